This design comes from an exercise in tuning for small area, a short achievable clock period and few clock cycles per item on the open sky130 flow, not from production work.
RTL that was checked went through simulation tests only; none was proved equivalent to the original.
The runs stand in the order in which they began. Some may have run side by side, so a run need not build on the results above it, and the first need not be the original design.
Not every run is shown, and edits may drop behaviour that the tests do not exercise.
The RTL of runs 5, 6, 8, 10, 12 to 19, 23 to 32, 36, 37, 40 and 42 to 47 was laid out without a check of its function.
Power figures rest on the tool's default switching activity, not on a simulated workload.

[run.sh]
#!/bin/bash
# synth_recipe.tcl (not shown) runs the flow's synth.tcl, then flattens the netlist and writes it again
# the make line also repeats each setting of config.mk as NAME=value (left out here)
make -C /OpenROAD-flow-scripts/flow DESIGN_CONFIG=/design/flow/config.mk WORK_HOME=/design/flow/orfs CLKGATE_MAP_FILE= SYNTH_SCRIPT=/design/flow/synth_recipe.tcl finish
[config.mk]
export PLATFORM = sky130hd
export DESIGN_NAME = simple_ALU
export DESIGN_NICKNAME = simple_ALU
export VERILOG_FILES = /design/flow/design.v
export SDC_FILE = /design/flow/constraint.sdc
export NUM_CORES = 4
export LEC_CHECK = 0
export CAP_MARGIN = 20
export CORE_MARGIN = 2
export CORE_UTILIZATION = 40
export SLEW_MARGIN = 20
[constraint.sdc]
create_clock -name core_clock -period 9.0 [get_ports {i_clk}]
set_input_delay 1.8000 -clock core_clock [delete_from_list [all_inputs] [get_ports {i_clk}]]
set_output_delay 1.8000 -clock core_clock [all_outputs]
set_load 0.01 [all_outputs]
[design.v]
`timescale 1ns / 1ns
module simple_ALU(input i_clk,
				  input i_rst,
				  input logic  [15:0] i_memData,
				  output logic  [15:0]  o_memData,
				  output logic [15:0] o_memAddr,
				  output logic o_memWrEnable);
  typedef enum bit [1:0] {FETCH, DECODE, EXECUTE, PCCOUNTER} state_t;
  state_t state, state_next;
  typedef enum bit [3:0] {ADD, ADDi, SUB, SUBi, SRA, SRAi, SRL, SRLi, SLL, SLLi, AND, ANDi, OR, ORi, XOR, XORi} state_opcode;
  state_opcode state_op, state_op_next;
  logic [5:0] r_programCounter, r_programCounter_next;
  logic [15:0] r_instruction, r_instruction_next;
  logic  [15:0] r_operand1, r_operand1_next;
  always@(posedge i_clk) begin
	r_programCounter	<=  r_programCounter_next;
	r_instruction 		<=  r_instruction_next;
	r_operand1 			<=  r_operand1_next;
    state 				<=  state_next;
    state_op 			<=  state_op_next;
  end
  always@(*) begin
    if(i_rst) begin
    	state_next 				= FETCH;
		state_op_next 			= ADD;
    	r_programCounter_next	= 0;
      	o_memAddr 				= 0;
  		r_instruction_next 		= 0;
		o_memData 				= 0;
		o_memWrEnable 			= 0;
		r_operand1_next 		= 0;
    end
  	else begin
		r_programCounter_next	= r_programCounter;
      	r_instruction_next 		= r_instruction;
		o_memWrEnable 			= 0;
		o_memData 				= 0;
		o_memAddr 				= 0;
		r_operand1_next 		= r_operand1;
      	state_next 				= state;
		state_op_next 			= state_op;
      case(state)
      	FETCH: begin
          r_instruction_next	= i_memData;
          o_memAddr 			= i_memData[11:6];
		  state_next 			= DECODE;
        end
        DECODE: begin
          case(r_instruction[15:12])
          	4'b0000: state_op_next = ADD	;
          	4'b1000: state_op_next = ADDi;
            4'b0001: state_op_next = SUB	;
            4'b1001: state_op_next = SUBi;
            4'b0010: state_op_next = SRA	;
            4'b1010: state_op_next = SRAi;
            4'b0011: state_op_next = SRL	;
            4'b1011: state_op_next = SRLi;
            4'b0100: state_op_next = SLL	;
            4'b1100: state_op_next = SLLi;
            4'b0101: state_op_next = AND	;
            4'b1101: state_op_next = ANDi;
            4'b0110: state_op_next = OR	;
            4'b1110: state_op_next = ORi	;
            4'b0111: state_op_next = XOR	;
            4'b1111: state_op_next = XORi;
            default: state_op_next = ADD;
          endcase
			r_operand1_next = i_memData;
			o_memAddr = r_instruction[5:0];
			state_next = EXECUTE;
        end
        EXECUTE: begin
			o_memAddr = r_instruction[11:6];
			o_memWrEnable = 1;
			case(state_op)
				ADD	: 	o_memData = r_operand1 + i_memData;
				ADDi:	o_memData = r_operand1 + r_instruction[5:0];
				SUB	:	o_memData = r_operand1 - i_memData;
				SUBi:	o_memData = r_operand1 - r_instruction[5:0];
				SRA	:	o_memData = $signed(r_operand1) >>> i_memData;
				SRAi:	o_memData = $signed(r_operand1) >>> r_instruction[5:0];
				SRL	:	o_memData = r_operand1 >> i_memData;
				SRLi:	o_memData = r_operand1 >> r_instruction[5:0];
				SLL	:	o_memData = r_operand1 << i_memData;
				SLLi:	o_memData = r_operand1 << r_instruction[5:0];
				AND	:	o_memData = r_operand1 & i_memData;
				ANDi:	o_memData = r_operand1 & r_instruction[5:0];
				OR	:	o_memData = r_operand1 | i_memData;
				ORi	:	o_memData = r_operand1 | r_instruction[5:0];
				XOR	:	o_memData = r_operand1 ^ i_memData;
				XORi:	o_memData = r_operand1 ^ r_instruction[5:0];
			endcase
			state_next = PCCOUNTER;
        end
        PCCOUNTER: begin
			r_programCounter_next	= r_programCounter + 1;
			o_memAddr 				= r_programCounter + 1;
			state_next 				= FETCH;
        end
		default : state_next = FETCH;
   	   endcase
    end
  end
endmodule
==> summary.md, run 1 <==
| Metric | Value |
|---|---|
| Crit path DAT | 6.16 ns |
| CP startpoint kind | primary input |
| Top layer used by detailed routing | met4 |
| Die height | 142 um |
| Layout Cells excl Fill | 1,233 |
| Status | finished clean |
| Bufs on Longest Clock Path | 2 |
| Area share of the largest cell type after synthesis | 0.152 |
| Remaining Overflow, GRT | 0 |
| Layout cells sized above 1 | 0.0741 |
| Register bit total from synthesis | 44 |
| Switching share of power | 0.481 |
| Met2 Wirelength | 13,500 um |
| Routed Antenna Nets | 0 |
| Tcrit/Tclk final | 0.885 |
| TritonRoute pass-1 iters | 5 |
| CP Capture Type | output port |
| Slowest stage delay, CP | 0.73 ns |
| Post-CTS Hold Fix Bufs | 0 |
| Width of the die | 142 um |
| Number of I/O pins | 51 |
| FF/Latch Area | 882 sq um |
| DR WL/cell | 25.2 um |
| Largest net degree at the start of global routing | 53 |
| ANT cells | 0 |
| Pwr dens | 155 nW/um^2 |
| Reg clk slew, reported paths | 0.07 ns |
| IO buf count | 41 |
| Sequential area share after synthesis | 0.116 |
| Flop pwr share | 0.244 |
| Initial antenna violation count | 0 |
| Clock network power share | 0.173 |
| Yosys cell types | 77 |
| Leakage power | 3.22 nW |
| DRC violations left | 0 |
| Async set-or-reset flop fraction in the synthesized netlist | 0 |
| Synth top area cells | mux2i_1 (15%), dfxtp_1 (12%), ha_1 (11%) |
| Fmax | 0.126 GHz |
| Clock latency on the worst-skew pair | 0.30 ns |
| Clk sinks | 44 |
| All-layer global routing usage | 0.307 |
| Final hold violations | 0 |
| Post_cts resized | 0 |
| Global-route wire length before repair | 47,200 um |
| Area grow syn2layout | 8.42% |
| Area leader, netlist | mux2i_1 |
| Final RePlAce weighted congestion | 1.02 |
| Die Area | 20,200 sq um |
| Psw | 0.616 mW |
| RSZ-0062 raised after global routing | false |
| Max-cap violations | 0 |
| TritonCTS Buffers | 5 |
| Vias | 8,213 |
| Rel. slew slack | 0.296 |
| DR iter-0 viols | 971 |
| Via density | 6.66 |
| Hold crit path type | register to register |
| # setup viols final | 0 |
| Core area | 18,700 sq um |
| Min Tclk post-route | 7.96 ns |
| Most used DFF post-synth | dfxtp_1 |
| CP max-delay cell | clkdlybuf4s50_1 |
| Yosys Warn Count | 1 |
| Setup Buffers After CTS | 0 |
| Mapped cell area | 7620 sq um |
| Setup TNS | 0 ns |
| Worst Path Required | 7.20 ns |
| Post-Place Cells | 1,224 |
| FP Rows | 50 |
| Combinational share of power | 0.584 |
| DP Wirelength | 23,300 um |
| Filler cell count | 1,962 |
| P_int | 0.665 mW |
| Setup Skew | 0.00698 ns |
| Area of the multi-input gates | 6160 sq um |
| Worst path bufs/invs | 4 |
| Avg Cell Area, Syn | 7.52 sq um |
| WS Path Type | primary input to output port |
| CP Max Fanout | 9 |
| Slew @ Worst Pin | 1.03 ns |
| H-Tree Depth | 2 |
| Syn Inst Count | 1,014 |
| Top Family by Delay on Critical Path | compound AO/OA/AOI/OAI gates |
| Met3 Routed Length | 2600 um |
| TritonCTS clock tree | built |
| Final Net Count | 1,086 |
| Clock root cell | clkbuf_16 |
| Worst path cell trace | clkdlybuf4s50_1 > inv_1 > ha_1 > nor2_1 > a21oi_1 > o221a_2 > inv_1 > ha_1 > nand2b_1 > a21oi_1 > o21ai_0 > o311ai_0 > nand2_1 > xor2_1 > a221oi_1 > clkdlybuf4s50_1 |
| M1 WL | 13,100 um |
| Post-synth EDFFs | 0 |
| Final WL | 31,100 um |
| Peak supply drop | 0.000136 V |
| Vias in the first global route | 7,746 |
| Initial Utilization | 0.407 |
| Fin. max-slew vios | 0 |
worst paths after layout:
path	slack [ns]	start	cells past startpoint	end
setup / recovery	1.04	i_memData[0]	16	o_memData[13]
hold / removal	0.49	r_instruction[14]	2	state_op[3]
setup reg to reg	7.21	state[0]	4	r_instruction[4]
hold reg to reg	0.49	r_instruction[14]	2	state_op[3]
sequential cells by signal (all words and copies together), names as in the netlist:
name / flops
r_instruction: 16
r_operand1: 16
r_programCounter: 6
state_op: 4
state: 2
cell usage after synthesis (7+ instances only):
cell type / instances
a211oi_1: 12
a21oi_1: 50
a221oi_1: 20
a22oi_1: 8
a31oi_1: 17
and2_1: 8
and3_1: 8
buf_4: 17
clkbuf_1: 65
dfxtp_1: 44
ha_1: 69
inv_1: 46
mux2_2: 12
mux2i_1: 116
mux4_2: 13
nand2_1: 76
nand3_1: 31
nand4_1: 10
nor2_1: 120
nor2b_1: 7
nor3_1: 28
o2111ai_1: 7
o211ai_1: 7
o21ai_0: 55
o22ai_1: 13
o31ai_1: 7
xnor2_1: 19
xor2_1: 9
power by group through the flow:
stage               Clock, mW  Combinational, mW  Sequential [mW]
floorplan                   0              0.549            0.251
global placement            0              0.726            0.311
detailed placement          0              0.728            0.310
CTS                     0.228              0.734            0.306
global route            0.234              0.812            0.314
finish                  0.221              0.748            0.312
layout by cell type (no fill, tap or decap), types with 17 or more instances in the layout:
master and n:
dfxtp_1 43, a21oi_1 50, o21ai_0 55, a31oi_1 17, mux2i_1 114, ha_1 69, nor3_1 28, clkdlybuf4s50_1 40
nor2_1 119, buf_4 21, a221oi_1 20, nand2_1 76, nand3_1 31, inv_1 46, xnor2_1 19
cell type report:
class	count	area share
multi-input cells	836	0.746
flip-flops and latches	44	0.107
inverters	48	0.0218
clock inverters	2	0.00469
clock buffers	6	0.0168
repair buffers	63	0.0687
well taps	234	0.0354
through the flow:
step / hold WS, ns / util / worst slack, ns / instance area (sq um) / power [mW]
after floorplan: 0.460 / - / 2.53 / 7650 / 0.800
after global placement: 0.474 / 0.432 / 1.12 / 8070 / 1.04
after detailed placement: 0.487 / 0.432 / 1.10 / 8080 / 1.04
after CTS: 0.496 / 0.442 / 1.07 / 8260 / 1.27
after global routing: 0.529 / 0.442 / 0.555 / 8260 / 1.36
final: 0.493 / 0.442 / 1.04 / 8260 / 1.28
metal layers:
metal / track usage / vias up
met5: 0 / -
met4: 0.157 / 0
met3: 0.0404 / 108
met2: 0.480 / 449
met1: 0.414 / 3943
li1: - / 3713
cells by family (layout without fill, tap and decap cells):
group,after synthesis,in the layout,synth area share
adders and majority gates,70,70,0.116
muxes,146,146,0.221
DFF,44,44,0.116
AOI/OAI and AO/OA,262,262,0.236
and+or+nand+nor,321,321,0.196
other,1,9,0.000492
buffers and inverters,142,119,0.0822
xor gates and xnor gates,28,28,0.0322
tightest hold or removal path: cells and delay by family, from the launching register on:
family	cells	cell delay, ns
DFF	1	0.33
muxes	1	0.07
and+or+nand+nor	1	0.07
Testbench counts, summed over its fixed seeds: cycles 639,992, instrs 160,000.
==> inputs of run 2 (changes only) <==
==> design.v (replaced) <==
`timescale 1ns / 1ns
module simple_ALU(input i_clk,
                  input i_rst,
                  input logic  [15:0] i_memData,
                  output logic [15:0] o_memData,
                  output logic [15:0] o_memAddr,
                  output logic o_memWrEnable);
  localparam logic [1:0] S_FETCH = 2'd0,   
                         S_WRITE = 2'd1,   
                         S_RD1   = 2'd2,   
                         S_RD2   = 2'd3;   
  logic [1:0]  state;
  logic [5:0]  addr;       
  logic [15:0] wdata;      
  logic        we;         
  logic        first;      
  logic [5:0]  pc;         
  logic        fwdI;       
  logic [15:0] ins;        
  logic [15:0] breg;       
  logic        aMem;       
  logic        bMem;       
  logic        twoRd;      
  assign o_memAddr     = {10'd0, addr};
  assign o_memData     = wdata;
  assign o_memWrEnable = we;
  wire [15:0] opA = aMem ? i_memData : wdata;
  wire [15:0] opB = bMem ? i_memData : breg;
  wire [2:0]  fn  = ins[14:12];
  wire        sub   = (fn == 3'd1);
  wire [15:0] sum   = opA + (opB ^ {16{sub}}) + {15'd0, sub};
  wire        big   = |opB[15:4];
  wire        left  = (fn == 3'd4);
  wire        fill  = (fn == 3'd2) & opA[15];
  wire [15:0] shin;
  wire [15:0] shout;
  wire [15:0] shres;
  genvar gi;
  generate
    for (gi = 0; gi < 16; gi++) begin : g_rev
      assign shin[gi]  = left ? opA[15-gi] : opA[gi];
      assign shres[gi] = left ? shout[15-gi] : shout[gi];
    end
  endgenerate
  wire [31:0] shx = {{16{fill}}, shin} >> opB[3:0];
  assign shout = shx[15:0];
  logic [15:0] alu;
  always_comb begin
    case (fn)
      3'd0, 3'd1: alu = sum;
      3'd2, 3'd3, 3'd4: alu = big ? {16{fill}} : shres;
      3'd5: alu = opA & opB;
      3'd6: alu = opA | opB;
      default: alu = opA ^ opB;
    endcase
  end
  wire [15:0] insIn = fwdI ? wdata : i_memData;
  wire [5:0]  dRd   = insIn[11:6];
  wire [5:0]  dRs   = insIn[5:0];
  wire        dImm  = insIn[15];
  wire        aKnown = we & (dRd == addr);
  wire        bKnown = dImm | (we & (dRs == addr));
  wire        needA  = ~aKnown;
  wire        needB  = ~bKnown;
  wire        same   = needA & needB & (dRd == dRs);
  wire        dTwo   = needA & needB & ~same;
  wire [5:0]  pcNext = pc + 6'd1;
  always_ff @(posedge i_clk) begin
    if (i_rst) begin
      state <= S_FETCH;
      addr  <= 6'd0;
      we    <= 1'b0;
      first <= 1'b1;
      pc    <= 6'd0;
      fwdI  <= 1'b0;
    end else begin
      case (state)
        S_FETCH: begin
          wdata <= alu;
          we    <= ~first;
          first <= 1'b0;
          addr  <= ins[11:6];
          pc    <= addr;
          fwdI  <= ~first & (ins[11:6] == addr);
          state <= S_WRITE;
        end
        S_WRITE: begin
          we    <= 1'b0;
          ins   <= insIn;
          breg  <= dImm ? {10'd0, dRs} : wdata;
          twoRd <= dTwo;
          aMem  <= needA;
          bMem  <= needB & ~dTwo;
          if (dTwo) begin
            addr  <= dRs;
            state <= S_RD1;
          end else if (needA) begin
            addr  <= dRd;
            state <= S_RD2;
          end else if (needB) begin
            addr  <= dRs;
            state <= S_RD2;
          end else begin
            addr  <= pcNext;
            state <= S_FETCH;
          end
        end
        S_RD1: begin
          addr  <= ins[11:6];
          state <= S_RD2;
        end
        default: begin   
          if (twoRd) breg <= i_memData;
          addr  <= pcNext;
          state <= S_FETCH;
        end
      endcase
    end
  end
endmodule
==> run 2 against run 1 <==
Against the previous run:
- via count fell by 32%
- fmax up 44%
- synthesized cell count is 31% lower
- cell count shrank 24%
- critical endpoint is now wdata[14]
- largest power group is now the clock network
- highest routed layer unchanged
==> summary.md, run 2 <==
| Metric | Value |
|---|---|
| Status | finished clean |
| Sequential area share after synthesis | 0.262 (+0.147) |
| Worst path bufs/invs | 2 (-2) |
| ANT cells | 0 (unchanged) |
| Design Power | 1.05 mW (-18%) |
| Routed Antenna Nets | 0 (unchanged) |
| Setup Skew | 0.00887 ns (+0.00189 ns) |
| Cell count along the critical path | 13 (-3) |
| CP startpoint kind | primary input |
| Worst path cell trace | clkdlybuf4s50_1 > mux2i_4 > inv_2 > mux2i_1 > fa_1 > a211oi_1 > o21ai_0 > a41o_1 > a21oi_1 > o21ai_0 > a31oi_1 > xnor2_1 > a22o_1 |
| Pwr dens | 147 nW/um^2 (-5.0%) |
| Post-CTS Hold Fix Bufs | 0 (unchanged) |
| Min Tclk post-route | 5.51 ns (-2.45 ns) |
| Dpl cell area | 6840 sq um (-15%) |
| FP Rows | 45 (-10%) |
| Layout cells sized above 1 | 0.0964 (+0.0223) |
| TritonCTS clock tree | built |
| Clock latency on the worst-skew pair | 0.33 ns (+0.03 ns) |
| Bufs on Longest Clock Path | 2 (unchanged) |
| Syn Inst Count | 701 (-31%) |
| Async set-or-reset flop fraction in the synthesized netlist | 0 (unchanged) |
| Fmax | 0.181 GHz (+44%) |
| Rel. slew slack | 0.269 (-0.0268) |
| DP Wirelength | 15,100 um (-36%) |
| Fin. max-slew vios | 0 (unchanged) |
| Yosys Warn Count | 1 (unchanged) |
| Via density | 5.95 (-11%) |
| Reg2Reg Setup Slack | 4.68 ns (-2.53 ns) |
| RSZ-0062 raised after global routing | false |
| Max-cap violations | 0 (unchanged) |
| Mapped cell area | 6330 sq um (-17%) |
| Area grow syn2layout | 13.0% |
| CP Capture Type | register |
| Post-synth EDFFs | 44 (+44) |
| DRC violations left | 0 (unchanged) |
| Area leader, netlist | edfxtp_1 |
| Top Family by Delay on Critical Path | compound AO/OA/AOI/OAI gates |
| CP Launch Point | i_memData[0] |
| FF-to-FF path depth | 13 (+9) |
| Reg2reg start | bMem |
| Remaining Overflow, GRT | 0 (unchanged) |
| Vias | 5,573 (-32%) |
| Die height | 130 um (-8.6%) |
| CP max-delay cell | fa_1 |
| Filler cell count | 1,487 (-24%) |
| Final WL | 20,200 um (-35%) |
| # setup viols final | 0 (unchanged) |
| Slowest stage delay, CP | 0.52 ns (-0.21 ns) |
| TritonRoute pass-1 iters | 5 (unchanged) |
| Crit path DAT | 5.60 ns (-0.56 ns) |
| Leakage power | 2.88 nW (-11%) |
| WS Path Type | primary input to register |
| Reg clk slew, reported paths | 0.06 ns (about the same) |
| Worst Path Required | 9.09 ns (+1.89 ns) |
| CP Max Fanout | 13 (+4) |
| Vias in the first global route | 5,320 (-31%) |
| Setup Buffers After CTS | 0 (unchanged) |
| Register bit total from synthesis | 61 (+39%) |
| Yosys cell types | 70 (-9.1%) |
| Hold crit path type | register to register |
| Worst slack at placement | 3.17 ns (+2.07 ns) |
| Synth top cells by count | mux2i_1 (68), nor2_1 (52), ha_1 (49) |
| Peak supply drop | 0.000132 V (-3.0%) |
| Width of the die | 130 um (-8.6%) |
| TritonCTS Buffers | 9 (+4) |
| Hold Path Stages | 1 (-1) |
| Tcrit/Tclk final | 0.613 (-0.272) |
| DR iter-0 viols | 459 (-53%) |
| Hold_sp | first |
| All-layer global routing usage | 0.239 (-0.0680) |
| Worst setup slack after layout | 3.49 ns (+2.45 ns) |
| Initial Utilization | 0.413 (+0.00599) |
| Endpoint of the worst hold-timing path | first |
| DR WL/cell | 21.5 um (-15%) |
| Number of I/O pins | 51 (unchanged) |
| IO buf count | 40 (-2.4%) |
| Critical path's most frequent cell | o21ai_0 |
| Final hold violations | 0 (unchanged) |
| Leading cell type in the layout, fill and taps excluded | mux2i_1 |
| H-Tree Depth | 3 (+1) |
| Most used DFF post-synth | edfxtp_1 |
| Final RePlAce weighted congestion | 1.00 (-1.2%) |
| Commonest non-fill, non-tap cells in the layout | mux2i_1 (68), nor2_1 (52), ha_1 (49) |
| Clk sinks | 61 (+39%) |
| Clock root cell | clkbuf_16 |
| Die Area | 16,900 sq um (-16%) |
| Leading cell type by number of instances after synthesis | mux2i_1 |
| Core area | 15,300 sq um (-18%) |
| Final Net Count | 789 (-27%) |
| Area share of the largest cell type after synthesis | 0.209 (+0.0563) |
| Reg-to-reg endpoint | wdata[14] |
| Setup TNS | 0 ns (unchanged) |
| Biggest regs | breg x16, wdata x16, ins x9 |
| Non-Filler Cell Area, Final | 7160 sq um (-13%) |
| Largest net degree at the start of global routing | 29 (-45%) |
| Synth top area cells | edfxtp_1 (21%), mux2i_1 (11%), ha_1 (9.7%) |
| Slew @ Worst Pin | 1.09 ns (+0.0680 ns) |
| Avg Cell Area, Syn | 9.03 sq um (+20%) |
| Global-route wire length before repair | 30,900 um (-35%) |
| Initial antenna violation count | 0 (unchanged) |
| Post_cts resized | 0 (unchanged) |
-- run 2: cells by family after synthesis --
logic type      after synthesis  share of synthesized area
mux                         107                      0.188
buf+inv                      89                     0.0658
fa+ha+maj                    50                      0.100
compound gates              185                      0.194
simple gates                148                      0.106
other cells                   1                   0.000592
flops                        61                      0.262
xor+xnor                     60                     0.0830
-- run 2: worst reg2reg max path: stages (launching register included) --
cell,delay [ns]
edfxtp_1,0.32
buf_4,0.33
mux2i_4,0.63
inv_2,0.28
mux2i_1,0.25
fa_1,0.52
a211oi_1,0.31
o21ai_0,0.20
a41o_1,0.28
a21oi_1,0.27
o21ai_0,0.20
a31oi_1,0.23
xnor2_1,0.08
a22o_1,0.18
-- run 2: area by class of cell --
type                       count  area (sq um)  area share
timing repair buffer          48           460      0.0643
multi-input combinational    560          4300       0.601
clock buffer                  13           272      0.0379
tap                          211           264      0.0369
inverter                      41           154      0.0215
clock inverter                 3          42.5     0.00594
sequential                    61          1660       0.232
-- run 2: per-stage QoR --
step           utilization  hold WS, ns  cells
3_5_place_dp         0.447        0.449    921
2_1_floorplan            -        0.427    710
5_1_grt              0.467        0.478    937
6_report             0.467        0.459    937
4_1_cts              0.467        0.463    937
3_3_place_gp         0.447        0.439    921
-- run 2: worst max path at each step --
stage / to / slack (ns)
global route: wdata[14] / 3.23
CTS: wdata[14] / 3.51
global placement: wdata[14] / 3.24
finish: wdata[14] / 3.49
detailed placement: wdata[14] / 3.17
floorplan: wdata[14] / 4.30
-- run 2: power by group --
group	internal, mW	switching (mW)
clock	0.239	0.133
combinational	0.142	0.191
sequential	0.327	0.0236
-- run 2: routing by layer --
metal | up-vias | global-route usage | share of wire
li1 | 2584 | - | -
met1 | 2756 | 0.329 | 0.45
met2 | 212 | 0.401 | 0.48
met3 | 21 | 0.0316 | 0.058
met4 | 0 | 0.0538 | 0.017
met5 | - | 0 | 0
Testbench counts for the RTL of run 2, summed over its fixed seeds: cycles 484,378, instrs 160,000.
==> inputs of run 3 (changes only) <==
==> design.v (replaced) <==
`timescale 1ns / 1ns
module simple_ALU(input i_clk,
                  input i_rst,
                  input logic  [15:0] i_memData,
                  output logic [15:0] o_memData,
                  output logic [15:0] o_memAddr,
                  output logic o_memWrEnable);
  localparam logic [1:0] S_FETCH = 2'd0,
                         S_DEC   = 2'd1,
                         S_RD1   = 2'd2,
                         S_RD2   = 2'd3;
  logic [1:0]  state;
  logic [5:0]  addr;       
  logic [15:0] wdata;      
  logic        we;         
  logic        kv;         
  logic        first;      
  logic [5:0]  pc;         
  logic        stale;      
  logic [5:0]  rd;         
  logic [5:0]  rs;         
  logic        twoRd;      
  logic        cmpB;       
  logic [15:0] breg;       
  logic        opAdd, opSh, opAnd, opOr, opXor;
  logic        sub, left, arith;
  assign o_memAddr     = {10'd0, addr};
  assign o_memData     = wdata;
  assign o_memWrEnable = we;
  wire [15:0] x = i_memData;
  wire [15:0] y = breg;
  wire [16:0] sum   = {x, 1'b1} + {y ^ {16{sub}}, sub};
  wire        big   = |y[15:4];
  wire        fill  = arith & x[15];
  wire [15:0] shin, shres;
  genvar gi;
  generate
    for (gi = 0; gi < 16; gi++) begin : g_rev
      assign shin[gi]  = left ? x[15-gi] : x[gi];
      assign shres[gi] = left ? shx[15-gi] : shx[gi];
    end
  endgenerate
  wire [31:0] shw = {{16{fill}}, shin} >> y[3:0];
  wire [15:0] shx = big ? {16{fill}} : shw[15:0];
  wire [15:0] alu = ({16{opAdd}} & sum[16:1])
                  | ({16{opSh}}  & shres)
                  | ({16{opAnd}} & (x & y))
                  | ({16{opOr}}  & (x | y))
                  | ({16{opXor}} & (x ^ y));
  wire [15:0] ins   = i_memData;
  wire [2:0]  dFn   = ins[14:12];
  wire [5:0]  dRd   = ins[11:6];
  wire [5:0]  dRs   = ins[5:0];
  wire        dImm  = ins[15];
  wire        aK    = kv & (dRd == addr);
  wire        bF    = ~dImm & kv & (dRs == addr);
  wire        bK    = dImm | bF;
  wire        comm  = (dFn == 3'd0) | (dFn[2] & (dFn[1:0] != 2'd0));
  wire        shift = (dFn == 3'd2) | (dFn == 3'd3) | (dFn == 3'd4);
  wire        eqRR  = (dRd == dRs);
  wire        same  = ~aK & ~bK & eqRR & ~shift;
  wire        bOnly = aK & ~bK & comm;
  wire        two   = ~bK & ~same & ~bOnly;      
  wire        none  = aK & bK;
  wire [5:0]  pcNext = pc + 6'd1;
  always_ff @(posedge i_clk) begin
    if (i_rst) begin
      state <= S_FETCH;
      addr  <= 6'd0;
      we    <= 1'b0;
      kv    <= 1'b0;
      first <= 1'b1;
      pc    <= 6'd0;
      stale <= 1'b0;
    end else begin
      case (state)
        S_FETCH: begin
          wdata <= alu;
          we    <= ~first;
          kv    <= ~first;
          first <= 1'b0;
          addr  <= rd;
          pc    <= addr;
          stale <= ~first & (rd == addr);
          state <= S_DEC;
        end
        S_DEC: begin
          we    <= 1'b0;
          if (stale) begin
            stale <= 1'b0;
          end else begin
            rd    <= dRd;
            rs    <= dRs;
            twoRd <= two;
            cmpB  <= two;
            sub   <= (dFn == 3'd1) & ~same;
            left  <= (dFn == 3'd4);
            arith <= (dFn == 3'd2);
            opAdd <= (dFn[2:1] == 2'd0) & ~same;
            opSh  <= shift | (same & (dFn == 3'd0));
            opAnd <= (dFn == 3'd5) | (same & (dFn == 3'd1 | dFn == 3'd7));
            opOr  <= (dFn == 3'd6);
            opXor <= (dFn == 3'd7) & ~same;
            if (same)
              breg <= (dFn == 3'd0) ? 16'd1 : (dFn == 3'd5) ? 16'hFFFF : 16'd0;
            else if (dImm)
              breg <= {10'd0, dRs};
            else
              breg <= wdata;
            if (same) begin
              left <= 1'b1;
              arith <= 1'b0;
            end
            if (two) begin
              addr  <= dRs;
              state <= S_RD1;
            end else if (none) begin
              addr  <= pcNext;
              state <= S_FETCH;
            end else begin
              addr  <= bOnly ? dRs : dRd;
              state <= S_RD2;
            end
          end
        end
        S_RD1: begin
          addr  <= rd;
          state <= S_RD2;
        end
        default: begin   
          if (cmpB) breg <= i_memData;
          addr  <= pcNext;
          state <= S_FETCH;
        end
      endcase
    end
  end
endmodule
==> run 3 against run 2 <==
Against the previous run:
- synthesized cell count rose by 2.3%
- cell area is 2.3% lower
- wire length up 0.36%
- core utilization is 0.90 points lower
- combinational power decreased by 13%
- setup slack improved by 0.53 ns
- total power down 1.8%
- area after synthesis shrank 1.0%
- first-iteration DRC count is 17% higher
- sequential power increased by 8.6%
- critical path type unchanged
==> summary.md, run 3 <==
| Metric | Value |
|---|---|
| Yosys cell types | 68 (-2.9%) |
| Adder-Cell Fraction of Synth Area | 0.104 (+0.00385) |
| Via density | 6.00 (+0.92%) |
| Largest net degree at the start of global routing | 23 (-21%) |
| DR WL/cell | 21.6 um (+0.14%) |
| RSZ-0062 raised after global routing | false |
| Initial antenna violation count | 0 (unchanged) |
| IO buf count | 40 (unchanged) |
| Tcrit/Tclk final | 0.554 (-0.0587) |
| Status | finished clean |
| Final hold violations | 0 (unchanged) |
| Compound-cell area share of the yosys netlist | 0.200 (+0.00565) |
| CP Launch Point | i_memData[9] |
| Mapped cell area | 6270 sq um (-1.0%) |
| Reg2Reg Setup Slack | 5.38 ns (+0.70 ns) |
| Dpl cell area | 6680 sq um (-2.4%) |
| Sequential area share after synthesis | 0.283 (+0.0203) |
| Reg-to-reg endpoint | wdata[12] |
| Post-Synth XOR/XNOR Area | 0.0825 (-0.000520) |
| TritonRoute pass-1 iters | 5 (unchanged) |
| Crit path DAT | 5.01 ns (-0.59 ns) |
| Slew @ Worst Pin | 1.07 ns (-0.0244 ns) |
| Die Area | 16,700 sq um (-1.0%) |
| DR iter-0 viols | 538 (+17%) |
| Final RePlAce weighted congestion | 0.918 (-8.6%) |
| Area of the multi-input gates | 4020 sq um (-6.7%) |
| Area leader, netlist | edfxtp_1 |
| Vias in the first global route | 5,254 (-1.2%) |
| Routed Antenna Nets | 0 (unchanged) |
| TritonCTS clock tree | built |
| FP Rows | 45 (unchanged) |
| Avg Cell Area, Syn | 8.74 sq um (-3.3%) |
| Hold slack | 0.455 ns (-0.00412 ns) |
| Bufs on Longest Clock Path | 2 (unchanged) |
| Async set-or-reset flop fraction in the synthesized netlist | 0 (unchanged) |
| Clock root cell | clkbuf_16 |
| All-layer global routing usage | 0.246 (+0.00731) |
| Worst Path Required | 9.02 ns (-0.07 ns) |
| Clk sinks | 65 (+6.6%) |
| Pwr dens | 148 nW/um^2 (+0.52%) |
| Vias | 5,636 (+1.1%) |
| Final Net Count | 793 (+0.51%) |
| Endpoint of the worst hold-timing path | first |
| Leakage power | 2.80 nW (-2.7%) |
| Syn Inst Count | 717 (+2.3%) |
| Setup Skew | 0.00946 ns (+0.000585 ns) |
| Non-Filler Cell Area, Final | 6990 sq um (-2.3%) |
| FF/Latch Area | 1770 sq um (+6.6%) |
| Met1 Track Usage GR | 0.358 (+0.0283) |
| Post-synthesis mux area share | 0.0911 (-0.0974) |
| Reg clk slew, reported paths | 0.06 ns (about the same) |
| Met3 Use GR | 0.0355 (+0.00394) |
| Post_cts resized | 0 (unchanged) |
| Min Tclk post-route | 4.99 ns (-0.529 ns) |
| Grt peak-use layer | met2 |
| Register bit total from synthesis | 65 (+6.6%) |
| Worst path cell trace | clkdlybuf4s50_1 > xnor2_1 > nand4_1 > or4_1 > nand3_1 > nor3_1 > nor2_1 > a22oi_1 |
| CP max-delay cell | nor2_1 |
| Simple-gate share of the synthesized area | 0.156 (+0.0504) |
| Hold Path Stages | 1 (unchanged) |
| Initial Utilization | 0.411 (-0.00282) |
| Number of I/O pins | 51 (unchanged) |
| Remaining Overflow, GRT | 0 (unchanged) |
| Leading cell type by number of instances after synthesis | nand2_1 |
| Setup TNS | 0 ns (unchanged) |
| Biggest regs | breg x16, wdata x16 |
| Core area | 15,300 sq um (-0.37%) |
| Global-route wire length before repair | 31,000 um (+0.31%) |
| Worst path bufs/invs | 1 (-1) |
| Area grow syn2layout | 11.6% |
| Clock latency on the worst-skew pair | 0.34 ns (about the same) |
| Top Family by Delay on Critical Path | simple AND/OR/NAND/NOR gates |
| DP Wirelength | 15,100 um (+0.57%) |
| # setup viols final | 0 (unchanged) |
| Hold crit path type | register to register |
| Leading cell type in the layout, fill and taps excluded | nand2_1 |
| Area share of the largest cell type after synthesis | 0.225 (+0.0166) |
| Fmax | 0.201 GHz (+11%) |
| Filler cell count | 1,441 (-3.1%) |
| Layout cells sized above 1 | 0.0701 (-0.0264) |
| Setup Buffers After CTS | 0 (unchanged) |
| ANT cells | 0 (unchanged) |
| Synth top cells by count | nand2_1 (79), ha_1 (52), a21oi_1 (49), nor2_1 (49), edfxtp_1 (47) |
| Final WL | 20,200 um (+0.36%) |
| Die height | 129 um (-0.51%) |
| CP Max Fanout | 15 (+2) |
| Commonest non-fill, non-tap cells in the layout | nand2_1 (79), ha_1 (52), nor2_1 (49), a21oi_1 (49), edfxtp_1 (47) |
| Max-cap violations | 0 (unchanged) |
| CP startpoint kind | primary input |
| Synth top area cells | edfxtp_1 (23%), ha_1 (10%), dfxtp_1 (5.8%) |
| FF-to-FF path depth | 7 (-6) |
| Slowest stage delay, CP | 0.82 ns (+0.30 ns) |
| Rel. slew slack | 0.284 (+0.0146) |
| Hold_sp | first |
| Post-synth EDFFs | 47 (+6.8%) |
| Met2 GRT Util | 0.383 (-0.0186) |
| Fin. max-slew vios | 0 (unchanged) |
| Most used DFF post-synth | edfxtp_1 |
| TritonCTS Buffers | 9 (unchanged) |
| Width of the die | 129 um (-0.51%) |
| WS Path Type | primary input to register |
| Post-CTS Hold Fix Bufs | 0 (unchanged) |
| Reg2reg start | breg[14] |
| H-Tree Depth | 3 (unchanged) |
| DRC violations left | 0 (unchanged) |
| Yosys Warn Count | 1 (unchanged) |
| CP Capture Type | register |
| Peak supply drop | 0.0000916 V (-31%) |
| Main combinational cell family by area after synthesis | compound AO/OA/AOI/OAI gates |
## run 3: layout make-up
| class | instances | area share |
|---|---|---|
| Timing Repair Buffer | 48 | 0.0658 |
| Clock inverter | 3 | 0.00250 |
| Inverter | 46 | 0.0247 |
| Sequential cell | 65 | 0.253 |
| Tap cell | 211 | 0.0377 |
| Multi-Input combinational cell | 553 | 0.574 |
| Clock buffer | 13 | 0.0419 |
## run 3: cell families (layout without fill, tap and decap cells)
group                    Yosys count  in the layout
XOR/XNOR                          59             59
buffers and inverters            108            110
other                              1             10
flip-flops                        65             65
multiplexers                      37             37
AO/OA/AOI/OAI                    185            185
AND/OR/NAND/NOR                  210            210
adder cells (fa/ha/maj)           52             52
## run 3: how the worst max path moves through the flow
stage,to,slack [ns],cells after the start
after floorplan,wdata[12],5.13,6
after global placement,breg[15],3.84,7
after detailed placement,breg[12],3.72,8
after CTS,breg[12],4.06,7
after global routing,breg[12],3.75,8
final,breg[12],4.01,8
## run 3: stage by stage
stage               total power, mW  setup WS, ns   util  std cells
floorplan                     0.577          5.13      -        726
global placement              0.662          3.84  0.438        922
detailed placement            0.668          3.72  0.438        922
CTS                            1.03          4.06  0.458        938
global route                   1.08          3.75  0.458        939
finish                         1.04          4.01  0.458        939
## run 3: power by group
part	internal [mW]	switching [mW]	leakage (nW)
registers	0.347	0.0325	0.579
logic	0.119	0.169	2.06
clock network	0.228	0.139	0.157
## run 3: layer usage
layer,part of all wire,wire (um)
met5,0,0
met4,0.019,390
met3,0.085,1710
met2,0.45,9150
met1,0.44,9000
## run 3: worst register-to-register path: cells and delay by family, from the launching register on
kind	cells	cell delay, ns
compound gates	1	0.15
mux	1	0.27
flops	1	0.47
simple gates	5	2.47
Testbench counts for the RTL of run 3, summed over its fixed seeds: cycles 486,726, instrs 160,000.
==> inputs of run 4 (changes only) <==
--- a/config.mk
+++ b/config.mk
@@ -9,3 +9,4 @@
 export CORE_MARGIN = 2
 export CORE_UTILIZATION = 40
+export SETUP_SLACK_MARGIN = 5
 export SLEW_MARGIN = 20
==> run 4 against run 3 <==
Against the previous run:
- wire length grew 0.27%
- sequential power barely moved
- first-iteration DRC count is 5.2% higher
- clock power about the same
- setup slack better by 0.99 ns
- still clean
- non-clock buffer count stayed put
- highest routed layer unchanged
- area after synthesis did not move
- fmax grew 25%
- critical endpoint is now wdata[14]
- largest cell class unchanged
- critical path type unchanged
- combinational power grew 2%
- cell area increased by 1.2%
- largest power group unchanged
==> summary.md, run 4 <==
| Metric | Value |
|---|---|
| Synth top cells by count | nand2_1 (79), ha_1 (52), a21oi_1 (49), nor2_1 (49), edfxtp_1 (47) |
| Clock network power share | 0.351 (-0.003) |
| Hold crit path type | register to register |
| Initial Utilization | 0.411 (unchanged) |
| Biggest regs | breg x16, wdata x16 |
| # setup viols final | 0 (unchanged) |
| Initial antenna violation count | 0 (unchanged) |
| Post-CTS Hold Fix Bufs | 0 (unchanged) |
| Combinational share of power | 0.284 (+0.005) |
| H-Tree Depth | 3 (unchanged) |
| Largest net degree at the start of global routing | 23 (unchanged) |
| Non-Filler Cell Area, Final | 7080 sq um (+1.2%) |
| Vias in the first global route | 5,322 (+1.3%) |
| Mapped cell area | 6270 sq um (unchanged) |
| Area grow syn2layout | 13.0% |
| Avg Cell Area, Syn | 8.74 sq um (unchanged) |
| TritonRoute pass-1 iters | 5 (unchanged) |
| DR iter-0 viols | 566 (+5.2%) |
| Final WL | 20,300 um (+0.27%) |
| Remaining Overflow, GRT | 0 (unchanged) |
| Leading cell type in the layout, fill and taps excluded | nand2_1 |
| Area share of the largest cell type after synthesis | 0.225 (unchanged) |
| Slew @ Worst Pin | 1.05 ns (-0.0216 ns) |
| Commonest non-fill, non-tap cells in the layout | nand2_1 (79), ha_1 (50), nor2_1 (48) |
| Status | finished clean |
| Switching share of power | 0.331 (+0.00137) |
| Pwr dens | 147 nW/um^2 (-0.65%) |
| Final RePlAce weighted congestion | 0.918 (unchanged) |
| CP Capture Type | register |
| Max-cap violations | 0 (unchanged) |
| Worst Path Required | 9.19 ns (+0.17 ns) |
| Width of the die | 129 um (unchanged) |
| DRC violations left | 0 (unchanged) |
| Reg clk slew, reported paths | 0.06 ns (about the same) |
| Die Area | 16,700 sq um (unchanged) |
| Most used DFF post-synth | edfxtp_1 |
| CP startpoint kind | primary input |
| Global-route wire length before repair | 31,200 um (+0.71%) |
| Leakage power | 2.82 nW (+0.90%) |
| RSZ-0062 raised after global routing | true |
| Setup Skew | 0.00755 ns (-0.00191 ns) |
| Routed Antenna Nets | 0 (unchanged) |
| TritonCTS clock tree | built |
| Rel. slew slack | 0.294 (+0.0106) |
| WS Path Type | primary input to register |
| Core area | 15,300 sq um (unchanged) |
| ANT cells | 0 (unchanged) |
| Fin. max-slew vios | 0 (unchanged) |
| Clock root cell | clkbuf_16 |
| Post-synth EDFFs | 47 (unchanged) |
| Area leader, netlist | edfxtp_1 |
| Die height | 129 um (unchanged) |
| Clock latency on the worst-skew pair | 0.34 ns (about the same) |
| Setup TNS | 0 ns (unchanged) |
| Sequential area share after synthesis | 0.283 (unchanged) |
| Via density | 6.07 (+1.2%) |
| Vias | 5,704 (+1.2%) |
| Fmax | 0.251 GHz (+25%) |
| Syn Inst Count | 717 (unchanged) |
| Peak supply drop | 0.0000923 V (+0.68%) |
| Layout cells sized above 1 | 0.114 (+0.0440) |
| Synth top area cells | edfxtp_1 (23%), ha_1 (10%), dfxtp_1 (5.8%) |
| Tcrit/Tclk final | 0.443 (-0.111) |
| CP Max Fanout | 15 (unchanged) |
| Crit path DAT | 4.18 ns (-0.83 ns) |
| IO buf count | 40 (unchanged) |
| DP Wirelength | 15,100 um (unchanged) |
| Clk sinks | 65 (unchanged) |
| Flop pwr share | 0.365 (-0.002) |
| Psw | 0.344 mW (+0.98%) |
| Bufs on Longest Clock Path | 2 (unchanged) |
| Number of I/O pins | 51 (unchanged) |
| Yosys Warn Count | 1 (unchanged) |
| Yosys cell types | 68 (unchanged) |
| Hold slack | 0.453 ns (-0.00189 ns) |
| FP Rows | 45 (unchanged) |
| Final Net Count | 793 (unchanged) |
| Async set-or-reset flop fraction in the synthesized netlist | 0 (unchanged) |
| DR WL/cell | 21.6 um (+0.27%) |
| Min Tclk post-route | 3.99 ns (-0.995 ns) |
| Final hold violations | 0 (unchanged) |
| Dpl cell area | 6680 sq um (unchanged) |
| TritonCTS Buffers | 9 (unchanged) |
| Leading cell type by number of instances after synthesis | nand2_1 |
| All-layer global routing usage | 0.248 (+0.00158) |
| Register bit total from synthesis | 65 (unchanged) |
| P_int | 0.697 mW (+0.36%) |
## run 4: metal layers
metal  routed length, um  global-route usage
met5                   0                   0
met4                 376              0.0723
met3                1890              0.0400
met2                9270               0.386
met1                8770               0.357
## run 4: critical path, stage by stage
cell and delay, ns:
clkdlybuf4s18_2 0.43, inv_1 0.25, o31ai_4 0.37, mux2i_1 0.23, a211o_1 0.33, a21oi_1 0.22, o221ai_1 0.31, nand4_1 0.22
## run 4: what timing repair did
action                                  in CTS  in global routing
gates resized for setup                     74                 14
pin swaps                                    1                  1
endpoints found under the setup margin      44                 24
buffers inserted                             1                  0
## run 4: area by class of cell
type	instances	area [sq um]
fill	1437	8180
sequential	65	1770
tap	211	264
timing repair buffer	48	417
multi-input combinational	553	4140
inverter	46	173
clock inverter	3	17.5
clock buffer	13	293
## run 4: cells by family (layout without fill, tap and decap cells)
group / count (synthesis) / after routing / synth area share
buf+inv: 108 / 110 / 0.0835
compound gates: 185 / 185 / 0.200
fa+ha+maj: 52 / 52 / 0.104
simple gates: 210 / 210 / 0.156
xor+xnor: 59 / 59 / 0.0825
flops: 65 / 65 / 0.283
other cells: 1 / 10 / 0.000598
mux: 37 / 37 / 0.0911
## run 4: worst paths after layout
| path | slack [ns] | cells after the start | end | startpoint |
|---|---|---|---|---|
| max reg2reg | 5.34 | 7 | wdata[12] | breg[14] |
| max | 5.01 | 8 | wdata[14] | i_memData[15] |
| min reg2reg | 0.45 | 1 | first | first |
| min | 0.45 | 1 | first | first |
## run 4: power groups by stage
stage / logic, mW / registers, mW / clock network [mW]
floorplan: 0.210 / 0.367 / 0
finish: 0.296 / 0.380 / 0.366
CTS: 0.292 / 0.379 / 0.368
global placement: 0.277 / 0.385 / 0
global route: 0.323 / 0.382 / 0.382
detailed placement: 0.283 / 0.385 / 0
## run 4: through the flow
step	util	cells	worst slack [ns]	power (mW)
final	0.464	939	5.01	1.04
after global routing	0.464	939	4.98	1.09
after CTS	0.464	939	5.00	1.04
after detailed placement	0.438	922	3.72	0.668
after global placement	0.438	922	3.84	0.662
after floorplan	-	726	5.13	0.577
==> inputs of run 5 (changes only) <==
--- a/design.v
+++ b/design.v
@@ -31,5 +31,4 @@
   wire [15:0] y = breg;
   wire [16:0] sum   = {x, 1'b1} + {y ^ {16{sub}}, sub};
-  wire        big   = |y[15:4];
   wire        fill  = arith & x[15];
   wire [15:0] shin, shres;
@@ -42,5 +41,5 @@
   endgenerate
   wire [31:0] shw = {{16{fill}}, shin} >> y[3:0];
-  wire [15:0] shx = big ? {16{fill}} : shw[15:0];
+  wire [15:0] shx = shw[15:0];
   wire [15:0] alu = ({16{opAdd}} & sum[16:1])
                   | ({16{opSh}}  & shres)
@@ -64,4 +63,6 @@
   wire        none  = aK & bK;
   wire [5:0]  pcNext = pc + 6'd1;
+  wire [15:0] bVal  = dImm ? {10'd0, dRs} : wdata;
+  wire        bBig  = dImm ? (dRs[5:4] != 2'd0) : (|wdata[15:4]);
   always_ff @(posedge i_clk) begin
     if (i_rst) begin
@@ -98,5 +99,6 @@
             arith <= (dFn == 3'd2);
             opAdd <= (dFn[2:1] == 2'd0) & ~same;
-            opSh  <= shift | (same & (dFn == 3'd0));
+            opSh  <= (shift & ~(bK & bBig & (dFn != 3'd2)))
+                   | (same & (dFn == 3'd0));
             opAnd <= (dFn == 3'd5) | (same & (dFn == 3'd1 | dFn == 3'd7));
             opOr  <= (dFn == 3'd6);
@@ -104,8 +106,6 @@
             if (same)
               breg <= (dFn == 3'd0) ? 16'd1 : (dFn == 3'd5) ? 16'hFFFF : 16'd0;
-            else if (dImm)
-              breg <= {10'd0, dRs};
             else
-              breg <= wdata;
+              breg <= (shift & bBig) ? 16'd15 : bVal;
             if (same) begin
               left <= 1'b1;
@@ -129,5 +129,8 @@
         end
         default: begin   
-          if (cmpB) breg <= i_memData;
+          if (cmpB) begin
+            breg <= (opSh & |i_memData[15:4]) ? 16'd15 : i_memData;
+            if (|i_memData[15:4] & ~arith) opSh <= 1'b0;
+          end
           addr  <= pcNext;
           state <= S_FETCH;
==> flow/run.sh (new file) <==
#!/bin/bash
set -euo pipefail
bash standard.sh SETUP_SLACK_MARGIN=6.5 finish > standard.log 2>&1
==> standard.sh (new file) <==
#!/bin/bash
# synth_recipe.tcl (not shown) runs the flow's synth.tcl, then flattens the netlist and writes it again
# the make line also repeats each setting of config.mk as NAME=value (left out here)
make -C /OpenROAD-flow-scripts/flow DESIGN_CONFIG=/design/flow/config.mk WORK_HOME=/design/flow/orfs CLKGATE_MAP_FILE= SYNTH_SCRIPT=/design/flow/synth_recipe.tcl "${@:-finish}"
--- a/config.mk
+++ b/config.mk
@@ -9,4 +9,3 @@
 export CORE_MARGIN = 2
 export CORE_UTILIZATION = 40
-export SETUP_SLACK_MARGIN = 5
 export SLEW_MARGIN = 20
removed: run.sh
==> run 5 against run 4 <==
Against the previous run:
- total power rose by 19%
- highest routed layer unchanged
- setup slack improved by 0.41 ns
- cell area rose by 30%
- first-iteration DRC count rose by 29%
- critical endpoint is now wdata[15]
==> summary.md, run 5 <==
| Metric | Value |
|---|---|
| Status | finished clean |
| Post-synth EDFFs | 47 (unchanged) |
| Initial antenna violation count | 0 (unchanged) |
| Routed Antenna Nets | 0 (unchanged) |
| Rel. slew slack | 0.339 (+0.0450) |
| Clock latency on the worst-skew pair | 0.34 ns (about the same) |
| CP Capture Type | register |
| Hold_sp | first |
| Peak supply drop | 0.0000798 V (-13%) |
| Slew @ Worst Pin | 0.991 ns (-0.0578 ns) |
| All-layer global routing usage | 0.285 (+0.0372) |
| Post-Place Cells | 977 (+6.0%) |
| Area grow syn2layout | 38.9% |
| Filler cell count | 1,441 (+0.28%) |
| Number of I/O pins | 51 (unchanged) |
| Worst path cell trace | buf_8 > buf_12 > mux2_4 > mux4_2 > nand2_2 > and3_4 > a21oi_4 > or4_1 |
| Leakage power | 3.60 nW (+27%) |
| Vias | 6,745 (+18%) |
| Setup Skew | 0.00749 ns (-0.0000523 ns) |
| Synth top cells by count | nand2_1 (88), o21ai_0 (57), a21oi_1 (54) |
| Core area | 16,300 sq um (+7.1%) |
| Yosys cell types | 72 (+5.9%) |
| Tcrit/Tclk final | 0.398 (-0.0458) |
| Bufs on Longest Clock Path | 2 (unchanged) |
| CP Launch Point | i_memData[15] |
| Min Tclk post-route | 3.58 ns (-0.413 ns) |
| Worst path bufs/invs | 2 (unchanged) |
| Leading cell type by number of instances after synthesis | nand2_1 |
| Die height | 133 um (+2.7%) |
| Avg Cell Area, Syn | 8.52 sq um (-2.6%) |
| ANT cells | 0 (unchanged) |
| Mapped cell area | 6620 sq um (+5.6%) |
| Die Area | 17,600 sq um (+5.4%) |
| Width of the die | 133 um (+2.7%) |
| CP Max Fanout | 6 (-9) |
| Global-route wire length before repair | 38,700 um (+24%) |
| Post-CTS Hold Fix Bufs | 0 (unchanged) |
| Setup TNS | 0 ns (unchanged) |
| Final Net Count | 934 (+18%) |
| Reg2reg start | breg[1] |
| Yosys Warn Count | 1 (unchanged) |
| Leading cell type in the layout, fill and taps excluded | nand2_1 |
| Worst Path Required | 9.08 ns (-0.11 ns) |
| Fin. max-slew vios | 0 (unchanged) |
| IO buf count | 40 (unchanged) |
| Clk sinks | 65 (unchanged) |
| TritonCTS Buffers | 9 (unchanged) |
| Area leader, netlist | edfxtp_1 |
| Final WL | 25,400 um (+25%) |
| Most used DFF post-synth | edfxtp_1 |
| Biggest regs | breg x16, wdata x16 |
| # setup viols final | 0 (unchanged) |
| Top Family by Delay on Critical Path | simple AND/OR/NAND/NOR gates |
| WS Path Type | primary input to register |
| Util after Layout | 0.562 (+0.0980) |
| TritonRoute pass-1 iters | 5 (unchanged) |
| Commonest non-fill, non-tap cells in the layout | nand2_1 (74), buf_4 (67), edfxtp_1 (47) |
| Remaining Overflow, GRT | 0 (unchanged) |
| CP max-delay cell | or4_1 |
| Layout cells sized above 1 | 0.368 (+0.254) |
| Sequential area share after synthesis | 0.268 (-0.0150) |
| Final RePlAce weighted congestion | 0.940 (+2.4%) |
| Design Power | 1.23 mW (+19%) |
| Crit path DAT | 3.65 ns (-0.53 ns) |
| DR WL/cell | 23.3 um (+7.8%) |
| Area share of the largest cell type after synthesis | 0.213 (-0.0119) |
| Largest net degree at the start of global routing | 33 (+43%) |
| Via density | 6.19 (+2.0%) |
| H-Tree Depth | 3 (unchanged) |
| Async set-or-reset flop fraction in the synthesized netlist | 0 (unchanged) |
| Reg clk slew, reported paths | 0.06 ns (about the same) |
| Non-Filler Cell Area, Final | 9190 sq um (+30%) |
| Pwr dens | 134 nW/um^2 (-8.7%) |
| Max-cap violations | 0 (unchanged) |
| DR iter-0 viols | 730 (+29%) |
| Hold crit path type | register to register |
| Layout Cells excl Fill | 1,089 (+16%) |
| Synth top area cells | edfxtp_1 (21%), ha_1 (9.8%), dfxtp_1 (5.4%) |
| TritonCTS clock tree | built |
| DRC violations left | 0 (unchanged) |
| Clock root cell | clkbuf_16 |
| Initial Utilization | 0.405 (-0.00595) |
| RSZ-0062 raised after global routing | true |
| Dpl cell area | 7200 sq um (+7.9%) |
| Syn Inst Count | 777 (+8.4%) |
| Register bit total from synthesis | 65 (unchanged) |
| Vias in the first global route | 6,580 (+24%) |
| Slowest stage delay, CP | 0.51 ns (+0.08 ns) |
| DP Wirelength | 16,400 um (+8.3%) |
| CP startpoint kind | primary input |
| FP Rows | 47 (+4.4%) |
| Final hold violations | 0 (unchanged) |
| Fmax | 0.279 GHz (+12%) |
[run 5: changes by cell type in the layout (fill, tap and decap cells not counted), moves of 10 or more]
cell	delta
buf_4	+60
clkdlybuf4s50_1	-24
buf_6	+32
nand2_2	+10
a21boi_2	+10
buf_12	+14
[run 5: cell type report]
| cell class | instances | area (sq um) | area share |
|---|---|---|---|
| tap | 220 | 275 | 0.0300 |
| clock inverter | 7 | 76.3 | 0.00831 |
| multi-input combinational | 605 | 5220 | 0.568 |
| inverter | 43 | 163 | 0.0177 |
| timing repair buffer | 140 | 1430 | 0.156 |
| clock buffer | 9 | 225 | 0.0245 |
| sequential | 65 | 1800 | 0.195 |
[run 5: path summary, 6_finish.rpt]
check	end	slack [ns]	depth (start not counted)
worst max-delay path	wdata[15]	5.42	8
worst min-delay path	first	0.45	2
worst max register to register	wdata[15]	5.74	8
worst min register to register	first	0.45	2
[run 5: kinds of logic after synthesis]
| group | after synthesis | share of synthesized area |
|---|---|---|
| flops | 65 | 0.268 |
| other cells | 1 | 0.000567 |
| mux | 37 | 0.0912 |
| buf+inv | 117 | 0.0785 |
| fa+ha+maj | 52 | 0.0983 |
| compound gates | 229 | 0.232 |
| simple gates | 217 | 0.154 |
| xor+xnor | 59 | 0.0781 |
[run 5: repair_timing]
item,CTS,global route
cloned,3,0
pin swaps,46,42
buffers inserted,77,16
setup endpoints to repair,135,87
resized for setup,352,55
[run 5: layer usage]
metal | share of wire | track usage | up-vias | wire (um)
li1 | - | - | 3007 | -
met3 | 0.099 | 0.0559 | 77 | 2510
met4 | 0.037 | 0.103 | 0 | 937
met2 | 0.46 | 0.455 | 407 | 11700
met1 | 0.40 | 0.385 | 3254 | 10300
met5 | 0 | 0 | - | 0
[run 5: power breakdown]
part | switching, mW | internal, mW
logic | 0.265 | 0.218
clock network | 0.156 | 0.217
registers | 0.0287 | 0.349
[run 5: tightest hold or removal path: stages (launching register included)]
cell and delay [ns]:
dfxtp_1 0.31, nand2_1 0.05, nand2_1 0.05
[run 5: through the flow]
stage | worst slack [ns] | hold WS (ns)
finish | 5.42 | 0.454
global route | 5.39 | 0.494
detailed placement | 4.01 | 0.438
global placement | 4.09 | 0.432
floorplan | 5.31 | 0.423
CTS | 5.46 | 0.447
==> inputs of run 6 (changes only) <==
==> run.sh (new file) <==
#!/bin/bash
# synth_recipe.tcl (not shown) runs the flow's synth.tcl, then flattens the netlist and writes it again
# the make line also repeats each setting of config.mk as NAME=value (left out here)
make -C /OpenROAD-flow-scripts/flow DESIGN_CONFIG=/design/flow/config.mk WORK_HOME=/design/flow/orfs CLKGATE_MAP_FILE= SYNTH_SCRIPT=/design/flow/synth_recipe.tcl finish
--- a/config.mk
+++ b/config.mk
@@ -9,3 +9,4 @@
 export CORE_MARGIN = 2
 export CORE_UTILIZATION = 40
+export SETUP_SLACK_MARGIN = 5
 export SLEW_MARGIN = 20
removed: flow/run.sh
removed: standard.sh
==> run 6 against run 5 <==
Against the previous run:
- register-to-register slack got worse by 0.42 ns
- highest routed layer unchanged
- total power fell by 11%
- cell area fell by 19%
- flip-flop and latch count did not move
- still clean
- sequential share of layout area rose by 4.2 points
- clock power fell by 5%
- first-iteration DRC count rose by 1.4%
- sequential power rose by 2%
- clock skew rose by 0.0023 ns
- via count fell by 5.9%
==> summary.md, run 6 <==
| Metric | Value |
|---|---|
| Reg2reg start | sub |
| DRC violations left | 0 (unchanged) |
| Sequential area share after synthesis | 0.268 (unchanged) |
| Clock latency on the worst-skew pair | 0.35 ns (about the same) |
| Leakage power | 2.90 nW (-20%) |
| Vias in the first global route | 6,021 (-8.5%) |
| Max-cap violations | 0 (unchanged) |
| Fmax | 0.251 GHz (-10%) |
| Reg-to-reg endpoint | wdata[15] |
| Combinational share of power | 0.324 (-0.067) |
| Leading cell type by number of instances after synthesis | nand2_1 |
| TritonCTS clock tree | built |
| Biggest regs | breg x16, wdata x16 |
| Vias | 6,346 (-5.9%) |
| DR iter-0 viols | 740 (+1.4%) |
| Tcrit/Tclk final | 0.443 (+0.0454) |
| Die Area | 17,600 sq um (unchanged) |
| Peak supply drop | 0.0000717 V (-10%) |
| Top Family by Delay on Critical Path | compound AO/OA/AOI/OAI gates |
| CP Max Fanout | 13 (+7) |
| Reg clk slew, reported paths | 0.06 ns (about the same) |
| Worst path cell trace | clkdlybuf4s15_2 > mux4_1 > mux2_2 > a22o_1 > a31oi_1 > o221ai_1 > a211o_1 |
| Status | finished clean |
| Clock root cell | clkbuf_16 |
| Final WL | 22,800 um (-10%) |
| Async set-or-reset flop fraction in the synthesized netlist | 0 (unchanged) |
| Rel. slew slack | 0.252 (-0.0870) |
| Avg Cell Area, Syn | 8.52 sq um (unchanged) |
| Slowest stage delay, CP | 0.62 ns (+0.11 ns) |
| Synth top area cells | edfxtp_1 (21%), ha_1 (9.8%), dfxtp_1 (5.4%) |
| IO buf count | 40 (unchanged) |
| Global-route wire length before repair | 35,000 um (-9.5%) |
| Initial antenna violation count | 0 (unchanged) |
| ANT cells | 0 (unchanged) |
| TritonCTS Buffers | 9 (unchanged) |
| Area share of the largest cell type after synthesis | 0.213 (unchanged) |
| Worst path bufs/invs | 1 (-1) |
| Area leader, netlist | edfxtp_1 |
| Met2 Wirelength | 10,500 um (-9.7%) |
| Hold crit path type | register to register |
| DP Wirelength | 16,000 um (-2.5%) |
| Clock network power share | 0.325 (+0.022) |
| Final hold violations | 0 (unchanged) |
| Clk sinks | 65 (unchanged) |
| Post-CTS Hold Fix Bufs | 0 (unchanged) |
| FF-to-FF path depth | 8 (unchanged) |
| Met3 Routed Length | 2500 um (-0.56%) |
| Mapped cell area | 6620 sq um (unchanged) |
| M1 WL | 9340 um (-9.1%) |
| Number of I/O pins | 51 (unchanged) |
| Initial Utilization | 0.405 (unchanged) |
| Final RePlAce weighted congestion | 0.968 (+3.0%) |
| Dpl cell area | 7030 sq um (-2.4%) |
| Routed Antenna Nets | 0 (unchanged) |
| Bufs on Longest Clock Path | 2 (unchanged) |
| Syn Inst Count | 777 (unchanged) |
| P_int | 0.706 mW (-9.9%) |
| Commonest non-fill, non-tap cells in the layout | nand2_1 (88), o21ai_0 (56), a21oi_1 (53) |
| H-Tree Depth | 3 (unchanged) |
| CP max-delay cell | mux4_1 |
| Fin. max-slew vios | 0 (unchanged) |
| FP Rows | 47 (unchanged) |
| All-layer global routing usage | 0.254 (-0.0309) |
| Reg2Reg Setup Slack | 5.32 ns (-0.42 ns) |
| DR WL/cell | 22.9 um (-1.8%) |
| Pwr dens | 147 nW/um^2 (+9.8%) |
| WS Path Type | primary input to register |
| # setup viols final | 0 (unchanged) |
| Min Tclk post-route | 3.99 ns (+0.409 ns) |
| Top layer used by detailed routing | met4 |
| Largest net degree at the start of global routing | 33 (unchanged) |
| Psw | 0.392 mW (-13%) |
| Via density | 6.36 (+2.7%) |
| RSZ-0062 raised after global routing | false |
| Yosys Warn Count | 1 (unchanged) |
| Remaining Overflow, GRT | 0 (unchanged) |
| CP Capture Type | register |
| Synth top cells by count | nand2_1 (88), o21ai_0 (57), a21oi_1 (54) |
| Die height | 133 um (unchanged) |
| Yosys cell types | 72 (unchanged) |
| Setup Skew | 0.00975 ns (+0.00225 ns) |
| Crit path DAT | 4.08 ns (+0.43 ns) |
| Layout cells sized above 1 | 0.114 (-0.254) |
| CP Launch Point | i_memData[13] |
| Register bit total from synthesis | 65 (unchanged) |
| Slew @ Worst Pin | 1.12 ns (+0.131 ns) |
| Non-Filler Cell Area, Final | 7450 sq um (-19%) |
| Width of the die | 133 um (unchanged) |
| Post-synth EDFFs | 47 (unchanged) |
| Area grow syn2layout | 12.6% |
| Critical path capture point | wdata[13] |
| Setup TNS | 0 ns (unchanged) |
| Worst Path Required | 9.09 ns (about the same) |
| Hold_sp | first |
| Cell count along the critical path | 7 (-1) |
| Core area | 16,300 sq um (unchanged) |
| Leading cell type in the layout, fill and taps excluded | nand2_1 |
| Switching share of power | 0.357 (-0.00779) |
| Most used DFF post-synth | edfxtp_1 |
| CP startpoint kind | primary input |
| Final Net Count | 843 (-9.7%) |
| Flop pwr share | 0.351 (+0.045) |
| TritonRoute pass-1 iters | 6 (+1) |
-- run 6: cell counts after synthesis --
No cell type changed its count.
-- run 6: area by class of cell --
class,count,area (sq um)
clock buffers,9,225
clock inverters,7,61.3
fillers,1607,8900
inverters,43,161
multi-input cells,604,4470
flip-flops and latches,65,1770
well taps,220,275
repair buffers,50,478
-- run 6: timing repair --
item	4_1_cts	5_1_grt
hold endpoints to repair	0	0
setup buffers	1	1
endpoints found under the setup margin	43	26
resized for setup	53	33
pin swaps	2	2
cloned	0	1
-- run 6: worst min-delay path by stage --
stage / to / slack [ns] / depth (start not counted)
2_1_floorplan: first / 0.42 / 2
3_3_place_gp: first / 0.43 / 2
3_5_place_dp: first / 0.45 / 2
4_1_cts: first / 0.46 / 2
5_1_grt: first / 0.48 / 2
6_report: first / 0.45 / 2
-- run 6: kinds of logic after synthesis --
group	after synthesis	share of synthesized area
multiplexers	37	0.0912
XOR/XNOR	59	0.0781
adder cells (fa/ha/maj)	52	0.0983
buffers and inverters	117	0.0785
AND/OR/NAND/NOR	217	0.154
other	1	0.000567
flip-flops	65	0.268
AO/OA/AOI/OAI	229	0.232
-- run 6: worst min-delay path, delay by kind of cell, from the launching register on --
| family | cells | cell delay (ns) |
|---|---|---|
| flops | 1 | 0.31 |
| simple gates | 2 | 0.10 |
-- run 6: metal layers --
layer,vias to the layer above,GRT usage
li1,2810,-
met4,0,0.0860
met1,3077,0.360
met3,50,0.0291
met2,409,0.404
met5,-,0
-- run 6: power groups by stage --
stage / sequential [mW] / clock [mW] / combinational [mW]
6_report: 0.385 / 0.356 / 0.356
5_1_grt: 0.387 / 0.362 / 0.385
4_1_cts: 0.384 / 0.355 / 0.339
3_5_place_dp: 0.390 / 0 / 0.334
3_3_place_gp: 0.390 / 0 / 0.329
2_1_floorplan: 0.372 / 0 / 0.244
-- run 6: through the flow --
stage / instances / setup slack [ns] / total power [mW] / utilization / hold WS [ns]
after floorplan: 786 / 5.08 / 0.617 / - / 0.423
after global routing: 998 / 5.00 / 1.13 / 0.456 / 0.480
after CTS: 996 / 4.90 / 1.08 / 0.450 / 0.459
after global placement: 979 / 3.94 / 0.719 / 0.430 / 0.431
after detailed placement: 979 / 3.94 / 0.724 / 0.430 / 0.451
final: 998 / 5.01 / 1.10 / 0.456 / 0.454
==> inputs of run 7 (changes only) <==
==> design.v (replaced) <==
`timescale 1ns / 1ns
module simple_ALU(input i_clk,
                  input i_rst,
                  input logic  [15:0] i_memData,
                  output logic [15:0] o_memData,
                  output logic [15:0] o_memAddr,
                  output logic o_memWrEnable);
  localparam logic [1:0] S_FETCH = 2'd0,
                         S_DEC   = 2'd1,
                         S_RD1   = 2'd2,
                         S_RD2   = 2'd3;
  logic [1:0]  state;
  logic [5:0]  addr;       
  logic [15:0] wdata;      
  logic        we;         
  logic        kv;         
  logic        first;      
  logic [5:0]  pc;         
  logic        stale;      
  logic [5:0]  rd;         
  logic        twoRd;      
  logic        sameRd;     
  logic [2:0]  fn;         
  logic [15:0] breg;       
  logic        zsh;        
  logic        opAdd, opSh, opAnd, opOr, opXor;
  logic        sub, left, arith;
  assign o_memAddr     = {10'd0, addr};
  assign o_memData     = wdata;
  assign o_memWrEnable = we;
  wire [15:0] x = i_memData;
  wire [15:0] y = breg;
  wire [16:0] sum   = {x, 1'b1} + {y ^ {16{sub}}, sub};
  wire        fill  = arith & x[15];
  wire [15:0] shin, shres;
  genvar gi;
  generate
    for (gi = 0; gi < 16; gi++) begin : g_rev
      assign shin[gi]  = left ? x[15-gi] : x[gi];
      assign shres[gi] = left ? shx[15-gi] : shx[gi];
    end
  endgenerate
  wire [31:0] shw = {{16{fill}}, shin} >> y[3:0];
  wire [15:0] shx = shw[15:0];
  wire [15:0] alu = ({16{opAdd}} & sum[16:1])
                  | ({16{opSh & ~zsh}} & shres)
                  | ({16{opAnd}} & (x & y))
                  | ({16{opOr}}  & (x | y))
                  | ({16{opXor}} & (x ^ y));
  wire [15:0] ins   = i_memData;
  wire [2:0]  dFn   = ins[14:12];
  wire [5:0]  dRd   = ins[11:6];
  wire [5:0]  dRs   = ins[5:0];
  wire        dImm  = ins[15];
  wire        aK    = kv & (dRd == addr);
  wire        bF    = ~dImm & kv & (dRs == addr);
  wire        bK    = dImm | bF;
  wire        dShift = (dFn == 3'd2) | (dFn == 3'd3) | (dFn == 3'd4);
  wire        dComm  = (dFn == 3'd0) | (dFn[2] & (dFn[1:0] != 2'd0));
  wire        same  = ~aK & ~bK & (dRd == dRs) & ~dShift;
  wire        bOnly = aK & ~bK & dComm;
  wire        two   = ~bK & ~same & ~bOnly;      
  wire        none  = aK & bK;
  wire [5:0]  pcNext = pc + 6'd1;
  wire [15:0] bVal  = dImm ? {10'd0, dRs} : wdata;
  wire        bBig  = dImm ? (dRs[5:4] != 2'd0) : (|wdata[15:4]);
  wire        mBig  = |i_memData[15:4];
  always_ff @(posedge i_clk) begin
    if (i_rst) begin
      state <= S_FETCH;
      addr  <= 6'd0;
      we    <= 1'b0;
      kv    <= 1'b0;
      first <= 1'b1;
      pc    <= 6'd0;
      stale <= 1'b0;
    end else begin
      case (state)
        S_FETCH: begin
          we    <= ~first;
          kv    <= ~first;
          first <= 1'b0;
          addr  <= rd;
          pc    <= addr;
          stale <= ~first & (rd == addr);
          state <= S_DEC;
        end
        S_DEC: begin
          we    <= 1'b0;
          if (stale) begin
            stale <= 1'b0;
          end else if (two) begin
            addr  <= dRs;
            state <= S_RD1;
          end else if (none) begin
            addr  <= pcNext;
            state <= S_FETCH;
          end else begin
            addr  <= bOnly ? dRs : dRd;
            state <= S_RD2;
          end
        end
        S_RD1: begin
          addr  <= rd;
          state <= S_RD2;
        end
        default: begin   
          addr  <= pcNext;
          state <= S_FETCH;
        end
      endcase
    end
  end
  always_ff @(posedge i_clk) begin
    case (state)
      S_FETCH: wdata <= alu;
      S_DEC: begin
        if (!stale) begin
          rd     <= dRd;
          fn     <= dFn;
          twoRd  <= two;
          sameRd <= same;
          sub    <= (dFn == 3'd1);
          left   <= (dFn == 3'd4);
          arith  <= (dFn == 3'd2);
          opAdd  <= (dFn[2:1] == 2'd0);
          opSh   <= dShift;
          opAnd  <= (dFn == 3'd5);
          opOr   <= (dFn == 3'd6);
          opXor  <= (dFn == 3'd7);
          breg   <= (dShift & bBig) ? 16'd15 : bVal;
          zsh    <= bBig & (dFn != 3'd2);
        end
      end
      S_RD2: begin
        if (twoRd) begin
          breg <= (opSh & mBig) ? 16'd15 : i_memData;
          zsh  <= mBig & ~arith;
        end
        if (sameRd) begin
          breg  <= (fn == 3'd0) ? 16'd1 : (fn == 3'd5) ? 16'hFFFF : 16'd0;
          zsh   <= 1'b0;
          sub   <= 1'b0;
          left  <= 1'b1;
          opAdd <= 1'b0;
          opSh  <= (fn == 3'd0);
          opAnd <= (fn == 3'd1) | (fn == 3'd5) | (fn == 3'd7);
          opXor <= 1'b0;
        end
      end
      default: ;
    endcase
  end
endmodule
==> run 7 against run 6 <==
Against the previous run:
- via count is 4.9% lower
- still clean on timing, DRC and antenna
- area after synthesis is 1.0% lower
- sequential power grew 31%
- non-clock buffer count rose by 2
- highest routed layer unchanged
- critical path depth rose by 2
- worst hold slack improved by 0.0038 ns
- wire length is 5.5% lower
- synthesized cell count up 0.51%
- total power rose by 35%
==> summary.md, run 7 <==
| Metric | Value |
|---|---|
| Status | finished clean |
| Tcrit/Tclk final | 0.445 (+0.00162) |
| Setup Skew | 0.00738 ns (-0.00237 ns) |
| Final WL | 21,600 um (-5.5%) |
| Worst Path Required | 9.10 ns (about the same) |
| IO buf count | 40 (unchanged) |
| CP Max Fanout | 13 (unchanged) |
| Final RePlAce weighted congestion | 0.964 (-0.46%) |
| Met2 Wirelength | 9620 um (-8.7%) |
| H-Tree Depth | 3 (unchanged) |
| Bufs on Longest Clock Path | 2 (unchanged) |
| DR WL/cell | 21.5 um (-5.9%) |
| Leading cell type by number of instances after synthesis | nand2_1 |
| Leakage power | 2.98 nW (+2.9%) |
| Number of I/O pins | 51 (unchanged) |
| Max-cap violations | 0 (unchanged) |
| FP Rows | 46 (-2.1%) |
| Die Area | 17,400 sq um (-1.0%) |
| Fin. max-slew vios | 0 (unchanged) |
| Die height | 132 um (-0.51%) |
| Layout cells sized above 1 | 0.0980 (-0.0164) |
| Setup TNS | 0 ns (unchanged) |
| Sequential area share after synthesis | 0.294 (+0.0257) |
| Top layer used by detailed routing | met4 |
| Core area | 15,900 sq um (-2.5%) |
| Fmax | 0.250 GHz (-0.36%) |
| Leading cell type in the layout, fill and taps excluded | nand2_1 |
| Area leader, netlist | edfxtp_1 |
| Post-CTS Hold Fix Bufs | 0 (unchanged) |
| Design Power | 1.49 mW (+35%) |
| Mapped cell area | 6550 sq um (-1.0%) |
| Routed Antenna Nets | 0 (unchanged) |
| Area grow syn2layout | 12.3% |
| Filler cell count | 1,566 (-2.6%) |
| Peak supply drop | 0.000109 V (+53%) |
| Yosys Warn Count | 1 (unchanged) |
| Initial Utilization | 0.411 (+0.00597) |
| Remaining Overflow, GRT | 0 (unchanged) |
| P_int | 0.889 mW (+26%) |
| TritonCTS clock tree | built |
| Psw | 0.597 mW (+52%) |
| Combinational share of power | 0.415 (+0.091) |
| Vias in the first global route | 5,554 (-7.8%) |
| DRC violations left | 0 (unchanged) |
| Min Tclk post-route | 4.00 ns (+0.0146 ns) |
| Clock network power share | 0.246 (-0.079) |
| Initial antenna violation count | 1 (+1) |
| WS Path Type | primary input to register |
| Clock latency on the worst-skew pair | 0.35 ns (about the same) |
| Syn Inst Count | 781 (+0.51%) |
| Width of the die | 132 um (-0.51%) |
| Commonest non-fill, non-tap cells in the layout | nand2_1 (91), nor2_1 (75), a21oi_1 (74) |
| Crit path DAT | 4.10 ns (+0.02 ns) |
| Post-synth EDFFs | 52 (+11%) |
| Avg Cell Area, Syn | 8.38 sq um (-1.5%) |
| Synth top area cells | edfxtp_1 (24%), ha_1 (9.7%), a21oi_1 (5.8%) |
| # setup viols final | 0 (unchanged) |
| Clk sinks | 70 (+7.7%) |
| All-layer global routing usage | 0.246 (-0.00879) |
| DR iter-0 viols | 853 (+15%) |
| Pwr dens | 202 nW/um^2 (+37%) |
| Area share of the largest cell type after synthesis | 0.238 (+0.0252) |
| Reg clk slew, reported paths | 0.06 ns (about the same) |
| Switching share of power | 0.402 (+0.0448) |
| Synth top cells by count | nand2_1 (92), nor2_1 (77), a21oi_1 (76) |
| Flop pwr share | 0.339 (-0.012) |
| Final Net Count | 850 (+0.83%) |
| DP Wirelength | 15,400 um (-3.9%) |
| Met3 Routed Length | 1960 um (-22%) |
| Global-route wire length before repair | 33,000 um (-5.7%) |
| CP startpoint kind | primary input |
| Hold crit path type | register to register |
| Clock root cell | clkbuf_16 |
| Via density | 6.02 (-5.3%) |
| Rel. slew slack | 0.273 (+0.0210) |
| TritonRoute pass-1 iters | 6 (unchanged) |
| Slew @ Worst Pin | 1.09 ns (-0.0315 ns) |
| Biggest regs | breg x16, wdata x16 |
| CP Capture Type | register |
| TritonCTS Buffers | 9 (unchanged) |
| Register bit total from synthesis | 70 (+7.7%) |
| Final hold violations | 0 (unchanged) |
| Largest net degree at the start of global routing | 25 (-24%) |
| Vias | 6,037 (-4.9%) |
| M1 WL | 9540 um (+2.2%) |
| RSZ-0062 raised after global routing | true |
| Most used DFF post-synth | edfxtp_1 |
| Yosys cell types | 62 (-14%) |
| Async set-or-reset flop fraction in the synthesized netlist | 0 (unchanged) |
==> run 7: cell types whose count changed in the layout (fill, tap and decap cells not counted), sizes merged, moves of 6 or more <==
cell,previous run,this run
a21o,4,10
nor2,43,77
a21boi,13,1
a21oi,54,76
a22oi,5,11
o21ai,57,47
==> run 7: cell type report <==
class	count	area (sq um)	share of cell area
antenna	1	2.50	0.000340
inverter	40	150	0.0204
sequential	70	1920	0.261
multi-input combinational	608	4220	0.574
clock buffer	11	264	0.0359
timing repair buffer	52	484	0.0658
clock inverter	5	37.5	0.00510
tap	216	270	0.0367
==> run 7: final timing paths <==
path | startpoint | end | slack (ns) | depth (start not counted)
hold reg to reg | first | first | 0.46 | 1
hold / removal | first | first | 0.46 | 1
setup reg to reg | left | wdata[14] | 5.79 | 4
setup / recovery | i_memData[11] | wdata[14] | 5.00 | 9
==> run 7: cells by family (layout without fill, tap and decap cells) <==
logic type | Yosys count | in the layout | synth area share
buffers and inverters | 112 | 108 | 0.0757
DFF | 70 | 70 | 0.294
other | 1 | 11 | 0.000573
and+or+nand+nor | 239 | 239 | 0.161
xor gates and xnor gates | 58 | 58 | 0.0776
AOI/OAI and AO/OA | 214 | 214 | 0.206
adders and majority gates | 51 | 51 | 0.0975
muxes | 36 | 36 | 0.0883
==> run 7: per-stage QoR <==
step,setup slack (ns),std cells,utilization,cell area [sq um],hold slack (ns)
after floorplan,5.24,790,-,6580,0.427
after global placement,4.03,979,0.436,6950,0.436
after detailed placement,4.00,979,0.436,6950,0.444
after CTS,4.98,996,0.457,7280,0.459
after global routing,4.89,1003,0.461,7350,0.492
final,5.00,1003,0.461,7350,0.458
==> run 7: power groups by stage <==
stage,logic [mW],clock network (mW),registers [mW]
final,0.617,0.365,0.504
after floorplan,0.441,0,0.461
after global placement,0.576,0,0.510
after global routing,0.673,0.385,0.512
after CTS,0.593,0.371,0.506
after detailed placement,0.584,0,0.512
==> run 7: layer usage <==
metal	vias to the layer above	global-route usage
li1	2791	-
met1	2882	0.349
met2	322	0.374
met3	42	0.0504
met4	0	0.0791
met5	-	0
==> run 7: timing repair <==
item / 4_1_cts / 5_1_grt
resized for setup: 36 / 28
cloned: 0 / 0
setup endpoints to repair: 37 / 21
setup buffers: 1 / 5
pin swaps: 1 / 5
==> run 7: worst max-delay path, stage by stage <==
cell	delay [ns]
clkdlybuf4s15_2	0.40
ha_1	0.49
a21o_1	0.21
a21o_1	0.16
a21oi_1	0.24
o21ai_0	0.13
a31oi_1	0.22
xnor2_1	0.09
a221o_1	0.34
Testbench counts for the RTL of run 7, summed over its fixed seeds: cycles 486,726, instrs 160,000.
==> inputs of run 8 (changes only) <==
==> design.v (replaced) <==
`timescale 1ns / 1ns
module simple_ALU(input i_clk,
                  input i_rst,
                  input logic  [15:0] i_memData,
                  output logic [15:0] o_memData,
                  output logic [15:0] o_memAddr,
                  output logic o_memWrEnable);
  localparam logic [2:0] S_FETCH = 3'd0,
                         S_DEC   = 3'd1,
                         S_RD1   = 3'd2,
                         S_RD2   = 3'd3,
                         S_SHX   = 3'd4;
  logic [2:0]  state;
  logic [5:0]  addr;       
  logic [15:0] wdata;      
  logic        we;         
  logic        kv;         
  logic        first;      
  logic [5:0]  pc;         
  logic        stale;      
  logic [5:0]  rd;         
  logic        twoRd;      
  logic        sameRd;     
  logic [15:0] breg;       
  logic        opAdd, opDbl, opAnd, opOr, opXor, opSh;
  logic        cin;        
  logic        left;       
  logic        arith;      
  logic        isAnd;      
  assign o_memAddr     = {10'd0, addr};
  assign o_memData     = wdata;
  assign o_memWrEnable = we;
  wire [15:0] x = i_memData;
  wire [15:0] y = breg;
  wire [16:0] sum = {x, 1'b1} + {y, cin};
  wire [15:0] xin;
  wire [15:0] u;
  genvar gi;
  generate
    for (gi = 0; gi < 16; gi++) begin : g_rev
      assign xin[gi] = left ? x[15-gi] : x[gi];
      assign u[gi]   = left ? s2[15-gi] : s2[gi];
    end
  endgenerate
  wire        fill1 = arith & x[15];
  wire [18:0] s1w   = {{3{fill1}}, xin} >> y[1:0];
  wire [15:0] s1    = s1w[15:0];
  wire        fill2 = arith & wdata[15];
  wire [27:0] s2w   = {{12{fill2}}, wdata} >> {y[3:2], 2'b00};
  wire [15:0] s2    = s2w[15:0];
  wire        big   = |y[15:4];
  wire [15:0] shr   = big ? {16{fill2}} : u;
  wire        inShx = (state == S_SHX);
  wire [15:0] alu = ({16{opAdd}} & sum[16:1])
                  | ({16{opDbl}} & {x[14:0], 1'b0})
                  | ({16{opAnd}} & (x & y))
                  | ({16{opOr}}  & (x | y))
                  | ({16{opXor}} & (x ^ y))
                  | ({16{opSh & inShx}} & s1)
                  | ({16{opSh & ~inShx}} & shr);
  wire [15:0] ins   = i_memData;
  wire [2:0]  dFn   = ins[14:12];
  wire [5:0]  dRd   = ins[11:6];
  wire [5:0]  dRs   = ins[5:0];
  wire        dImm  = ins[15];
  wire        aK    = kv & (dRd == addr);
  wire        bK    = dImm | (kv & (dRs == addr));
  wire        dShift = (dFn == 3'd2) | (dFn == 3'd3) | (dFn == 3'd4);
  wire        dComm  = (dFn == 3'd0) | (dFn[2] & (dFn[1:0] != 2'd0));
  wire        dSub   = (dFn == 3'd1);
  wire        same  = ~aK & ~bK & (dRd == dRs) & ~dShift;
  wire        bOnly = aK & ~bK & dComm;
  wire        two   = ~bK & ~same & ~bOnly;      
  wire        none  = aK & bK;
  wire [5:0]  pcNext = pc + 6'd1;
  wire [15:0] bDec  = dImm ? {10'd0, dRs} : wdata;
  always_ff @(posedge i_clk) begin
    if (i_rst) begin
      state <= S_FETCH;
      addr  <= 6'd0;
      we    <= 1'b0;
      kv    <= 1'b0;
      first <= 1'b1;
      pc    <= 6'd0;
      stale <= 1'b0;
    end else begin
      case (state)
        S_FETCH: begin
          we    <= ~first;
          kv    <= ~first;
          first <= 1'b0;
          addr  <= rd;
          pc    <= addr;
          stale <= ~first & (rd == addr);
          state <= S_DEC;
        end
        S_DEC: begin
          we    <= 1'b0;
          if (stale) begin
            stale <= 1'b0;
          end else if (two) begin
            addr  <= dRs;
            state <= S_RD1;
          end else if (none) begin
            addr  <= pcNext;
            state <= dShift ? S_SHX : S_FETCH;
          end else begin
            addr  <= bOnly ? dRs : dRd;
            state <= S_RD2;
          end
        end
        S_RD1: begin
          addr  <= rd;
          state <= S_RD2;
        end
        S_RD2: begin
          addr  <= pcNext;
          state <= opSh ? S_SHX : S_FETCH;
        end
        default: begin   
          state <= S_FETCH;
        end
      endcase
    end
  end
  always_ff @(posedge i_clk) begin
    case (state)
      S_FETCH, S_SHX: wdata <= alu;
      S_DEC: begin
        if (!stale) begin
          rd     <= dRd;
          twoRd  <= two;
          sameRd <= same;
          breg   <= bDec ^ {16{dSub}};
          cin    <= dSub;
          opAdd  <= (dFn[2:1] == 2'd0);
          opDbl  <= 1'b0;
          opAnd  <= (dFn == 3'd5);
          opOr   <= (dFn == 3'd6);
          opXor  <= (dFn == 3'd7);
          opSh   <= dShift;
          left   <= (dFn == 3'd4);
          arith  <= (dFn == 3'd2);
          isAnd  <= (dFn == 3'd5);
        end
      end
      S_RD2: begin
        if (twoRd) breg <= i_memData ^ {16{cin}};
        if (sameRd) begin
          opAdd <= 1'b0;
          opDbl <= opAdd & ~cin;
          opAnd <= cin | opAnd | opXor;
          opXor <= 1'b0;
          cin   <= 1'b0;
          breg  <= isAnd ? 16'hFFFF : 16'd0;
        end
      end
      default: ;
    endcase
  end
endmodule
==> flow/run.sh (new file) <==
#!/bin/bash
# Standard layout, with plain buffers (not delay cells) on the ports.
# Full make output goes to standard.log here; ORFS keeps each step's log
# under orfs/logs/.
set -euo pipefail
bash standard.sh "BUFFER_PORTS_ARGS=-buffer_cell sky130_fd_sc_hd__buf_2" finish > standard.log 2>&1
==> standard.sh (new file) <==
#!/bin/bash
# synth_recipe.tcl (not shown) runs the flow's synth.tcl, then flattens the netlist and writes it again
# the make line also repeats each setting of config.mk as NAME=value (left out here)
make -C /OpenROAD-flow-scripts/flow DESIGN_CONFIG=/design/flow/config.mk WORK_HOME=/design/flow/orfs CLKGATE_MAP_FILE= SYNTH_SCRIPT=/design/flow/synth_recipe.tcl "${@:-finish}"
--- a/config.mk
+++ b/config.mk
@@ -9,4 +9,5 @@
 export CORE_MARGIN = 2
 export CORE_UTILIZATION = 40
+export CTS_BUF_LIST = sky130_fd_sc_hd__clkbuf_8
 export SETUP_SLACK_MARGIN = 5
 export SLEW_MARGIN = 20
removed: run.sh
==> run 8 against run 7 <==
Against the previous run:
- still clean
- wire length is 0.21% lower
- combinational power shrank 5.0%
- cell count shrank 3.8%
- clock skew rose by 0.0061 ns
- sequential share of layout area rose by 0.82 points
- cell area fell by 5.1%
- first-iteration DRC count down 13%
- non-clock buffer count is 6 lower
- critical path type unchanged
- critical endpoint unchanged
- largest cell class unchanged
- highest routed layer unchanged
==> summary.md, run 8 <==
| Metric | Value |
|---|---|
| Min Tclk post-route | 3.81 ns (-0.190 ns) |
| Dpl cell area | 6790 sq um (-2.3%) |
| Max-cap violations | 0 (unchanged) |
| P_int | 0.770 mW (-13%) |
| Post-CTS Hold Fix Bufs | 0 (unchanged) |
| Yosys Warn Count | 1 (unchanged) |
| Vias | 5,989 (-0.80%) |
| Flop pwr share | 0.387 (+0.048) |
| Post_cts resized | 0 (-100%) |
| CP Launch Point | i_memData[0] |
| Switching share of power | 0.435 (+0.0333) |
| TritonCTS Buffers | 9 (unchanged) |
| Layout Cells excl Fill | 965 (-3.8%) |
| Hold_sp | pc[5] |
| Biggest regs | breg x16, wdata x16 |
| Post-synth EDFFs | 50 (-3.8%) |
| Fmax | 0.262 GHz (+5.0%) |
| Commonest non-fill, non-tap cells in the layout | nand2_1 (57), o21ai_0 (50), edfxtp_1 (50) |
| Rel. slew slack | 0.339 (+0.0657) |
| FF-to-FF path depth | 8 (+4) |
| Peak supply drop | 0.0000772 V (-29%) |
| Synth top cells by count | nand2_1 (57), edfxtp_1 (50), o21ai_0 (50) |
| Remaining Overflow, GRT | 0 (unchanged) |
| Final RePlAce weighted congestion | 0.961 (-0.33%) |
| IO buf count | 40 (unchanged) |
| Area grow syn2layout | 5.10% |
| Initial Utilization | 0.405 (-0.00575) |
| DP Wirelength | 15,600 um (+1.5%) |
| Yosys cell types | 70 (+13%) |
| Most used DFF post-synth | edfxtp_1 |
| Vias in the first global route | 5,739 (+3.3%) |
| Reg2reg start | breg[1] |
| Pwr dens | 195 nW/um^2 (-3.5%) |
| DRC violations left | 0 (unchanged) |
| CP Capture Type | register |
| FP Rows | 47 (+2.2%) |
| Global-route wire length before repair | 33,800 um (+2.4%) |
| RSZ-0062 raised after global routing | false |
| WS Path Type | primary input to register |
| Leakage power | 2.71 nW (-9.2%) |
| Layout cells sized above 1 | 0.133 (+0.0351) |
| Fin. max-slew vios | 0 (unchanged) |
| Die Area | 17,700 sq um (+1.4%) |
| Leading cell type in the layout, fill and taps excluded | nand2_1 |
| Mapped cell area | 6640 sq um (+1.5%) |
| Worst Path Required | 9.13 ns (+0.03 ns) |
| Post-Place Cells | 947 (-3.3%) |
| Clk sinks | 69 (-1.4%) |
| Register bit total from synthesis | 69 (-1.4%) |
| Reg2Reg Setup Slack | 5.58 ns (-0.21 ns) |
| Setup Buffers After CTS | 0 (-1) |
| Final WL | 21,600 um (-0.21%) |
| Clock network power share | 0.183 (-0.063) |
| Status | finished clean |
| Async set-or-reset flop fraction in the synthesized netlist | 0 (unchanged) |
| Die height | 133 um (+0.71%) |
| Endpoint of the worst hold-timing path | pc[5] |
| H-Tree Depth | 3 (unchanged) |
| Psw | 0.592 mW (-0.74%) |
| Width of the die | 133 um (+0.71%) |
| Reg-to-reg endpoint | wdata[14] |
| Setup TNS | 0 ns (unchanged) |
| Tcrit/Tclk final | 0.424 (-0.0211) |
| TritonCTS clock tree | built |
| Largest net degree at the start of global routing | 45 (+80%) |
| CP Max Fanout | 12 (-1) |
| Slew @ Worst Pin | 0.991 ns (-0.0986 ns) |
| Setup Skew | 0.0134 ns (+0.00606 ns) |
| Area share of the largest cell type after synthesis | 0.226 (-0.0125) |
| Non-Filler Cell Area, Final | 6980 sq um (-5.1%) |
| Hold crit path type | register to register |
| Sequential area share after synthesis | 0.283 (-0.0103) |
| Avg Cell Area, Syn | 8.87 sq um (+5.8%) |
| Leading cell type by number of instances after synthesis | nand2_1 |
| Clock root cell | clkbuf_8 |
| Combinational share of power | 0.430 (+0.015) |
| Reg clk slew, reported paths | 0.08 ns (+0.02 ns) |
| CP startpoint kind | primary input |
| # setup viols final | 0 (unchanged) |
| Bufs on Longest Clock Path | 2 (unchanged) |
| Core area | 16,400 sq um (+2.9%) |
| Syn Inst Count | 749 (-4.1%) |
| Design Power | 1.36 mW (-8.3%) |
| Via density | 6.21 (+3.1%) |
| Crit path DAT | 3.94 ns (-0.16 ns) |
| Hold Path Stages | 2 (+1) |
| DR WL/cell | 22.3 um (+3.7%) |
| All-layer global routing usage | 0.249 (+0.00320) |
| Routed Antenna Nets | 0 (unchanged) |
| DR iter-0 viols | 745 (-13%) |
| Final Net Count | 792 (-6.8%) |
| Area leader, netlist | edfxtp_1 |
| Synth top area cells | edfxtp_1 (23%), ha_1 (6.4%), mux4_2 (6.1%) |
| TritonRoute pass-1 iters | 9 (+3) |
| Number of I/O pins | 51 (unchanged) |
| Final hold violations | 0 (unchanged) |
| Clock latency on the worst-skew pair | 0.39 ns (+0.04 ns) |
| Initial antenna violation count | 1 (unchanged) |
==> run 8: power by group through the flow <==
stage / sequential, mW / combinational, mW / clock, mW
after floorplan: 0.465 / 0.475 / 0
after global placement: 0.530 / 0.567 / 0
after detailed placement: 0.530 / 0.576 / 0
after CTS: 0.524 / 0.579 / 0.252
after global routing: 0.537 / 0.640 / 0.266
final: 0.527 / 0.586 / 0.250
==> run 8: worst max path at each step <==
stage	to	slack, ns	depth (start not counted)
floorplan	wdata[9]	5.26	9
global placement	wdata[15]	4.95	6
detailed placement	wdata[14]	4.93	9
CTS	wdata[14]	5.33	9
global route	wdata[14]	5.07	9
finish	wdata[14]	5.19	9
==> run 8: final cells by class <==
cell class              instances  area (sq um)
repair buffers                 46           253
inverters                      44           165
flip-flops and latches         69          1880
clock inverters                 6          37.5
clock buffers                  10           138
diodes                          1          2.50
well taps                     220           275
fillers                      1625          9420
multi-input cells             569          4230
==> run 8: kinds of logic after synthesis <==
group | Yosys count | share of synthesized area
compound gates | 226 | 0.232
simple gates | 182 | 0.133
buf+inv | 120 | 0.0863
xor+xnor | 72 | 0.0960
flops | 69 | 0.283
mux | 44 | 0.102
fa+ha+maj | 35 | 0.0670
other cells | 1 | 0.000564
==> run 8: layer usage <==
layer | global-route usage | share of wire | vias to the layer above
li1 | - | - | 2703
met1 | 0.352 | 0.44 | 2957
met2 | 0.370 | 0.44 | 281
met3 | 0.0444 | 0.082 | 48
met4 | 0.114 | 0.036 | 0
met5 | 0 | 0 | -
==> run 8: critical path: stages <==
cell and delay [ns]:
buf_2 0.23, inv_1 0.13, ha_1 0.35, a211oi_1 0.43, o211ai_1 0.26, a31oi_1 0.35
o41ai_2 0.11, xnor2_1 0.19, o21ai_1 0.08
==> run 8: through the flow <==
step | hold slack, ns | worst slack, ns | utilization
detailed placement | 0.472 | 4.93 | 0.414
global route | 0.514 | 5.07 | 0.425
floorplan | 0.448 | 5.26 | -
global placement | 0.457 | 4.95 | 0.414
finish | 0.483 | 5.19 | 0.426
CTS | 0.484 | 5.33 | 0.425
==> inputs of run 9 (changes only) <==
==> design.v: back to that of run 3 <==
==> run 9 against run 8 <==
Against the previous run:
- synthesized cell count down 4.3%
- still clean
- die area is 5.5% lower
- sequential power fell by 28%
- clock power about the same
==> summary.md, run 9 <==
| Metric | Value |
|---|---|
| All-layer global routing usage | 0.245 (-0.00423) |
| Vias in the first global route | 5,286 (-7.9%) |
| Number of I/O pins | 51 (unchanged) |
| Peak supply drop | 0.0000842 V (+9.0%) |
| Avg Cell Area, Syn | 8.74 sq um (-1.5%) |
| Commonest non-fill, non-tap cells in the layout | nand2_1 (79), ha_1 (52), nor2_1 (48) |
| Yosys Warn Count | 1 (unchanged) |
| DR iter-0 viols | 604 (-19%) |
| WS Path Type | primary input to register |
| TritonCTS clock tree | built |
| Leading cell type by number of instances after synthesis | nand2_1 |
| CP Max Fanout | 12 (unchanged) |
| Reg-to-reg endpoint | wdata[12] |
| Layout Cells excl Fill | 937 (-2.9%) |
| IO buf count | 40 (unchanged) |
| # setup viols final | 0 (unchanged) |
| Vias | 5,716 (-4.6%) |
| Tcrit/Tclk final | 0.442 (+0.0188) |
| ANT cells | 0 (-1) |
| TritonCTS Buffers | 9 (unchanged) |
| Endpoint of the worst hold-timing path | pc[5] |
| Setup Skew | 0.0108 ns (-0.00267 ns) |
| Layout cells sized above 1 | 0.127 (-0.00634) |
| CP Launch Point | i_memData[1] |
| RSZ-0062 raised after global routing | false |
| Reg2Reg Setup Slack | 5.31 ns (-0.27 ns) |
| Max-cap violations | 0 (unchanged) |
| Hold_sp | pc[5] |
| Min Tclk post-route | 3.98 ns (+0.169 ns) |
| Remaining Overflow, GRT | 0 (unchanged) |
| CP max-delay cell | mux4_2 |
| Area share of the largest cell type after synthesis | 0.225 (-0.000749) |
| Worst Path Required | 9.11 ns (-0.02 ns) |
| Post-Place Cells | 921 (-2.7%) |
| Die height | 129 um (-2.8%) |
| Biggest regs | breg x16, wdata x16 |
| Fmax | 0.251 GHz (-4.3%) |
| Final Net Count | 791 (-0.13%) |
| Setup TNS | 0 ns (unchanged) |
| Hold crit path type | register to register |
| CP startpoint kind | primary input |
| Die Area | 16,700 sq um (-5.5%) |
| Synth top cells by count | nand2_1 (79), ha_1 (52), a21oi_1 (49), nor2_1 (49), edfxtp_1 (47) |
| Clock latency on the worst-skew pair | 0.38 ns (about the same) |
| Sequential area share after synthesis | 0.283 (-0.000492) |
| Worst path cell trace | buf_2 > mux4_2 > mux4_2 > a221oi_2 > o31ai_1 > or3_1 |
| Clock root cell | clkbuf_8 |
| H-Tree Depth | 3 (unchanged) |
| Async set-or-reset flop fraction in the synthesized netlist | 0 (unchanged) |
| Final RePlAce weighted congestion | 0.951 (-1.1%) |
| Rel. slew slack | 0.374 (+0.0344) |
| CP Capture Type | register |
| Syn Inst Count | 717 (-4.3%) |
| Core area | 15,300 sq um (-7.0%) |
| Reg clk slew, reported paths | 0.07 ns (about the same) |
| Largest net degree at the start of global routing | 26 (-42%) |
| Area grow syn2layout | 6.73% |
| DR WL/cell | 21.4 um (-4.0%) |
| Yosys cell types | 68 (-2.9%) |
| FF-to-FF path depth | 7 (-1) |
| Slew @ Worst Pin | 0.931 ns (-0.0602 ns) |
| Pwr dens | 136 nW/um^2 (-31%) |
| Width of the die | 129 um (-2.8%) |
| Fin. max-slew vios | 0 (unchanged) |
| Hold Path Stages | 2 (unchanged) |
| Filler cell count | 1,448 (-11%) |
| Slowest stage delay, CP | 0.56 ns (+0.13 ns) |
| Critical path's most frequent cell | mux4_2 |
| Global-route wire length before repair | 30,800 um (-9.0%) |
| Status | finished clean |
| Synth top area cells | edfxtp_1 (23%), ha_1 (10%), dfxtp_1 (5.8%) |
| Most used DFF post-synth | edfxtp_1 |
| Crit path DAT | 4.09 ns (+0.15 ns) |
| Bufs on Longest Clock Path | 2 (unchanged) |
| Setup Buffers After CTS | 0 (unchanged) |
| Clk sinks | 65 (-5.8%) |
| Leading cell type in the layout, fill and taps excluded | nand2_1 |
| Via density | 6.10 (-1.7%) |
| Initial Utilization | 0.411 (+0.00572) |
| Register bit total from synthesis | 65 (-5.8%) |
| Mapped cell area | 6270 sq um (-5.7%) |
| DP Wirelength | 15,000 um (-3.8%) |
| Post-synth EDFFs | 47 (-6.0%) |
| Routed Antenna Nets | 0 (unchanged) |
| Final hold violations | 0 (unchanged) |
| Final WL | 20,100 um (-6.8%) |
| Area leader, netlist | edfxtp_1 |
| TritonRoute pass-1 iters | 5 (-4) |
| DRC violations left | 0 (unchanged) |
| Initial antenna violation count | 0 (-1) |
| FP Rows | 45 (-4.3%) |
| Reg2reg start | breg[13] |
| Leakage power | 2.74 nW (+1.3%) |
-- run 9: power by group --
group          switching [mW]  internal, mW  leakage, nW
registers              0.0313         0.346        0.579
clock network           0.125         0.123        0.102
logic                   0.172         0.109         2.06
total                   0.328         0.578         2.74
-- run 9: worst max-delay path, delay by kind of cell --
family / cells / cell delay (ns)
multiplexers: 2 / 1.11
AO/OA/AOI/OAI: 2 / 0.52
AND/OR/NAND/NOR: 1 / 0.45
buffers and inverters: 1 / 0.21
-- run 9: per-stage QoR --
step                 util  power (mW)  area (sq um)  worst slack [ns]  hold WS (ns)
CTS                 0.437       0.900          6670              5.04         0.479
floorplan               -       0.577          6300              5.13         0.427
finish              0.438       0.906          6690              5.02         0.478
global route        0.438       0.950          6690              5.01         0.496
detailed placement  0.424       0.655          6470              4.20         0.457
global placement    0.424       0.650          6470              4.37         0.436
-- run 9: area by class of cell --
class	count	area, sq um	area share
well taps	211	264	0.0395
flip-flops and latches	65	1770	0.265
clock inverters	7	56.3	0.00842
clock buffers	9	124	0.0185
multi-input cells	553	4050	0.606
inverters	46	173	0.0258
repair buffers	46	245	0.0367
-- run 9: routing by layer --
layer,track usage,share of wire,vias up
met3,0.0582,0.095,36
met4,0.0844,0.024,0
met1,0.338,0.43,2776
met5,0,0,-
li1,-,-,2604
met2,0.376,0.45,300
-- run 9: repair_timing --
item,CTS,global route
setup endpoints to repair,17,18
resized for setup,4,4
endpoints found under the hold margin,0,0
hold buffers,0,0
-- run 9: how the worst max path moves through the flow --
stage / end / slack (ns) / depth (start not counted)
6_report: wdata[12] / 5.02 / 6
5_1_grt: breg[14] / 5.01 / 8
4_1_cts: wdata[12] / 5.04 / 9
3_5_place_dp: breg[10] / 4.20 / 8
3_3_place_gp: breg[12] / 4.37 / 7
2_1_floorplan: wdata[12] / 5.13 / 6
-- run 9: cells by family (layout without fill, tap and decap cells) --
group / after synthesis / count (layout) / share of synthesized area
buf+inv: 108 / 108 / 0.0835
fa+ha+maj: 52 / 52 / 0.104
xor+xnor: 59 / 59 / 0.0825
compound gates: 185 / 185 / 0.200
mux: 37 / 37 / 0.0911
simple gates: 210 / 210 / 0.156
other cells: 1 / 10 / 0.000598
flops: 65 / 65 / 0.283
Testbench counts for the RTL of run 9, summed over its fixed seeds: cycles 486,726, instrs 160,000.
==> inputs of run 10 (changes only) <==
==> design.v: back to that of run 8 <==
==> flow/run.sh (replaced) <==
#!/bin/bash
# Standard layout, with plain buffers (not delay cells) on the ports and the
# timing repair aiming at 5.5 ns of setup slack.
# Full make output goes to standard.log here; ORFS keeps each step's log
# under orfs/logs/.
set -euo pipefail
bash standard.sh "BUFFER_PORTS_ARGS=-buffer_cell sky130_fd_sc_hd__buf_2" SETUP_SLACK_MARGIN=5.5 finish > standard.log 2>&1
--- a/config.mk
+++ b/config.mk
@@ -10,4 +10,3 @@
 export CORE_UTILIZATION = 40
 export CTS_BUF_LIST = sky130_fd_sc_hd__clkbuf_8
-export SETUP_SLACK_MARGIN = 5
 export SLEW_MARGIN = 20
==> run 10 against run 9 <==
Against the previous run:
- still clean
- sequential share of layout area is 0.29 points lower
- setup slack better by 0.54 ns
- fmax increased by 16%
- clock-buffer cell count stayed put
- clock power barely moved
- cell area is 7.4% higher
- global-route usage grew 0.84 points
- critical path type unchanged
- critical endpoint is now wdata[14]
==> summary.md, run 10 <==
| Metric | Value |
|---|---|
| Reg clk slew, reported paths | 0.08 ns (about the same) |
| Leading cell type in the layout, fill and taps excluded | nand2_1 |
| FF-to-FF path depth | 9 (+2) |
| Final Net Count | 793 (+0.25%) |
| Initial antenna violation count | 0 (unchanged) |
| TritonRoute pass-1 iters | 5 (unchanged) |
| Layout Cells excl Fill | 965 (+3.0%) |
| TritonCTS Buffers | 9 (unchanged) |
| Clk sinks | 69 (+6.2%) |
| Util after Layout | 0.438 (-0.000560) |
| Die height | 133 um (+2.9%) |
| Status | finished clean |
| Synth top cells by count | nand2_1 (57), edfxtp_1 (50), o21ai_0 (50) |
| Die Area | 17,700 sq um (+5.8%) |
| Layout cells sized above 1 | 0.172 (+0.0451) |
| DRC violations left | 0 (unchanged) |
| Flop pwr share | 0.376 (-0.041) |
| Syn Inst Count | 749 (+4.5%) |
| Peak supply drop | 0.0000775 V (-7.9%) |
| Routed Antenna Nets | 0 (unchanged) |
| Worst path bufs/invs | 3 (+2) |
| Worst Path Required | 9.12 ns (about the same) |
| Via density | 6.18 (+1.2%) |
| CP startpoint kind | primary input |
| Combinational share of power | 0.445 (+0.135) |
| Sequential area share after synthesis | 0.283 (+0.000492) |
| Hold_sp | pc[5] |
| Slew @ Worst Pin | 0.997 ns (+0.0661 ns) |
| Bufs on Longest Clock Path | 2 (unchanged) |
| CP Max Fanout | 12 (unchanged) |
| Clock network power share | 0.180 (-0.094) |
| Area share of the largest cell type after synthesis | 0.226 (+0.000749) |
| Rel. slew slack | 0.335 (-0.0384) |
| Tcrit/Tclk final | 0.382 (-0.0603) |
| Worst slack at placement | 5.01 ns (+0.807 ns) |
| Top Family by Delay on Critical Path | compound AO/OA/AOI/OAI gates |
| Commonest non-fill, non-tap cells in the layout | nand2_1 (57), edfxtp_1 (50), o21ai_0 (47) |
| Core area | 16,400 sq um (+7.5%) |
| Async set-or-reset flop fraction in the synthesized netlist | 0 (unchanged) |
| Setup Skew | 0.00943 ns (-0.00134 ns) |
| Fmax | 0.291 GHz (+16%) |
| Mapped cell area | 6640 sq um (+6.0%) |
| Reg2reg start | breg[1] |
| Fin. max-slew vios | 0 (unchanged) |
| Reg2Reg Setup Slack | 5.77 ns (+0.46 ns) |
| RSZ-0062 raised after global routing | true |
| Width of the die | 133 um (+2.9%) |
| Vias | 5,960 (+4.3%) |
| ANT cells | 0 (unchanged) |
| Yosys cell types | 70 (+2.9%) |
| Avg Cell Area, Syn | 8.87 sq um (+1.5%) |
| Synth top area cells | edfxtp_1 (23%), ha_1 (6.4%), mux4_2 (6.1%) |
| Final hold violations | 0 (unchanged) |
| Dpl cell area | 6940 sq um (+7.3%) |
| # setup viols final | 0 (unchanged) |
| TritonCTS clock tree | built |
| Max-cap violations | 0 (unchanged) |
| Global-route wire length before repair | 33,900 um (+9.9%) |
| Leakage power | 2.72 nW (-0.91%) |
| Clock root cell | clkbuf_8 |
| Leading cell type by number of instances after synthesis | nand2_1 |
| CP max-delay cell | buf_2 |
| Post-Place Cells | 947 (+2.8%) |
| Final RePlAce weighted congestion | 0.981 (+3.2%) |
| Post-CTS Hold Fix Bufs | 0 (unchanged) |
| Design Power | 1.39 mW (+54%) |
| Biggest regs | breg x16, wdata x16 |
| CP Capture Type | register |
| Yosys Warn Count | 1 (unchanged) |
| Psw | 0.609 mW (+86%) |
| All-layer global routing usage | 0.253 (+0.00841) |
==> run 10: cell count changes after synthesis, moves of 8 or more <==
cell / delta
nand2_1: -22
o211ai_1: +19
ha_1: -18
o21ai_1: +18
buf_2: +15
a21oi_1: -14
xnor2_1: +13
o21ai_0: +12
nor2b_1: +9
o221ai_1: -9
a22o_1: +8
o31ai_1: -8
==> run 10: layout make-up <==
cell class | count | area (sq um)
Clock inverter | 7 | 51.3
Tap cell | 220 | 275
Timing Repair Buffer | 47 | 285
Inverter | 44 | 168
Clock buffer | 9 | 124
Multi-Input combinational cell | 569 | 4400
Fill cell | 1614 | 9230
Sequential cell | 69 | 1880
==> run 10: worst max path at each step <==
stage | from | cells past startpoint | slack (ns) | endpoint
floorplan | i_memData[0] | 9 | 5.49 | wdata[9]
global placement | i_memData[0] | 9 | 5.02 | wdata[14]
detailed placement | i_memData[0] | 9 | 5.01 | wdata[14]
CTS | i_memData[3] | 9 | 5.51 | wdata[14]
global route | i_memData[9] | 9 | 5.49 | wdata[14]
finish | i_memData[5] | 10 | 5.56 | wdata[14]
==> run 10: cell families after synthesis <==
group / after synthesis / share of synthesized area
AO/OA/AOI/OAI: 226 / 0.232
AND/OR/NAND/NOR: 182 / 0.133
buffers and inverters: 120 / 0.0863
XOR/XNOR: 72 / 0.0960
flip-flops: 69 / 0.283
multiplexers: 44 / 0.102
adder cells (fa/ha/maj): 35 / 0.0670
other: 1 / 0.000564
==> run 10: repair_timing <==
item / CTS / global route
setup buffers: 1 / 0
pin swaps: 1 / 2
endpoints found under the hold margin: 0 / 0
resized for setup: 2 / 15
setup endpoints to repair: 4 / 8
==> run 10: tightest hold or removal path, cell delays in order (launching register included) <==
cell and delay (ns):
dfxtp_1 0.32, nand2_1 0.06, a21oi_1 0.05
==> run 10: routing by layer <==
| metal | part of all wire | vias up | wire length (um) | track usage |
|---|---|---|---|---|
| met2 | 0.45 | 291 | 9830 | 0.381 |
| li1 | - | 2711 | - | - |
| met3 | 0.085 | 42 | 1870 | 0.0659 |
| met4 | 0.035 | 2 | 766 | 0.115 |
| met5 | 0.0024 | - | 52 | 0.0222 |
| met1 | 0.43 | 2914 | 9530 | 0.339 |
==> run 10: power by group through the flow <==
stage / Clock (mW) / Sequential (mW) / Combinational [mW]
4_1_cts: 0.255 / 0.522 / 0.609
6_report: 0.250 / 0.524 / 0.620
3_3_place_gp: 0 / 0.527 / 0.597
2_1_floorplan: 0 / 0.465 / 0.503
5_1_grt: 0.267 / 0.534 / 0.677
3_5_place_dp: 0 / 0.529 / 0.603
==> inputs of run 11 (changes only) <==
==> design.v: back to that of run 3 <==
==> run 11 against run 10 <==
Against the previous run:
- synthesized cell count decreased by 4.3%
- sequential share of layout area decreased by 2.9 points
- critical path type unchanged
- sequential power decreased by 27%
- area after synthesis decreased by 5.7%
- core utilization increased by 6.0 points
- combinational power decreased by 45%
- clock power increased by 14%
- non-clock buffer count increased by 37
- setup slack got worse by 0.25 ns
- largest power group is now sequential cells
- critical path depth decreased by 4
- die area decreased by 5.5%
==> summary.md, run 11 <==
| Metric | Value |
|---|---|
| Status | finished clean |
| Register bit total from synthesis | 65 |
| Vias in the first global route | 5,613 |
| Clock latency on the worst-skew pair | 0.36 ns |
| Synth top area cells | edfxtp_1 (23%), ha_1 (10%), dfxtp_1 (5.8%) |
| RSZ-0062 raised after global routing | true |
| Area grow syn2layout | 21.1% |
| Worst slack at placement | 4.44 ns (-0.566 ns) |
| Biggest regs | breg x16, wdata x16 |
| Hold slack | 0.459 ns |
| Worst setup slack after layout | 5.31 ns |
| WS Path Type | primary input to register |
| CP Capture Type | register |
| Setup TNS | 0 ns |
| Global-route wire length before repair | 32,500 um (-4.1%) |
| Switching share of power | 0.349 |
| CP startpoint kind | primary input |
| Setup Skew | 0.00767 ns (-0.00175 ns) |
| Layout cells sized above 1 | 0.250 (+0.0782) |
| TritonCTS clock tree | built |
| FF-to-FF path depth | 9 (unchanged) |
| Post-CTS Hold Fix Bufs | 0 (unchanged) |
| Crit path DAT | 3.80 ns |
| Avg Cell Area, Syn | 8.74 sq um (-1.5%) |
| Pwr dens | 132 nW/um^2 |
| ANT cells | 0 (unchanged) |
| Util after Layout | 0.497 (+0.0598) |
| Hold Path Stages | 1 |
| DP Wirelength | 15,200 um |
| DR WL/cell | 22.0 um |
| Width of the die | 129 um (-2.8%) |
| Slew @ Worst Pin | 0.864 ns (-0.133 ns) |
| FP Rows | 45 |
| Worst Path Required | 9.10 ns (-0.02 ns) |
| Non-Filler Cell Area, Final | 7590 sq um |
| Mapped cell area | 6270 sq um (-5.7%) |
| Reg clk slew, reported paths | 0.07 ns (about the same) |
| Leading cell type in the layout, fill and taps excluded | nand2_1 |
| DRC violations left | 0 (unchanged) |
| Via density | 6.03 (-2.4%) |
| Synth top cells by count | nand2_1 (79), ha_1 (52), a21oi_1 (49), nor2_1 (49), edfxtp_1 (47) |
| Psw | 0.350 mW (-43%) |
| Dpl cell area | 6570 sq um (-5.4%) |
| Filler cell count | 1,416 (-12%) |
| Rel. slew slack | 0.419 (+0.0834) |
| Clk sinks | 65 (-5.8%) |
| CP Max Fanout | 11 (-1) |
| Core area | 15,300 sq um (-7.0%) |
| Yosys Warn Count | 1 (unchanged) |
| TritonCTS Buffers | 9 (unchanged) |
| Commonest non-fill, non-tap cells in the layout | nand2_1 (78), nor2_1 (47), edfxtp_1 (47) |
| Bufs on Longest Clock Path | 2 (unchanged) |
| P_int | 0.653 mW |
| Final Net Count | 829 (+4.5%) |
| Leakage power | 3.06 nW (+13%) |
| TritonRoute pass-1 iters | 7 (+2) |
| Clock root cell | clkbuf_8 |
| Fmax | 0.271 GHz (-6.9%) |
| Vias | 5,878 (-1.4%) |
| Final hold violations | 0 (unchanged) |
| Remaining Overflow, GRT | 0 |
| Sequential area share after synthesis | 0.283 (-0.000492) |
| Yosys cell types | 68 (-2.9%) |
| # setup viols final | 0 (unchanged) |
| Clock network power share | 0.284 (+0.104) |
| Min Tclk post-route | 3.69 ns |
| Die height | 129 um (-2.8%) |
| Most used DFF post-synth | edfxtp_1 |
| Number of I/O pins | 51 |
| Async set-or-reset flop fraction in the synthesized netlist | 0 (unchanged) |
| IO buf count | 40 |
| Final WL | 21,400 um |
| Area leader, netlist | edfxtp_1 |
| Fin. max-slew vios | 0 (unchanged) |
| Combinational share of power | 0.337 (-0.108) |
| Leading cell type by number of instances after synthesis | nand2_1 |
| Area share of the largest cell type after synthesis | 0.225 (-0.000749) |
| Initial Utilization | 0.411 |
| Peak supply drop | 0.0000797 V (+2.9%) |
| Die Area | 16,700 sq um (-5.5%) |
| DR iter-0 viols | 539 |
| H-Tree Depth | 3 |
| Routed Antenna Nets | 0 (unchanged) |
| Final RePlAce weighted congestion | 0.936 (-4.6%) |
| Syn Inst Count | 717 (-4.3%) |
| Largest net degree at the start of global routing | 32 |
| Tcrit/Tclk final | 0.410 (+0.0282) |
| Post-synth EDFFs | 47 |
| Hold crit path type | register to register |
| Initial antenna violation count | 0 (unchanged) |
| All-layer global routing usage | 0.258 (+0.00473) |
| Max-cap violations | 0 (unchanged) |
| Flop pwr share | 0.379 (+0.003) |
==> run 11: cell types whose count changed in the layout (fill, tap and decap cells not counted), sizes merged, moves of 8 or more <==
cell	previous run	this run
o21ai	68	38
nor2b	11	2
o31ai	0	8
nand2	57	79
xnor2	32	19
o221ai	1	10
buf	40	84
a21oi	35	50
ha	34	52
a22o	8	0
o211ai	28	9
==> run 11: worst paths after layout <==
kind | start | endpoint | slack, ns
worst min register to register | first | first | 0.46
worst max-delay path | i_memData[13] | wdata[12] | 5.31
worst min-delay path | first | first | 0.46
worst max register to register | breg[2] | wdata[15] | 5.84
==> run 11: repair_timing <==
item	in CTS	in global routing
gates resized for setup	79	40
endpoints found under the setup margin	36	38
setup buffers	23	15
pin swaps	20	25
==> run 11: layout make-up <==
cell class	count	area (sq um)	area share
Clock inverter	6	82.6	0.0109
Inverter	46	176	0.0232
Sequential cell	65	1770	0.233
Clock buffer	10	138	0.0181
Multi-Input combinational cell	553	4460	0.587
Timing Repair Buffer	84	702	0.0925
Tap cell	211	264	0.0348
==> run 11: cells by family (layout without fill, tap and decap cells) <==
kind of cell             Yosys count  after routing  synth area share
flip-flops                        65             65             0.283
adder cells (fa/ha/maj)           52             52             0.104
other                              1             10          0.000598
buffers and inverters            108            146            0.0835
AO/OA/AOI/OAI                    185            185             0.200
multiplexers                      37             37            0.0911
XOR/XNOR                          59             59            0.0825
AND/OR/NAND/NOR                  210            210             0.156
==> run 11: worst max-delay path: stages <==
cell      delay, ns
buf_6          0.13
mux4_2         0.48
mux4_2         0.55
a221oi_4       0.34
o31ai_4        0.14
or3_1          0.35
==> run 11: per-stage QoR <==
stage                     std cells  total power [mW]
after detailed placement        920             0.662
after global routing            975              1.05
after floorplan                 726             0.586
after global placement          920             0.656
final                           975              1.00
after CTS                       959             0.980
==> run 11: power groups by stage <==
stage / logic (mW) / clock network, mW / registers, mW
floorplan: 0.218 / 0 / 0.367
global placement: 0.271 / 0 / 0.386
detailed placement: 0.276 / 0 / 0.386
CTS: 0.313 / 0.287 / 0.380
global route: 0.367 / 0.301 / 0.382
finish: 0.338 / 0.285 / 0.380
==> run 11: routing by layer <==
metal	vias up	wire [um]	GRT usage
li1	2682	-	-
met1	2848	9060	0.355
met2	301	9470	0.384
met3	47	2160	0.0665
met4	0	720	0.109
met5	-	0	0
Testbench counts for the RTL of run 11, summed over its fixed seeds: cycles 486,726, instrs 160,000.
==> inputs of run 12 (changes only) <==
==> design.v: back to that of run 8 <==
==> flow/run.sh (replaced) <==
#!/bin/bash
# Standard layout, with plain buffers (not delay cells) on the ports and the
# timing repair aiming at 6.0 ns of setup slack.
# Full make output goes to standard.log here; ORFS keeps each step's log
# under orfs/logs/.
set -euo pipefail
bash standard.sh "BUFFER_PORTS_ARGS=-buffer_cell sky130_fd_sc_hd__buf_2" SETUP_SLACK_MARGIN=6.0 finish > standard.log 2>&1
==> run 12 against run 11 <==
Against the previous run:
- still clean
- critical endpoint unchanged
- clock skew rose by 0.0075 ns
- synthesized cell count rose by 4.5%
- fmax rose by 14%
- combinational power rose by 120%
- flip-flop and latch count rose by 4
- cell count rose by 4.3%
- sequential power rose by 39%
- first-iteration DRC count rose by 15%
- wire length rose by 10%
==> summary.md, run 12 <==
| Metric | Value |
|---|---|
| Routed Antenna Nets | 0 (unchanged) |
| H-Tree Depth | 3 (unchanged) |
| Area share of the largest cell type after synthesis | 0.226 (+0.000749) |
| Clock network power share | 0.171 (-0.113) |
| Vias in the first global route | 5,902 (+5.1%) |
| Initial antenna violation count | 1 (+1) |
| # setup viols final | 0 (unchanged) |
| Yosys Warn Count | 1 (unchanged) |
| TritonCTS Buffers | 9 (unchanged) |
| Most used DFF post-synth | edfxtp_1 |
| Crit path DAT | 3.36 ns (-0.44 ns) |
| Final Net Count | 845 (+1.9%) |
| Via density | 6.19 (+2.7%) |
| Remaining Overflow, GRT | 0 (unchanged) |
| Commonest non-fill, non-tap cells in the layout | nand2_1 (55), buf_4 (51), edfxtp_1 (50) |
| Max-cap violations | 0 (unchanged) |
| Setup TNS | 0 ns (unchanged) |
| Psw | 0.650 mW (+86%) |
| Biggest regs | breg x16, wdata x16 |
| Combinational share of power | 0.485 (+0.148) |
| Bufs on Longest Clock Path | 2 (unchanged) |
| Initial Utilization | 0.405 (-0.00572) |
| TritonRoute pass-1 iters | 5 (-2) |
| TritonCTS clock tree | built |
| Width of the die | 133 um (+2.9%) |
| Min Tclk post-route | 3.24 ns (-0.448 ns) |
| Mapped cell area | 6640 sq um (+6.0%) |
| Post-CTS Hold Fix Bufs | 0 (unchanged) |
| P_int | 0.889 mW (+36%) |
| Pwr dens | 189 nW/um^2 (+43%) |
| Rel. slew slack | 0.290 (-0.129) |
| Leading cell type in the layout, fill and taps excluded | nand2_1 |
| Design Power | 1.54 mW (+53%) |
| Largest net degree at the start of global routing | 45 (+41%) |
| Flop pwr share | 0.344 (-0.035) |
| Clock root cell | clkbuf_8 |
| Dpl cell area | 7010 sq um (+6.8%) |
| CP Max Fanout | 5 (-6) |
| DP Wirelength | 16,100 um (+5.9%) |
| Core area | 16,400 sq um (+7.5%) |
| Non-Filler Cell Area, Final | 8160 sq um (+7.5%) |
| Worst Path Required | 9.11 ns (about the same) |
| Status | finished clean |
| Synth top area cells | edfxtp_1 (23%), ha_1 (6.4%), mux4_2 (6.1%) |
| Peak supply drop | 0.0000681 V (-15%) |
| Clock latency on the worst-skew pair | 0.38 ns (+0.02 ns) |
| Final RePlAce weighted congestion | 0.922 (-1.5%) |
| DR WL/cell | 23.2 um (+5.7%) |
| Final hold violations | 0 (unchanged) |
| Reg clk slew, reported paths | 0.08 ns (about the same) |
| Synth top cells by count | nand2_1 (57), edfxtp_1 (50), o21ai_0 (50) |
| Setup Skew | 0.0152 ns (+0.00751 ns) |
| Hold_sp | pc[1] |
| Layout cells sized above 1 | 0.281 (+0.0311) |
| Leakage power | 3.12 nW (+2.1%) |
| Tcrit/Tclk final | 0.360 (-0.0498) |
| Area grow syn2layout | 22.8% |
| Yosys cell types | 70 (+2.9%) |
| DRC violations left | 0 (unchanged) |
| Avg Cell Area, Syn | 8.87 sq um (+1.5%) |
| Die height | 133 um (+2.9%) |
| FP Rows | 47 (+4.4%) |
| Final WL | 23,600 um (+10%) |
| Global-route wire length before repair | 36,400 um (+12%) |
| Area leader, netlist | edfxtp_1 |
| Async set-or-reset flop fraction in the synthesized netlist | 0 (unchanged) |
| Register bit total from synthesis | 69 (+6.2%) |
| Vias | 6,298 (+7.1%) |
| All-layer global routing usage | 0.270 (+0.0119) |
| Clk sinks | 69 (+6.2%) |
| Reg2Reg Setup Slack | 5.89 ns (+0.05 ns) |
| Fmax | 0.308 GHz (+14%) |
| ANT cells | 0 (unchanged) |
| Slew @ Worst Pin | 1.07 ns (+0.202 ns) |
| RSZ-0062 raised after global routing | true |
| Syn Inst Count | 749 (+4.5%) |
| Post-synth EDFFs | 50 (+6.4%) |
| CP Capture Type | register |
| Hold crit path type | register to register |
| CP startpoint kind | primary input |
| Fin. max-slew vios | 0 (unchanged) |
| Number of I/O pins | 51 (unchanged) |
| IO buf count | 40 (unchanged) |
| WS Path Type | primary input to register |
| CP Launch Point | i_memData[1] |
| Leading cell type by number of instances after synthesis | nand2_1 |
| Switching share of power | 0.422 (+0.0733) |
| Sequential area share after synthesis | 0.283 (+0.000492) |
| Reg2reg start | breg[1] |
| DR iter-0 viols | 619 (+15%) |
| Die Area | 17,700 sq um (+5.8%) |
## run 12: changes by cell type after synthesis, moves of 9 or more
cell      change
xnor2_1      +13
nand2_1      -22
a21oi_1      -14
ha_1         -18
o211ai_1     +19
nor2b_1       +9
o221ai_1      -9
o21ai_1      +18
o21ai_0      +12
buf_2        +15
## run 12: cells by family after synthesis
group / count (synthesis) / synth area share
other: 1 / 0.000564
multiplexers: 44 / 0.102
buffers and inverters: 120 / 0.0863
XOR/XNOR: 72 / 0.0960
AO/OA/AOI/OAI: 226 / 0.232
AND/OR/NAND/NOR: 182 / 0.133
flip-flops: 69 / 0.283
adder cells (fa/ha/maj): 35 / 0.0670
## run 12: worst max-delay path, cell delays in order
cell	delay (ns)
buf_12	0.09
inv_2	0.04
ha_4	0.27
o21ai_2	0.08
o211ai_1	0.19
buf_4	0.19
nand3_2	0.07
a211o_1	0.32
xor2_1	0.23
o21ai_1	0.09
## run 12: layer usage
| layer | share of wire | vias up | global-route usage |
|---|---|---|---|
| met5 | 0 | - | 0 |
| met4 | 0.037 | 0 | 0.107 |
| met3 | 0.079 | 65 | 0.0345 |
| met2 | 0.46 | 330 | 0.420 |
| met1 | 0.42 | 3091 | 0.381 |
| li1 | - | 2812 | - |
## run 12: through the flow
| stage | utilization | worst slack, ns | hold slack, ns | std cells |
|---|---|---|---|---|
| after floorplan | - | 5.52 | 0.448 | 758 |
| after global placement | 0.428 | 5.00 | 0.457 | 947 |
| after detailed placement | 0.428 | 4.98 | 0.484 | 947 |
| after CTS | 0.482 | 5.81 | 0.496 | 999 |
| after global routing | 0.497 | 5.73 | 0.546 | 1017 |
| final | 0.497 | 5.76 | 0.495 | 1017 |
## run 12: area by class of cell
type	count	area, sq um
Sequential cell	69	1880
Clock buffer	9	124
Multi-Input combinational cell	569	4710
Tap cell	220	275
Clock inverter	7	66.3
Fill cell	1554	8250
Inverter	44	184
Timing Repair Buffer	99	917
## run 12: timing repair
item,CTS,global route
pin swaps,45,27
gates cloned,1,1
gates resized for setup,95,27
setup endpoints to repair,40,27
setup buffers,35,17
## run 12: final timing paths
kind / end / depth (start not counted)
max reg2reg: wdata[12] / 9
min reg2reg: pc[1] / 2
max: wdata[12] / 10
min: pc[1] / 2
## run 12: power groups by stage
stage / Sequential [mW] / Combinational, mW / Clock [mW]
final: 0.529 / 0.747 / 0.263
after global placement: 0.529 / 0.609 / 0
after CTS: 0.523 / 0.705 / 0.268
after detailed placement: 0.531 / 0.615 / 0
after floorplan: 0.465 / 0.516 / 0
after global routing: 0.536 / 0.805 / 0.279
==> inputs of run 13 (changes only) <==
==> flow/run.sh (replaced) <==
#!/bin/bash
# Standard layout, with plain buffers (not delay cells) on the ports and the
# timing repair aiming at 5.5 ns of setup slack.
# Full make output goes to standard.log here; ORFS keeps each step's log
# under orfs/logs/.
set -euo pipefail
bash standard.sh "BUFFER_PORTS_ARGS=-buffer_cell sky130_fd_sc_hd__buf_2" SETUP_SLACK_MARGIN=5.5 finish > standard.log 2>&1
--- a/config.mk
+++ b/config.mk
@@ -6,4 +6,5 @@
 export NUM_CORES = 4
 export LEC_CHECK = 0
+export ABC_AREA = 1
 export CAP_MARGIN = 20
 export CORE_MARGIN = 2
==> run 13 against run 12 <==
Against the previous run:
- still clean on timing, DRC and antenna
- register-to-register slack is essentially flat
- first-iteration DRC count grew 32%
- worst hold slack lost 0.037 ns
- area after synthesis grew 0.85%
- non-clock buffer count shrank 54
- fmax shrank 4.1%
- cell count grew 22%
- critical path depth grew 1
- largest cell class unchanged
==> summary.md, run 13 <==
| Metric | Value |
|---|---|
| Hold_sp | first |
| Pwr dens | 161 nW/um^2 (-14%) |
| Hold Path Stages | 2 (unchanged) |
| CP Max Fanout | 9 (+4) |
| Non-Filler Cell Area, Final | 7210 sq um (-12%) |
| Endpoint of the worst hold-timing path | first |
| H-Tree Depth | 3 (unchanged) |
| Slew @ Worst Pin | 1.11 ns (+0.0439 ns) |
| Most used DFF post-synth | edfxtp_1 |
| Psw | 0.495 mW (-24%) |
| All-layer global routing usage | 0.274 (+0.00441) |
| IO buf count | 40 (unchanged) |
| Area leader, netlist | edfxtp_1 |
| Via density | 5.65 (-8.7%) |
| Bufs on Longest Clock Path | 2 (unchanged) |
| Reg clk slew, reported paths | 0.09 ns (about the same) |
| Vias in the first global route | 6,343 (+7.5%) |
| Area of the multi-input gates | 4200 sq um (-11%) |
| WS Path Type | primary input to register |
| Leading cell type by number of instances after synthesis | nand2_1 |
| Remaining Overflow, GRT | 0 (unchanged) |
| Crit path DAT | 3.51 ns (+0.15 ns) |
| Initial antenna violation count | 0 (-1) |
| Dpl cell area | 6950 sq um (-0.91%) |
| TritonCTS clock tree | built |
| Register bit total from synthesis | 69 (unchanged) |
| DP Wirelength | 18,000 um (+12%) |
| Area share of the largest cell type after synthesis | 0.224 (-0.00190) |
| Fin. max-slew vios | 0 (unchanged) |
| Initial Utilization | 0.407 (+0.00197) |
| Leakage power | 3.23 nW (+3.5%) |
| DRC violations left | 0 (unchanged) |
| Area grow syn2layout | 7.64% |
| Commonest non-fill, non-tap cells in the layout | nand2_1 (288), o21ai_0 (110), inv_1 (77) |
| DR WL/cell | 19.5 um (-16%) |
| Synth top cells by count | nand2_1 (291), o21ai_0 (111), inv_1 (77) |
| Switching share of power | 0.425 (+0.00268) |
| Final WL | 24,200 um (+2.5%) |
| Max-cap violations | 0 (unchanged) |
| Setup Skew | 0.0198 ns (+0.00459 ns) |
| Clk sinks | 69 (unchanged) |
| Syn Inst Count | 1,010 (+35%) |
| Rel. slew slack | 0.258 (-0.0317) |
| Combinational share of power | 0.380 (-0.105) |
| Peak supply drop | 0.0000975 V (+43%) |
| Status | finished clean |
| TritonRoute pass-1 iters | 6 (+1) |
| Routed Antenna Nets | 0 (unchanged) |
| TritonCTS Buffers | 9 (unchanged) |
| Final Net Count | 1,067 (+26%) |
| Post-synth EDFFs | 50 (unchanged) |
| Design Power | 1.16 mW (-24%) |
| Global-route wire length before repair | 37,100 um (+1.8%) |
| Flop pwr share | 0.386 (+0.042) |
| Number of I/O pins | 51 (unchanged) |
| Mapped cell area | 6700 sq um (+0.85%) |
| Final RePlAce weighted congestion | 0.956 (+3.7%) |
| CP Capture Type | register |
| Reg2reg start | breg[1] |
| Leading cell type in the layout, fill and taps excluded | nand2_1 |
| Width of the die | 133 um (+0.41%) |
| Sequential area share after synthesis | 0.281 (-0.00238) |
| Die height | 133 um (+0.41%) |
| Yosys Warn Count | 1 (unchanged) |
| FF/Latch Area | 1880 sq um (about the same) |
| Clock network power share | 0.234 (+0.063) |
| Worst slack at placement | 5.11 ns (+0.134 ns) |
| Core area | 16,500 sq um (+0.36%) |
| Min Tclk post-route | 3.38 ns (+0.140 ns) |
| Final hold violations | 0 (unchanged) |
| Clock root cell | clkbuf_8 |
| Layout Cells excl Fill | 1,239 (+22%) |
| Yosys cell types | 50 (-29%) |
| Clock latency on the worst-skew pair | 0.38 ns (about the same) |
| Biggest regs | breg x16, wdata x16 |
| CP startpoint kind | primary input |
| Fmax | 0.296 GHz (-4.1%) |
| Setup TNS | 0 ns (unchanged) |
| Vias | 7,006 (+11%) |
| Filler cell count | 1,800 (+16%) |
| Reg2Reg Setup Slack | 5.90 ns (about the same) |
| Worst Path Required | 9.12 ns (about the same) |
| RSZ-0062 raised after global routing | true |
| FP Rows | 47 (unchanged) |
| FF-to-FF path depth | 15 (+6) |
| P_int | 0.669 mW (-25%) |
| Layout cells sized above 1 | 0.115 (-0.166) |
| Largest net degree at the start of global routing | 57 (+27%) |
| Hold crit path type | register to register |
| Die Area | 17,800 sq um (+0.82%) |
| Post-Place Cells | 1,222 (+29%) |
| ANT cells | 0 (unchanged) |
| Async set-or-reset flop fraction in the synthesized netlist | 0 (unchanged) |
| # setup viols final | 0 (unchanged) |
| Worst setup slack after layout | 5.62 ns (-0.140 ns) |
| Avg Cell Area, Syn | 6.63 sq um (-25%) |
| Tcrit/Tclk final | 0.376 (+0.0155) |
| Synth top area cells | edfxtp_1 (22%), nand2_1 (16%), o21ai_0 (8.3%) |
| Reg-to-reg endpoint | wdata[10] |
| DR iter-0 viols | 815 (+32%) |
## run 13: final cells by class
type | count | area share
flip-flops and latches | 69 | 0.261
clock inverters | 7 | 0.0104
well taps | 220 | 0.0382
clock buffers | 9 | 0.0172
repair buffers | 45 | 0.0361
inverters | 106 | 0.0555
multi-input cells | 783 | 0.582
## run 13: cell families (layout without fill, tap and decap cells)
group | after synthesis | count (layout) | share of synthesized area
adders and majority gates | 35 | 35 | 0.0665
AOI/OAI and AO/OA | 241 | 241 | 0.202
muxes | 6 | 6 | 0.00896
xor gates and xnor gates | 39 | 39 | 0.0510
and+or+nand+nor | 452 | 452 | 0.285
DFF | 69 | 69 | 0.281
buffers and inverters | 167 | 167 | 0.105
other | 1 | 10 | 0.000560
## run 13: power by group through the flow
stage               clock [mW]  sequential [mW]  combinational, mW
floorplan                    0            0.429              0.318
global placement             0            0.454              0.425
detailed placement           0            0.455              0.425
CTS                      0.274            0.448              0.427
global route             0.284            0.455              0.496
finish                   0.272            0.449              0.443
## run 13: worst max-delay path by stage
stage	startpoint	to	cells after the start
after floorplan	i_memData[0]	wdata[13]	17
after CTS	i_memData[2]	wdata[5]	12
after global placement	i_memData[1]	wdata[10]	16
final	i_memData[7]	wdata[14]	11
after global routing	i_memData[1]	wdata[10]	16
after detailed placement	i_memData[1]	wdata[10]	16
## run 13: what timing repair did
item,CTS,global route
resized for setup,1,21
endpoints found under the setup margin,1,10
hold buffers,0,0
setup buffers,0,1
hold endpoints to repair,0,0
## run 13: layer usage
layer  vias to the layer above  GRT usage  part of all wire
li1                       3363          -                 -
met1                      3281      0.393              0.45
met2                       329      0.424              0.44
met3                        33     0.0468             0.089
met4                         0     0.0804             0.021
met5                         -          0                 0
## run 13: metrics by stage
step,hold WS (ns),util
6_report,0.458,0.438
5_1_grt,0.490,0.438
4_1_cts,0.459,0.434
3_5_place_dp,0.439,0.422
3_3_place_gp,0.431,0.422
2_1_floorplan,0.420,-
## run 13: worst max-delay path, stage by stage
cell and delay [ns]:
clkbuf_4 0.22, inv_1 0.10, ha_1 0.41, a21oi_2 0.17, nor2_1 0.06, nor2_1 0.17, nor2_1 0.06, a211oi_1 0.25
nand3_1 0.12, nand3_1 0.09, nand2_1 0.06
==> inputs of run 14 (changes only) <==
--- a/design.v
+++ b/design.v
@@ -12,10 +12,11 @@
                          S_SHX   = 3'd4;
   logic [2:0]  state;
-  logic [5:0]  addr;       
+  logic [5:0]  rs;         
+  logic [5:0]  pcn;        
+  logic        selRd, selRs, selPc;   
   logic [15:0] wdata;      
   logic        we;         
   logic        kv;         
   logic        first;      
-  logic [5:0]  pc;         
   logic        stale;      
   logic [5:0]  rd;         
@@ -28,4 +29,5 @@
   logic        arith;      
   logic        isAnd;      
+  wire  [5:0]  addr = ({6{selRd}} & rd) | ({6{selRs}} & rs) | ({6{selPc}} & pcn);
   assign o_memAddr     = {10'd0, addr};
   assign o_memData     = wdata;
@@ -64,6 +66,6 @@
   wire [5:0]  dRs   = ins[5:0];
   wire        dImm  = ins[15];
-  wire        aK    = kv & (dRd == addr);
-  wire        bK    = dImm | (kv & (dRs == addr));
+  wire        aK    = kv & (dRd == rd);
+  wire        bK    = dImm | (kv & (dRs == rd));
   wire        dShift = (dFn == 3'd2) | (dFn == 3'd3) | (dFn == 3'd4);
   wire        dComm  = (dFn == 3'd0) | (dFn[2] & (dFn[1:0] != 2'd0));
@@ -73,14 +75,15 @@
   wire        two   = ~bK & ~same & ~bOnly;      
   wire        none  = aK & bK;
-  wire [5:0]  pcNext = pc + 6'd1;
   wire [15:0] bDec  = dImm ? {10'd0, dRs} : wdata;
   always_ff @(posedge i_clk) begin
     if (i_rst) begin
       state <= S_FETCH;
-      addr  <= 6'd0;
+      selRd <= 1'b0;
+      selRs <= 1'b0;
+      selPc <= 1'b1;
+      pcn   <= 6'd0;
       we    <= 1'b0;
       kv    <= 1'b0;
       first <= 1'b1;
-      pc    <= 6'd0;
       stale <= 1'b0;
     end else begin
@@ -90,7 +93,7 @@
           kv    <= ~first;
           first <= 1'b0;
-          addr  <= rd;
-          pc    <= addr;
-          stale <= ~first & (rd == addr);
+          {selRd, selRs, selPc} <= 3'b100;
+          pcn   <= pcn + 6'd1;
+          stale <= ~first & (rd == pcn);
           state <= S_DEC;
         end
@@ -99,21 +102,22 @@
           if (stale) begin
             stale <= 1'b0;
+            kv    <= 1'b0;
           end else if (two) begin
-            addr  <= dRs;
+            {selRd, selRs, selPc} <= 3'b010;
             state <= S_RD1;
           end else if (none) begin
-            addr  <= pcNext;
+            {selRd, selRs, selPc} <= 3'b001;
             state <= dShift ? S_SHX : S_FETCH;
           end else begin
-            addr  <= bOnly ? dRs : dRd;
+            {selRd, selRs, selPc} <= {~bOnly, bOnly, 1'b0};
             state <= S_RD2;
           end
         end
         S_RD1: begin
-          addr  <= rd;
+          {selRd, selRs, selPc} <= 3'b100;
           state <= S_RD2;
         end
         S_RD2: begin
-          addr  <= pcNext;
+          {selRd, selRs, selPc} <= 3'b001;
           state <= opSh ? S_SHX : S_FETCH;
         end
@@ -124,10 +128,11 @@
     end
   end
+  always_ff @(posedge i_clk) wdata <= alu;
   always_ff @(posedge i_clk) begin
     case (state)
-      S_FETCH, S_SHX: wdata <= alu;
       S_DEC: begin
         if (!stale) begin
           rd     <= dRd;
+          rs     <= dRs;
           twoRd  <= two;
           sameRd <= same;
--- a/config.mk
+++ b/config.mk
@@ -6,5 +6,4 @@
 export NUM_CORES = 4
 export LEC_CHECK = 0
-export ABC_AREA = 1
 export CAP_MARGIN = 20
 export CORE_MARGIN = 2
==> run 14 against run 13 <==
Against the previous run:
- first-iteration DRC count is 18% lower
- cell area shrank 4.2%
- setup slack lost 0.093 ns
- sequential power up 11%
- register-to-register slack got worse by 0.04 ns
- global-route usage shrank 3.3 points
- critical endpoint is now wdata[8]
==> summary.md, run 14 <==
| Metric | Value |
|---|---|
| Register bit total from synthesis | 72 (+4.3%) |
| Worst Path Required | 9.26 ns (+0.14 ns) |
| DR iter-0 viols | 666 (-18%) |
| Synth top cells by count | o21ai_0 (63), nand2_1 (51), nor2_1 (47) |
| Hold crit path type | register to register |
| All-layer global routing usage | 0.241 (-0.0329) |
| Async set-or-reset flop fraction in the synthesized netlist | 0 (unchanged) |
| Final hold violations | 0 (unchanged) |
| Bufs on Longest Clock Path | 2 (unchanged) |
| H-Tree Depth | 3 (unchanged) |
| CP max-delay cell | ha_1 |
| TritonRoute pass-1 iters | 6 (unchanged) |
| WS Path Type | primary input to register |
| Avg Cell Area, Syn | 8.94 sq um (+35%) |
| Vias | 5,765 (-18%) |
| Sequential area share after synthesis | 0.283 (+0.00167) |
| Area share of the largest cell type after synthesis | 0.184 (-0.0398) |
| Clock root cell | clkbuf_8 |
| FP Rows | 46 (-2.1%) |
| TritonCTS clock tree | built |
| Fin. max-slew vios | 0 (unchanged) |
| Commonest non-fill, non-tap cells in the layout | o21ai_0 (62), nand2_1 (51), nor2_1 (46), inv_1 (46) |
| Worst path cell trace | clkbuf_4 > inv_1 > ha_1 > a211oi_1 > o21a_2 > a21oi_1 > o21ai_0 > o32ai_1 > a221o_1 |
| Final WL | 20,700 um (-14%) |
| Hold Path Stages | 2 (unchanged) |
| CP startpoint kind | primary input |
| Fmax | 0.288 GHz (-2.7%) |
| IO buf count | 40 (unchanged) |
| DR WL/cell | 22.0 um (+13%) |
| Layout cells sized above 1 | 0.157 (+0.0422) |
| Initial antenna violation count | 0 (unchanged) |
| Die height | 132 um (-1.3%) |
| Post-CTS Hold Fix Bufs | 0 (unchanged) |
| Width of the die | 132 um (-1.3%) |
| # setup viols final | 0 (unchanged) |
| Layout Cells excl Fill | 942 (-24%) |
| Remaining Overflow, GRT | 0 (unchanged) |
| Slew @ Worst Pin | 1.05 ns (-0.0565 ns) |
| Most used DFF post-synth | edfxtp_1 |
| Area leader, netlist | edfxtp_1 |
| Number of I/O pins | 51 (unchanged) |
| Final RePlAce weighted congestion | 0.972 (+1.7%) |
| Yosys Warn Count | 1 (unchanged) |
| Rel. slew slack | 0.296 (+0.0378) |
| RSZ-0062 raised after global routing | true |
| Post-synth EDFFs | 40 (-20%) |
| Status | finished clean |
| Core area | 15,900 sq um (-3.5%) |
| Reg2reg start | state[0] |
| Clock latency on the worst-skew pair | 0.37 ns (about the same) |
| Global-route wire length before repair | 32,600 um (-12%) |
| TritonCTS Buffers | 9 (unchanged) |
| Reg clk slew, reported paths | 0.09 ns (about the same) |
| CP Capture Type | register |
| Routed Antenna Nets | 0 (unchanged) |
| Die Area | 17,300 sq um (-2.6%) |
| Top Family by Delay on Critical Path | compound AO/OA/AOI/OAI gates |
| Final Net Count | 774 (-27%) |
| Tcrit/Tclk final | 0.386 (+0.0103) |
| DRC violations left | 0 (unchanged) |
| Reg2Reg Setup Slack | 5.86 ns (-0.04 ns) |
| Syn Inst Count | 729 (-28%) |
| Pwr dens | 179 nW/um^2 (+11%) |
| Endpoint of the worst hold-timing path | we |
| Worst slack at placement | 5.11 ns (-0.00441 ns) |
| Synth top area cells | edfxtp_1 (18%), dfxtp_1 (9.8%), ha_1 (6.5%) |
| Post-Place Cells | 926 (-24%) |
| Biggest regs | breg x16, wdata x16 |
| Max-cap violations | 0 (unchanged) |
| Design Power | 1.24 mW (+6.3%) |
| Slowest stage delay, CP | 0.35 ns (-0.06 ns) |
| Setup Skew | 0.0101 ns (-0.00964 ns) |
| Yosys cell types | 75 (+50%) |
| FF-to-FF path depth | 5 (-10) |
| Hold_sp | we |
| Vias in the first global route | 5,476 (-14%) |
| Clk sinks | 72 (+4.3%) |
| Setup TNS | 0 ns (unchanged) |
| Peak supply drop | 0.0000725 V (-26%) |
| CP Max Fanout | 10 (+1) |
| Crit path DAT | 3.74 ns (+0.23 ns) |
| Area grow syn2layout | 6.03% |
| Leading cell type in the layout, fill and taps excluded | o21ai_0 |
| Initial Utilization | 0.410 (+0.00345) |
| Reg-to-reg endpoint | breg[6] |
| Largest net degree at the start of global routing | 36 (-37%) |
| Worst path bufs/invs | 2 (unchanged) |
| Worst setup slack after layout | 5.52 ns (-0.0931 ns) |
| Mapped cell area | 6520 sq um (-2.7%) |
| Via density | 6.12 (+8.2%) |
| Leakage power | 2.72 nW (-16%) |
| ANT cells | 0 (unchanged) |
| Min Tclk post-route | 3.48 ns (+0.0931 ns) |
| DP Wirelength | 15,300 um (-15%) |
| Leading cell type by number of instances after synthesis | o21ai_0 |
run 14: timing repair:
item,in CTS,in global routing
setup buffers,0,0
endpoints found under the setup margin,1,9
gates resized for setup,0,10
pin swaps,1,0
hold endpoints to repair,0,0
run 14: per-stage QoR:
| stage | utilization | hold slack, ns | area (sq um) |
|---|---|---|---|
| after floorplan | - | 0.445 | 6630 |
| after global placement | 0.423 | 0.445 | 6710 |
| after detailed placement | 0.423 | 0.460 | 6710 |
| after CTS | 0.433 | 0.471 | 6880 |
| after global routing | 0.435 | 0.486 | 6910 |
| final | 0.435 | 0.467 | 6910 |
run 14: worst max path at each step:
stage,cells past startpoint,end,start
floorplan,9,wdata[9],i_memData[5]
global placement,9,wdata[8],i_memData[0]
detailed placement,9,wdata[8],i_memData[0]
CTS,9,wdata[8],i_memData[0]
global route,9,wdata[8],i_memData[0]
finish,9,wdata[8],i_memData[0]
run 14: logic make-up after synthesis:
group | after synthesis | share of synthesized area
multiplexers | 42 | 0.0987
AND/OR/NAND/NOR | 168 | 0.130
XOR/XNOR | 70 | 0.0941
AO/OA/AOI/OAI | 223 | 0.238
other | 1 | 0.000575
flip-flops | 72 | 0.283
adder cells (fa/ha/maj) | 35 | 0.0683
buffers and inverters | 118 | 0.0875
run 14: routing by layer:
metal | vias up | GRT usage | share of wire
met5 | - | 0 | 0
met2 | 286 | 0.363 | 0.44
met1 | 2818 | 0.346 | 0.44
met4 | 0 | 0.0960 | 0.030
met3 | 37 | 0.0367 | 0.082
li1 | 2624 | - | -
run 14: worst reg2reg max path, cell delays in order (launching register included):
cell     delay (ns)
dfxtp_1        0.58
nand2_1        0.19
nor2_2         0.64
buf_4          0.37
a21o_1         0.31
a21o_1         0.67
run 14: power by group:
group | switching (mW) | total, mW | internal, mW
sequential | 0.0951 | 0.497 | 0.402
clock | 0.145 | 0.246 | 0.100
combinational | 0.285 | 0.495 | 0.210
run 14: cell type report:
type                            count  area, sq um
Fill cell                        1607         8970
Multi-Input combinational cell    548         4210
Sequential cell                    72         1840
Tap cell                          216          270
Timing Repair Buffer               44          240
Inverter                           46          175
Clock buffer                        9          124
Clock inverter                      7         47.5
==> inputs of run 15 (changes only) <==
--- a/config.mk
+++ b/config.mk
@@ -6,4 +6,5 @@
 export NUM_CORES = 4
 export LEC_CHECK = 0
+export ABC_AREA = 1
 export CAP_MARGIN = 20
 export CORE_MARGIN = 2
==> run 15 against run 14 <==
Against the previous run:
- still clean on timing, DRC and antenna
- fmax up 2.4%
- worst hold slack worse by 0.014 ns
- cell area down 0.58%
- critical endpoint is now wdata[9]
- largest cell class unchanged
==> summary.md, run 15 <==
| Metric | Value |
|---|---|
| TritonCTS clock tree | built |
| Final WL | 23,800 um (+15%) |
| Hold Path Stages | 2 (unchanged) |
| Vias in the first global route | 6,114 (+12%) |
| Peak supply drop | 0.0000854 V (+18%) |
| Bufs on Longest Clock Path | 2 (unchanged) |
| Die height | 131 um (-0.67%) |
| Synth top cells by count | nand2_1 (305), o21ai_0 (95), a21oi_1 (77) |
| Biggest regs | breg x16, wdata x16 |
| Setup Skew | 0.00703 ns (-0.00310 ns) |
| Fmax | 0.294 GHz (+2.4%) |
| Initial antenna violation count | 0 (unchanged) |
| Setup TNS | 0 ns (unchanged) |
| Hold slack | 0.453 ns (-0.0138 ns) |
| Reg2Reg Setup Slack | 5.75 ns (-0.11 ns) |
| Top layer used by detailed routing | met4 |
| IO buf count | 40 (unchanged) |
| TritonCTS Buffers | 9 (unchanged) |
| Final Net Count | 1,033 (+33%) |
| Initial Utilization | 0.408 (-0.00272) |
| Met3 Routed Length | 1870 um (+10%) |
| Remaining Overflow, GRT | 0 (unchanged) |
| Number of I/O pins | 51 (unchanged) |
| Fin. max-slew vios | 0 (unchanged) |
| Width of the die | 131 um (-0.67%) |
| Final hold violations | 0 (unchanged) |
| Async set-or-reset flop fraction in the synthesized netlist | 0 (unchanged) |
| TritonRoute pass-1 iters | 5 (-1) |
| Filler cell count | 1,723 (+7.2%) |
| Reg-to-reg endpoint | wdata[9] |
| CP startpoint kind | primary input |
| Mapped cell area | 6430 sq um (-1.4%) |
| DRC violations left | 0 (unchanged) |
| M1 WL | 10,900 um (+18%) |
| Vias | 6,748 (+17%) |
| Yosys Warn Count | 1 (unchanged) |
| Layout cells sized above 1 | 0.0904 (-0.0667) |
| Clock latency on the worst-skew pair | 0.38 ns (about the same) |
| Post-synth EDFFs | 40 (unchanged) |
| Sequential area share after synthesis | 0.286 (+0.00396) |
| CP Max Fanout | 9 (-1) |
| DR WL/cell | 19.8 um (-10%) |
| Area leader, netlist | edfxtp_1 |
| Hold_sp | first |
| Yosys cell types | 46 (-39%) |
| Reg2reg start | breg[1] |
| Global-route wire length before repair | 36,600 um (+12%) |
| Core area | 15,800 sq um (-0.72%) |
| H-Tree Depth | 3 (unchanged) |
| FF-to-FF path depth | 9 (+4) |
| Min Tclk post-route | 3.40 ns (-0.0805 ns) |
| Reg clk slew, reported paths | 0.09 ns (about the same) |
| Tcrit/Tclk final | 0.377 (-0.00895) |
| WS Path Type | primary input to register |
| Met2 Wirelength | 10,300 um (+12%) |
| Routed Antenna Nets | 0 (unchanged) |
| Max-cap violations | 0 (unchanged) |
| Final RePlAce weighted congestion | 0.954 (-1.9%) |
| DR iter-0 viols | 831 (+25%) |
| Leading cell type by number of instances after synthesis | nand2_1 |
| Hold crit path type | register to register |
| Leakage power | 3.11 nW (+14%) |
| # setup viols final | 0 (unchanged) |
| Largest net degree at the start of global routing | 47 (+31%) |
| Worst slack at placement | 5.23 ns (+0.128 ns) |
| All-layer global routing usage | 0.289 (+0.0475) |
| Syn Inst Count | 968 (+33%) |
| Rel. slew slack | 0.393 (+0.0978) |
| Slew @ Worst Pin | 0.900 ns (-0.153 ns) |
| Area grow syn2layout | 6.89% |
| Via density | 5.62 (-8.2%) |
| Area share of the largest cell type after synthesis | 0.187 (+0.00258) |
| Synth top area cells | edfxtp_1 (19%), nand2_1 (18%), dfxtp_1 (10%) |
| DP Wirelength | 17,600 um (+15%) |
| Setup Buffers After CTS | 0 (unchanged) |
| Crit path DAT | 3.68 ns (-0.06 ns) |
| Clk sinks | 72 (unchanged) |
| Pwr dens | 174 nW/um^2 (-3.0%) |
| FP Rows | 46 (unchanged) |
| Commonest non-fill, non-tap cells in the layout | nand2_1 (305), o21ai_0 (95), a21oi_1 (77) |
| RSZ-0062 raised after global routing | false |
| CP Capture Type | register |
| Die Area | 17,100 sq um (-1.3%) |
| Leading cell type in the layout, fill and taps excluded | nand2_1 |
| Post_cts resized | 0 (unchanged) |
| Most used DFF post-synth | edfxtp_1 |
| Register bit total from synthesis | 72 (unchanged) |
| ANT cells | 0 (unchanged) |
| CP Launch Point | i_memData[2] |
| Clock root cell | clkbuf_8 |
| Endpoint of the worst hold-timing path | first |
| Worst setup slack after layout | 5.60 ns (+0.0805 ns) |
| Avg Cell Area, Syn | 6.64 sq um (-26%) |
| Post-CTS Hold Fix Bufs | 0 (unchanged) |
| Status | finished clean |
| Worst Path Required | 9.28 ns (+0.02 ns) |
## run 15: changes by cell type after synthesis, sizes merged, moves of 13 or more
| cell | previous run | this run |
|---|---|---|
| nand3 | 7 | 58 |
| xnor2 | 30 | 17 |
| nand2 | 51 | 306 |
| xor2 | 40 | 10 |
| o211ai | 25 | 12 |
| o21ai | 76 | 103 |
| a21oi | 36 | 79 |
| inv | 46 | 92 |
| mux4 | 17 | 0 |
## run 15: worst max-delay path by stage
stage | endpoint | slack (ns) | depth (start not counted)
floorplan | wdata[9] | 5.66 | 10
global placement | wdata[9] | 5.23 | 9
detailed placement | wdata[9] | 5.23 | 9
CTS | wdata[9] | 5.63 | 9
global route | wdata[9] | 5.52 | 10
finish | wdata[9] | 5.60 | 10
## run 15: through the flow
step,std cells,instance area (sq um),power (mW),utilization
after global placement,1185,6660,0.897,0.422
after floorplan,977,6460,0.754,-
after detailed placement,1185,6660,0.897,0.422
after global routing,1201,6870,1.27,0.436
after CTS,1201,6870,1.19,0.436
final,1201,6870,1.19,0.436
## run 15: cell families after synthesis
family	count (synthesis)	share of synthesized area
AND/OR/NAND/NOR	446	0.285
AO/OA/AOI/OAI	227	0.200
buffers and inverters	148	0.103
flip-flops	72	0.286
adder cells (fa/ha/maj)	35	0.0693
XOR/XNOR	27	0.0368
multiplexers	12	0.0187
other	1	0.000583
## run 15: cell type report
type | count | area [sq um] | share of cell area
Timing Repair Buffer | 44 | 230 | 0.0335
Multi-Input combinational cell | 757 | 3960 | 0.576
Sequential cell | 72 | 1840 | 0.268
Clock buffer | 10 | 138 | 0.0200
Tap cell | 216 | 270 | 0.0393
Inverter | 96 | 360 | 0.0524
Clock inverter | 6 | 73.8 | 0.0107
## run 15: worst max-delay path, cell delays in order
cell	delay [ns]
buf_2	0.24
inv_2	0.10
ha_1	0.39
a21oi_1	0.16
nand2_1	0.13
a21oi_1	0.31
o21ai_0	0.15
or2_2	0.29
nand2_1	0.08
nand2_1	0.04
## run 15: power breakdown
part / switching, mW / leakage, nW / internal (mW)
sequential: 0.0656 / 0.648 / 0.395
combinational: 0.295 / 2.35 / 0.147
clock: 0.150 / 0.109 / 0.140
## run 15: routing by layer
layer  vias up  track usage
met5         -            0
met4         0        0.103
met3        46       0.0497
met2       327        0.430
met1      3133        0.420
li1       3242            -
==> inputs of run 16 (changes only) <==
--- a/design.v
+++ b/design.v
@@ -28,5 +28,4 @@
   logic        left;       
   logic        arith;      
-  logic        isAnd;      
   wire  [5:0]  addr = ({6{selRd}} & rd) | ({6{selRs}} & rs) | ({6{selPc}} & pcn);
   assign o_memAddr     = {10'd0, addr};
@@ -76,4 +75,7 @@
   wire        none  = aK & bK;
   wire [15:0] bDec  = dImm ? {10'd0, dRs} : wdata;
+  wire        bLoad = (state == S_DEC) ? ~stale : (state == S_RD2) & twoRd;
+  wire [15:0] bNew  = ((state == S_DEC) ? bDec : i_memData)
+                    ^ {16{(state == S_DEC) ? dSub : cin}};
   always_ff @(posedge i_clk) begin
     if (i_rst) begin
@@ -130,4 +132,5 @@
   always_ff @(posedge i_clk) wdata <= alu;
   always_ff @(posedge i_clk) begin
+    if (bLoad) breg <= bNew;
     case (state)
       S_DEC: begin
@@ -137,5 +140,4 @@
           twoRd  <= two;
           sameRd <= same;
-          breg   <= bDec ^ {16{dSub}};
           cin    <= dSub;
           opAdd  <= (dFn[2:1] == 2'd0);
@@ -147,9 +149,7 @@
           left   <= (dFn == 3'd4);
           arith  <= (dFn == 3'd2);
-          isAnd  <= (dFn == 3'd5);
         end
       end
       S_RD2: begin
-        if (twoRd) breg <= i_memData ^ {16{cin}};
         if (sameRd) begin
           opAdd <= 1'b0;
@@ -158,5 +158,5 @@
           opXor <= 1'b0;
           cin   <= 1'b0;
-          breg  <= isAnd ? 16'hFFFF : 16'd0;
+          breg  <= opAnd ? 16'hFFFF : 16'd0;
         end
       end
==> run 16 against run 15 <==
Against the previous run:
- die area down 2.9%
- cell count fell by 0.17%
- clock-buffer cell count shrank 1
- synthesized cell count is 2.4% higher
==> summary.md, run 16 <==
| Metric | Value |
|---|---|
| Max-cap violations | 0 (unchanged) |
| Routed Antenna Nets | 0 (unchanged) |
| Yosys Warn Count | 1 (unchanged) |
| Clock root cell | clkbuf_8 |
| Avg Cell Area, Syn | 6.30 sq um (-5.2%) |
| Leading cell type by number of instances after synthesis | nand2_1 |
| Dpl cell area | 6480 sq um (-2.7%) |
| Area grow syn2layout | 7.72% |
| WS Path Type | primary input to register |
| Vias | 6,893 (+2.1%) |
| Core area | 15,200 sq um (-3.6%) |
| DR WL/cell | 20.0 um (+1.1%) |
| Leading cell type in the layout, fill and taps excluded | nand2_1 |
| Slew @ Worst Pin | 0.997 ns (+0.0966 ns) |
| Number of I/O pins | 51 (unchanged) |
| Commonest non-fill, non-tap cells in the layout | nand2_1 (307), inv_1 (112), nand3_1 (86) |
| Syn Inst Count | 991 (+2.4%) |
| Final RePlAce weighted congestion | 0.998 (+4.6%) |
| Reg clk slew, reported paths | 0.09 ns (about the same) |
| Final Net Count | 1,059 (+2.5%) |
| Setup TNS | 0 ns (unchanged) |
| Setup Skew | 0.0153 ns (+0.00824 ns) |
| Clk sinks | 71 (-1.4%) |
| Crit path DAT | 3.59 ns (-0.09 ns) |
| DR iter-0 viols | 813 (-2.2%) |
| Util after Layout | 0.442 (+0.00632) |
| Die height | 129 um (-1.4%) |
| Die Area | 16,600 sq um (-2.9%) |
| Area leader, netlist | nand2_1 |
| CP Max Fanout | 8 (-1) |
| Fin. max-slew vios | 0 (unchanged) |
| DRC violations left | 0 (unchanged) |
| ANT cells | 0 (unchanged) |
| Fmax | 0.298 GHz (+1.3%) |
| Hold crit path type | register to register |
| CP Capture Type | register |
| Initial antenna violation count | 1 (+1) |
| DP Wirelength | 18,700 um (+5.8%) |
| Clock latency on the worst-skew pair | 0.38 ns (about the same) |
| # setup viols final | 0 (unchanged) |
| Worst Path Required | 9.24 ns (-0.04 ns) |
| Width of the die | 129 um (-1.4%) |
| Min Tclk post-route | 3.35 ns (-0.0434 ns) |
| Remaining Overflow, GRT | 0 (unchanged) |
| TritonCTS Buffers | 9 (unchanged) |
| Sequential area share after synthesis | 0.265 (-0.0218) |
| Vias in the first global route | 6,130 (+0.26%) |
| Non-Filler Cell Area, Final | 6720 sq um (-2.2%) |
| Design Power | 1.55 mW (+30%) |
| Async set-or-reset flop fraction in the synthesized netlist | 0 (unchanged) |
| Layout Cells excl Fill | 1,199 (-0.17%) |
| Setup Buffers After CTS | 0 (unchanged) |
| RSZ-0062 raised after global routing | false |
| Synth top cells by count | nand2_1 (307), inv_1 (112), nand3_1 (86) |
| All-layer global routing usage | 0.295 (+0.00632) |
| CP startpoint kind | primary input |
| Rel. slew slack | 0.328 (-0.0651) |
| TritonRoute pass-1 iters | 6 (+1) |
| Area share of the largest cell type after synthesis | 0.185 (-0.00213) |
| FP Rows | 45 (-2.2%) |
| Final hold violations | 0 (unchanged) |
| Status | finished clean |
| Worst slack at placement | 5.09 ns (-0.147 ns) |
| TritonCTS clock tree | built |
| Filler cell count | 1,682 (-2.4%) |
| Mapped cell area | 6240 sq um (-3.0%) |
| Peak supply drop | 0.000102 V (+19%) |
| Synth top area cells | nand2_1 (18%), dfxtp_1 (15%), edfxtp_1 (11%) |
| IO buf count | 40 (unchanged) |
| Yosys cell types | 47 (+2.2%) |
| Bufs on Longest Clock Path | 2 (unchanged) |
| Post-synth EDFFs | 23 (-43%) |
| Largest net degree at the start of global routing | 50 (+6.4%) |
| Tcrit/Tclk final | 0.373 (-0.00482) |
| Worst setup slack after layout | 5.65 ns (+0.0434 ns) |
| Initial Utilization | 0.410 (+0.00272) |
| Pwr dens | 230 nW/um^2 (+33%) |
| Leakage power | 3.24 nW (+4.2%) |
| Biggest regs | breg x16, wdata x16 |
| Post-Place Cells | 1,183 (-0.17%) |
| Most used DFF post-synth | dfxtp_1 |
| Layout cells sized above 1 | 0.0762 (-0.0142) |
| Global-route wire length before repair | 36,400 um (-0.43%) |
| Via density | 5.75 (+2.3%) |
| Register bit total from synthesis | 71 (-1.4%) |
| H-Tree Depth | 3 (unchanged) |
| Hold slack | 0.460 ns (+0.00735 ns) |
| Final WL | 24,000 um (+0.91%) |
==> run 16: changes by cell type after synthesis, moves of 11 or more <==
cell	previous run	this run
inv_2	16	5
nand3_1	57	86
edfxtp_1	40	23
dfxtp_1	32	48
xnor2_1	17	6
a21oi_1	77	66
inv_1	76	112
o21ai_0	95	71
==> run 16: repair_timing <==
action	4_1_cts	5_1_grt
hold buffers	0	0
endpoints found under the setup margin	1	2
gates resized for setup	1	2
gates cloned	0	0
==> run 16: metal layers <==
layer | track usage | vias up | share of wire
met4 | 0.114 | 0 | 0.032
met5 | 0 | - | 0
li1 | - | 3320 | -
met2 | 0.420 | 347 | 0.41
met1 | 0.420 | 3179 | 0.45
met3 | 0.0840 | 47 | 0.10
==> run 16: power breakdown <==
group	total (mW)	switching [mW]	internal, mW
combinational	0.748	0.503	0.246
sequential	0.500	0.103	0.397
clock	0.301	0.142	0.159
==> run 16: cell type report <==
type / instances / area, sq um / share of cell area
Inverter: 120 / 450 / 0.0670
Sequential cell: 71 / 1650 / 0.246
Tap cell: 188 / 235 / 0.0350
Clock buffer: 9 / 124 / 0.0184
Clock inverter: 7 / 100 / 0.0149
Multi-Input combinational cell: 762 / 3940 / 0.587
Timing Repair Buffer: 42 / 215 / 0.0320
==> run 16: worst paths after layout <==
path	start	endpoint	slack [ns]	cells after the start
worst min-delay path	first	first	0.46	2
worst min register to register	first	first	0.46	2
worst max-delay path	i_memData[7]	wdata[8]	5.65	10
worst max register to register	breg[1]	wdata[12]	5.95	11
==> run 16: critical path, cell delays in order <==
cell and delay (ns):
buf_2 0.25, inv_1 0.14, ha_1 0.44, nand2_1 0.14, nor2_1 0.21, nand3_1 0.13, nand3_1 0.10, nand2_1 0.05
nand3_1 0.19, nand4_1 0.15
==> run 16: kinds of logic (layout without fill, tap and decap cells) <==
kind of cell / Yosys count / in the layout / share of synthesized area
xor+xnor: 8 / 8 / 0.0112
compound gates: 210 / 210 / 0.196
buf+inv: 167 / 178 / 0.111
mux: 8 / 8 / 0.0128
fa+ha+maj: 35 / 35 / 0.0714
simple gates: 491 / 491 / 0.332
flops: 71 / 71 / 0.265
other cells: 1 / 10 / 0.000601
==> inputs of run 17 (changes only) <==
==> flow/run.sh (replaced) <==
#!/bin/bash
# Standard layout, with plain buffers (not delay cells) on the ports and the
# timing repair aiming at 5.75 ns of setup slack.
# Full make output goes to standard.log here; ORFS keeps each step's log
# under orfs/logs/.
set -euo pipefail
bash standard.sh "BUFFER_PORTS_ARGS=-buffer_cell sky130_fd_sc_hd__buf_2" SETUP_SLACK_MARGIN=5.75 finish > standard.log 2>&1
==> run 17 against run 16 <==
Against the previous run:
- still clean on timing, DRC and antenna
- global-route usage decreased by 0.31 points
- clock skew increased by 0.0023 ns
- cell area increased by 2.5%
- clock power about the same
- critical endpoint is now wdata[15]
- largest cell class unchanged
- highest routed layer unchanged
==> summary.md, run 17 <==
| Metric | Value |
|---|---|
| Crit path DAT | 3.48 ns (-0.11 ns) |
| Width of the die | 129 um (unchanged) |
| Area share of the largest cell type after synthesis | 0.185 (unchanged) |
| Compound-cell area share of the yosys netlist | 0.196 (unchanged) |
| Tcrit/Tclk final | 0.356 (-0.0168) |
| Synth top area cells | nand2_1 (18%), dfxtp_1 (15%), edfxtp_1 (11%) |
| Simple-gate share of the synthesized area | 0.332 (unchanged) |
| FP Rows | 45 (unchanged) |
| Remaining Overflow, GRT | 0 (unchanged) |
| Async set-or-reset flop fraction in the synthesized netlist | 0 (unchanged) |
| Max-cap violations | 0 (unchanged) |
| Clock root cell | clkbuf_8 |
| # setup viols final | 0 (unchanged) |
| Commonest non-fill, non-tap cells in the layout | nand2_1 (303), inv_1 (107), nand3_1 (86) |
| Leading cell type by number of instances after synthesis | nand2_1 |
| Adder-Cell Fraction of Synth Area | 0.0714 (unchanged) |
| Final Net Count | 1,062 (+0.28%) |
| Main combinational cell family by area after synthesis | simple AND/OR/NAND/NOR gates |
| Hold slack | 0.468 ns (+0.00731 ns) |
| Leakage power | 3.25 nW (+0.26%) |
| Vias in the first global route | 6,085 (-0.73%) |
| Global-route wire length before repair | 36,400 um (unchanged) |
| Clock latency on the worst-skew pair | 0.39 ns (about the same) |
| Reg clk slew, reported paths | 0.09 ns (about the same) |
| Layout cells sized above 1 | 0.103 (+0.0264) |
| Peak supply drop | 0.0000932 V (-8.6%) |
| Setup TNS | 0 ns (unchanged) |
| Worst Path Required | 9.28 ns (+0.04 ns) |
| Sequential area share after synthesis | 0.265 (unchanged) |
| Pwr dens | 229 nW/um^2 (-0.62%) |
| Final RePlAce weighted congestion | 1.05 (+5.6%) |
| WS Path Type | primary input to register |
| Hold crit path type | register to register |
| DR WL/cell | 20.0 um (-0.13%) |
| Number of I/O pins | 51 (unchanged) |
| DRC violations left | 0 (unchanged) |
| Area leader, netlist | nand2_1 |
| Min Tclk post-route | 3.20 ns (-0.152 ns) |
| Rel. slew slack | 0.401 (+0.0729) |
| RSZ-0062 raised after global routing | true |
| Bufs on Longest Clock Path | 2 (unchanged) |
| Biggest regs | breg x16, wdata x16 |
| Avg Cell Area, Syn | 6.30 sq um (unchanged) |
| Design Power | 1.58 mW (+1.9%) |
| Syn Inst Count | 991 (unchanged) |
| Area grow syn2layout | 10.4% |
| Post-synth EDFFs | 23 (unchanged) |
| IO buf count | 40 (unchanged) |
| Slew @ Worst Pin | 0.896 ns (-0.101 ns) |
| Register bit total from synthesis | 71 (unchanged) |
| Leading cell type in the layout, fill and taps excluded | nand2_1 |
| Status | finished clean |
| CP startpoint kind | primary input |
| Post-Synth XOR/XNOR Area | 0.0112 (unchanged) |
| Setup Skew | 0.0175 ns (+0.00226 ns) |
| DR iter-0 viols | 788 (-3.1%) |
| DP Wirelength | 18,300 um (-2.1%) |
| Fmax | 0.312 GHz (+4.7%) |
| Die height | 129 um (unchanged) |
| Yosys cell types | 47 (unchanged) |
| ANT cells | 0 (unchanged) |
| TritonRoute pass-1 iters | 5 (-1) |
| Synth top cells by count | nand2_1 (307), inv_1 (112), nand3_1 (86) |
| Die Area | 16,600 sq um (unchanged) |
| H-Tree Depth | 3 (unchanged) |
| Most used DFF post-synth | dfxtp_1 |
| Final WL | 24,000 um (+0.12%) |
| Initial Utilization | 0.410 (unchanged) |
| Yosys Warn Count | 1 (unchanged) |
| Vias | 6,890 (-0.044%) |
| Largest net degree at the start of global routing | 46 (-8.0%) |
| Core area | 15,200 sq um (unchanged) |
| TritonCTS Buffers | 9 (unchanged) |
| Post-CTS Hold Fix Bufs | 0 (unchanged) |
| Clk sinks | 71 (unchanged) |
| Fin. max-slew vios | 0 (unchanged) |
| All-layer global routing usage | 0.292 (-0.00308) |
| TritonCTS clock tree | built |
| Via density | 5.73 (-0.29%) |
| Routed Antenna Nets | 0 (unchanged) |
| Final hold violations | 0 (unchanged) |
| Mapped cell area | 6240 sq um (unchanged) |
| CP Capture Type | register |
| Initial antenna violation count | 0 (-1) |
| Filler cell count | 1,657 (-1.5%) |
| CP Max Fanout | 8 (unchanged) |
| Post-synthesis mux area share | 0.0128 (unchanged) |
==> run 17: changes by cell type in the layout (fill, tap and decap cells not counted), moves of 4 or more <==
cell	delta
ha_1	-11
buf_2	-7
clkbuf_4	+7
ha_4	+7
inv_1	-5
ha_2	+4
nand2_1	-4
nand2_2	+4
==> run 17: layer usage <==
| layer | global-route usage | vias to the layer above | routed length [um] |
|---|---|---|---|
| met5 | 0 | - | 0 |
| li1 | - | 3325 | - |
| met3 | 0.0723 | 50 | 2220 |
| met2 | 0.425 | 305 | 10300 |
| met1 | 0.419 | 3210 | 10800 |
| met4 | 0.102 | 0 | 763 |
==> run 17: final cells by class <==
cell class                 instances  area, sq um  share of cell area
tap                              188          235              0.0342
sequential                        71         1650               0.240
inverter                         120          459              0.0667
clock buffer                       9          124              0.0180
clock inverter                     7         93.8              0.0136
multi-input combinational        762         4070               0.591
timing repair buffer              45          255              0.0371
==> run 17: timing repair <==
item	CTS	global route
setup buffers	2	1
pin swaps	1	1
resized for setup	5	30
setup endpoints to repair	18	12
hold endpoints to repair	0	0
==> run 17: stage by stage <==
step	cells	setup WS, ns	area (sq um)	util
5_1_grt	1202	5.74	6890	0.453
2_1_floorplan	1000	5.76	6300	-
3_3_place_gp	1183	5.06	6500	0.428
4_1_cts	1201	5.78	6770	0.445
6_report	1202	5.80	6890	0.453
3_5_place_dp	1183	5.04	6500	0.428
==> run 17: report_power, final <==
group          internal, mW  switching [mW]
sequential            0.397           0.107
combinational         0.268           0.505
clock                 0.157           0.144
total                 0.822           0.756
==> run 17: path summary, 6_finish.rpt <==
kind / start / to / slack, ns / cells past startpoint
setup / recovery: i_memData[15] / wdata[15] / 5.80 / 9
setup reg to reg: breg[1] / wdata[10] / 6.05 / 10
hold / removal: first / first / 0.47 / 2
hold reg to reg: first / first / 0.47 / 2
==> run 17: worst max-delay path, cell delays in order <==
cell and delay (ns):
buf_2 0.27, inv_1 0.23, ha_1 0.35, inv_1 0.08, o22ai_1 0.07, a221oi_1 0.43
nand2_1 0.10, nor2_1 0.09, nand2_1 0.05
==> run 17: cell families after synthesis <==
group           count (synthesis)
compound gates                210
xor+xnor                        8
buf+inv                       167
fa+ha+maj                      35
simple gates                  491
other cells                     1
mux                             8
flops                          71
==> inputs of run 18 (changes only) <==
==> flow/run.sh (replaced) <==
#!/bin/bash
# Standard layout, with plain buffers (not delay cells) on the ports and the
# timing repair aiming at 6.0 ns of setup slack.
# Full make output goes to standard.log here; ORFS keeps each step's log
# under orfs/logs/.
set -euo pipefail
bash standard.sh "BUFFER_PORTS_ARGS=-buffer_cell sky130_fd_sc_hd__buf_2" SETUP_SLACK_MARGIN=6.0 finish > standard.log 2>&1
==> run 18 against run 17 <==
Against the previous run:
- still clean on timing, DRC and antenna
- sequential share of layout area fell by 1.1 points
- non-clock buffer count grew 7
- setup slack better by 0.12 ns
- largest power group unchanged
==> summary.md, run 18 <==
| Metric | Value |
|---|---|
| Status | finished clean |
| Leakage power | 3.31 nW (+2.0%) |
| Sequential area share after synthesis | 0.265 (unchanged) |
| Width of the die | 129 um (unchanged) |
| Util after Layout | 0.475 (+0.0215) |
| Via density | 5.73 (about the same) |
| Post-synth EDFFs | 23 (unchanged) |
| Met2 GRT Util | 0.428 (+0.00311) |
| RSZ-0062 raised after global routing | true |
| Area of the multi-input gates | 4270 sq um (+5.0%) |
| Setup TNS | 0 ns (unchanged) |
| Met3 Use GR | 0.0557 (-0.0166) |
| Clock root cell | clkbuf_8 |
| Area grow syn2layout | 15.6% |
| CP max-delay cell | ha_4 |
| CP Capture Type | register |
| FP Rows | 45 (unchanged) |
| Die Area | 16,600 sq um (unchanged) |
| Slowest stage delay, CP | 0.27 ns (-0.16 ns) |
| Final hold violations | 0 (unchanged) |
| Filler cell count | 1,577 (-4.8%) |
| DP Wirelength | 17,900 um (-1.8%) |
| Slew @ Worst Pin | 0.825 ns (-0.0708 ns) |
| Tcrit/Tclk final | 0.342 (-0.0136) |
| Largest net degree at the start of global routing | 50 (+8.7%) |
| Max-cap violations | 0 (unchanged) |
| CP Max Fanout | 8 (unchanged) |
| TritonCTS clock tree | built |
| Combinational share of power | 0.525 (+0.035) |
| Vias in the first global route | 6,088 (+0.049%) |
| Core area | 15,200 sq um (unchanged) |
| Global-route wire length before repair | 35,900 um (-1.4%) |
| Reg2Reg Setup Slack | 6.24 ns (+0.19 ns) |
| Dpl cell area | 6690 sq um (+2.9%) |
| Critical path's most frequent cell | nand2_1 |
| Min Tclk post-route | 3.08 ns (-0.123 ns) |
| Met1 Track Usage GR | 0.421 (+0.00254) |
| Synth top cells by count | nand2_1 (307), inv_1 (112), nand3_1 (86) |
| Biggest regs | breg x16, wdata x16 |
| TritonCTS Buffers | 9 (unchanged) |
| Avg Cell Area, Syn | 6.30 sq um (unchanged) |
| Layout cells sized above 1 | 0.153 (+0.0502) |
| Bufs on Longest Clock Path | 2 (unchanged) |
| Hold_sp | first |
| Hold Path Stages | 2 (unchanged) |
| Flop pwr share | 0.305 (-0.014) |
| Synth top area cells | nand2_1 (18%), dfxtp_1 (15%), edfxtp_1 (11%) |
| IO buf count | 40 (unchanged) |
| Grt peak-use layer | met2 |
| Final RePlAce weighted congestion | 1.00 (-5.0%) |
| Peak supply drop | 0.0000821 V (-12%) |
| Crit path DAT | 3.38 ns (-0.10 ns) |
| TritonRoute pass-1 iters | 5 (unchanged) |
| Initial antenna violation count | 0 (unchanged) |
| Clock latency on the worst-skew pair | 0.36 ns (-0.03 ns) |
| FF-to-FF path depth | 10 (unchanged) |
| Clock network power share | 0.169 (-0.022) |
| Area share of the largest cell type after synthesis | 0.185 (unchanged) |
| Fmax | 0.325 GHz (+4.0%) |
| Yosys Warn Count | 1 (unchanged) |
| Reg-to-reg endpoint | wdata[14] |
| Non-Filler Cell Area, Final | 7210 sq um (+4.7%) |
| P_int | 0.835 mW (+1.7%) |
| Final Net Count | 1,069 (+0.66%) |
| Yosys cell types | 47 (unchanged) |
| WS Path Type | primary input to register |
| Worst path cell trace | buf_4 > inv_2 > ha_4 > a21o_1 > a21o_1 > a21oi_1 > nand2_1 > nand2_1 > nand3_1 > nand2_1 |
| Initial Utilization | 0.410 (unchanged) |
| ANT cells | 0 (unchanged) |
| Setup Skew | 0.0224 ns (+0.00483 ns) |
| Psw | 0.779 mW (+3.0%) |
| Area leader, netlist | nand2_1 |
| Register bit total from synthesis | 71 (unchanged) |
| Reg2reg start | breg[1] |
| Die height | 129 um (unchanged) |
| Routed Antenna Nets | 0 (unchanged) |
| Vias | 6,932 (+0.61%) |
| Leading cell type in the layout, fill and taps excluded | nand2_1 |
| Clk sinks | 71 (unchanged) |
| Leading cell type by number of instances after synthesis | nand2_1 |
| Endpoint of the worst hold-timing path | first |
| Commonest non-fill, non-tap cells in the layout | nand2_1 (298), inv_1 (96), nand3_1 (79) |
| Remaining Overflow, GRT | 0 (unchanged) |
| Number of I/O pins | 51 (unchanged) |
| H-Tree Depth | 3 (unchanged) |
| Final WL | 23,800 um (-1.1%) |
| Rel. slew slack | 0.450 (+0.0486) |
| DR iter-0 viols | 844 (+7.1%) |
| # setup viols final | 0 (unchanged) |
| Pwr dens | 224 nW/um^2 (-2.3%) |
| Layout Cells excl Fill | 1,209 (+0.58%) |
| FF/Latch Area | 1650 sq um (+0.15%) |
| DRC violations left | 0 (unchanged) |
| Post-Place Cells | 1,184 (+0.085%) |
| CP startpoint kind | primary input |
| Syn Inst Count | 991 (unchanged) |
| Hold crit path type | register to register |
| Mapped cell area | 6240 sq um (unchanged) |
| Switching share of power | 0.482 (+0.00336) |
| DR WL/cell | 19.7 um (-1.7%) |
| Hold slack | 0.459 ns (-0.00815 ns) |
| Most used DFF post-synth | dfxtp_1 |
| Worst Path Required | 9.30 ns (+0.02 ns) |
| Reg clk slew, reported paths | 0.09 ns (about the same) |
| Fin. max-slew vios | 0 (unchanged) |
| All-layer global routing usage | 0.288 (-0.00354) |
| Async set-or-reset flop fraction in the synthesized netlist | 0 (unchanged) |
## run 18: cell counts after synthesis
Identical to the previous run, type by type.
## run 18: per-stage QoR
stage | power (mW) | worst slack, ns
floorplan | 1.04 | 5.95
CTS | 1.56 | 5.93
detailed placement | 1.27 | 5.22
global placement | 1.27 | 5.29
finish | 1.61 | 5.92
global route | 1.72 | 5.86
## run 18: worst max-delay path, delay by kind of cell
kind | cells | cell delay, ns
AO/OA/AOI/OAI | 3 | 0.57
adder cells (fa/ha/maj) | 1 | 0.27
buffers and inverters | 2 | 0.28
AND/OR/NAND/NOR | 4 | 0.45
## run 18: kinds of logic after synthesis
| group | Yosys count | synth area share |
|---|---|---|
| adders and majority gates | 35 | 0.0714 |
| and+or+nand+nor | 491 | 0.332 |
| other | 1 | 0.000601 |
| buffers and inverters | 167 | 0.111 |
| AOI/OAI and AO/OA | 210 | 0.196 |
| xor gates and xnor gates | 8 | 0.0112 |
| DFF | 71 | 0.265 |
| muxes | 8 | 0.0128 |
## run 18: worst max path at each step
stage | startpoint | end | depth (start not counted)
3_5_place_dp | i_memData[13] | breg[14] | 8
3_3_place_gp | i_memData[13] | breg[14] | 8
5_1_grt | i_memData[7] | wdata[14] | 10
2_1_floorplan | i_memData[0] | wdata[9] | 13
4_1_cts | i_memData[9] | wdata[14] | 10
6_report | i_memData[7] | wdata[14] | 10
## run 18: timing repair
action | 4_1_cts | 5_1_grt
pin swaps | 1 | 7
hold buffers | 0 | 0
resized for setup | 37 | 37
setup buffers | 5 | 4
setup endpoints to repair | 38 | 35
## run 18: area by class of cell
type                       count  share of cell area
inverter                     120              0.0666
multi-input combinational    762               0.592
timing repair buffer          52              0.0510
sequential                    71               0.229
tap                          188              0.0326
clock inverter                 6             0.00937
clock buffer                  10              0.0191
## run 18: per-layer routing
metal / up-vias / wire (um)
li1: 3352 / -
met5: - / 0
met3: 43 / 2470
met4: 0 / 682
met1: 3210 / 10500
met2: 327 / 10100
## run 18: power by group through the flow
stage | Sequential (mW) | Combinational, mW | Clock, mW
2_1_floorplan | 0.456 | 0.582 | 0
3_3_place_gp | 0.494 | 0.777 | 0
3_5_place_dp | 0.492 | 0.781 | 0
4_1_cts | 0.486 | 0.806 | 0.272
5_1_grt | 0.497 | 0.937 | 0.287
6_report | 0.492 | 0.848 | 0.274
==> inputs of run 19 (changes only) <==
--- a/design.v
+++ b/design.v
@@ -35,21 +35,18 @@
   wire [15:0] y = breg;
   wire [16:0] sum = {x, 1'b1} + {y, cin};
-  wire [15:0] xin;
+  wire [15:0] win;
   wire [15:0] u;
   genvar gi;
   generate
     for (gi = 0; gi < 16; gi++) begin : g_rev
-      assign xin[gi] = left ? x[15-gi] : x[gi];
-      assign u[gi]   = left ? s2[15-gi] : s2[gi];
+      assign win[gi] = left ? wdata[15-gi] : wdata[gi];
+      assign u[gi]   = left ? sw[15-gi] : sw[gi];
     end
   endgenerate
-  wire        fill1 = arith & x[15];
-  wire [18:0] s1w   = {{3{fill1}}, xin} >> y[1:0];
-  wire [15:0] s1    = s1w[15:0];
-  wire        fill2 = arith & wdata[15];
-  wire [27:0] s2w   = {{12{fill2}}, wdata} >> {y[3:2], 2'b00};
-  wire [15:0] s2    = s2w[15:0];
+  wire        fill  = arith & wdata[15];
+  wire [31:0] sww   = {{16{fill}}, win} >> y[3:0];
+  wire [15:0] sw    = sww[15:0];
   wire        big   = |y[15:4];
-  wire [15:0] shr   = big ? {16{fill2}} : u;
+  wire [15:0] shr   = big ? {16{fill}} : u;
   wire        inShx = (state == S_SHX);
   wire [15:0] alu = ({16{opAdd}} & sum[16:1])
@@ -58,5 +55,5 @@
                   | ({16{opOr}}  & (x | y))
                   | ({16{opXor}} & (x ^ y))
-                  | ({16{opSh & inShx}} & s1)
+                  | ({16{opSh & inShx}} & x)
                   | ({16{opSh & ~inShx}} & shr);
   wire [15:0] ins   = i_memData;
==> flow/run.sh (replaced) <==
#!/bin/bash
# Standard layout, with plain buffers (not delay cells) on the ports and the
# timing repair aiming at 5.75 ns of setup slack.
# Full make output goes to standard.log here; ORFS keeps each step's log
# under orfs/logs/.
set -euo pipefail
bash standard.sh "BUFFER_PORTS_ARGS=-buffer_cell sky130_fd_sc_hd__buf_2" SETUP_SLACK_MARGIN=5.75 finish > standard.log 2>&1
==> run 19 against run 18 <==
Against the previous run:
- core utilization down 1.9 points
- clock power up 24%
- area after synthesis down 0.26%
- flip-flop and latch count unchanged
- register-to-register slack worse by 0.25 ns
- critical endpoint is now wdata[12]
- first-iteration DRC count down 0.95%
- via count down 1.8%
==> summary.md, run 19 <==
| Metric | Value |
|---|---|
| Die Area | 16,600 sq um (-0.26%) |
| Routed Antenna Nets | 0 (unchanged) |
| Mapped cell area | 6220 sq um (-0.26%) |
| Syn Inst Count | 965 (-2.6%) |
| Initial Utilization | 0.409 (-0.00107) |
| TritonCTS Buffers | 9 (unchanged) |
| Avg Cell Area, Syn | 6.45 sq um (+2.4%) |
| Crit path DAT | 3.53 ns (+0.15 ns) |
| Fin. max-slew vios | 0 (unchanged) |
| Yosys cell types | 50 (+6.4%) |
| ANT cells | 0 (unchanged) |
| Vias in the first global route | 6,206 (+1.9%) |
| Dpl cell area | 6460 sq um (-3.5%) |
| Bufs on Longest Clock Path | 2 (unchanged) |
| Post-Place Cells | 1,157 (-2.3%) |
| Clk sinks | 71 (unchanged) |
| CP Max Fanout | 6 (-2) |
| Leakage power | 3.22 nW (-2.6%) |
| Final hold violations | 0 (unchanged) |
| Post-synth EDFFs | 23 (unchanged) |
| FP Rows | 45 (unchanged) |
| Async set-or-reset flop fraction in the synthesized netlist | 0 (unchanged) |
| DRC violations left | 0 (unchanged) |
| Final Net Count | 1,034 (-3.3%) |
| Global-route wire length before repair | 33,800 um (-5.9%) |
| TritonRoute pass-1 iters | 8 (+3) |
| DR WL/cell | 18.6 um (-5.3%) |
| # setup viols final | 0 (unchanged) |
| Core area | 15,200 sq um (unchanged) |
| Area grow syn2layout | 11.4% |
| Via density | 5.80 (+1.2%) |
| Synth top cells by count | nand2_1 (259), nand3_1 (194), inv_1 (97) |
| IO buf count | 40 (unchanged) |
| Filler cell count | 1,655 (+4.9%) |
| Reg clk slew, reported paths | 0.08 ns (about the same) |
| Worst slack at placement | 5.26 ns (+0.0407 ns) |
| Peak supply drop | 0.0000880 V (+7.2%) |
| Register bit total from synthesis | 71 (unchanged) |
| Vias | 6,810 (-1.8%) |
| Worst setup slack after layout | 5.80 ns (-0.120 ns) |
| Hold crit path type | register to register |
| Clock root cell | clkbuf_8 |
| RSZ-0062 raised after global routing | true |
| Die height | 129 um (-0.13%) |
| Leading cell type by number of instances after synthesis | nand2_1 |
| CP startpoint kind | primary input |
| Largest net degree at the start of global routing | 34 (-32%) |
| Fmax | 0.313 GHz (-3.8%) |
| Area of the multi-input gates | 4120 sq um (-3.5%) |
| Setup TNS | 0 ns (unchanged) |
| CP Capture Type | register |
| Area leader, netlist | nand2_1 |
| FF/Latch Area | 1650 sq um (-0.15%) |
| Commonest non-fill, non-tap cells in the layout | nand2_1 (252), nand3_1 (192), inv_1 (92) |
| Area share of the largest cell type after synthesis | 0.156 (-0.0285) |
| Max-cap violations | 0 (unchanged) |
| DP Wirelength | 16,300 um (-9.2%) |
| Setup Skew | 0.00961 ns (-0.0128 ns) |
| Min Tclk post-route | 3.20 ns (+0.120 ns) |
| Rel. slew slack | 0.293 (-0.157) |
| Sequential area share after synthesis | 0.265 (+0.000692) |
| Width of the die | 129 um (-0.13%) |
| Layout cells sized above 1 | 0.117 (-0.0362) |
| Initial antenna violation count | 0 (unchanged) |
| Status | finished clean |
| Most used DFF post-synth | dfxtp_1 |
| H-Tree Depth | 3 (unchanged) |
| Final WL | 21,900 um (-8.0%) |
| Synth top area cells | nand2_1 (16%), nand3_1 (16%), dfxtp_1 (15%) |
| Biggest regs | breg x16, wdata x16 |
| Tcrit/Tclk final | 0.355 (+0.0134) |
| Non-Filler Cell Area, Final | 6930 sq um (-3.9%) |
| TritonCTS clock tree | built |
| Number of I/O pins | 51 (unchanged) |
| Worst Path Required | 9.33 ns (+0.03 ns) |
| DR iter-0 viols | 836 (-0.95%) |
| Slew @ Worst Pin | 1.05 ns (+0.229 ns) |
| Final RePlAce weighted congestion | 0.971 (-3.0%) |
| Yosys Warn Count | 1 (unchanged) |
| Leading cell type in the layout, fill and taps excluded | nand2_1 |
| Clock latency on the worst-skew pair | 0.39 ns (+0.03 ns) |
| All-layer global routing usage | 0.265 (-0.0230) |
| Remaining Overflow, GRT | 0 (unchanged) |
| Layout Cells excl Fill | 1,174 (-2.9%) |
| WS Path Type | primary input to register |
| Pwr dens | 249 nW/um^2 (+11%) |
[run 19: worst paths after layout]
check	from	to	slack [ns]	cells past startpoint
worst max-delay path	i_memData[11]	wdata[12]	5.80	13
worst min-delay path	we	we	0.46	2
worst max register to register	breg[2]	wdata[12]	5.99	12
worst min register to register	we	we	0.46	2
[run 19: metal layers]
layer / global-route usage / part of all wire / routed length (um)
met5: 0 / 0 / 0
met4: 0.0908 / 0.028 / 605
met3: 0.0486 / 0.081 / 1760
met2: 0.404 / 0.44 / 9560
met1: 0.378 / 0.45 / 9950
[run 19: repair_timing]
item                                    4_1_cts  5_1_grt
hold endpoints to repair                      0        0
pin swaps                                     1        2
buffers inserted                              0        1
cloned                                        0        0
gates resized for setup                       5       42
hold buffers                                  0        0
endpoints found under the setup margin        7       13
[run 19: kinds of logic (layout without fill, tap and decap cells)]
family,Yosys count,in the layout,synth area share
fa+ha+maj,35,35,0.0716
xor+xnor,13,13,0.0183
other cells,1,10,0.000603
simple gates,523,523,0.371
buf+inv,155,167,0.108
flops,71,71,0.265
compound gates,167,167,0.166
[run 19: per-stage QoR]
stage | hold slack [ns] | power (mW) | utilization
after detailed placement | 0.451 | 1.32 | 0.425
after floorplan | 0.448 | 1.08 | -
after CTS | 0.463 | 1.66 | 0.443
final | 0.462 | 1.72 | 0.456
after global placement | 0.450 | 1.32 | 0.425
after global routing | 0.489 | 1.85 | 0.456
[run 19: final cells by class]
cell class | count | area share
sequential | 71 | 0.238
clock inverter | 5 | 0.0150
multi-input combinational | 748 | 0.595
timing repair buffer | 45 | 0.0370
inverter | 106 | 0.0590
clock buffer | 11 | 0.0218
tap | 188 | 0.0339
[run 19: critical path, cell delays in order]
cell	delay [ns]
buf_2	0.20
inv_1	0.19
ha_4	0.30
nand2_1	0.08
inv_1	0.06
a21oi_1	0.16
o21a_1	0.13
nand2_1	0.08
nand2_1	0.07
nand2_1	0.05
o21bai_1	0.25
inv_1	0.07
nand2_1	0.08
[run 19: where the power goes]
part           internal [mW]  switching, mW  leakage, nW
registers              0.397          0.124        0.620
logic                  0.315          0.548         2.47
clock network          0.199          0.141        0.130
==> inputs of run 20 (changes only) <==
--- a/design.v
+++ b/design.v
@@ -6,10 +6,10 @@
                   output logic [15:0] o_memAddr,
                   output logic o_memWrEnable);
-  localparam logic [2:0] S_FETCH = 3'd0,
-                         S_DEC   = 3'd1,
-                         S_RD1   = 3'd2,
-                         S_RD2   = 3'd3,
-                         S_SHX   = 3'd4;
-  logic [2:0]  state;
+  localparam logic [1:0] S_FETCH = 2'd0,
+                         S_DEC   = 2'd1,
+                         S_RD1   = 2'd2,
+                         S_RD2   = 2'd3;
+  logic [1:0]  state;
+  logic [5:0]  rd;         
   logic [5:0]  rs;         
   logic [5:0]  pcn;        
@@ -20,8 +20,8 @@
   logic        first;      
   logic        stale;      
-  logic [5:0]  rd;         
   logic        twoRd;      
   logic        sameRd;     
   logic [15:0] breg;       
+  logic        zsh;        
   logic        opAdd, opDbl, opAnd, opOr, opXor, opSh;
   logic        cin;        
@@ -35,19 +35,16 @@
   wire [15:0] y = breg;
   wire [16:0] sum = {x, 1'b1} + {y, cin};
-  wire [15:0] win;
+  wire [15:0] xin;
   wire [15:0] u;
   genvar gi;
   generate
     for (gi = 0; gi < 16; gi++) begin : g_rev
-      assign win[gi] = left ? wdata[15-gi] : wdata[gi];
+      assign xin[gi] = left ? x[15-gi] : x[gi];
       assign u[gi]   = left ? sw[15-gi] : sw[gi];
     end
   endgenerate
-  wire        fill  = arith & wdata[15];
-  wire [31:0] sww   = {{16{fill}}, win} >> y[3:0];
-  wire [15:0] sw    = sww[15:0];
-  wire        big   = |y[15:4];
-  wire [15:0] shr   = big ? {16{fill}} : u;
-  wire        inShx = (state == S_SHX);
+  wire        fill = arith & x[15];
+  wire [31:0] sww  = {{16{fill}}, xin} >> y[3:0];
+  wire [15:0] sw   = sww[15:0];
   wire [15:0] alu = ({16{opAdd}} & sum[16:1])
                   | ({16{opDbl}} & {x[14:0], 1'b0})
@@ -55,6 +52,5 @@
                   | ({16{opOr}}  & (x | y))
                   | ({16{opXor}} & (x ^ y))
-                  | ({16{opSh & inShx}} & x)
-                  | ({16{opSh & ~inShx}} & shr);
+                  | ({16{opSh & ~zsh}} & u);
   wire [15:0] ins   = i_memData;
   wire [2:0]  dFn   = ins[14:12];
@@ -71,8 +67,11 @@
   wire        two   = ~bK & ~same & ~bOnly;      
   wire        none  = aK & bK;
-  wire [15:0] bDec  = dImm ? {10'd0, dRs} : wdata;
-  wire        bLoad = (state == S_DEC) ? ~stale : (state == S_RD2) & twoRd;
-  wire [15:0] bNew  = ((state == S_DEC) ? bDec : i_memData)
-                    ^ {16{(state == S_DEC) ? dSub : cin}};
+  wire        inDec = (state == S_DEC);
+  wire        bLoad = inDec ? ~stale : (state == S_RD2) & twoRd;
+  wire [15:0] bSrc  = inDec ? (dImm ? {10'd0, dRs} : wdata) : i_memData;
+  wire        bSh   = inDec ? dShift : opSh;
+  wire        bSra  = inDec ? (dFn == 3'd2) : arith;
+  wire        bBig  = |bSrc[15:4];
+  wire [15:0] bNew  = (bSh & bBig) ? 16'd15 : bSrc ^ {16{inDec ? dSub : cin}};
   always_ff @(posedge i_clk) begin
     if (i_rst) begin
@@ -107,5 +106,5 @@
           end else if (none) begin
             {selRd, selRs, selPc} <= 3'b001;
-            state <= dShift ? S_SHX : S_FETCH;
+            state <= S_FETCH;
           end else begin
             {selRd, selRs, selPc} <= {~bOnly, bOnly, 1'b0};
@@ -117,9 +116,6 @@
           state <= S_RD2;
         end
-        S_RD2: begin
+        default: begin   
           {selRd, selRs, selPc} <= 3'b001;
-          state <= opSh ? S_SHX : S_FETCH;
-        end
-        default: begin   
           state <= S_FETCH;
         end
@@ -129,5 +125,8 @@
   always_ff @(posedge i_clk) wdata <= alu;
   always_ff @(posedge i_clk) begin
-    if (bLoad) breg <= bNew;
+    if (bLoad) begin
+      breg <= bNew;
+      zsh  <= bSh & bBig & ~bSra;
+    end
     case (state)
       S_DEC: begin
==> run 20 against run 19 <==
Against the previous run:
- critical path depth is 3 lower
- sequential power hardly changed
- total power is 0.46% lower
- sequential share of layout area is 1.1 points higher
- still clean
- via count is 3.2% lower
- first-iteration DRC count is 12% lower
- largest power group unchanged
- clock skew is 0.0095 ns higher
- setup slack worse by 0.014 ns
- synthesized cell count is 2.1% lower
==> summary.md, run 20 <==
| Metric | Value |
|---|---|
| Status | finished clean |
| CP startpoint kind | primary input |
| Width of the die | 128 um (-0.77%) |
| Vias | 6,590 (-3.2%) |
| Syn Inst Count | 945 (-2.1%) |
| DP Wirelength | 16,100 um (-1.0%) |
| Reg2reg start | breg[0] |
| Commonest non-fill, non-tap cells in the layout | nand2_1 (226), nand3_1 (196), inv_1 (97) |
| Die height | 128 um (-0.77%) |
| Layout cells sized above 1 | 0.0947 (-0.0219) |
| H-Tree Depth | 3 (unchanged) |
| Global-route wire length before repair | 34,100 um (+0.86%) |
| Post-Place Cells | 1,132 (-2.2%) |
| Hold crit path type | register to register |
| Leakage power | 3.09 nW (-4.2%) |
| Crit path DAT | 3.48 ns (-0.05 ns) |
| Clock root cell | clkbuf_8 |
| Biggest regs | breg x16, wdata x16 |
| DRC violations left | 0 (unchanged) |
| Hold slack | 0.465 ns (+0.00381 ns) |
| CP Capture Type | register |
| Min Tclk post-route | 3.21 ns (+0.0137 ns) |
| Worst setup slack after layout | 5.79 ns (-0.0137 ns) |
| Sequential area share after synthesis | 0.271 (+0.00592) |
| Rel. slew slack | 0.277 (-0.0159) |
| Reg-to-reg endpoint | wdata[9] |
| Mapped cell area | 6120 sq um (-1.6%) |
| Area share of the largest cell type after synthesis | 0.161 (+0.00477) |
| # setup viols final | 0 (unchanged) |
| Setup Skew | 0.0191 ns (+0.00949 ns) |
| Filler cell count | 1,636 (-1.1%) |
| Combinational share of power | 0.536 (+0.035) |
| Endpoint of the worst hold-timing path | we |
| Most used DFF post-synth | dfxtp_1 |
| Bufs on Longest Clock Path | 2 (unchanged) |
| CP Max Fanout | 8 (+2) |
| Core area | 15,100 sq um (-0.74%) |
| All-layer global routing usage | 0.274 (+0.00846) |
| Design Power | 1.72 mW (-0.46%) |
| Dpl cell area | 6340 sq um (-1.8%) |
| TritonCTS Buffers | 9 (unchanged) |
| Met3 Use GR | 0.0463 (-0.00232) |
| Number of I/O pins | 51 (unchanged) |
| Flop pwr share | 0.303 (about the same) |
| Avg Cell Area, Syn | 6.48 sq um (+0.49%) |
| Area leader, netlist | nand3_1 |
| DR WL/cell | 19.2 um (+2.9%) |
| Final RePlAce weighted congestion | 0.919 (-5.4%) |
| Vias in the first global route | 6,072 (-2.2%) |
| Non-Filler Cell Area, Final | 6660 sq um (-4.0%) |
| Clk sinks | 71 (unchanged) |
| Final hold violations | 0 (unchanged) |
| Die Area | 16,300 sq um (-1.5%) |
| Yosys cell types | 38 (-24%) |
| Max-cap violations | 0 (unchanged) |
| FF-to-FF path depth | 9 (-3) |
| Setup TNS | 0 ns (unchanged) |
| Async set-or-reset flop fraction in the synthesized netlist | 0 (unchanged) |
| Final WL | 22,000 um (+0.70%) |
| Switching share of power | 0.492 (+0.0210) |
| Met2 GRT Util | 0.425 (+0.0210) |
| FP Rows | 45 (unchanged) |
| Leading cell type in the layout, fill and taps excluded | nand2_1 |
| Psw | 0.845 mW (+4.0%) |
| Reg2Reg Setup Slack | 5.96 ns (-0.03 ns) |
| Routed Antenna Nets | 0 (unchanged) |
| FF/Latch Area | 1660 sq um (+0.61%) |
| Layout Cells excl Fill | 1,149 (-2.1%) |
| Reg clk slew, reported paths | 0.09 ns (about the same) |
| Clock network power share | 0.161 (-0.036) |
| Worst Path Required | 9.26 ns (-0.07 ns) |
| Leading cell type by number of instances after synthesis | nand2_1 |
| IO buf count | 40 (unchanged) |
| Initial Utilization | 0.406 (-0.00350) |
| Fmax | 0.311 GHz (-0.43%) |
| DR iter-0 viols | 735 (-12%) |
| Worst slack at placement | 5.26 ns (-0.00134 ns) |
| ANT cells | 0 (unchanged) |
| Post-synth EDFFs | 24 (+4.3%) |
| Fin. max-slew vios | 0 (unchanged) |
| Remaining Overflow, GRT | 0 (unchanged) |
| WS Path Type | primary input to register |
| Initial antenna violation count | 0 (unchanged) |
| Grt peak-use layer | met2 |
| Slew @ Worst Pin | 1.08 ns (+0.0270 ns) |
| Hold Path Stages | 2 (unchanged) |
| Util after Layout | 0.441 (-0.0148) |
| Area grow syn2layout | 8.68% |
| TritonCTS clock tree | built |
| Peak supply drop | 0.000112 V (+27%) |
| Yosys Warn Count | 1 (unchanged) |
| Hold_sp | we |
| Pwr dens | 258 nW/um^2 (+3.7%) |
| Tcrit/Tclk final | 0.357 (+0.00153) |
| Area of the multi-input gates | 3900 sq um (-5.3%) |
| Register bit total from synthesis | 71 (unchanged) |
| Via density | 5.74 (-1.1%) |
| TritonRoute pass-1 iters | 5 (-3) |
| P_int | 0.871 mW (-4.4%) |
| Synth top area cells | nand3_1 (16%), dfxtp_1 (15%), nand2_1 (14%) |
| Met1 Track Usage GR | 0.388 (+0.0103) |
| Synth top cells by count | nand2_1 (227), nand3_1 (197), inv_1 (99) |
| Final Net Count | 1,009 (-2.4%) |
| Largest net degree at the start of global routing | 34 (unchanged) |
| RSZ-0062 raised after global routing | true |
| Clock latency on the worst-skew pair | 0.38 ns (about the same) |
-- run 20: cell types whose count changed after synthesis, moves of 15 or more --
| cell | previous run | this run |
|---|---|---|
| a21o_1 | 15 | 0 |
| a21oi_1 | 32 | 53 |
| a31oi_1 | 17 | 1 |
| nand2_1 | 259 | 227 |
| nor2_1 | 37 | 53 |
-- run 20: how the worst max path moves through the flow --
stage,start,end,slack (ns),cells past startpoint
after floorplan,i_memData[3],wdata[8],5.77,11
after global placement,i_memData[15],breg[8],5.29,10
after detailed placement,i_memData[2],wdata[9],5.26,11
after CTS,i_memData[0],wdata[9],5.73,10
after global routing,i_memData[0],wdata[9],5.72,10
final,i_memData[0],wdata[9],5.79,10
-- run 20: what timing repair did --
action                                  4_1_cts  5_1_grt
gates resized for setup                       7       23
setup buffers                                 0        1
endpoints found under the setup margin       19       23
pin swaps                                     0        1
hold buffers                                  0        0
-- run 20: layout make-up --
type / count / share of cell area
tap: 188 / 0.0353
clock inverter: 7 / 0.0117
sequential: 71 / 0.250
inverter: 105 / 0.0609
clock buffer: 9 / 0.0186
multi-input combinational: 725 / 0.587
timing repair buffer: 44 / 0.0372
-- run 20: power groups by stage --
stage | Combinational [mW] | Sequential (mW) | Clock (mW)
final | 0.921 | 0.519 | 0.276
after global routing | 1.03 | 0.526 | 0.295
after CTS | 0.884 | 0.514 | 0.281
after floorplan | 0.672 | 0.471 | 0
after global placement | 0.868 | 0.522 | 0
after detailed placement | 0.870 | 0.520 | 0
-- run 20: logic make-up after synthesis --
family | synth area share
xor+xnor | 0.0400
flops | 0.271
buf+inv | 0.113
fa+ha+maj | 0.0727
other cells | 0.000612
simple gates | 0.372
compound gates | 0.131
-- run 20: worst max-delay path: stages --
cell and delay (ns):
buf_2 0.19, inv_2 0.11, fa_2 0.44, o21ai_4 0.20, nand2_1 0.07, nand2_1 0.12, a21oi_1 0.10, or2_2 0.28
nand3_1 0.07, nand3_1 0.08
-- run 20: routing by layer --
metal	wire length (um)	vias to the layer above
li1	-	3172
met1	9740	3075
met2	9900	309
met3	1830	34
met4	558	0
met5	0	-
Testbench counts for the RTL of run 20, summed over its fixed seeds: cycles 487,097, instrs 160,000.
==> inputs of run 21 (changes only) <==
==> flow/run.sh (replaced) <==
#!/bin/bash
# Standard layout, with plain buffers (not delay cells) on the ports and the
# timing repair aiming at 6.0 ns of setup slack.
# Full make output goes to standard.log here; ORFS keeps each step's log
# under orfs/logs/.
set -euo pipefail
bash standard.sh "BUFFER_PORTS_ARGS=-buffer_cell sky130_fd_sc_hd__buf_2" SETUP_SLACK_MARGIN=6.0 finish > standard.log 2>&1
==> run 21 against run 20 <==
Against the previous run:
- register-to-register slack improved by 0.19 ns
- via count increased by 2.1%
- clock skew decreased by 0.0074 ns
- clock-buffer cell count unchanged
- clock power decreased by 6%
- first-iteration DRC count decreased by 3.1%
- fmax increased by 8.4%
- non-clock buffer count increased by 14
- area after synthesis unchanged
- sequential share of layout area decreased by 1.5 points
- flip-flop and latch count unchanged
==> summary.md, run 21 <==
| Metric | Value |
|---|---|
| Status | finished clean |
| Area leader, netlist | nand3_1 |
| Width of the die | 128 um (unchanged) |
| Initial Utilization | 0.406 (unchanged) |
| Final RePlAce weighted congestion | 0.942 (+2.5%) |
| TritonCTS Buffers | 9 (unchanged) |
| Min Tclk post-route | 2.96 ns (-0.249 ns) |
| Clock latency on the worst-skew pair | 0.39 ns (about the same) |
| Pwr dens | 253 nW/um^2 (-1.8%) |
| Switching share of power | 0.496 (+0.00412) |
| Psw | 0.892 mW (+5.6%) |
| Vias in the first global route | 6,043 (-0.48%) |
| Die Area | 16,300 sq um (unchanged) |
| Layout Cells excl Fill | 1,165 (+1.4%) |
| Initial antenna violation count | 0 (unchanged) |
| Number of I/O pins | 51 (unchanged) |
| Core area | 15,100 sq um (unchanged) |
| Async set-or-reset flop fraction in the synthesized netlist | 0 (unchanged) |
| Slew @ Worst Pin | 1.02 ns (-0.0656 ns) |
| CP Max Fanout | 9 (+1) |
| Area grow syn2layout | 15.8% |
| CP startpoint kind | primary input |
| Syn Inst Count | 945 (unchanged) |
| Leading cell type by number of instances after synthesis | nand2_1 |
| Leakage power | 3.22 nW (+4.2%) |
| Biggest regs | breg x16, wdata x16 |
| WS Path Type | primary input to register |
| IO buf count | 40 (unchanged) |
| DP Wirelength | 16,000 um (-0.74%) |
| Clock root cell | clkbuf_8 |
| Synth top area cells | nand3_1 (16%), dfxtp_1 (15%), nand2_1 (14%) |
| Synth top cells by count | nand2_1 (227), nand3_1 (197), inv_1 (99) |
| CP Capture Type | register |
| Register bit total from synthesis | 71 (unchanged) |
| Commonest non-fill, non-tap cells in the layout | nand2_1 (221), nand3_1 (194), inv_1 (87) |
| FP Rows | 45 (unchanged) |
| Area of the multi-input gates | 4150 sq um (+6.3%) |
| Area share of the largest cell type after synthesis | 0.161 (unchanged) |
| Leading cell type in the layout, fill and taps excluded | nand2_1 |
| TritonCTS clock tree | built |
| Final Net Count | 1,025 (+1.6%) |
| Hold crit path type | register to register |
| DR iter-0 viols | 712 (-3.1%) |
| Global-route wire length before repair | 33,900 um (-0.67%) |
| Layout cells sized above 1 | 0.162 (+0.0670) |
| ANT cells | 0 (unchanged) |
| Peak supply drop | 0.000155 V (+39%) |
| Most used DFF post-synth | dfxtp_1 |
| All-layer global routing usage | 0.272 (-0.00139) |
| FF/Latch Area | 1670 sq um (+0.38%) |
| Rel. slew slack | 0.322 (+0.0447) |
| Post-synth EDFFs | 24 (unchanged) |
| Yosys cell types | 38 (unchanged) |
| H-Tree Depth | 3 (unchanged) |
| Setup TNS | 0 ns (unchanged) |
| Clk sinks | 71 (unchanged) |
| Sequential area share after synthesis | 0.271 (unchanged) |
| # setup viols final | 0 (unchanged) |
| RSZ-0062 raised after global routing | true |
| Mapped cell area | 6120 sq um (unchanged) |
| Filler cell count | 1,589 (-2.9%) |
| Die height | 128 um (unchanged) |
| Largest net degree at the start of global routing | 34 (unchanged) |
| Setup Skew | 0.0118 ns (-0.00736 ns) |
| TritonRoute pass-1 iters | 6 (+1) |
| Remaining Overflow, GRT | 0 (unchanged) |
| Bufs on Longest Clock Path | 2 (unchanged) |
| P_int | 0.905 mW (+3.9%) |
| Routed Antenna Nets | 0 (unchanged) |
| Clock network power share | 0.145 (-0.016) |
| Yosys Warn Count | 1 (unchanged) |
| Combinational share of power | 0.569 (+0.033) |
| Crit path DAT | 3.23 ns (-0.25 ns) |
| DR WL/cell | 19.2 um (+0.29%) |
| Worst Path Required | 9.27 ns (about the same) |
| Reg clk slew, reported paths | 0.10 ns (about the same) |
| Vias | 6,727 (+2.1%) |
| Fmax | 0.337 GHz (+8.4%) |
| Via density | 5.77 (+0.68%) |
| Max-cap violations | 0 (unchanged) |
| DRC violations left | 0 (unchanged) |
| Final WL | 22,400 um (+1.7%) |
| Final hold violations | 0 (unchanged) |
| Avg Cell Area, Syn | 6.48 sq um (unchanged) |
| Post-Place Cells | 1,132 (unchanged) |
| Tcrit/Tclk final | 0.329 (-0.0277) |
| Flop pwr share | 0.286 (-0.017) |
| Fin. max-slew vios | 0 (unchanged) |
run 21: cells by family after synthesis:
family	share of synthesized area
AO/OA/AOI/OAI	0.131
XOR/XNOR	0.0400
adder cells (fa/ha/maj)	0.0727
buffers and inverters	0.113
flip-flops	0.271
other	0.000612
AND/OR/NAND/NOR	0.372
run 21: layout make-up:
cell class,instances,share of cell area
timing repair buffer,58,0.0607
clock inverter,7,0.00829
clock buffer,9,0.0175
inverter,105,0.0605
sequential,71,0.235
tap,188,0.0332
multi-input combinational,727,0.585
run 21: stage by stage:
stage	instance area [sq um]	worst slack (ns)	total power [mW]	utilization	hold slack (ns)
CTS	6850	5.99	1.73	0.454	0.460
global placement	6560	5.35	1.45	0.435	0.442
floorplan	6440	5.96	1.20	-	0.451
detailed placement	6560	5.33	1.45	0.435	0.446
global route	7090	5.98	1.93	0.470	0.496
finish	7090	6.04	1.80	0.470	0.459
run 21: power groups by stage:
| stage | logic (mW) | registers (mW) | clock network, mW |
|---|---|---|---|
| finish | 1.02 | 0.514 | 0.260 |
| global route | 1.13 | 0.521 | 0.280 |
| CTS | 0.956 | 0.511 | 0.266 |
| detailed placement | 0.935 | 0.519 | 0 |
| global placement | 0.932 | 0.519 | 0 |
| floorplan | 0.728 | 0.471 | 0 |
run 21: final timing paths:
path / slack [ns] / depth (start not counted) / end / start
hold reg to reg: 0.46 / 2 / we / we
hold / removal: 0.46 / 2 / we / we
setup / recovery: 6.04 / 11 / wdata[8] / i_memData[3]
setup reg to reg: 6.15 / 10 / wdata[6] / left
run 21: what timing repair did:
action,4_1_cts,5_1_grt
endpoints found under the setup margin,29,36
pin swaps,0,6
cloned,0,2
resized for setup,17,50
setup buffers,5,9
hold buffers,0,0
run 21: per-layer routing:
layer / global-route usage / vias up / routed length, um
met3: 0.0484 / 75 / 1870
met1: 0.372 / 3103 / 9440
met5: 0 / - / 0
li1: - / 3215 / -
met2: 0.421 / 334 / 10100
met4: 0.123 / 0 / 988
run 21: critical path, stage by stage:
cell and delay, ns:
clkbuf_4 0.23, inv_4 0.06, ha_4 0.30, inv_2 0.04, o21ai_2 0.15, inv_1 0.09
nand2_2 0.09, a21oi_2 0.08, or2_4 0.25, nand3_2 0.05, nand3_1 0.08
==> inputs of run 22 (changes only) <==
==> flow/run.sh (replaced) <==
#!/bin/bash
# Standard layout, with plain buffers (not delay cells) on the ports and the
# timing repair aiming at 6.25 ns of setup slack.
# Full make output goes to standard.log here; ORFS keeps each step's log
# under orfs/logs/.
set -euo pipefail
bash standard.sh "BUFFER_PORTS_ARGS=-buffer_cell sky130_fd_sc_hd__buf_2" SETUP_SLACK_MARGIN=6.25 finish > standard.log 2>&1
==> run 22 against run 21 <==
Against the previous run:
- highest routed layer unchanged
- sequential share of layout area fell by 3.2 points
- setup slack improved by 0.072 ns
- largest cell class unchanged
- clock skew rose by 0.0076 ns
- still clean
- synthesized cell count did not move
- die area did not move
- core utilization rose by 8.2 points
- wire length rose by 8.3%
- worst hold slack got worse by 0.0027 ns
- clock-buffer cell count did not move
==> summary.md, run 22 <==
| Metric | Value |
|---|---|
| Peak supply drop | 0.000120 V (-23%) |
| Core area | 15,100 sq um (unchanged) |
| Critical path's most frequent cell | nand3_2 |
| RSZ-0062 raised after global routing | true |
| CP startpoint kind | primary input |
| CP max-delay cell | ha_4 |
| Layout Cells excl Fill | 1,203 (+3.3%) |
| Post-synth EDFFs | 24 (unchanged) |
| TritonCTS clock tree | built |
| Worst setup slack after layout | 6.11 ns (+0.0716 ns) |
| Vias | 7,075 (+5.2%) |
| Register bit total from synthesis | 71 (unchanged) |
| Layout cells sized above 1 | 0.324 (+0.162) |
| Fmax | 0.346 GHz (+2.5%) |
| Routed Antenna Nets | 0 (unchanged) |
| Worst slack at placement | 5.41 ns (+0.0814 ns) |
| Number of I/O pins | 51 (unchanged) |
| Post-Place Cells | 1,133 (+0.088%) |
| Tcrit/Tclk final | 0.321 (-0.00796) |
| Setup TNS | 0 ns (unchanged) |
| TritonRoute pass-1 iters | 6 (unchanged) |
| Design Power | 2.07 mW (+15%) |
| Clk sinks | 71 (unchanged) |
| Area grow syn2layout | 35.9% |
| DP Wirelength | 16,200 um (+1.1%) |
| Setup Skew | 0.0193 ns (+0.00757 ns) |
| Post-CTS Hold Fix Bufs | 0 (unchanged) |
| Clock root cell | clkbuf_8 |
| Global-route wire length before repair | 35,900 um (+6.0%) |
| Initial Utilization | 0.406 (unchanged) |
| WS Path Type | primary input to register |
| Synth top area cells | nand3_1 (16%), dfxtp_1 (15%), nand2_1 (14%) |
| Min Tclk post-route | 2.89 ns (-0.0716 ns) |
| Reg clk slew, reported paths | 0.09 ns (about the same) |
| ANT cells | 0 (unchanged) |
| Vias in the first global route | 6,345 (+5.0%) |
| Worst path cell trace | buf_12 > inv_4 > ha_4 > inv_1 > o21ai_2 > inv_2 > nand2_4 > a21oi_2 > or2_4 > nand3_2 > nand3_2 |
| Hold crit path type | register to register |
| Die height | 128 um (unchanged) |
| Dpl cell area | 6700 sq um (+2.1%) |
| Syn Inst Count | 945 (unchanged) |
| Clock latency on the worst-skew pair | 0.39 ns (about the same) |
| DR WL/cell | 20.2 um (+4.8%) |
| Synth top cells by count | nand2_1 (227), nand3_1 (197), inv_1 (99) |
| Commonest non-fill, non-tap cells in the layout | nand2_1 (187), nand3_1 (154), inv_1 (74) |
| H-Tree Depth | 3 (unchanged) |
| DRC violations left | 0 (unchanged) |
| Leading cell type in the layout, fill and taps excluded | nand2_1 |
| Filler cell count | 1,460 (-8.1%) |
| Final hold violations | 0 (unchanged) |
| Fin. max-slew vios | 0 (unchanged) |
| CP Max Fanout | 8 (-1) |
| FF/Latch Area | 1690 sq um (+1.4%) |
| Async set-or-reset flop fraction in the synthesized netlist | 0 (unchanged) |
| Non-Filler Cell Area, Final | 8320 sq um (+17%) |
| Die Area | 16,300 sq um (unchanged) |
| TritonCTS Buffers | 9 (unchanged) |
| Final Net Count | 1,063 (+3.7%) |
| Avg Cell Area, Syn | 6.48 sq um (unchanged) |
| Leakage power | 3.65 nW (+14%) |
| CP Capture Type | register |
| Max-cap violations | 0 (unchanged) |
| Most used DFF post-synth | dfxtp_1 |
| Area share of the largest cell type after synthesis | 0.161 (unchanged) |
| All-layer global routing usage | 0.288 (+0.0161) |
| Slew @ Worst Pin | 0.870 ns (-0.146 ns) |
| Yosys cell types | 38 (unchanged) |
| Via density | 5.88 (+1.9%) |
| Final WL | 24,300 um (+8.3%) |
| Biggest regs | breg x16, wdata x16 |
| Area leader, netlist | nand3_1 |
| Worst Path Required | 9.28 ns (about the same) |
| Mapped cell area | 6120 sq um (unchanged) |
| Initial antenna violation count | 0 (unchanged) |
| DR iter-0 viols | 679 (-4.6%) |
| Hold slack | 0.456 ns (-0.00269 ns) |
| Final RePlAce weighted congestion | 1.02 (+8.7%) |
| Bufs on Longest Clock Path | 2 (unchanged) |
| IO buf count | 40 (unchanged) |
| Yosys Warn Count | 1 (unchanged) |
| Rel. slew slack | 0.420 (+0.0981) |
| Status | finished clean |
| Remaining Overflow, GRT | 0 (unchanged) |
| FP Rows | 45 (unchanged) |
| Leading cell type by number of instances after synthesis | nand2_1 |
| Largest net degree at the start of global routing | 34 (unchanged) |
| Pwr dens | 248 nW/um^2 (-1.9%) |
| # setup viols final | 0 (unchanged) |
| Slowest stage delay, CP | 0.29 ns (about the same) |
| Sequential area share after synthesis | 0.271 (unchanged) |
| Width of the die | 128 um (unchanged) |
| Area of the multi-input gates | 4810 sq um (+16%) |
| Crit path DAT | 3.17 ns (-0.06 ns) |
| Util after Layout | 0.552 (+0.0815) |
run 22: cell types whose count changed in the layout (fill, tap and decap cells not counted), moves of 8 or more:
cell     delta
a21oi_1    -12
buf_12      +8
buf_4      +23
dfxtp_1    -12
dfxtp_2     +9
inv_1      -13
nand2_1    -34
nand2_2    +22
nand2_4     +9
nand3_1    -40
nand3_2    +36
nor2_1      -8
run 22: layout make-up:
cell class,instances,share of cell area
Inverter,105,0.0586
Clock inverter,7,0.00707
Timing Repair Buffer,95,0.109
Sequential cell,71,0.203
Timing Repair inverter,1,0.000601
Multi-Input combinational cell,727,0.578
Clock buffer,9,0.0149
Tap cell,188,0.0283
run 22: power by group:
group	leakage, nW	internal, mW	switching (mW)
registers	0.624	0.415	0.113
logic	2.93	0.507	0.773
clock network	0.0974	0.106	0.154
total	3.65	1.03	1.04
run 22: per-layer routing:
layer,up-vias,part of all wire,routed length [um],global-route usage
li1,3304,-,-,-
met1,3315,0.41,9950,0.385
met2,371,0.46,11300,0.463
met3,85,0.079,1920,0.0501
met4,0,0.046,1120,0.119
met5,-,0,0,0
run 22: critical path, delay by kind of cell:
family,cells,cell delay [ns]
AOI/OAI and AO/OA,2,0.31
adders and majority gates,1,0.29
buffers and inverters,4,0.31
and+or+nand+nor,4,0.45
run 22: worst paths after layout:
path | start | to | slack (ns) | cells after the start
max | i_memData[4] | wdata[9] | 6.11 | 11
min | we | we | 0.46 | 2
max reg2reg | breg[1] | wdata[9] | 6.19 | 10
min reg2reg | we | we | 0.46 | 2
run 22: cell families after synthesis:
logic type / count (synthesis) / share of synthesized area
and+or+nand+nor: 512 / 0.372
AOI/OAI and AO/OA: 140 / 0.131
DFF: 71 / 0.271
xor gates and xnor gates: 28 / 0.0400
buffers and inverters: 158 / 0.113
other: 1 / 0.000612
adders and majority gates: 35 / 0.0727
run 22: repair_timing:
action | 4_1_cts | 5_1_grt
setup endpoints to repair | 50 | 47
resized for setup | 114 | 152
pin swaps | 38 | 76
cloned | 2 | 2
setup buffers | 25 | 25
==> inputs of run 23 (changes only) <==
--- a/design.v
+++ b/design.v
@@ -23,5 +23,4 @@
   logic        sameRd;     
   logic [15:0] breg;       
-  logic        zsh;        
   logic        opAdd, opDbl, opAnd, opOr, opXor, opSh;
   logic        cin;        
@@ -47,4 +46,5 @@
   wire [31:0] sww  = {{16{fill}}, xin} >> y[3:0];
   wire [15:0] sw   = sww[15:0];
+  wire        big  = |y[15:4];
   wire [15:0] alu = ({16{opAdd}} & sum[16:1])
                   | ({16{opDbl}} & {x[14:0], 1'b0})
@@ -52,5 +52,6 @@
                   | ({16{opOr}}  & (x | y))
                   | ({16{opXor}} & (x ^ y))
-                  | ({16{opSh & ~zsh}} & u);
+                  | ({16{opSh & ~big}} & u)
+                  | ({16{arith & big}} & {16{x[15]}});
   wire [15:0] ins   = i_memData;
   wire [2:0]  dFn   = ins[14:12];
@@ -70,8 +71,5 @@
   wire        bLoad = inDec ? ~stale : (state == S_RD2) & twoRd;
   wire [15:0] bSrc  = inDec ? (dImm ? {10'd0, dRs} : wdata) : i_memData;
-  wire        bSh   = inDec ? dShift : opSh;
-  wire        bSra  = inDec ? (dFn == 3'd2) : arith;
-  wire        bBig  = |bSrc[15:4];
-  wire [15:0] bNew  = (bSh & bBig) ? 16'd15 : bSrc ^ {16{inDec ? dSub : cin}};
+  wire [15:0] bNew  = bSrc ^ {16{inDec ? dSub : cin}};
   always_ff @(posedge i_clk) begin
     if (i_rst) begin
@@ -125,8 +123,5 @@
   always_ff @(posedge i_clk) wdata <= alu;
   always_ff @(posedge i_clk) begin
-    if (bLoad) begin
-      breg <= bNew;
-      zsh  <= bSh & bBig & ~bSra;
-    end
+    if (bLoad) breg <= bNew;
     case (state)
       S_DEC: begin
==> flow/run.sh (replaced) <==
#!/bin/bash
# Standard layout, with plain buffers (not delay cells) on the ports and the
# timing repair aiming at 6.0 ns of setup slack.
# Full make output goes to standard.log here; ORFS keeps each step's log
# under orfs/logs/.
set -euo pipefail
bash standard.sh "BUFFER_PORTS_ARGS=-buffer_cell sky130_fd_sc_hd__buf_2" SETUP_SLACK_MARGIN=6.0 finish > standard.log 2>&1
==> run 23 against run 22 <==
Against the previous run:
- clock-buffer cell count increased by 1
- critical path depth unchanged
- flip-flop and latch count decreased by 1
- global-route usage decreased by 0.55 points
- still clean
- area after synthesis decreased by 3.0%
- total power decreased by 26%
- setup slack got worse by 0.090 ns
- critical endpoint is now wdata[14]
- highest routed layer unchanged
==> summary.md, run 23 <==
| Metric | Value |
|---|---|
| Status | finished clean |
| Crit path DAT | 3.23 ns (+0.06 ns) |
| Endpoint of the worst hold-timing path | we |
| Reg clk slew, reported paths | 0.08 ns (about the same) |
| Routed Antenna Nets | 0 (unchanged) |
| Clock latency on the worst-skew pair | 0.37 ns (-0.02 ns) |
| Hold_sp | we |
| Clock root cell | clkbuf_8 |
| DP Wirelength | 16,200 um (+0.35%) |
| All-layer global routing usage | 0.283 (-0.00549) |
| TritonRoute pass-1 iters | 5 (-1) |
| Compound-cell area share of the yosys netlist | 0.131 (about the same) |
| Core area | 14,500 sq um (-3.7%) |
| Post-Place Cells | 1,113 (-1.8%) |
| Yosys Warn Count | 1 (unchanged) |
| FF-to-FF path depth | 11 (+1) |
| Avg Cell Area, Syn | 6.39 sq um (-1.3%) |
| Peak supply drop | 0.0000764 V (-36%) |
| H-Tree Depth | 3 (unchanged) |
| TritonCTS clock tree | built |
| Die height | 126 um (-1.5%) |
| Simple-gate share of the synthesized area | 0.391 (+0.0186) |
| Post-synth EDFFs | 23 (-4.2%) |
| # setup viols final | 0 (unchanged) |
| Yosys cell types | 42 (+11%) |
| Initial Utilization | 0.409 (+0.00294) |
| CP Max Fanout | 8 (unchanged) |
| CP max-delay cell | or2_2 |
| Post-Synth XOR/XNOR Area | 0.0310 (-0.00909) |
| Layout Cells excl Fill | 1,150 (-4.4%) |
| Async set-or-reset flop fraction in the synthesized netlist | 0 (unchanged) |
| Synth top cells by count | nand2_1 (245), nand3_1 (194), inv_1 (73) |
| Pwr dens | 219 nW/um^2 (-12%) |
| IO buf count | 40 (unchanged) |
| Worst path cell trace | buf_4 > inv_2 > ha_4 > nand2_1 > or2_2 > nand3_4 > nand3_2 > nand2_1 > nand2_1 > nand3_1 > nand3_1 |
| Min Tclk post-route | 2.98 ns (+0.0895 ns) |
| Fin. max-slew vios | 0 (unchanged) |
| Main combinational cell family by area after synthesis | simple AND/OR/NAND/NOR gates |
| Clk sinks | 70 (-1.4%) |
| Fmax | 0.335 GHz (-3.0%) |
| Adder-Cell Fraction of Synth Area | 0.0750 (+0.00224) |
| DR iter-0 viols | 709 (+4.4%) |
| Sequential area share after synthesis | 0.275 (+0.00329) |
| Met1 Track Usage GR | 0.384 (-0.000916) |
| Area leader, netlist | nand3_1 |
| Reg2Reg Setup Slack | 6.20 ns (about the same) |
| Die Area | 15,800 sq um (-2.9%) |
| TritonCTS Buffers | 9 (unchanged) |
| Rel. slew slack | 0.295 (-0.125) |
| Vias in the first global route | 6,163 (-2.9%) |
| Filler cell count | 1,523 (+4.3%) |
| Mapped cell area | 5940 sq um (-3.0%) |
| Commonest non-fill, non-tap cells in the layout | nand2_1 (233), nand3_1 (187), nor2_1 (58) |
| Final hold violations | 0 (unchanged) |
| Vias | 6,667 (-5.8%) |
| Final RePlAce weighted congestion | 0.978 (-4.5%) |
| Initial antenna violation count | 1 (+1) |
| Bufs on Longest Clock Path | 2 (unchanged) |
| Critical path's most frequent cell | nand2_1 |
| Largest net degree at the start of global routing | 33 (-2.9%) |
| Leakage power | 3.05 nW (-16%) |
| Slew @ Worst Pin | 1.05 ns (+0.183 ns) |
| Top Family by Delay on Critical Path | simple AND/OR/NAND/NOR gates |
| Via density | 5.80 (-1.4%) |
| Leading cell type by number of instances after synthesis | nand2_1 |
| Register bit total from synthesis | 70 (-1.4%) |
| Max-cap violations | 0 (unchanged) |
| Post-synthesis mux area share | 0 (unchanged) |
| DR WL/cell | 19.5 um (-3.4%) |
| Setup Skew | 0.00916 ns (-0.0102 ns) |
| Met3 Use GR | 0.0565 (+0.00642) |
| Area grow syn2layout | 17.9% |
| Biggest regs | breg x16, wdata x16 |
| Most used DFF post-synth | dfxtp_1 |
| Remaining Overflow, GRT | 0 (unchanged) |
| Tcrit/Tclk final | 0.331 (+0.00995) |
| WS Path Type | primary input to register |
| Layout cells sized above 1 | 0.180 (-0.144) |
| RSZ-0062 raised after global routing | true |
| Width of the die | 126 um (-1.5%) |
| Reg-to-reg endpoint | wdata[12] |
| CP startpoint kind | primary input |
| Number of I/O pins | 51 (unchanged) |
| FP Rows | 44 (-2.2%) |
| Reg2reg start | breg[1] |
| Syn Inst Count | 929 (-1.7%) |
| Worst slack at placement | 5.36 ns (-0.0533 ns) |
| Slowest stage delay, CP | 0.33 ns (+0.04 ns) |
| Worst setup slack after layout | 6.02 ns (-0.0895 ns) |
| Setup TNS | 0 ns (unchanged) |
| Synth top area cells | nand3_1 (16%), dfxtp_1 (16%), nand2_1 (15%) |
| Met2 GRT Util | 0.448 (-0.0153) |
| CP Capture Type | register |
| Final WL | 22,400 um (-7.7%) |
| Leading cell type in the layout, fill and taps excluded | nand2_1 |
| Global-route wire length before repair | 35,000 um (-2.4%) |
| DRC violations left | 0 (unchanged) |
| Final Net Count | 1,013 (-4.7%) |
| Area share of the largest cell type after synthesis | 0.163 (+0.00242) |
| Worst Path Required | 9.25 ns (-0.03 ns) |
| Hold Path Stages | 2 (unchanged) |
| Grt peak-use layer | met2 |
run 23: timing repair:
action,4_1_cts,5_1_grt
endpoints found under the setup margin,27,31
pin swaps,1,10
hold buffers,0,0
gates resized for setup,26,66
cloned,0,0
buffers inserted,6,14
run 23: report_power, final:
group / leakage (nW) / switching, mW / internal (mW) / total, mW
sequential: 0.614 / 0.0978 / 0.385 / 0.482
clock: 0.107 / 0.138 / 0.137 / 0.275
combinational: 2.33 / 0.479 / 0.298 / 0.777
total: 3.05 / 0.714 / 0.820 / 1.53
run 23: logic make-up after synthesis:
family	Yosys count
fa+ha+maj	35
other cells	1
compound gates	135
buf+inv	135
simple gates	532
flops	70
xor+xnor	21
run 23: layout make-up:
| type | instances | area [sq um] | area share |
|---|---|---|---|
| Multi-Input combinational cell | 733 | 4140 | 0.591 |
| Sequential cell | 70 | 1640 | 0.234 |
| Timing Repair Buffer | 63 | 455 | 0.0650 |
| Inverter | 83 | 333 | 0.0475 |
| Tap cell | 184 | 230 | 0.0329 |
| Clock buffer | 10 | 138 | 0.0197 |
| Clock inverter | 6 | 67.6 | 0.00965 |
| Antenna cell | 1 | 2.50 | 0.000357 |
run 23: tightest hold or removal path: cells and delay by family, from the launching register on:
kind               cells  cell delay [ns]
AOI/OAI and AO/OA      1             0.05
DFF                    1             0.31
and+or+nand+nor        1             0.05
run 23: layer usage:
layer	wire [um]	part of all wire
met1	9720	0.43
met2	10200	0.46
met3	1780	0.079
met4	689	0.031
met5	0	0
run 23: how the worst max path moves through the flow:
| stage | from | cells after the start | slack (ns) | end |
|---|---|---|---|---|
| 3_3_place_gp | i_memData[15] | 8 | 5.33 | breg[5] |
| 2_1_floorplan | i_memData[2] | 12 | 5.91 | wdata[13] |
| 4_1_cts | i_memData[15] | 8 | 5.99 | breg[5] |
| 3_5_place_dp | i_memData[15] | 8 | 5.36 | breg[5] |
| 6_report | i_memData[4] | 11 | 6.02 | wdata[14] |
| 5_1_grt | i_memData[2] | 12 | 5.92 | wdata[12] |
run 23: metrics by stage:
step | util | cell area [sq um] | power (mW) | hold WS, ns
floorplan | - | 6190 | 0.983 | 0.420
global placement | 0.435 | 6320 | 1.18 | 0.432
detailed placement | 0.437 | 6350 | 1.18 | 0.443
CTS | 0.460 | 6690 | 1.47 | 0.462
global route | 0.482 | 7000 | 1.64 | 0.493
finish | 0.482 | 7000 | 1.53 | 0.457
==> inputs of run 24 (changes only) <==
==> flow/run.sh (replaced) <==
#!/bin/bash
# Standard layout, with plain buffers (not delay cells) on the ports and the
# timing repair aiming at 6.0 ns of setup slack, then power (area) recovery
# on the paths with slack.
# Full make output goes to standard.log here; ORFS keeps each step's log
# under orfs/logs/.
set -euo pipefail
bash standard.sh "BUFFER_PORTS_ARGS=-buffer_cell sky130_fd_sc_hd__buf_2" SETUP_SLACK_MARGIN=6.0 RECOVER_POWER=100 finish > standard.log 2>&1
==> run 24 against run 23 <==
Against the previous run:
- cell area decreased by 2.9%
- worst hold slack better by 0.0033 ns
- setup slack got worse by 0.68 ns
- largest cell class unchanged
- critical path depth is 1 lower
- critical endpoint is now wdata[13]
- total power down 1.6%
- via count down 0.43%
- first-iteration DRC count increased by 5.9%
- die area unchanged
- clock skew about the same
- highest routed layer unchanged
- flip-flop and latch count is the same
==> summary.md, run 24 <==
| Metric | Value |
|---|---|
| Hold slack | 0.461 ns (+0.00330 ns) |
| Core area | 14,500 sq um (unchanged) |
| Post-synth EDFFs | 23 (unchanged) |
| Via density | 5.77 (-0.43%) |
| DP Wirelength | 16,200 um (unchanged) |
| TritonCTS Buffers | 9 (unchanged) |
| Filler cell count | 1,569 (+3.0%) |
| Worst slack at placement | 5.36 ns (unchanged) |
| Syn Inst Count | 929 (unchanged) |
| Fmax | 0.273 GHz (-19%) |
| Die height | 126 um (unchanged) |
| Worst setup slack after layout | 5.34 ns (-0.683 ns) |
| Synth top area cells | nand3_1 (16%), dfxtp_1 (16%), nand2_1 (15%) |
| Avg Cell Area, Syn | 6.39 sq um (unchanged) |
| Leading cell type in the layout, fill and taps excluded | nand2_1 |
| Vias in the first global route | 6,163 (unchanged) |
| Routed Antenna Nets | 0 (unchanged) |
| Commonest non-fill, non-tap cells in the layout | nand2_1 (237), nand3_1 (189), nor2_1 (58) |
| Area leader, netlist | nand3_1 |
| Synth top cells by count | nand2_1 (245), nand3_1 (194), inv_1 (73) |
| Final Net Count | 1,013 (unchanged) |
| Sequential area share after synthesis | 0.275 (unchanged) |
| CP Capture Type | register |
| Area grow syn2layout | 14.5% |
| Async set-or-reset flop fraction in the synthesized netlist | 0 (unchanged) |
| Util after Layout | 0.468 (-0.0139) |
| FP Rows | 44 (unchanged) |
| Final hold violations | 0 (unchanged) |
| Most used DFF post-synth | dfxtp_1 |
| Setup TNS | 0 ns (unchanged) |
| Clock latency on the worst-skew pair | 0.37 ns (about the same) |
| WS Path Type | primary input to register |
| Non-Filler Cell Area, Final | 6800 sq um (-2.9%) |
| Clock root cell | clkbuf_8 |
| CP startpoint kind | primary input |
| DR iter-0 viols | 751 (+5.9%) |
| Yosys cell types | 42 (unchanged) |
| Leakage power | 2.92 nW (-4.5%) |
| DRC violations left | 0 (unchanged) |
| Area share of the largest cell type after synthesis | 0.163 (unchanged) |
| TritonRoute pass-1 iters | 5 (unchanged) |
| Final RePlAce weighted congestion | 0.978 (unchanged) |
| Initial antenna violation count | 1 (unchanged) |
| Peak supply drop | 0.0000749 V (-2.0%) |
| CP Max Fanout | 8 (unchanged) |
| TritonCTS clock tree | built |
| Biggest regs | breg x16, wdata x16 |
| Width of the die | 126 um (unchanged) |
| Register bit total from synthesis | 70 (unchanged) |
| Reg clk slew, reported paths | 0.08 ns (about the same) |
| Status | finished clean |
| Post-CTS Hold Fix Bufs | 0 (unchanged) |
| # setup viols final | 0 (unchanged) |
| H-Tree Depth | 3 (unchanged) |
| Clk sinks | 70 (unchanged) |
| Layout cells sized above 1 | 0.122 (-0.0580) |
| Min Tclk post-route | 3.66 ns (+0.683 ns) |
| Dpl cell area | 6350 sq um (unchanged) |
| IO buf count | 40 (unchanged) |
| Bufs on Longest Clock Path | 2 (unchanged) |
| Tcrit/Tclk final | 0.407 (+0.0759) |
| Final WL | 22,400 um (about the same) |
| Leading cell type by number of instances after synthesis | nand2_1 |
| Max-cap violations | 0 (unchanged) |
| Die Area | 15,800 sq um (unchanged) |
| Largest net degree at the start of global routing | 33 (unchanged) |
| DR WL/cell | 19.5 um (about the same) |
| Slew @ Worst Pin | 1.35 ns (+0.298 ns) |
| Crit path DAT | 3.93 ns (+0.70 ns) |
| RSZ-0062 raised after global routing | true |
| All-layer global routing usage | 0.283 (unchanged) |
| Hold crit path type | register to register |
| Setup Skew | 0.00871 ns (-0.000447 ns) |
| Global-route wire length before repair | 35,000 um (unchanged) |
| Mapped cell area | 5940 sq um (unchanged) |
| Yosys Warn Count | 1 (unchanged) |
| Initial Utilization | 0.409 (unchanged) |
| Fin. max-slew vios | 0 (unchanged) |
| Rel. slew slack | 0.0898 (-0.206) |
| Worst Path Required | 9.26 ns (about the same) |
| Pwr dens | 222 nW/um^2 (+1.3%) |
| Vias | 6,638 (-0.43%) |
| Number of I/O pins | 51 (unchanged) |
| Remaining Overflow, GRT | 0 (unchanged) |
run 24: cell counts after synthesis:
No cell type changed its count.
run 24: per-stage QoR:
| stage | total power, mW | std cells |
|---|---|---|
| after floorplan | 0.983 | 938 |
| after global placement | 1.18 | 1112 |
| after detailed placement | 1.18 | 1113 |
| after CTS | 1.47 | 1135 |
| after global routing | 1.62 | 1149 |
| final | 1.51 | 1150 |
run 24: final timing paths:
check	from	to	slack, ns	cells past startpoint
worst max-delay path	i_memData[8]	wdata[13]	5.34	10
worst min-delay path	we	we	0.46	2
worst max register to register	state[1]	breg[13]	5.98	8
worst min register to register	we	we	0.46	2
run 24: timing repair:
item,CTS,global route
endpoints found under the setup margin,27,31
pin swaps,1,10
endpoints found under the hold margin,0,0
setup buffers,6,14
resized for setup,26,66
run 24: worst max-delay path, stage by stage:
cell and delay, ns:
clkbuf_1 0.47, clkinvlp_2 0.36, ha_1 0.43, nand2_1 0.14, nor4_1 0.30, nand2_2 0.10, a21oi_2 0.13, nor2_1 0.04
nor2_1 0.09, nand2_1 0.05
run 24: metal layers:
metal	part of all wire	up-vias	GRT usage
met2	0.46	285	0.448
met3	0.077	45	0.0565
met4	0.029	0	0.105
met1	0.44	3130	0.384
li1	-	3178	-
met5	0	-	0
run 24: report_power, final:
part | internal [mW] | leakage [nW] | total [mW] | switching, mW
logic | 0.279 | 2.19 | 0.752 | 0.473
registers | 0.385 | 0.614 | 0.482 | 0.0976
clock network | 0.137 | 0.107 | 0.276 | 0.138
run 24: cells by family (layout without fill, tap and decap cells):
logic type                 Yosys count  count (layout)  synth area share
and+or+nand+nor                    532             532             0.391
DFF                                 70              70             0.275
other                                1              11          0.000631
buffers and inverters              135             162            0.0975
xor gates and xnor gates            21              21            0.0310
AOI/OAI and AO/OA                  135             135             0.131
adders and majority gates           35              35            0.0750
run 24: final cells by class:
type,instances,area [sq um],share of cell area
Sequential cell,70,1640,0.241
Inverter,83,328,0.0482
Timing Repair Buffer,63,347,0.0510
Multi-Input combinational cell,733,4050,0.595
Antenna cell,1,2.50,0.000368
Tap cell,184,230,0.0338
Clock buffer,10,138,0.0202
Clock inverter,6,67.6,0.00993
==> inputs of run 25 (changes only) <==
==> flow/run.sh (replaced) <==
#!/bin/bash
# Standard layout, with plain buffers (not delay cells) on the ports and the
# timing repair aiming at 6.0 ns of setup slack.
# Full make output goes to standard.log here; ORFS keeps each step's log
# under orfs/logs/.
set -euo pipefail
bash standard.sh "BUFFER_PORTS_ARGS=-buffer_cell sky130_fd_sc_hd__buf_2" SETUP_SLACK_MARGIN=6.0 finish > standard.log 2>&1
--- a/config.mk
+++ b/config.mk
@@ -9,5 +9,5 @@
 export CAP_MARGIN = 20
 export CORE_MARGIN = 2
-export CORE_UTILIZATION = 40
+export CORE_UTILIZATION = 60
 export CTS_BUF_LIST = sky130_fd_sc_hd__clkbuf_8
 export SLEW_MARGIN = 20
==> run 25 against run 24 <==
Against the previous run:
- via count up 7.0%
- still clean
- first-iteration DRC count up 39%
- clock-buffer cell count unchanged
- largest cell class unchanged
- critical path depth down 7
- total power up 4.1%
- critical path type is now register to output port
- flip-flop and latch count unchanged
- register-to-register slack better by 0.22 ns
- synthesized cell count unchanged
- global-route usage up 12 points
- fmax up 22%
- wire length up 0.27%
==> summary.md, run 25 <==
| Metric | Value |
|---|---|
| Status | finished clean |
| Rel. slew slack | 0.343 (+0.253) |
| Final RePlAce weighted congestion | 1.00 (+2.5%) |
| Global-route wire length before repair | 33,700 um (-3.8%) |
| Largest net degree at the start of global routing | 34 (+3.0%) |
| CP Capture Type | output port |
| Peak supply drop | 0.000110 V (+47%) |
| Mapped cell area | 5940 sq um (unchanged) |
| Vias in the first global route | 6,201 (+0.62%) |
| # setup viols final | 0 (unchanged) |
| Synth top cells by count | nand2_1 (245), nand3_1 (194), inv_1 (73) |
| Fmax | 0.333 GHz (+22%) |
| Initial Utilization | 0.613 (+0.205) |
| Pwr dens | 227 nW/um^2 (+2.2%) |
| Combinational share of power | 0.526 (+0.028) |
| P_int | 0.823 mW (+2.8%) |
| DR WL/cell | 20.5 um (+5.1%) |
| Non-Filler Cell Area, Final | 6920 sq um (+1.8%) |
| TritonCTS Buffers | 9 (unchanged) |
| Area share of the largest cell type after synthesis | 0.163 (unchanged) |
| Area leader, netlist | nand3_1 |
| Clock root cell | clkbuf_8 |
| Hold crit path type | register to register |
| Remaining Overflow, GRT | 0 (unchanged) |
| Min Tclk post-route | 3.00 ns (-0.664 ns) |
| Die Area | 10,700 sq um (-32%) |
| Final WL | 22,500 um (+0.27%) |
| Commonest non-fill, non-tap cells in the layout | nand2_1 (233), nand3_1 (186), nor2_1 (55) |
| DR iter-0 viols | 1,047 (+39%) |
| Routed Antenna Nets | 0 (unchanged) |
| RSZ-0062 raised after global routing | true |
| Crit path DAT | 1.20 ns (-2.73 ns) |
| TritonRoute pass-1 iters | 8 (+3) |
| Psw | 0.748 mW (+5.5%) |
| Width of the die | 104 um (-18%) |
| Leading cell type by number of instances after synthesis | nand2_1 |
| Switching share of power | 0.476 (+0.00641) |
| Setup TNS | 0 ns (unchanged) |
| Flop pwr share | 0.305 (-0.014) |
| Post-CTS Hold Fix Bufs | 0 (unchanged) |
| H-Tree Depth | 3 (unchanged) |
| Vias | 7,103 (+7.0%) |
| Initial antenna violation count | 0 (-1) |
| Bufs on Longest Clock Path | 2 (unchanged) |
| Async set-or-reset flop fraction in the synthesized netlist | 0 (unchanged) |
| FP Rows | 36 (-18%) |
| Leakage power | 3.05 nW (+4.5%) |
| Die height | 104 um (-18%) |
| All-layer global routing usage | 0.398 (+0.115) |
| Leading cell type in the layout, fill and taps excluded | nand2_1 |
| Tcrit/Tclk final | 0.333 (-0.0738) |
| DP Wirelength | 16,000 um (-1.6%) |
| IO buf count | 40 (unchanged) |
| CP startpoint kind | register |
| Reg2reg start | breg[3] |
| Slew @ Worst Pin | 0.982 ns (-0.369 ns) |
| WS Path Type | register to output port |
| DRC violations left | 0 (unchanged) |
| CP Launch Point | rd[4] |
| Post-synth EDFFs | 23 (unchanged) |
| Avg Cell Area, Syn | 6.39 sq um (unchanged) |
| Clock latency on the worst-skew pair | 0.36 ns (about the same) |
| Clock network power share | 0.169 (-0.014) |
| Yosys Warn Count | 1 (unchanged) |
| Layout cells sized above 1 | 0.182 (+0.0593) |
| CP Max Fanout | 2 (-6) |
| Reg clk slew, reported paths | 0.08 ns (about the same) |
| Hold slack | 0.459 ns (-0.00138 ns) |
| Biggest regs | breg x16, wdata x16 |
| Final hold violations | 0 (unchanged) |
| ANT cells | 0 (-1) |
| Final Net Count | 1,012 (-0.099%) |
| Fin. max-slew vios | 0 (unchanged) |
| Clk sinks | 70 (unchanged) |
| Yosys cell types | 42 (unchanged) |
| Most used DFF post-synth | dfxtp_1 |
| Via density | 6.47 (+12%) |
| Worst Path Required | 7.20 ns (-2.06 ns) |
| Synth top area cells | nand3_1 (16%), dfxtp_1 (16%), nand2_1 (15%) |
| Number of I/O pins | 51 (unchanged) |
| Setup Skew | 0.0112 ns (+0.00250 ns) |
| Core area | 9680 sq um (-33%) |
| Dpl cell area | 6260 sq um (-1.4%) |
| Max-cap violations | 0 (unchanged) |
| Hold_sp | we |
| Area grow syn2layout | 16.5% |
| Syn Inst Count | 929 (unchanged) |
| TritonCTS clock tree | built |
| Register bit total from synthesis | 70 (unchanged) |
| Sequential area share after synthesis | 0.275 (unchanged) |
[run 25: cell counts after synthesis]
Identical to the previous run, type by type.
[run 25: through the flow]
stage | setup slack, ns | power (mW) | instances | util
2_1_floorplan | 5.91 | 0.983 | 938 | -
3_3_place_gp | 5.29 | 1.17 | 1062 | 0.647
3_5_place_dp | 5.28 | 1.18 | 1062 | 0.647
4_1_cts | 5.98 | 1.47 | 1084 | 0.683
5_1_grt | 5.92 | 1.65 | 1097 | 0.715
6_report | 6.00 | 1.57 | 1097 | 0.715
[run 25: timing repair]
item                       4_1_cts  5_1_grt
gates cloned                     0        1
pin swaps                        4       22
setup buffers                    6       11
resized for setup               31       73
setup endpoints to repair       21       29
[run 25: per-layer routing]
| metal | track usage | up-vias | part of all wire |
|---|---|---|---|
| met1 | 0.551 | 3211 | 0.37 |
| met3 | 0.0831 | 111 | 0.14 |
| li1 | - | 3189 | - |
| met5 | 0 | - | 0 |
| met2 | 0.604 | 592 | 0.44 |
| met4 | 0.171 | 0 | 0.050 |
[run 25: path summary, 6_finish.rpt]
path	to	slack, ns	cells after the start
max	o_memAddr[4]	6.00	3
min	we	0.46	2
max reg2reg	wdata[15]	6.20	11
min reg2reg	we	0.46	2
[run 25: cell families after synthesis]
logic type | count (synthesis) | synth area share
other cells | 1 | 0.000631
simple gates | 532 | 0.391
compound gates | 135 | 0.131
flops | 70 | 0.275
buf+inv | 135 | 0.0975
fa+ha+maj | 35 | 0.0750
xor+xnor | 21 | 0.0310
[run 25: cell type report]
| type | instances | area [sq um] |
|---|---|---|
| sequential | 70 | 1640 |
| multi-input combinational | 733 | 4140 |
| tap | 133 | 166 |
| timing repair inverter | 1 | 7.51 |
| inverter | 83 | 330 |
| clock inverter | 6 | 61.3 |
| clock buffer | 10 | 138 |
| timing repair buffer | 61 | 442 |
| fill | 797 | 2760 |
[run 25: power groups by stage]
stage / registers [mW] / clock network (mW) / logic, mW
2_1_floorplan: 0.434 / 0 / 0.549
3_3_place_gp: 0.475 / 0 / 0.693
3_5_place_dp: 0.478 / 0 / 0.706
4_1_cts: 0.469 / 0.265 / 0.737
5_1_grt: 0.479 / 0.273 / 0.897
6_report: 0.479 / 0.266 / 0.826
[run 25: worst max-delay path, stage by stage, from the launching register on]
cell and delay (ns):
edfxtp_1 0.41, inv_2 0.06, o211ai_1 0.20, buf_2 0.17
==> inputs of run 26 (changes only) <==
--- a/config.mk
+++ b/config.mk
@@ -9,5 +9,6 @@
 export CAP_MARGIN = 20
 export CORE_MARGIN = 2
-export CORE_UTILIZATION = 60
+export CORE_UTILIZATION = 40
 export CTS_BUF_LIST = sky130_fd_sc_hd__clkbuf_8
 export SLEW_MARGIN = 20
+export TNS_END_PERCENT = 0
==> run 26 against run 25 <==
Against the previous run:
- first-iteration DRC count fell by 33%
- clock power up 3%
- total power fell by 4.7%
- sequential power is essentially flat
- critical endpoint is now o_memAddr[2]
- worst hold slack lost 0.0080 ns
- highest routed layer unchanged
- fmax is 1.2% lower
- critical path depth unchanged
- global-route usage shrank 13 points
- setup slack worse by 0.036 ns
==> summary.md, run 26 <==
| Metric | Value |
|---|---|
| Die Area | 15,800 sq um (+48%) |
| FF/Latch Area | 1630 sq um (-0.46%) |
| Status | finished clean |
| Rel. slew slack | 0.322 (-0.0213) |
| TritonRoute pass-1 iters | 5 (-3) |
| Leading cell type in the layout, fill and taps excluded | nand2_1 |
| Pwr dens | 221 nW/um^2 (-2.7%) |
| Remaining Overflow, GRT | 0 (unchanged) |
| Async set-or-reset flop fraction in the synthesized netlist | 0 (unchanged) |
| ANT cells | 0 (unchanged) |
| TritonCTS clock tree | built |
| Largest net degree at the start of global routing | 33 (-2.9%) |
| Worst path cell trace | inv_1 > o211ai_1 > buf_2 |
| DR iter-0 viols | 701 (-33%) |
| DRC violations left | 0 (unchanged) |
| Peak supply drop | 0.000123 V (+12%) |
| Leading cell type by number of instances after synthesis | nand2_1 |
| Post-CTS Hold Fix Bufs | 0 (unchanged) |
| Syn Inst Count | 929 (unchanged) |
| Fin. max-slew vios | 0 (unchanged) |
| CP Max Fanout | 4 (+2) |
| Slew @ Worst Pin | 1.01 ns (+0.0318 ns) |
| Final hold violations | 0 (unchanged) |
| H-Tree Depth | 3 (unchanged) |
| Tcrit/Tclk final | 0.337 (+0.00401) |
| Yosys cell types | 42 (unchanged) |
| Via density | 5.72 (-12%) |
| Worst Path Required | 7.20 ns (about the same) |
| Routed Antenna Nets | 0 (unchanged) |
| Bufs on Longest Clock Path | 2 (unchanged) |
| Min Tclk post-route | 3.04 ns (+0.0361 ns) |
| Most used DFF post-synth | dfxtp_1 |
| WS Path Type | register to output port |
| Area grow syn2layout | 14.1% |
| Layout cells sized above 1 | 0.139 (-0.0427) |
| Synth top area cells | nand3_1 (16%), dfxtp_1 (16%), nand2_1 (15%) |
| Final WL | 21,500 um (-4.4%) |
| Area of the multi-input gates | 4000 sq um (-3.3%) |
| Sequential area share after synthesis | 0.275 (unchanged) |
| Vias in the first global route | 5,858 (-5.5%) |
| CP startpoint kind | register |
| Number of I/O pins | 51 (unchanged) |
| TritonCTS Buffers | 9 (unchanged) |
| Register bit total from synthesis | 70 (unchanged) |
| CP Capture Type | output port |
| DP Wirelength | 15,800 um (-1.1%) |
| Yosys Warn Count | 1 (unchanged) |
| Global-route wire length before repair | 33,400 um (-0.92%) |
| Crit path DAT | 1.24 ns (+0.04 ns) |
| Initial Utilization | 0.409 (-0.205) |
| Commonest non-fill, non-tap cells in the layout | nand2_1 (240), nand3_1 (189), inv_1 (63) |
| Design Power | 1.50 mW (-4.7%) |
| Area leader, netlist | nand3_1 |
| Filler cell count | 1,530 (+92%) |
| Setup Skew | 0.0130 ns (+0.00174 ns) |
| FP Rows | 44 (+22%) |
| Vias | 6,533 (-8.0%) |
| Width of the die | 126 um (+22%) |
| Hold crit path type | register to register |
| Core area | 14,500 sq um (+50%) |
| DR WL/cell | 18.8 um (-8.1%) |
| RSZ-0062 raised after global routing | true |
| Biggest regs | breg x16, wdata x16 |
| Area share of the largest cell type after synthesis | 0.163 (unchanged) |
| Post-synth EDFFs | 23 (unchanged) |
| Clock root cell | clkbuf_8 |
| Clock latency on the worst-skew pair | 0.36 ns (about the same) |
| Final Net Count | 1,006 (-0.59%) |
| Avg Cell Area, Syn | 6.39 sq um (unchanged) |
| Slowest stage delay, CP | 0.47 ns (+0.06 ns) |
| Die height | 126 um (+22%) |
| Synth top cells by count | nand2_1 (245), nand3_1 (194), inv_1 (73) |
| Fmax | 0.329 GHz (-1.2%) |
| Max-cap violations | 0 (unchanged) |
| IO buf count | 40 (unchanged) |
| Clk sinks | 70 (unchanged) |
| Setup TNS | 0 ns (unchanged) |
| Final RePlAce weighted congestion | 0.960 (-4.2%) |
| All-layer global routing usage | 0.269 (-0.130) |
| Initial antenna violation count | 0 (unchanged) |
| Leakage power | 3.00 nW (-1.5%) |
| Mapped cell area | 5940 sq um (unchanged) |
| Reg clk slew, reported paths | 0.08 ns (about the same) |
| # setup viols final | 0 (unchanged) |
| CP max-delay cell | edfxtp_1 |
## run 26: layout make-up
type                    count  area share
repair buffers             56      0.0550
clock buffers              11      0.0223
multi-input cells         733       0.591
clock inverters             5     0.00868
inverters                  83      0.0486
well taps                 184      0.0340
flip-flops and latches     70       0.241
## run 26: path summary, 6_finish.rpt
kind | cells after the start | startpoint | end | slack (ns)
setup / recovery | 3 | rd[2] | o_memAddr[2] | 5.96
hold / removal | 2 | we | we | 0.45
setup reg to reg | 11 | breg[2] | wdata[13] | 6.19
hold reg to reg | 2 | we | we | 0.45
## run 26: stage by stage
stage	worst slack, ns	cell area (sq um)	instances	util	hold slack, ns
after floorplan	5.91	6110	938	-	0.420
after global placement	5.33	6250	1112	0.430	0.439
after detailed placement	5.29	6270	1113	0.431	0.447
after CTS	5.87	6550	1130	0.451	0.457
after global routing	5.87	6780	1142	0.466	0.473
final	5.96	6780	1142	0.466	0.451
## run 26: logic make-up after synthesis
group | share of synthesized area
AND/OR/NAND/NOR | 0.391
AO/OA/AOI/OAI | 0.131
buffers and inverters | 0.0975
flip-flops | 0.275
adder cells (fa/ha/maj) | 0.0750
XOR/XNOR | 0.0310
other | 0.000631
## run 26: layer usage
metal,GRT usage,share of wire
met3,0.0259,0.068
met5,0,0
met1,0.385,0.45
met4,0.112,0.035
met2,0.416,0.45
## run 26: power breakdown
group | switching, mW | total [mW] | internal (mW) | leakage (nW)
registers | 0.0942 | 0.478 | 0.384 | 0.612
clock network | 0.132 | 0.275 | 0.144 | 0.107
logic | 0.463 | 0.744 | 0.281 | 2.28
## run 26: worst max-delay path, delay by kind of cell (launching register included)
family | cells | cell delay (ns)
flops | 1 | 0.47
compound gates | 1 | 0.16
buf+inv | 2 | 0.25
## run 26: timing repair
item / CTS / global route
setup endpoints to repair: 30 / 35
gates resized for setup: 20 / 37
buffers inserted: 1 / 12
pin swaps: 0 / 6
==> inputs of run 27 (changes only) <==
--- a/design.v
+++ b/design.v
@@ -33,5 +33,5 @@
   wire [15:0] x = i_memData;
   wire [15:0] y = breg;
-  wire [16:0] sum = {x, 1'b1} + {y, cin};
+  wire [16:0] sum = {x, 1'b1} + {y ^ {16{cin}}, cin};
   wire [15:0] xin;
   wire [15:0] u;
@@ -70,6 +70,5 @@
   wire        inDec = (state == S_DEC);
   wire        bLoad = inDec ? ~stale : (state == S_RD2) & twoRd;
-  wire [15:0] bSrc  = inDec ? (dImm ? {10'd0, dRs} : wdata) : i_memData;
-  wire [15:0] bNew  = bSrc ^ {16{inDec ? dSub : cin}};
+  wire [15:0] bNew  = inDec ? (dImm ? {10'd0, dRs} : wdata) : i_memData;
   always_ff @(posedge i_clk) begin
     if (i_rst) begin
@@ -122,4 +121,5 @@
   end
   always_ff @(posedge i_clk) wdata <= alu;
+  always_ff @(posedge i_clk) rs <= dRs;
   always_ff @(posedge i_clk) begin
     if (bLoad) breg <= bNew;
@@ -128,5 +128,4 @@
         if (!stale) begin
           rd     <= dRd;
-          rs     <= dRs;
           twoRd  <= two;
           sameRd <= same;
==> run 27 against run 26 <==
Against the previous run:
- still clean on timing, DRC and antenna
- cell area up 3.3%
- non-clock buffer count fell by 6
- area after synthesis rose by 5.9%
- sequential share of layout area fell by 1.6 points
- register-to-register slack better by 0.25 ns
- clock skew down 0.0045 ns
- combinational power rose by 19%
- worst hold slack gained 0.016 ns
- critical path type is now primary input to register
- highest routed layer unchanged
==> summary.md, run 27 <==
| Metric | Value |
|---|---|
| Area grow syn2layout | 11.3% |
| Final RePlAce weighted congestion | 0.988 (+2.9%) |
| Setup Skew | 0.00841 ns (-0.00454 ns) |
| Yosys cell types | 48 (+14%) |
| Syn Inst Count | 952 (+2.5%) |
| Avg Cell Area, Syn | 6.61 sq um (+3.3%) |
| Worst Path Required | 9.28 ns (+2.08 ns) |
| Initial Utilization | 0.412 (+0.00355) |
| TritonCTS clock tree | built |
| Slowest stage delay, CP | 0.40 ns (-0.07 ns) |
| Async set-or-reset flop fraction in the synthesized netlist | 0 (unchanged) |
| Core area | 15,300 sq um (+5.0%) |
| TritonCTS Buffers | 9 (unchanged) |
| Number of I/O pins | 51 (unchanged) |
| Post-synth EDFFs | 17 (-26%) |
| Crit path DAT | 3.26 ns (+2.02 ns) |
| Via density | 5.65 (-1.3%) |
| CP max-delay cell | ha_2 |
| Largest net degree at the start of global routing | 34 (+3.0%) |
| DR iter-0 viols | 653 (-6.8%) |
| Rel. slew slack | 0.410 (+0.0884) |
| Status | finished clean |
| Synth top cells by count | nand2_1 (258), nand3_1 (179), inv_1 (64) |
| Fmax | 0.335 GHz (+1.8%) |
| Biggest regs | breg x16, wdata x16 |
| FP Rows | 45 (+2.3%) |
| # setup viols final | 0 (unchanged) |
| Min Tclk post-route | 2.98 ns (-0.0530 ns) |
| Reg clk slew, reported paths | 0.08 ns (about the same) |
| Hold slack | 0.467 ns (+0.0161 ns) |
| Initial antenna violation count | 0 (unchanged) |
| CP Max Fanout | 9 (+5) |
| CP startpoint kind | primary input |
| Vias in the first global route | 5,925 (+1.1%) |
| Clock latency on the worst-skew pair | 0.38 ns (+0.02 ns) |
| Reg2reg start | breg[1] |
| Fin. max-slew vios | 0 (unchanged) |
| Util after Layout | 0.459 (-0.00746) |
| Die height | 129 um (+2.8%) |
| Leading cell type in the layout, fill and taps excluded | nand2_1 |
| Leakage power | 3.16 nW (+5.3%) |
| Vias | 6,703 (+2.6%) |
| Width of the die | 129 um (+2.8%) |
| Layout cells sized above 1 | 0.128 (-0.0108) |
| H-Tree Depth | 3 (unchanged) |
| Final hold violations | 0 (unchanged) |
| Post-CTS Hold Fix Bufs | 0 (unchanged) |
| Hold crit path type | register to register |
| Setup TNS | 0 ns (unchanged) |
| Final Net Count | 1,041 (+3.5%) |
| Synth top area cells | dfxtp_1 (17%), nand2_1 (15%), nand3_1 (14%) |
| Slew @ Worst Pin | 0.885 ns (-0.129 ns) |
| All-layer global routing usage | 0.261 (-0.00751) |
| RSZ-0062 raised after global routing | true |
| Max-cap violations | 0 (unchanged) |
| DR WL/cell | 18.4 um (-2.4%) |
| Register bit total from synthesis | 70 (unchanged) |
| Hold_sp | we |
| Die Area | 16,700 sq um (+5.7%) |
| Area share of the largest cell type after synthesis | 0.169 (+0.00522) |
| Tcrit/Tclk final | 0.332 (-0.00588) |
| TritonRoute pass-1 iters | 9 (+4) |
| DP Wirelength | 15,700 um (-0.61%) |
| DRC violations left | 0 (unchanged) |
| Global-route wire length before repair | 33,100 um (-0.85%) |
| Bufs on Longest Clock Path | 2 (unchanged) |
| Area leader, netlist | dfxtp_1 |
| Final WL | 21,800 um (+1.5%) |
| Mapped cell area | 6290 sq um (+5.9%) |
| Remaining Overflow, GRT | 0 (unchanged) |
| Clock root cell | clkbuf_8 |
| Worst path cell trace | clkbuf_4 > ha_2 > nand2_1 > o21ai_0 > a21oi_1 > a21oi_1 > nor2_1 > nor2_1 > nand2_1 |
| Routed Antenna Nets | 0 (unchanged) |
| Most used DFF post-synth | dfxtp_1 |
| Leading cell type by number of instances after synthesis | nand2_1 |
| Peak supply drop | 0.000117 V (-4.9%) |
| WS Path Type | primary input to register |
| Commonest non-fill, non-tap cells in the layout | nand2_1 (258), nand3_1 (178), inv_1 (62) |
| Post-Place Cells | 1,164 (+4.6%) |
| CP Launch Point | i_memData[7] |
| Sequential area share after synthesis | 0.250 (-0.0248) |
| CP Capture Type | register |
| Pwr dens | 240 nW/um^2 (+8.6%) |
| Non-Filler Cell Area, Final | 7000 sq um (+3.3%) |
| Clk sinks | 70 (unchanged) |
| Dpl cell area | 6510 sq um (+3.9%) |
| IO buf count | 40 (unchanged) |
| Layout Cells excl Fill | 1,187 (+3.9%) |
| ANT cells | 0 (unchanged) |
| Yosys Warn Count | 1 (unchanged) |
-- run 27: critical path: cells and delay by family --
| family | cells | cell delay (ns) |
|---|---|---|
| compound gates | 3 | 0.55 |
| fa+ha+maj | 1 | 0.40 |
| simple gates | 4 | 0.33 |
| buf+inv | 1 | 0.18 |
-- run 27: logic make-up after synthesis --
family	Yosys count	share of synthesized area
AOI/OAI and AO/OA	131	0.128
xor gates and xnor gates	32	0.0446
adders and majority gates	52	0.103
buffers and inverters	132	0.0973
DFF	70	0.250
other	1	0.000596
and+or+nand+nor	534	0.376
-- run 27: layout make-up --
type	instances	area [sq um]
inverters	81	312
fillers	1620	8260
repair buffers	50	315
clock buffers	10	138
clock inverters	6	93.8
well taps	211	264
flip-flops and latches	70	1580
multi-input cells	759	4300
-- run 27: repair_timing --
item	in CTS	in global routing
endpoints found under the setup margin	10	23
gates resized for setup	4	48
pin swaps	0	1
buffers inserted	3	4
-- run 27: metrics by stage --
step | power [mW] | setup WS, ns
after CTS | 1.61 | 5.94
final | 1.68 | 6.02
after detailed placement | 1.31 | 5.51
after global placement | 1.31 | 5.48
after global routing | 1.81 | 5.96
after floorplan | 1.10 | 5.96
-- run 27: final timing paths --
path | slack, ns | to | cells past startpoint
max reg2reg | 6.44 | wdata[12] | 12
max | 6.02 | wdata[12] | 9
min | 0.47 | we | 2
min reg2reg | 0.47 | we | 2
-- run 27: per-layer routing --
layer / vias to the layer above / routed length, um / share of wire / global-route usage
met2: 304 / 9660 / 0.44 / 0.406
met5: - / 0 / 0 / 0
met1: 3103 / 9610 / 0.44 / 0.358
met3: 47 / 1790 / 0.082 / 0.0537
met4: 0 / 733 / 0.034 / 0.0980
li1: 3249 / - / - / -
-- run 27: power breakdown --
group	internal, mW	leakage, nW	switching, mW
logic	0.334	2.44	0.550
clock network	0.165	0.113	0.138
registers	0.388	0.607	0.106
total	0.887	3.16	0.793
==> inputs of run 28 (changes only) <==
--- a/design.v
+++ b/design.v
@@ -33,5 +33,5 @@
   wire [15:0] x = i_memData;
   wire [15:0] y = breg;
-  wire [16:0] sum = {x, 1'b1} + {y ^ {16{cin}}, cin};
+  wire [16:0] sum = {x, 1'b1} + {y, cin};
   wire [15:0] xin;
   wire [15:0] u;
@@ -70,5 +70,6 @@
   wire        inDec = (state == S_DEC);
   wire        bLoad = inDec ? ~stale : (state == S_RD2) & twoRd;
-  wire [15:0] bNew  = inDec ? (dImm ? {10'd0, dRs} : wdata) : i_memData;
+  wire [15:0] bSrc  = inDec ? (dImm ? {10'd0, dRs} : wdata) : i_memData;
+  wire [15:0] bNew  = bSrc ^ {16{inDec ? dSub : cin}};
   always_ff @(posedge i_clk) begin
     if (i_rst) begin
==> run 28 against run 27 <==
Against the previous run:
- wire length fell by 2.8%
- clock skew is 0.0017 ns higher
- cell area decreased by 5.2%
- critical path type unchanged
==> summary.md, run 28 <==
| Metric | Value |
|---|---|
| Area leader, netlist | dfxtp_1 |
| Slew @ Worst Pin | 1.02 ns (+0.131 ns) |
| Design Power | 1.48 mW (-12%) |
| Fmax | 0.327 GHz (-2.4%) |
| Post-Place Cells | 1,121 (-3.7%) |
| Tcrit/Tclk final | 0.340 (+0.00821) |
| Final WL | 21,200 um (-2.8%) |
| Routed Antenna Nets | 0 (unchanged) |
| Commonest non-fill, non-tap cells in the layout | nand2_1 (234), nand3_1 (193), nor2_1 (70) |
| DRC violations left | 0 (unchanged) |
| Final Net Count | 1,008 (-3.2%) |
| TritonCTS Buffers | 9 (unchanged) |
| WS Path Type | primary input to register |
| Met1 Track Usage GR | 0.385 (+0.0265) |
| Area of the multi-input gates | 3960 sq um (-8.0%) |
| Post-synth EDFFs | 17 (unchanged) |
| Hold Path Stages | 2 (unchanged) |
| Leading cell type in the layout, fill and taps excluded | nand2_1 |
| Non-Filler Cell Area, Final | 6630 sq um (-5.2%) |
| FF-to-FF path depth | 11 (-1) |
| Yosys Warn Count | 1 (unchanged) |
| DR iter-0 viols | 676 (+3.5%) |
| Die Area | 15,700 sq um (-6.3%) |
| Clock latency on the worst-skew pair | 0.38 ns (about the same) |
| # setup viols final | 0 (unchanged) |
| Remaining Overflow, GRT | 0 (unchanged) |
| Largest net degree at the start of global routing | 34 (unchanged) |
| Clock root cell | clkbuf_8 |
| Avg Cell Area, Syn | 6.27 sq um (-5.1%) |
| RSZ-0062 raised after global routing | true |
| Grt peak-use layer | met2 |
| Most used DFF post-synth | dfxtp_1 |
| Async set-or-reset flop fraction in the synthesized netlist | 0 (unchanged) |
| TritonCTS clock tree | built |
| TritonRoute pass-1 iters | 5 (-4) |
| Final hold violations | 0 (unchanged) |
| CP Max Fanout | 8 (-1) |
| Layout cells sized above 1 | 0.125 (-0.00307) |
| Filler cell count | 1,535 (-5.2%) |
| Number of I/O pins | 51 (unchanged) |
| Leakage power | 2.97 nW (-6.0%) |
| Mapped cell area | 5880 sq um (-6.5%) |
| Setup TNS | 0 ns (unchanged) |
| Max-cap violations | 0 (unchanged) |
| Register bit total from synthesis | 70 (unchanged) |
| Synth top area cells | dfxtp_1 (18%), nand3_1 (17%), nand2_1 (15%) |
| Util after Layout | 0.460 (+0.00113) |
| Min Tclk post-route | 3.06 ns (+0.0739 ns) |
| Met3 Use GR | 0.0561 (+0.00238) |
| CP startpoint kind | primary input |
| Status | finished clean |
| Crit path DAT | 3.33 ns (+0.07 ns) |
| Reg2Reg Setup Slack | 6.21 ns (-0.23 ns) |
| Width of the die | 125 um (-3.2%) |
| DP Wirelength | 15,700 um (-0.26%) |
| Setup Skew | 0.0101 ns (+0.00169 ns) |
| Pwr dens | 224 nW/um^2 (-6.8%) |
| Via density | 5.74 (+1.7%) |
| H-Tree Depth | 3 (unchanged) |
| Biggest regs | breg x16, wdata x16 |
| Dpl cell area | 6140 sq um (-5.6%) |
| DR WL/cell | 18.5 um (+0.82%) |
| Final RePlAce weighted congestion | 0.897 (-9.2%) |
| ANT cells | 0 (unchanged) |
| CP Capture Type | register |
| All-layer global routing usage | 0.272 (+0.0110) |
| Clk sinks | 70 (unchanged) |
| IO buf count | 40 (unchanged) |
| Synth top cells by count | nand2_1 (237), nand3_1 (196), inv_1 (75) |
| Leading cell type by number of instances after synthesis | nand2_1 |
| Initial antenna violation count | 0 (unchanged) |
| Rel. slew slack | 0.320 (-0.0901) |
| Syn Inst Count | 938 (-1.5%) |
| Fin. max-slew vios | 0 (unchanged) |
| Layout Cells excl Fill | 1,144 (-3.6%) |
| Peak supply drop | 0.0000909 V (-22%) |
| Yosys cell types | 38 (-21%) |
| Die height | 125 um (-3.2%) |
| FF/Latch Area | 1570 sq um (-0.16%) |
| Area share of the largest cell type after synthesis | 0.180 (+0.0118) |
| Initial Utilization | 0.408 (-0.00468) |
| Bufs on Longest Clock Path | 2 (unchanged) |
| FP Rows | 44 (-2.2%) |
| Global-route wire length before repair | 33,500 um (+1.3%) |
| Hold crit path type | register to register |
| Worst Path Required | 9.28 ns (about the same) |
| Reg clk slew, reported paths | 0.09 ns (about the same) |
| Vias in the first global route | 5,920 (-0.084%) |
| Area grow syn2layout | 12.8% |
| Sequential area share after synthesis | 0.267 (+0.0175) |
| Core area | 14,400 sq um (-5.5%) |
| Vias | 6,571 (-2.0%) |
| Post-CTS Hold Fix Bufs | 0 (unchanged) |
| Met2 GRT Util | 0.402 (-0.00340) |
[run 28: final timing paths]
kind / startpoint / endpoint
setup / recovery: i_memData[2] / wdata[13]
hold / removal: we / we
setup reg to reg: breg[2] / wdata[13]
hold reg to reg: we / we
[run 28: area by class of cell]
| type | instances | share of cell area |
|---|---|---|
| inverters | 84 | 0.0500 |
| multi-input cells | 739 | 0.597 |
| clock inverters | 7 | 0.0153 |
| flip-flops and latches | 70 | 0.237 |
| well taps | 184 | 0.0347 |
| repair buffers | 51 | 0.0475 |
| clock buffers | 9 | 0.0187 |
[run 28: per-stage QoR]
| stage | setup slack (ns) | hold WS [ns] |
|---|---|---|
| finish | 5.94 | 0.454 |
| global route | 5.88 | 0.521 |
| CTS | 5.96 | 0.457 |
| detailed placement | 5.29 | 0.444 |
| global placement | 5.28 | 0.443 |
| floorplan | 5.82 | 0.451 |
[run 28: worst max-delay path, stage by stage]
cell	delay [ns]
buf_4	0.17
inv_1	0.13
ha_4	0.33
a21oi_1	0.08
nand2_2	0.11
inv_2	0.05
o21ai_4	0.20
nand2_1	0.09
a21oi_1	0.17
nor2_1	0.05
nor2_1	0.09
nand2_1	0.06
[run 28: where the power goes]
group	internal, mW	switching (mW)
Sequential	0.378	0.0844
Clock	0.160	0.144
Combinational	0.262	0.456
[run 28: kinds of logic after synthesis]
group,after synthesis,share of synthesized area
simple gates,534,0.393
xor+xnor,15,0.0223
flops,70,0.267
fa+ha+maj,35,0.0758
buf+inv,138,0.101
compound gates,145,0.140
other cells,1,0.000638
[run 28: repair_timing]
| action | in CTS | in global routing |
|---|---|---|
| setup buffers | 7 | 0 |
| setup endpoints to repair | 22 | 29 |
| resized for setup | 35 | 19 |
| pin swaps | 1 | 0 |
[run 28: layer usage]
metal,up-vias,wire [um]
met5,-,0
met4,0,751
met3,56,1690
met2,304,9120
met1,3031,9600
li1,3180,-
==> inputs of run 29 (changes only) <==
==> flow/run.sh (replaced) <==
#!/bin/bash
# Standard layout, with plain buffers (not delay cells) on the ports, the
# timing repair aiming at 6.0 ns of setup slack, and clock tree synthesis
# without dummy loads.
# Full make output goes to standard.log here; ORFS keeps each step's log
# under orfs/logs/.
set -euo pipefail
bash standard.sh "BUFFER_PORTS_ARGS=-buffer_cell sky130_fd_sc_hd__buf_2" SETUP_SLACK_MARGIN=6.0 "CTS_ARGS=-sink_clustering_enable -repair_clock_nets -buf_list sky130_fd_sc_hd__clkbuf_8 -dont_use_dummy_load" finish > standard.log 2>&1
==> run 29 against run 28 <==
Against the previous run:
- still clean
- sequential power is essentially flat
- largest power group unchanged
- flip-flop and latch count is the same
- sequential share of layout area grew 0.35 points
- combinational power is essentially flat
- via count decreased by 0.81%
- cell area down 1.5%
- highest routed layer unchanged
==> summary.md, run 29 <==
| Metric | Value |
|---|---|
| Syn Inst Count | 938 (unchanged) |
| RSZ-0062 raised after global routing | true |
| Slowest stage delay, CP | 0.33 ns (about the same) |
| CP Launch Point | i_memData[0] |
| Reg clk slew, reported paths | 0.09 ns (about the same) |
| ANT cells | 0 (unchanged) |
| TritonCTS clock tree | built |
| FF/Latch Area | 1570 sq um (unchanged) |
| TritonRoute pass-1 iters | 5 (unchanged) |
| Status | finished clean |
| Worst Path Required | 9.26 ns (-0.02 ns) |
| Crit path DAT | 3.30 ns (-0.03 ns) |
| Number of I/O pins | 51 (unchanged) |
| Leading cell type in the layout, fill and taps excluded | nand2_1 |
| Rel. slew slack | 0.325 (+0.00533) |
| CP Capture Type | register |
| Bufs on Longest Clock Path | 2 (unchanged) |
| FF-to-FF path depth | 11 (unchanged) |
| Vias in the first global route | 5,885 (-0.59%) |
| Synth top area cells | dfxtp_1 (18%), nand3_1 (17%), nand2_1 (15%) |
| Peak supply drop | 0.0000910 V (+0.14%) |
| Post-CTS Hold Fix Bufs | 0 (unchanged) |
| Area leader, netlist | dfxtp_1 |
| Die Area | 15,700 sq um (unchanged) |
| Mapped cell area | 5880 sq um (unchanged) |
| Remaining Overflow, GRT | 0 (unchanged) |
| Post-Place Cells | 1,121 (unchanged) |
| Final WL | 21,200 um (+0.12%) |
| Setup Skew | 0.0238 ns (+0.0136 ns) |
| Biggest regs | breg x16, wdata x16 |
| Hold crit path type | register to register |
| Hold_sp | we |
| Clock root cell | clkbuf_8 |
| FP Rows | 44 (unchanged) |
| Leakage power | 2.92 nW (-1.8%) |
| CP max-delay cell | fa_2 |
| Width of the die | 125 um (unchanged) |
| Post-synth EDFFs | 17 (unchanged) |
| WS Path Type | primary input to register |
| Tcrit/Tclk final | 0.338 (-0.00141) |
| DRC violations left | 0 (unchanged) |
| Avg Cell Area, Syn | 6.27 sq um (unchanged) |
| Largest net degree at the start of global routing | 34 (unchanged) |
| Async set-or-reset flop fraction in the synthesized netlist | 0 (unchanged) |
| DR WL/cell | 18.6 um (+0.74%) |
| Fmax | 0.328 GHz (+0.42%) |
| Setup TNS | 0 ns (unchanged) |
| CP Max Fanout | 9 (+1) |
| Final RePlAce weighted congestion | 0.897 (unchanged) |
| Min Tclk post-route | 3.05 ns (-0.0127 ns) |
| Sequential area share after synthesis | 0.267 (unchanged) |
| IO buf count | 40 (unchanged) |
| Hold Path Stages | 2 (unchanged) |
| Non-Filler Cell Area, Final | 6540 sq um (-1.5%) |
| Yosys cell types | 38 (unchanged) |
| Area share of the largest cell type after synthesis | 0.180 (unchanged) |
| Area of the multi-input gates | 3960 sq um (about the same) |
| Layout cells sized above 1 | 0.122 (-0.00328) |
| H-Tree Depth | 3 (unchanged) |
| Dpl cell area | 6140 sq um (unchanged) |
| Initial antenna violation count | 0 (unchanged) |
| Reg2reg start | breg[2] |
| All-layer global routing usage | 0.271 (-0.000656) |
| DP Wirelength | 15,700 um (unchanged) |
| Register bit total from synthesis | 70 (unchanged) |
| Filler cell count | 1,546 (+0.72%) |
| Fin. max-slew vios | 0 (unchanged) |
| Leading cell type by number of instances after synthesis | nand2_1 |
| Core area | 14,400 sq um (unchanged) |
| Clock latency on the worst-skew pair | 0.38 ns (about the same) |
| Die height | 125 um (unchanged) |
| Max-cap violations | 0 (unchanged) |
| DR iter-0 viols | 679 (+0.44%) |
| # setup viols final | 0 (unchanged) |
| Synth top cells by count | nand2_1 (237), nand3_1 (196), inv_1 (75) |
| Layout Cells excl Fill | 1,137 (-0.61%) |
| Slew @ Worst Pin | 1.01 ns (-0.00797 ns) |
| Clk sinks | 70 (unchanged) |
| Global-route wire length before repair | 33,200 um (-0.82%) |
| Final hold violations | 0 (unchanged) |
| Worst path cell trace | buf_4 > inv_4 > fa_2 > inv_2 > nand3_2 > nand2_2 > inv_2 > o21ai_4 > nand2_1 > a21oi_1 > nor2_1 > nor2_1 > nand2_1 |
| Final Net Count | 1,008 (unchanged) |
| Via density | 5.73 (-0.20%) |
| Most used DFF post-synth | dfxtp_1 |
| Initial Utilization | 0.408 (unchanged) |
| Area grow syn2layout | 11.2% |
| Commonest non-fill, non-tap cells in the layout | nand2_1 (234), nand3_1 (193), nor2_1 (70) |
| CP startpoint kind | primary input |
| Pwr dens | 212 nW/um^2 (-5.2%) |
| Routed Antenna Nets | 0 (unchanged) |
| TritonCTS Buffers | 9 (unchanged) |
| Yosys Warn Count | 1 (unchanged) |
| Vias | 6,518 (-0.81%) |
[run 29: cell type report]
type / count / share of cell area
inverter: 84 / 0.0507
tap: 184 / 0.0352
sequential: 70 / 0.241
clock buffer: 9 / 0.0189
timing repair buffer: 51 / 0.0486
multi-input combinational: 739 / 0.606
[run 29: routing by layer]
| layer | vias up | track usage | share of wire |
|---|---|---|---|
| met1 | 2984 | 0.383 | 0.45 |
| met2 | 311 | 0.405 | 0.43 |
| met4 | 0 | 0.112 | 0.032 |
| met5 | - | 0 | 0 |
| met3 | 49 | 0.0535 | 0.084 |
| li1 | 3174 | - | - |
[run 29: logic make-up after synthesis]
kind of cell | synth area share
xor+xnor | 0.0223
other cells | 0.000638
compound gates | 0.140
fa+ha+maj | 0.0758
buf+inv | 0.101
simple gates | 0.393
flops | 0.267
[run 29: path summary, 6_finish.rpt]
check	slack, ns	endpoint
min	0.45	we
max reg2reg	6.23	wdata[13]
min reg2reg	0.45	we
max	5.95	wdata[13]
[run 29: worst max-delay path: cells and delay by family]
family | cells | cell delay, ns
AND/OR/NAND/NOR | 6 | 0.45
AO/OA/AOI/OAI | 2 | 0.36
buffers and inverters | 4 | 0.35
adder cells (fa/ha/maj) | 1 | 0.33
[run 29: through the flow]
step	worst slack, ns	hold WS (ns)	utilization	total power, mW
floorplan	5.82	0.451	-	0.937
global placement	5.28	0.443	0.426	1.12
detailed placement	5.29	0.444	0.426	1.12
CTS	5.97	0.457	0.449	1.36
global route	5.88	0.521	0.453	1.50
finish	5.95	0.455	0.453	1.39
[run 29: repair_timing]
action,4_1_cts,5_1_grt
resized for setup,41,16
endpoints found under the setup margin,22,27
pin swaps,1,1
setup buffers,7,0
[run 29: report_power, final]
part | switching (mW) | internal (mW) | leakage [nW]
clock | 0.117 | 0.0892 | 0.0647
combinational | 0.456 | 0.263 | 2.25
sequential | 0.0842 | 0.378 | 0.607
total | 0.657 | 0.730 | 2.92
==> inputs of run 30 (changes only) <==
==> flow/run.sh (replaced) <==
#!/bin/bash
# Standard layout, with plain buffers (not delay cells) on the ports and the
# timing repair aiming at 6.15 ns of setup slack.
# Full make output goes to standard.log here; ORFS keeps each step's log
# under orfs/logs/.
set -euo pipefail
bash standard.sh "BUFFER_PORTS_ARGS=-buffer_cell sky130_fd_sc_hd__buf_2" SETUP_SLACK_MARGIN=6.15 finish > standard.log 2>&1
==> run 30 against run 29 <==
Against the previous run:
- sequential share of layout area fell by 0.96 points
- wire length grew 0.79%
- setup slack improved by 0.065 ns
- still clean on timing, DRC and antenna
- flip-flop and latch count is the same
- critical path depth fell by 10
- die area did not move
- largest cell class unchanged
==> summary.md, run 30 <==
| Metric | Value |
|---|---|
| Area share of the largest cell type after synthesis | 0.180 (unchanged) |
| Core area | 14,400 sq um (unchanged) |
| Pwr dens | 223 nW/um^2 (+5.0%) |
| Setup Skew | 0.0147 ns (-0.00910 ns) |
| Yosys Warn Count | 1 (unchanged) |
| DR WL/cell | 18.6 um (-0.43%) |
| Max-cap violations | 0 (unchanged) |
| Min Tclk post-route | 2.98 ns (-0.0646 ns) |
| Register bit total from synthesis | 70 (unchanged) |
| M1 WL | 9710 um (+1.8%) |
| Number of I/O pins | 51 (unchanged) |
| RSZ-0062 raised after global routing | true |
| CP Capture Type | output port |
| Dpl cell area | 6140 sq um (unchanged) |
| Status | finished clean |
| Die height | 125 um (unchanged) |
| All-layer global routing usage | 0.273 (+0.00129) |
| Hold crit path type | register to register |
| Setup TNS | 0 ns (unchanged) |
| Synth top area cells | dfxtp_1 (18%), nand3_1 (17%), nand2_1 (15%) |
| Most used DFF post-synth | dfxtp_1 |
| Hold slack | 0.454 ns (-0.00116 ns) |
| Vias in the first global route | 5,910 (+0.42%) |
| Fin. max-slew vios | 0 (unchanged) |
| Peak supply drop | 0.0000921 V (+1.2%) |
| Post-Place Cells | 1,121 (unchanged) |
| Final RePlAce weighted congestion | 0.897 (unchanged) |
| Die Area | 15,700 sq um (unchanged) |
| Design Power | 1.52 mW (+9.9%) |
| CP Max Fanout | 2 (-7) |
| IO buf count | 40 (unchanged) |
| Final Net Count | 1,015 (+0.69%) |
| Leading cell type in the layout, fill and taps excluded | nand2_1 |
| Bufs on Longest Clock Path | 2 (unchanged) |
| Mapped cell area | 5880 sq um (unchanged) |
| Met3 Routed Length | 1680 um (-5.6%) |
| Layout Cells excl Fill | 1,151 (+1.2%) |
| Fmax | 0.336 GHz (+2.2%) |
| Clock latency on the worst-skew pair | 0.39 ns (about the same) |
| Biggest regs | breg x16, wdata x16 |
| Area grow syn2layout | 16.3% |
| Filler cell count | 1,509 (-2.4%) |
| Yosys cell types | 38 (unchanged) |
| Async set-or-reset flop fraction in the synthesized netlist | 0 (unchanged) |
| Syn Inst Count | 938 (unchanged) |
| H-Tree Depth | 3 (unchanged) |
| Met2 Wirelength | 9280 um (+0.91%) |
| Largest net degree at the start of global routing | 34 (unchanged) |
| Slew @ Worst Pin | 1.01 ns (+0.00341 ns) |
| # setup viols final | 0 (unchanged) |
| ANT cells | 0 (unchanged) |
| FF/Latch Area | 1580 sq um (+0.48%) |
| Initial antenna violation count | 0 (unchanged) |
| Reg clk slew, reported paths | 0.09 ns (about the same) |
| Initial Utilization | 0.408 (unchanged) |
| Avg Cell Area, Syn | 6.27 sq um (unchanged) |
| Leading cell type by number of instances after synthesis | nand2_1 |
| Sequential area share after synthesis | 0.267 (unchanged) |
| Worst slack at placement | 5.29 ns (unchanged) |
| Commonest non-fill, non-tap cells in the layout | nand2_1 (230), nand3_1 (191), nor2_1 (68) |
| Rel. slew slack | 0.323 (-0.00228) |
| Clock root cell | clkbuf_8 |
| TritonCTS Buffers | 9 (unchanged) |
| CP startpoint kind | register |
| DR iter-0 viols | 739 (+8.8%) |
| Routed Antenna Nets | 0 (unchanged) |
| Worst Path Required | 7.20 ns (-2.06 ns) |
| Global-route wire length before repair | 33,400 um (+0.50%) |
| Layout cells sized above 1 | 0.158 (+0.0365) |
| Worst setup slack after layout | 6.02 ns (+0.0646 ns) |
| Crit path DAT | 1.18 ns (-2.12 ns) |
| Util after Layout | 0.474 (+0.0210) |
| Area leader, netlist | dfxtp_1 |
| Via density | 5.68 (-0.85%) |
| Width of the die | 125 um (unchanged) |
| Leakage power | 3.03 nW (+3.6%) |
| Area of the multi-input gates | 4060 sq um (+2.6%) |
| Top layer used by detailed routing | met4 |
| Non-Filler Cell Area, Final | 6840 sq um (+4.6%) |
| Tcrit/Tclk final | 0.331 (-0.00718) |
| DRC violations left | 0 (unchanged) |
| Final WL | 21,400 um (+0.79%) |
| Vias | 6,542 (+0.37%) |
| TritonCTS clock tree | built |
| Remaining Overflow, GRT | 0 (unchanged) |
| FP Rows | 44 (unchanged) |
| DP Wirelength | 15,700 um (unchanged) |
| WS Path Type | register to output port |
| Final hold violations | 0 (unchanged) |
| Synth top cells by count | nand2_1 (237), nand3_1 (196), inv_1 (75) |
| TritonRoute pass-1 iters | 6 (+1) |
| Post-synth EDFFs | 17 (unchanged) |
| Clk sinks | 70 (unchanged) |
-- run 30: cell type report --
type | instances | area share
Sequential cell | 70 | 0.231
Clock buffer | 9 | 0.0181
Inverter | 84 | 0.0492
Timing Repair Buffer | 58 | 0.0593
Tap cell | 184 | 0.0337
Clock inverter | 7 | 0.0148
Multi-Input combinational cell | 739 | 0.594
-- run 30: path summary, 6_finish.rpt --
kind,startpoint,to,slack [ns],depth (start not counted)
worst max-delay path,rd[4],o_memAddr[4],6.02,3
worst min-delay path,we,we,0.45,2
worst max register to register,breg[2],wdata[13],6.28,11
worst min register to register,we,we,0.45,2
-- run 30: power by group --
group	switching [mW]	internal, mW	total [mW]
Sequential	0.0845	0.378	0.463
Clock	0.144	0.160	0.304
Combinational	0.471	0.286	0.757
Total	0.700	0.824	1.52
-- run 30: repair_timing --
item                                    in CTS  in global routing
hold buffers                                 0                  0
buffers inserted                             8                  6
endpoints found under the hold margin        0                  0
endpoints found under the setup margin      31                 39
pin swaps                                    1                 10
gates resized for setup                     42                 58
-- run 30: per-layer routing --
metal  vias to the layer above  track usage
met4                         0        0.114
met2                       285        0.405
met1                      3010        0.385
met5                         -            0
li1                       3198            -
met3                        49       0.0565
-- run 30: kinds of logic after synthesis --
kind of cell / Yosys count / share of synthesized area
simple gates: 534 / 0.393
compound gates: 145 / 0.140
flops: 70 / 0.267
fa+ha+maj: 35 / 0.0758
xor+xnor: 15 / 0.0223
other cells: 1 / 0.000638
buf+inv: 138 / 0.101
-- run 30: worst max-delay path, cell delays in order (launching register included) --
cell	delay, ns
edfxtp_1	0.39
inv_2	0.05
o211ai_1	0.19
buf_2	0.17
==> inputs of run 31 (changes only) <==
==> flow/run.sh (replaced) <==
#!/bin/bash
# Standard layout, with plain buffers (not delay cells) on the ports, the
# timing repair aiming at 6.15 ns of setup slack, and clock tree synthesis
# without dummy loads.
# Full make output goes to standard.log here; ORFS keeps each step's log
# under orfs/logs/.
set -euo pipefail
bash standard.sh "BUFFER_PORTS_ARGS=-buffer_cell sky130_fd_sc_hd__buf_2" SETUP_SLACK_MARGIN=6.15 "CTS_ARGS=-sink_clustering_enable -repair_clock_nets -buf_list sky130_fd_sc_hd__clkbuf_8 -dont_use_dummy_load" finish > standard.log 2>&1
==> run 31 against run 30 <==
Against the previous run:
- die area stayed put
- global-route usage down 0.13 points
- critical path depth stayed put
- area after synthesis unchanged
- clock power decreased by 32%
- total power decreased by 4.8%
- sequential share of layout area barely moved
- clock skew is 0.010 ns higher
- setup slack improved by 0.0041 ns
==> summary.md, run 31 <==
| Metric | Value |
|---|---|
| Status | finished clean |
| Hold_sp | we |
| Fin. max-slew vios | 0 (unchanged) |
| Switching share of power | 0.471 (+0.0120) |
| Clk sinks | 70 (unchanged) |
| WS Path Type | register to output port |
| All-layer global routing usage | 0.271 (-0.00129) |
| Worst Path Required | 7.20 ns (about the same) |
| Reg clk slew, reported paths | 0.09 ns (about the same) |
| # setup viols final | 0 (unchanged) |
| Clock network power share | 0.142 (-0.057) |
| Design Power | 1.45 mW (-4.8%) |
| P_int | 0.767 mW (-6.9%) |
| Remaining Overflow, GRT | 0 (unchanged) |
| Tcrit/Tclk final | 0.331 (-0.000452) |
| Commonest non-fill, non-tap cells in the layout | nand2_1 (229), nand3_1 (190), nor2_1 (67) |
| Die height | 125 um (unchanged) |
| Non-Filler Cell Area, Final | 6830 sq um (-0.20%) |
| Reg2reg start | breg[2] |
| Hold Path Stages | 2 (unchanged) |
| Area share of the largest cell type after synthesis | 0.180 (unchanged) |
| Final hold violations | 0 (unchanged) |
| Initial antenna violation count | 0 (unchanged) |
| CP Capture Type | output port |
| DR iter-0 viols | 703 (-4.9%) |
| TritonCTS Buffers | 9 (unchanged) |
| Post-CTS Hold Fix Bufs | 0 (unchanged) |
| Fmax | 0.336 GHz (+0.14%) |
| Most used DFF post-synth | dfxtp_1 |
| DR WL/cell | 18.8 um (+1.1%) |
| Synth top area cells | dfxtp_1 (18%), nand3_1 (17%), nand2_1 (15%) |
| Rel. slew slack | 0.296 (-0.0268) |
| H-Tree Depth | 3 (unchanged) |
| Final Net Count | 1,019 (+0.39%) |
| Width of the die | 125 um (unchanged) |
| Slew @ Worst Pin | 1.05 ns (+0.0400 ns) |
| Routed Antenna Nets | 0 (unchanged) |
| Biggest regs | breg x16, wdata x16 |
| Reg2Reg Setup Slack | 6.27 ns (about the same) |
| Max-cap violations | 0 (unchanged) |
| IO buf count | 40 (unchanged) |
| Via density | 5.74 (+1.0%) |
| Final WL | 21,500 um (+0.85%) |
| Reg-to-reg endpoint | wdata[13] |
| Avg Cell Area, Syn | 6.27 sq um (unchanged) |
| Clock root cell | clkbuf_8 |
| Async set-or-reset flop fraction in the synthesized netlist | 0 (unchanged) |
| Largest net degree at the start of global routing | 34 (unchanged) |
| Area leader, netlist | dfxtp_1 |
| Die Area | 15,700 sq um (unchanged) |
| ANT cells | 0 (unchanged) |
| Bufs on Longest Clock Path | 2 (unchanged) |
| Number of I/O pins | 51 (unchanged) |
| TritonCTS clock tree | built |
| DRC violations left | 0 (unchanged) |
| Critical path capture point | o_memAddr[4] |
| Layout Cells excl Fill | 1,148 (-0.26%) |
| Leakage power | 3.00 nW (-0.78%) |
| Psw | 0.684 mW (-2.3%) |
| Final RePlAce weighted congestion | 0.897 (unchanged) |
| Vias | 6,591 (+0.75%) |
| Setup Skew | 0.0246 ns (+0.00996 ns) |
| Vias in the first global route | 5,883 (-0.46%) |
| Core area | 14,400 sq um (unchanged) |
| Combinational share of power | 0.539 (+0.042) |
| Hold crit path type | register to register |
| Global-route wire length before repair | 33,200 um (-0.52%) |
| Pwr dens | 213 nW/um^2 (-4.6%) |
| Yosys Warn Count | 1 (unchanged) |
| Min Tclk post-route | 2.98 ns (-0.00407 ns) |
| Mapped cell area | 5880 sq um (unchanged) |
| CP Launch Point | selRd |
| FF-to-FF path depth | 11 (unchanged) |
| CP startpoint kind | register |
| Register bit total from synthesis | 70 (unchanged) |
| TritonRoute pass-1 iters | 6 (unchanged) |
| Layout cells sized above 1 | 0.164 (+0.00568) |
| Leading cell type by number of instances after synthesis | nand2_1 |
| Initial Utilization | 0.408 (unchanged) |
| DP Wirelength | 15,700 um (unchanged) |
| Synth top cells by count | nand2_1 (237), nand3_1 (196), inv_1 (75) |
| Dpl cell area | 6140 sq um (unchanged) |
| Yosys cell types | 38 (unchanged) |
| Post-synth EDFFs | 17 (unchanged) |
| Crit path DAT | 1.18 ns (about the same) |
| Sequential area share after synthesis | 0.267 (unchanged) |
| CP Max Fanout | 6 (+4) |
| Leading cell type in the layout, fill and taps excluded | nand2_1 |
| Syn Inst Count | 938 (unchanged) |
| Util after Layout | 0.473 (-0.000955) |
| Post-Place Cells | 1,121 (unchanged) |
| Area grow syn2layout | 16.1% |
| FP Rows | 44 (unchanged) |
| Flop pwr share | 0.319 (+0.015) |
| Setup TNS | 0 ns (unchanged) |
| Peak supply drop | 0.0000905 V (-1.7%) |
| RSZ-0062 raised after global routing | true |
| Clock latency on the worst-skew pair | 0.38 ns (about the same) |
==> run 31: cell counts after synthesis <==
Identical to the previous run, type by type.
==> run 31: worst max-delay path, cell delays in order, from the launching register on <==
cell and delay [ns]:
dfxtp_2 0.36, inv_4 0.05, o211ai_1 0.20, buf_2 0.17
==> run 31: through the flow <==
step	hold slack, ns	setup slack [ns]
after floorplan	0.451	5.82
after global placement	0.443	5.28
after detailed placement	0.444	5.29
after CTS	0.457	5.98
after global routing	0.521	5.98
final	0.454	6.02
==> run 31: cell type report <==
type | instances | area, sq um
Clock buffer | 9 | 124
Fill cell | 1513 | 7600
Inverter | 84 | 337
Multi-Input combinational cell | 739 | 4110
Sequential cell | 70 | 1580
Tap cell | 184 | 230
Timing Repair Buffer | 62 | 443
==> run 31: repair_timing <==
| action | CTS | global route |
|---|---|---|
| gates resized for setup | 43 | 70 |
| buffers inserted | 7 | 11 |
| setup endpoints to repair | 32 | 39 |
| pin swaps | 1 | 15 |
==> run 31: how the worst min path moves through the flow <==
stage | end | slack [ns]
finish | we | 0.45
global route | kv | 0.52
CTS | we | 0.46
detailed placement | we | 0.44
global placement | we | 0.44
floorplan | first | 0.45
==> run 31: cell families after synthesis <==
logic type | Yosys count | share of synthesized area
other | 1 | 0.000638
AOI/OAI and AO/OA | 145 | 0.140
adders and majority gates | 35 | 0.0758
buffers and inverters | 138 | 0.101
xor gates and xnor gates | 15 | 0.0223
DFF | 70 | 0.267
and+or+nand+nor | 534 | 0.393
==> run 31: power groups by stage <==
stage	Sequential [mW]	Combinational, mW	Clock [mW]
finish	0.463	0.781	0.206
detailed placement	0.465	0.655	0
global route	0.470	0.867	0.220
floorplan	0.428	0.509	0
global placement	0.469	0.652	0
CTS	0.457	0.694	0.208
==> run 31: layer usage <==
| metal | GRT usage | part of all wire | vias to the layer above |
|---|---|---|---|
| met4 | 0.112 | 0.036 | 0 |
| met3 | 0.0535 | 0.081 | 57 |
| li1 | - | - | 3194 |
| met5 | 0 | 0 | - |
| met2 | 0.405 | 0.43 | 306 |
| met1 | 0.383 | 0.45 | 3034 |
==> inputs of run 32 (changes only) <==
--- a/design.v
+++ b/design.v
@@ -17,5 +17,4 @@
   logic [15:0] wdata;      
   logic        we;         
-  logic        kv;         
   logic        first;      
   logic        stale;      
@@ -23,5 +22,5 @@
   logic        sameRd;     
   logic [15:0] breg;       
-  logic        opAdd, opDbl, opAnd, opOr, opXor, opSh;
+  logic        opAdd, opAnd, opOr, opXor, opSh;
   logic        cin;        
   logic        left;       
@@ -34,19 +33,17 @@
   wire [15:0] y = breg;
   wire [16:0] sum = {x, 1'b1} + {y, cin};
-  wire [15:0] xin;
-  wire [15:0] u;
-  genvar gi;
-  generate
-    for (gi = 0; gi < 16; gi++) begin : g_rev
-      assign xin[gi] = left ? x[15-gi] : x[gi];
-      assign u[gi]   = left ? sw[15-gi] : sw[gi];
-    end
-  endgenerate
+  wire [3:0]  rot  = left ? 4'd0 - y[3:0] : y[3:0];
+  wire [15:0] r0   = rot[0] ? {x[0], x[15:1]}     : x;
+  wire [15:0] r1   = rot[1] ? {r0[1:0], r0[15:2]} : r0;
+  wire [15:0] r2   = rot[2] ? {r1[3:0], r1[15:4]} : r1;
+  wire [15:0] r3   = rot[3] ? {r2[7:0], r2[15:8]} : r2;
   wire        fill = arith & x[15];
-  wire [31:0] sww  = {{16{fill}}, xin} >> y[3:0];
-  wire [15:0] sw   = sww[15:0];
+  logic [15:0] keep;
+  always_comb
+    for (int i = 0; i < 16; i++)
+      keep[i] = left ? (i >= y[3:0]) : (i + y[3:0] < 16);
+  wire [15:0] u    = (keep & r3) | (~keep & {16{fill}});
   wire        big  = |y[15:4];
   wire [15:0] alu = ({16{opAdd}} & sum[16:1])
-                  | ({16{opDbl}} & {x[14:0], 1'b0})
                   | ({16{opAnd}} & (x & y))
                   | ({16{opOr}}  & (x | y))
@@ -59,6 +56,6 @@
   wire [5:0]  dRs   = ins[5:0];
   wire        dImm  = ins[15];
-  wire        aK    = kv & (dRd == rd);
-  wire        bK    = dImm | (kv & (dRs == rd));
+  wire        aK    = we & (dRd == rd);
+  wire        bK    = dImm | (we & (dRs == rd));
   wire        dShift = (dFn == 3'd2) | (dFn == 3'd3) | (dFn == 3'd4);
   wire        dComm  = (dFn == 3'd0) | (dFn[2] & (dFn[1:0] != 2'd0));
@@ -80,5 +77,4 @@
       pcn   <= 6'd0;
       we    <= 1'b0;
-      kv    <= 1'b0;
       first <= 1'b1;
       stale <= 1'b0;
@@ -87,5 +83,4 @@
         S_FETCH: begin
           we    <= ~first;
-          kv    <= ~first;
           first <= 1'b0;
           {selRd, selRs, selPc} <= 3'b100;
@@ -98,5 +93,4 @@
           if (stale) begin
             stale <= 1'b0;
-            kv    <= 1'b0;
           end else if (two) begin
             {selRd, selRs, selPc} <= 3'b010;
@@ -133,5 +127,4 @@
           cin    <= dSub;
           opAdd  <= (dFn[2:1] == 2'd0);
-          opDbl  <= 1'b0;
           opAnd  <= (dFn == 3'd5);
           opOr   <= (dFn == 3'd6);
@@ -145,9 +138,10 @@
         if (sameRd) begin
           opAdd <= 1'b0;
-          opDbl <= opAdd & ~cin;
+          opSh  <= opAdd & ~cin;
+          left  <= opAdd & ~cin;
           opAnd <= cin | opAnd | opXor;
           opXor <= 1'b0;
           cin   <= 1'b0;
-          breg  <= opAnd ? 16'hFFFF : 16'd0;
+          breg  <= opAnd ? 16'hFFFF : {15'd0, opAdd & ~cin};
         end
       end
==> flow/run.sh (replaced) <==
#!/bin/bash
# Standard layout, with plain buffers (not delay cells) on the ports, the
# timing repair aiming at 6.0 ns of setup slack, and clock tree synthesis
# without dummy loads.
# Full make output goes to standard.log here; ORFS keeps each step's log
# under orfs/logs/.
set -euo pipefail
bash standard.sh "BUFFER_PORTS_ARGS=-buffer_cell sky130_fd_sc_hd__buf_2" SETUP_SLACK_MARGIN=6.0 "CTS_ARGS=-sink_clustering_enable -repair_clock_nets -buf_list sky130_fd_sc_hd__clkbuf_8 -dont_use_dummy_load" finish > standard.log 2>&1
==> run 32 against run 31 <==
Against the previous run:
- critical path depth rose by 10
- largest power group unchanged
- total power rose by 17%
- clock skew fell by 0.012 ns
- critical endpoint is now wdata[11]
- global-route usage barely moved
- cell count fell by 0.87%
- via count fell by 3.5%
- clock-buffer cell count did not move
- sequential power rose by 3%
- wire length rose by 0.98%
- still clean on timing, DRC and antenna
- register-to-register slack got worse by 0.08 ns
==> summary.md, run 32 <==
| Metric | Value |
|---|---|
| Status | finished clean |
| Leading cell type in the layout, fill and taps excluded | nand2_1 |
| Combinational share of power | 0.600 (+0.061) |
| Slowest stage delay, CP | 0.34 ns (-0.02 ns) |
| Biggest regs | breg x16, wdata x16 |
| Crit path DAT | 3.29 ns (+2.11 ns) |
| Routed Antenna Nets | 0 (unchanged) |
| Pwr dens | 246 nW/um^2 (+16%) |
| CP Capture Type | register |
| Initial Utilization | 0.409 (+0.00182) |
| Via density | 5.59 (-2.6%) |
| Rel. slew slack | 0.405 (+0.109) |
| Bufs on Longest Clock Path | 2 (unchanged) |
| Die height | 126 um (+0.59%) |
| TritonRoute pass-1 iters | 5 (-1) |
| Final hold violations | 0 (unchanged) |
| Max-cap violations | 0 (unchanged) |
| Slew @ Worst Pin | 0.893 ns (-0.159 ns) |
| Compound-cell area share of the yosys netlist | 0.184 (+0.0433) |
| DRC violations left | 0 (unchanged) |
| Final RePlAce weighted congestion | 0.966 (+7.7%) |
| Commonest non-fill, non-tap cells in the layout | nand2_1 (251), nand3_1 (80), nor2_1 (64) |
| Synth top cells by count | nand2_1 (267), nand3_1 (90), inv_1 (77) |
| Psw | 0.852 mW (+25%) |
| Synth top area cells | dfxtp_1 (17%), nand2_1 (17%), edfxtp_1 (8.1%) |
| Adder-Cell Fraction of Synth Area | 0.0833 (+0.00750) |
| Sequential area share after synthesis | 0.256 (-0.0116) |
| Area of the multi-input gates | 4260 sq um (+3.7%) |
| Clock network power share | 0.120 (-0.022) |
| Clock root cell | clkbuf_8 |
| Reg2reg start | breg[0] |
| Flop pwr share | 0.280 (-0.039) |
| Util after Layout | 0.475 (+0.00175) |
| Min Tclk post-route | 3.06 ns (+0.0789 ns) |
| Leading cell type by number of instances after synthesis | nand2_1 |
| Tcrit/Tclk final | 0.339 (+0.00877) |
| Post-synthesis mux area share | 0.00168 (+0.00168) |
| Number of I/O pins | 51 (unchanged) |
| Most used DFF post-synth | dfxtp_1 |
| DP Wirelength | 16,300 um (+3.9%) |
| WS Path Type | primary input to register |
| Yosys cell types | 50 (+32%) |
| # setup viols final | 0 (unchanged) |
| Worst path cell trace | buf_8 > clkinvlp_4 > ha_4 > buf_4 > nand3_2 > nand2_2 > nand3_2 > nand2_4 > nand2_2 > nand2_2 > a21oi_2 > o21ai_1 > nand4_1 |
| Post-synth EDFFs | 16 (-1) |
| Yosys Warn Count | 1 (unchanged) |
| Worst setup slack after layout | 5.94 ns (-0.0789 ns) |
| Vias in the first global route | 5,955 (+1.2%) |
| IO buf count | 40 (unchanged) |
| Clk sinks | 68 (-2.9%) |
| FP Rows | 44 (unchanged) |
| DR WL/cell | 19.1 um (+1.9%) |
| Width of the die | 126 um (+0.59%) |
| Area grow syn2layout | 16.0% (about the same) |
| Peak supply drop | 0.000149 V (+64%) |
| Register bit total from synthesis | 68 (-2.9%) |
| Critical path's most frequent cell | nand2_2 |
| CP Max Fanout | 7 (+1) |
| TritonCTS clock tree | built |
| ANT cells | 0 (unchanged) |
| Setup TNS | 0 ns (unchanged) |
| Vias | 6,362 (-3.5%) |
| Final WL | 21,800 um (+0.98%) |
| Avg Cell Area, Syn | 6.48 sq um (+3.4%) |
| Main combinational cell family by area after synthesis | simple AND/OR/NAND/NOR gates |
| Worst slack at placement | 5.35 ns (+0.0615 ns) |
| Clock latency on the worst-skew pair | 0.36 ns (-0.02 ns) |
| Layout cells sized above 1 | 0.192 (+0.0279) |
| Setup Skew | 0.0128 ns (-0.0118 ns) |
| Area share of the largest cell type after synthesis | 0.175 (-0.00553) |
| Simple-gate share of the synthesized area | 0.339 (-0.0535) |
| Leakage power | 3.07 nW (+2.2%) |
| Fin. max-slew vios | 0 (unchanged) |
| Largest net degree at the start of global routing | 36 (+5.9%) |
| Core area | 14,500 sq um (+0.76%) |
| Die Area | 15,900 sq um (+1.2%) |
| Mapped cell area | 5950 sq um (+1.2%) |
| Global-route wire length before repair | 33,500 um (+0.85%) |
| CP startpoint kind | primary input |
| Area leader, netlist | dfxtp_1 |
| Initial antenna violation count | 0 (unchanged) |
| Switching share of power | 0.502 (+0.0304) |
| Syn Inst Count | 918 (-2.1%) |
| P_int | 0.846 mW (+10%) |
| Post-Synth XOR/XNOR Area | 0.0311 (+0.00877) |
| Hold crit path type | register to register |
| Hold slack | 0.482 ns (+0.0282 ns) |
| Fmax | 0.327 GHz (-2.6%) |
| Worst Path Required | 9.23 ns (+2.03 ns) |
| Remaining Overflow, GRT | 0 (unchanged) |
| Async set-or-reset flop fraction in the synthesized netlist | 0 (unchanged) |
| H-Tree Depth | 3 (unchanged) |
| TritonCTS Buffers | 9 (unchanged) |
| Reg clk slew, reported paths | 0.07 ns (-0.02 ns) |
| RSZ-0062 raised after global routing | true |
| CP max-delay cell | ha_4 |
| DR iter-0 viols | 683 (-2.8%) |
| CP Launch Point | i_memData[1] |
| All-layer global routing usage | 0.272 (+0.000410) |
| Filler cell count | 1,551 (+2.5%) |
| Hold_sp | first |
| Design Power | 1.70 mW (+17%) |
| FF/Latch Area | 1520 sq um (-3.7%) |
| Final Net Count | 1,013 (-0.59%) |
run 32: cell count changes after synthesis, moves of 9 or more:
cell,change
a22oi_1,+9
buf_2,-11
clkbuf_1,-12
nand2_1,+30
nand3_1,-106
o21ai_0,+20
o21ai_1,-13
run 32: repair_timing:
item | 4_1_cts | 5_1_grt
resized for setup | 42 | 60
setup buffers | 9 | 9
endpoints found under the setup margin | 19 | 34
pin swaps | 3 | 20
gates cloned | 0 | 0
hold buffers | 0 | 0
run 32: logic make-up after synthesis:
family,after synthesis
AOI/OAI and AO/OA,184
xor gates and xnor gates,19
adders and majority gates,39
buffers and inverters,131
DFF,68
muxes,1
other,1
and+or+nand+nor,475
run 32: power groups by stage:
stage               sequential (mW)  clock (mW)  combinational (mW)
global placement              0.480           0               0.880
CTS                           0.473       0.205               0.920
floorplan                     0.443           0               0.686
detailed placement            0.479           0               0.872
finish                        0.476       0.203                1.02
global route                  0.482       0.215                1.13
run 32: final timing paths:
kind | to | slack (ns) | cells after the start
worst max register to register | wdata[3] | 6.19 | 11
worst min register to register | first | 0.48 | 2
worst max-delay path | wdata[11] | 5.94 | 13
worst min-delay path | first | 0.48 | 2
run 32: area by class of cell:
cell class,count,area share
Multi-Input combinational cell,728,0.617
Sequential cell,68,0.221
Timing Repair Buffer,61,0.0591
Inverter,88,0.0518
Tap cell,184,0.0333
Clock buffer,9,0.0179
run 32: per-stage QoR:
stage / std cells / cell area [sq um]
CTS: 1129 / 6600
floorplan: 927 / 6100
finish: 1138 / 6900
detailed placement: 1111 / 6270
global route: 1138 / 6900
global placement: 1111 / 6270
run 32: worst max-delay path, delay by kind of cell:
kind	cells	cell delay [ns]
AOI/OAI and AO/OA	2	0.17
adders and majority gates	1	0.34
buffers and inverters	3	0.37
and+or+nand+nor	7	0.60
run 32: per-layer routing:
metal | global-route usage | wire, um | vias to the layer above
met3 | 0.0535 | 1730 | 35
li1 | - | - | 3128
met5 | 0 | 0 | -
met4 | 0.0931 | 639 | 0
met1 | 0.368 | 9530 | 2929
met2 | 0.434 | 9850 | 270
==> inputs of run 33 (changes only) <==
--- a/design.v
+++ b/design.v
@@ -33,15 +33,16 @@
   wire [15:0] y = breg;
   wire [16:0] sum = {x, 1'b1} + {y, cin};
-  wire [3:0]  rot  = left ? 4'd0 - y[3:0] : y[3:0];
-  wire [15:0] r0   = rot[0] ? {x[0], x[15:1]}     : x;
-  wire [15:0] r1   = rot[1] ? {r0[1:0], r0[15:2]} : r0;
-  wire [15:0] r2   = rot[2] ? {r1[3:0], r1[15:4]} : r1;
-  wire [15:0] r3   = rot[3] ? {r2[7:0], r2[15:8]} : r2;
+  wire [15:0] xin;
+  wire [15:0] u;
+  genvar gi;
+  generate
+    for (gi = 0; gi < 16; gi++) begin : g_rev
+      assign xin[gi] = left ? x[15-gi] : x[gi];
+      assign u[gi]   = left ? sw[15-gi] : sw[gi];
+    end
+  endgenerate
   wire        fill = arith & x[15];
-  logic [15:0] keep;
-  always_comb
-    for (int i = 0; i < 16; i++)
-      keep[i] = left ? (i >= y[3:0]) : (i + y[3:0] < 16);
-  wire [15:0] u    = (keep & r3) | (~keep & {16{fill}});
+  wire [31:0] sww  = {{16{fill}}, xin} >> y[3:0];
+  wire [15:0] sw   = sww[15:0];
   wire        big  = |y[15:4];
   wire [15:0] alu = ({16{opAdd}} & sum[16:1])
==> flow/run.sh (replaced) <==
#!/bin/bash
# Standard layout, with plain buffers (not delay cells) on the ports, the
# timing repair aiming at 5.9 ns of setup slack, and clock tree synthesis
# without dummy loads.
# Full make output goes to standard.log here; ORFS keeps each step's log
# under orfs/logs/.
set -euo pipefail
bash standard.sh "BUFFER_PORTS_ARGS=-buffer_cell sky130_fd_sc_hd__buf_2" SETUP_SLACK_MARGIN=5.9 "CTS_ARGS=-sink_clustering_enable -repair_clock_nets -buf_list sky130_fd_sc_hd__clkbuf_8 -dont_use_dummy_load" finish > standard.log 2>&1
==> run 33 against run 32 <==
Against the previous run:
- first-iteration DRC count fell by 7.0%
- combinational power decreased by 9%
- clock skew up 0.0070 ns
- worst hold slack better by 0.029 ns
- largest power group unchanged
- non-clock buffer count decreased by 19
- clock-buffer cell count is the same
- highest routed layer unchanged
- register-to-register slack worse by 0.21 ns
- sequential power grew 5.9%
- flip-flop and latch count did not move
- synthesized cell count is 4.1% higher
- critical path type unchanged
- global-route usage is 1.2 points lower
- fmax decreased by 2.7%
==> summary.md, run 33 <==
| Metric | Value |
|---|---|
| Crit path DAT | 3.38 ns (+0.09 ns) |
| Die height | 126 um (-0.23%) |
| CP max-delay cell | or2_2 |
| Mapped cell area | 5920 sq um (-0.46%) |
| Top Family by Delay on Critical Path | simple AND/OR/NAND/NOR gates |
| Register bit total from synthesis | 68 (unchanged) |
| FF/Latch Area | 1520 sq um (about the same) |
| Post-CTS Hold Fix Bufs | 0 (unchanged) |
| CP Max Fanout | 8 (+1) |
| ANT cells | 0 (unchanged) |
| Peak supply drop | 0.000109 V (-27%) |
| Filler cell count | 1,570 (+1.2%) |
| Remaining Overflow, GRT | 0 (unchanged) |
| Leading cell type in the layout, fill and taps excluded | nand2_1 |
| TritonCTS Buffers | 9 (unchanged) |
| TritonCTS clock tree | built |
| Critical path's most frequent cell | nand2_1 |
| Initial antenna violation count | 0 (unchanged) |
| Clock network power share | 0.125 (+0.005) |
| Sequential area share after synthesis | 0.257 (+0.00119) |
| DP Wirelength | 15,800 um (-3.0%) |
| Dpl cell area | 6270 sq um (unchanged) |
| Rel. slew slack | 0.283 (-0.122) |
| Initial Utilization | 0.409 (about the same) |
| DRC violations left | 0 (unchanged) |
| Width of the die | 126 um (-0.23%) |
| Number of I/O pins | 51 (unchanged) |
| All-layer global routing usage | 0.260 (-0.0121) |
| Worst path bufs/invs | 3 (unchanged) |
| Final WL | 20,600 um (-5.5%) |
| Leading cell type by number of instances after synthesis | nand2_1 |
| Global-route wire length before repair | 32,100 um (-4.3%) |
| Setup TNS | 0 ns (unchanged) |
| FP Rows | 44 (unchanged) |
| Max-cap violations | 0 (unchanged) |
| Area leader, netlist | dfxtp_1 |
| Min Tclk post-route | 3.14 ns (+0.0848 ns) |
| Slew @ Worst Pin | 1.07 ns (+0.179 ns) |
| Clock root cell | clkbuf_8 |
| Via density | 5.56 (-0.56%) |
| Non-Filler Cell Area, Final | 6510 sq um (-5.7%) |
| WS Path Type | primary input to register |
| Routed Antenna Nets | 0 (unchanged) |
| Final hold violations | 0 (unchanged) |
| Area grow syn2layout | 9.89% |
| Bufs on Longest Clock Path | 2 (unchanged) |
| Util after Layout | 0.450 (-0.0255) |
| Combinational share of power | 0.568 (-0.032) |
| Final RePlAce weighted congestion | 0.921 (-4.7%) |
| TritonRoute pass-1 iters | 7 (+2) |
| Setup Skew | 0.0198 ns (+0.00698 ns) |
| Die Area | 15,800 sq um (-0.45%) |
| Clk sinks | 68 (unchanged) |
| Yosys cell types | 42 (-16%) |
| DR WL/cell | 17.8 um (-6.9%) |
| IO buf count | 40 (unchanged) |
| P_int | 0.833 mW (-1.6%) |
| Synth top area cells | dfxtp_1 (18%), nand2_1 (17%), nand3_1 (16%) |
| CP Capture Type | register |
| Pwr dens | 252 nW/um^2 (+2.6%) |
| Worst Path Required | 9.24 ns (about the same) |
| Most used DFF post-synth | dfxtp_1 |
| Leakage power | 3.05 nW (-0.48%) |
| Hold crit path type | register to register |
| Fin. max-slew vios | 0 (unchanged) |
| Status | finished clean |
| CP startpoint kind | primary input |
| Commonest non-fill, non-tap cells in the layout | nand2_1 (271), nand3_1 (188), inv_1 (85) |
| Worst path cell trace | buf_2 > inv_2 > ha_4 > nand2_1 > nor2_2 > o21ai_0 > nand2_1 > or2_2 > nand3_1 > nand3_1 > inv_1 > nand2_1 |
| Avg Cell Area, Syn | 6.20 sq um (-4.4%) |
| Core area | 14,500 sq um (-0.38%) |
| Largest net degree at the start of global routing | 34 (-5.6%) |
| RSZ-0062 raised after global routing | true |
| Switching share of power | 0.493 (-0.00849) |
| Slowest stage delay, CP | 0.30 ns (-0.04 ns) |
| Yosys Warn Count | 1 (unchanged) |
| Flop pwr share | 0.307 (+0.027) |
| Clock latency on the worst-skew pair | 0.37 ns (about the same) |
| Psw | 0.810 mW (-4.9%) |
| Synth top cells by count | nand2_1 (271), nand3_1 (188), inv_1 (92) |
| Biggest regs | breg x16, wdata x16 |
| Async set-or-reset flop fraction in the synthesized netlist | 0 (unchanged) |
| Area of the multi-input gates | 4020 sq um (-5.6%) |
| DR iter-0 viols | 635 (-7.0%) |
| Fmax | 0.318 GHz (-2.7%) |
| Syn Inst Count | 956 (+4.1%) |
| Vias | 6,421 (+0.93%) |
| # setup viols final | 0 (unchanged) |
| Tcrit/Tclk final | 0.349 (+0.00943) |
| H-Tree Depth | 3 (unchanged) |
| Area share of the largest cell type after synthesis | 0.176 (+0.000813) |
| Post-synth EDFFs | 16 (unchanged) |
| Layout cells sized above 1 | 0.0989 (-0.0930) |
| Reg clk slew, reported paths | 0.08 ns (about the same) |
| Vias in the first global route | 5,745 (-3.5%) |
| Final Net Count | 1,026 (+1.3%) |
==> run 33: cell types whose count changed after synthesis, moves of 8 or more <==
cell,change
a211oi_1,-8
a21oi_1,-9
a22oi_1,-9
inv_1,+15
nand3_1,+98
nor2_1,-11
o21ai_0,-24
xnor2_1,+10
xor2_1,-8
==> run 33: area by class of cell <==
cell class                      count  share of cell area
Clock buffer                        9              0.0190
Inverter                          103              0.0594
Multi-Input combinational cell    749               0.618
Sequential cell                    68               0.234
Tap cell                          184              0.0354
Timing Repair Buffer               42              0.0346
==> run 33: path summary, 6_finish.rpt <==
kind,slack [ns],cells after the start,to,startpoint
max,5.86,12,wdata[7],i_memData[1]
min,0.51,1,pcn[4],pcn[4]
max reg2reg,5.98,11,wdata[7],breg[1]
min reg2reg,0.51,1,pcn[4],pcn[4]
==> run 33: cell families after synthesis <==
kind of cell / synth area share
adder cells (fa/ha/maj): 0.0752
flip-flops: 0.257
AO/OA/AOI/OAI: 0.121
XOR/XNOR: 0.0296
other: 0.000633
buffers and inverters: 0.105
AND/OR/NAND/NOR: 0.412
==> run 33: metrics by stage <==
step / power (mW) / instances / hold slack (ns) / worst slack, ns
6_report: 1.64 / 1155 / 0.511 / 5.86
5_1_grt: 1.79 / 1155 / 0.537 / 5.75
4_1_cts: 1.62 / 1155 / 0.515 / 5.86
3_5_place_dp: 1.40 / 1146 / 0.499 / 5.39
3_3_place_gp: 1.40 / 1146 / 0.496 / 5.35
2_1_floorplan: 1.15 / 965 / 0.463 / 5.89
==> run 33: layer usage <==
layer  track usage  vias up  wire [um]
met5             0        -          0
met4        0.0837        0        518
met3        0.0527       34       1170
met2         0.402      227       9190
met1         0.364     2960       9680
li1              -     3200          -
==> run 33: power by group through the flow <==
stage | logic, mW | registers, mW | clock network (mW)
CTS | 0.912 | 0.502 | 0.207
finish | 0.933 | 0.504 | 0.206
detailed placement | 0.890 | 0.507 | 0
global placement | 0.892 | 0.510 | 0
global route | 1.05 | 0.515 | 0.220
floorplan | 0.700 | 0.455 | 0
==> run 33: repair_timing <==
action | in CTS | in global routing
pin swaps | 0 | 1
gates resized for setup | 13 | 11
endpoints found under the setup margin | 11 | 19
endpoints found under the hold margin | 0 | 0
setup buffers | 0 | 0
Testbench counts for the RTL of run 33, summed over its fixed seeds: cycles 487,097, instrs 160,000.
==> inputs of run 34 (changes only) <==
==> flow/run.sh (replaced) <==
#!/bin/bash
# Standard layout, with plain buffers (not delay cells) on the ports, the
# timing repair aiming at 6.0 ns of setup slack, and clock tree synthesis
# without dummy loads.
# Full make output goes to standard.log here; ORFS keeps each step's log
# under orfs/logs/.
set -euo pipefail
bash standard.sh "BUFFER_PORTS_ARGS=-buffer_cell sky130_fd_sc_hd__buf_2" SETUP_SLACK_MARGIN=6.0 "CTS_ARGS=-sink_clustering_enable -repair_clock_nets -buf_list sky130_fd_sc_hd__clkbuf_8 -dont_use_dummy_load" finish > standard.log 2>&1
==> run 34 against run 33 <==
Against the previous run:
- still clean on timing, DRC and antenna
- core utilization rose by 0.32 points
- clock power hardly changed
- flip-flop and latch count unchanged
- wire length up 3.5%
- area after synthesis unchanged
- critical endpoint is now wdata[0]
==> summary.md, run 34 <==
| Metric | Value |
|---|---|
| CP max-delay cell | nand2_1 |
| CP Max Fanout | 9 (+1) |
| Setup TNS | 0 ns (unchanged) |
| Final Net Count | 1,030 (+0.39%) |
| Bufs on Longest Clock Path | 2 (unchanged) |
| Die height | 126 um (unchanged) |
| Slowest stage delay, CP | 0.39 ns (+0.09 ns) |
| Design Power | 1.66 mW (+1.0%) |
| Post-synth EDFFs | 16 (unchanged) |
| CP Capture Type | register |
| Status | finished clean |
| Commonest non-fill, non-tap cells in the layout | nand2_1 (269), nand3_1 (188), inv_1 (83) |
| Combinational share of power | 0.579 (+0.011) |
| ANT cells | 0 (unchanged) |
| Yosys cell types | 42 (unchanged) |
| Hold crit path type | register to register |
| Flop pwr share | 0.298 (-0.009) |
| Clock latency on the worst-skew pair | 0.37 ns (about the same) |
| Clock root cell | clkbuf_8 |
| Core area | 14,500 sq um (unchanged) |
| Via density | 5.58 (+0.31%) |
| All-layer global routing usage | 0.264 (+0.00396) |
| Width of the die | 126 um (unchanged) |
| Hold Path Stages | 2 (+1) |
| Max-cap violations | 0 (unchanged) |
| Clk sinks | 68 (unchanged) |
| Psw | 0.821 mW (+1.3%) |
| Number of I/O pins | 51 (unchanged) |
| Critical path's most frequent cell | nand2_1 |
| WS Path Type | primary input to register |
| Initial Utilization | 0.409 (unchanged) |
| Reg clk slew, reported paths | 0.09 ns (about the same) |
| H-Tree Depth | 3 (unchanged) |
| Vias | 6,463 (+0.65%) |
| Setup Skew | 0.0317 ns (+0.0119 ns) |
| Final WL | 21,300 um (+3.5%) |
| Area grow syn2layout | 10.7% |
| TritonRoute pass-1 iters | 5 (-2) |
| Leading cell type in the layout, fill and taps excluded | nand2_1 |
| Hold slack | 0.504 ns (-0.00677 ns) |
| Routed Antenna Nets | 0 (unchanged) |
| DRC violations left | 0 (unchanged) |
| Post-Place Cells | 1,147 (+0.087%) |
| Switching share of power | 0.495 (+0.00162) |
| Layout cells sized above 1 | 0.109 (+0.00985) |
| P_int | 0.838 mW (+0.68%) |
| Clock network power share | 0.122 (-0.003) |
| Worst path cell trace | buf_2 > nand2_1 > inv_1 > nand2_1 > inv_2 > nor3_1 > nand2_1 |
| Fmax | 0.328 GHz (+2.9%) |
| Slew @ Worst Pin | 0.887 ns (-0.185 ns) |
| Peak supply drop | 0.000108 V (-1.0%) |
| FF-to-FF path depth | 11 (unchanged) |
| Worst Path Required | 9.25 ns (about the same) |
| FP Rows | 44 (unchanged) |
| Remaining Overflow, GRT | 0 (unchanged) |
| Layout Cells excl Fill | 1,159 (+0.35%) |
| Die Area | 15,800 sq um (unchanged) |
| Worst slack at placement | 5.38 ns (-0.00609 ns) |
| IO buf count | 40 (unchanged) |
| Area leader, netlist | dfxtp_1 |
| Most used DFF post-synth | dfxtp_1 |
| Synth top cells by count | nand2_1 (271), nand3_1 (188), inv_1 (92) |
| Register bit total from synthesis | 68 (unchanged) |
| Leading cell type by number of instances after synthesis | nand2_1 |
| Biggest regs | breg x16, wdata x16 |
| CP startpoint kind | primary input |
| Largest net degree at the start of global routing | 34 (unchanged) |
| Rel. slew slack | 0.403 (+0.120) |
| Fin. max-slew vios | 0 (unchanged) |
| Yosys Warn Count | 1 (unchanged) |
| Crit path DAT | 3.31 ns (-0.07 ns) |
| Sequential area share after synthesis | 0.257 (unchanged) |
| RSZ-0062 raised after global routing | true |
| Final RePlAce weighted congestion | 0.954 (+3.6%) |
| Leakage power | 3.07 nW (+0.56%) |
| TritonCTS clock tree | built |
| Worst setup slack after layout | 5.95 ns (+0.0871 ns) |
| TritonCTS Buffers | 9 (unchanged) |
| Final hold violations | 0 (unchanged) |
| Min Tclk post-route | 3.05 ns (-0.0871 ns) |
| Area share of the largest cell type after synthesis | 0.176 (unchanged) |
| Async set-or-reset flop fraction in the synthesized netlist | 0 (unchanged) |
| # setup viols final | 0 (unchanged) |
| Synth top area cells | dfxtp_1 (18%), nand2_1 (17%), nand3_1 (16%) |
| Avg Cell Area, Syn | 6.20 sq um (unchanged) |
| Syn Inst Count | 956 (unchanged) |
| Tcrit/Tclk final | 0.339 (-0.00968) |
| DR WL/cell | 18.4 um (+3.1%) |
| Initial antenna violation count | 0 (unchanged) |
| DR iter-0 viols | 661 (+4.1%) |
| Pwr dens | 253 nW/um^2 (+0.28%) |
| DP Wirelength | 15,800 um (+0.26%) |
| Global-route wire length before repair | 32,500 um (+1.2%) |
| Vias in the first global route | 5,820 (+1.3%) |
| Mapped cell area | 5920 sq um (unchanged) |
-- run 34: logic make-up (layout without fill, tap and decap cells) --
| family | after synthesis | count (layout) | share of synthesized area |
|---|---|---|---|
| xor gates and xnor gates | 20 | 20 | 0.0296 |
| and+or+nand+nor | 561 | 561 | 0.412 |
| DFF | 68 | 68 | 0.257 |
| buffers and inverters | 148 | 157 | 0.105 |
| adders and majority gates | 35 | 35 | 0.0752 |
| AOI/OAI and AO/OA | 123 | 124 | 0.121 |
| other | 1 | 10 | 0.000633 |
-- run 34: worst max-delay path, delay by kind of cell --
family / cells / cell delay [ns]
and+or+nand+nor: 4 / 0.96
buffers and inverters: 3 / 0.53
-- run 34: power by group through the flow --
| stage | clock, mW | combinational (mW) | sequential, mW |
|---|---|---|---|
| after global placement | 0 | 0.913 | 0.498 |
| final | 0.203 | 0.961 | 0.495 |
| after global routing | 0.220 | 1.07 | 0.502 |
| after CTS | 0.209 | 0.944 | 0.491 |
| after detailed placement | 0 | 0.916 | 0.496 |
| after floorplan | 0 | 0.703 | 0.455 |
-- run 34: layer usage --
layer  wire, um  track usage  part of all wire
met1       9420        0.366              0.44
met2       9640        0.418              0.45
met3       1830       0.0531             0.086
met4        397       0.0732             0.019
met5          0            0                 0
-- run 34: final cells by class --
class / instances / area (sq um)
repair buffers: 45 / 263
fillers: 1583 / 7920
flip-flops and latches: 68 / 1520
inverters: 103 / 389
multi-input cells: 750 / 4030
clock buffers: 9 / 124
well taps: 184 / 230
-- run 34: per-stage QoR --
stage,area [sq um],utilization
after global placement,6290,0.434
after CTS,6520,0.450
after floorplan,6090,-
final,6560,0.453
after global routing,6560,0.453
after detailed placement,6290,0.434
-- run 34: timing repair --
action,in CTS,in global routing
cloned,0,1
hold buffers,0,0
setup endpoints to repair,22,25
pin swaps,1,0
resized for setup,30,4
buffers inserted,0,2
-- run 34: final timing paths --
check,from,end,slack [ns]
worst max register to register,breg[2],wdata[7],6.04
worst min register to register,first,first,0.50
worst max-delay path,i_memData[15],wdata[0],5.95
worst min-delay path,first,first,0.50
==> inputs of run 35 (changes only) <==
--- a/config.mk
+++ b/config.mk
@@ -11,4 +11,5 @@
 export CORE_UTILIZATION = 40
 export CTS_BUF_LIST = sky130_fd_sc_hd__clkbuf_8
+export PLACE_DENSITY = 0.8
 export SLEW_MARGIN = 20
 export TNS_END_PERCENT = 0
==> run 35 against run 34 <==
Against the previous run:
- core utilization is 1.0 points higher
- non-clock buffer count rose by 4
- critical path depth is 5 higher
- setup slack gained 0.069 ns
- cell count grew 0.26%
- via count up 3.9%
- clock skew down 0.0045 ns
- flip-flop and latch count did not move
- combinational power increased by 0.9%
==> summary.md, run 35 <==
| Metric | Value |
|---|---|
| Area of the multi-input gates | 4080 sq um (+1.2%) |
| All-layer global routing usage | 0.243 (-0.0212) |
| Post-synth EDFFs | 16 (unchanged) |
| Status | finished clean |
| DP Wirelength | 14,500 um (-8.2%) |
| Biggest regs | breg x16, wdata x16 |
| Number of I/O pins | 51 (unchanged) |
| Area grow syn2layout | 13.2% |
| Commonest non-fill, non-tap cells in the layout | nand2_1 (263), nand3_1 (187), inv_1 (73) |
| Combinational share of power | 0.579 (about the same) |
| Pwr dens | 250 nW/um^2 (-1.3%) |
| Largest net degree at the start of global routing | 34 (unchanged) |
| Die Area | 15,800 sq um (unchanged) |
| Most used DFF post-synth | dfxtp_1 |
| Final WL | 19,300 um (-9.1%) |
| H-Tree Depth | 3 (unchanged) |
| Synth top cells by count | nand2_1 (271), nand3_1 (188), inv_1 (92) |
| Rel. slew slack | 0.269 (-0.133) |
| Width of the die | 126 um (unchanged) |
| CP startpoint kind | primary input |
| Vias | 6,717 (+3.9%) |
| Leading cell type in the layout, fill and taps excluded | nand2_1 |
| Routed Antenna Nets | 0 (unchanged) |
| Layout cells sized above 1 | 0.137 (+0.0283) |
| Clock root cell | clkbuf_8 |
| Sequential area share after synthesis | 0.257 (unchanged) |
| DR iter-0 viols | 906 (+37%) |
| Dpl cell area | 6270 sq um (-0.24%) |
| Leakage power | 3.10 nW (+0.81%) |
| TritonCTS clock tree | built |
| Critical path's most frequent cell | nand2_1 |
| Vias in the first global route | 5,768 (-0.89%) |
| CP Max Fanout | 7 (-2) |
| Crit path DAT | 3.20 ns (-0.11 ns) |
| WS Path Type | primary input to register |
| Fmax | 0.335 GHz (+2.3%) |
| Syn Inst Count | 956 (unchanged) |
| TritonCTS Buffers | 9 (unchanged) |
| Tcrit/Tclk final | 0.332 (-0.00770) |
| Yosys Warn Count | 1 (unchanged) |
| Clk sinks | 68 (unchanged) |
| Final hold violations | 0 (unchanged) |
| Async set-or-reset flop fraction in the synthesized netlist | 0 (unchanged) |
| Die height | 126 um (unchanged) |
| Hold slack | 0.476 ns (-0.0284 ns) |
| Design Power | 1.67 mW (+0.93%) |
| Post-CTS Hold Fix Bufs | 0 (unchanged) |
| # setup viols final | 0 (unchanged) |
| Clock network power share | 0.119 (-0.003) |
| Final RePlAce weighted congestion | 1.03 (+7.6%) |
| Avg Cell Area, Syn | 6.20 sq um (unchanged) |
| Via density | 5.78 (+3.7%) |
| Yosys cell types | 42 (unchanged) |
| Register bit total from synthesis | 68 (unchanged) |
| Peak supply drop | 0.000107 V (-0.44%) |
| Slowest stage delay, CP | 0.31 ns (-0.08 ns) |
| Area share of the largest cell type after synthesis | 0.176 (unchanged) |
| Hold crit path type | register to register |
| TritonRoute pass-1 iters | 5 (unchanged) |
| Initial Utilization | 0.409 (unchanged) |
| Area leader, netlist | dfxtp_1 |
| Top layer used by detailed routing | met4 |
| Clock latency on the worst-skew pair | 0.36 ns (about the same) |
| Worst Path Required | 9.22 ns (-0.03 ns) |
| Slew @ Worst Pin | 1.09 ns (+0.205 ns) |
| Global-route wire length before repair | 30,600 um (-5.6%) |
| Reg2Reg Setup Slack | 6.18 ns (+0.14 ns) |
| Mapped cell area | 5920 sq um (unchanged) |
| DR WL/cell | 16.6 um (-9.4%) |
| M1 WL | 8530 um (-9.4%) |
| Final Net Count | 1,033 (+0.29%) |
| Min Tclk post-route | 2.98 ns (-0.0693 ns) |
| Filler cell count | 1,481 (-6.4%) |
| Reg clk slew, reported paths | 0.08 ns (about the same) |
| Initial antenna violation count | 0 (unchanged) |
| Remaining Overflow, GRT | 0 (unchanged) |
| Bufs on Longest Clock Path | 2 (unchanged) |
| Met2 Wirelength | 8490 um (-12%) |
| Met3 Routed Length | 1840 um (+0.71%) |
| Max-cap violations | 0 (unchanged) |
| Synth top area cells | dfxtp_1 (18%), nand2_1 (17%), nand3_1 (16%) |
| Switching share of power | 0.489 (-0.00553) |
| IO buf count | 40 (unchanged) |
| FP Rows | 44 (unchanged) |
| CP Capture Type | register |
| Flop pwr share | 0.302 (+0.004) |
| Setup Skew | 0.0272 ns (-0.00451 ns) |
| Core area | 14,500 sq um (unchanged) |
| Psw | 0.819 mW (-0.19%) |
| CP max-delay cell | ha_4 |
| DRC violations left | 0 (unchanged) |
| Leading cell type by number of instances after synthesis | nand2_1 |
| ANT cells | 0 (unchanged) |
| Worst path cell trace | buf_4 > inv_2 > ha_4 > nand2_1 > inv_1 > nand4_1 > nand2_2 > nand2_1 > a21oi_1 > nor2_1 > nor2_1 > nand2_1 |
| P_int | 0.855 mW (+2.0%) |
| RSZ-0062 raised after global routing | true |
| Non-Filler Cell Area, Final | 6700 sq um (+2.3%) |
| Setup TNS | 0 ns (unchanged) |
| Fin. max-slew vios | 0 (unchanged) |
| FF/Latch Area | 1520 sq um (about the same) |
[run 35: changes by cell type in the layout (fill, tap and decap cells not counted), moves of 3 or more]
cell,before,now
a21oi_2,3,6
a21oi_1,36,32
buf_2,30,24
nand2_2,4,10
inv_2,15,22
buf_6,0,9
nand2_1,269,263
inv_4,1,4
inv_1,83,73
[run 35: metrics by stage]
step / instances / util / setup WS [ns]
CTS: 1154 / 0.449 / 5.98
finish: 1162 / 0.463 / 6.02
floorplan: 965 / - / 5.91
global route: 1162 / 0.463 / 5.95
detailed placement: 1145 / 0.433 / 5.35
global placement: 1145 / 0.433 / 5.37
[run 35: path summary, 6_finish.rpt]
kind | from | endpoint | depth (start not counted)
max | i_memData[3] | wdata[13] | 12
min reg2reg | pcn[3] | pcn[4] | 1
min | pcn[3] | pcn[4] | 1
max reg2reg | breg[2] | wdata[7] | 11
[run 35: layer usage]
metal | vias up | GRT usage
met3 | 47 | 0.0348
met2 | 384 | 0.373
li1 | 3214 | -
met5 | - | 0
met1 | 3072 | 0.351
met4 | 0 | 0.0778
[run 35: cell families (layout without fill, tap and decap cells)]
logic type      after synthesis  after routing  share of synthesized area
simple gates                561            561                      0.412
buf+inv                     148            161                      0.105
compound gates              123            123                      0.121
flops                        68             68                      0.257
fa+ha+maj                    35             35                     0.0752
xor+xnor                     20             20                     0.0296
other cells                   1             10                   0.000633
[run 35: power by group through the flow]
stage / Clock (mW) / Sequential (mW) / Combinational, mW
2_1_floorplan: 0 / 0.455 / 0.703
3_3_place_gp: 0 / 0.506 / 0.873
3_5_place_dp: 0 / 0.504 / 0.882
4_1_cts: 0.197 / 0.498 / 0.911
5_1_grt: 0.211 / 0.512 / 1.08
6_report: 0.200 / 0.505 / 0.970
[run 35: area by class of cell]
| type | instances | share of cell area |
|---|---|---|
| tap | 184 | 0.0343 |
| sequential | 68 | 0.227 |
| timing repair buffer | 49 | 0.0521 |
| multi-input combinational | 749 | 0.608 |
| clock buffer | 9 | 0.0185 |
| inverter | 103 | 0.0597 |
[run 35: critical path, delay by kind of cell]
kind / cells / cell delay, ns
buffers and inverters: 3 / 0.32
and+or+nand+nor: 7 / 0.61
adders and majority gates: 1 / 0.31
AOI/OAI and AO/OA: 1 / 0.17
[run 35: timing repair]
action / CTS / global route
setup buffers: 0 / 8
endpoints found under the setup margin: 16 / 27
pin swaps: 2 / 16
gates resized for setup: 33 / 52
==> inputs of run 36 (changes only) <==
--- a/design.v
+++ b/design.v
@@ -42,8 +42,10 @@
     end
   endgenerate
-  wire        fill = arith & x[15];
-  wire [31:0] sww  = {{16{fill}}, xin} >> y[3:0];
-  wire [15:0] sw   = sww[15:0];
+  wire [15:0] sw   = xin >> y[3:0];
   wire        big  = |y[15:4];
+  logic [15:0] sraMask;
+  always_comb
+    for (int i = 0; i < 16; i++)
+      sraMask[i] = arith & (big | (i + y[3:0] >= 16));
   wire [15:0] alu = ({16{opAdd}} & sum[16:1])
                   | ({16{opAnd}} & (x & y))
@@ -51,5 +53,5 @@
                   | ({16{opXor}} & (x ^ y))
                   | ({16{opSh & ~big}} & u)
-                  | ({16{arith & big}} & {16{x[15]}});
+                  | (sraMask & {16{x[15]}});
   wire [15:0] ins   = i_memData;
   wire [2:0]  dFn   = ins[14:12];
--- a/config.mk
+++ b/config.mk
@@ -11,5 +11,4 @@
 export CORE_UTILIZATION = 40
 export CTS_BUF_LIST = sky130_fd_sc_hd__clkbuf_8
-export PLACE_DENSITY = 0.8
 export SLEW_MARGIN = 20
 export TNS_END_PERCENT = 0
==> run 36 against run 35 <==
Against the previous run:
- register-to-register slack improved by 0.11 ns
- clock skew fell by 0.0084 ns
- setup slack got worse by 0.045 ns
- wire length rose by 16%
- sequential power fell by 5.3%
- clock power rose by 5%
- clock-buffer cell count did not move
- highest routed layer unchanged
- largest power group unchanged
- core utilization fell by 0.22 points
- area after synthesis rose by 1.4%
==> summary.md, run 36 <==
| Metric | Value |
|---|---|
| Biggest regs | breg x16, wdata x16 |
| Yosys cell types | 44 (+4.8%) |
| FP Rows | 44 (unchanged) |
| Async set-or-reset flop fraction in the synthesized netlist | 0 (unchanged) |
| Leading cell type in the layout, fill and taps excluded | nand2_1 |
| Remaining Overflow, GRT | 0 (unchanged) |
| Filler cell count | 1,545 (+4.3%) |
| CP Capture Type | register |
| Setup TNS | 0 ns (unchanged) |
| Syn Inst Count | 965 (+0.94%) |
| Initial Utilization | 0.411 (+0.00240) |
| Routed Antenna Nets | 0 (unchanged) |
| Setup Skew | 0.0187 ns (-0.00840 ns) |
| Tcrit/Tclk final | 0.337 (+0.00498) |
| Sequential area share after synthesis | 0.253 (-0.00343) |
| TritonCTS Buffers | 9 (unchanged) |
| Yosys Warn Count | 1 (unchanged) |
| CP startpoint kind | primary input |
| DP Wirelength | 17,200 um (+19%) |
| Rel. slew slack | 0.243 (-0.0260) |
| Area share of the largest cell type after synthesis | 0.179 (+0.00370) |
| Layout Cells excl Fill | 1,172 (+0.86%) |
| Vias in the first global route | 6,047 (+4.8%) |
| Worst setup slack after layout | 5.97 ns (-0.0448 ns) |
| IO buf count | 40 (unchanged) |
| Register bit total from synthesis | 68 (unchanged) |
| Leading cell type by number of instances after synthesis | nand2_1 |
| Post-Place Cells | 1,156 (+0.96%) |
| Initial antenna violation count | 0 (unchanged) |
| Synth top cells by count | nand2_1 (287), nand3_1 (140), inv_1 (93) |
| Final Net Count | 1,043 (+0.97%) |
| Worst Path Required | 9.24 ns (+0.02 ns) |
| ANT cells | 0 (unchanged) |
| Fin. max-slew vios | 0 (unchanged) |
| Worst slack at placement | 5.45 ns (+0.0947 ns) |
| Global-route wire length before repair | 34,700 um (+13%) |
| Design Power | 1.71 mW (+2.0%) |
| Util after Layout | 0.461 (-0.00221) |
| TritonCTS clock tree | built |
| Avg Cell Area, Syn | 6.22 sq um (+0.41%) |
| Clock latency on the worst-skew pair | 0.37 ns (about the same) |
| Pwr dens | 254 nW/um^2 (+1.7%) |
| Max-cap violations | 0 (unchanged) |
| Status | finished clean |
| Clock root cell | clkbuf_8 |
| Peak supply drop | 0.000119 V (+11%) |
| WS Path Type | primary input to register |
| Via density | 5.64 (-2.4%) |
| Hold crit path type | register to register |
| Layout cells sized above 1 | 0.139 (+0.00165) |
| Area leader, netlist | nand2_1 |
| Die height | 127 um (+0.65%) |
| Dpl cell area | 6360 sq um (+1.3%) |
| Min Tclk post-route | 3.03 ns (+0.0448 ns) |
| Area grow syn2layout | 12.0% |
| Width of the die | 127 um (+0.65%) |
| Commonest non-fill, non-tap cells in the layout | nand2_1 (278), nand3_1 (139), inv_1 (83) |
| Reg clk slew, reported paths | 0.08 ns (about the same) |
| Most used DFF post-synth | dfxtp_1 |
| # setup viols final | 0 (unchanged) |
| Bufs on Longest Clock Path | 2 (unchanged) |
| Core area | 14,600 sq um (+0.76%) |
| H-Tree Depth | 3 (unchanged) |
| RSZ-0062 raised after global routing | true |
| Fmax | 0.330 GHz (-1.5%) |
| Number of I/O pins | 51 (unchanged) |
| Largest net degree at the start of global routing | 34 (unchanged) |
| DR iter-0 viols | 686 (-24%) |
| Non-Filler Cell Area, Final | 6720 sq um (+0.28%) |
| Final WL | 22,400 um (+16%) |
| Post-synth EDFFs | 16 (unchanged) |
| Clk sinks | 68 (unchanged) |
| Crit path DAT | 3.27 ns (+0.07 ns) |
| Mapped cell area | 6000 sq um (+1.4%) |
| All-layer global routing usage | 0.281 (+0.0381) |
| Vias | 6,609 (-1.6%) |
| CP Max Fanout | 7 (unchanged) |
| Final RePlAce weighted congestion | 0.933 (-9.1%) |
| Leakage power | 3.10 nW (+0.19%) |
| Synth top area cells | nand2_1 (18%), dfxtp_1 (17%), nand3_1 (12%) |
| TritonRoute pass-1 iters | 5 (unchanged) |
| Hold slack | 0.451 ns (-0.0251 ns) |
| DRC violations left | 0 (unchanged) |
| DR WL/cell | 19.1 um (+15%) |
| Die Area | 16,000 sq um (+1.3%) |
| Slew @ Worst Pin | 1.14 ns (+0.0430 ns) |
| Final hold violations | 0 (unchanged) |
==> run 36: worst paths after layout <==
path	end	depth (start not counted)	from	slack (ns)
setup / recovery	wdata[3]	9	i_memData[2]	5.97
hold / removal	first	2	first	0.45
setup reg to reg	wdata[3]	8	breg[2]	6.29
hold reg to reg	first	2	first	0.45
==> run 36: timing repair <==
action,in CTS,in global routing
cloned,0,0
pin swaps,0,7
hold endpoints to repair,0,0
hold buffers,0,0
endpoints found under the setup margin,21,26
resized for setup,12,51
buffers inserted,0,7
==> run 36: critical path: stages <==
cell	delay [ns]
clkbuf_4	0.20
inv_2	0.09
ha_4	0.27
nand2_1	0.10
nand3_2	0.11
o21ai_0	0.16
a21oi_1	0.09
nor3_1	0.31
nand2_1	0.13
==> run 36: metal layers <==
metal | global-route usage | vias to the layer above | wire length, um
met5 | 0 | - | 0
met4 | 0.0944 | 0 | 624
met3 | 0.0540 | 45 | 1540
met2 | 0.437 | 284 | 10200
met1 | 0.390 | 3038 | 10000
li1 | - | 3242 | -
==> run 36: area by class of cell <==
cell class              count  area, sq um  area share
multi-input cells         760         4140       0.616
flip-flops and latches     68         1520       0.226
inverters                 101          387      0.0575
repair buffers             50          318      0.0473
well taps                 184          230      0.0342
clock buffers               9          124      0.0184
==> run 36: cells by family (layout without fill, tap and decap cells) <==
| kind of cell | after synthesis | after routing | synth area share |
|---|---|---|---|
| compound gates | 149 | 149 | 0.140 |
| xor+xnor | 20 | 20 | 0.0292 |
| fa+ha+maj | 35 | 35 | 0.0742 |
| buf+inv | 146 | 160 | 0.108 |
| flops | 68 | 68 | 0.253 |
| other cells | 1 | 10 | 0.000625 |
| simple gates | 546 | 546 | 0.395 |
==> run 36: power breakdown <==
part / switching, mW / leakage, nW / internal, mW
Combinational: 0.657 / 2.45 / 0.363
Clock: 0.121 / 0.0647 / 0.0894
Sequential: 0.0899 / 0.588 / 0.388
==> inputs of run 37 (changes only) <==
==> flow/run.sh (replaced) <==
#!/bin/bash
# Standard layout, with plain buffers (not delay cells) on the ports, the
# timing repair aiming at 6.1 ns of setup slack, and clock tree synthesis
# without dummy loads.
# Full make output goes to standard.log here; ORFS keeps each step's log
# under orfs/logs/.
set -euo pipefail
bash standard.sh "BUFFER_PORTS_ARGS=-buffer_cell sky130_fd_sc_hd__buf_2" SETUP_SLACK_MARGIN=6.1 "CTS_ARGS=-sink_clustering_enable -repair_clock_nets -buf_list sky130_fd_sc_hd__clkbuf_8 -dont_use_dummy_load" finish > standard.log 2>&1
==> run 37 against run 36 <==
Against the previous run:
- register-to-register slack better by 0.17 ns
- largest power group unchanged
- core utilization rose by 0.57 points
- cell area is 1.2% higher
==> summary.md, run 37 <==
| Metric | Value |
|---|---|
| Final Net Count | 1,047 (+0.38%) |
| Clk sinks | 68 (unchanged) |
| Setup TNS | 0 ns (unchanged) |
| Area of the multi-input gates | 4170 sq um (+0.69%) |
| Layout Cells excl Fill | 1,176 (+0.34%) |
| Fmax | 0.337 GHz (+2.2%) |
| Status | finished clean |
| Area share of the largest cell type after synthesis | 0.179 (unchanged) |
| DRC violations left | 0 (unchanged) |
| Pwr dens | 252 nW/um^2 (-0.83%) |
| Leakage power | 3.13 nW (+0.88%) |
| Number of I/O pins | 51 (unchanged) |
| Width of the die | 127 um (unchanged) |
| Mapped cell area | 6000 sq um (unchanged) |
| Design Power | 1.72 mW (+0.41%) |
| DR WL/cell | 18.8 um (-1.5%) |
| Tcrit/Tclk final | 0.329 (-0.00729) |
| Reg clk slew, reported paths | 0.08 ns (about the same) |
| Crit path DAT | 3.20 ns (-0.07 ns) |
| Final RePlAce weighted congestion | 0.969 (+3.8%) |
| Largest net degree at the start of global routing | 34 (unchanged) |
| CP Launch Point | i_memData[8] |
| DP Wirelength | 16,700 um (-3.3%) |
| Biggest regs | breg x16, wdata x16 |
| Global-route wire length before repair | 33,900 um (-2.2%) |
| IO buf count | 40 (unchanged) |
| Final hold violations | 0 (unchanged) |
| Vias | 6,745 (+2.1%) |
| Most used DFF post-synth | dfxtp_1 |
| Via density | 5.74 (+1.7%) |
| Sequential area share after synthesis | 0.253 (unchanged) |
| Remaining Overflow, GRT | 0 (unchanged) |
| Layout cells sized above 1 | 0.153 (+0.0146) |
| Area leader, netlist | nand2_1 |
| All-layer global routing usage | 0.273 (-0.00776) |
| Area grow syn2layout | 13.4% |
| Avg Cell Area, Syn | 6.22 sq um (unchanged) |
| Hold_sp | first |
| DR iter-0 viols | 862 (+26%) |
| Post-CTS Hold Fix Bufs | 0 (unchanged) |
| Min Tclk post-route | 2.96 ns (-0.0656 ns) |
| CP Capture Type | register |
| Initial Utilization | 0.411 (unchanged) |
| Async set-or-reset flop fraction in the synthesized netlist | 0 (unchanged) |
| Max-cap violations | 0 (unchanged) |
| TritonCTS Buffers | 9 (unchanged) |
| Hold crit path type | register to register |
| Die height | 127 um (unchanged) |
| Hold Path Stages | 2 (unchanged) |
| Clock root cell | clkbuf_8 |
| Post-synth EDFFs | 16 (unchanged) |
| Bufs on Longest Clock Path | 2 (unchanged) |
| Syn Inst Count | 965 (unchanged) |
| Util after Layout | 0.467 (+0.00575) |
| Core area | 14,600 sq um (unchanged) |
| WS Path Type | primary input to register |
| Final WL | 22,100 um (-1.2%) |
| Rel. slew slack | 0.403 (+0.160) |
| FF-to-FF path depth | 10 (+2) |
| Post-Place Cells | 1,157 (+0.087%) |
| Yosys cell types | 44 (unchanged) |
| Register bit total from synthesis | 68 (unchanged) |
| Routed Antenna Nets | 0 (unchanged) |
| Synth top area cells | nand2_1 (18%), dfxtp_1 (17%), nand3_1 (12%) |
| Peak supply drop | 0.0000827 V (-31%) |
| TritonRoute pass-1 iters | 8 (+3) |
| Clock latency on the worst-skew pair | 0.37 ns (about the same) |
| CP startpoint kind | primary input |
| Commonest non-fill, non-tap cells in the layout | nand2_1 (274), nand3_1 (136), inv_1 (82) |
| # setup viols final | 0 (unchanged) |
| Slew @ Worst Pin | 0.886 ns (-0.249 ns) |
| FP Rows | 44 (unchanged) |
| Leading cell type by number of instances after synthesis | nand2_1 |
| CP Max Fanout | 7 (unchanged) |
| TritonCTS clock tree | built |
| Filler cell count | 1,537 (-0.52%) |
| Fin. max-slew vios | 0 (unchanged) |
| Leading cell type in the layout, fill and taps excluded | nand2_1 |
| Worst Path Required | 9.23 ns (about the same) |
| RSZ-0062 raised after global routing | true |
| ANT cells | 0 (unchanged) |
| Setup Skew | 0.0210 ns (+0.00225 ns) |
| Die Area | 16,000 sq um (unchanged) |
| FF/Latch Area | 1530 sq um (+0.25%) |
| Synth top cells by count | nand2_1 (287), nand3_1 (140), inv_1 (93) |
| Hold slack | 0.457 ns (+0.00620 ns) |
| Initial antenna violation count | 0 (unchanged) |
| H-Tree Depth | 3 (unchanged) |
| Yosys Warn Count | 1 (unchanged) |
| Reg2reg start | breg[2] |
| Vias in the first global route | 5,913 (-2.2%) |
==> run 37: logic make-up after synthesis <==
group | Yosys count | synth area share
flops | 68 | 0.253
buf+inv | 146 | 0.108
other cells | 1 | 0.000625
simple gates | 546 | 0.395
compound gates | 149 | 0.140
fa+ha+maj | 35 | 0.0742
xor+xnor | 20 | 0.0292
==> run 37: cell type report <==
type / count / area share
clock buffer: 9 / 0.0182
inverter: 101 / 0.0583
multi-input combinational: 760 / 0.613
sequential: 68 / 0.224
tap: 184 / 0.0338
timing repair buffer: 54 / 0.0528
==> run 37: critical path, stage by stage <==
cell     delay, ns
buf_4         0.15
inv_1         0.10
ha_2          0.39
nand2_1       0.10
nor2_1        0.19
nand3_1       0.17
nand2_1       0.10
nand2_1       0.05
nand3_1       0.06
nand3_1       0.09
==> run 37: worst paths after layout <==
path	endpoint	slack, ns
worst min register to register	first	0.46
worst min-delay path	first	0.46
worst max register to register	wdata[5]	6.46
worst max-delay path	wdata[12]	6.04
==> run 37: where the power goes <==
part | total (mW) | internal, mW | switching [mW]
logic | 1.04 | 0.376 | 0.663
clock network | 0.204 | 0.0892 | 0.115
registers | 0.472 | 0.388 | 0.0841
==> run 37: what timing repair did <==
| item | CTS | global route |
|---|---|---|
| pin swaps | 5 | 5 |
| endpoints found under the setup margin | 25 | 25 |
| resized for setup | 46 | 16 |
| setup buffers | 8 | 2 |
==> run 37: layer usage <==
layer | vias to the layer above | GRT usage | wire [um]
met4 | 0 | 0.101 | 639
met3 | 50 | 0.0527 | 2170
met1 | 3056 | 0.393 | 9780
li1 | 3246 | - | -
met2 | 393 | 0.403 | 9530
met5 | - | 0 | 0
==> run 37: stage by stage <==
step                      worst slack (ns)  cell area (sq um)
final                                 6.04               6810
after floorplan                       6.02               6230
after global placement                5.44               6400
after detailed placement              5.44               6400
after global routing                  5.95               6810
after CTS                             6.08               6740
==> inputs of run 38 (changes only) <==
--- a/design.v
+++ b/design.v
@@ -42,10 +42,8 @@
     end
   endgenerate
-  wire [15:0] sw   = xin >> y[3:0];
+  wire        fill = arith & x[15];
+  wire [31:0] sww  = {{16{fill}}, xin} >> y[3:0];
+  wire [15:0] sw   = sww[15:0];
   wire        big  = |y[15:4];
-  logic [15:0] sraMask;
-  always_comb
-    for (int i = 0; i < 16; i++)
-      sraMask[i] = arith & (big | (i + y[3:0] >= 16));
   wire [15:0] alu = ({16{opAdd}} & sum[16:1])
                   | ({16{opAnd}} & (x & y))
@@ -53,5 +51,5 @@
                   | ({16{opXor}} & (x ^ y))
                   | ({16{opSh & ~big}} & u)
-                  | (sraMask & {16{x[15]}});
+                  | ({16{arith & big}} & {16{x[15]}});
   wire [15:0] ins   = i_memData;
   wire [2:0]  dFn   = ins[14:12];
==> flow/run.sh (replaced) <==
#!/bin/bash
# Standard layout, with plain buffers (not delay cells) on the ports, the
# timing repair aiming at 6.0 ns of setup slack, and clock tree synthesis
# without dummy loads.
# Full make output goes to standard.log here; ORFS keeps each step's log
# under orfs/logs/.
set -euo pipefail
bash standard.sh "BUFFER_PORTS_ARGS=-buffer_cell sky130_fd_sc_hd__buf_2" SETUP_SLACK_MARGIN=6.0 "CTS_ARGS=-sink_clustering_enable -repair_clock_nets -buf_list sky130_fd_sc_hd__clkbuf_8 -dont_use_dummy_load -sink_clustering_size 40 -sink_clustering_max_diameter 200" finish > standard.log 2>&1
==> run 38 against run 37 <==
Against the previous run:
- worst hold slack improved by 0.047 ns
- sequential power up 4.9%
- clock power barely moved
- register-to-register slack got worse by 0.42 ns
- highest routed layer unchanged
- fmax fell by 2.9%
- cell count down 1.4%
- total power shrank 3.3%
- core utilization is 1.4 points lower
- largest cell class unchanged
- wire length fell by 3.8%
- non-clock buffer count down 9
- flip-flop and latch count stayed put
- sequential share of layout area up 0.82 points
==> summary.md, run 38 <==
| Metric | Value |
|---|---|
| Layout Cells excl Fill | 1,159 (-1.4%) |
| Setup TNS | 0 ns (unchanged) |
| Switching share of power | 0.495 (-0.00776) |
| Hold_sp | first |
| Mapped cell area | 5920 sq um (-1.3%) |
| FF-to-FF path depth | 11 (+1) |
| Initial Utilization | 0.409 (-0.00240) |
| Most used DFF post-synth | dfxtp_1 |
| Reg2Reg Setup Slack | 6.04 ns (-0.42 ns) |
| Dpl cell area | 6290 sq um (-1.7%) |
| P_int | 0.838 mW (-1.8%) |
| TritonRoute pass-1 iters | 5 (-3) |
| Async set-or-reset flop fraction in the synthesized netlist | 0 (unchanged) |
| Register bit total from synthesis | 68 (unchanged) |
| Clock network power share | 0.122 (+0.003) |
| Post-synth EDFFs | 16 (unchanged) |
| Number of I/O pins | 51 (unchanged) |
| Commonest non-fill, non-tap cells in the layout | nand2_1 (269), nand3_1 (188), inv_1 (83) |
| Vias | 6,463 (-4.2%) |
| Via density | 5.58 (-2.8%) |
| Sequential area share after synthesis | 0.257 (+0.00343) |
| Worst Path Required | 9.25 ns (+0.02 ns) |
| Remaining Overflow, GRT | 0 (unchanged) |
| Initial antenna violation count | 0 (unchanged) |
| FP Rows | 44 (unchanged) |
| Leading cell type by number of instances after synthesis | nand2_1 |
| Reg-to-reg endpoint | wdata[7] |
| Worst setup slack after layout | 5.95 ns (-0.0901 ns) |
| Width of the die | 126 um (-0.65%) |
| Hold crit path type | register to register |
| Combinational share of power | 0.579 (-0.027) |
| CP Capture Type | register |
| H-Tree Depth | 3 (unchanged) |
| Syn Inst Count | 956 (-0.93%) |
| Final RePlAce weighted congestion | 0.954 (-1.5%) |
| Biggest regs | breg x16, wdata x16 |
| Bufs on Longest Clock Path | 2 (unchanged) |
| Reg2reg start | breg[2] |
| Rel. slew slack | 0.403 (-0.000641) |
| RSZ-0062 raised after global routing | true |
| Yosys Warn Count | 1 (unchanged) |
| Non-Filler Cell Area, Final | 6560 sq um (-3.7%) |
| Crit path DAT | 3.31 ns (+0.11 ns) |
| Fin. max-slew vios | 0 (unchanged) |
| # setup viols final | 0 (unchanged) |
| Global-route wire length before repair | 32,500 um (-4.4%) |
| WS Path Type | primary input to register |
| ANT cells | 0 (unchanged) |
| Die height | 126 um (-0.65%) |
| Yosys cell types | 42 (-4.5%) |
| Largest net degree at the start of global routing | 34 (unchanged) |
| Setup Skew | 0.0317 ns (+0.0107 ns) |
| Clk sinks | 68 (unchanged) |
| Reg clk slew, reported paths | 0.09 ns (about the same) |
| Area grow syn2layout | 10.7% |
| Leakage power | 3.07 nW (-1.9%) |
| Final Net Count | 1,030 (-1.6%) |
| Status | finished clean |
| DRC violations left | 0 (unchanged) |
| Routed Antenna Nets | 0 (unchanged) |
| Clock root cell | clkbuf_8 |
| Vias in the first global route | 5,820 (-1.6%) |
| Area leader, netlist | dfxtp_1 |
| IO buf count | 40 (unchanged) |
| Die Area | 15,800 sq um (-1.3%) |
| Core area | 14,500 sq um (-0.75%) |
| Tcrit/Tclk final | 0.339 (+0.0100) |
| Util after Layout | 0.453 (-0.0138) |
| Leading cell type in the layout, fill and taps excluded | nand2_1 |
| Min Tclk post-route | 3.05 ns (+0.0901 ns) |
| Synth top cells by count | nand2_1 (271), nand3_1 (188), inv_1 (92) |
| TritonCTS Buffers | 9 (unchanged) |
| Synth top area cells | dfxtp_1 (18%), nand2_1 (17%), nand3_1 (16%) |
| CP Max Fanout | 9 (+2) |
| Endpoint of the worst hold-timing path | first |
| Hold Path Stages | 2 (unchanged) |
| Final hold violations | 0 (unchanged) |
| Post-Place Cells | 1,147 (-0.86%) |
| Fmax | 0.328 GHz (-2.9%) |
| Area share of the largest cell type after synthesis | 0.176 (-0.00370) |
| Peak supply drop | 0.000108 V (+30%) |
| Final WL | 21,300 um (-3.8%) |
| DR iter-0 viols | 661 (-23%) |
| DR WL/cell | 18.4 um (-2.4%) |
| Avg Cell Area, Syn | 6.20 sq um (-0.41%) |
| Slew @ Worst Pin | 0.887 ns (+0.000952 ns) |
| Flop pwr share | 0.298 (+0.023) |
| Max-cap violations | 0 (unchanged) |
| Worst slack at placement | 5.38 ns (-0.0614 ns) |
| Layout cells sized above 1 | 0.109 (-0.0445) |
| CP startpoint kind | primary input |
| DP Wirelength | 15,800 um (-5.0%) |
| Psw | 0.821 mW (-4.8%) |
| TritonCTS clock tree | built |
| Clock latency on the worst-skew pair | 0.37 ns (about the same) |
| Pwr dens | 253 nW/um^2 (+0.44%) |
| All-layer global routing usage | 0.264 (-0.00919) |
-- run 38: cell types whose count changed after synthesis, sizes merged, moves of 3 or more --
| cell | delta |
|---|---|
| clkinv | +3 |
| nand2 | -26 |
| nand3 | +45 |
| o211ai | +7 |
| a21oi | -17 |
| buf | -3 |
| clkbuf | +3 |
| o2111ai | -4 |
| nor3 | +4 |
| o21ai | -14 |
| nor2 | -5 |
| nand4 | -9 |
-- run 38: worst max path at each step --
stage / start / to / cells past startpoint
final: i_memData[15] / wdata[0] / 7
after global routing: i_memData[3] / wdata[5] / 11
after CTS: i_memData[0] / wdata[15] / 13
after detailed placement: i_memData[3] / wdata[7] / 12
after global placement: i_memData[3] / wdata[7] / 12
after floorplan: i_memData[11] / wdata[14] / 14
-- run 38: worst max-delay path, stage by stage --
cell and delay (ns):
buf_2 0.18, nand2_1 0.15, inv_1 0.14, nand2_1 0.39, inv_2 0.21, nor3_1 0.33
nand2_1 0.09
-- run 38: repair_timing --
| action | CTS | global route |
|---|---|---|
| cloned | 0 | 1 |
| pin swaps | 1 | 0 |
| hold buffers | 0 | 0 |
| buffers inserted | 0 | 2 |
| gates resized for setup | 30 | 4 |
| endpoints found under the setup margin | 22 | 25 |
-- run 38: cell families after synthesis --
family / Yosys count / synth area share
other: 1 / 0.000633
buffers and inverters: 148 / 0.105
XOR/XNOR: 20 / 0.0296
adder cells (fa/ha/maj): 35 / 0.0752
AO/OA/AOI/OAI: 123 / 0.121
AND/OR/NAND/NOR: 561 / 0.412
flip-flops: 68 / 0.257
-- run 38: layout make-up --
type / instances / area (sq um)
Clock buffer: 9 / 124
Tap cell: 184 / 230
Sequential cell: 68 / 1520
Multi-Input combinational cell: 750 / 4030
Inverter: 103 / 389
Timing Repair Buffer: 45 / 263
Fill cell: 1583 / 7920
-- run 38: power groups by stage --
stage / sequential [mW] / combinational [mW] / clock [mW]
after floorplan: 0.455 / 0.703 / 0
after global placement: 0.498 / 0.913 / 0
after detailed placement: 0.496 / 0.916 / 0
after CTS: 0.491 / 0.944 / 0.209
after global routing: 0.502 / 1.07 / 0.220
final: 0.495 / 0.961 / 0.203
-- run 38: metal layers --
metal	share of wire	wire (um)	GRT usage	up-vias
met2	0.45	9640	0.418	277
met1	0.44	9420	0.366	2946
met4	0.019	397	0.0732	0
met3	0.086	1830	0.0531	29
li1	-	-	-	3211
met5	0	0	0	-
-- run 38: per-stage QoR --
step	hold WS (ns)	power (mW)
2_1_floorplan	0.463	1.16
3_3_place_gp	0.490	1.41
3_5_place_dp	0.493	1.41
4_1_cts	0.509	1.64
5_1_grt	0.517	1.80
6_report	0.504	1.66
Testbench counts for the RTL of run 38, summed over its fixed seeds: cycles 487,097, instrs 160,000.
==> inputs of run 39 (changes only) <==
==> flow/run.sh (replaced) <==
#!/bin/bash
# Standard layout, with plain buffers (not delay cells) on the ports, the
# timing repair aiming at 6.0 ns of setup slack, and clock tree synthesis
# without dummy loads.
# Full make output goes to standard.log here; ORFS keeps each step's log
# under orfs/logs/.
set -euo pipefail
bash standard.sh "BUFFER_PORTS_ARGS=-buffer_cell sky130_fd_sc_hd__buf_4" SETUP_SLACK_MARGIN=6.0 "CTS_ARGS=-sink_clustering_enable -repair_clock_nets -buf_list sky130_fd_sc_hd__clkbuf_8 -dont_use_dummy_load" finish > standard.log 2>&1
==> run 39 against run 38 <==
Against the previous run:
- still clean
- non-clock buffer count rose by 10
- flip-flop and latch count stayed put
- worst hold slack gained 0.0049 ns
- clock-buffer cell count did not move
- wire length is 1.2% higher
- largest cell class unchanged
==> summary.md, run 39 <==
| Metric | Value |
|---|---|
| DP Wirelength | 16,000 um (+0.81%) |
| Global-route wire length before repair | 32,600 um (+0.32%) |
| Slowest stage delay, CP | 0.51 ns (+0.12 ns) |
| TritonRoute pass-1 iters | 7 (+2) |
| Fmax | 0.331 GHz (+0.97%) |
| Slew @ Worst Pin | 0.999 ns (+0.113 ns) |
| FP Rows | 44 (unchanged) |
| Final RePlAce weighted congestion | 0.932 (-2.4%) |
| Mapped cell area | 5920 sq um (unchanged) |
| Register bit total from synthesis | 68 (unchanged) |
| Rel. slew slack | 0.331 (-0.0713) |
| Synth top area cells | dfxtp_1 (18%), nand2_1 (17%), nand3_1 (16%) |
| Area grow syn2layout | 15.0% |
| Die height | 126 um (unchanged) |
| Area leader, netlist | dfxtp_1 |
| Flop pwr share | 0.287 (-0.011) |
| Clock network power share | 0.120 (-0.002) |
| Setup Skew | 0.0226 ns (-0.00911 ns) |
| Min Tclk post-route | 3.02 ns (-0.0294 ns) |
| Status | finished clean |
| Crit path DAT | 1.22 ns (-2.09 ns) |
| TritonCTS Buffers | 9 (unchanged) |
| Pwr dens | 254 nW/um^2 (+0.22%) |
| Hold slack | 0.509 ns (+0.00490 ns) |
| Vias in the first global route | 5,792 (-0.48%) |
| Async set-or-reset flop fraction in the synthesized netlist | 0 (unchanged) |
| Number of I/O pins | 51 (unchanged) |
| Area share of the largest cell type after synthesis | 0.176 (unchanged) |
| Remaining Overflow, GRT | 0 (unchanged) |
| Filler cell count | 1,584 (+0.063%) |
| Worst setup slack after layout | 5.98 ns (+0.0294 ns) |
| TritonCTS clock tree | built |
| Die Area | 15,800 sq um (unchanged) |
| Avg Cell Area, Syn | 6.20 sq um (unchanged) |
| Clock root cell | clkbuf_8 |
| All-layer global routing usage | 0.265 (+0.000899) |
| Worst slack at placement | 5.51 ns (+0.129 ns) |
| Initial antenna violation count | 0 (unchanged) |
| Clk sinks | 68 (unchanged) |
| Final Net Count | 1,040 (+0.97%) |
| Biggest regs | breg x16, wdata x16 |
| Dpl cell area | 6390 sq um (+1.6%) |
| Layout cells sized above 1 | 0.144 (+0.0354) |
| Hold crit path type | register to register |
| Tcrit/Tclk final | 0.336 (-0.00326) |
| Worst Path Required | 7.20 ns (-2.05 ns) |
| CP startpoint kind | register |
| Syn Inst Count | 956 (unchanged) |
| Final hold violations | 0 (unchanged) |
| Leading cell type by number of instances after synthesis | nand2_1 |
| DR iter-0 viols | 654 (-1.1%) |
| CP Capture Type | output port |
| Sequential area share after synthesis | 0.257 (unchanged) |
| Bufs on Longest Clock Path | 2 (unchanged) |
| # setup viols final | 0 (unchanged) |
| DRC violations left | 0 (unchanged) |
| Post-synth EDFFs | 16 (unchanged) |
| Non-Filler Cell Area, Final | 6810 sq um (+3.9%) |
| ANT cells | 0 (unchanged) |
| P_int | 0.877 mW (+4.6%) |
| Fin. max-slew vios | 0 (unchanged) |
| Via density | 5.68 (+1.8%) |
| Initial Utilization | 0.409 (unchanged) |
| Combinational share of power | 0.593 (+0.014) |
| Most used DFF post-synth | dfxtp_1 |
| Routed Antenna Nets | 0 (unchanged) |
| Yosys cell types | 42 (unchanged) |
| Synth top cells by count | nand2_1 (271), nand3_1 (188), inv_1 (92) |
| Commonest non-fill, non-tap cells in the layout | nand2_1 (259), nand3_1 (187), inv_1 (75) |
| WS Path Type | register to output port |
| Reg clk slew, reported paths | 0.09 ns (about the same) |
| IO buf count | 40 (unchanged) |
| RSZ-0062 raised after global routing | true |
| Area of the multi-input gates | 4100 sq um (+1.9%) |
| Psw | 0.851 mW (+3.7%) |
| Leading cell type in the layout, fill and taps excluded | nand2_1 |
| Top Family by Delay on Critical Path | flip-flops |
| FF/Latch Area | 1520 sq um (unchanged) |
| H-Tree Depth | 3 (unchanged) |
| CP Max Fanout | 5 (-4) |
| Final WL | 21,500 um (+1.2%) |
| Setup TNS | 0 ns (unchanged) |
| Yosys Warn Count | 1 (unchanged) |
| Largest net degree at the start of global routing | 34 (unchanged) |
| Vias | 6,638 (+2.7%) |
| Width of the die | 126 um (unchanged) |
| CP max-delay cell | edfxtp_1 |
| Leakage power | 3.15 nW (+2.4%) |
| Core area | 14,500 sq um (unchanged) |
| Post-CTS Hold Fix Bufs | 0 (unchanged) |
| Clock latency on the worst-skew pair | 0.39 ns (+0.02 ns) |
| Worst path cell trace | nand2_1 > o211ai_1 > buf_4 |
| Max-cap violations | 0 (unchanged) |
| Worst path bufs/invs | 1 (-2) |
| Peak supply drop | 0.000140 V (+30%) |
| DR WL/cell | 18.4 um (+0.30%) |
| Switching share of power | 0.493 (-0.00224) |
[run 39: logic make-up (layout without fill, tap and decap cells)]
group | Yosys count | after routing | share of synthesized area
compound gates | 123 | 124 | 0.121
xor+xnor | 20 | 20 | 0.0296
fa+ha+maj | 35 | 35 | 0.0752
buf+inv | 148 | 167 | 0.105
flops | 68 | 68 | 0.257
other cells | 1 | 10 | 0.000633
simple gates | 561 | 561 | 0.412
[run 39: area by class of cell]
cell class,instances,share of cell area
flip-flops and latches,68,0.224
repair buffers,55,0.0639
multi-input cells,750,0.602
clock buffers,9,0.0182
inverters,103,0.0584
well taps,184,0.0338
[run 39: stage by stage]
step	power, mW	utilization	cells
after floorplan	1.16	-	965
after global placement	1.44	0.441	1147
after detailed placement	1.43	0.441	1147
after CTS	1.65	0.452	1156
after global routing	1.86	0.470	1169
final	1.73	0.470	1169
[run 39: worst paths after layout]
check,to,slack [ns],from,depth (start not counted)
setup / recovery,o_memAddr[3],5.98,rd[3],3
hold / removal,pcn[4],0.51,pcn[4],1
setup reg to reg,wdata[7],6.17,breg[2],11
hold reg to reg,pcn[4],0.51,pcn[4],1
[run 39: layer usage]
| metal | GRT usage | vias to the layer above | part of all wire |
|---|---|---|---|
| li1 | - | 3232 | - |
| met1 | 0.370 | 3059 | 0.45 |
| met2 | 0.403 | 299 | 0.45 |
| met3 | 0.0501 | 48 | 0.071 |
| met4 | 0.105 | 0 | 0.030 |
| met5 | 0 | - | 0 |
[run 39: timing repair]
| action | in CTS | in global routing |
|---|---|---|
| setup endpoints to repair | 20 | 27 |
| gates cloned | 0 | 1 |
| hold endpoints to repair | 0 | 0 |
| setup buffers | 0 | 12 |
| resized for setup | 6 | 53 |
| pin swaps | 0 | 13 |
[run 39: power by group through the flow]
stage | clock network, mW | logic [mW] | registers, mW
final | 0.207 | 1.02 | 0.496
after global routing | 0.218 | 1.14 | 0.504
after CTS | 0.208 | 0.949 | 0.493
after detailed placement | 0 | 0.935 | 0.498
after global placement | 0 | 0.934 | 0.502
after floorplan | 0 | 0.703 | 0.455
==> inputs of run 40 (changes only) <==
--- a/design.v
+++ b/design.v
@@ -65,5 +65,6 @@
   wire        bOnly = aK & ~bK & dComm;
   wire        two   = ~bK & ~same & ~bOnly;      
-  wire        none  = aK & bK;
+  wire        zImm  = dImm & ((dFn == 3'd3) | (dFn == 3'd4)) & (dRs[5:4] != 2'd0);
+  wire        none  = (aK & bK) | zImm;
   wire        inDec = (state == S_DEC);
   wire        bLoad = inDec ? ~stale : (state == S_RD2) & twoRd;
==> flow/run.sh (replaced) <==
#!/bin/bash
# Standard layout, with plain buffers (not delay cells) on the ports, the
# timing repair aiming at 6.0 ns of setup slack, and clock tree synthesis
# without dummy loads.
# Full make output goes to standard.log here; ORFS keeps each step's log
# under orfs/logs/.
set -euo pipefail
bash standard.sh "BUFFER_PORTS_ARGS=-buffer_cell sky130_fd_sc_hd__buf_2" SETUP_SLACK_MARGIN=6.0 "CTS_ARGS=-sink_clustering_enable -repair_clock_nets -buf_list sky130_fd_sc_hd__clkbuf_8 -dont_use_dummy_load" finish > standard.log 2>&1
==> run 40 against run 39 <==
Against the previous run:
- total power decreased by 14%
- via count decreased by 0.48%
- sequential power decreased by 5.2%
- fmax increased by 1.6%
- still clean on timing, DRC and antenna
- area after synthesis increased by 0.87%
==> summary.md, run 40 <==
| Metric | Value |
|---|---|
| Status | finished clean |
| All-layer global routing usage | 0.271 (+0.00663) |
| Pwr dens | 219 nW/um^2 (-14%) |
| Hold_sp | first |
| RSZ-0062 raised after global routing | true |
| Reg clk slew, reported paths | 0.07 ns (-0.02 ns) |
| TritonCTS Buffers | 9 (unchanged) |
| Fmax | 0.336 GHz (+1.6%) |
| Clock network power share | 0.139 (+0.019) |
| Clock latency on the worst-skew pair | 0.38 ns (about the same) |
| Number of I/O pins | 51 (unchanged) |
| CP max-delay cell | edfxtp_1 |
| TritonRoute pass-1 iters | 5 (-2) |
| Final hold violations | 0 (unchanged) |
| Routed Antenna Nets | 0 (unchanged) |
| Area share of the largest cell type after synthesis | 0.174 (-0.00151) |
| Design Power | 1.49 mW (-14%) |
| H-Tree Depth | 3 (unchanged) |
| Switching share of power | 0.481 (-0.0114) |
| Fin. max-slew vios | 0 (unchanged) |
| Setup TNS | 0 ns (unchanged) |
| Initial Utilization | 0.410 (+0.000429) |
| DP Wirelength | 16,100 um (+1.1%) |
| IO buf count | 40 (unchanged) |
| Vias | 6,606 (-0.48%) |
| FF-to-FF path depth | 11 (unchanged) |
| Setup Skew | 0.0326 ns (+0.0100 ns) |
| Hold slack | 0.457 ns (-0.0517 ns) |
| Global-route wire length before repair | 33,800 um (+3.7%) |
| Vias in the first global route | 6,008 (+3.7%) |
| Leading cell type in the layout, fill and taps excluded | nand2_1 |
| Top Family by Delay on Critical Path | flip-flops |
| Flop pwr share | 0.315 (+0.028) |
| Area leader, netlist | dfxtp_1 |
| Tcrit/Tclk final | 0.331 (-0.00528) |
| Initial antenna violation count | 0 (unchanged) |
| Synth top area cells | dfxtp_1 (17%), nand2_1 (17%), nand3_1 (15%) |
| Die Area | 15,900 sq um (+0.85%) |
| Hold Path Stages | 2 (+1) |
| CP Capture Type | output port |
| Register bit total from synthesis | 68 (unchanged) |
| Core area | 14,600 sq um (+0.76%) |
| Width of the die | 126 um (+0.42%) |
| Worst path cell trace | inv_1 > o211ai_1 > buf_2 |
| P_int | 0.775 mW (-12%) |
| Syn Inst Count | 952 (-0.42%) |
| ANT cells | 0 (unchanged) |
| Max-cap violations | 0 (unchanged) |
| Clock root cell | clkbuf_8 |
| DR iter-0 viols | 625 (-4.4%) |
| Synth top cells by count | nand2_1 (277), nand3_1 (176), inv_1 (74) |
| Final RePlAce weighted congestion | 0.982 (+5.4%) |
| Via density | 5.69 (+0.20%) |
| Yosys Warn Count | 1 (unchanged) |
| Biggest regs | breg x16, wdata x16 |
| Async set-or-reset flop fraction in the synthesized netlist | 0 (unchanged) |
| Clk sinks | 68 (unchanged) |
| Slew @ Worst Pin | 0.875 ns (-0.124 ns) |
| Crit path DAT | 1.18 ns (-0.04 ns) |
| Area grow syn2layout | 14.1% |
| Psw | 0.718 mW (-16%) |
| DR WL/cell | 18.6 um (+0.87%) |
| Endpoint of the worst hold-timing path | first |
| # setup viols final | 0 (unchanged) |
| Remaining Overflow, GRT | 0 (unchanged) |
| Hold crit path type | register to register |
| Mapped cell area | 5970 sq um (+0.87%) |
| Leading cell type by number of instances after synthesis | nand2_1 |
| WS Path Type | register to output port |
| Reg-to-reg endpoint | wdata[13] |
| Die height | 126 um (+0.42%) |
| Worst slack at placement | 5.40 ns (-0.112 ns) |
| Post-synth EDFFs | 16 (unchanged) |
| Final WL | 21,600 um (+0.18%) |
| Min Tclk post-route | 2.98 ns (-0.0475 ns) |
| Avg Cell Area, Syn | 6.28 sq um (+1.3%) |
| Worst setup slack after layout | 6.02 ns (+0.0475 ns) |
| Rel. slew slack | 0.411 (+0.0793) |
| Slowest stage delay, CP | 0.41 ns (-0.10 ns) |
| Bufs on Longest Clock Path | 2 (unchanged) |
| Reg2reg start | breg[2] |
| Layout cells sized above 1 | 0.160 (+0.0155) |
| Leakage power | 3.08 nW (-2.1%) |
| Reg2Reg Setup Slack | 6.15 ns (-0.02 ns) |
| Worst path bufs/invs | 2 (+1) |
| CP Max Fanout | 3 (-2) |
| Largest net degree at the start of global routing | 34 (unchanged) |
| Most used DFF post-synth | dfxtp_1 |
| Commonest non-fill, non-tap cells in the layout | nand2_1 (263), nand3_1 (176), nor2_1 (60) |
| Yosys cell types | 47 (+12%) |
| Final Net Count | 1,032 (-0.77%) |
| Peak supply drop | 0.000118 V (-16%) |
| CP startpoint kind | register |
| TritonCTS clock tree | built |
| Sequential area share after synthesis | 0.255 (-0.00221) |
| Combinational share of power | 0.546 (-0.047) |
| FP Rows | 44 (unchanged) |
| DRC violations left | 0 (unchanged) |
| Worst Path Required | 7.20 ns (about the same) |
-- run 40: per-layer routing --
layer	track usage	part of all wire
met2	0.417	0.45
met3	0.0489	0.074
met1	0.388	0.46
met5	0	0
met4	0.0821	0.021
-- run 40: tightest hold or removal path, cell delays in order, from the launching register on --
cell,delay (ns)
dfxtp_1,0.32
nand2_1,0.06
nand2_1,0.04
-- run 40: worst max-delay path by stage --
| stage | cells past startpoint | slack [ns] | end | start |
|---|---|---|---|---|
| floorplan | 12 | 5.98 | wdata[14] | i_memData[12] |
| finish | 3 | 6.02 | o_memAddr[2] | rd[2] |
| CTS | 11 | 5.94 | wdata[12] | i_memData[9] |
| global route | 12 | 5.93 | wdata[13] | i_memData[2] |
| global placement | 13 | 5.41 | wdata[10] | i_memData[4] |
| detailed placement | 13 | 5.40 | wdata[10] | i_memData[4] |
-- run 40: through the flow --
| stage | utilization | instances | area [sq um] |
|---|---|---|---|
| 2_1_floorplan | - | 961 | 6260 |
| 3_3_place_gp | 0.438 | 1140 | 6390 |
| 3_5_place_dp | 0.438 | 1140 | 6390 |
| 4_1_cts | 0.451 | 1155 | 6580 |
| 5_1_grt | 0.467 | 1161 | 6820 |
| 6_report | 0.467 | 1161 | 6820 |
-- run 40: repair_timing --
| action | in CTS | in global routing |
|---|---|---|
| resized for setup | 12 | 61 |
| pin swaps | 2 | 9 |
| setup endpoints to repair | 18 | 22 |
| cloned | 0 | 0 |
| hold buffers | 0 | 0 |
| setup buffers | 6 | 6 |
-- run 40: area by class of cell --
class,count,area [sq um]
clock buffers,9,124
inverters,86,348
repair buffers,54,354
multi-input cells,760,4240
flip-flops and latches,68,1530
fillers,1530,7770
well taps,184,230
-- run 40: power by group through the flow --
stage	sequential [mW]	combinational, mW	clock, mW
CTS	0.467	0.760	0.210
global route	0.476	0.907	0.223
finish	0.470	0.815	0.208
detailed placement	0.474	0.743	0
floorplan	0.429	0.590	0
global placement	0.476	0.742	0
-- run 40: kinds of logic after synthesis --
kind of cell             Yosys count  synth area share
AO/OA/AOI/OAI                    147             0.144
XOR/XNOR                          11            0.0161
adder cells (fa/ha/maj)           35            0.0746
buffers and inverters            133            0.0997
flip-flops                        68             0.255
other                              1          0.000628
AND/OR/NAND/NOR                  557             0.410
==> inputs of run 41 (changes only) <==
--- a/design.v
+++ b/design.v
@@ -65,6 +65,5 @@
   wire        bOnly = aK & ~bK & dComm;
   wire        two   = ~bK & ~same & ~bOnly;      
-  wire        zImm  = dImm & ((dFn == 3'd3) | (dFn == 3'd4)) & (dRs[5:4] != 2'd0);
-  wire        none  = (aK & bK) | zImm;
+  wire        none  = aK & bK;
   wire        inDec = (state == S_DEC);
   wire        bLoad = inDec ? ~stale : (state == S_RD2) & twoRd;
--- a/config.mk
+++ b/config.mk
@@ -7,8 +7,8 @@
 export LEC_CHECK = 0
 export ABC_AREA = 1
-export CAP_MARGIN = 20
+export CAP_MARGIN = 5
 export CORE_MARGIN = 2
 export CORE_UTILIZATION = 40
 export CTS_BUF_LIST = sky130_fd_sc_hd__clkbuf_8
-export SLEW_MARGIN = 20
+export SLEW_MARGIN = 5
 export TNS_END_PERCENT = 0
==> run 41 against run 40 <==
Against the previous run:
- still clean
- die area fell by 0.84%
- cell count down 0.17%
- area after synthesis is 0.86% lower
- critical path type is now primary input to register
- critical endpoint is now wdata[0]
- largest cell class unchanged
- highest routed layer unchanged
==> summary.md, run 41 <==
| Metric | Value |
|---|---|
| Tcrit/Tclk final | 0.342 (+0.0112) |
| Pwr dens | 253 nW/um^2 (+16%) |
| Remaining Overflow, GRT | 0 (unchanged) |
| Combinational share of power | 0.580 (+0.034) |
| Final Net Count | 1,030 (-0.19%) |
| All-layer global routing usage | 0.264 (-0.00753) |
| CP startpoint kind | primary input |
| Clock root cell | clkbuf_8 |
| Final RePlAce weighted congestion | 0.954 (-2.8%) |
| Post-CTS Hold Fix Bufs | 0 (unchanged) |
| Area leader, netlist | dfxtp_1 |
| Biggest regs | breg x16, wdata x16 |
| Psw | 0.820 mW (+14%) |
| Clock latency on the worst-skew pair | 0.37 ns (about the same) |
| Final hold violations | 0 (unchanged) |
| Fmax | 0.325 GHz (-3.3%) |
| Clk sinks | 68 (unchanged) |
| Setup Skew | 0.0314 ns (-0.00116 ns) |
| TritonRoute pass-1 iters | 6 (+1) |
| FP Rows | 44 (unchanged) |
| Avg Cell Area, Syn | 6.20 sq um (-1.3%) |
| # setup viols final | 0 (unchanged) |
| Global-route wire length before repair | 32,500 um (-3.9%) |
| Die height | 126 um (-0.42%) |
| Area grow syn2layout | 10.6% |
| Hold slack | 0.504 ns (+0.0467 ns) |
| Fin. max-slew vios | 0 (unchanged) |
| Bufs on Longest Clock Path | 2 (unchanged) |
| Hold crit path type | register to register |
| Core area | 14,500 sq um (-0.75%) |
| Slew @ Worst Pin | 1.11 ns (+0.234 ns) |
| Area share of the largest cell type after synthesis | 0.176 (+0.00151) |
| Width of the die | 126 um (-0.42%) |
| Hold Path Stages | 2 (unchanged) |
| DRC violations left | 0 (unchanged) |
| FF-to-FF path depth | 11 (unchanged) |
| Synth top area cells | dfxtp_1 (18%), nand2_1 (17%), nand3_1 (16%) |
| Async set-or-reset flop fraction in the synthesized netlist | 0 (unchanged) |
| Grt peak-use layer | met2 |
| Worst Path Required | 9.25 ns (+2.05 ns) |
| RSZ-0062 raised after global routing | true |
| DR WL/cell | 18.3 um (-1.2%) |
| Reg clk slew, reported paths | 0.09 ns (+0.02 ns) |
| WS Path Type | primary input to register |
| Via density | 5.57 (-2.1%) |
| DP Wirelength | 15,800 um (-1.8%) |
| IO buf count | 40 (unchanged) |
| Met3 Use GR | 0.0531 (+0.00425) |
| Switching share of power | 0.495 (+0.0135) |
| Met1 Track Usage GR | 0.366 (-0.0216) |
| Leakage power | 3.07 nW (-0.29%) |
| Setup TNS | 0 ns (unchanged) |
| Commonest non-fill, non-tap cells in the layout | nand2_1 (269), nand3_1 (188), inv_1 (83) |
| CP Capture Type | register |
| Flop pwr share | 0.298 (-0.017) |
| Die Area | 15,800 sq um (-0.84%) |
| Synth top cells by count | nand2_1 (271), nand3_1 (188), inv_1 (92) |
| Leading cell type in the layout, fill and taps excluded | nand2_1 |
| Design Power | 1.66 mW (+11%) |
| Non-Filler Cell Area, Final | 6550 sq um (-3.9%) |
| P_int | 0.838 mW (+8.2%) |
| Leading cell type by number of instances after synthesis | nand2_1 |
| Initial antenna violation count | 0 (unchanged) |
| Largest net degree at the start of global routing | 34 (unchanged) |
| Initial Utilization | 0.409 (-0.000429) |
| Mapped cell area | 5920 sq um (-0.86%) |
| Syn Inst Count | 956 (+0.42%) |
| Final WL | 21,300 um (-1.4%) |
| Vias | 6,459 (-2.2%) |
| Dpl cell area | 6290 sq um (-1.6%) |
| DR iter-0 viols | 703 (+12%) |
| Rel. slew slack | 0.258 (-0.152) |
| Yosys cell types | 42 (-11%) |
| Number of I/O pins | 51 (unchanged) |
| H-Tree Depth | 3 (unchanged) |
| Peak supply drop | 0.000108 V (-8.4%) |
| Most used DFF post-synth | dfxtp_1 |
| ANT cells | 0 (unchanged) |
| Sequential area share after synthesis | 0.257 (+0.00221) |
| CP Max Fanout | 9 (+6) |
| Max-cap violations | 0 (unchanged) |
| Routed Antenna Nets | 0 (unchanged) |
| TritonCTS Buffers | 9 (unchanged) |
| Yosys Warn Count | 1 (unchanged) |
| Crit path DAT | 3.33 ns (+2.15 ns) |
| Layout cells sized above 1 | 0.108 (-0.0520) |
| Register bit total from synthesis | 68 (unchanged) |
| Status | finished clean |
| Vias in the first global route | 5,820 (-3.1%) |
| Clock network power share | 0.122 (-0.017) |
| Met2 GRT Util | 0.418 (+0.00162) |
| TritonCTS clock tree | built |
| Post-synth EDFFs | 16 (unchanged) |
| Min Tclk post-route | 3.08 ns (+0.101 ns) |
==> run 41: cell types whose count changed after synthesis, sizes merged, moves of 9 or more <==
cell,previous run,this run
inv,82,99
a21oi,50,39
nand3,177,188
nand2,282,273
nor3,5,14
xnor2,7,16
==> run 41: power by group through the flow <==
stage	clock, mW	combinational (mW)	sequential (mW)
global route	0.220	1.07	0.502
detailed placement	0	0.916	0.496
floorplan	0	0.703	0.455
global placement	0	0.913	0.498
CTS	0.209	0.944	0.491
finish	0.203	0.962	0.494
==> run 41: critical path, cell delays in order <==
cell and delay (ns):
buf_2 0.18, nand2_1 0.15, inv_1 0.14, nand2_1 0.41
inv_2 0.22, nor3_1 0.33, nand2_1 0.09
==> run 41: worst paths after layout <==
path	from	to	slack, ns
min	first	first	0.50
min reg2reg	first	first	0.50
max	i_memData[15]	wdata[0]	5.92
max reg2reg	breg[2]	wdata[7]	6.05
==> run 41: timing repair <==
item / CTS / global route
buffers inserted: 0 / 2
gates resized for setup: 30 / 4
endpoints found under the setup margin: 22 / 25
pin swaps: 1 / 0
hold endpoints to repair: 0 / 0
gates cloned: 0 / 1
==> run 41: layout make-up <==
class                   instances  area, sq um
fillers                      1584         7930
inverters                     103          389
multi-input cells             750         4020
repair buffers                 45          263
clock buffers                   9          124
well taps                     184          230
flip-flops and latches         68         1520
==> run 41: per-layer routing <==
layer  routed length, um  part of all wire  up-vias
li1                    -                 -     3216
met1                9390              0.44     2928
met2                9690              0.46      292
met5                   0                 0        -
met4                 326             0.015        0
met3                1860             0.087       23
==> run 41: cells by family (layout without fill, tap and decap cells) <==
family,after synthesis,after routing,synth area share
other,1,10,0.000633
flip-flops,68,68,0.257
buffers and inverters,148,157,0.105
AND/OR/NAND/NOR,561,561,0.412
adder cells (fa/ha/maj),35,35,0.0752
AO/OA/AOI/OAI,123,124,0.121
XOR/XNOR,20,20,0.0296
==> run 41: through the flow <==
| stage | utilization | worst slack (ns) | std cells |
|---|---|---|---|
| floorplan | - | 5.91 | 965 |
| global placement | 0.434 | 5.40 | 1147 |
| detailed placement | 0.434 | 5.38 | 1147 |
| CTS | 0.450 | 5.98 | 1156 |
| global route | 0.453 | 5.85 | 1159 |
| finish | 0.453 | 5.92 | 1159 |
Testbench counts for the RTL of run 41, summed over its fixed seeds: cycles 487,097, instrs 160,000.
==> inputs of run 42 (changes only) <==
--- a/design.v
+++ b/design.v
@@ -21,5 +21,4 @@
   logic        twoRd;      
   logic        sameRd;     
-  logic [15:0] breg;       
   logic        opAdd, opAnd, opOr, opXor, opSh;
   logic        cin;        
@@ -31,5 +30,5 @@
   assign o_memWrEnable = we;
   wire [15:0] x = i_memData;
-  wire [15:0] y = breg;
+  wire [15:0] y = wdata;
   wire [16:0] sum = {x, 1'b1} + {y, cin};
   wire [15:0] xin;
@@ -65,9 +64,6 @@
   wire        bOnly = aK & ~bK & dComm;
   wire        two   = ~bK & ~same & ~bOnly;      
-  wire        none  = aK & bK;
-  wire        inDec = (state == S_DEC);
-  wire        bLoad = inDec ? ~stale : (state == S_RD2) & twoRd;
-  wire [15:0] bSrc  = inDec ? (dImm ? {10'd0, dRs} : wdata) : i_memData;
-  wire [15:0] bNew  = bSrc ^ {16{inDec ? dSub : cin}};
+  wire        zImm  = dImm & ((dFn == 3'd3) | (dFn == 3'd4)) & (dRs[5:4] != 2'd0);
+  wire        none  = (aK & bK) | zImm;
   always_ff @(posedge i_clk) begin
     if (i_rst) begin
@@ -116,8 +112,19 @@
     end
   end
-  always_ff @(posedge i_clk) wdata <= alu;
+  always_ff @(posedge i_clk) begin
+    case (state)
+      S_FETCH: wdata <= alu;
+      S_DEC:   if (!stale) wdata <= (dImm ? {10'd0, dRs} : wdata) ^ {16{dSub}};
+      S_RD2: begin
+        if (twoRd)
+          wdata <= i_memData ^ {16{cin}};
+        else if (sameRd)
+          wdata <= opAnd ? 16'hFFFF : {15'd0, opAdd & ~cin};
+      end
+      default: ;
+    endcase
+  end
   always_ff @(posedge i_clk) rs <= dRs;
   always_ff @(posedge i_clk) begin
-    if (bLoad) breg <= bNew;
     case (state)
       S_DEC: begin
@@ -144,5 +151,4 @@
           opXor <= 1'b0;
           cin   <= 1'b0;
-          breg  <= opAnd ? 16'hFFFF : {15'd0, opAdd & ~cin};
         end
       end
--- a/config.mk
+++ b/config.mk
@@ -7,8 +7,8 @@
 export LEC_CHECK = 0
 export ABC_AREA = 1
-export CAP_MARGIN = 5
+export CAP_MARGIN = 20
 export CORE_MARGIN = 2
 export CORE_UTILIZATION = 40
 export CTS_BUF_LIST = sky130_fd_sc_hd__clkbuf_8
-export SLEW_MARGIN = 5
+export SLEW_MARGIN = 20
 export TNS_END_PERCENT = 0
==> run 42 against run 41 <==
Against the previous run:
- flip-flop and latch count fell by 16
- wire length up 1.2%
- sequential share of layout area shrank 2.3 points
- combinational power down 29%
- core utilization is 1.3 points higher
- clock-buffer cell count decreased by 4
- clock skew down 0.023 ns
- critical path type unchanged
- largest power group unchanged
==> summary.md, run 42 <==
| Metric | Value |
|---|---|
| Status | finished clean |
| Clk sinks | 52 (-24%) |
| Mapped cell area | 5770 sq um (-2.6%) |
| All-layer global routing usage | 0.284 (+0.0201) |
| Worst slack at placement | 5.15 ns (-0.229 ns) |
| Tcrit/Tclk final | 0.366 (+0.0244) |
| TritonCTS clock tree | built |
| Routed Antenna Nets | 0 (unchanged) |
| Dpl cell area | 6100 sq um (-3.0%) |
| FP Rows | 43 (-2.3%) |
| Peak supply drop | 0.0000920 V (-15%) |
| Core area | 14,000 sq um (-3.4%) |
| Biggest register | wdata |
| Commonest non-fill, non-tap cells in the layout | nand2_1 (209), nand3_1 (197), inv_1 (73) |
| Area share of the largest cell type after synthesis | 0.177 (+0.00122) |
| Largest net degree at the start of global routing | 34 (unchanged) |
| Number of I/O pins | 51 (unchanged) |
| Post-synth EDFFs | 32 (+16) |
| Syn Inst Count | 928 (-2.9%) |
| Yosys Warn Count | 1 (unchanged) |
| Most used DFF post-synth | edfxtp_1 |
| TritonCTS Buffers | 5 (-4) |
| ANT cells | 0 (unchanged) |
| Setup TNS | 0 ns (unchanged) |
| Leading cell type in the layout, fill and taps excluded | nand2_1 |
| Initial antenna violation count | 0 (unchanged) |
| Min Tclk post-route | 3.30 ns (+0.219 ns) |
| Worst Path Required | 9.25 ns (about the same) |
| RSZ-0062 raised after global routing | true |
| Fmax | 0.303 GHz (-6.7%) |
| Non-Filler Cell Area, Final | 6520 sq um (-0.57%) |
| Reg2reg start | cin |
| IO buf count | 40 (unchanged) |
| Post-Place Cells | 1,106 (-3.6%) |
| Leakage power | 2.88 nW (-6.2%) |
| Flop pwr share | 0.313 (+0.015) |
| Clock network power share | 0.111 (-0.011) |
| H-Tree Depth | 2 (-1) |
| Rel. slew slack | 0.335 (+0.0772) |
| Final hold violations | 0 (unchanged) |
| Layout Cells excl Fill | 1,120 (-3.4%) |
| Final Net Count | 996 (-3.3%) |
| Psw | 0.586 mW (-29%) |
| Leading cell type by number of instances after synthesis | nand2_1 |
| Area grow syn2layout | 12.9% |
| CP Capture Type | register |
| Pwr dens | 182 nW/um^2 (-28%) |
| Remaining Overflow, GRT | 0 (unchanged) |
| CP startpoint kind | primary input |
| Register bit total from synthesis | 52 (-24%) |
| Die height | 124 um (-1.3%) |
| Clock latency on the worst-skew pair | 0.32 ns (-0.05 ns) |
| Clock root cell | clkbuf_8 |
| Final WL | 21,500 um (+1.2%) |
| Initial Utilization | 0.412 (+0.00334) |
| DR WL/cell | 19.2 um (+4.7%) |
| Critical path capture point | selRd |
| Via density | 5.84 (+4.8%) |
| TritonRoute pass-1 iters | 8 (+2) |
| Reg2Reg Setup Slack | 5.92 ns (-0.13 ns) |
| DR iter-0 viols | 744 (+5.8%) |
| Filler cell count | 1,502 (-5.2%) |
| DP Wirelength | 15,500 um (-2.2%) |
| # setup viols final | 0 (unchanged) |
| Sequential area share after synthesis | 0.236 (-0.0209) |
| Width of the die | 124 um (-1.3%) |
| P_int | 0.601 mW (-28%) |
| Synth top cells by count | nand2_1 (218), nand3_1 (204), inv_1 (81) |
| Reg clk slew, reported paths | 0.09 ns (about the same) |
| Combinational share of power | 0.576 (-0.004) |
| Switching share of power | 0.494 (-0.000977) |
| Largest register FFs | 16 |
| Worst setup slack after layout | 5.70 ns (-0.219 ns) |
| Setup Skew | 0.00838 ns (-0.0230 ns) |
| Yosys cell types | 43 (+2.4%) |
| Avg Cell Area, Syn | 6.22 sq um (+0.34%) |
| Design Power | 1.19 mW (-28%) |
| Post-CTS Hold Fix Bufs | 0 (unchanged) |
| Bufs on Longest Clock Path | 2 (unchanged) |
| Synth top area cells | nand3_1 (18%), edfxtp_1 (17%), nand2_1 (14%) |
| Max-cap violations | 0 (unchanged) |
| Fin. max-slew vios | 0 (unchanged) |
| Die Area | 15,400 sq um (-2.5%) |
| Util after Layout | 0.466 (+0.0132) |
| Layout cells sized above 1 | 0.138 (+0.0306) |
| Hold crit path type | register to register |
| Vias | 6,539 (+1.2%) |
| CP Max Fanout | 7 (-2) |
| CP Launch Point | i_memData[13] |
| Slew @ Worst Pin | 0.993 ns (-0.115 ns) |
| Final RePlAce weighted congestion | 0.961 (+0.68%) |
| FF-to-FF path depth | 14 (+3) |
| Hold slack | 0.454 ns (-0.0504 ns) |
| Crit path DAT | 3.55 ns (+0.22 ns) |
| Area of the multi-input gates | 4110 sq um (+2.2%) |
| Area leader, netlist | nand3_1 |
| DRC violations left | 0 (unchanged) |
| Global-route wire length before repair | 33,200 um (+2.3%) |
| WS Path Type | primary input to register |
| Async set-or-reset flop fraction in the synthesized netlist | 0 (unchanged) |
| Vias in the first global route | 5,916 (+1.6%) |
| FF/Latch Area | 1360 sq um (-11%) |
| Reg-to-reg endpoint | wdata[9] |
run 42: cell types whose count changed in the layout (fill, tap and decap cells not counted), moves of 7 or more:
| cell | previous run | this run |
|---|---|---|
| dfxtp_1 | 51 | 20 |
| nand2_1 | 269 | 209 |
| nor2_1 | 57 | 64 |
| nand3_1 | 188 | 197 |
| a31oi_1 | 17 | 1 |
| o21ai_0 | 32 | 57 |
| a21oi_1 | 36 | 43 |
| inv_1 | 83 | 73 |
| a32o_1 | 0 | 10 |
| edfxtp_1 | 16 | 32 |
run 42: layout make-up:
| type | count | share of cell area |
|---|---|---|
| multi-input cells | 733 | 0.631 |
| repair buffers | 53 | 0.0576 |
| well taps | 180 | 0.0346 |
| flip-flops and latches | 52 | 0.209 |
| clock buffers | 5 | 0.0106 |
| inverters | 97 | 0.0572 |
run 42: repair_timing:
item                       CTS  global route
setup endpoints to repair   27            31
resized for setup           66             5
buffers inserted             9             0
pin swaps                   15             2
run 42: worst min path at each step:
stage,from,end,slack (ns),cells after the start
final,first,first,0.45,2
after global placement,first,first,0.43,2
after global routing,first,first,0.50,2
after detailed placement,first,first,0.43,2
after CTS,first,first,0.46,2
after floorplan,first,first,0.42,2
run 42: worst max-delay path: stages:
cell	delay (ns)
buf_2	0.20
nor2_1	0.09
ha_1	0.20
a21oi_1	0.35
nand4_1	0.14
nor2_1	0.23
nand2_1	0.13
nand2_1	0.10
nand3_1	0.09
inv_2	0.06
nand2_1	0.04
a21oi_1	0.10
run 42: cells by family (layout without fill, tap and decap cells):
logic type,Yosys count,after routing,share of synthesized area
DFF,52,52,0.236
xor gates and xnor gates,17,17,0.0258
adders and majority gates,36,36,0.0794
buffers and inverters,152,155,0.113
other,1,10,0.000650
and+or+nand+nor,516,516,0.390
AOI/OAI and AO/OA,154,154,0.155
run 42: routing by layer:
metal | wire (um) | GRT usage | vias to the layer above
met5 | 0 | 0 | -
met4 | 567 | 0.0934 | 0
met3 | 1990 | 0.0476 | 49
met2 | 9390 | 0.432 | 344
met1 | 9570 | 0.406 | 2989
li1 | - | - | 3157
run 42: power groups by stage:
| stage | Combinational, mW | Sequential, mW | Clock [mW] |
|---|---|---|---|
| final | 0.684 | 0.372 | 0.132 |
| after floorplan | 0.482 | 0.338 | 0 |
| after global placement | 0.613 | 0.374 | 0 |
| after global routing | 0.761 | 0.376 | 0.144 |
| after CTS | 0.665 | 0.368 | 0.134 |
| after detailed placement | 0.613 | 0.373 | 0 |
==> inputs of run 43 (changes only) <==
==> flow/run.sh (replaced) <==
#!/bin/bash
# Standard layout, with plain buffers (not delay cells) on the ports, the
# timing repair aiming at 5.8 ns of setup slack, and clock tree synthesis
# without dummy loads.
# Full make output goes to standard.log here; ORFS keeps each step's log
# under orfs/logs/.
set -euo pipefail
bash standard.sh "BUFFER_PORTS_ARGS=-buffer_cell sky130_fd_sc_hd__buf_2" SETUP_SLACK_MARGIN=5.8 "CTS_ARGS=-sink_clustering_enable -repair_clock_nets -buf_list sky130_fd_sc_hd__clkbuf_8 -dont_use_dummy_load" finish > standard.log 2>&1
==> run 43 against run 42 <==
Against the previous run:
- clock power hardly changed
- sequential power about the same
- flip-flop and latch count unchanged
- area after synthesis is the same
- fmax is 0.30% lower
- cell count unchanged
- clock-buffer cell count stayed put
- global-route usage down 0.23 points
- non-clock buffer count stayed put
- register-to-register slack improved by 0.03 ns
- first-iteration DRC count is 0.40% higher
- critical endpoint unchanged
- largest power group unchanged
==> summary.md, run 43 <==
| Metric | Value |
|---|---|
| Vias in the first global route | 5,836 (-1.4%) |
| Mapped cell area | 5770 sq um (unchanged) |
| Clk sinks | 52 (unchanged) |
| Slew @ Worst Pin | 0.993 ns (+0.0000144 ns) |
| CP Capture Type | register |
| Final RePlAce weighted congestion | 0.961 (unchanged) |
| Min Tclk post-route | 3.31 ns (+0.0101 ns) |
| Post-synthesis mux area share | 0 (unchanged) |
| Area leader, netlist | nand3_1 |
| Via density | 5.87 (+0.47%) |
| Largest register FFs | 16 (unchanged) |
| Area of the multi-input gates | 4140 sq um (+0.61%) |
| Main combinational cell family by area after synthesis | simple AND/OR/NAND/NOR gates |
| Status | finished clean |
| Crit path DAT | 3.56 ns (about the same) |
| Sequential area share after synthesis | 0.236 (unchanged) |
| Post-Synth XOR/XNOR Area | 0.0258 (unchanged) |
| RSZ-0062 raised after global routing | true |
| Compound-cell area share of the yosys netlist | 0.155 (unchanged) |
| Async set-or-reset flop fraction in the synthesized netlist | 0 (unchanged) |
| Commonest non-fill, non-tap cells in the layout | nand2_1 (205), nand3_1 (196), inv_1 (74) |
| Yosys cell types | 43 (unchanged) |
| H-Tree Depth | 2 (unchanged) |
| Syn Inst Count | 928 (unchanged) |
| Width of the die | 124 um (unchanged) |
| Simple-gate share of the synthesized area | 0.390 (unchanged) |
| Synth top cells by count | nand2_1 (218), nand3_1 (204), inv_1 (81) |
| TritonCTS clock tree | built |
| Synth top area cells | nand3_1 (18%), edfxtp_1 (17%), nand2_1 (14%) |
| Avg Cell Area, Syn | 6.22 sq um (unchanged) |
| CP Max Fanout | 7 (unchanged) |
| Vias | 6,570 (+0.47%) |
| Layout cells sized above 1 | 0.145 (+0.00638) |
| Final WL | 21,300 um (-0.91%) |
| Bufs on Longest Clock Path | 2 (unchanged) |
| Final hold violations | 0 (unchanged) |
| Critical path's most frequent cell | nand2_1 |
| Initial antenna violation count | 0 (unchanged) |
| Fmax | 0.302 GHz (-0.30%) |
| DR WL/cell | 19.0 um (-0.91%) |
| Dpl cell area | 6100 sq um (unchanged) |
| Tcrit/Tclk final | 0.367 (+0.00112) |
| Non-Filler Cell Area, Final | 6540 sq um (+0.33%) |
| Area grow syn2layout | 13.3% |
| Setup Skew | 0.00667 ns (-0.00172 ns) |
| Leakage power | 2.88 nW (-0.17%) |
| Hold slack | 0.454 ns (-0.00000100 ns) |
| Final Net Count | 996 (unchanged) |
| Leading cell type by number of instances after synthesis | nand2_1 |
| Pwr dens | 182 nW/um^2 (-0.13%) |
| Peak supply drop | 0.0000912 V (-0.89%) |
| Adder-Cell Fraction of Synth Area | 0.0794 (unchanged) |
| CP startpoint kind | primary input |
| DRC violations left | 0 (unchanged) |
| Global-route wire length before repair | 32,900 um (-0.92%) |
| Filler cell count | 1,498 (-0.27%) |
| Die Area | 15,400 sq um (unchanged) |
| Clock latency on the worst-skew pair | 0.31 ns (about the same) |
| CP max-delay cell | a21oi_1 |
| FF/Latch Area | 1360 sq um (unchanged) |
| Yosys Warn Count | 1 (unchanged) |
| Reg clk slew, reported paths | 0.09 ns (about the same) |
| DP Wirelength | 15,500 um (unchanged) |
| Number of I/O pins | 51 (unchanged) |
| Hold crit path type | register to register |
| Register bit total from synthesis | 52 (unchanged) |
| Most used DFF post-synth | edfxtp_1 |
| Routed Antenna Nets | 0 (unchanged) |
| Max-cap violations | 0 (unchanged) |
| Post-synth EDFFs | 32 (unchanged) |
| Slowest stage delay, CP | 0.36 ns (about the same) |
| TritonCTS Buffers | 5 (unchanged) |
| FP Rows | 43 (unchanged) |
| TritonRoute pass-1 iters | 5 (-3) |
| Remaining Overflow, GRT | 0 (unchanged) |
| Area share of the largest cell type after synthesis | 0.177 (unchanged) |
| Initial Utilization | 0.412 (unchanged) |
| Worst Path Required | 9.25 ns (about the same) |
| Fin. max-slew vios | 0 (unchanged) |
| All-layer global routing usage | 0.281 (-0.00231) |
| Core area | 14,000 sq um (unchanged) |
| # setup viols final | 0 (unchanged) |
| Largest net degree at the start of global routing | 34 (unchanged) |
| Biggest register | wdata |
| ANT cells | 0 (unchanged) |
| Clock root cell | clkbuf_8 |
| Die height | 124 um (unchanged) |
| Leading cell type in the layout, fill and taps excluded | nand2_1 |
| Worst path cell trace | buf_2 > nor2_1 > ha_1 > a21oi_1 > nand4_1 > nor2_1 > nand2_1 > nand2_1 > nand3_1 > inv_2 > nand2_1 > a21oi_1 |
| Rel. slew slack | 0.335 (about the same) |
| WS Path Type | primary input to register |
| IO buf count | 40 (unchanged) |
| DR iter-0 viols | 747 (+0.40%) |
| Setup TNS | 0 ns (unchanged) |
-- run 43: cells by family (layout without fill, tap and decap cells) --
logic type | after synthesis | in the layout
AOI/OAI and AO/OA | 154 | 154
xor gates and xnor gates | 17 | 17
adders and majority gates | 36 | 36
buffers and inverters | 152 | 155
DFF | 52 | 52
other | 1 | 10
and+or+nand+nor | 516 | 516
-- run 43: worst paths after layout --
| kind | from | end | slack [ns] | cells past startpoint |
|---|---|---|---|---|
| setup / recovery | i_memData[13] | selRd | 5.69 | 12 |
| hold / removal | first | first | 0.45 | 2 |
| hold reg to reg | first | first | 0.45 | 2 |
| setup reg to reg | cin | wdata[13] | 5.95 | 14 |
-- run 43: where the power goes --
part | internal [mW] | total [mW] | switching [mW]
Clock | 0.0506 | 0.132 | 0.0811
Combinational | 0.257 | 0.687 | 0.430
Sequential | 0.295 | 0.371 | 0.0762
-- run 43: area by class of cell --
type,count,area share
clock buffer,5,0.0105
inverter,97,0.0570
multi-input combinational,733,0.633
sequential,52,0.208
tap,180,0.0345
timing repair buffer,53,0.0569
-- run 43: worst max-delay path: cells and delay by family --
kind                       cells  cell delay [ns]
AOI/OAI and AO/OA              2             0.46
adders and majority gates      1             0.20
buffers and inverters          2             0.26
and+or+nand+nor                7             0.82
-- run 43: per-layer routing --
metal,GRT usage,up-vias,share of wire,wire length [um]
li1,-,3161,-,-
met1,0.406,3004,0.45,9510
met2,0.420,342,0.43,9090
met3,0.0508,63,0.094,2010
met4,0.0962,0,0.034,716
met5,0,-,0,0
-- run 43: repair_timing --
| action | 4_1_cts | 5_1_grt |
|---|---|---|
| hold buffers | 0 | 0 |
| pin swaps | 0 | 18 |
| resized for setup | 26 | 52 |
| buffers inserted | 2 | 7 |
| setup endpoints to repair | 18 | 19 |
-- run 43: per-stage QoR --
stage / cells / utilization / setup WS, ns / power (mW)
2_1_floorplan: 937 / - / 5.67 / 0.821
3_3_place_gp: 1106 / 0.436 / 5.16 / 0.988
3_5_place_dp: 1106 / 0.436 / 5.15 / 0.986
4_1_cts: 1113 / 0.448 / 5.69 / 1.13
5_1_grt: 1120 / 0.467 / 5.65 / 1.29
6_report: 1120 / 0.467 / 5.69 / 1.19
==> inputs of run 44 (changes only) <==
--- a/design.v
+++ b/design.v
@@ -64,6 +64,5 @@
   wire        bOnly = aK & ~bK & dComm;
   wire        two   = ~bK & ~same & ~bOnly;      
-  wire        zImm  = dImm & ((dFn == 3'd3) | (dFn == 3'd4)) & (dRs[5:4] != 2'd0);
-  wire        none  = (aK & bK) | zImm;
+  wire        none  = aK & bK;
   always_ff @(posedge i_clk) begin
     if (i_rst) begin
==> flow/run.sh (replaced) <==
#!/bin/bash
# Standard layout, with plain buffers (not delay cells) on the ports, the
# timing repair aiming at 6.0 ns of setup slack, and clock tree synthesis
# without dummy loads.
# Full make output goes to standard.log here; ORFS keeps each step's log
# under orfs/logs/.
set -euo pipefail
bash standard.sh "BUFFER_PORTS_ARGS=-buffer_cell sky130_fd_sc_hd__buf_2" SETUP_SLACK_MARGIN=6.0 "CTS_ARGS=-sink_clustering_enable -repair_clock_nets -buf_list sky130_fd_sc_hd__clkbuf_8 -dont_use_dummy_load" finish > standard.log 2>&1
==> run 44 against run 43 <==
Against the previous run:
- critical path type unchanged
- cell area is 0.75% higher
- setup slack gained 0.037 ns
- global-route usage up 0.47 points
- core utilization is 0.53 points higher
- sequential power about the same
- non-clock buffer count rose by 9
- largest power group unchanged
- still clean on timing, DRC and antenna
- clock skew rose by 0.013 ns
- highest routed layer unchanged
- clock power about the same
==> summary.md, run 44 <==
| Metric | Value |
|---|---|
| Hold crit path type | register to register |
| CP Max Fanout | 9 (+2) |
| Global-route wire length before repair | 33,000 um (+0.38%) |
| Area leader, netlist | nand3_1 |
| Largest net degree at the start of global routing | 34 (unchanged) |
| Die height | 124 um (-0.38%) |
| TritonCTS clock tree | built |
| Area grow syn2layout | 15.0% |
| Async set-or-reset flop fraction in the synthesized netlist | 0 (unchanged) |
| Remaining Overflow, GRT | 0 (unchanged) |
| Combinational share of power | 0.580 (+0.002) |
| Number of I/O pins | 51 (unchanged) |
| Tcrit/Tclk final | 0.363 (-0.00414) |
| Status | finished clean |
| Setup Skew | 0.0199 ns (+0.0133 ns) |
| Most used DFF post-synth | edfxtp_1 |
| Clock latency on the worst-skew pair | 0.33 ns (+0.02 ns) |
| Critical path's most frequent cell | nand2_1 |
| Hold slack | 0.489 ns (+0.0353 ns) |
| Fmax | 0.306 GHz (+1.1%) |
| Post-synth EDFFs | 32 (unchanged) |
| Clock network power share | 0.110 (about the same) |
| WS Path Type | primary input to register |
| Syn Inst Count | 919 (-0.97%) |
| Core area | 13,900 sq um (-0.38%) |
| DRC violations left | 0 (unchanged) |
| Flop pwr share | 0.310 (-0.002) |
| Util after Layout | 0.473 (+0.00531) |
| Leakage power | 2.88 nW (+0.19%) |
| Die Area | 15,300 sq um (-0.76%) |
| Clock root cell | clkbuf_8 |
| Width of the die | 124 um (-0.38%) |
| Register bit total from synthesis | 52 (unchanged) |
| Min Tclk post-route | 3.27 ns (-0.0372 ns) |
| CP startpoint kind | primary input |
| IO buf count | 40 (unchanged) |
| Avg Cell Area, Syn | 6.23 sq um (+0.19%) |
| Fin. max-slew vios | 0 (unchanged) |
| Worst Path Required | 9.07 ns (-0.18 ns) |
| Post-CTS Hold Fix Bufs | 0 (unchanged) |
| Leading cell type in the layout, fill and taps excluded | nand2_1 |
| Setup TNS | 0 ns (unchanged) |
| H-Tree Depth | 2 (unchanged) |
| Final WL | 21,400 um (+0.19%) |
| Final Net Count | 996 (unchanged) |
| Area share of the largest cell type after synthesis | 0.169 (-0.00822) |
| Max-cap violations | 0 (unchanged) |
| Non-Filler Cell Area, Final | 6590 sq um (+0.75%) |
| DR iter-0 viols | 902 (+21%) |
| FP Rows | 43 (unchanged) |
| Worst path cell trace | buf_4 > inv_1 > ha_4 > a21oi_1 > o21bai_1 > a21oi_2 > nand3_1 > nand2_1 > nor2_1 > nor2_1 > nand2_1 > nand2_1 > nand2_1 |
| Yosys Warn Count | 1 (unchanged) |
| TritonRoute pass-1 iters | 6 (+1) |
| Slew @ Worst Pin | 0.997 ns (+0.00338 ns) |
| Bufs on Longest Clock Path | 2 (unchanged) |
| Filler cell count | 1,479 (-1.3%) |
| Yosys cell types | 41 (-4.7%) |
| Synth top cells by count | nand2_1 (229), nand3_1 (193), inv_1 (84) |
| Leading cell type by number of instances after synthesis | nand2_1 |
| Clk sinks | 52 (unchanged) |
| All-layer global routing usage | 0.286 (+0.00474) |
| Design Power | 1.20 mW (+0.91%) |
| Final RePlAce weighted congestion | 0.991 (+3.2%) |
| Mapped cell area | 5720 sq um (-0.78%) |
| TritonCTS Buffers | 5 (unchanged) |
| Layout cells sized above 1 | 0.151 (+0.00638) |
| Via density | 5.76 (-1.8%) |
| RSZ-0062 raised after global routing | true |
| Final hold violations | 0 (unchanged) |
| Peak supply drop | 0.0000786 V (-14%) |
| DP Wirelength | 15,000 um (-2.9%) |
| CP Capture Type | register |
| Initial Utilization | 0.411 (-0.00164) |
| Reg clk slew, reported paths | 0.11 ns (+0.02 ns) |
| Biggest register | wdata |
| Sequential area share after synthesis | 0.238 (+0.00186) |
| DR WL/cell | 19.1 um (+0.19%) |
| Initial antenna violation count | 0 (unchanged) |
| Pwr dens | 182 nW/um^2 (+0.16%) |
| Dpl cell area | 6060 sq um (-0.66%) |
| Switching share of power | 0.492 (-0.00154) |
| P_int | 0.610 mW (+1.2%) |
| ANT cells | 0 (unchanged) |
| Rel. slew slack | 0.329 (-0.00683) |
| Psw | 0.591 mW (+0.59%) |
| Crit path DAT | 3.34 ns (-0.22 ns) |
| Vias in the first global route | 5,900 (+1.1%) |
| Vias | 6,451 (-1.8%) |
| Synth top area cells | nand3_1 (17%), edfxtp_1 (17%), nand2_1 (15%) |
| # setup viols final | 0 (unchanged) |
| Commonest non-fill, non-tap cells in the layout | nand2_1 (217), nand3_1 (185), inv_1 (68) |
| Largest register FFs | 16 (unchanged) |
| Routed Antenna Nets | 0 (unchanged) |
| Slowest stage delay, CP | 0.29 ns (-0.07 ns) |
| CP max-delay cell | ha_4 |
run 44: cell types whose count changed after synthesis, sizes merged, moves of 4 or more:
cell and change:
nor2 -10, o21ai +4, nand2 +10, inv -5, nand4 +4, nor3 +4
nand3 -11
run 44: power groups by stage:
stage                     Clock [mW]  Combinational, mW  Sequential, mW
after detailed placement           0              0.612           0.375
after global placement             0              0.612           0.375
after CTS                      0.139              0.659           0.369
after global routing           0.144              0.776           0.378
after floorplan                    0              0.484           0.339
final                          0.132              0.696           0.372
run 44: what timing repair did:
item	CTS	global route
pin swaps	10	23
cloned	0	0
gates resized for setup	61	23
buffers inserted	13	6
setup endpoints to repair	23	33
run 44: per-stage QoR:
| step | instances | worst slack, ns |
|---|---|---|
| 2_1_floorplan | 928 | 5.71 |
| 3_3_place_gp | 1096 | 4.97 |
| 3_5_place_dp | 1096 | 4.93 |
| 4_1_cts | 1114 | 5.76 |
| 5_1_grt | 1120 | 5.63 |
| 6_report | 1120 | 5.73 |
run 44: kinds of logic (layout without fill, tap and decap cells):
family                     Yosys count  in the layout  share of synthesized area
and+or+nand+nor                    511            511                      0.388
AOI/OAI and AO/OA                  153            153                      0.154
buffers and inverters              148            160                      0.111
DFF                                 52             52                      0.238
adders and majority gates           36             36                     0.0800
xor gates and xnor gates            18             18                     0.0275
other                                1             10                   0.000655
run 44: layer usage:
metal / global-route usage / up-vias / share of wire
met1: 0.396 / 2967 / 0.44
met5: 0 / - / 0
met4: 0.121 / 0 / 0.038
met2: 0.448 / 296 / 0.44
li1: - / 3140 / -
met3: 0.0371 / 48 / 0.088
run 44: worst max-delay path: cells and delay by family:
family                     cells  cell delay (ns)
buffers and inverters          2             0.30
and+or+nand+nor                7             0.49
adders and majority gates      1             0.29
AOI/OAI and AO/OA              3             0.46
run 44: layout make-up:
| class | instances | area (sq um) | share of cell area |
|---|---|---|---|
| clock buffers | 5 | 68.8 | 0.0105 |
| repair buffers | 62 | 458 | 0.0695 |
| well taps | 180 | 225 | 0.0342 |
| multi-input cells | 728 | 4090 | 0.622 |
| flip-flops and latches | 52 | 1360 | 0.207 |
| inverters | 93 | 378 | 0.0574 |
run 44: final timing paths:
path | start | end | slack, ns | depth (start not counted)
max | i_memData[9] | wdata[12] | 5.73 | 13
min | first | first | 0.49 | 2
max reg2reg | wdata[1] | wdata[12] | 5.86 | 13
min reg2reg | first | first | 0.49 | 2
==> inputs of run 45 (changes only) <==
--- a/design.v
+++ b/design.v
@@ -64,5 +64,6 @@
   wire        bOnly = aK & ~bK & dComm;
   wire        two   = ~bK & ~same & ~bOnly;      
-  wire        none  = aK & bK;
+  wire        zImm  = dImm & ((dFn == 3'd3) | (dFn == 3'd4)) & (dRs[5:4] != 2'd0);
+  wire        none  = (aK & bK) | zImm;
   always_ff @(posedge i_clk) begin
     if (i_rst) begin
--- a/config.mk
+++ b/config.mk
@@ -6,5 +6,4 @@
 export NUM_CORES = 4
 export LEC_CHECK = 0
-export ABC_AREA = 1
 export CAP_MARGIN = 20
 export CORE_MARGIN = 2
==> run 45 against run 44 <==
Against the previous run:
- setup slack got worse by 0.50 ns
- total power increased by 8.6%
- clock power is 5% higher
- critical path depth is 6 lower
- cell area up 1.3%
- register-to-register slack got worse by 0.16 ns
- first-iteration DRC count fell by 2.2%
- critical endpoint is now wdata[15]
- highest routed layer unchanged
==> summary.md, run 45 <==
| Metric | Value |
|---|---|
| Status | finished clean |
| Top Family by Delay on Critical Path | multiplexers |
| Clock latency on the worst-skew pair | 0.32 ns (about the same) |
| DR WL/cell | 24.5 um (+28%) |
| Largest register FFs | 16 (unchanged) |
| Worst path cell trace | buf_8 > mux4_2 > mux2_4 > and3_1 > or3_4 > a221o_1 > a211o_1 |
| Worst slack at placement | 4.60 ns (-0.336 ns) |
| Reg-to-reg endpoint | wdata[7] |
| CP Capture Type | register |
| DR iter-0 viols | 882 (-2.2%) |
| FF-to-FF path depth | 8 (-5) |
| Die height | 126 um (+2.0%) |
| Via density | 6.68 (+16%) |
| Initial Utilization | 0.410 (-0.000755) |
| Leading cell type by number of instances after synthesis | inv_1 |
| Yosys cell types | 68 (+66%) |
| Tcrit/Tclk final | 0.419 (+0.0561) |
| Slew @ Worst Pin | 0.856 ns (-0.140 ns) |
| WS Path Type | primary input to register |
| DRC violations left | 0 (unchanged) |
| Yosys Warn Count | 1 (unchanged) |
| CP Max Fanout | 25 (+16) |
| CP startpoint kind | primary input |
| Async set-or-reset flop fraction in the synthesized netlist | 0 (unchanged) |
| Register bit total from synthesis | 52 (unchanged) |
| ANT cells | 0 (unchanged) |
| Final hold violations | 0 (unchanged) |
| Fin. max-slew vios | 0 (unchanged) |
| Area leader, netlist | edfxtp_1 |
| Final RePlAce weighted congestion | 0.951 (-4.1%) |
| All-layer global routing usage | 0.276 (-0.0106) |
| Peak supply drop | 0.0000908 V (+15%) |
| FF/Latch Area | 1360 sq um (unchanged) |
| Width of the die | 126 um (+2.0%) |
| RSZ-0062 raised after global routing | true |
| Reg2reg start | wdata[1] |
| Worst path bufs/invs | 1 (-1) |
| Worst setup slack after layout | 5.23 ns (-0.505 ns) |
| Bufs on Longest Clock Path | 2 (unchanged) |
| Area of the multi-input gates | 4310 sq um (+5.4%) |
| Hold crit path type | register to register |
| IO buf count | 40 (unchanged) |
| Mapped cell area | 5960 sq um (+4.1%) |
| TritonRoute pass-1 iters | 6 (unchanged) |
| Syn Inst Count | 726 (-21%) |
| Final Net Count | 788 (-21%) |
| Setup Skew | 0.00957 ns (-0.0104 ns) |
| Vias | 6,120 (-5.1%) |
| Most used DFF post-synth | edfxtp_1 |
| Area grow syn2layout | 11.9% |
| Largest net degree at the start of global routing | 32 (-5.9%) |
| Hold Path Stages | 2 (unchanged) |
| Hold_sp | first |
| Number of I/O pins | 51 (unchanged) |
| Post-CTS Hold Fix Bufs | 0 (unchanged) |
| Leading cell type in the layout, fill and taps excluded | inv_1 |
| Reg clk slew, reported paths | 0.11 ns (about the same) |
| Die Area | 15,900 sq um (+4.0%) |
| Worst Path Required | 9.08 ns (about the same) |
| Initial antenna violation count | 0 (unchanged) |
| Remaining Overflow, GRT | 0 (unchanged) |
| Pwr dens | 195 nW/um^2 (+7.2%) |
| Core area | 14,500 sq um (+4.3%) |
| TritonCTS clock tree | built |
| Slowest stage delay, CP | 0.49 ns (+0.20 ns) |
| TritonCTS Buffers | 5 (unchanged) |
| Area share of the largest cell type after synthesis | 0.161 (-0.00750) |
| Clk sinks | 52 (unchanged) |
| Rel. slew slack | 0.429 (+0.101) |
| Synth top area cells | edfxtp_1 (16%), ha_1 (7.3%), dfxtp_1 (6.7%) |
| Synth top cells by count | inv_1 (64), a21oi_1 (59), nor2_1 (47) |
| Post-synth EDFFs | 32 (unchanged) |
| FP Rows | 44 (+2.3%) |
| Endpoint of the worst hold-timing path | first |
| H-Tree Depth | 2 (unchanged) |
| Layout cells sized above 1 | 0.173 (+0.0224) |
| Sequential area share after synthesis | 0.228 (-0.00939) |
| Global-route wire length before repair | 34,300 um (+4.1%) |
| Final WL | 22,400 um (+4.9%) |
| Setup TNS | 0 ns (unchanged) |
| Commonest non-fill, non-tap cells in the layout | inv_1 (60), a21oi_1 (54), nor2_1 (47) |
| Routed Antenna Nets | 0 (unchanged) |
| CP max-delay cell | mux4_2 |
| Avg Cell Area, Syn | 8.21 sq um (+32%) |
| Crit path DAT | 3.86 ns (+0.52 ns) |
| Min Tclk post-route | 3.77 ns (+0.505 ns) |
| Max-cap violations | 0 (unchanged) |
| Clock root cell | clkbuf_8 |
| # setup viols final | 0 (unchanged) |
| Reg2Reg Setup Slack | 5.70 ns (-0.16 ns) |
| Filler cell count | 1,486 (+0.47%) |
| Leakage power | 2.67 nW (-7.2%) |
| Fmax | 0.265 GHz (-13%) |
| Biggest register | wdata |
| DP Wirelength | 15,800 um (+5.2%) |
| Vias in the first global route | 5,423 (-8.1%) |
-- run 45: cell types whose count changed in the layout (fill, tap and decap cells not counted), moves of 11 or more --
cell	before	now
a21o_1	1	15
o21ai_0	59	31
nand2b_1	0	18
a222oi_1	0	18
mux2i_1	0	16
nand3_1	185	18
inv_2	15	4
xor2_1	6	20
xnor2_1	12	44
nand2_1	217	38
mux4_2	0	14
a21oi_1	41	54
-- run 45: per-stage QoR --
step                power (mW)  hold WS [ns]  cell area, sq um  std cells  utilization
global placement          1.06         0.460              6230        901        0.428
floorplan                0.855         0.444              6050        735            -
finish                    1.30         0.473              6670        916        0.459
CTS                       1.24         0.475              6500        913        0.447
detailed placement        1.06         0.460              6230        901        0.428
global route              1.38         0.505              6670        916        0.459
-- run 45: per-layer routing --
metal  vias up  track usage  routed length (um)
met5         -            0                   0
met4         0       0.0827                 731
met3        50       0.0348                2510
met2       437        0.406                9780
met1      2976        0.419                9380
li1       2657            -                   -
-- run 45: how the worst max path moves through the flow --
stage,from,cells after the start,endpoint
detailed placement,i_memData[0],9,wdata[15]
global placement,i_memData[2],9,wdata[14]
floorplan,i_memData[0],7,wdata[15]
CTS,i_memData[2],7,wdata[15]
global route,i_memData[2],9,wdata[14]
finish,i_memData[15],7,wdata[15]
-- run 45: power breakdown --
part	internal [mW]	switching, mW
Combinational	0.332	0.457
Clock	0.0508	0.0870
Sequential	0.298	0.0789
Total	0.682	0.622
-- run 45: kinds of logic (layout without fill, tap and decap cells) --
family	after synthesis	in the layout	share of synthesized area
xor gates and xnor gates	64	64	0.0941
buffers and inverters	135	132	0.0949
other	1	10	0.000629
adders and majority gates	36	36	0.0768
and+or+nand+nor	189	189	0.158
AOI/OAI and AO/OA	209	209	0.240
muxes	40	40	0.108
DFF	52	52	0.228
-- run 45: area by class of cell --
class	count	share of cell area
sequential	52	0.204
multi-input combinational	548	0.647
inverter	66	0.0375
timing repair buffer	61	0.0668
tap	184	0.0345
clock buffer	5	0.0103
-- run 45: worst reg2reg max path, stage by stage (launching register included) --
cell       delay, ns
edfxtp_1        0.73
inv_1           0.45
ha_1            0.51
nor2b_2         0.25
o2111ai_4       0.17
and3_4          0.26
or4_1           0.45
and3_1          0.24
o21ai_0         0.10
-- run 45: what timing repair did --
action	in CTS	in global routing
gates resized for setup	43	32
setup buffers	7	3
setup endpoints to repair	32	32
pin swaps	3	8
==> inputs of run 46 (changes only) <==
--- a/design.v
+++ b/design.v
@@ -21,4 +21,5 @@
   logic        twoRd;      
   logic        sameRd;     
+  logic [15:0] breg;       
   logic        opAdd, opAnd, opOr, opXor, opSh;
   logic        cin;        
@@ -30,5 +31,5 @@
   assign o_memWrEnable = we;
   wire [15:0] x = i_memData;
-  wire [15:0] y = wdata;
+  wire [15:0] y = breg;
   wire [16:0] sum = {x, 1'b1} + {y, cin};
   wire [15:0] xin;
@@ -64,6 +65,9 @@
   wire        bOnly = aK & ~bK & dComm;
   wire        two   = ~bK & ~same & ~bOnly;      
-  wire        zImm  = dImm & ((dFn == 3'd3) | (dFn == 3'd4)) & (dRs[5:4] != 2'd0);
-  wire        none  = (aK & bK) | zImm;
+  wire        none  = aK & bK;
+  wire        inDec = (state == S_DEC);
+  wire        bLoad = inDec ? ~stale : (state == S_RD2) & twoRd;
+  wire [15:0] bSrc  = inDec ? (dImm ? {10'd0, dRs} : wdata) : i_memData;
+  wire [15:0] bNew  = bSrc ^ {16{inDec ? dSub : cin}};
   always_ff @(posedge i_clk) begin
     if (i_rst) begin
@@ -77,4 +81,6 @@
       stale <= 1'b0;
     end else begin
+      we    <= 1'b0;
+      stale <= 1'b0;
       case (state)
         S_FETCH: begin
@@ -87,17 +93,8 @@
         end
         S_DEC: begin
-          we    <= 1'b0;
-          if (stale) begin
-            stale <= 1'b0;
-          end else if (two) begin
-            {selRd, selRs, selPc} <= 3'b010;
-            state <= S_RD1;
-          end else if (none) begin
-            {selRd, selRs, selPc} <= 3'b001;
-            state <= S_FETCH;
-          end else begin
-            {selRd, selRs, selPc} <= {~bOnly, bOnly, 1'b0};
-            state <= S_RD2;
-          end
+          selRd <= stale | (~two & ~none & ~bOnly);
+          selRs <= ~stale & (two | bOnly);
+          selPc <= ~stale & none;
+          state <= stale ? S_DEC : two ? S_RD1 : none ? S_FETCH : S_RD2;
         end
         S_RD1: begin
@@ -112,19 +109,8 @@
     end
   end
-  always_ff @(posedge i_clk) begin
-    case (state)
-      S_FETCH: wdata <= alu;
-      S_DEC:   if (!stale) wdata <= (dImm ? {10'd0, dRs} : wdata) ^ {16{dSub}};
-      S_RD2: begin
-        if (twoRd)
-          wdata <= i_memData ^ {16{cin}};
-        else if (sameRd)
-          wdata <= opAnd ? 16'hFFFF : {15'd0, opAdd & ~cin};
-      end
-      default: ;
-    endcase
-  end
+  always_ff @(posedge i_clk) wdata <= alu;
   always_ff @(posedge i_clk) rs <= dRs;
   always_ff @(posedge i_clk) begin
+    if (bLoad) breg <= bNew;
     case (state)
       S_DEC: begin
@@ -151,4 +137,5 @@
           opXor <= 1'b0;
           cin   <= 1'b0;
+          breg  <= opAnd ? 16'hFFFF : {15'd0, opAdd & ~cin};
         end
       end
--- a/config.mk
+++ b/config.mk
@@ -6,4 +6,5 @@
 export NUM_CORES = 4
 export LEC_CHECK = 0
+export ABC_AREA = 1
 export CAP_MARGIN = 20
 export CORE_MARGIN = 2
==> run 46 against run 45 <==
Against the previous run:
- core utilization increased by 0.91 points
- first-iteration DRC count decreased by 25%
- sequential power increased by 25%
- setup slack improved by 0.78 ns
- fmax increased by 26%
- total power increased by 21%
- global-route usage decreased by 1.5 points
- largest cell class unchanged
==> summary.md, run 46 <==
| Metric | Value |
|---|---|
| Status | finished clean |
| TritonCTS clock tree | built |
| H-Tree Depth | 3 (+1) |
| Avg Cell Area, Syn | 6.26 sq um (-24%) |
| Mapped cell area | 5850 sq um (-1.8%) |
| CP startpoint kind | primary input |
| Max-cap violations | 0 (unchanged) |
| Endpoint of the worst hold-timing path | first |
| Rel. slew slack | 0.310 (-0.119) |
| Synth top cells by count | nand2_1 (267), nand3_1 (197), inv_1 (90) |
| Min Tclk post-route | 3.00 ns (-0.777 ns) |
| Fmax | 0.334 GHz (+26%) |
| Peak supply drop | 0.000110 V (+21%) |
| Initial Utilization | 0.406 (-0.00442) |
| Reg2Reg Setup Slack | 6.09 ns (+0.39 ns) |
| ANT cells | 0 (unchanged) |
| Routed Antenna Nets | 0 (unchanged) |
| Hold crit path type | register to register |
| Core area | 14,400 sq um (-0.76%) |
| Vias in the first global route | 5,714 (+5.4%) |
| Largest net degree at the start of global routing | 34 (+6.3%) |
| Post-Synth XOR/XNOR Area | 0.0314 (-0.0626) |
| Pwr dens | 233 nW/um^2 (+19%) |
| DRC violations left | 0 (unchanged) |
| Post-synth EDFFs | 16 (-50%) |
| Slew @ Worst Pin | 1.03 ns (+0.175 ns) |
| Clock root cell | clkbuf_8 |
| Worst Path Required | 9.24 ns (+0.16 ns) |
| Width of the die | 125 um (-0.89%) |
| Clk sinks | 68 (+31%) |
| Area of the multi-input gates | 4070 sq um (-5.7%) |
| Most used DFF post-synth | dfxtp_1 |
| Util after Layout | 0.468 (+0.00914) |
| FF/Latch Area | 1520 sq um (+12%) |
| Hold Path Stages | 2 (unchanged) |
| Commonest non-fill, non-tap cells in the layout | nand2_1 (250), nand3_1 (191), inv_1 (74) |
| Filler cell count | 1,539 (+3.6%) |
| Yosys cell types | 44 (-35%) |
| WS Path Type | primary input to register |
| Leakage power | 3.18 nW (+19%) |
| Setup TNS | 0 ns (unchanged) |
| Global-route wire length before repair | 32,000 um (-6.8%) |
| Tcrit/Tclk final | 0.333 (-0.0863) |
| Layout cells sized above 1 | 0.160 (-0.0134) |
| Sequential area share after synthesis | 0.260 (+0.0316) |
| Final Net Count | 1,023 (+30%) |
| Hold_sp | first |
| Post-synthesis mux area share | 0 (-0.108) |
| # setup viols final | 0 (unchanged) |
| Bufs on Longest Clock Path | 2 (unchanged) |
| DR iter-0 viols | 660 (-25%) |
| Dpl cell area | 6260 sq um (+0.62%) |
| Initial antenna violation count | 0 (unchanged) |
| Worst slack at placement | 5.31 ns (+0.714 ns) |
| Leading cell type in the layout, fill and taps excluded | nand2_1 |
| Syn Inst Count | 934 (+29%) |
| Reg-to-reg endpoint | wdata[9] |
| Worst setup slack after layout | 6.00 ns (+0.777 ns) |
| Adder-Cell Fraction of Synth Area | 0.0761 (-0.000709) |
| Simple-gate share of the synthesized area | 0.422 (+0.264) |
| Crit path DAT | 3.24 ns (-0.62 ns) |
| FP Rows | 44 (unchanged) |
| Reg2reg start | breg[2] |
| Non-Filler Cell Area, Final | 6750 sq um (+1.2%) |
| Remaining Overflow, GRT | 0 (unchanged) |
| Reg clk slew, reported paths | 0.08 ns (-0.03 ns) |
| Die height | 125 um (-0.89%) |
| Yosys Warn Count | 1 (unchanged) |
| Final WL | 20,800 um (-7.0%) |
| All-layer global routing usage | 0.261 (-0.0146) |
| CP Capture Type | register |
| FF-to-FF path depth | 11 (+3) |
| Leading cell type by number of instances after synthesis | nand2_1 |
| IO buf count | 40 (unchanged) |
| RSZ-0062 raised after global routing | true |
| DP Wirelength | 15,400 um (-2.3%) |
| Post-CTS Hold Fix Bufs | 0 (unchanged) |
| Compound-cell area share of the yosys netlist | 0.103 (-0.136) |
| Via density | 5.58 (-16%) |
| Area grow syn2layout | 15.4% |
| Die Area | 15,600 sq um (-1.8%) |
| Fin. max-slew vios | 0 (unchanged) |
| Synth top area cells | dfxtp_1 (18%), nand2_1 (17%), nand3_1 (17%) |
| TritonCTS Buffers | 9 (+4) |
| Biggest regs | breg x16, wdata x16 |
| Design Power | 1.57 mW (+21%) |
| Setup Skew | 0.0238 ns (+0.0142 ns) |
| Vias | 6,429 (+5.0%) |
| Number of I/O pins | 51 (unchanged) |
| Final RePlAce weighted congestion | 0.897 (-5.6%) |
| Area share of the largest cell type after synthesis | 0.178 (+0.0167) |
| Area leader, netlist | dfxtp_1 |
| DR WL/cell | 18.1 um (-26%) |
| Main combinational cell family by area after synthesis | simple AND/OR/NAND/NOR gates |
| Final hold violations | 0 (unchanged) |
| CP Max Fanout | 7 (-72%) |
| Register bit total from synthesis | 68 (+31%) |
| Async set-or-reset flop fraction in the synthesized netlist | 0 (unchanged) |
| TritonRoute pass-1 iters | 5 (-1) |
| Clock latency on the worst-skew pair | 0.37 ns (+0.05 ns) |
run 46: stage by stage:
stage	instances	hold slack [ns]
floorplan	943	0.411
global placement	1126	0.439
detailed placement	1126	0.442
CTS	1138	0.458
global route	1152	0.478
finish	1152	0.454
run 46: worst max-delay path by stage:
| stage | to | startpoint | depth (start not counted) | slack, ns |
|---|---|---|---|---|
| 2_1_floorplan | wdata[6] | i_memData[4] | 11 | 5.96 |
| 4_1_cts | wdata[15] | i_memData[2] | 12 | 5.87 |
| 3_3_place_gp | wdata[11] | i_memData[4] | 14 | 5.30 |
| 3_5_place_dp | wdata[11] | i_memData[4] | 14 | 5.31 |
| 6_report | wdata[15] | i_memData[5] | 13 | 6.00 |
| 5_1_grt | wdata[14] | i_memData[3] | 15 | 5.93 |
run 46: routing by layer:
| layer | wire [um] | part of all wire | global-route usage |
|---|---|---|---|
| met5 | 0 | 0 | 0 |
| met4 | 751 | 0.036 | 0.0980 |
| met2 | 9170 | 0.44 | 0.391 |
| met3 | 1620 | 0.078 | 0.0462 |
| met1 | 9290 | 0.45 | 0.376 |
run 46: what timing repair did:
| action | in CTS | in global routing |
|---|---|---|
| cloned | 0 | 1 |
| pin swaps | 0 | 20 |
| setup buffers | 3 | 13 |
| gates resized for setup | 8 | 73 |
| endpoints found under the setup margin | 15 | 26 |
run 46: power by group:
part	total, mW	switching (mW)	internal (mW)	leakage, nW
sequential	0.471	0.0923	0.379	0.589
clock	0.204	0.115	0.0893	0.0647
combinational	0.898	0.552	0.346	2.52
total	1.57	0.760	0.814	3.18
run 46: critical path, stage by stage:
cell      delay (ns)
buf_6           0.13
inv_1           0.09
ha_4            0.27
nand2_1         0.11
inv_1           0.09
a21oi_2         0.19
nand2_4         0.09
nand2_1         0.11
nand3b_1        0.09
nand3_1         0.09
nand2_1         0.08
inv_1           0.05
nand2_1         0.05
run 46: logic make-up after synthesis:
| family | count (synthesis) |
|---|---|
| AOI/OAI and AO/OA | 103 |
| DFF | 68 |
| buffers and inverters | 142 |
| xor gates and xnor gates | 21 |
| other | 1 |
| adders and majority gates | 35 |
| and+or+nand+nor | 564 |
run 46: area by class of cell:
class	count	share of cell area
flip-flops and latches	68	0.225
multi-input cells	734	0.603
well taps	184	0.0341
inverters	98	0.0569
repair buffers	59	0.0626
clock buffers	9	0.0183
==> inputs of run 47 (changes only) <==
--- a/design.v
+++ b/design.v
@@ -65,5 +65,6 @@
   wire        bOnly = aK & ~bK & dComm;
   wire        two   = ~bK & ~same & ~bOnly;      
-  wire        none  = aK & bK;
+  wire        zImm  = dImm & ((dFn == 3'd3) | (dFn == 3'd4)) & (dRs[5:4] != 2'd0);
+  wire        none  = (aK & bK) | zImm;
   wire        inDec = (state == S_DEC);
   wire        bLoad = inDec ? ~stale : (state == S_RD2) & twoRd;
==> run 47 against run 46 <==
Against the previous run:
- flip-flop and latch count did not move
- area after synthesis is 0.19% lower
- via count up 0.78%
- non-clock buffer count rose by 2
- wire length increased by 1.3%
- register-to-register slack improved by 0.03 ns
- clock-buffer cell count is the same
- first-iteration DRC count increased by 1.2%
- die area shrank 0.18%
- critical path type unchanged
- largest cell class unchanged
==> summary.md, run 47 <==
| Metric | Value |
|---|---|
| DRC violations left | 0 (unchanged) |
| CP Capture Type | register |
| Fmax | 0.335 GHz (+0.49%) |
| Clock latency on the worst-skew pair | 0.37 ns (about the same) |
| TritonRoute pass-1 iters | 5 (unchanged) |
| Post-synth EDFFs | 16 (unchanged) |
| Slowest stage delay, CP | 0.29 ns (+0.02 ns) |
| Post-CTS Hold Fix Bufs | 0 (unchanged) |
| Global-route wire length before repair | 31,800 um (-0.80%) |
| Vias in the first global route | 5,602 (-2.0%) |
| Mapped cell area | 5840 sq um (-0.19%) |
| Flop pwr share | 0.287 (-0.012) |
| Area leader, netlist | dfxtp_1 |
| Leading cell type by number of instances after synthesis | nand2_1 |
| Biggest regs | breg x16, wdata x16 |
| Synth top cells by count | nand2_1 (271), nand3_1 (192), inv_1 (87) |
| Psw | 0.810 mW (+6.6%) |
| Clock root cell | clkbuf_8 |
| Layout cells sized above 1 | 0.168 (+0.00774) |
| Combinational share of power | 0.590 (+0.019) |
| Reg clk slew, reported paths | 0.08 ns (about the same) |
| Setup TNS | 0 ns (unchanged) |
| Fin. max-slew vios | 0 (unchanged) |
| Initial Utilization | 0.405 (-0.000781) |
| Die Area | 15,600 sq um (-0.18%) |
| ANT cells | 0 (unchanged) |
| Routed Antenna Nets | 0 (unchanged) |
| Switching share of power | 0.488 (+0.00499) |
| Setup Skew | 0.0247 ns (+0.000854 ns) |
| Leakage power | 3.17 nW (-0.16%) |
| Avg Cell Area, Syn | 6.25 sq um (-0.19%) |
| Clk sinks | 68 (unchanged) |
| Area share of the largest cell type after synthesis | 0.178 (+0.000343) |
| Most used DFF post-synth | dfxtp_1 |
| CP max-delay cell | ha_4 |
| Die height | 125 um (about the same) |
| Sequential area share after synthesis | 0.261 (+0.000501) |
| Status | finished clean |
| WS Path Type | primary input to register |
| Final Net Count | 1,026 (+0.29%) |
| Largest net degree at the start of global routing | 34 (unchanged) |
| Number of I/O pins | 51 (unchanged) |
| Slew @ Worst Pin | 1.10 ns (+0.0683 ns) |
| Critical path's most frequent cell | nand2_2 |
| Width of the die | 125 um (about the same) |
| CP startpoint kind | primary input |
| Worst path bufs/invs | 3 (-1) |
| Min Tclk post-route | 2.98 ns (-0.0145 ns) |
| Max-cap violations | 0 (unchanged) |
| Tcrit/Tclk final | 0.331 (-0.00161) |
| Worst path cell trace | buf_6 > clkinvlp_4 > ha_4 > a21oi_4 > nand2_2 > nand2_2 > nand2_4 > or2_4 > nand3_2 > nand3_1 > inv_1 > nand2_1 |
| P_int | 0.850 mW (+4.5%) |
| Pwr dens | 243 nW/um^2 (+4.4%) |
| Yosys cell types | 46 (+4.5%) |
| Crit path DAT | 3.22 ns (-0.02 ns) |
| CP Max Fanout | 7 (unchanged) |
| Top Family by Delay on Critical Path | simple AND/OR/NAND/NOR gates |
| H-Tree Depth | 3 (unchanged) |
| Area grow syn2layout | 16.8% |
| Peak supply drop | 0.0000940 V (-15%) |
| Final RePlAce weighted congestion | 0.944 (+5.2%) |
| Async set-or-reset flop fraction in the synthesized netlist | 0 (unchanged) |
| Syn Inst Count | 934 (unchanged) |
| Synth top area cells | dfxtp_1 (18%), nand2_1 (17%), nand3_1 (16%) |
| DR WL/cell | 18.3 um (+1.1%) |
| RSZ-0062 raised after global routing | true |
| DP Wirelength | 15,600 um (+0.79%) |
| Commonest non-fill, non-tap cells in the layout | nand2_1 (256), nand3_1 (185), inv_1 (70) |
| Via density | 5.61 (+0.52%) |
| All-layer global routing usage | 0.261 (-0.000335) |
| Bufs on Longest Clock Path | 2 (unchanged) |
| Final hold violations | 0 (unchanged) |
| Worst Path Required | 9.24 ns (about the same) |
| Core area | 14,400 sq um (unchanged) |
| # setup viols final | 0 (unchanged) |
| DR iter-0 viols | 668 (+1.2%) |
| IO buf count | 40 (unchanged) |
| Register bit total from synthesis | 68 (unchanged) |
| FP Rows | 44 (unchanged) |
| Vias | 6,479 (+0.78%) |
| Leading cell type in the layout, fill and taps excluded | nand2_1 |
| TritonCTS clock tree | built |
| Hold crit path type | register to register |
| Final WL | 21,100 um (+1.3%) |
| Util after Layout | 0.473 (+0.00486) |
| Rel. slew slack | 0.267 (-0.0430) |
| Initial antenna violation count | 0 (unchanged) |
| Filler cell count | 1,559 (+1.3%) |
| Yosys Warn Count | 1 (unchanged) |
| TritonCTS Buffers | 9 (unchanged) |
| Clock network power share | 0.123 (-0.007) |
| Remaining Overflow, GRT | 0 (unchanged) |
run 47: cell types whose count changed after synthesis, moves of 3 or more:
cell,delta
nand3_1,-5
xnor2_1,-3
nand2_1,+4
o21ai_1,+3
o21ai_0,+3
inv_1,-3
o21ai_2,-3
run 47: layout make-up:
cell class / count / area, sq um / area share
sequential: 68 / 1520 / 0.223
tap: 184 / 230 / 0.0337
clock buffer: 9 / 124 / 0.0182
multi-input combinational: 735 / 4100 / 0.601
timing repair buffer: 61 / 455 / 0.0668
inverter: 98 / 392 / 0.0574
run 47: tightest hold or removal path, stage by stage (launching register included):
cell and delay, ns:
dfxtp_1 0.32, nand2_1 0.06, nand2_1 0.04
run 47: per-layer routing:
layer	up-vias	part of all wire	global-route usage
met3	41	0.074	0.0314
met4	0	0.026	0.0961
met1	3018	0.45	0.375
li1	3155	-	-
met2	265	0.45	0.401
met5	-	0	0
run 47: logic make-up (layout without fill, tap and decap cells):
family | count (synthesis) | after routing | share of synthesized area
and+or+nand+nor | 563 | 563 | 0.421
buffers and inverters | 140 | 168 | 0.104
AOI/OAI and AO/OA | 107 | 107 | 0.107
DFF | 68 | 68 | 0.261
adders and majority gates | 35 | 35 | 0.0763
xor gates and xnor gates | 20 | 20 | 0.0300
other | 1 | 10 | 0.000642
run 47: power by group through the flow:
stage	combinational (mW)	sequential, mW	clock, mW
6_report	0.979	0.477	0.204
3_3_place_gp	0.862	0.481	0
2_1_floorplan	0.661	0.445	0
4_1_cts	0.875	0.473	0.208
3_5_place_dp	0.864	0.478	0
5_1_grt	1.08	0.483	0.220
run 47: timing repair:
action                                  CTS  global route
resized for setup                        11            88
pin swaps                                 1            28
buffers inserted                          4            14
endpoints found under the setup margin   26            19
run 47: final timing paths:
path         endpoint         start  slack (ns)  cells past startpoint
max          wdata[6]  i_memData[1]        6.02                     12
min             first         first        0.45                      2
min reg2reg     first         first        0.45                      2
max reg2reg  wdata[8]       breg[2]        6.12                     11
run 47: metrics by stage:
| stage | total power [mW] | worst slack, ns | area (sq um) | hold slack [ns] | cells |
|---|---|---|---|---|---|
| global placement | 1.34 | 5.29 | 6270 | 0.432 | 1128 |
| global route | 1.78 | 5.96 | 6820 | 0.484 | 1155 |
| floorplan | 1.11 | 5.96 | 6060 | 0.411 | 943 |
| detailed placement | 1.34 | 5.28 | 6270 | 0.436 | 1128 |
| CTS | 1.56 | 5.91 | 6450 | 0.454 | 1141 |
| finish | 1.66 | 6.02 | 6820 | 0.454 | 1155 |
==> inputs of run 48 (changes only) <==
--- a/design.v
+++ b/design.v
@@ -65,6 +65,5 @@
   wire        bOnly = aK & ~bK & dComm;
   wire        two   = ~bK & ~same & ~bOnly;      
-  wire        zImm  = dImm & ((dFn == 3'd3) | (dFn == 3'd4)) & (dRs[5:4] != 2'd0);
-  wire        none  = (aK & bK) | zImm;
+  wire        none  = aK & bK;
   wire        inDec = (state == S_DEC);
   wire        bLoad = inDec ? ~stale : (state == S_RD2) & twoRd;
@@ -82,6 +81,4 @@
       stale <= 1'b0;
     end else begin
-      we    <= 1'b0;
-      stale <= 1'b0;
       case (state)
         S_FETCH: begin
@@ -94,8 +91,17 @@
         end
         S_DEC: begin
-          selRd <= stale | (~two & ~none & ~bOnly);
-          selRs <= ~stale & (two | bOnly);
-          selPc <= ~stale & none;
-          state <= stale ? S_DEC : two ? S_RD1 : none ? S_FETCH : S_RD2;
+          we    <= 1'b0;
+          if (stale) begin
+            stale <= 1'b0;
+          end else if (two) begin
+            {selRd, selRs, selPc} <= 3'b010;
+            state <= S_RD1;
+          end else if (none) begin
+            {selRd, selRs, selPc} <= 3'b001;
+            state <= S_FETCH;
+          end else begin
+            {selRd, selRs, selPc} <= {~bOnly, bOnly, 1'b0};
+            state <= S_RD2;
+          end
         end
         S_RD1: begin
==> flow/run.sh (replaced) <==
#!/bin/bash
# Standard layout, with plain buffers (not delay cells) on the ports, the
# timing repair aiming at 6.0 ns of setup slack, and clock tree synthesis
# without dummy loads.
# Full make output goes to standard.log here; ORFS keeps each step's log
# under orfs/logs/.
set -euo pipefail
bash standard.sh "BUFFER_PORTS_ARGS=-buffer_cell sky130_fd_sc_hd__buf_2" SETUP_SLACK_MARGIN=6.0 "CTS_ARGS=-sink_clustering_enable -repair_clock_nets -buf_list sky130_fd_sc_hd__clkbuf_16 -dont_use_dummy_load" finish > standard.log 2>&1
==> run 48 against run 47 <==
Against the previous run:
- sequential power is 4.2% higher
- area after synthesis up 1.4%
- worst hold slack better by 0.047 ns
- clock power rose by 48%
- critical path depth is 5 lower
- first-iteration DRC count shrank 3.9%
- cell count grew 0.61%
- non-clock buffer count is 13 lower
- register-to-register slack better by 0.06 ns
- largest cell class unchanged
- largest power group unchanged
==> summary.md, run 48 <==
| Metric | Value |
|---|---|
| Bufs on Longest Clock Path | 2 (unchanged) |
| Hold crit path type | register to register |
| Yosys Warn Count | 1 (unchanged) |
| Leakage power | 3.13 nW (-1.2%) |
| CP startpoint kind | primary input |
| Slowest stage delay, CP | 0.41 ns (+0.12 ns) |
| Dpl cell area | 6290 sq um (+0.32%) |
| Routed Antenna Nets | 0 (unchanged) |
| Fin. max-slew vios | 0 (unchanged) |
| ANT cells | 0 (unchanged) |
| Met2 Wirelength | 9770 um (+3.0%) |
| Area grow syn2layout | 14.3% |
| Critical path's most frequent cell | nand2_1 |
| Remaining Overflow, GRT | 0 (unchanged) |
| Commonest non-fill, non-tap cells in the layout | nand2_1 (265), nand3_1 (188), inv_1 (76) |
| Met3 Routed Length | 1880 um (+21%) |
| Reg-to-reg endpoint | wdata[12] |
| RSZ-0062 raised after global routing | true |
| Tcrit/Tclk final | 0.345 (+0.0134) |
| DRC violations left | 0 (unchanged) |
| Syn Inst Count | 956 (+2.4%) |
| Largest net degree at the start of global routing | 34 (unchanged) |
| Core area | 14,500 sq um (+0.38%) |
| Vias | 6,519 (+0.62%) |
| All-layer global routing usage | 0.267 (+0.00665) |
| DR iter-0 viols | 642 (-3.9%) |
| Synth top cells by count | nand2_1 (271), nand3_1 (188), inv_1 (92) |
| Number of I/O pins | 51 (unchanged) |
| FF-to-FF path depth | 10 (-1) |
| Rel. slew slack | 0.393 (+0.126) |
| Avg Cell Area, Syn | 6.20 sq um (-0.90%) |
| CP Capture Type | register |
| Worst path cell trace | buf_2 > nand2_1 > inv_1 > nand2_1 > inv_2 > nor3_1 > nand2_1 |
| DR WL/cell | 18.5 um (+1.2%) |
| Async set-or-reset flop fraction in the synthesized netlist | 0 (unchanged) |
| Biggest regs | breg x16, wdata x16 |
| WS Path Type | primary input to register |
| Initial Utilization | 0.409 (+0.00425) |
| Clk sinks | 68 (unchanged) |
| Crit path DAT | 3.33 ns (+0.11 ns) |
| Max-cap violations | 0 (unchanged) |
| Fmax | 0.322 GHz (-3.9%) |
| Die height | 126 um (+0.69%) |
| Area leader, netlist | dfxtp_1 |
| IO buf count | 40 (unchanged) |
| Width of the die | 126 um (+0.69%) |
| Reg clk slew, reported paths | 0.06 ns (-0.02 ns) |
| Status | finished clean |
| Peak supply drop | 0.000112 V (+19%) |
| Global-route wire length before repair | 32,900 um (+3.4%) |
| Hold_sp | first |
| CP max-delay cell | nand2_1 |
| Worst Path Required | 9.23 ns (about the same) |
| Final hold violations | 0 (unchanged) |
| Layout cells sized above 1 | 0.130 (-0.0380) |
| # setup viols final | 0 (unchanged) |
| Leading cell type by number of instances after synthesis | nand2_1 |
| Register bit total from synthesis | 68 (unchanged) |
| TritonCTS clock tree | built |
| Clock root cell | clkbuf_16 |
| Post-CTS Hold Fix Bufs | 0 (unchanged) |
| Clock latency on the worst-skew pair | 0.34 ns (-0.03 ns) |
| Slew @ Worst Pin | 0.900 ns (-0.199 ns) |
| Setup Skew | 0.0192 ns (-0.00547 ns) |
| Final RePlAce weighted congestion | 0.954 (+1.1%) |
| Final Net Count | 1,033 (+0.68%) |
| Via density | 5.61 (about the same) |
| Endpoint of the worst hold-timing path | first |
| Vias in the first global route | 5,893 (+5.2%) |
| Die Area | 15,800 sq um (+1.4%) |
| Reg2reg start | breg[3] |
| FP Rows | 44 (unchanged) |
| Area share of the largest cell type after synthesis | 0.176 (-0.00252) |
| Synth top area cells | dfxtp_1 (18%), nand2_1 (17%), nand3_1 (16%) |
| Initial antenna violation count | 0 (unchanged) |
| TritonRoute pass-1 iters | 5 (unchanged) |
| Mapped cell area | 5920 sq um (+1.4%) |
| Setup TNS | 0 ns (unchanged) |
| H-Tree Depth | 3 (unchanged) |
| Final WL | 21,500 um (+1.9%) |
| Min Tclk post-route | 3.10 ns (+0.120 ns) |
| Yosys cell types | 42 (-8.7%) |
| Non-Filler Cell Area, Final | 6770 sq um (-0.79%) |
| Sequential area share after synthesis | 0.257 (-0.00369) |
| Pwr dens | 264 nW/um^2 (+8.3%) |
| M1 WL | 9460 um (-0.60%) |
| TritonCTS Buffers | 9 (unchanged) |
| Most used DFF post-synth | dfxtp_1 |
| DP Wirelength | 15,800 um (+1.7%) |
| Top layer used by detailed routing | met4 |
| Post-synth EDFFs | 16 (unchanged) |
| CP Max Fanout | 9 (+2) |
| Reg2Reg Setup Slack | 6.18 ns (+0.06 ns) |
| Hold Path Stages | 2 (unchanged) |
| Leading cell type in the layout, fill and taps excluded | nand2_1 |
==> run 48: cell types whose count changed after synthesis, sizes merged, moves of 5 or more <==
cell,before,now
xor2,12,4
a21oi,31,39
xnor2,8,16
o21ai,37,42
nand3,193,188
inv,94,99
clkbuf,12,17
==> run 48: final cells by class <==
type	instances	area (sq um)
fillers	1544	7710
clock buffers	9	225
repair buffers	48	320
multi-input cells	750	4070
flip-flops and latches	68	1520
well taps	184	230
inverters	103	399
==> run 48: cells by family after synthesis <==
family                   Yosys count  synth area share
other                              1          0.000633
flip-flops                        68             0.257
AND/OR/NAND/NOR                  561             0.412
AO/OA/AOI/OAI                    123             0.121
buffers and inverters            148             0.105
adder cells (fa/ha/maj)           35            0.0752
XOR/XNOR                          20            0.0296
==> run 48: how the worst max path moves through the flow <==
stage                             start        end  cells past startpoint  slack, ns
final                     i_memData[15]   wdata[0]                      7       5.90
after global routing      i_memData[15]   wdata[0]                      7       5.91
after CTS                  i_memData[5]   wdata[7]                     12       5.95
after detailed placement   i_memData[3]   wdata[7]                     12       5.38
after global placement     i_memData[3]   wdata[7]                     12       5.40
after floorplan           i_memData[11]  wdata[14]                     14       5.91
==> run 48: power by group <==
| group | leakage, nW | switching, mW | total [mW] | internal, mW |
|---|---|---|---|---|
| registers | 0.588 | 0.107 | 0.497 | 0.389 |
| logic | 2.43 | 0.613 | 0.986 | 0.373 |
| clock network | 0.111 | 0.126 | 0.301 | 0.175 |
| total | 3.13 | 0.846 | 1.78 | 0.937 |
==> run 48: metal layers <==
metal,GRT usage,vias to the layer above
met3,0.0518,26
met4,0.0804,0
li1,-,3218
met2,0.421,282
met1,0.373,2993
met5,0,-
==> run 48: stage by stage <==
| step | setup slack, ns | power [mW] | std cells | util | hold WS, ns |
|---|---|---|---|---|---|
| 2_1_floorplan | 5.91 | 1.16 | 965 | - | 0.463 |
| 3_3_place_gp | 5.40 | 1.41 | 1147 | 0.434 | 0.490 |
| 5_1_grt | 5.91 | 1.92 | 1162 | 0.467 | 0.513 |
| 6_report | 5.90 | 1.78 | 1162 | 0.467 | 0.501 |
| 3_5_place_dp | 5.38 | 1.41 | 1147 | 0.434 | 0.493 |
| 4_1_cts | 5.95 | 1.75 | 1159 | 0.459 | 0.505 |
==> run 48: critical path: cells and delay by family <==
family / cells / cell delay, ns
simple gates: 4 / 0.98
buf+inv: 3 / 0.55
==> run 48: timing repair <==
item,CTS,global route
setup endpoints to repair,20,23
buffers inserted,2,3
cloned,1,0
pin swaps,2,4
gates resized for setup,30,39
Testbench counts for the RTL of run 48, summed over its fixed seeds: cycles 487,097, instrs 160,000.
==> inputs of run 49 (changes only) <==
==> flow/run.sh (replaced) <==
#!/bin/bash
# Standard layout, with plain buffers (not delay cells) on the ports, the
# timing repair aiming at 6.0 ns of setup slack, and clock tree synthesis
# without dummy loads.
# Full make output goes to standard.log here; ORFS keeps each step's log
# under orfs/logs/.
set -euo pipefail
bash standard.sh "BUFFER_PORTS_ARGS=-buffer_cell sky130_fd_sc_hd__buf_2" SETUP_SLACK_MARGIN=6.0 "CTS_ARGS=-sink_clustering_enable -repair_clock_nets -buf_list {sky130_fd_sc_hd__clkbuf_4 sky130_fd_sc_hd__clkbuf_8} -dont_use_dummy_load" finish > standard.log 2>&1
==> run 49 against run 48 <==
Against the previous run:
- setup slack improved by 0.050 ns
- first-iteration DRC count rose by 3.0%
- largest cell class unchanged
- critical path depth stayed put
- critical path type unchanged
- wire length down 1.1%
- still clean
- highest routed layer unchanged
- die area did not move
==> summary.md, run 49 <==
| Metric | Value |
|---|---|
| Status | finished clean |
| Post-synth EDFFs | 16 (unchanged) |
| Remaining Overflow, GRT | 0 (unchanged) |
| Die Area | 15,800 sq um (unchanged) |
| Hold crit path type | register to register |
| Top Family by Delay on Critical Path | simple AND/OR/NAND/NOR gates |
| Commonest non-fill, non-tap cells in the layout | nand2_1 (269), nand3_1 (188), inv_1 (83) |
| Top layer used by detailed routing | met4 |
| Synth top cells by count | nand2_1 (271), nand3_1 (188), inv_1 (92) |
| Area leader, netlist | dfxtp_1 |
| CP max-delay cell | nand2_1 |
| Vias in the first global route | 5,820 (-1.2%) |
| Tcrit/Tclk final | 0.339 (-0.00557) |
| Clk sinks | 68 (unchanged) |
| Syn Inst Count | 956 (unchanged) |
| Worst Path Required | 9.25 ns (+0.02 ns) |
| CP startpoint kind | primary input |
| Final Net Count | 1,030 (-0.29%) |
| Met3 Routed Length | 1830 um (-2.9%) |
| H-Tree Depth | 3 (unchanged) |
| Area grow syn2layout | 10.7% |
| DR iter-0 viols | 661 (+3.0%) |
| Vias | 6,463 (-0.86%) |
| TritonCTS clock tree | built |
| Reg2Reg Setup Slack | 6.04 ns (-0.14 ns) |
| Slowest stage delay, CP | 0.39 ns (-0.02 ns) |
| DR WL/cell | 18.4 um (-0.80%) |
| RSZ-0062 raised after global routing | true |
| Met2 Wirelength | 9640 um (-1.3%) |
| Rel. slew slack | 0.403 (+0.00923) |
| Global-route wire length before repair | 32,500 um (-1.3%) |
| Core area | 14,500 sq um (unchanged) |
| Synth top area cells | dfxtp_1 (18%), nand2_1 (17%), nand3_1 (16%) |
| Layout cells sized above 1 | 0.109 (-0.0211) |
| Number of I/O pins | 51 (unchanged) |
| Leading cell type by number of instances after synthesis | nand2_1 |
| Fin. max-slew vios | 0 (unchanged) |
| TritonCTS Buffers | 9 (unchanged) |
| Avg Cell Area, Syn | 6.20 sq um (unchanged) |
| Reg2reg start | breg[2] |
| Peak supply drop | 0.000108 V (-3.7%) |
| # setup viols final | 0 (unchanged) |
| Worst path bufs/invs | 3 (unchanged) |
| Leakage power | 3.07 nW (-1.9%) |
| Final WL | 21,300 um (-1.1%) |
| Via density | 5.58 (-0.60%) |
| Pwr dens | 253 nW/um^2 (-3.9%) |
| Design Power | 1.66 mW (-7.0%) |
| Largest net degree at the start of global routing | 34 (unchanged) |
| IO buf count | 40 (unchanged) |
| Hold Path Stages | 2 (unchanged) |
| Reg clk slew, reported paths | 0.09 ns (+0.03 ns) |
| Leading cell type in the layout, fill and taps excluded | nand2_1 |
| Min Tclk post-route | 3.05 ns (-0.0501 ns) |
| Clock root cell | clkbuf_8 |
| Most used DFF post-synth | dfxtp_1 |
| Fmax | 0.328 GHz (+1.6%) |
| Max-cap violations | 0 (unchanged) |
| All-layer global routing usage | 0.264 (-0.00360) |
| Bufs on Longest Clock Path | 2 (unchanged) |
| Final hold violations | 0 (unchanged) |
| Mapped cell area | 5920 sq um (unchanged) |
| Hold_sp | first |
| Endpoint of the worst hold-timing path | first |
| FF-to-FF path depth | 11 (+1) |
| Critical path's most frequent cell | nand2_1 |
| Async set-or-reset flop fraction in the synthesized netlist | 0 (unchanged) |
| Setup Skew | 0.0317 ns (+0.0125 ns) |
| Reg-to-reg endpoint | wdata[7] |
| Setup TNS | 0 ns (unchanged) |
| DRC violations left | 0 (unchanged) |
| Routed Antenna Nets | 0 (unchanged) |
| CP Capture Type | register |
| M1 WL | 9420 um (-0.50%) |
| Width of the die | 126 um (unchanged) |
| Area share of the largest cell type after synthesis | 0.176 (unchanged) |
| Sequential area share after synthesis | 0.257 (unchanged) |
| Final RePlAce weighted congestion | 0.954 (unchanged) |
| Initial Utilization | 0.409 (unchanged) |
| TritonRoute pass-1 iters | 5 (unchanged) |
| Clock latency on the worst-skew pair | 0.37 ns (+0.03 ns) |
| Initial antenna violation count | 0 (unchanged) |
| CP Max Fanout | 9 (unchanged) |
| ANT cells | 0 (unchanged) |
| WS Path Type | primary input to register |
| Worst path cell trace | buf_2 > nand2_1 > inv_1 > nand2_1 > inv_2 > nor3_1 > nand2_1 |
| DP Wirelength | 15,800 um (unchanged) |
| Slew @ Worst Pin | 0.887 ns (-0.0137 ns) |
| Die height | 126 um (unchanged) |
| Biggest regs | breg x16, wdata x16 |
| Yosys cell types | 42 (unchanged) |
| Register bit total from synthesis | 68 (unchanged) |
| Crit path DAT | 3.31 ns (-0.02 ns) |
| FP Rows | 44 (unchanged) |
| Yosys Warn Count | 1 (unchanged) |
## run 49: changes by cell type in the layout (fill, tap and decap cells not counted), sizes merged
cell      before  now
clkbuf        13   10
clkinvlp       2    0
clkinv         3    4
inv           98   99
## run 49: layout make-up
type	count	area, sq um
timing repair buffer	45	263
sequential	68	1520
fill	1583	7920
tap	184	230
clock buffer	9	124
multi-input combinational	750	4030
inverter	103	389
## run 49: kinds of logic after synthesis
family,count (synthesis),synth area share
compound gates,123,0.121
xor+xnor,20,0.0296
fa+ha+maj,35,0.0752
buf+inv,148,0.105
flops,68,0.257
other cells,1,0.000633
simple gates,561,0.412
## run 49: layer usage
| metal | vias up | global-route usage |
|---|---|---|
| met5 | - | 0 |
| met4 | 0 | 0.0732 |
| met3 | 29 | 0.0531 |
| met2 | 277 | 0.418 |
| met1 | 2946 | 0.366 |
| li1 | 3211 | - |
## run 49: timing repair
action	in CTS	in global routing
setup buffers	0	2
resized for setup	30	4
hold buffers	0	0
setup endpoints to repair	22	25
cloned	0	1
pin swaps	1	0
## run 49: worst max-delay path by stage
stage                             start        end  slack, ns  cells after the start
after floorplan           i_memData[11]  wdata[14]       5.91                     14
after global placement     i_memData[3]   wdata[7]       5.40                     12
after detailed placement   i_memData[3]   wdata[7]       5.38                     12
after CTS                  i_memData[0]  wdata[15]       5.98                     13
after global routing       i_memData[3]   wdata[5]       5.85                     11
final                     i_memData[15]   wdata[0]       5.95                      7
## run 49: stage by stage
stage / area (sq um) / std cells / setup WS [ns] / hold slack, ns / utilization
final: 6560 / 1159 / 5.95 / 0.504 / 0.453
after floorplan: 6090 / 965 / 5.91 / 0.463 / -
after detailed placement: 6290 / 1147 / 5.38 / 0.493 / 0.434
after CTS: 6520 / 1156 / 5.98 / 0.509 / 0.450
after global placement: 6290 / 1147 / 5.40 / 0.490 / 0.434
after global routing: 6560 / 1159 / 5.85 / 0.517 / 0.453
## run 49: power breakdown
group,internal [mW],switching (mW),total (mW)
clock,0.0892,0.114,0.203
combinational,0.360,0.601,0.961
sequential,0.389,0.106,0.495
total,0.838,0.821,1.66
## run 49: worst reg2reg max path, delay by kind of cell (launching register included)
| kind | cells | cell delay, ns |
|---|---|---|
| fa+ha+maj | 1 | 0.46 |
| flops | 1 | 0.72 |
| simple gates | 7 | 0.76 |
| compound gates | 1 | 0.17 |
| buf+inv | 2 | 0.73 |
==> inputs of run 50 (changes only) <==
==> flow/run.sh (replaced) <==
#!/bin/bash
# Standard layout, with plain buffers (not delay cells) on the ports, the
# timing repair aiming at 6.0 ns of setup slack, and clock tree synthesis
# without dummy loads.
# Full make output goes to standard.log here; ORFS keeps each step's log
# under orfs/logs/.
set -euo pipefail
bash standard.sh "BUFFER_PORTS_ARGS=-buffer_cell sky130_fd_sc_hd__buf_2" SETUP_SLACK_MARGIN=6.0 "CTS_ARGS=-sink_clustering_enable -repair_clock_nets -buf_list sky130_fd_sc_hd__clkbuf_8 -dont_use_dummy_load" finish > standard.log 2>&1
--- a/config.mk
+++ b/config.mk
@@ -8,4 +8,6 @@
 export ABC_AREA = 1
 export CAP_MARGIN = 20
+export CELL_PAD_IN_SITES_DETAIL_PLACEMENT = 0
+export CELL_PAD_IN_SITES_GLOBAL_PLACEMENT = 0
 export CORE_MARGIN = 2
 export CORE_UTILIZATION = 40
==> run 50 against run 49 <==
Against the previous run:
- worst hold slack unchanged
- total power unchanged
- clock power about the same
- area after synthesis unchanged
- clock skew unchanged
- fmax unchanged
- sequential power about the same
- register-to-register slack about the same
- critical path type unchanged
- largest cell class unchanged
- largest power group unchanged
- highest routed layer unchanged
==> summary.md, run 50 <==
| Metric | Value |
|---|---|
| Status | finished clean |
| Crit path DAT | 3.31 ns (about the same) |
| Initial antenna violation count | 0 (unchanged) |
| Setup TNS | 0 ns (unchanged) |
| Mapped cell area | 5920 sq um (unchanged) |
| Final RePlAce weighted congestion | 0.954 (unchanged) |
| DR iter-0 viols | 661 (unchanged) |
| IO buf count | 40 (unchanged) |
| P_int | 0.838 mW (unchanged) |
| Vias in the first global route | 5,820 (unchanged) |
| CP Capture Type | register |
| FF/Latch Area | 1520 sq um (unchanged) |
| Max-cap violations | 0 (unchanged) |
| DP Wirelength | 15,800 um (unchanged) |
| Area share of the largest cell type after synthesis | 0.176 (unchanged) |
| WS Path Type | primary input to register |
| Peak supply drop | 0.000108 V (unchanged) |
| Tcrit/Tclk final | 0.339 (unchanged) |
| Met3 Use GR | 0.0531 (unchanged) |
| Final WL | 21,300 um (unchanged) |
| Setup Skew | 0.0317 ns (unchanged) |
| Design Power | 1.66 mW (unchanged) |
| Via density | 5.58 (unchanged) |
| Leakage power | 3.07 nW (unchanged) |
| Remaining Overflow, GRT | 0 (unchanged) |
| Clock root cell | clkbuf_8 |
| Leading cell type by number of instances after synthesis | nand2_1 |
| Bufs on Longest Clock Path | 2 (unchanged) |
| Post-Place Cells | 1,147 (unchanged) |
| Most used DFF post-synth | dfxtp_1 |
| Yosys Warn Count | 1 (unchanged) |
| Leading cell type in the layout, fill and taps excluded | nand2_1 |
| Largest net degree at the start of global routing | 34 (unchanged) |
| Switching share of power | 0.495 (unchanged) |
| Final hold violations | 0 (unchanged) |
| Filler cell count | 1,583 (unchanged) |
| Routed Antenna Nets | 0 (unchanged) |
| CP Max Fanout | 9 (unchanged) |
| Min Tclk post-route | 3.05 ns (unchanged) |
| Avg Cell Area, Syn | 6.20 sq um (unchanged) |
| Layout Cells excl Fill | 1,159 (unchanged) |
| Hold slack | 0.504 ns (unchanged) |
| TritonCTS Buffers | 9 (unchanged) |
| Fin. max-slew vios | 0 (unchanged) |
| Post-synth EDFFs | 16 (unchanged) |
| RSZ-0062 raised after global routing | true |
| Pwr dens | 253 nW/um^2 (unchanged) |
| Die height | 126 um (unchanged) |
| Final Net Count | 1,030 (unchanged) |
| Slew @ Worst Pin | 0.887 ns (unchanged) |
| Global-route wire length before repair | 32,500 um (unchanged) |
| Met1 Track Usage GR | 0.366 (unchanged) |
| Sequential area share after synthesis | 0.257 (unchanged) |
| # setup viols final | 0 (unchanged) |
| Commonest non-fill, non-tap cells in the layout | nand2_1 (269), nand3_1 (188), inv_1 (83) |
| Met2 GRT Util | 0.418 (unchanged) |
| Non-Filler Cell Area, Final | 6560 sq um (unchanged) |
| Biggest regs | breg x16, wdata x16 |
| Initial Utilization | 0.409 (unchanged) |
| H-Tree Depth | 3 (unchanged) |
| Synth top cells by count | nand2_1 (271), nand3_1 (188), inv_1 (92) |
| Worst Path Required | 9.25 ns (about the same) |
| Syn Inst Count | 956 (unchanged) |
| Fmax | 0.328 GHz (unchanged) |
| Combinational share of power | 0.579 (about the same) |
| ANT cells | 0 (unchanged) |
| Area grow syn2layout | 10.7% (unchanged) |
| Vias | 6,463 (unchanged) |
| Width of the die | 126 um (unchanged) |
| TritonRoute pass-1 iters | 5 (unchanged) |
| All-layer global routing usage | 0.264 (unchanged) |
| Dpl cell area | 6290 sq um (unchanged) |
| TritonCTS clock tree | built |
| Register bit total from synthesis | 68 (unchanged) |
| Flop pwr share | 0.298 (about the same) |
| Area of the multi-input gates | 4030 sq um (unchanged) |
| Area leader, netlist | dfxtp_1 |
| Clock network power share | 0.122 (about the same) |
| DR WL/cell | 18.4 um (unchanged) |
| Synth top area cells | dfxtp_1 (18%), nand2_1 (17%), nand3_1 (16%) |
| Die Area | 15,800 sq um (unchanged) |
| Psw | 0.821 mW (unchanged) |
| Yosys cell types | 42 (unchanged) |
| Layout cells sized above 1 | 0.109 (unchanged) |
| Reg clk slew, reported paths | 0.09 ns (about the same) |
| Grt peak-use layer | met2 |
| DRC violations left | 0 (unchanged) |
| Rel. slew slack | 0.403 (unchanged) |
| Core area | 14,500 sq um (unchanged) |
| Clock latency on the worst-skew pair | 0.37 ns (about the same) |
| Async set-or-reset flop fraction in the synthesized netlist | 0 (unchanged) |
| FP Rows | 44 (unchanged) |
| Hold crit path type | register to register |
| Clk sinks | 68 (unchanged) |
| CP startpoint kind | primary input |
| Post-CTS Hold Fix Bufs | 0 (unchanged) |
| Number of I/O pins | 51 (unchanged) |
## run 50: cell counts after synthesis
Identical to the previous run, type by type.
## run 50: logic make-up after synthesis
group	synth area share
other	0.000633
and+or+nand+nor	0.412
adders and majority gates	0.0752
buffers and inverters	0.105
DFF	0.257
xor gates and xnor gates	0.0296
AOI/OAI and AO/OA	0.121
## run 50: layout make-up
class                           instances  share of cell area
Sequential cell                        68               0.232
Multi-Input combinational cell        750               0.614
Inverter                              103              0.0594
Clock buffer                            9              0.0189
Tap cell                              184              0.0351
Timing Repair Buffer                   45              0.0401
## run 50: power groups by stage
| stage | clock network, mW | registers [mW] | logic (mW) |
|---|---|---|---|
| 3_5_place_dp | 0 | 0.496 | 0.916 |
| 2_1_floorplan | 0 | 0.455 | 0.703 |
| 3_3_place_gp | 0 | 0.498 | 0.913 |
| 4_1_cts | 0.209 | 0.491 | 0.944 |
| 5_1_grt | 0.220 | 0.502 | 1.07 |
| 6_report | 0.203 | 0.495 | 0.961 |
## run 50: metal layers
| layer | up-vias | part of all wire |
|---|---|---|
| met5 | - | 0 |
| met4 | 0 | 0.019 |
| met3 | 29 | 0.086 |
| met2 | 277 | 0.45 |
| met1 | 2946 | 0.44 |
| li1 | 3211 | - |
## run 50: per-stage QoR
step                      worst slack (ns)   util
after floorplan                       5.91      -
after global placement                5.40  0.434
after detailed placement              5.38  0.434
after CTS                             5.98  0.450
after global routing                  5.85  0.453
final                                 5.95  0.453
## run 50: timing repair
| item | in CTS | in global routing |
|---|---|---|
| cloned | 0 | 1 |
| pin swaps | 1 | 0 |
| setup buffers | 0 | 2 |
| gates resized for setup | 30 | 4 |
| setup endpoints to repair | 22 | 25 |
## run 50: final timing paths
check	start	cells after the start	slack, ns	endpoint
setup / recovery	i_memData[15]	7	5.95	wdata[0]
hold / removal	first	2	0.50	first
hold reg to reg	first	2	0.50	first
setup reg to reg	breg[2]	11	6.04	wdata[7]
## run 50: worst max-delay path, cell delays in order
cell,delay [ns]
buf_2,0.18
nand2_1,0.15
inv_1,0.14
nand2_1,0.39
inv_2,0.21
nor3_1,0.33
nand2_1,0.09
==> inputs of run 51 (changes only) <==
--- a/config.mk
+++ b/config.mk
@@ -8,9 +8,8 @@
 export ABC_AREA = 1
 export CAP_MARGIN = 20
-export CELL_PAD_IN_SITES_DETAIL_PLACEMENT = 0
-export CELL_PAD_IN_SITES_GLOBAL_PLACEMENT = 0
 export CORE_MARGIN = 2
 export CORE_UTILIZATION = 40
 export CTS_BUF_LIST = sky130_fd_sc_hd__clkbuf_8
+export GPL_ROUTABILITY_DRIVEN = 0
 export SLEW_MARGIN = 20
 export TNS_END_PERCENT = 0
==> run 51 against run 50 <==
Against the previous run:
- setup slack got worse by 0.034 ns
- fmax fell by 1.1%
- sequential share of layout area fell by 0.26 points
- die area did not move
- via count rose by 0.14%
- non-clock buffer count rose by 3
- sequential power rose by 2%
- combinational power barely moved
- total power rose by 0.94%
- first-iteration DRC count fell by 6.4%
- critical path type unchanged
- critical endpoint unchanged
==> summary.md, run 51 <==
| Metric | Value |
|---|---|
| Status | finished clean |
| CP Capture Type | register |
| Register bit total from synthesis | 68 (unchanged) |
| Clk sinks | 68 (unchanged) |
| Global-route wire length before repair | 31,700 um (-2.5%) |
| Synth top area cells | dfxtp_1 (18%), nand2_1 (17%), nand3_1 (16%) |
| Worst Path Required | 9.25 ns (about the same) |
| Util after Layout | 0.457 (+0.00475) |
| Clock root cell | clkbuf_8 |
| TritonCTS Buffers | 9 (unchanged) |
| IO buf count | 40 (unchanged) |
| Routed Antenna Nets | 0 (unchanged) |
| Flop pwr share | 0.301 (+0.003) |
| Avg Cell Area, Syn | 6.20 sq um (unchanged) |
| DP Wirelength | 15,700 um (-1.0%) |
| FF-to-FF path depth | 11 (unchanged) |
| TritonRoute pass-1 iters | 6 (+1) |
| Biggest regs | breg x16, wdata x16 |
| Top layer used by detailed routing | met4 |
| Filler cell count | 1,575 (-0.51%) |
| Post-Place Cells | 1,146 (-0.087%) |
| Met3 Routed Length | 1590 um (-13%) |
| RSZ-0062 raised after global routing | true |
| P_int | 0.844 mW (+0.70%) |
| Reg-to-reg endpoint | wdata[7] |
| Leading cell type in the layout, fill and taps excluded | nand2_1 |
| Area grow syn2layout | 11.8% |
| Vias in the first global route | 5,665 (-2.7%) |
| Combinational share of power | 0.575 (-0.004) |
| DRC violations left | 0 (unchanged) |
| Most used DFF post-synth | dfxtp_1 |
| Sequential area share after synthesis | 0.257 (unchanged) |
| Critical path capture point | wdata[0] |
| Min Tclk post-route | 3.09 ns (+0.0335 ns) |
| Fin. max-slew vios | 0 (unchanged) |
| Commonest non-fill, non-tap cells in the layout | nand2_1 (266), nand3_1 (188), inv_1 (76) |
| Hold crit path type | register to register |
| Worst path bufs/invs | 3 (unchanged) |
| Die height | 126 um (unchanged) |
| Core area | 14,500 sq um (unchanged) |
| Met2 Wirelength | 9320 um (-3.3%) |
| Crit path DAT | 3.34 ns (+0.03 ns) |
| Width of the die | 126 um (unchanged) |
| Number of I/O pins | 51 (unchanged) |
| Initial Utilization | 0.409 (unchanged) |
| Async set-or-reset flop fraction in the synthesized netlist | 0 (unchanged) |
| Slowest stage delay, CP | 0.39 ns (about the same) |
| WS Path Type | primary input to register |
| Layout cells sized above 1 | 0.126 (+0.0170) |
| Fmax | 0.324 GHz (-1.1%) |
| H-Tree Depth | 3 (unchanged) |
| Final Net Count | 1,033 (+0.29%) |
| Post-CTS Hold Fix Bufs | 0 (unchanged) |
| Final WL | 21,000 um (-1.4%) |
| Slew @ Worst Pin | 0.885 ns (-0.00191 ns) |
| Cell count along the critical path | 7 (unchanged) |
| Initial antenna violation count | 0 (unchanged) |
| TritonCTS clock tree | built |
| Setup TNS | 0 ns (unchanged) |
| Largest net degree at the start of global routing | 34 (unchanged) |
| Vias | 6,472 (+0.14%) |
| Design Power | 1.67 mW (+0.94%) |
| Reg2reg start | breg[2] |
| Layout Cells excl Fill | 1,162 (+0.26%) |
| Final hold violations | 0 (unchanged) |
| Remaining Overflow, GRT | 0 (unchanged) |
| Critical path's most frequent cell | nand2_1 |
| Area share of the largest cell type after synthesis | 0.176 (unchanged) |
| Setup Skew | 0.0215 ns (-0.0102 ns) |
| Synth top cells by count | nand2_1 (271), nand3_1 (188), inv_1 (92) |
| ANT cells | 0 (unchanged) |
| Leakage power | 3.08 nW (+0.16%) |
| Clock network power share | 0.125 (+0.003) |
| Yosys Warn Count | 1 (unchanged) |
| Mapped cell area | 5920 sq um (unchanged) |
| Post-synth EDFFs | 16 (unchanged) |
| Die Area | 15,800 sq um (unchanged) |
| DR WL/cell | 18.1 um (-1.6%) |
| DR iter-0 viols | 619 (-6.4%) |
| Clock latency on the worst-skew pair | 0.37 ns (about the same) |
| Syn Inst Count | 956 (unchanged) |
| M1 WL | 9520 um (+1.1%) |
| All-layer global routing usage | 0.256 (-0.00749) |
| Bufs on Longest Clock Path | 2 (unchanged) |
| Psw | 0.831 mW (+1.2%) |
| Worst path cell trace | buf_2 > nand2_1 > inv_1 > nand2_1 > inv_2 > nor3_1 > nand2_1 |
| Max-cap violations | 0 (unchanged) |
| CP max-delay cell | nand2_1 |
| Top Family by Delay on Critical Path | simple AND/OR/NAND/NOR gates |
| # setup viols final | 0 (unchanged) |
| CP startpoint kind | primary input |
| FP Rows | 44 (unchanged) |
| Yosys cell types | 42 (unchanged) |
| Reg2Reg Setup Slack | 6.10 ns (+0.06 ns) |
| Tcrit/Tclk final | 0.343 (+0.00373) |
| Leading cell type by number of instances after synthesis | nand2_1 |
| Hold slack | 0.510 ns (+0.00539 ns) |
| Pwr dens | 253 nW/um^2 (-0.11%) |
| Reg clk slew, reported paths | 0.08 ns (about the same) |
| CP Max Fanout | 9 (unchanged) |
| CP Launch Point | i_memData[15] |
| Via density | 5.57 (-0.12%) |
| Area leader, netlist | dfxtp_1 |
| Peak supply drop | 0.000130 V (+21%) |
| Rel. slew slack | 0.404 (+0.00128) |
| Switching share of power | 0.496 (+0.00118) |
==> run 51: cell counts after synthesis <==
Identical to the previous run, type by type.
==> run 51: metal layers <==
layer | vias up | GRT usage
li1 | 3212 | -
met5 | - | 0
met3 | 37 | 0.0467
met4 | 0 | 0.0889
met1 | 2961 | 0.360
met2 | 262 | 0.396
==> run 51: per-stage QoR <==
step | worst slack, ns | area [sq um]
3_5_place_dp | 5.41 | 6280
6_report | 5.91 | 6620
3_3_place_gp | 5.40 | 6280
4_1_cts | 5.87 | 6450
2_1_floorplan | 5.91 | 6090
5_1_grt | 5.89 | 6620
==> run 51: cell families after synthesis <==
kind of cell | Yosys count | share of synthesized area
AND/OR/NAND/NOR | 561 | 0.412
adder cells (fa/ha/maj) | 35 | 0.0752
AO/OA/AOI/OAI | 123 | 0.121
flip-flops | 68 | 0.257
XOR/XNOR | 20 | 0.0296
buffers and inverters | 148 | 0.105
other | 1 | 0.000633
==> run 51: worst register-to-register path, delay by kind of cell (launching register included) <==
family	cells	cell delay (ns)
buffers and inverters	2	0.73
AND/OR/NAND/NOR	7	0.75
AO/OA/AOI/OAI	1	0.17
adder cells (fa/ha/maj)	1	0.46
flip-flops	1	0.69
==> run 51: worst min path at each step <==
| stage | startpoint | endpoint | slack, ns | cells past startpoint |
|---|---|---|---|---|
| after CTS | first | first | 0.51 | 2 |
| after global placement | first | first | 0.50 | 2 |
| after floorplan | pcn[4] | pcn[4] | 0.46 | 1 |
| after detailed placement | pcn[4] | pcn[4] | 0.50 | 1 |
| final | pcn[4] | pcn[4] | 0.51 | 1 |
| after global routing | pcn[4] | pcn[4] | 0.53 | 1 |
==> run 51: power groups by stage <==
stage	Sequential [mW]	Combinational, mW	Clock (mW)
2_1_floorplan	0.455	0.703	0
3_5_place_dp	0.505	0.898	0
6_report	0.503	0.963	0.209
4_1_cts	0.499	0.913	0.212
3_3_place_gp	0.508	0.894	0
5_1_grt	0.511	1.07	0.220
==> run 51: area by class of cell <==
cell class | instances | area, sq um | area share
sequential | 68 | 1520 | 0.230
multi-input combinational | 750 | 4060 | 0.613
inverter | 103 | 393 | 0.0593
timing repair buffer | 48 | 293 | 0.0442
clock buffer | 9 | 124 | 0.0187
tap | 184 | 230 | 0.0348
==> run 51: repair_timing <==
item	in CTS	in global routing
setup endpoints to repair	22	29
pin swaps	1	6
gates cloned	0	1
gates resized for setup	11	43
buffers inserted	0	6

[afterwards: timing with drivers on the ports]
How much do the figures lean on ideal ports? The routed layouts below were timed once more, with nothing changed but the port constraints.
Step 1 sets driving cells, clkbuf_16 on the clock port and buf_2 on the other inputs (assumed; they add their load-dependent delay and slew).
Step 2 times the ports against the registers' clock, not the clock port: input delays grow and output delays shrink by t, the midpoint of the rising clock arrivals with the driver on.
a / b / c = no drivers / after step 1 / after step 2; a / b = the first two.
run | t, ns | setup slack, ns | worst setup path at the end | slew at the worst register clock pin (ns)
run 1 | 0.333 | 1.036 / 1.007 / 1.007 | input to output | 0.07 / 0.07
run 2 | 0.368 | 3.486 / 3.502 / 3.134 | input to register | 0.06 / 0.06
run 3 | 0.369 | 4.014 / 4.008 / 3.639 | input to register | 0.06 / 0.06
run 4 | 0.369 | 5.009 / 5.009 / 4.639 | input to register | 0.06 / 0.06
run 5 | 0.380 | 5.421 / 5.418 / 5.038 | input to register | 0.07 / 0.07
run 6 | 0.384 | 5.013 / 5.034 / 4.650 | input to register | 0.06 / 0.06
run 7 | 0.388 | 4.998 / 5.014 / 4.627 | input to register | 0.06 / 0.06
run 8 | 0.425 | 5.188 / 5.195 / 4.770 | input to register | 0.09 / 0.09
run 9 | 0.408 | 5.019 / 5.034 / 4.625 | input to register | 0.08 / 0.08
run 10 | 0.423 | 5.561 / 5.577 / 5.153 | input to register | 0.09 / 0.09
run 11 | 0.391 | 5.307 / 5.301 / 4.910 | input to register | 0.08 / 0.08
run 12 | 0.415 | 5.756 / 5.723 / 5.307 | input to register | 0.09 / 0.09
run 13 | 0.414 | 5.616 / 5.636 / 5.222 | input to register | 0.10 / 0.10
run 14 | 0.406 | 5.523 / 5.537 / 5.131 | input to register | 0.09 / 0.09
run 15 | 0.421 | 5.604 / 5.623 / 5.201 | input to register | 0.09 / 0.09
run 16 | 0.410 | 5.647 / 5.659 / 5.249 | input to register | 0.09 / 0.09
run 17 | 0.414 | 5.799 / 5.811 / 5.396 | input to register | 0.09 / 0.09
run 18 | 0.387 | 5.921 / 5.937 / 5.551 | input to register | 0.09 / 0.09
run 19 | 0.419 | 5.801 / 5.811 / 5.392 | input to register | 0.09 / 0.09
run 20 | 0.409 | 5.787 / 5.790 / 5.381 | input to register | 0.09 / 0.09
run 21 | 0.419 | 6.036 / 6.017 / 5.597 | input to register | 0.10 / 0.10
run 22 | 0.419 | 6.108 / 6.071 / 5.661 | input to register | 0.10 / 0.10
run 23 | 0.406 | 6.018 / 6.034 / 5.628 | input to register | 0.09 / 0.09
run 24 | 0.406 | 5.335 / 5.348 / 4.942 | input to register | 0.09 / 0.09
run 25 | 0.394 | 5.999 / 5.963 / 5.580 | input to register | 0.08 / 0.08
run 26 | 0.390 | 5.963 / 5.929 / 5.583 | input to register | 0.09 / 0.09
run 27 | 0.413 | 6.016 / 5.989 / 5.612 | input to register | 0.08 / 0.08
run 28 | 0.417 | 5.942 / 5.953 / 5.538 | input to register | 0.09 / 0.09
run 29 | 0.411 | 5.955 / 5.964 / 5.557 | input to register | 0.09 / 0.09
run 30 | 0.423 | 6.019 / 5.979 / 5.642 | input to register | 0.09 / 0.09
run 31 | 0.410 | 6.024 / 5.985 / 5.623 | input to register | 0.09 / 0.09
run 32 | 0.399 | 5.945 / 5.936 / 5.538 | input to register | 0.07 / 0.07
run 33 | 0.391 | 5.860 / 5.872 / 5.481 | input to register | 0.08 / 0.08
run 34 | 0.387 | 5.947 / 5.958 / 5.571 | input to register | 0.09 / 0.09
run 35 | 0.377 | 6.016 / 6.003 / 5.633 | input to register | 0.09 / 0.09
run 36 | 0.399 | 5.971 / 5.960 / 5.583 | input to register | 0.08 / 0.08
run 37 | 0.403 | 6.037 / 6.032 / 5.646 | input to register | 0.08 / 0.08
run 38 | 0.387 | 5.947 / 5.958 / 5.571 | input to register | 0.09 / 0.09
run 39 | 0.413 | 5.976 / 5.936 / 5.614 | input to register | 0.09 / 0.09
run 40 | 0.395 | 6.024 / 5.989 / 5.643 | input to register | 0.09 / 0.09
run 41 | 0.386 | 5.923 / 5.937 / 5.551 | input to register | 0.09 / 0.09
run 42 | 0.344 | 5.704 / 5.712 / 5.368 | input to register | 0.10 / 0.10
run 43 | 0.343 | 5.694 / 5.703 / 5.360 | input to register | 0.10 / 0.10
run 44 | 0.352 | 5.731 / 5.714 / 5.366 | input to register | 0.11 / 0.11
run 45 | 0.352 | 5.226 / 5.224 / 4.872 | input to register | 0.11 / 0.11
run 46 | 0.396 | 6.003 / 5.979 / 5.594 | input to register | 0.08 / 0.08
run 47 | 0.395 | 6.017 / 5.984 / 5.611 | input to register | 0.08 / 0.08
run 48 | 0.372 | 5.897 / 5.914 / 5.542 | input to register | 0.06 / 0.06
run 49 | 0.387 | 5.947 / 5.958 / 5.571 | input to register | 0.09 / 0.09
run 50 | 0.387 | 5.947 / 5.958 / 5.571 | input to register | 0.09 / 0.09
run 51 | 0.395 | 5.913 / 5.927 / 5.533 | input to register | 0.08 / 0.08
After both steps every run listed still meets setup and hold. For run 12, which loses most, drivers alone change the setup slack by -0.033 ns; drivers and shift together by -0.449 ns.
